Context: an optimization exercise on an open-source flow, tuned for small area, a short achievable clock period and few clock cycles. The choices shown serve that exercise and are no tape-out recipe.
RTL that was checked went through simulation tests only; none was proved equivalent to the original.
The runs stand in the order in which they began. Some may have run side by side, so a run need not build on the results above it, and the first need not be the original design.
Some runs may be left out. An edit can pass the tests and still lose a function that they never use.
Only the layout flow was run in runs 2, 4, 5, 7 to 16 and 21; the RTL was not checked for function there.

**flow/config.mk**
```make
export PLATFORM = sky130hd
export DESIGN_NAME = geofence
export DESIGN_NICKNAME = geofence
export VERILOG_FILES = /design/flow/design.v
export SDC_FILE = /design/flow/constraint.sdc
export NUM_CORES = 4
export LEC_CHECK = 0
export CAP_MARGIN = 20
export CORE_MARGIN = 2
export CORE_UTILIZATION = 40
export SLEW_MARGIN = 20
```
**flow/constraint.sdc**
```tcl
create_clock -name core_clock -period 13.0 [get_ports {clk}]
set_input_delay 2.6000 -clock core_clock [delete_from_list [all_inputs] [get_ports {clk}]]
set_output_delay 2.6000 -clock core_clock [all_outputs]
set_load 0.01 [all_outputs]
```
**flow/design.v**
```verilog
`timescale 1ns/10ps
module geofence (clk, reset, X, Y, valid, is_inside);
input clk;
input reset;
input [9:0] X;
input [9:0] Y;
output reg valid;
output reg is_inside;
parameter INIT=3'd0, IN_DATA=3'd1, FIND_LEFT_POINT=3'd2, SLOPE_SORT=3'd3
          ,CROSS_PRODUCT=3'd4,CROSS_PRODUCT1=3'd5,FINAL=3'd6;
reg [3:0] state, next_state;
reg [19:0] data_y_x[0:7];
reg signed [21:0] multiply_result1,multiply_result2,
                  cross_pro_result1,cross_pro_result2,cross_pro_result3,cross_pro_result4;
reg [2:0] i, j, k,h;
reg [3:0] f;
mul_shift_add slope1(
    .a(data_y_x[i][19:10]), 
    .b(data_y_x[1][19:10]),
    .c(data_y_x[i+1][9:0]),
    .d(data_y_x[1][9:0]),
    .result(multiply_result1)
);
mul_shift_add slope2(
    .a(data_y_x[i+1][19:10]),
    .b(data_y_x[1][19:10]),
    .c(data_y_x[i][9:0]),
    .d(data_y_x[1][9:0]),
    .result(multiply_result2)
);
mul_shift_add cross_pro1(
    .a(data_y_x[j][9:0]),
    .b(data_y_x[0][9:0]),
    .c(data_y_x[j+1][19:10]),
    .d(data_y_x[0][19:10]),
    .result(cross_pro_result1)
);
mul_shift_add cross_pro2(
    .a(data_y_x[j][19:10]),
    .b(data_y_x[0][19:10]),
    .c(data_y_x[j+1][9:0]),
    .d(data_y_x[0][9:0]),
    .result(cross_pro_result2)
);
mul_shift_add cross_pro3(
    .a(data_y_x[1][19:10]),
    .b(data_y_x[0][19:10]),
    .c(data_y_x[7][9:0]),
    .d(data_y_x[0][9:0]),
    .result(cross_pro_result3)
);
mul_shift_add cross_pro4(
    .a(data_y_x[7][19:10]),
    .b(data_y_x[0][19:10]),
    .c(data_y_x[1][9:0]),
    .d(data_y_x[0][9:0]),
    .result(cross_pro_result4)
);
always @(posedge clk or posedge reset ) begin
  if(reset) state<=IN_DATA;
  else state<=next_state;
end
always @(*) begin
    case (state)
        INIT: next_state<=IN_DATA;
        IN_DATA: next_state<=(i>6)?FIND_LEFT_POINT:IN_DATA;
        FIND_LEFT_POINT:next_state<=(j>4)?SLOPE_SORT:FIND_LEFT_POINT;
        SLOPE_SORT:next_state<=(k>3)?CROSS_PRODUCT:SLOPE_SORT;
        CROSS_PRODUCT:next_state<=(j>5)?CROSS_PRODUCT1:CROSS_PRODUCT;
        CROSS_PRODUCT1:next_state<=FINAL;
        FINAL:next_state<=INIT;
        default: next_state<=INIT;
    endcase
end
always @(posedge clk or posedge reset) begin
    if (reset) begin
        i<=0;
        j<=0;
        k<=0;
        h<=0;
        valid<=0;
    end
    else begin
       case (state)
       INIT: begin
            i<=0;
            j<=0;
            k<=0;
            h<=0;
            valid<=0;          
        end
        IN_DATA: begin
            data_y_x[i][9:0]<=X;
            data_y_x[i][19:10]<=Y;
            i<=i+1;
        end
        FIND_LEFT_POINT: begin
            i<=2;
            data_y_x[1]<=(data_y_x[1][9:0]<data_y_x[j+2][9:0])?data_y_x[1]:data_y_x[j+2];
            data_y_x[j+2]<=(data_y_x[1][9:0]<data_y_x[j+2][9:0])?data_y_x[j+2]:data_y_x[1];
            j<=j+1;
        end
        SLOPE_SORT:begin
            j<=1;   
            data_y_x[i]<=(multiply_result1>multiply_result2)?data_y_x[i]:data_y_x[i+1];
            data_y_x[i+1]<=(multiply_result1>multiply_result2)?data_y_x[i+1]:data_y_x[i];
            k<=(i>5)?k+1:k;
            i<=(i>5)?2:i+1;
        end
        CROSS_PRODUCT:begin
            k<=0;
            h<=(cross_pro_result1<cross_pro_result2)?h+1:h;
            j<=j+1;
        end
        CROSS_PRODUCT1:begin
            h<=(cross_pro_result3<cross_pro_result4)?h+1:h;
        end
        FINAL:begin
            is_inside<=(h>6||h==0)?1:0;
            valid<=1;
        end
        default: begin
            i<=0;
            j<=0;
            k<=0;
            valid<=0;
            is_inside<=0;
        end   
    endcase
    end
end
endmodule
module mul_shift_add(
    input  [9:0] a,
    input  [9:0] b,
    input  [9:0] c,
    input  [9:0] d,
    output reg signed [21:0] result
);
    reg signed [10:0] a_b,c_d,a_abs, b_abs;
    reg  [21:0] accumulate1;
    always @(*) begin
            a_b=a-b;
            c_d=c-d;
            a_abs=(a_b < 0)?-a_b:a_b;
            b_abs=(c_d < 0)?-c_d:c_d;
            accumulate1= ((b_abs[0])?a_abs:0)+((b_abs[1])?a_abs<<1:0)+((b_abs[2])?a_abs<<2:0)+((b_abs[3])?a_abs<<3:0)+
                       ((b_abs[4])?a_abs<<4:0)+((b_abs[5])?a_abs<<5:0)+((b_abs[6])?a_abs<<6:0)+((b_abs[7])?a_abs<<7:0)+
                       ((b_abs[8])?a_abs<<8:0)+((b_abs[9])?a_abs<<9:0);
            result=((a_b < 0) ^ (c_d < 0))?-accumulate1:accumulate1;
    end
endmodule
```
**flow/run.sh**
```bash
#!/bin/bash
# synth_recipe.tcl (not shown) runs the flow's synth.tcl, then flattens the netlist and writes it again
# the make line also repeats each setting of config.mk as NAME=value (left out here)
make -C /OpenROAD-flow-scripts/flow DESIGN_CONFIG=/design/flow/config.mk WORK_HOME=/design/flow/orfs CLKGATE_MAP_FILE= SYNTH_SCRIPT=/design/flow/synth_recipe.tcl finish
```
==> results of run 1 <==
layout make-up:
cell class | instances | area [um2]
fillers | 12000 | 68400
clock buffers | 17 | 425
inverters | 663 | 2490
well taps | 1625 | 2030
flip-flops and latches | 177 | 5240
clock inverters | 15 | 199
multi-input cells | 4683 | 40800
repair buffers | 239 | 1930
state kept, by name (all words and copies together) (netlist names):
signal and flops:
h 3, j 3, state 3, is_inside 1
valid 1, k 3, data_y_x 160, i 3
worst paths after layout:
kind	end	slack (ns)	cells after the start
hold reg to reg	k[2]$_DFFE_PP0P_	0.55	2
setup / recovery	data_y_x[1][14]$_DFFE_PP_	0.58	47
hold / removal	k[2]$_DFFE_PP0P_	0.55	2
min in group asynchronous	valid$_DFFE_PP0N_	2.83	2
max in group asynchronous	i[2]$_DFFE_PP0N_	9.70	2
setup reg to reg	data_y_x[1][14]$_DFFE_PP_	0.58	47
cells in the mapped netlist, drive strengths merged (111+ instances only):
master	instances	area (um2)
xor2	175	1530
edfxtp	161	4830
nor2	641	2410
xnor2	271	2370
o21ai	231	1160
nand2	619	2330
clkbuf	227	855
a21oi	263	1320
nand2b	111	694
ha	419	5240
inv	661	2480
o211ai	135	1010
fa	642	12900
critical path: cells and delay by family, from the launching register on:
| family | cells | cell delay [ns] |
|---|---|---|
| AO/OA/AOI/OAI | 12 | 2.37 |
| adder cells (fa/ha/maj) | 9 | 4.06 |
| multiplexers | 2 | 0.47 |
| flip-flops | 1 | 0.43 |
| AND/OR/NAND/NOR | 11 | 2.07 |
| buffers and inverters | 8 | 1.38 |
| XOR/XNOR | 5 | 1.32 |
cells in the final DEF, fill, tap and decap left out, types with 12 or more instances in the layout:
cell,instances
a211oi_1,25
a21o_1,90
a21oi_1,261
a221oi_1,32
a222oi_1,106
a22oi_1,65
a31o_2,20
a31oi_1,25
a41oi_1,30
and2_1,63
and3_1,12
buf_4,207
clkbuf_16,17
clkdlybuf4s50_1,23
dfrtp_1,12
edfxtp_1,161
fa_1,642
ha_1,412
inv_1,658
mux2_2,58
mux2i_1,53
nand2_1,616
nand2b_1,110
nand3_1,54
nand4_1,28
nor2_1,634
nor2b_1,75
nor3_1,71
nor4_1,12
o211ai_1,135
o21a_1,50
o21ai_0,219
o21bai_1,14
o31ai_1,45
or2_2,35
or3_1,17
xnor2_1,245
xnor2_2,24
xor2_1,165
layer usage:
metal / wire [um] / global-route usage (%) / vias up
met5: 65 / 0 / -
met4: 7100 / 9.91 / 8
met3: 14800 / 4.71 / 417
met2: 72100 / 41.0 / 1972
met1: 70100 / 35.7 / 21300
li1: - / - / 19800
what timing repair did:
item                       in CTS  in global routing
pin swaps                       0                  5
setup endpoints to repair      17                163
resized for setup               2                 71
setup buffers                   0                 12
cells by family after synthesis:
family,after synthesis
adder cells (fa/ha/maj),1061
AND/OR/NAND/NOR,1800
multiplexers,113
buffers and inverters,927
AO/OA/AOI/OAI,1256
flip-flops,177
XOR/XNOR,453
per-stage QoR:
| step | utilization (%) | area (um2) | setup slack, ns | hold WS [ns] | setup TNS, ns |
|---|---|---|---|---|---|
| after global routing | 43.7 | 53100 | -0.0376 | 0.605 | -0.537 |
| after floorplan | - | 48900 | 0.0163 | 0.494 | 0 |
| after global placement | 42.8 | 52000 | 0.0492 | 0.526 | 0 |
| after detailed placement | 42.8 | 52000 | -0.0361 | 0.538 | -0.303 |
| after CTS | 43.3 | 52600 | 0.000741 | 0.553 | 0 |
| final | 43.7 | 53100 | 0.580 | 0.546 | 0 |
==> flow_summary.yaml, run 1 <==
outcome:
  status: "no timing/DRC/antenna violations"
floorplan:
  die_h_um: 354
  die_x_um: 354
  dieArea_mm2: 0.125
  start_util_pct: 40.2
  io_pins: 24
  fp-row-count: 128
  core_area_mm2: 0.122
yosys:
  ys_types: 98
  synthMuxAreaShare_pct: 2.46
  ys_ff_latch: 177
  synth_top_family_by_area: "adder cells"
  synthAdderAreaFrac_pct: 37.0
  synth_edf_count: 161
  async_reset_ff_share_pct: 9.04
  synth_compound_area_share_pct: 17.8
  synthSimpleGateAreaFrac_pct: 16.6
  syn_area_per_cell_um2: 8.45
  ys.flop_type: "edfxtp_1"
  synth-xor-area-share_pct: 8.31
  syn-num-nets: 6870
  synth_cells: 5787
  seq_area_frac_synth_pct: 10.7
  yosys_warnings: 4
  syn_area_mm2: 0.0489
min_path:
  worstHoldStart: "k[2]$_DFFE_PP0P_"
  hold_path.class: "flop to flop"
place:
  post-dp-hpwl_um: 132000
  dp.cells: 7375
  gp_congestion: 0.961
  port_buffers: 23
clock_tree:
  clkTransAtPathRegs_ns: 0.08
  clockRootBuffer: "clkbuf_16"
  cts_sinks: 177
  cts_tree: "yes"
  clk_latency_ns: 0.51
  cts_max_level: 4
  cts_buffers: 17
  ctsHoldBuffers: 0
  cts_max_path_buffers: 2
worst_setup_path:
  crit_start: "i[0]$_DFFE_PP0N_"
  cpPeakStageDelay_ns: 0.63
  r2r_start: "i[0]$_DFFE_PP0N_"
  critPathCaptureType: "flop"
  critPathLaunchType: "flop"
  cp.required_ns: 13.20
  cp_slowest_cell: "or4b_2"
  arrival_ns: 12.62
  path_class: "flop to flop"
  cpMostUsedCell: "fa_1"
  path_max_fanout: 28
sta:
  maxSlewHeadroom_pct: 19.7
  post-route-period-util_pct: 95.5
  tightest_slew_ns: 1.20
  hold_viol: 0
  skew_ns: 0.0180
  period_needed_ns: 12.42
  fmax_mhz: 80.5
  setup-violations-final: 0
  slew_viol_final: 0
layout:
  drive_above_1_share_pct: 8.11
  area_growth_pct: 8.62
  num_antenna_cells: 0
  final_cells: 7419
  nNetsFinal: 6864
route:
  drc: 0
  avgRoutedWirePerCell_um: 22.1
  vias: 43500
  via_per_inst: 5.87
  drt_iter0_markers: 5007
  drt-total-wl_um: 164000
  ant_nets: 0
  first_pass_iters: 14
grt:
  grt_max_degree: 88
  gr-total-overflow: 0
  grt_pass1_wl_um: 256000
  grtUsageTotal_pct: 26.1
  grt_pass1_vias: 43300
  antenna_found_initial: 6
run:
  drv_cap: 0
Testbench counts, summed over its fixed seeds: cycles 56,320.
Power of run 1 is not shown: the default activity estimate is doubtful for this run.
==> run 2, diff against run 1 <==
==> flow/design.v (replaced) <==
`timescale 1ns/10ps
module geofence (clk, reset, X, Y, valid, is_inside);
input clk;
input reset;
input [9:0] X;
input [9:0] Y;
output reg valid;
output reg is_inside;
localparam S0 = 3'd0, S1 = 3'd1, S2 = 3'd2, S3 = 3'd3, SF = 3'd4;
reg [3:0] cnt;           
reg [2:0] st;
reg [9:0] px, py;        
reg       wsx, wsy;      
reg [9:0] wmx, wmy;
reg       lsx, lsy, rsx, rsy;
reg [9:0] lmx, lmy, rmx, rmy;
wire       dsx = X < px;
wire       dsy = Y < py;
wire [9:0] dmx = dsx ? px - X : X - px;
wire [9:0] dmy = dsy ? py - Y : Y - py;
function automatic [1:0] cross_sign;    
    input       asx, asy; input [9:0] amx, amy;
    input       bsx, bsy; input [9:0] bmx, bmy;
    reg s1, s2;
    reg [19:0] m1, m2;
    reg [20:0] d;
    begin
        m1 = amx * bmy;
        m2 = amy * bmx;
        s1 = asx ^ bsy;
        s2 = asy ^ bsx;
        d  = {1'b0, m1} - {1'b0, m2};
        if (s1 != s2)
            cross_sign = (((amx == 0) || (bmy == 0)) && ((amy == 0) || (bmx == 0))) ? 2'b01 : {s1, 1'b0};
        else if (d == 0)
            cross_sign = 2'b01;
        else
            cross_sign = {s1 ^ d[20], 1'b0};
    end
endfunction
wire [1:0] ca = cross_sign(lsx, lsy, lmx, lmy, wsx, wsy, wmx, wmy);   
wire [1:0] cb = cross_sign(wsx, wsy, wmx, wmy, rsx, rsy, rmx, rmy);   
wire a_neg = ca[1], a_zero = ca[0], a_pos = !ca[1] && !ca[0];
wire b_neg = cb[1], b_zero = cb[0];
wire w_zero = (wmx == 0) && (wmy == 0);
wire opp = ((lmx != 0) && (lsx != wsx)) || ((lmy != 0) && (lsy != wsy));
reg [2:0] st_n;
reg       set_l, set_r, neg_l;
always @(*) begin
    st_n  = st;
    set_l = 1'b0;
    set_r = 1'b0;
    neg_l = 1'b0;
    if (!w_zero) begin
        case (st)
        S0: begin st_n = S1; set_l = 1'b1; set_r = 1'b1; end
        S1: begin
            if (a_neg && b_neg) st_n = SF;
            else if (a_neg) begin set_l = 1'b1; if (b_zero) st_n = S2; end
            else if (b_neg) begin set_r = 1'b1; if (a_zero) st_n = S2; end
            else if (a_zero && b_zero && opp) st_n = S3;
        end
        S2: if (a_neg) st_n = SF;
        S3: if (a_pos) st_n = S2;
            else if (a_neg) begin st_n = S2; neg_l = 1'b1; end
        default: st_n = SF;
        endcase
    end
end
wire proc = (cnt >= 4'd2) && (cnt <= 4'd8);
always @(posedge clk or posedge reset) begin
    if (reset) begin
        cnt <= 4'd0;
        st <= S0;
        valid <= 1'b0;
        is_inside <= 1'b0;
    end else begin
        cnt <= (cnt == 4'd9) ? 4'd0 : cnt + 4'd1;
        valid <= (cnt == 4'd8);
        if (cnt == 4'd8) is_inside <= (st_n == SF);
        if (proc) st <= st_n;
        else st <= S0;
    end
end
always @(posedge clk) begin
    if (cnt == 4'd0) begin
        px <= X;
        py <= Y;
    end
    if (cnt >= 4'd1 && cnt <= 4'd7) begin
        wsx <= dsx; wmx <= dmx;
        wsy <= dsy; wmy <= dmy;
    end
    if (proc && set_l) begin
        lsx <= wsx; lmx <= wmx;
        lsy <= wsy; lmy <= wmy;
    end else if (proc && neg_l) begin
        lsx <= !lsx;
        lsy <= !lsy;
    end
    if (proc && set_r) begin
        rsx <= wsx; rmx <= wmx;
        rsy <= wsy; rmy <= wmy;
    end
end
endmodule
==> flow_summary.yaml, run 2 <==
sta:
  final.setup.tns_ns: 0
  maxSlewHeadroom_pct: 25.5
  hold_viol: 0
  tightest_slew_ns: 1.12
  fmax_mhz: 111
  post-route-period-util_pct: 69.6
  setup-violations-final: 0
  rsz0062_at_grt: "no"
  period_needed_ns: 9.04
  slew_viol_final: 0
  skew_ns: 0.00982
route:
  avgRoutedWirePerCell_um: 16.3
  drt_iter0_markers: 731
  drc: 0
  via_per_inst: 5.14
  ant_nets: 0
  drt-total-wl_um: 44300
  vias: 14000
  first_pass_iters: 5
yosys:
  synth_most_common_cell: "inv_1"
  seq_area_frac_synth_pct: 14.2
  synthTopCellsByCount: "inv_1 (435), fa_1 (328), ha_1 (242), nand2_1 (224), and2_1 (215)"
  synthSimpleGateAreaFrac_pct: 16.1
  synth-xor-area-share_pct: 1.68
  syn_area_per_cell_um2: 9.38
  syn_area_mm2: 0.0198
  ys_ff_latch: 95
  synth_edf_count: 86
  synthAdderAreaFrac_pct: 48.5
  syn-num-nets: 2700
  synthMuxAreaShare_pct: 1.51
  async_reset_ff_share_pct: 9.47
  synth_top_area_cell: "fa_1"
  ys_types: 77
  yosys_warnings: 1
  ys.flop_type: "edfxtp_1"
  synth_cells: 2108
  synth_compound_area_share_pct: 7.75
  synth.top_cell.area_share_pct: 33.2
  synth_area_leaders: "fa_1 (33%), ha_1 (15%), edfxtp_1 (13%), inv_1 (8.3%), and2_1 (6.8%)"
  synth_top_family_by_area: "adder cells"
place:
  post-dp-hpwl_um: 35700
  port_buffers: 23
  gp_congestion: 0.850
worst_setup_path:
  cp.required_ns: 12.96
  cpPeakStageDelay_ns: 1.09
  critPathCaptureType: "flop"
  critPathLaunchType: "flop"
  arrival_ns: 9.01
  cp_slowest_cell: "edfxtp_1"
  path_cells: "nand2_1, fa_1, fa_1, fa_1, fa_1, fa_1, fa_1, inv_1, fa_1, inv_1, ha_1, and4_1, nand2_1, o21ai_0, o22ai_1, or4_1, nor4_2, nand4b_1, o22a_2, nor2_1, nor2_1, nor2_2"
  path_max_fanout: 23
  cpMostUsedCell: "fa_1"
  crit_family: "adder cells"
  path_class: "flop to flop"
  worst-path-buf-inv: 2
grt:
  antenna_found_initial: 0
  gr-total-overflow: 0
  grt_max_degree: 24
  grtUsageTotal_pct: 18.5
  grt_pass1_wl_um: 75900
  grt_pass1_vias: 14900
layout:
  layout_commonest_cell: "inv_1"
  fill_cells: 4872
  area_growth_pct: 5.21
  drive_above_1_share_pct: 2.43
  ff_latch_area_mm2: 0.00281
  num_antenna_cells: 0
  nNetsFinal: 2645
  final_cell_mix: "inv_1 (435), fa_1 (328), ha_1 (242)"
  multi_input_area_mm2: 0.0150
clock_tree:
  clkTransAtPathRegs_ns: 0.07
  ctsHoldBuffers: 0
  cts_resized: 0
  cts_buffers: 9
  cts_tree: "yes"
  clockRootBuffer: "clkbuf_16"
  cts_setup_buffers: 0
  cts_sinks: 95
  clk_latency_ns: 0.35
  cts_max_level: 3
  cts_max_path_buffers: 2
floorplan:
  start_util_pct: 40.5
  die_h_um: 226
  core_area_mm2: 0.0488
  io_pins: 24
  dieArea_mm2: 0.0512
  die_x_um: 226
  fp-row-count: 81
min_path:
  hold_path.class: "flop to flop"
outcome:
  status: "no timing/DRC/antenna violations"
run:
  drv_cap: 0
==> run 2: per-stage QoR <==
step	instances	hold WS (ns)	setup WS [ns]	utilization, %	cell area [um2]
3_5_place_dp	2706	0.535	3.97	42.0	20500
6_report	2722	0.533	3.96	42.6	20800
5_1_grt	2722	0.575	3.36	42.6	20800
3_3_place_gp	2706	0.523	4.04	42.0	20500
4_1_cts	2722	0.552	3.94	42.6	20800
2_1_floorplan	2108	0.424	5.12	-	19800
==> run 2: logic make-up after synthesis <==
kind of cell    count (synthesis)
xor+xnor                       38
buf+inv                       530
flops                          95
mux                            29
simple gates                  620
compound gates                226
fa+ha+maj                     570
==> run 2: layout make-up <==
class / instances / area share (%)
clock buffers: 9 / 1.08
clock inverters: 7 / 0.265
inverters: 435 / 7.85
multi-input cells: 1483 / 72.0
flip-flops and latches: 95 / 13.5
well taps: 664 / 4.00
repair buffers: 29 / 1.32
==> run 2: final timing paths <==
kind,cells after the start,to,slack (ns),startpoint
max,22,rmy[6]$_DFFE_PP_,3.96,wmx[4]$_DFFE_PP_
min,1,is_inside$_DFFE_PP0P_,0.53,is_inside$_DFFE_PP0P_
max reg2reg,22,rmy[6]$_DFFE_PP_,3.96,wmx[4]$_DFFE_PP_
min reg2reg,1,is_inside$_DFFE_PP0P_,0.53,is_inside$_DFFE_PP0P_
max in group asynchronous,2,is_inside$_DFFE_PP0P_,10.23,reset
min in group asynchronous,2,st[2]$_DFF_PP0_,2.52,reset
==> run 2: layer usage <==
layer | wire length [um] | track usage [%] | vias up
met5 | 0 | 0 | -
met4 | 608 | 3.14 | 0
met3 | 1850 | 1.18 | 41
met2 | 22400 | 33.0 | 318
met1 | 19400 | 25.1 | 7089
li1 | - | - | 6551
==> run 2: worst register-to-register path: stages (launching register included) <==
cell and delay, ns:
edfxtp_1 1.09, nand2_1 0.21, fa_1 0.55, fa_1 0.56, fa_1 0.43, fa_1 0.53, fa_1 0.44, fa_1 0.49
inv_1 0.05, fa_1 0.47, inv_1 0.04, ha_1 0.40, and4_1 0.28, nand2_1 0.07, o21ai_0 0.44, o22ai_1 0.16
or4_1 0.55, nor4_2 0.27, nand4b_1 0.31, o22a_2 0.36, nor2_1 0.12, nor2_1 0.06, nor2_2 0.78
Power of run 2 is not shown: default switching activity piles up to over one toggle a cycle in this logic, so the estimate is an artifact.
==> run 3, diff against run 2 <==
==> flow/design.v (replaced) <==
`timescale 1ns/10ps
module geofence (clk, reset, X, Y, valid, is_inside);
input clk;
input reset;
input [9:0] X;
input [9:0] Y;
output reg valid;
output reg is_inside;
localparam S0 = 3'd0, S1 = 3'd1, S2 = 3'd2, S3 = 3'd3, SF = 3'd4;
reg [3:0] cnt;           
reg [2:0] st;
reg [9:0] px, py;        
reg       wsx, wsy;      
reg [9:0] wmx, wmy;
reg       lsx, lsy, rsx, rsy;
reg [9:0] lmx, lmy, rmx, rmy;
wire [10:0] dx = {1'b0, X} - {1'b0, px};
wire [10:0] dy = {1'b0, Y} - {1'b0, py};
wire       dsx = dx[10];
wire       dsy = dy[10];
wire [9:0] dmx = (dx[9:0] ^ {10{dsx}}) + {9'd0, dsx};
wire [9:0] dmy = (dy[9:0] ^ {10{dsy}}) + {9'd0, dsy};
wire       a_n, a_z, b_n, b_z;
xsign ua (.a(lmx), .b(wmy), .c(lmy), .d(wmx), .neg(a_n), .zero(a_z));   
xsign ub (.a(wmx), .b(rmy), .c(wmy), .d(rmx), .neg(b_n), .zero(b_z));   
wire lzx = lmx == 0, lzy = lmy == 0, wzx = wmx == 0, wzy = wmy == 0;
wire rzx = rmx == 0, rzy = rmy == 0;
wire a_s1 = lsx ^ wsy, a_s2 = lsy ^ wsx;
wire b_s1 = wsx ^ rsy, b_s2 = wsy ^ rsx;
wire [1:0] ca = (a_s1 != a_s2) ? (((lzx || wzy) && (lzy || wzx)) ? 2'b01 : {a_s1, 1'b0})
                               : (a_z ? 2'b01 : {a_s1 ^ a_n, 1'b0});
wire [1:0] cb = (b_s1 != b_s2) ? (((wzx || rzy) && (wzy || rzx)) ? 2'b01 : {b_s1, 1'b0})
                               : (b_z ? 2'b01 : {b_s1 ^ b_n, 1'b0});
wire a_neg = ca[1], a_zero = ca[0], a_pos = !ca[1] && !ca[0];
wire b_neg = cb[1], b_zero = cb[0];
wire w_zero = wzx && wzy;
wire opp = (!lzx && (lsx != wsx)) || (!lzy && (lsy != wsy));
reg [2:0] st_n;
reg       set_l, set_r, neg_l;
always @(*) begin
    st_n  = st;
    set_l = 1'b0;
    set_r = 1'b0;
    neg_l = 1'b0;
    if (!w_zero) begin
        case (st)
        S0: begin st_n = S1; set_l = 1'b1; set_r = 1'b1; end
        S1: begin
            if (a_neg && b_neg) st_n = SF;
            else if (a_neg) begin set_l = 1'b1; if (b_zero) st_n = S2; end
            else if (b_neg) begin set_r = 1'b1; if (a_zero) st_n = S2; end
            else if (a_zero && b_zero && opp) st_n = S3;
        end
        S2: if (a_neg) st_n = SF;
        S3: if (a_pos) st_n = S2;
            else if (a_neg) begin st_n = S2; neg_l = 1'b1; end
        default: st_n = SF;
        endcase
    end
end
wire proc = (cnt >= 4'd2) && (cnt <= 4'd8);
always @(posedge clk or posedge reset) begin
    if (reset) begin
        cnt <= 4'd0;
        st <= S0;
        valid <= 1'b0;
        is_inside <= 1'b0;
    end else begin
        cnt <= (cnt == 4'd9) ? 4'd0 : cnt + 4'd1;
        valid <= (cnt == 4'd8);
        if (cnt == 4'd8) is_inside <= (st_n == SF);
        if (proc) st <= st_n;
        else st <= S0;
    end
end
always @(posedge clk) begin
    if (cnt == 4'd0) begin
        px <= X;
        py <= Y;
    end
    wsx <= dsx; wmx <= dmx;
    wsy <= dsy; wmy <= dmy;
    if (proc && set_l) begin
        lsx <= wsx; lmx <= wmx;
        lsy <= wsy; lmy <= wmy;
    end else if (proc && neg_l) begin
        lsx <= !lsx;
        lsy <= !lsy;
    end
    if (proc && set_r) begin
        rsx <= wsx; rmx <= wmx;
        rsy <= wsy; rmy <= wmy;
    end
end
endmodule
module xsign (input [9:0] a, input [9:0] b, input [9:0] c, input [9:0] d, output neg, output zero);
wire [9:0] cn = ~c, dn = ~d;
wire t1, t2, t3, t4, t5, t6, t7, t8, t9, t10, t11, t12, t13, t14, t15, t16, t17, t18, t19, t20, t21, t22, t23, t24, t25, t26, t27, t28, t29, t30, t31, t32, t33, t34, t35, t36, t37, t38, t39, t40, t41, t42, t43, t44, t45, t46, t47, t48, t49, t50, t51, t52, t53, t54, t55, t56, t57, t58, t59, t60, t61, t62, t63, t64, t65, t66, t67, t68, t69, t70, t71, t72, t73, t74, t75, t76, t77, t78, t79, t80, t81, t82, t83, t84, t85, t86, t87, t88, t89, t90, t91, t92, t93, t94, t95, t96, t97, t98, t99, t100, t101, t102, t103, t104, t105, t106, t107, t108, t109, t110, t111, t112, t113, t114, t115, t116, t117, t118, t119, t120, t121, t122, t123, t124, t125, t126, t127, t128, t129, t130, t131, t132, t133, t134, t135, t136, t137, t138, t139, t140, t141, t142, t143, t144, t145, t146, t147, t148, t149, t150, t151, t152, t153, t154, t155, t156, t157, t158, t159, t160, t161, t162, t163, t164, t165, t166, t167, t168, t169, t170, t171, t172, t173, t174, t175, t176, t177, t178, t179, t180, t181, t182, t183, t184, t185, t186, t187, t188, t189, t190, t191, t192, t193, t194, t195, t196, t197, t198, t199, t200, t201, t202, t203, t204, t205, t206, t207, t208, t209, t210, t211, t212, t213, t214, t215, t216, t217, t218, t219, t220, t221, t222, t223, t224, t225, t226, t227, t228, t229, t230, t231, t232, t233, t234, t235, t236, t237, t238, t239, t240, t241, t242, t243, t244, t245, t246, t247, t248, t249, t250, t251, t252, t253, t254, t255, t256, t257, t258, t259, t260, t261, t262, t263, t264, t265, t266, t267, t268, t269, t270, t271, t272, t273, t274, t275, t276, t277, t278, t279, t280, t281, t282, t283, t284, t285, t286, t287, t288, t289, t290, t291, t292, t293, t294, t295, t296, t297, t298, t299, t300, t301, t302, t303, t304, t305, t306, t307, t308, t309, t310, t311, t312, t313, t314, t315, t316, t317, t318, t319, t320, t321, t322, t323, t324, t325, t326, t327, t328, t329, t330, t331, t332, t333, t334, t335, t336, t337, t338, t339, t340, t341, t342, t343, t344, t345, t346, t347, t348, t349, t350, t351, t352, t353, t354, t355, t356, t357, t358, t359, t360, t361, t362, t363, t364, t365, t366, t367, t368, t369, t370, t371, t372, t373, t374, t375, t376, t377, t378, t379, t380, t381, t382, t383, t384, t385, t386, t387, t388, t389, t390, t391, t392, t393, t394, t395, t396, t397, t398, t399, t400, t401, t402, t403, t404, t405, t406, t407, t408, t409, t410, t411, t412, t413, t414, t415, t416, t417, t418, t419, t420, t421, t422, t423, t424, t425, t426, t427, t428, t429, t430, t431, t432, t433, t434, t435, t436, t437, t438, t439, t440, t441, t442, t443, t444, t445, t446, t447, t448, t449, t450, t451, t452, t453, t454, t455, t456, t457, t458, t459, t460, t461, t462, t463, t464, t465, t466, t467, t468, t469, t470, t471, t472, t473, t474, t475, t476, t477, t478, t479, t480, t481, t482, t483, t484, t485, t486, t487, t488, t489, t490, t491, t492, t493, t494, t495, t496, t497, t498, t499, t500, t501, t502, t503, t504, t505, t506, t507, t508, t509, t510, t511, t512, t513, t514, t515, t516, t517, t518, t519, t520, t521, t522, t523, t524, t525, t526, t527, t528, t529, t530, t531, t532, t533, t534, t535, t536, t537, t538, t539, t540, t541, t542, t543, t544, t545, t546, t547, t548, t549, t550, t551, t552, t553, t554, t555, t556, t557, t558, t559, t560, t561, t562, t563, t564, t565, t566, t567, t568, t569, t570, t571, t572, t573, t574, t575, t576, t577, t578, t579, t580, t581, t582, t583, t584, t585, t586, t587, t588, t589, t590, t591, t592, t593, t594, t595, t596, t597, t598, t599, t600, t601, t602, t603, t604;
assign t1 = (a[0] & b[0]);
assign t2 = (cn[0] & d[0]);
assign t3 = d[0];
assign t4 = (a[0] & b[1]);
assign t5 = (a[1] & b[0]);
assign t6 = (cn[1] & d[0]);
assign t7 = (cn[0] & d[1]);
assign t8 = d[1];
assign t9 = (a[0] & b[2]);
assign t10 = (a[1] & b[1]);
assign t11 = (a[2] & b[0]);
assign t12 = (cn[2] & d[0]);
assign t13 = (cn[1] & d[1]);
assign t14 = (cn[0] & d[2]);
assign t15 = d[2];
assign t16 = (a[0] & b[3]);
assign t17 = (a[1] & b[2]);
assign t18 = (a[2] & b[1]);
assign t19 = (a[3] & b[0]);
assign t20 = (cn[3] & d[0]);
assign t21 = (cn[2] & d[1]);
assign t22 = (cn[1] & d[2]);
assign t23 = (cn[0] & d[3]);
assign t24 = d[3];
assign t25 = (a[0] & b[4]);
assign t26 = (a[1] & b[3]);
assign t27 = (a[2] & b[2]);
assign t28 = (a[3] & b[1]);
assign t29 = (a[4] & b[0]);
assign t30 = (cn[4] & d[0]);
assign t31 = (cn[3] & d[1]);
assign t32 = (cn[2] & d[2]);
assign t33 = (cn[1] & d[3]);
assign t34 = (cn[0] & d[4]);
assign t35 = d[4];
assign t36 = (a[0] & b[5]);
assign t37 = (a[1] & b[4]);
assign t38 = (a[2] & b[3]);
assign t39 = (a[3] & b[2]);
assign t40 = (a[4] & b[1]);
assign t41 = (a[5] & b[0]);
assign t42 = (cn[5] & d[0]);
assign t43 = (cn[4] & d[1]);
assign t44 = (cn[3] & d[2]);
assign t45 = (cn[2] & d[3]);
assign t46 = (cn[1] & d[4]);
assign t47 = (cn[0] & d[5]);
assign t48 = d[5];
assign t49 = (a[0] & b[6]);
assign t50 = (a[1] & b[5]);
assign t51 = (a[2] & b[4]);
assign t52 = (a[3] & b[3]);
assign t53 = (a[4] & b[2]);
assign t54 = (a[5] & b[1]);
assign t55 = (a[6] & b[0]);
assign t56 = (cn[6] & d[0]);
assign t57 = (cn[5] & d[1]);
assign t58 = (cn[4] & d[2]);
assign t59 = (cn[3] & d[3]);
assign t60 = (cn[2] & d[4]);
assign t61 = (cn[1] & d[5]);
assign t62 = (cn[0] & d[6]);
assign t63 = d[6];
assign t64 = (a[0] & b[7]);
assign t65 = (a[1] & b[6]);
assign t66 = (a[2] & b[5]);
assign t67 = (a[3] & b[4]);
assign t68 = (a[4] & b[3]);
assign t69 = (a[5] & b[2]);
assign t70 = (a[6] & b[1]);
assign t71 = (a[7] & b[0]);
assign t72 = (cn[7] & d[0]);
assign t73 = (cn[6] & d[1]);
assign t74 = (cn[5] & d[2]);
assign t75 = (cn[4] & d[3]);
assign t76 = (cn[3] & d[4]);
assign t77 = (cn[2] & d[5]);
assign t78 = (cn[1] & d[6]);
assign t79 = (cn[0] & d[7]);
assign t80 = d[7];
assign t81 = (a[0] & b[8]);
assign t82 = (a[1] & b[7]);
assign t83 = (a[2] & b[6]);
assign t84 = (a[3] & b[5]);
assign t85 = (a[4] & b[4]);
assign t86 = (a[5] & b[3]);
assign t87 = (a[6] & b[2]);
assign t88 = (a[7] & b[1]);
assign t89 = (a[8] & b[0]);
assign t90 = (cn[8] & d[0]);
assign t91 = (cn[7] & d[1]);
assign t92 = (cn[6] & d[2]);
assign t93 = (cn[5] & d[3]);
assign t94 = (cn[4] & d[4]);
assign t95 = (cn[3] & d[5]);
assign t96 = (cn[2] & d[6]);
assign t97 = (cn[1] & d[7]);
assign t98 = (cn[0] & d[8]);
assign t99 = d[8];
assign t100 = (a[0] & b[9]);
assign t101 = (a[1] & b[8]);
assign t102 = (a[2] & b[7]);
assign t103 = (a[3] & b[6]);
assign t104 = (a[4] & b[5]);
assign t105 = (a[5] & b[4]);
assign t106 = (a[6] & b[3]);
assign t107 = (a[7] & b[2]);
assign t108 = (a[8] & b[1]);
assign t109 = (a[9] & b[0]);
assign t110 = (cn[9] & d[0]);
assign t111 = (cn[8] & d[1]);
assign t112 = (cn[7] & d[2]);
assign t113 = (cn[6] & d[3]);
assign t114 = (cn[5] & d[4]);
assign t115 = (cn[4] & d[5]);
assign t116 = (cn[3] & d[6]);
assign t117 = (cn[2] & d[7]);
assign t118 = (cn[1] & d[8]);
assign t119 = (cn[0] & d[9]);
assign t120 = d[9];
assign t121 = (a[1] & b[9]);
assign t122 = (a[2] & b[8]);
assign t123 = (a[3] & b[7]);
assign t124 = (a[4] & b[6]);
assign t125 = (a[5] & b[5]);
assign t126 = (a[6] & b[4]);
assign t127 = (a[7] & b[3]);
assign t128 = (a[8] & b[2]);
assign t129 = (a[9] & b[1]);
assign t130 = (cn[9] & d[1]);
assign t131 = (cn[8] & d[2]);
assign t132 = (cn[7] & d[3]);
assign t133 = (cn[6] & d[4]);
assign t134 = (cn[5] & d[5]);
assign t135 = (cn[4] & d[6]);
assign t136 = (cn[3] & d[7]);
assign t137 = (cn[2] & d[8]);
assign t138 = (cn[1] & d[9]);
assign t139 = dn[0];
assign t140 = (a[2] & b[9]);
assign t141 = (a[3] & b[8]);
assign t142 = (a[4] & b[7]);
assign t143 = (a[5] & b[6]);
assign t144 = (a[6] & b[5]);
assign t145 = (a[7] & b[4]);
assign t146 = (a[8] & b[3]);
assign t147 = (a[9] & b[2]);
assign t148 = (cn[9] & d[2]);
assign t149 = (cn[8] & d[3]);
assign t150 = (cn[7] & d[4]);
assign t151 = (cn[6] & d[5]);
assign t152 = (cn[5] & d[6]);
assign t153 = (cn[4] & d[7]);
assign t154 = (cn[3] & d[8]);
assign t155 = (cn[2] & d[9]);
assign t156 = dn[1];
assign t157 = (a[3] & b[9]);
assign t158 = (a[4] & b[8]);
assign t159 = (a[5] & b[7]);
assign t160 = (a[6] & b[6]);
assign t161 = (a[7] & b[5]);
assign t162 = (a[8] & b[4]);
assign t163 = (a[9] & b[3]);
assign t164 = (cn[9] & d[3]);
assign t165 = (cn[8] & d[4]);
assign t166 = (cn[7] & d[5]);
assign t167 = (cn[6] & d[6]);
assign t168 = (cn[5] & d[7]);
assign t169 = (cn[4] & d[8]);
assign t170 = (cn[3] & d[9]);
assign t171 = dn[2];
assign t172 = (a[4] & b[9]);
assign t173 = (a[5] & b[8]);
assign t174 = (a[6] & b[7]);
assign t175 = (a[7] & b[6]);
assign t176 = (a[8] & b[5]);
assign t177 = (a[9] & b[4]);
assign t178 = (cn[9] & d[4]);
assign t179 = (cn[8] & d[5]);
assign t180 = (cn[7] & d[6]);
assign t181 = (cn[6] & d[7]);
assign t182 = (cn[5] & d[8]);
assign t183 = (cn[4] & d[9]);
assign t184 = dn[3];
assign t185 = (a[5] & b[9]);
assign t186 = (a[6] & b[8]);
assign t187 = (a[7] & b[7]);
assign t188 = (a[8] & b[6]);
assign t189 = (a[9] & b[5]);
assign t190 = (cn[9] & d[5]);
assign t191 = (cn[8] & d[6]);
assign t192 = (cn[7] & d[7]);
assign t193 = (cn[6] & d[8]);
assign t194 = (cn[5] & d[9]);
assign t195 = dn[4];
assign t196 = (a[6] & b[9]);
assign t197 = (a[7] & b[8]);
assign t198 = (a[8] & b[7]);
assign t199 = (a[9] & b[6]);
assign t200 = (cn[9] & d[6]);
assign t201 = (cn[8] & d[7]);
assign t202 = (cn[7] & d[8]);
assign t203 = (cn[6] & d[9]);
assign t204 = dn[5];
assign t205 = (a[7] & b[9]);
assign t206 = (a[8] & b[8]);
assign t207 = (a[9] & b[7]);
assign t208 = (cn[9] & d[7]);
assign t209 = (cn[8] & d[8]);
assign t210 = (cn[7] & d[9]);
assign t211 = dn[6];
assign t212 = (a[8] & b[9]);
assign t213 = (a[9] & b[8]);
assign t214 = (cn[9] & d[8]);
assign t215 = (cn[8] & d[9]);
assign t216 = dn[7];
assign t217 = (a[9] & b[9]);
assign t218 = (cn[9] & d[9]);
assign t219 = dn[8];
assign t220 = dn[9];
assign {t222, t221} = {1'b0, t100} + {1'b0, t101} + {1'b0, t102};
assign {t224, t223} = {1'b0, t121} + {1'b0, t122} + {1'b0, t123};
assign {t226, t225} = {1'b0, t49} + {1'b0, t50} + {1'b0, t51};
assign {t228, t227} = {1'b0, t64} + {1'b0, t65} + {1'b0, t66};
assign {t230, t229} = {1'b0, t67} + {1'b0, t68} + {1'b0, t69};
assign t231 = t70 ^ t71;
assign t232 = t70 & t71;
assign {t234, t233} = {1'b0, t81} + {1'b0, t82} + {1'b0, t83};
assign {t236, t235} = {1'b0, t84} + {1'b0, t85} + {1'b0, t86};
assign {t238, t237} = {1'b0, t87} + {1'b0, t88} + {1'b0, t89};
assign {t240, t239} = {1'b0, t90} + {1'b0, t91} + {1'b0, t92};
assign t241 = t93 ^ t94;
assign t242 = t93 & t94;
assign {t244, t243} = {1'b0, t103} + {1'b0, t104} + {1'b0, t105};
assign {t246, t245} = {1'b0, t106} + {1'b0, t107} + {1'b0, t108};
assign {t248, t247} = {1'b0, t109} + {1'b0, t110} + {1'b0, t111};
assign {t250, t249} = {1'b0, t112} + {1'b0, t113} + {1'b0, t114};
assign {t252, t251} = {1'b0, t115} + {1'b0, t116} + {1'b0, t117};
assign t253 = t118 ^ t119;
assign t254 = t118 & t119;
assign {t256, t255} = {1'b0, t124} + {1'b0, t125} + {1'b0, t126};
assign {t258, t257} = {1'b0, t127} + {1'b0, t128} + {1'b0, t129};
assign {t260, t259} = {1'b0, t130} + {1'b0, t131} + {1'b0, t132};
assign {t262, t261} = {1'b0, t133} + {1'b0, t134} + {1'b0, t135};
assign {t264, t263} = {1'b0, t136} + {1'b0, t137} + {1'b0, t138};
assign t265 = ~(t139 ^ t223);
assign t266 = t139 | t223;
assign {t268, t267} = {1'b0, t140} + {1'b0, t141} + {1'b0, t142};
assign {t270, t269} = {1'b0, t143} + {1'b0, t144} + {1'b0, t145};
assign {t272, t271} = {1'b0, t146} + {1'b0, t147} + {1'b0, t148};
assign {t274, t273} = {1'b0, t149} + {1'b0, t150} + {1'b0, t151};
assign {t276, t275} = {1'b0, t152} + {1'b0, t153} + {1'b0, t154};
assign t277 = t155 ^ t156;
assign t278 = t155 & t156;
assign {t280, t279} = {1'b0, t157} + {1'b0, t158} + {1'b0, t159};
assign {t282, t281} = {1'b0, t160} + {1'b0, t161} + {1'b0, t162};
assign {t284, t283} = {1'b0, t163} + {1'b0, t164} + {1'b0, t165};
assign {t286, t285} = {1'b0, t166} + {1'b0, t167} + {1'b0, t168};
assign {t288, t287} = {1'b0, t172} + {1'b0, t173} + {1'b0, t174};
assign {t290, t289} = {1'b0, t175} + {1'b0, t176} + {1'b0, t177};
assign {t292, t291} = {1'b0, t25} + {1'b0, t26} + {1'b0, t27};
assign {t294, t293} = {1'b0, t36} + {1'b0, t37} + {1'b0, t38};
assign {t296, t295} = {1'b0, t39} + {1'b0, t40} + {1'b0, t41};
assign t297 = t42 ^ t43;
assign t298 = t42 & t43;
assign {t300, t299} = {1'b0, t52} + {1'b0, t53} + {1'b0, t54};
assign {t302, t301} = {1'b0, t55} + {1'b0, t56} + {1'b0, t57};
assign {t304, t303} = {1'b0, t58} + {1'b0, t59} + {1'b0, t60};
assign t305 = t61 ^ t62;
assign t306 = t61 & t62;
assign {t308, t307} = {1'b0, t72} + {1'b0, t73} + {1'b0, t74};
assign {t310, t309} = {1'b0, t75} + {1'b0, t76} + {1'b0, t77};
assign {t312, t311} = {1'b0, t78} + {1'b0, t79} + {1'b0, t80};
assign {t314, t313} = {1'b0, t227} + {1'b0, t229} + {1'b0, t231};
assign {t316, t315} = {1'b0, t95} + {1'b0, t96} + {1'b0, t97};
assign {t318, t317} = {1'b0, t98} + {1'b0, t99} + {1'b0, t233};
assign {t320, t319} = {1'b0, t235} + {1'b0, t237} + {1'b0, t239};
assign {t322, t321} = {1'b0, t241} + {1'b0, t228} + {1'b0, t230};
assign {t324, t323} = {1'b0, t120} + {1'b0, t221} + {1'b0, t243};
assign {t326, t325} = {1'b0, t245} + {1'b0, t247} + {1'b0, t249};
assign {t328, t327} = {1'b0, t251} + {1'b0, t253} + {1'b0, t234};
assign {t330, t329} = {1'b0, t236} + {1'b0, t238} + {1'b0, t240};
assign {t332, t331} = {1'b0, t222} + {1'b0, t255} + {1'b0, t257};
assign {t334, t333} = {1'b0, t259} + {1'b0, t261} + {1'b0, t263};
assign {t336, t335} = {1'b0, t265} + {1'b0, t244} + {1'b0, t246};
assign {t338, t337} = {1'b0, t248} + {1'b0, t250} + {1'b0, t252};
assign {t340, t339} = {1'b0, t224} + {1'b0, t267} + {1'b0, t269};
assign {t342, t341} = {1'b0, t271} + {1'b0, t273} + {1'b0, t275};
assign {t344, t343} = {1'b0, t277} + {1'b0, t256} + {1'b0, t258};
assign {t346, t345} = {1'b0, t260} + {1'b0, t262} + {1'b0, t264};
assign {t348, t347} = {1'b0, t169} + {1'b0, t170} + {1'b0, t171};
assign {t350, t349} = {1'b0, t279} + {1'b0, t281} + {1'b0, t283};
assign {t352, t351} = {1'b0, t285} + {1'b0, t268} + {1'b0, t270};
assign {t354, t353} = {1'b0, t272} + {1'b0, t274} + {1'b0, t276};
assign {t356, t355} = {1'b0, t178} + {1'b0, t179} + {1'b0, t180};
assign {t358, t357} = {1'b0, t181} + {1'b0, t182} + {1'b0, t183};
assign {t360, t359} = {1'b0, t184} + {1'b0, t287} + {1'b0, t289};
assign {t362, t361} = {1'b0, t280} + {1'b0, t282} + {1'b0, t284};
assign {t364, t363} = {1'b0, t185} + {1'b0, t186} + {1'b0, t187};
assign {t366, t365} = {1'b0, t188} + {1'b0, t189} + {1'b0, t190};
assign {t368, t367} = {1'b0, t191} + {1'b0, t192} + {1'b0, t193};
assign {t370, t369} = {1'b0, t194} + {1'b0, t195} + {1'b0, t288};
assign {t372, t371} = {1'b0, t196} + {1'b0, t197} + {1'b0, t198};
assign {t374, t373} = {1'b0, t199} + {1'b0, t200} + {1'b0, t201};
assign t375 = t9 ^ t10;
assign t376 = t9 & t10;
assign {t378, t377} = {1'b0, t16} + {1'b0, t17} + {1'b0, t18};
assign {t380, t379} = {1'b0, t19} + {1'b0, t20} + {1'b0, t21};
assign {t382, t381} = {1'b0, t28} + {1'b0, t29} + {1'b0, t30};
assign {t384, t383} = {1'b0, t31} + {1'b0, t32} + {1'b0, t33};
assign t385 = t34 ^ t35;
assign t386 = t34 & t35;
assign {t388, t387} = {1'b0, t44} + {1'b0, t45} + {1'b0, t46};
assign {t390, t389} = {1'b0, t47} + {1'b0, t48} + {1'b0, t293};
assign {t392, t391} = {1'b0, t295} + {1'b0, t297} + {1'b0, t292};
assign {t394, t393} = {1'b0, t63} + {1'b0, t225} + {1'b0, t299};
assign {t396, t395} = {1'b0, t301} + {1'b0, t303} + {1'b0, t305};
assign {t398, t397} = {1'b0, t294} + {1'b0, t296} + {1'b0, t298};
assign {t400, t399} = {1'b0, t226} + {1'b0, t307} + {1'b0, t309};
assign {t402, t401} = {1'b0, t311} + {1'b0, t313} + {1'b0, t300};
assign {t404, t403} = {1'b0, t302} + {1'b0, t304} + {1'b0, t306};
assign {t406, t405} = {1'b0, t232} + {1'b0, t315} + {1'b0, t317};
assign {t408, t407} = {1'b0, t319} + {1'b0, t321} + {1'b0, t308};
assign {t410, t409} = {1'b0, t310} + {1'b0, t312} + {1'b0, t314};
assign {t412, t411} = {1'b0, t242} + {1'b0, t323} + {1'b0, t325};
assign {t414, t413} = {1'b0, t327} + {1'b0, t329} + {1'b0, t316};
assign {t416, t415} = {1'b0, t318} + {1'b0, t320} + {1'b0, t322};
assign {t418, t417} = {1'b0, t254} + {1'b0, t331} + {1'b0, t333};
assign {t420, t419} = {1'b0, t335} + {1'b0, t337} + {1'b0, t324};
assign {t422, t421} = {1'b0, t326} + {1'b0, t328} + {1'b0, t330};
assign {t424, t423} = {1'b0, t266} + {1'b0, t339} + {1'b0, t341};
assign {t426, t425} = {1'b0, t343} + {1'b0, t345} + {1'b0, t332};
assign {t428, t427} = {1'b0, t334} + {1'b0, t336} + {1'b0, t338};
assign {t430, t429} = {1'b0, t278} + {1'b0, t347} + {1'b0, t349};
assign {t432, t431} = {1'b0, t351} + {1'b0, t353} + {1'b0, t340};
assign {t434, t433} = {1'b0, t342} + {1'b0, t344} + {1'b0, t346};
assign {t436, t435} = {1'b0, t286} + {1'b0, t355} + {1'b0, t357};
assign {t438, t437} = {1'b0, t359} + {1'b0, t361} + {1'b0, t348};
assign {t440, t439} = {1'b0, t350} + {1'b0, t352} + {1'b0, t354};
assign {t442, t441} = {1'b0, t290} + {1'b0, t363} + {1'b0, t365};
assign {t444, t443} = {1'b0, t367} + {1'b0, t369} + {1'b0, t356};
assign {t446, t445} = {1'b0, t358} + {1'b0, t360} + {1'b0, t362};
assign {t448, t447} = {1'b0, t202} + {1'b0, t203} + {1'b0, t204};
assign {t450, t449} = {1'b0, t371} + {1'b0, t373} + {1'b0, t364};
assign {t452, t451} = {1'b0, t366} + {1'b0, t368} + {1'b0, t370};
assign {t454, t453} = {1'b0, t205} + {1'b0, t206} + {1'b0, t207};
assign {t456, t455} = {1'b0, t208} + {1'b0, t209} + {1'b0, t210};
assign {t458, t457} = {1'b0, t211} + {1'b0, t372} + {1'b0, t374};
assign {t460, t459} = {1'b0, t212} + {1'b0, t213} + {1'b0, t214};
assign t461 = t4 ^ t5;
assign t462 = t4 & t5;
assign {t464, t463} = {1'b0, t11} + {1'b0, t12} + {1'b0, t13};
assign t465 = t14 ^ t15;
assign t466 = t14 & t15;
assign {t468, t467} = {1'b0, t22} + {1'b0, t23} + {1'b0, t24};
assign {t470, t469} = {1'b0, t377} + {1'b0, t379} + {1'b0, t376};
assign {t472, t471} = {1'b0, t291} + {1'b0, t381} + {1'b0, t383};
assign {t474, t473} = {1'b0, t385} + {1'b0, t378} + {1'b0, t380};
assign {t476, t475} = {1'b0, t387} + {1'b0, t389} + {1'b0, t391};
assign {t478, t477} = {1'b0, t382} + {1'b0, t384} + {1'b0, t386};
assign {t480, t479} = {1'b0, t393} + {1'b0, t395} + {1'b0, t397};
assign {t482, t481} = {1'b0, t388} + {1'b0, t390} + {1'b0, t392};
assign {t484, t483} = {1'b0, t399} + {1'b0, t401} + {1'b0, t403};
assign {t486, t485} = {1'b0, t394} + {1'b0, t396} + {1'b0, t398};
assign {t488, t487} = {1'b0, t405} + {1'b0, t407} + {1'b0, t409};
assign {t490, t489} = {1'b0, t400} + {1'b0, t402} + {1'b0, t404};
assign {t492, t491} = {1'b0, t411} + {1'b0, t413} + {1'b0, t415};
assign {t494, t493} = {1'b0, t406} + {1'b0, t408} + {1'b0, t410};
assign {t496, t495} = {1'b0, t417} + {1'b0, t419} + {1'b0, t421};
assign {t498, t497} = {1'b0, t412} + {1'b0, t414} + {1'b0, t416};
assign {t500, t499} = {1'b0, t423} + {1'b0, t425} + {1'b0, t427};
assign {t502, t501} = {1'b0, t418} + {1'b0, t420} + {1'b0, t422};
assign {t504, t503} = {1'b0, t429} + {1'b0, t431} + {1'b0, t433};
assign {t506, t505} = {1'b0, t424} + {1'b0, t426} + {1'b0, t428};
assign {t508, t507} = {1'b0, t435} + {1'b0, t437} + {1'b0, t439};
assign {t510, t509} = {1'b0, t430} + {1'b0, t432} + {1'b0, t434};
assign {t512, t511} = {1'b0, t441} + {1'b0, t443} + {1'b0, t445};
assign {t514, t513} = {1'b0, t436} + {1'b0, t438} + {1'b0, t440};
assign {t516, t515} = {1'b0, t447} + {1'b0, t449} + {1'b0, t451};
assign {t518, t517} = {1'b0, t442} + {1'b0, t444} + {1'b0, t446};
assign {t520, t519} = {1'b0, t453} + {1'b0, t455} + {1'b0, t457};
assign {t522, t521} = {1'b0, t448} + {1'b0, t450} + {1'b0, t452};
assign {t524, t523} = {1'b0, t215} + {1'b0, t216} + {1'b0, t459};
assign {t526, t525} = {1'b0, t454} + {1'b0, t456} + {1'b0, t458};
assign {t528, t527} = {1'b0, t217} + {1'b0, t218} + {1'b0, t219};
assign t529 = t6 ^ t7;
assign t530 = t6 & t7;
assign {t532, t531} = {1'b0, t375} + {1'b0, t463} + {1'b0, t465};
assign {t534, t533} = {1'b0, t467} + {1'b0, t469} + {1'b0, t464};
assign {t536, t535} = {1'b0, t471} + {1'b0, t473} + {1'b0, t468};
assign {t538, t537} = {1'b0, t475} + {1'b0, t477} + {1'b0, t472};
assign {t540, t539} = {1'b0, t479} + {1'b0, t481} + {1'b0, t476};
assign {t542, t541} = {1'b0, t483} + {1'b0, t485} + {1'b0, t480};
assign {t544, t543} = {1'b0, t487} + {1'b0, t489} + {1'b0, t484};
assign {t546, t545} = {1'b0, t491} + {1'b0, t493} + {1'b0, t488};
assign {t548, t547} = {1'b0, t495} + {1'b0, t497} + {1'b0, t492};
assign {t550, t549} = {1'b0, t499} + {1'b0, t501} + {1'b0, t496};
assign {t552, t551} = {1'b0, t503} + {1'b0, t505} + {1'b0, t500};
assign {t554, t553} = {1'b0, t507} + {1'b0, t509} + {1'b0, t504};
assign {t556, t555} = {1'b0, t511} + {1'b0, t513} + {1'b0, t508};
assign {t558, t557} = {1'b0, t515} + {1'b0, t517} + {1'b0, t512};
assign {t560, t559} = {1'b0, t519} + {1'b0, t521} + {1'b0, t516};
assign {t562, t561} = {1'b0, t523} + {1'b0, t525} + {1'b0, t520};
assign {t564, t563} = {1'b0, t460} + {1'b0, t527} + {1'b0, t524};
assign t565 = t1 ^ t2;
assign t566 = t1 & t2;
assign {t568, t567} = {1'b0, t8} + {1'b0, t461} + {1'b0, t529};
assign {t570, t569} = {1'b0, t462} + {1'b0, t531} + {1'b0, t530};
assign {t572, t571} = {1'b0, t466} + {1'b0, t533} + {1'b0, t532};
assign {t574, t573} = {1'b0, t470} + {1'b0, t535} + {1'b0, t534};
assign {t576, t575} = {1'b0, t474} + {1'b0, t537} + {1'b0, t536};
assign {t578, t577} = {1'b0, t478} + {1'b0, t539} + {1'b0, t538};
assign {t580, t579} = {1'b0, t482} + {1'b0, t541} + {1'b0, t540};
assign {t582, t581} = {1'b0, t486} + {1'b0, t543} + {1'b0, t542};
assign {t584, t583} = {1'b0, t490} + {1'b0, t545} + {1'b0, t544};
assign {t586, t585} = {1'b0, t494} + {1'b0, t547} + {1'b0, t546};
assign {t588, t587} = {1'b0, t498} + {1'b0, t549} + {1'b0, t548};
assign {t590, t589} = {1'b0, t502} + {1'b0, t551} + {1'b0, t550};
assign {t592, t591} = {1'b0, t506} + {1'b0, t553} + {1'b0, t552};
assign {t594, t593} = {1'b0, t510} + {1'b0, t555} + {1'b0, t554};
assign {t596, t595} = {1'b0, t514} + {1'b0, t557} + {1'b0, t556};
assign {t598, t597} = {1'b0, t518} + {1'b0, t559} + {1'b0, t558};
assign {t600, t599} = {1'b0, t522} + {1'b0, t561} + {1'b0, t560};
assign {t602, t601} = {1'b0, t526} + {1'b0, t563} + {1'b0, t562};
assign {t604, t603} = {1'b0, t220} + {1'b0, t528} + {1'b0, t564};
wire [20:0] r1 = {1'b1, t603, t601, t599, t597, t595, t593, t591, t589, t587, t585, t583, t581, t579, t577, t575, t573, t571, t569, t567, t3};
wire [20:0] r2 = {t604, t602, t600, t598, t596, t594, t592, t590, t588, t586, t584, t582, t580, t578, t576, t574, t572, t570, t568, t566, t565};
wire [20:0] s = r1 + r2;
assign neg = s[20];
wire [20:0] zc = {r1[19:0] | r2[19:0], 1'b0};
assign zero = ((r1 ^ r2) == zc);
endmodule
==> flow_summary.yaml, run 3 <==
layout:
  layout_commonest_cell: "fa_1"
  finalInstanceArea_mm2: 0.0186
  area_growth_pct: 6.59
  nNetsFinal: 2240
  final_cell_mix: "fa_1 (360), inv_1 (332), nand2_1 (135)"
  utilization_pct: 43.2
  num_antenna_cells: 0
  drive_above_1_share_pct: 3.05
route:
  via_per_inst: 5.13
  first_pass_iters: 5
  drt_iter0_markers: 759
  drt-total-wl_um: 43800
  avgRoutedWirePerCell_um: 18.9
  drc: 0
  vias: 11900
  ant_nets: 0
yosys:
  synth_most_common_cell: "fa_1"
  synth_area_leaders: "fa_1 (41%), edfxtp_1 (11%), ha_1 (8.9%), inv_1 (7.1%), and2_1 (3.9%)"
  yosys_warnings: 1
  synth_cells: 1757
  synthTopCellsByCount: "fa_1 (360), inv_1 (332), nand2_1 (135), ha_1 (124), and2_1 (110)"
  ys_types: 67
  syn-num-nets: 2263
  synth_top_area_cell: "fa_1"
  syn_area_per_cell_um2: 9.95
  ys.flop_type: "edfxtp_1"
  async_reset_ff_share_pct: 9.47
  seq_area_frac_synth_pct: 14.8
  synth_edf_count: 64
  syn_area_mm2: 0.0175
  synth.top_cell.area_share_pct: 41.2
  ys_ff_latch: 95
grt:
  antenna_found_initial: 0
  grt_pass1_wl_um: 71300
  grt_max_degree: 26
  grtUsageTotal_pct: 20.7
  gr-total-overflow: 0
  grt_pass1_vias: 13200
worst_setup_path:
  path_cells: "inv_1, nor2_1, fa_1, fa_1, inv_1, fa_1, fa_1, fa_1, fa_1, inv_1, ha_1, a21oi_1, o21ai_0, nor4b_1, a221oi_2, o211ai_1, mux2i_1, nand4_1, a211o_1, inv_2, mux2i_1"
  r2r-end: "lsy$_DFFE_PP_"
  r2r_slack_ns: 5.35
  crit_family: "adder cells"
  path_max_fanout: 21
  cp.required_ns: 13.10
  cpPeakStageDelay_ns: 0.81
  critPathCaptureType: "flop"
  cpMostUsedCell: "fa_1"
  arrival_ns: 7.75
  worst-path-buf-inv: 4
  path_depth: 21
  r2r_start: "wmx[1]$_DFF_P_"
  path_class: "flop to flop"
  critPathLaunchType: "flop"
  crit_end: "lsy$_DFFE_PP_"
  r2r_cells: 21
  cp_slowest_cell: "dfxtp_1"
  crit_start: "wmx[1]$_DFF_P_"
clock_tree:
  ctsHoldBuffers: 0
  clk_latency_ns: 0.35
  cts_buffers: 9
  cts_setup_buffers: 0
  clkTransAtPathRegs_ns: 0.08
  cts_max_path_buffers: 2
  clockRootBuffer: "clkbuf_16"
  cts_sinks: 95
  cts_tree: "yes"
  cts_max_level: 3
  cts_resized: 0
floorplan:
  die_x_um: 213
  dieArea_mm2: 0.0454
  core_area_mm2: 0.0431
  die_h_um: 213
  start_util_pct: 40.6
  io_pins: 24
  fp-row-count: 76
sta:
  final.setup.tns_ns: 0
  skew_ns: 0.0124
  slew_viol_final: 0
  hold_viol: 0
  fmax_mhz: 131
  rsz0062_at_grt: "no"
  maxSlewHeadroom_pct: 45.9
  tightest_slew_ns: 0.804
  period_needed_ns: 7.65
  setup-violations-final: 0
  worst_slack_ns: 5.35
  post-route-period-util_pct: 58.9
place:
  gp_congestion: 0.859
  post-dp-hpwl_um: 33000
  port_buffers: 23
  dpl_cell_area_mm2: 0.0183
  pre_cts_ws_ns: 5.42
min_path:
  hold_path.class: "flop to flop"
outcome:
  status: "no timing/DRC/antenna violations"
run:
  drv_cap: 0
run 3: changes by cell type in the layout (fill, tap and decap cells not counted), sizes merged, moves of 32 or more:
cell	previous run	this run
nor2b	16	92
and2	217	110
inv	438	337
ha	242	124
nand2	224	135
nand2b	12	63
fa	328	360
run 3: worst min path at each step:
stage	slack, ns	start	depth (start not counted)	to
floorplan	0.47	wmy[1]$_DFF_P_	0	lmy[1]$_DFFE_PP_
global placement	0.53	is_inside$_DFFE_PP0P_	2	is_inside$_DFFE_PP0P_
detailed placement	0.52	is_inside$_DFFE_PP0P_	2	is_inside$_DFFE_PP0P_
CTS	0.55	is_inside$_DFFE_PP0P_	2	is_inside$_DFFE_PP0P_
global route	0.57	is_inside$_DFFE_PP0P_	2	is_inside$_DFFE_PP0P_
finish	0.55	is_inside$_DFFE_PP0P_	2	is_inside$_DFFE_PP0P_
run 3: layer usage:
layer / wire, um / global-route usage (%) / share of wire [%]
met1: 18100 / 27.5 / 41
met2: 22100 / 35.6 / 50
met3: 2640 / 2.66 / 6.0
met4: 1010 / 5.64 / 2.3
met5: 0 / 0 / 0
run 3: cells by family (layout without fill, tap and decap cells):
logic type      after synthesis  after routing  synth area share [%]
compound gates              106            106                  4.07
xor+xnor                     85             85                  4.26
fa+ha+maj                   484            484                  50.1
buf+inv                     415            397                  8.91
flops                        95             95                  14.8
mux                           5              5                 0.286
simple gates                567            567                  17.5
run 3: final cells by class:
cell class / instances / area, um2
fill: 4068 / 24400
multi-input combinational: 1247 / 13300
sequential: 95 / 2590
inverter: 336 / 1260
tap: 585 / 732
timing repair buffer: 45 / 395
clock buffer: 9 / 225
clock inverter: 7 / 85.1
run 3: worst min-delay path: stages, from the launching register on:
cell and delay [ns]:
dfrtp_1 0.38, nand2_1 0.06, o21ai_1 0.06
run 3: per-stage QoR:
step / instances / hold slack (ns)
global placement: 2308 / 0.526
global route: 2324 / 0.569
floorplan: 1757 / 0.466
detailed placement: 2308 / 0.525
finish: 2324 / 0.548
CTS: 2324 / 0.550
Testbench counts for the RTL of run 3, summed over its fixed seeds: cycles 12,800.
Power of run 3 is left out for the same reason.
==> run 4, diff against run 3 <==
--- a/flow/design.v
+++ b/flow/design.v
@@ -523,8 +523,45 @@
 assign {t604, t603} = {1'b0, t220} + {1'b0, t528} + {1'b0, t564};
 wire [20:0] r1 = {1'b1, t603, t601, t599, t597, t595, t593, t591, t589, t587, t585, t583, t581, t579, t577, t575, t573, t571, t569, t567, t3};
 wire [20:0] r2 = {t604, t602, t600, t598, t596, t594, t592, t590, t588, t586, t584, t582, t580, t578, t576, t574, t572, t570, t568, t566, t565};
-wire [20:0] s = r1 + r2;
-assign neg = s[20];
+wire cg0_0 = (r1[1] & r2[1]) | ((r1[1] | r2[1]) & (r1[0] & r2[0]));
+wire cp0_0 = (r1[1] | r2[1]) & (r1[0] | r2[0]);
+wire cg0_2 = (r1[3] & r2[3]) | ((r1[3] | r2[3]) & (r1[2] & r2[2]));
+wire cp0_2 = (r1[3] | r2[3]) & (r1[2] | r2[2]);
+wire cg0_4 = (r1[5] & r2[5]) | ((r1[5] | r2[5]) & (r1[4] & r2[4]));
+wire cp0_4 = (r1[5] | r2[5]) & (r1[4] | r2[4]);
+wire cg0_6 = (r1[7] & r2[7]) | ((r1[7] | r2[7]) & (r1[6] & r2[6]));
+wire cp0_6 = (r1[7] | r2[7]) & (r1[6] | r2[6]);
+wire cg0_8 = (r1[9] & r2[9]) | ((r1[9] | r2[9]) & (r1[8] & r2[8]));
+wire cp0_8 = (r1[9] | r2[9]) & (r1[8] | r2[8]);
+wire cg0_10 = (r1[11] & r2[11]) | ((r1[11] | r2[11]) & (r1[10] & r2[10]));
+wire cp0_10 = (r1[11] | r2[11]) & (r1[10] | r2[10]);
+wire cg0_12 = (r1[13] & r2[13]) | ((r1[13] | r2[13]) & (r1[12] & r2[12]));
+wire cp0_12 = (r1[13] | r2[13]) & (r1[12] | r2[12]);
+wire cg0_14 = (r1[15] & r2[15]) | ((r1[15] | r2[15]) & (r1[14] & r2[14]));
+wire cp0_14 = (r1[15] | r2[15]) & (r1[14] | r2[14]);
+wire cg0_16 = (r1[17] & r2[17]) | ((r1[17] | r2[17]) & (r1[16] & r2[16]));
+wire cp0_16 = (r1[17] | r2[17]) & (r1[16] | r2[16]);
+wire cg0_18 = (r1[19] & r2[19]) | ((r1[19] | r2[19]) & (r1[18] & r2[18]));
+wire cp0_18 = (r1[19] | r2[19]) & (r1[18] | r2[18]);
+wire cg1_0 = cg0_2 | (cp0_2 & cg0_0);
+wire cp1_0 = cp0_2 & cp0_0;
+wire cg1_2 = cg0_6 | (cp0_6 & cg0_4);
+wire cp1_2 = cp0_6 & cp0_4;
+wire cg1_4 = cg0_10 | (cp0_10 & cg0_8);
+wire cp1_4 = cp0_10 & cp0_8;
+wire cg1_6 = cg0_14 | (cp0_14 & cg0_12);
+wire cp1_6 = cp0_14 & cp0_12;
+wire cg1_8 = cg0_18 | (cp0_18 & cg0_16);
+wire cp1_8 = cp0_18 & cp0_16;
+wire cg2_0 = cg1_2 | (cp1_2 & cg1_0);
+wire cp2_0 = cp1_2 & cp1_0;
+wire cg2_2 = cg1_6 | (cp1_6 & cg1_4);
+wire cp2_2 = cp1_6 & cp1_4;
+wire cg3_0 = cg2_2 | (cp2_2 & cg2_0);
+wire cp3_0 = cp2_2 & cp2_0;
+wire cg4_0 = cg1_8 | (cp1_8 & cg3_0);
+wire cp4_0 = cp1_8 & cp3_0;
+assign neg = r1[20] ^ r2[20] ^ cg4_0;
 wire [20:0] zc = {r1[19:0] | r2[19:0], 1'b0};
 assign zero = ((r1 ^ r2) == zc);
 endmodule
==> flow/flow/run.sh (new file) <==
#!/bin/bash
# Standard ORFS layout, with timing repair aimed at a setup slack of 6.5 ns
# (the clock period and constraints are the design's).
set -euo pipefail
bash standard.sh SETUP_SLACK_MARGIN=6.5 finish > standard_flow.log 2>&1
==> flow/standard.sh (new file) <==
#!/bin/bash
# synth_recipe.tcl (not shown) runs the flow's synth.tcl, then flattens the netlist and writes it again
# the make line also repeats each setting of config.mk as NAME=value (left out here)
make -C /OpenROAD-flow-scripts/flow DESIGN_CONFIG=/design/flow/config.mk WORK_HOME=/design/flow/orfs CLKGATE_MAP_FILE= SYNTH_SCRIPT=/design/flow/synth_recipe.tcl "${@:-finish}"
removed: flow/run.sh
==> flow_summary.yaml, run 4 <==
grt:
  grt_busiest_layer: "met2"
  grtUsageTotal_pct: 22.2
  grt_pass1_wl_um: 76100
  antenna_found_initial: 1
  gr-total-overflow: 0
  grtUsageMet3_pct: 3.69
  grt_pass1_vias: 13800
  grt_max_degree: 26
  met1_usage_pct: 29.3
  use_met2_pct: 37.3
min_path:
  worstHoldStart: "px[0]$_DFFE_PN_"
  hold_path.class: "flop to flop"
  min_to: "wmx[0]$_DFF_P_"
  min_path_cells: 2
sta:
  setup-violations-final: 0
  maxSlewHeadroom_pct: 39.8
  hold_viol: 0
  post-route-period-util_pct: 55.1
  fmax_mhz: 140
  tightest_slew_ns: 0.895
  skew_ns: 0.0148
  rsz0062_at_grt: "yes"
  period_needed_ns: 7.16
  slew_viol_final: 0
  final.setup.tns_ns: 0
layout:
  area_growth_pct: 13.4
  layout_commonest_cell: "inv_1"
  fill_cells: 4060
  nNetsFinal: 2374
  drive_above_1_share_pct: 10.0
  final_cell_mix: "inv_1 (362), fa_1 (360), ha_1 (122)"
yosys:
  syn_area_mm2: 0.0176
  syn-num-nets: 2296
  ys.flop_type: "edfxtp_1"
  seq_area_frac_synth_pct: 14.7
  synth_most_common_cell: "inv_1"
  synth_area_leaders: "fa_1 (41%), edfxtp_1 (11%), ha_1 (8.8%), inv_1 (7.8%), nor2b_1 (3.9%)"
  synthTopCellsByCount: "inv_1 (366), fa_1 (360), ha_1 (124), nand2_1 (117), nor2b_1 (109)"
  synth_cells: 1790
  ys_ff_latch: 95
  ys_types: 63
  syn_area_per_cell_um2: 9.84
  synth_edf_count: 64
  synth_top_area_cell: "fa_1"
  yosys_warnings: 1
  async_reset_ff_share_pct: 9.47
  synth.top_cell.area_share_pct: 40.9
route:
  vias: 12600
  drt-total-wl_um: 47200
  avgRoutedWirePerCell_um: 19.2
  via_per_inst: 5.13
  drc: 0
  drt_iter0_markers: 944
  ant_nets: 0
  first_pass_iters: 5
clock_tree:
  cts_sinks: 95
  cts_max_level: 3
  cts_max_path_buffers: 2
  clk_latency_ns: 0.35
  cts_tree: "yes"
  ctsHoldBuffers: 0
  cts_buffers: 9
  clockRootBuffer: "clkbuf_16"
  clkTransAtPathRegs_ns: 0.06
worst_setup_path:
  path_class: "flop to flop"
  critPathCaptureType: "flop"
  r2r_slack_ns: 5.84
  arrival_ns: 7.22
  cp.required_ns: 13.06
  critPathLaunchType: "flop"
  r2r_start: "rmy[6]$_DFFE_PP_"
  path_max_fanout: 5
  r2r_cells: 20
  r2r-end: "rsx$_DFFE_PP_"
run:
  drv_cap: 0
floorplan:
  core_area_mm2: 0.0433
  dieArea_mm2: 0.0457
  io_pins: 24
  die_x_um: 214
  fp-row-count: 76
  start_util_pct: 40.7
  die_h_um: 214
place:
  port_buffers: 23
  gp_congestion: 0.868
  post-dp-hpwl_um: 32900
outcome:
  status: "no timing/DRC/antenna violations"
==> run 4: critical path, stage by stage, from the launching register on <==
cell,delay (ns)
edfxtp_1,0.47
and2_1,0.23
fa_1,0.51
inv_1,0.06
fa_1,0.51
fa_1,0.58
fa_1,0.45
fa_1,0.57
fa_1,0.43
ha_1,0.25
or4_4,0.53
or4b_4,0.52
a211oi_4,0.24
o41ai_4,0.13
and2_4,0.22
mux2i_1,0.11
a2111o_1,0.42
nand2b_4,0.19
buf_12,0.14
a21oi_4,0.14
buf_6,0.15
==> run 4: layout make-up <==
cell class	instances	area, um2	area share, %
repair buffers	145	1380	6.89
inverters	368	1390	6.94
diodes	1	2.50	0.0125
clock buffers	13	283	1.42
well taps	585	732	3.67
clock inverters	3	22.5	0.113
flip-flops and latches	95	2630	13.2
multi-input cells	1249	13500	67.8
==> run 4: worst max path at each step <==
stage                     start                    end  slack (ns)  cells past startpoint
3_3_place_gp     wmx[2]$_DFF_P_       rmx[8]$_DFFE_PP_        5.02                     20
5_1_grt        rmx[5]$_DFFE_PP_  is_inside$_DFFE_PP0P_        5.66                     23
4_1_cts          wmy[9]$_DFF_P_  is_inside$_DFFE_PP0P_        5.92                     24
3_5_place_dp     wmy[4]$_DFF_P_          lsy$_DFFE_PP_        5.07                     22
6_report       rmy[6]$_DFFE_PP_          rsx$_DFFE_PP_        5.84                     20
2_1_floorplan  rmx[3]$_DFFE_PP_       rmx[0]$_DFFE_PP_        6.05                     22
==> run 4: what timing repair did <==
| action | CTS | global route |
|---|---|---|
| pin swaps | 6 | 6 |
| setup endpoints to repair | 50 | 50 |
| gates cloned | 4 | 0 |
| buffers inserted | 99 | 10 |
| resized for setup | 47 | 13 |
==> run 4: logic make-up (layout without fill, tap and decap cells) <==
logic type	count (synthesis)	after routing	synth area share (%)
simple gates	561	561	17.1
other cells	0	1	0
compound gates	109	111	4.18
xor+xnor	85	85	4.23
fa+ha+maj	484	484	49.7
mux	8	8	0.469
flops	95	95	14.7
buf+inv	448	529	9.55
==> run 4: per-stage QoR <==
step,setup WS [ns],hold slack (ns),cell area [um2],utilization (%),std cells
after global placement,5.02,0.538,18400,42.6,2329
after global routing,5.66,0.572,20000,46.2,2459
final,5.84,0.550,20000,46.2,2459
after CTS,5.92,0.554,19800,45.9,2448
after detailed placement,5.07,0.535,18400,42.6,2329
after floorplan,6.05,0.466,17800,-,1790
==> run 4: routing by layer <==
layer  wire length [um]  vias up
met5                  0        -
met1              19200     6457
met4               1780        0
met2              22800      476
li1                   -     5550
met3               3450      122
Power of run 4 is left out for the same reason.
==> run 5, diff against run 4 <==
==> flow/flow/run.sh (replaced) <==
#!/bin/bash
# Standard ORFS layout, with timing repair aimed at a setup slack of 7.5 ns
# (the clock period and constraints are the design's).
set -euo pipefail
bash standard.sh SETUP_SLACK_MARGIN=7.5 finish > standard_flow.log 2>&1
==> flow_summary.yaml, run 5 <==
worst_setup_path:
  r2r_cells: 23
  r2r-end: "rmx[9]$_DFFE_PP_"
  path_class: "flop to flop"
  crit_start: "wmx[4]$_DFF_P_"
  critPathCaptureType: "flop"
  r2r_start: "wmx[4]$_DFF_P_"
  path_max_fanout: 14
  arrival_ns: 7.25
  cp.required_ns: 13.07
  r2r_slack_ns: 5.82
  critPathLaunchType: "flop"
yosys:
  synth_edf_count: 64
  synth_most_common_cell: "inv_1"
  ys.flop_type: "edfxtp_1"
  ys_types: 63
  synth.top_cell.area_share_pct: 40.9
  synthTopCellsByCount: "inv_1 (366), fa_1 (360), ha_1 (124), nand2_1 (117), nor2b_1 (109)"
  syn-num-nets: 2296
  synth_area_leaders: "fa_1 (41%), edfxtp_1 (11%), ha_1 (8.8%), inv_1 (7.8%), nor2b_1 (3.9%)"
  async_reset_ff_share_pct: 9.47
  synth_top_area_cell: "fa_1"
  seq_area_frac_synth_pct: 14.7
  synth_cells: 1790
  ys_ff_latch: 95
  syn_area_per_cell_um2: 9.84
  syn_area_mm2: 0.0176
  yosys_warnings: 1
place:
  post-dp-hpwl_um: 33000
  gp_congestion: 0.860
  port_buffers: 23
  pre_cts_ws_ns: 5.04
min_path:
  min_path_cells: 1
  hold_path.class: "flop to flop"
  min_to: "cnt[2]$_DFF_PP0_"
  worstHoldStart: "cnt[2]$_DFF_PP0_"
sta:
  worst_slack_ns: 5.82
  period_needed_ns: 7.18
  fmax_mhz: 139
  hold_viol: 0
  tightest_slew_ns: 0.792
  rsz0062_at_grt: "yes"
  final.setup.tns_ns: 0
  maxSlewHeadroom_pct: 46.7
  setup-violations-final: 0
  skew_ns: 0.0116
  post-route-period-util_pct: 55.2
  holdWs_ns: 0.572
  slew_viol_final: 0
floorplan:
  fp-row-count: 76
  dieArea_mm2: 0.0457
  core_area_mm2: 0.0433
  io_pins: 24
  start_util_pct: 40.7
  die_x_um: 214
  die_h_um: 214
clock_tree:
  cts_tree: "yes"
  cts_sinks: 95
  clkTransAtPathRegs_ns: 0.07
  clockRootBuffer: "clkbuf_16"
  ctsHoldBuffers: 0
  cts_max_path_buffers: 2
  clk_latency_ns: 0.36
  cts_max_level: 3
  cts_buffers: 9
grt:
  grt_pass1_vias: 14100
  grt_pass1_wl_um: 77500
  antenna_found_initial: 1
  grtUsageTotal_pct: 22.6
  gr-total-overflow: 0
  grt_max_degree: 26
route:
  drt-total-wl_um: 48600
  ant_nets: 0
  drt_iter0_markers: 949
  via_per_inst: 5.16
  avgRoutedWirePerCell_um: 19.6
  first_pass_iters: 6
  vias: 12800
  drc: 0
layout:
  nNetsFinal: 2394
  layout_commonest_cell: "inv_1"
  area_growth_pct: 15.3
  drive_above_1_share_pct: 13.0
  final_cell_mix: "inv_1 (360), fa_1 (355), ha_1 (117)"
  fill_cells: 4036
  utilization_pct: 46.9
run:
  drv_cap: 0
outcome:
  status: "no timing/DRC/antenna violations"
-- run 5: cell count changes in the layout (fill, tap and decap cells not counted), sizes merged, moves of 2 or more --
cell | previous run | this run
buf | 121 | 140
clkdlybuf4s50 | 23 | 20
clkbuf | 13 | 11
dlymetal6s2s | 0 | 2
-- run 5: cell families after synthesis --
kind of cell,after synthesis,synth area share [%]
mux,8,0.469
buf+inv,448,9.55
flops,95,14.7
xor+xnor,85,4.23
fa+ha+maj,484,49.7
simple gates,561,17.1
compound gates,109,4.18
-- run 5: critical path: stages (launching register included) --
cell and delay (ns):
dfxtp_4 0.53, nand2_2 0.09, fa_1 0.51, inv_1 0.08
fa_1 0.55, inv_2 0.05, fa_1 0.55, fa_1 0.44
fa_1 0.56, inv_2 0.04, fa_1 0.51, inv_1 0.05
ha_2 0.16, or4_4 0.48, or4b_4 0.53, a211oi_4 0.24
o41ai_4 0.12, and2_4 0.21, mux2i_1 0.12, a2111o_1 0.44
nand2b_4 0.18, buf_6 0.13, a21oi_4 0.17, buf_6 0.15
-- run 5: timing repair --
action | CTS | global route
cloned | 5 | 0
setup buffers | 110 | 18
endpoints found under the hold margin | 0 | 0
setup endpoints to repair | 60 | 57
resized for setup | 65 | 39
pin swaps | 26 | 25
-- run 5: worst max path at each step --
stage / endpoint / slack, ns / cells past startpoint
floorplan: rmx[0]$_DFFE_PP_ / 6.05 / 22
global placement: rmx[7]$_DFFE_PP_ / 5.03 / 20
detailed placement: lsx$_DFFE_PP_ / 5.04 / 22
CTS: rmx[7]$_DFFE_PP_ / 5.92 / 24
global route: rmx[9]$_DFFE_PP_ / 5.63 / 23
finish: rmx[9]$_DFFE_PP_ / 5.82 / 23
-- run 5: layout make-up --
| type | instances | area [um2] | share of cell area [%] |
|---|---|---|---|
| Tap cell | 585 | 732 | 3.60 |
| Multi-Input combinational cell | 1249 | 13700 | 67.4 |
| Timing Repair Buffer | 165 | 1560 | 7.68 |
| Clock inverter | 5 | 36.3 | 0.179 |
| Inverter | 368 | 1390 | 6.86 |
| Clock buffer | 11 | 264 | 1.30 |
| Antenna cell | 1 | 2.50 | 0.0123 |
| Sequential cell | 95 | 2630 | 13.0 |
-- run 5: routing by layer --
layer / vias up / wire (um) / track usage (%)
li1: 5593 / - / -
met1: 6575 / 19700 / 29.8
met2: 505 / 23400 / 37.7
met3: 126 / 3750 / 3.88
met4: 0 / 1800 / 7.83
met5: - / 0 / 0
-- run 5: stage by stage --
| step | instances | cell area (um2) |
|---|---|---|
| finish | 2479 | 20300 |
| floorplan | 1790 | 17800 |
| CTS | 2460 | 20000 |
| detailed placement | 2329 | 18500 |
| global placement | 2329 | 18500 |
| global route | 2478 | 20300 |
Power of run 5 is left out for the same reason.
==> run 6, diff against run 5 <==
--- a/flow/design.v
+++ b/flow/design.v
@@ -523,45 +523,8 @@
 assign {t604, t603} = {1'b0, t220} + {1'b0, t528} + {1'b0, t564};
 wire [20:0] r1 = {1'b1, t603, t601, t599, t597, t595, t593, t591, t589, t587, t585, t583, t581, t579, t577, t575, t573, t571, t569, t567, t3};
 wire [20:0] r2 = {t604, t602, t600, t598, t596, t594, t592, t590, t588, t586, t584, t582, t580, t578, t576, t574, t572, t570, t568, t566, t565};
-wire cg0_0 = (r1[1] & r2[1]) | ((r1[1] | r2[1]) & (r1[0] & r2[0]));
-wire cp0_0 = (r1[1] | r2[1]) & (r1[0] | r2[0]);
-wire cg0_2 = (r1[3] & r2[3]) | ((r1[3] | r2[3]) & (r1[2] & r2[2]));
-wire cp0_2 = (r1[3] | r2[3]) & (r1[2] | r2[2]);
-wire cg0_4 = (r1[5] & r2[5]) | ((r1[5] | r2[5]) & (r1[4] & r2[4]));
-wire cp0_4 = (r1[5] | r2[5]) & (r1[4] | r2[4]);
-wire cg0_6 = (r1[7] & r2[7]) | ((r1[7] | r2[7]) & (r1[6] & r2[6]));
-wire cp0_6 = (r1[7] | r2[7]) & (r1[6] | r2[6]);
-wire cg0_8 = (r1[9] & r2[9]) | ((r1[9] | r2[9]) & (r1[8] & r2[8]));
-wire cp0_8 = (r1[9] | r2[9]) & (r1[8] | r2[8]);
-wire cg0_10 = (r1[11] & r2[11]) | ((r1[11] | r2[11]) & (r1[10] & r2[10]));
-wire cp0_10 = (r1[11] | r2[11]) & (r1[10] | r2[10]);
-wire cg0_12 = (r1[13] & r2[13]) | ((r1[13] | r2[13]) & (r1[12] & r2[12]));
-wire cp0_12 = (r1[13] | r2[13]) & (r1[12] | r2[12]);
-wire cg0_14 = (r1[15] & r2[15]) | ((r1[15] | r2[15]) & (r1[14] & r2[14]));
-wire cp0_14 = (r1[15] | r2[15]) & (r1[14] | r2[14]);
-wire cg0_16 = (r1[17] & r2[17]) | ((r1[17] | r2[17]) & (r1[16] & r2[16]));
-wire cp0_16 = (r1[17] | r2[17]) & (r1[16] | r2[16]);
-wire cg0_18 = (r1[19] & r2[19]) | ((r1[19] | r2[19]) & (r1[18] & r2[18]));
-wire cp0_18 = (r1[19] | r2[19]) & (r1[18] | r2[18]);
-wire cg1_0 = cg0_2 | (cp0_2 & cg0_0);
-wire cp1_0 = cp0_2 & cp0_0;
-wire cg1_2 = cg0_6 | (cp0_6 & cg0_4);
-wire cp1_2 = cp0_6 & cp0_4;
-wire cg1_4 = cg0_10 | (cp0_10 & cg0_8);
-wire cp1_4 = cp0_10 & cp0_8;
-wire cg1_6 = cg0_14 | (cp0_14 & cg0_12);
-wire cp1_6 = cp0_14 & cp0_12;
-wire cg1_8 = cg0_18 | (cp0_18 & cg0_16);
-wire cp1_8 = cp0_18 & cp0_16;
-wire cg2_0 = cg1_2 | (cp1_2 & cg1_0);
-wire cp2_0 = cp1_2 & cp1_0;
-wire cg2_2 = cg1_6 | (cp1_6 & cg1_4);
-wire cp2_2 = cp1_6 & cp1_4;
-wire cg3_0 = cg2_2 | (cp2_2 & cg2_0);
-wire cp3_0 = cp2_2 & cp2_0;
-wire cg4_0 = cg1_8 | (cp1_8 & cg3_0);
-wire cp4_0 = cp1_8 & cp3_0;
-assign neg = r1[20] ^ r2[20] ^ cg4_0;
+wire [20:0] s = r1 + r2;
+assign neg = s[20];
 wire [20:0] zc = {r1[19:0] | r2[19:0], 1'b0};
 assign zero = ((r1 ^ r2) == zc);
 endmodule
==> flow/run.sh (new file) <==
#!/bin/bash
# synth_recipe.tcl (not shown) runs the flow's synth.tcl, then flattens the netlist and writes it again
# the make line also repeats each setting of config.mk as NAME=value (left out here)
make -C /OpenROAD-flow-scripts/flow DESIGN_CONFIG=/design/flow/config.mk WORK_HOME=/design/flow/orfs CLKGATE_MAP_FILE= SYNTH_SCRIPT=/design/flow/synth_recipe.tcl finish
--- a/flow/config.mk
+++ b/flow/config.mk
@@ -8,4 +8,5 @@
 export CAP_MARGIN = 20
 export CORE_MARGIN = 2
 export CORE_UTILIZATION = 40
+export SETUP_SLACK_MARGIN = 5
 export SLEW_MARGIN = 20
removed: flow/flow/run.sh
removed: flow/standard.sh
==> flow_summary.yaml, run 6 <==
route:
  via_per_inst: 5.12
  avgRoutedWirePerCell_um: 18.9
  drc: 0
  drt_iter0_markers: 759
  vias: 11900
  ant_nets: 0
  drt-total-wl_um: 43800
  first_pass_iters: 5
yosys:
  synthAdderAreaFrac_pct: 50.1
  synth_cells: 1757
  synth_top_area_cell: "fa_1"
  synth_most_common_cell: "fa_1"
  seq_area_frac_synth_pct: 14.8
  yosys_warnings: 1
  ys.flop_type: "edfxtp_1"
  synth.top_cell.area_share_pct: 41.2
  synth_edf_count: 64
  synthTopCellsByCount: "fa_1 (360), inv_1 (332), nand2_1 (135), ha_1 (124), and2_1 (110)"
  async_reset_ff_share_pct: 9.47
  syn_area_per_cell_um2: 9.95
  syn-num-nets: 2263
  synthSimpleGateAreaFrac_pct: 17.5
  ys_types: 67
  syn_area_mm2: 0.0175
  synth_top_family_by_area: "adder cells"
  synth_compound_area_share_pct: 4.07
  synthMuxAreaShare_pct: 0.286
  ys_ff_latch: 95
  synth-xor-area-share_pct: 4.26
  synth_area_leaders: "fa_1 (41%), edfxtp_1 (11%), ha_1 (8.9%), inv_1 (7.1%), and2_1 (3.9%)"
clock_tree:
  cts_sinks: 95
  cts_resized: 0
  clockRootBuffer: "clkbuf_16"
  ctsHoldBuffers: 0
  cts_setup_buffers: 0
  cts_tree: "yes"
  clkTransAtPathRegs_ns: 0.08
  cts_max_path_buffers: 2
  cts_max_level: 3
  cts_buffers: 9
  clk_latency_ns: 0.35
layout:
  final_cell_mix: "fa_1 (360), inv_1 (332), nand2_1 (135)"
  ff_latch_area_mm2: 0.00259
  num_antenna_cells: 0
  nNetsFinal: 2240
  layout_commonest_cell: "fa_1"
  finalInstanceArea_mm2: 0.0186
  area_growth_pct: 6.60
  drive_above_1_share_pct: 3.11
  fill_cells: 4067
  multi_input_area_mm2: 0.0133
worst_setup_path:
  arrival_ns: 7.63
  worst-path-buf-inv: 5
  cp.required_ns: 13.10
  r2r-end: "lsy$_DFFE_PP_"
  critPathLaunchType: "flop"
  critPathCaptureType: "flop"
  path_max_fanout: 21
  r2r_cells: 22
  crit_family: "adder cells"
  cpMostUsedCell: "fa_1"
  path_cells: "buf_4, nand2_1, fa_1, inv_1, fa_1, inv_1, fa_1, fa_1, fa_1, fa_1, inv_1, ha_1, a21o_1, a221o_1, a221oi_2, o21ai_2, nor4bb_1, nor3_2, nand4_1, a211o_1, inv_2, mux2i_1"
  r2r_start: "wmx[6]$_DFF_P_"
  path_class: "flop to flop"
  cp_slowest_cell: "dfxtp_1"
  cpPeakStageDelay_ns: 0.77
  r2r_slack_ns: 5.46
sta:
  skew_ns: 0.0134
  period_needed_ns: 7.54
  final.setup.tns_ns: 0
  post-route-period-util_pct: 58.0
  setup-violations-final: 0
  rsz0062_at_grt: "no"
  holdWs_ns: 0.548
  maxSlewHeadroom_pct: 45.7
  slew_viol_final: 0
  tightest_slew_ns: 0.807
  hold_viol: 0
  fmax_mhz: 133
grt:
  grtUsageTotal_pct: 20.7
  grt_pass1_vias: 13200
  antenna_found_initial: 0
  grt_max_degree: 26
  grt_pass1_wl_um: 71300
  gr-total-overflow: 0
place:
  port_buffers: 23
  dpl_cell_area_mm2: 0.0183
  gp_congestion: 0.859
  post-dp-hpwl_um: 33000
min_path:
  hold_path.class: "flop to flop"
  min_to: "is_inside$_DFFE_PP0P_"
  worstHoldStart: "is_inside$_DFFE_PP0P_"
  min_path_cells: 2
floorplan:
  die_h_um: 213
  start_util_pct: 40.6
  dieArea_mm2: 0.0454
  die_x_um: 213
  fp-row-count: 76
  core_area_mm2: 0.0431
  io_pins: 24
run:
  drv_cap: 0
outcome:
  status: "no timing/DRC/antenna violations"
## run 6: layout make-up
cell class	instances	share of cell area, %
Clock buffer	9	1.21
Clock inverter	7	0.457
Inverter	336	6.77
Multi-Input combinational cell	1247	71.6
Sequential cell	95	13.9
Tap cell	585	3.93
Timing Repair Buffer	45	2.12
## run 6: routing by layer
| layer | routed length [um] | part of all wire, % | GRT usage [%] |
|---|---|---|---|
| met1 | 18100 | 41 | 27.5 |
| met2 | 22200 | 51 | 35.6 |
| met3 | 2540 | 5.8 | 2.66 |
| met4 | 949 | 2.2 | 5.64 |
| met5 | 0 | 0 | 0 |
## run 6: worst max-delay path by stage
stage	start	to	cells past startpoint
floorplan	wmx[4]$_DFF_P_	rmx[0]$_DFFE_PP_	22
global placement	wmx[1]$_DFF_P_	lsy$_DFFE_PP_	21
detailed placement	wmx[1]$_DFF_P_	lsy$_DFFE_PP_	21
CTS	wmx[1]$_DFF_P_	lsy$_DFFE_PP_	21
global route	wmx[8]$_DFF_P_	lsy$_DFFE_PP_	21
finish	wmx[6]$_DFF_P_	lsy$_DFFE_PP_	22
## run 6: cells by family after synthesis
family,count (synthesis)
compound gates,106
buf+inv,415
flops,95
simple gates,567
xor+xnor,85
fa+ha+maj,484
mux,5
## run 6: worst min-delay path, cell delays in order, from the launching register on
cell     delay, ns
dfrtp_1       0.38
nand2_1       0.06
o21ai_1       0.06
## run 6: per-stage QoR
step / utilization, % / std cells / setup WS [ns]
2_1_floorplan: - / 1757 / 5.09
3_3_place_gp: 42.5 / 2308 / 5.56
3_5_place_dp: 42.5 / 2308 / 5.42
4_1_cts: 43.2 / 2324 / 5.42
5_1_grt: 43.2 / 2324 / 5.01
6_report: 43.2 / 2324 / 5.46
Testbench counts for the RTL of run 6, summed over its fixed seeds: cycles 12,800.
Power of run 6 is left out for the same reason.
==> run 7, diff against run 6 <==
--- a/flow/design.v
+++ b/flow/design.v
@@ -11,9 +11,11 @@
 reg [2:0] st;
 reg [9:0] px, py;        
 reg       wsx, wsy;      
-reg [9:0] wmx, wmy;
+reg [9:0] wmx_n, wmy_n;      
+wire [9:0] wmx = ~wmx_n, wmy = ~wmy_n;
 reg       lsx, lsy, rsx, rsy;
-reg [9:0] lmx, lmy, rmx, rmy;
+reg [9:0] lmx_n, lmy, rmx, rmy_n;   
+wire [9:0] lmx = ~lmx_n, rmy = ~rmy_n;
 wire [10:0] dx = {1'b0, X} - {1'b0, px};
 wire [10:0] dy = {1'b0, Y} - {1'b0, py};
 wire       dsx = dx[10];
@@ -22,7 +24,7 @@
 wire [9:0] dmy = (dy[9:0] ^ {10{dsy}}) + {9'd0, dsy};
 wire       a_n, a_z, b_n, b_z;
 xsign ua (.a(lmx), .b(wmy), .c(lmy), .d(wmx), .neg(a_n), .zero(a_z));   
-xsign ub (.a(wmx), .b(rmy), .c(wmy), .d(rmx), .neg(b_n), .zero(b_z));   
+xsign ub (.a(wmx), .b(rmy), .c(rmx), .d(wmy), .neg(b_n), .zero(b_z));   
 wire lzx = lmx == 0, lzy = lmy == 0, wzx = wmx == 0, wzy = wmy == 0;
 wire rzx = rmx == 0, rzy = rmy == 0;
 wire a_s1 = lsx ^ wsy, a_s2 = lsy ^ wsx;
@@ -78,10 +80,10 @@
         px <= X;
         py <= Y;
     end
-    wsx <= dsx; wmx <= dmx;
-    wsy <= dsy; wmy <= dmy;
+    wsx <= dsx; wmx_n <= ~dmx;
+    wsy <= dsy; wmy_n <= ~dmy;
     if (proc && set_l) begin
-        lsx <= wsx; lmx <= wmx;
+        lsx <= wsx; lmx_n <= wmx_n;
         lsy <= wsy; lmy <= wmy;
     end else if (proc && neg_l) begin
         lsx <= !lsx;
@@ -89,7 +91,7 @@
     end
     if (proc && set_r) begin
         rsx <= wsx; rmx <= wmx;
-        rsy <= wsy; rmy <= wmy;
+        rsy <= wsy; rmy_n <= wmy_n;
     end
 end
 endmodule
@@ -523,8 +525,45 @@
 assign {t604, t603} = {1'b0, t220} + {1'b0, t528} + {1'b0, t564};
 wire [20:0] r1 = {1'b1, t603, t601, t599, t597, t595, t593, t591, t589, t587, t585, t583, t581, t579, t577, t575, t573, t571, t569, t567, t3};
 wire [20:0] r2 = {t604, t602, t600, t598, t596, t594, t592, t590, t588, t586, t584, t582, t580, t578, t576, t574, t572, t570, t568, t566, t565};
-wire [20:0] s = r1 + r2;
-assign neg = s[20];
+wire cg0_0 = (r1[1] & r2[1]) | ((r1[1] | r2[1]) & (r1[0] & r2[0]));
+wire cp0_0 = (r1[1] | r2[1]) & (r1[0] | r2[0]);
+wire cg0_2 = (r1[3] & r2[3]) | ((r1[3] | r2[3]) & (r1[2] & r2[2]));
+wire cp0_2 = (r1[3] | r2[3]) & (r1[2] | r2[2]);
+wire cg0_4 = (r1[5] & r2[5]) | ((r1[5] | r2[5]) & (r1[4] & r2[4]));
+wire cp0_4 = (r1[5] | r2[5]) & (r1[4] | r2[4]);
+wire cg0_6 = (r1[7] & r2[7]) | ((r1[7] | r2[7]) & (r1[6] & r2[6]));
+wire cp0_6 = (r1[7] | r2[7]) & (r1[6] | r2[6]);
+wire cg0_8 = (r1[9] & r2[9]) | ((r1[9] | r2[9]) & (r1[8] & r2[8]));
+wire cp0_8 = (r1[9] | r2[9]) & (r1[8] | r2[8]);
+wire cg0_10 = (r1[11] & r2[11]) | ((r1[11] | r2[11]) & (r1[10] & r2[10]));
+wire cp0_10 = (r1[11] | r2[11]) & (r1[10] | r2[10]);
+wire cg0_12 = (r1[13] & r2[13]) | ((r1[13] | r2[13]) & (r1[12] & r2[12]));
+wire cp0_12 = (r1[13] | r2[13]) & (r1[12] | r2[12]);
+wire cg0_14 = (r1[15] & r2[15]) | ((r1[15] | r2[15]) & (r1[14] & r2[14]));
+wire cp0_14 = (r1[15] | r2[15]) & (r1[14] | r2[14]);
+wire cg0_16 = (r1[17] & r2[17]) | ((r1[17] | r2[17]) & (r1[16] & r2[16]));
+wire cp0_16 = (r1[17] | r2[17]) & (r1[16] | r2[16]);
+wire cg0_18 = (r1[19] & r2[19]) | ((r1[19] | r2[19]) & (r1[18] & r2[18]));
+wire cp0_18 = (r1[19] | r2[19]) & (r1[18] | r2[18]);
+wire cg1_0 = cg0_2 | (cp0_2 & cg0_0);
+wire cp1_0 = cp0_2 & cp0_0;
+wire cg1_2 = cg0_6 | (cp0_6 & cg0_4);
+wire cp1_2 = cp0_6 & cp0_4;
+wire cg1_4 = cg0_10 | (cp0_10 & cg0_8);
+wire cp1_4 = cp0_10 & cp0_8;
+wire cg1_6 = cg0_14 | (cp0_14 & cg0_12);
+wire cp1_6 = cp0_14 & cp0_12;
+wire cg1_8 = cg0_18 | (cp0_18 & cg0_16);
+wire cp1_8 = cp0_18 & cp0_16;
+wire cg2_0 = cg1_2 | (cp1_2 & cg1_0);
+wire cp2_0 = cp1_2 & cp1_0;
+wire cg2_2 = cg1_6 | (cp1_6 & cg1_4);
+wire cp2_2 = cp1_6 & cp1_4;
+wire cg3_0 = cg2_2 | (cp2_2 & cg2_0);
+wire cp3_0 = cp2_2 & cp2_0;
+wire cg4_0 = cg1_8 | (cp1_8 & cg3_0);
+wire cp4_0 = cp1_8 & cp3_0;
+assign neg = r1[20] ^ r2[20] ^ cg4_0;
 wire [20:0] zc = {r1[19:0] | r2[19:0], 1'b0};
 assign zero = ((r1 ^ r2) == zc);
 endmodule
==> flow/flow/run.sh (new file) <==
#!/bin/bash
# Standard ORFS layout with two additions (same clock period and constraints):
#  1. after the standard synthesis, flow/polarity.py removes the inverters that
#     Yosys's full-adder extraction leaves between adders (logic unchanged);
#  2. timing repair aims at a larger setup slack than the default.
set -euo pipefail
RES="$PWD/orfs/results/$FLOW_PLATFORM/geofence/base"
LIB="$FLOW_HOME/platforms/$FLOW_PLATFORM/lib/sky130_fd_sc_hd__tt_025C_1v80.lib"
bash standard.sh "$RES/1_2_yosys.v" > synth.log 2>&1
cp "$RES/1_2_yosys.v" 1_2_yosys.before_polarity.v
python3 flow/polarity.py "$RES/1_2_yosys.v" "$LIB" > polarity.log 2>&1
bash standard.sh SETUP_SLACK_6.5=MARGIN finish > layout.log 2>&1
==> flow/flow/polarity.py (new file) <==
#!/usr/bin/env python3
"""Inverter clean-up for a Yosys-mapped sky130hd netlist (flat, one module).

A full adder is self-dual: FA(~a, ~b, ~c) = (~sum, ~cout).  Simple gates have
an output-complemented twin with the same pins (and2/nand2, or2/nor2, ...).
This pass removes every inverter, then picks for each full adder and each such
gate whether it works in complemented polarity, so that as few signals as
possible need an inverter, re-adding one inverter per signal that still needs
its complement.  The logic function of the netlist is unchanged.

usage: polarity.py netlist.v liberty.lib [out.v]
"""
import re, sys, random

src, libf = sys.argv[1], sys.argv[2]
dst = sys.argv[3] if len(sys.argv) > 3 else src
P = "sky130_fd_sc_hd__"
OUTPINS = {"X", "Y", "Q", "Q_N", "SUM", "COUT", "HI", "LO"}
PAIRS = [("and2", "nand2"), ("or2", "nor2"), ("xor2", "xnor2"), ("a21o", "a21oi"),
         ("o21a", "o21ai"), ("a22o", "a22oi"), ("o22a", "o22ai"), ("and3", "nand3"),
         ("or3", "nor3"), ("and4", "nand4"), ("or4", "nor4"), ("a211o", "a211oi"),
         ("o211a", "o211ai"), ("a31o", "a31oi"), ("o31a", "o31ai"), ("and2b", "nand2b"),
         ("or2b", "nor2b"), ("mux2", "mux2i")]
COMP = {}
for a, b in PAIRS:
    COMP[a] = b
    COMP[b] = a

lib = open(libf).read()
area = {}
cpos = [(m.start(), m.group(1)) for m in re.finditer(r'cell \("(' + P + r'\w+)"\)', lib)]
for i, (pos, name) in enumerate(cpos):
    end = cpos[i + 1][0] if i + 1 < len(cpos) else len(lib)
    m = re.search(r'\n\s*area : ([0-9.]+);', lib[pos:end])
    if m:
        area[name] = float(m.group(1))
dont_use = {"sky130_fd_sc_hd__probe_p_8", "sky130_fd_sc_hd__probec_p_8"}

def family(t):
    m = re.match(P + r'(\w+?)_(\d+)$', t)
    return (m.group(1), int(m.group(2))) if m else (None, None)

def comp_type(t):
    fam, _ = family(t)
    c = COMP.get(fam)
    if not c:
        return None
    for size in (1, 2, 0, 4):
        name = f"{P}{c}_{size}"
        if name in area:
            return name
    return None

text = open(src).read()
mstart = text.index("module ")
hdr_end = text.index(";", mstart) + 1
endm = text.rindex("endmodule")
body = text[hdr_end:endm]
inst_re = re.compile(r'\n(\s*)(' + P + r'\w+)\s+(\S+)\s*\((.*?)\);', re.S)
pin_re = re.compile(r'\.(\w+)\(\s*((?:\\\S+\s)|[^()\s]*)\s*\)')
cells = []
for m in inst_re.finditer(body):
    pins = [(p, n.strip()) for p, n in pin_re.findall(m.group(4))]
    cells.append({"type": m.group(2), "name": m.group(3), "pins": pins, "span": m.span()})
ports = set()
for m in re.finditer(r'\n\s*(?:input|output|inout)\s+(?:\[[^\]]*\]\s*)?([^;]+);', body):
    for n in m.group(1).split(","):
        ports.add(n.strip())
def netbase(n):
    return n.split("[")[0].strip() if not n.startswith("\\") else n

drv = {}
for i, c in enumerate(cells):
    for p, n in c["pins"]:
        if p in OUTPINS and n:
            drv[n] = (i, p)

def is_inv(c):
    fam, _ = family(c["type"])
    return fam in ("inv", "clkinv")

removable = set()
for i, c in enumerate(cells):
    if is_inv(c):
        y = dict(c["pins"]).get("Y")
        a = dict(c["pins"]).get("A")
        if y and a and netbase(y) not in ports and not y.startswith("1'") and not a.startswith("1'"):
            removable.add(i)

memo = {}
def base(n):
    if n in memo:
        return memo[n]
    d = drv.get(n)
    if d and d[0] in removable:
        a = dict(cells[d[0]]["pins"])["A"]
        b, q = base(a)
        r = (b, q ^ 1)
    else:
        r = (n, 0)
    memo[n] = r
    return r

flip_kind = {}
for i, c in enumerate(cells):
    if i in removable:
        continue
    fam, _ = family(c["type"])
    if fam == "fa":
        flip_kind[i] = "fa"
    elif fam in COMP and comp_type(c["type"]):
        flip_kind[i] = "gate"
flip = {i: 0 for i in flip_kind}

# consumer pins
cons = {}      # base -> list of (cell, pin index, q)
for i, c in enumerate(cells):
    if i in removable:
        continue
    for k, (p, n) in enumerate(c["pins"]):
        if p in OUTPINS or not n or n.startswith("1'"):
            continue
        b, q = base(n)
        cons.setdefault(b, []).append((i, k, q))
cell_in_bases = {}
for b, lst in cons.items():
    for i, k, q in lst:
        cell_in_bases.setdefault(i, set()).add(b)
cell_out_bases = {}
for n, (i, p) in drv.items():
    if i not in removable:
        cell_out_bases.setdefault(i, set()).add(n)

def fdrv(b):
    d = drv.get(b)
    return flip.get(d[0], 0) if d else 0

def needs(b):
    fd = fdrv(b)
    for i, k, q in cons.get(b, ()):
        fc = flip[i] if flip_kind.get(i) == "fa" else 0
        if q ^ fc ^ fd:
            return 1
    return 0

INV = area[P + "inv_1"]
def gate_cost(i):
    if flip_kind.get(i) == "gate" and flip[i]:
        return area[comp_type(cells[i]["type"])] - area[cells[i]["type"]]
    return 0.0

def affected(i):
    s = set(cell_out_bases.get(i, ()))
    if flip_kind[i] == "fa":
        s |= cell_in_bases.get(i, set())
    return s

def total():
    return INV * sum(needs(b) for b in cons) + sum(gate_cost(i) for i in flip_kind)

start = total()
before_inv = len(removable)
rng = random.Random(1)
order = list(flip_kind)

def local_cost(i):
    aff = affected(i)
    return INV * sum(needs(b) for b in aff) + gate_cost(i)

def greedy():
    improved = True
    passes = 0
    while improved and passes < 50:
        improved = False
        passes += 1
        rng.shuffle(order)
        for i in order:
            c0 = local_cost(i)
            flip[i] ^= 1
            c1 = local_cost(i)
            if c1 < c0 - 1e-9:
                improved = True
            else:
                flip[i] ^= 1

# simulated annealing over single flips, then greedy polish
import math
cur = total()
best, bestflip = cur, dict(flip)
T0, T1 = 4.0, 0.05
steps = 400 * len(order) if order else 0
for s_ in range(steps):
    T = T0 * (T1 / T0) ** (s_ / max(1, steps - 1))
    i = order[rng.randrange(len(order))]
    c0 = local_cost(i)
    flip[i] ^= 1
    c1 = local_cost(i)
    d = c1 - c0
    if d <= 0 or rng.random() < math.exp(-d / T):
        cur += d
        if cur < best - 1e-9:
            best, bestflip = cur, dict(flip)
    else:
        flip[i] ^= 1
flip.update(bestflip)
greedy()
end = total()

# rewrite
newpins = {i: list(c["pins"]) for i, c in enumerate(cells)}
newtype = {i: c["type"] for i, c in enumerate(cells)}
for i, k in flip_kind.items():
    if k == "gate" and flip[i]:
        t = comp_type(cells[i]["type"])
        newtype[i] = t
        outp = "Y" if family(t)[0] in [b for a, b in PAIRS] and family(t)[0] != "mux2" or family(t)[0] == "mux2i" else "X"
        # inverting families use Y, non-inverting use X
        fam = family(t)[0]
        outp = "Y" if fam in ("nand2", "nor2", "xnor2", "a21oi", "o21ai", "a22oi", "o22ai", "nand3", "nor3", "nand4", "nor4", "a211oi", "o211ai", "a31oi", "o31ai", "nand2b", "nor2b", "mux2i") else "X"
        newpins[i] = [((outp if p in ("X", "Y") else p), n) for p, n in newpins[i]]
newinv = []
newwires = []
cnt = 0
for b, lst in cons.items():
    fd = fdrv(b)
    invnet = None
    for i, k, q in lst:
        fc = flip[i] if flip_kind.get(i) == "fa" else 0
        if q ^ fc ^ fd:
            if invnet is None:
                cnt += 1
                invnet = f"_pol{cnt}_"
                newwires.append(invnet)
                newinv.append((f"_polinv{cnt}_", b, invnet))
            n = invnet
        else:
            n = b
        p, _ = newpins[i][k]
        newpins[i][k] = (p, n)

def fmt(n):
    return n + " " if n.startswith("\\") else n
out = []
pos = 0
for i, c in enumerate(cells):
    s, e = c["span"]
    out.append(body[pos:s])
    pos = e
    if i in removable:
        continue
    ind = "\n  "
    pins = ",\n".join(f"    .{p}({fmt(n)})" for p, n in newpins[i])
    out.append(f"{ind}{newtype[i]} {c['name']} (\n{pins}\n  );")
out.append(body[pos:])
for name, a, y in newinv:
    out.append(f"  {P}inv_1 {name} (\n    .A({fmt(a)}),\n    .Y({y})\n  );\n")
nb = "".join(out)
decl = "".join(f"\n  wire {w};" for w in newwires)
res = text[:hdr_end] + decl + nb + text[endm:]
open(dst, "w").write(res)
nflip = sum(1 for i in flip if flip[i])
print(f"polarity: removed {before_inv} inverters, added {len(newinv)}; flipped {nflip} cells; cost {start:.1f} -> {end:.1f} (um2, inverters + gate swaps)")
==> flow/standard.sh (new file) <==
#!/bin/bash
# synth_recipe.tcl (not shown) runs the flow's synth.tcl, then flattens the netlist and writes it again
# the make line also repeats each setting of config.mk as NAME=value (left out here)
make -C /OpenROAD-flow-scripts/flow DESIGN_CONFIG=/design/flow/config.mk WORK_HOME=/design/flow/orfs CLKGATE_MAP_FILE= SYNTH_SCRIPT=/design/flow/synth_recipe.tcl "${@:-finish}"
--- a/flow/config.mk
+++ b/flow/config.mk
@@ -5,8 +5,8 @@
 export SDC_FILE = /design/flow/constraint.sdc
 export NUM_CORES = 4
 export LEC_CHECK = 0
+export ABC_CLOCK_PERIOD_IN_PS = 4000
 export CAP_MARGIN = 20
 export CORE_MARGIN = 2
 export CORE_UTILIZATION = 40
-export SETUP_SLACK_MARGIN = 5
 export SLEW_MARGIN = 20
removed: flow/run.sh
==> flow_summary.yaml, run 7 <==
grt:
  grt_pass1_vias: 12700
  grtUsageTotal_pct: 21.3
  antenna_found_initial: 0
  gr-total-overflow: 0
  grt_pass1_wl_um: 68700
  grt_max_degree: 26
run:
  drv_cap: 0
worst_setup_path:
  critPathCaptureType: "flop"
  cpPeakStageDelay_ns: 0.83
  path_max_fanout: 22
  cpMostUsedCell: "fa_1"
  path_class: "flop to flop"
  r2r-end: "rmx[2]$_DFFE_PP_"
  r2r_slack_ns: 5.45
  critPathLaunchType: "flop"
  path_cells: "buf_4, nor2_1, fa_1, fa_1, fa_1, fa_1, fa_1, fa_1, inv_1, ha_1, nor4_1, nand3_1, a211o_1, a31oi_2, xnor2_1, inv_1, a221o_1, o21a_1, nor2_4"
  r2r_cells: 19
  cp.required_ns: 12.98
  arrival_ns: 7.53
  cp_slowest_cell: "dfxtp_1"
  r2r_start: "wmy_n[5]$_DFF_P_"
layout:
  num_antenna_cells: 0
  finalInstanceArea_mm2: 0.0173
  multi_input_area_mm2: 0.0127
  layout_commonest_cell: "nor2_1"
  final_cells: 2102
  final_cell_mix: "nor2_1 (432), fa_1 (360), inv_1 (169)"
  drive_above_1_share_pct: 3.04
  nNetsFinal: 2078
  area_growth_pct: 6.11
  fill_cells: 3809
  utilization_pct: 43.3
  ff_latch_area_mm2: 0.00259
yosys:
  syn_area_mm2: 0.0163
  syn-num-nets: 2109
  yosys_warnings: 1
  synth_cells: 1603
  syn_area_per_cell_um2: 10.2
sta:
  tightest_slew_ns: 0.959
  post-route-period-util_pct: 58.1
  skew_ns: 0.0103
  slew_viol_final: 0
  fmax_mhz: 132
  maxSlewHeadroom_pct: 35.5
  setup-violations-final: 0
  final.setup.tns_ns: 0
  rsz0062_at_grt: "no"
  hold_viol: 0
  period_needed_ns: 7.55
clock_tree:
  ctsHoldBuffers: 0
  cts_resized: 0
  clockRootBuffer: "clkbuf_16"
  cts_setup_buffers: 0
  cts_max_path_buffers: 2
  clkTransAtPathRegs_ns: 0.07
  clk_latency_ns: 0.35
  cts_sinks: 95
  cts_max_level: 3
  cts_tree: "yes"
  cts_buffers: 9
route:
  drt-total-wl_um: 41500
  avgRoutedWirePerCell_um: 19.7
  ant_nets: 0
  drc: 0
  vias: 11400
  drt_iter0_markers: 713
  first_pass_iters: 5
  via_per_inst: 5.44
place:
  gp_congestion: 0.836
  port_buffers: 23
  dp.cells: 2086
  dpl_cell_area_mm2: 0.0170
  post-dp-hpwl_um: 31600
min_path:
  min_path_cells: 1
  worstHoldStart: "px[0]$_DFFE_PN_"
  hold_path.class: "flop to flop"
  min_to: "wmx_n[0]$_DFF_P_"
floorplan:
  die_x_um: 206
  die_h_um: 206
  io_pins: 24
  fp-row-count: 73
  start_util_pct: 40.8
  core_area_mm2: 0.0399
  dieArea_mm2: 0.0423
outcome:
  status: "no timing/DRC/antenna violations"
-- run 7: per-layer routing --
| metal | routed length, um | vias to the layer above | share of wire (%) | global-route usage [%] |
|---|---|---|---|---|
| met1 | 17200 | 5909 | 41 | 29.1 |
| met2 | 19800 | 460 | 48 | 34.5 |
| met3 | 3150 | 87 | 7.6 | 3.26 |
| met4 | 1410 | 0 | 3.4 | 7.63 |
| met5 | 0 | - | 0 | 0 |
| li1 | - | 4972 | - | - |
-- run 7: stage by stage --
stage	hold slack, ns	worst slack [ns]
after global routing	0.543	5.12
after floorplan	0.409	5.67
after detailed placement	0.484	5.18
after global placement	0.472	5.33
final	0.498	5.45
after CTS	0.510	5.16
-- run 7: worst max-delay path by stage --
stage,start,end,cells past startpoint,slack (ns)
3_5_place_dp,wmy_n[5]$_DFF_P_,rmx[2]$_DFFE_PP_,18,5.18
2_1_floorplan,wmy_n[7]$_DFF_P_,rmx[0]$_DFFE_PP_,23,5.67
4_1_cts,wmy_n[5]$_DFF_P_,rmx[2]$_DFFE_PP_,18,5.16
6_report,wmy_n[5]$_DFF_P_,rmx[2]$_DFFE_PP_,19,5.45
3_3_place_gp,wmx_n[3]$_DFF_P_,lmx_n[0]$_DFFE_PP_,21,5.33
5_1_grt,wmy_n[5]$_DFF_P_,rmx[0]$_DFFE_PP_,18,5.12
-- run 7: worst max-delay path, delay by kind of cell (launching register included) --
kind | cells | cell delay [ns]
flops | 1 | 0.83
fa+ha+maj | 7 | 3.31
simple gates | 4 | 1.03
buf+inv | 3 | 0.55
xor+xnor | 1 | 0.21
compound gates | 4 | 1.23
-- run 7: final cells by class --
| class | count | area share [%] |
|---|---|---|
| Tap cell | 525 | 3.80 |
| Inverter | 169 | 3.67 |
| Multi-Input combinational cell | 1253 | 73.8 |
| Clock inverter | 5 | 0.196 |
| Timing Repair Buffer | 44 | 2.25 |
| Sequential cell | 95 | 15.0 |
| Clock buffer | 11 | 1.35 |
Power of run 7 is left out for the same reason.
==> run 8, diff against run 7 <==
--- a/flow/config.mk
+++ b/flow/config.mk
@@ -5,7 +5,6 @@
 export SDC_FILE = /design/flow/constraint.sdc
 export NUM_CORES = 4
 export LEC_CHECK = 0
-export ABC_CLOCK_PERIOD_IN_PS = 4000
 export CAP_MARGIN = 20
 export CORE_MARGIN = 2
 export CORE_UTILIZATION = 40
==> flow_summary.yaml, run 8 <==
route:
  ant_nets: 0
  via_per_inst: 5.44
  drt-total-wl_um: 41500
  avgRoutedWirePerCell_um: 19.7
  first_pass_iters: 5
  drc: 0
  vias: 11400
  drt_iter0_markers: 713
floorplan:
  core_area_mm2: 0.0399
  fp-row-count: 73
  dieArea_mm2: 0.0423
  io_pins: 24
  die_x_um: 206
  start_util_pct: 40.8
  die_h_um: 206
place:
  post-dp-hpwl_um: 31600
  port_buffers: 23
  dpl_cell_area_mm2: 0.0170
  gp_congestion: 0.836
clock_tree:
  clkTransAtPathRegs_ns: 0.07
  cts_max_level: 3
  cts_setup_buffers: 0
  cts_sinks: 95
  clockRootBuffer: "clkbuf_16"
  cts_buffers: 9
  ctsHoldBuffers: 0
  clk_latency_ns: 0.35
  cts_tree: "yes"
  cts_max_path_buffers: 2
  cts_resized: 0
sta:
  skew_ns: 0.0103
  hold_viol: 0
  fmax_mhz: 132
  post-route-period-util_pct: 58.1
  maxSlewHeadroom_pct: 35.5
  rsz0062_at_grt: "no"
  final.setup.tns_ns: 0
  period_needed_ns: 7.55
  setup-violations-final: 0
  slew_viol_final: 0
  tightest_slew_ns: 0.959
layout:
  utilization_pct: 43.3
  num_antenna_cells: 0
  finalInstanceArea_mm2: 0.0173
  final_cell_mix: "nor2_1 (432), fa_1 (360), inv_1 (169)"
  area_growth_pct: 6.11
  layout_commonest_cell: "nor2_1"
  drive_above_1_share_pct: 3.04
  nNetsFinal: 2078
yosys:
  syn-num-nets: 2109
  yosys_warnings: 1
  synth_cells: 1603
  syn_area_mm2: 0.0163
  syn_area_per_cell_um2: 10.2
grt:
  grtUsageTotal_pct: 21.3
  grt_pass1_vias: 12700
  met1_usage_pct: 29.1
  antenna_found_initial: 0
  grtUsageMet3_pct: 3.26
  grt_pass1_wl_um: 68700
  gr-total-overflow: 0
  grt_busiest_layer: "met2"
  grt_max_degree: 26
  use_met2_pct: 34.5
worst_setup_path:
  critPathLaunchType: "flop"
  cp.required_ns: 12.98
  path_class: "flop to flop"
  path_max_fanout: 22
  r2r_slack_ns: 5.45
  arrival_ns: 7.53
  critPathCaptureType: "flop"
run:
  drv_cap: 0
outcome:
  status: "no timing/DRC/antenna violations"
min_path:
  hold_path.class: "flop to flop"
run 8: final timing paths:
kind                                  start          endpoint  cells past startpoint
setup / recovery           wmy_n[5]$_DFF_P_  rmx[2]$_DFFE_PP_                     19
hold / removal              px[0]$_DFFE_PN_  wmx_n[0]$_DFF_P_                      1
setup reg to reg           wmy_n[5]$_DFF_P_  rmx[2]$_DFFE_PP_                     19
hold reg to reg             px[0]$_DFFE_PN_  wmx_n[0]$_DFF_P_                      1
max in group asynchronous             reset   st[2]$_DFF_PP0_                      2
min in group asynchronous             reset   valid$_DFF_PP0_                      2
run 8: cell type report:
class                      instances  area, um2
clock buffer                      11        233
timing repair buffer              44        388
multi-input combinational       1253      12700
clock inverter                     5       33.8
tap                              525        657
sequential                        95       2590
fill                            3809      22600
inverter                         169        634
run 8: critical path: stages (launching register included):
cell and delay [ns]:
dfxtp_1 0.83, buf_4 0.36, nor2_1 0.10, fa_1 0.50
fa_1 0.53, fa_1 0.58, fa_1 0.45, fa_1 0.51
fa_1 0.52, inv_1 0.05, ha_1 0.22, nor4_1 0.27
nand3_1 0.16, a211o_1 0.36, a31oi_2 0.18, xnor2_1 0.21
inv_1 0.14, a221o_1 0.44, o21a_1 0.25, nor2_4 0.50
run 8: metal layers:
metal | vias up | part of all wire (%)
met1 | 5909 | 41
met5 | - | 0
met2 | 460 | 48
li1 | 4972 | -
met3 | 87 | 7.6
met4 | 0 | 3.4
run 8: metrics by stage:
| step | hold slack, ns | cells | setup slack (ns) |
|---|---|---|---|
| after floorplan | 0.409 | 1603 | 5.67 |
| final | 0.498 | 2102 | 5.45 |
| after CTS | 0.510 | 2102 | 5.16 |
| after global routing | 0.543 | 2102 | 5.12 |
| after detailed placement | 0.484 | 2086 | 5.18 |
| after global placement | 0.472 | 2086 | 5.33 |
Power of run 8 is left out for the same reason.
==> run 9, diff against run 8 <==
--- a/flow/flow/run.sh
+++ b/flow/flow/run.sh
@@ -9,4 +9,4 @@
 bash standard.sh "$RES/1_2_yosys.v" > synth.log 2>&1
 cp "$RES/1_2_yosys.v" 1_2_yosys.before_polarity.v
 python3 flow/polarity.py "$RES/1_2_yosys.v" "$LIB" > polarity.log 2>&1
-bash standard.sh SETUP_SLACK_6.5=MARGIN finish > layout.log 2>&1
+bash standard.sh SETUP_SLACK_MARGIN=6.5 finish > layout.log 2>&1
==> flow_summary.yaml, run 9 <==
outcome:
  status: "no timing/DRC/antenna violations"
yosys:
  syn_area_per_cell_um2: 10.2
  yosys_warnings: 1
  synth_cells: 1603
  syn-num-nets: 2109
  syn_area_mm2: 0.0163
place:
  post-dp-hpwl_um: 30900
  port_buffers: 23
  gp_congestion: 0.835
sta:
  tightest_slew_ns: 0.847
  setup-violations-final: 0
  slew_viol_final: 0
  post-route-period-util_pct: 49.3
  hold_viol: 0
  period_needed_ns: 6.41
  skew_ns: 0.00789
  final.setup.tns_ns: 0
  rsz0062_at_grt: "yes"
  fmax_mhz: 156
  maxSlewHeadroom_pct: 42.8
clock_tree:
  clkTransAtPathRegs_ns: 0.07
  cts_max_level: 3
  clk_latency_ns: 0.37
  cts_max_path_buffers: 2
  ctsHoldBuffers: 0
  cts_tree: "yes"
  cts_buffers: 9
  clockRootBuffer: "clkbuf_16"
  cts_sinks: 95
worst_setup_path:
  critPathLaunchType: "flop"
  r2r-end: "rmy_n[0]$_DFFE_PP_"
  critPathCaptureType: "flop"
  path_class: "flop to flop"
  arrival_ns: 6.49
  r2r_cells: 20
  r2r_start: "lmy[7]$_DFFE_PP_"
  cp.required_ns: 13.08
  path_max_fanout: 11
  r2r_slack_ns: 6.59
floorplan:
  die_x_um: 206
  core_area_mm2: 0.0399
  dieArea_mm2: 0.0423
  start_util_pct: 40.8
  fp-row-count: 73
  die_h_um: 206
  io_pins: 24
route:
  drt-total-wl_um: 45600
  vias: 12200
  drt_iter0_markers: 1041
  first_pass_iters: 5
  drc: 0
  avgRoutedWirePerCell_um: 20.3
  via_per_inst: 5.42
  ant_nets: 0
min_path:
  min_to: "wmx_n[0]$_DFF_P_"
  worstHoldStart: "px[0]$_DFFE_PN_"
  min_path_cells: 1
  hold_path.class: "flop to flop"
layout:
  ff_latch_area_mm2: 0.00263
  nNetsFinal: 2223
  drive_above_1_share_pct: 17.0
  num_antenna_cells: 0
  fill_cells: 3613
  multi_input_area_mm2: 0.0132
  area_growth_pct: 18.5
  layout_commonest_cell: "nor2_1"
  final_cell_mix: "nor2_1 (400), fa_1 (348), inv_1 (165)"
  utilization_pct: 48.3
grt:
  grt_pass1_vias: 13100
  grt_pass1_wl_um: 71300
  grt_max_degree: 26
  grtUsageTotal_pct: 22.3
  gr-total-overflow: 0
  antenna_found_initial: 0
run:
  drv_cap: 0
[run 9: how the worst max path moves through the flow]
stage                             startpoint                 end  slack (ns)
after global placement      wmx_n[3]$_DFF_P_  lmx_n[0]$_DFFE_PP_        5.59
after CTS                 lmx_n[2]$_DFFE_PP_    rmx[3]$_DFFE_PP_        6.50
after floorplan             wmy_n[8]$_DFF_P_    rmx[0]$_DFFE_PP_        6.50
after detailed placement    wmy_n[7]$_DFF_P_    rmx[2]$_DFFE_PP_        5.54
after global routing      lmx_n[2]$_DFFE_PP_    rmx[3]$_DFFE_PP_        6.41
final                       lmy[7]$_DFFE_PP_  rmy_n[0]$_DFFE_PP_        6.59
[run 9: layer usage]
metal | track usage, % | vias to the layer above | wire, um
met4 | 8.66 | 0 | 1610
met1 | 28.8 | 6173 | 17700
met2 | 36.3 | 602 | 21800
met3 | 5.34 | 118 | 4490
li1 | - | 5279 | -
met5 | 0 | - | 0
[run 9: what timing repair did]
action                     4_1_cts  5_1_grt
setup endpoints to repair       50       51
resized for setup               77      103
pin swaps                       20       73
gates cloned                     6        3
setup buffers                   77       60
[run 9: final cells by class]
class,instances,share of cell area (%)
Multi-Input combinational cell,1255,68.3
Sequential cell,95,13.7
Timing Repair Buffer,187,9.84
Tap cell,525,3.41
Inverter,169,3.29
Clock buffer,10,1.24
Clock inverter,6,0.311
[run 9: metrics by stage]
stage,setup slack (ns),cell area [um2],hold WS [ns],std cells
after CTS,6.50,18300,0.513,2184
after global placement,5.59,17000,0.471,2085
after floorplan,6.50,16300,0.409,1603
after detailed placement,5.54,17000,0.486,2085
final,6.59,19300,0.507,2247
after global routing,6.41,19300,0.558,2247
[run 9: worst max-delay path, stage by stage (launching register included)]
cell	delay [ns]
edfxtp_1	0.54
buf_6	0.20
nor2_4	0.08
fa_1	0.45
fa_1	0.58
fa_1	0.45
fa_1	0.54
fa_2	0.45
fa_1	0.56
inv_2	0.05
ha_4	0.17
nor4_4	0.26
nand3_2	0.11
a211o_1	0.35
a31oi_4	0.18
xnor2_2	0.16
inv_2	0.07
a221o_2	0.40
o21a_4	0.26
nor2_4	0.10
buf_12	0.15
Power of run 9 is left out for the same reason.
==> run 10, diff against run 9 <==
--- a/flow/flow/run.sh
+++ b/flow/flow/run.sh
@@ -9,4 +9,4 @@
 bash standard.sh "$RES/1_2_yosys.v" > synth.log 2>&1
 cp "$RES/1_2_yosys.v" 1_2_yosys.before_polarity.v
 python3 flow/polarity.py "$RES/1_2_yosys.v" "$LIB" > polarity.log 2>&1
-bash standard.sh SETUP_SLACK_MARGIN=6.5 finish > layout.log 2>&1
+bash standard.sh SETUP_SLACK_MARGIN=3 finish > layout.log 2>&1
--- a/flow/config.mk
+++ b/flow/config.mk
@@ -7,5 +7,6 @@
 export LEC_CHECK = 0
 export CAP_MARGIN = 20
 export CORE_MARGIN = 2
-export CORE_UTILIZATION = 40
+export CORE_UTILIZATION = 65
+export PLACE_DENSITY = 0.75
 export SLEW_MARGIN = 20
==> flow_summary.yaml, run 10 <==
route:
  drt-total-wl_um: 39200
  first_pass_iters: 5
  ant_nets: 0
  avgRoutedWirePerCell_um: 20.6
  drc: 0
  drt_iter0_markers: 952
  via_per_inst: 6.16
  vias: 11700
floorplan:
  io_pins: 24
  die_h_um: 162
  dieArea_mm2: 0.0263
  die_x_um: 162
  fp-row-count: 57
  core_area_mm2: 0.0245
  start_util_pct: 66.5
worst_setup_path:
  r2r_slack_ns: 5.18
  worst-path-buf-inv: 2
  r2r-end: "rmy_n[2]$_DFFE_PP_"
  r2r_start: "wmy_n[5]$_DFF_P_"
  cpMostUsedCell: "fa_1"
  path_class: "flop to flop"
  cpPeakStageDelay_ns: 0.82
  path_cells: "buf_4, nor2_1, fa_1, fa_1, fa_1, fa_1, fa_1, fa_1, ha_1, or2_1, a2111oi_0, a211o_1, a31oi_2, xnor2_1, inv_1, a221o_1, o21a_1, nor2_2"
  crit_family: "adder cells"
  arrival_ns: 7.79
  cp.required_ns: 12.97
  crit_start: "wmy_n[5]$_DFF_P_"
  crit_end: "rmy_n[2]$_DFFE_PP_"
  cp_slowest_cell: "nor2_2"
  r2r_cells: 18
  critPathLaunchType: "flop"
  critPathCaptureType: "flop"
  path_max_fanout: 22
  path_depth: 18
grt:
  grt_pass1_vias: 12700
  gr-total-overflow: 0
  antenna_found_initial: 0
  grt_max_degree: 26
  grtUsageTotal_pct: 32.5
  grt_pass1_wl_um: 65300
place:
  gp_congestion: 0.885
  port_buffers: 23
  post-dp-hpwl_um: 30000
clock_tree:
  cts_tree: "yes"
  cts_setup_buffers: 0
  cts_max_level: 3
  cts_max_path_buffers: 2
  ctsHoldBuffers: 0
  clk_latency_ns: 0.36
  cts_buffers: 9
  clkTransAtPathRegs_ns: 0.07
  clockRootBuffer: "clkbuf_16"
  cts_resized: 0
  cts_sinks: 95
sta:
  rsz0062_at_grt: "no"
  final.setup.tns_ns: 0
  setup-violations-final: 0
  fmax_mhz: 128
  tightest_slew_ns: 1.08
  skew_ns: 0.0117
  maxSlewHeadroom_pct: 27.8
  slew_viol_final: 0
  period_needed_ns: 7.82
  hold_viol: 0
  post-route-period-util_pct: 60.1
layout:
  area_growth_pct: 4.79
  ff_latch_area_mm2: 0.00259
  num_antenna_cells: 0
  drive_above_1_share_pct: 3.11
  nNetsFinal: 2078
  layout_commonest_cell: "nor2_1"
  fill_cells: 1843
  final_cell_mix: "nor2_1 (432), fa_1 (360), inv_1 (169)"
  multi_input_area_mm2: 0.0127
yosys:
  synth_cells: 1603
  syn_area_mm2: 0.0163
  yosys_warnings: 1
  syn_area_per_cell_um2: 10.2
  syn-num-nets: 2109
outcome:
  status: "no timing/DRC/antenna violations"
min_path:
  hold_path.class: "flop to flop"
run:
  drv_cap: 0
## run 10: cell count changes in the layout (fill, tap and decap cells not counted), sizes merged
cell	previous run	this run
inv	174	170
bufbuf	4	0
bufinv	0	1
a21oi	36	35
clkinv	1	3
clkbuf	13	11
buf	157	21
nor2	434	433
## run 10: layout make-up
class / instances / area share [%]
Multi-Input combinational cell: 1253 / 74.7
Tap cell: 324 / 2.38
Clock buffer: 11 / 1.42
Inverter: 169 / 3.72
Clock inverter: 5 / 0.381
Sequential cell: 95 / 15.2
Timing Repair Buffer: 44 / 2.27
## run 10: worst min-delay path by stage
stage | start | end | slack (ns) | cells past startpoint
after floorplan | wsx$_DFF_P_ | rsx$_DFFE_PP_ | 0.41 | 0
after global placement | px[0]$_DFFE_PN_ | wmx_n[0]$_DFF_P_ | 0.48 | 1
after detailed placement | py[0]$_DFFE_PN_ | wmy_n[0]$_DFF_P_ | 0.50 | 1
after CTS | py[0]$_DFFE_PN_ | wmy_n[0]$_DFF_P_ | 0.52 | 1
after global routing | py[0]$_DFFE_PN_ | wmy_n[0]$_DFF_P_ | 0.53 | 1
final | px[0]$_DFFE_PN_ | wmx_n[0]$_DFF_P_ | 0.51 | 1
## run 10: stage by stage
step | util (%) | cells | hold slack [ns] | cell area [um2] | worst slack, ns
6_report | 69.7 | 1901 | 0.511 | 17100 | 5.18
5_1_grt | 69.7 | 1901 | 0.532 | 17100 | 4.92
4_1_cts | 69.7 | 1901 | 0.520 | 17000 | 5.30
3_5_place_dp | 68.4 | 1885 | 0.500 | 16700 | 5.34
3_3_place_gp | 68.4 | 1885 | 0.476 | 16700 | 5.46
2_1_floorplan | - | 1603 | 0.409 | 16300 | 5.67
## run 10: worst reg2reg max path: stages (launching register included)
cell and delay (ns):
dfxtp_1 0.77, buf_4 0.35, nor2_1 0.09, fa_1 0.58, fa_1 0.44, fa_1 0.51
fa_1 0.44, fa_1 0.56, fa_1 0.45, ha_1 0.23, or2_1 0.20, a2111oi_0 0.47
a211o_1 0.26, a31oi_2 0.10, xnor2_1 0.34, inv_1 0.14, a221o_1 0.44, o21a_1 0.23
nor2_2 0.82
## run 10: routing by layer
metal | global-route usage, % | vias to the layer above | share of wire, %
met4 | 9.49 | 0 | 3.5
li1 | - | 4971 | -
met5 | 0 | - | 0
met1 | 44.9 | 5905 | 38
met3 | 6.31 | 125 | 9.9
met2 | 53.2 | 701 | 48
Power of run 10 is left out for the same reason.
==> run 11, diff against run 10 <==
==> flow/design.v (replaced) <==
`timescale 1ns/10ps
module geofence (clk, reset, X, Y, valid, is_inside);
input clk;
input reset;
input [9:0] X;
input [9:0] Y;
output reg valid;
output reg is_inside;
localparam S0 = 3'd0, S1 = 3'd1, S2 = 3'd2, S3 = 3'd3, SF = 3'd4;
reg [3:0] cnt;           
reg [2:0] st;
reg [9:0] px, py;        
reg       wsx, wsy;      
reg [9:0] wmx, wmy_n;        
wire [9:0] wmy = ~wmy_n;
reg       lsx, lsy, rsx, rsy;
reg [9:0] lmx_n, lmy, rmx_n, rmy;       
wire [9:0] lmx = ~lmx_n, rmx = ~rmx_n;
wire [10:0] dx = {1'b0, X} - {1'b0, px};
wire [10:0] dy = {1'b0, Y} - {1'b0, py};
wire       dsx = dx[10];
wire       dsy = dy[10];
wire [9:0] dmx = (dx[9:0] ^ {10{dsx}}) + {9'd0, dsx};
wire [9:0] dmy = (dy[9:0] ^ {10{dsy}}) + {9'd0, dsy};
wire       a_n, a_z, b_n, b_z;
xsign ua (.a(lmx), .b(wmy), .c(lmy), .d(wmx), .neg(a_n), .zero(a_z));   
xsign ub (.a(wmy), .b(rmx), .c(wmx), .d(rmy), .neg(b_n), .zero(b_z));   
wire lzx = lmx == 0, lzy = lmy == 0, wzx = wmx == 0, wzy = wmy == 0;
wire rzx = rmx == 0, rzy = rmy == 0;
wire a_s1 = lsx ^ wsy, a_s2 = lsy ^ wsx;
wire b_s1 = wsy ^ rsx, b_s2 = wsx ^ rsy;
wire [1:0] ca = (a_s1 != a_s2) ? (((lzx || wzy) && (lzy || wzx)) ? 2'b01 : {a_s1, 1'b0})
                               : (a_z ? 2'b01 : {a_s1 ^ a_n, 1'b0});
wire [1:0] cr = (b_s1 != b_s2) ? (((wzx || rzy) && (wzy || rzx)) ? 2'b01 : {b_s1, 1'b0})
                               : (b_z ? 2'b01 : {b_s1 ^ b_n, 1'b0});
wire a_neg = ca[1], a_zero = ca[0], a_pos = !ca[1] && !ca[0];
wire b_neg = !cr[1] && !cr[0], b_zero = cr[0];
wire w_zero = wzx && wzy;
wire opp = (!lzx && (lsx != wsx)) || (!lzy && (lsy != wsy));
reg [2:0] st_n;
reg       set_l, set_r, neg_l;
always @(*) begin
    st_n  = st;
    set_l = 1'b0;
    set_r = 1'b0;
    neg_l = 1'b0;
    if (!w_zero) begin
        case (st)
        S0: begin st_n = S1; set_l = 1'b1; set_r = 1'b1; end
        S1: begin
            if (a_neg && b_neg) st_n = SF;
            else if (a_neg) begin set_l = 1'b1; if (b_zero) st_n = S2; end
            else if (b_neg) begin set_r = 1'b1; if (a_zero) st_n = S2; end
            else if (a_zero && b_zero && opp) st_n = S3;
        end
        S2: if (a_neg) st_n = SF;
        S3: if (a_pos) st_n = S2;
            else if (a_neg) begin st_n = S2; neg_l = 1'b1; end
        default: st_n = SF;
        endcase
    end
end
wire proc = (cnt >= 4'd2) && (cnt <= 4'd8);
always @(posedge clk or posedge reset) begin
    if (reset) begin
        cnt <= 4'd0;
        st <= S0;
        valid <= 1'b0;
        is_inside <= 1'b0;
    end else begin
        cnt <= (cnt == 4'd9) ? 4'd0 : cnt + 4'd1;
        valid <= (cnt == 4'd8);
        if (cnt == 4'd8) is_inside <= (st_n == SF);
        if (proc) st <= st_n;
        else st <= S0;
    end
end
always @(posedge clk) begin
    if (cnt == 4'd0) begin
        px <= X;
        py <= Y;
    end
    wsx <= dsx; wmx <= dmx;
    wsy <= dsy; wmy_n <= ~dmy;
    if (proc && set_l) begin
        lsx <= wsx; lmx_n <= ~wmx;
        lsy <= wsy; lmy <= wmy;
    end else if (proc && neg_l) begin
        lsx <= !lsx;
        lsy <= !lsy;
    end
    if (proc && set_r) begin
        rsx <= wsx; rmx_n <= ~wmx;
        rsy <= wsy; rmy <= wmy;
    end
end
endmodule
module xsign (input [9:0] a, input [9:0] b, input [9:0] c, input [9:0] d, output neg, output zero);
wire t1, t2, t3, t4, t5, t6, t7, t8, t9, t10, t11, t12, t13, t14, t15, t16, t17, t18, t19, t20, t21, t22, t23, t24, t25, t26, t27, t28, t29, t30, t31, t32, t33, t34, t35, t36, t37, t38, t39, t40, t41, t42, t43, t44, t45, t46, t47, t48, t49, t50, t51, t52, t53, t54, t55, t56, t57, t58, t59, t60, t61, t62, t63, t64, t65, t66, t67, t68, t69, t70, t71, t72, t73, t74, t75, t76, t77, t78, t79, t80, t81, t82, t83, t84, t85, t86, t87, t88, t89, t90, t91, t92, t93, t94, t95, t96, t97, t98, t99, t100, t101, t102, t103, t104, t105, t106, t107, t108, t109, t110, t111, t112, t113, t114, t115, t116, t117, t118, t119, t120, t121, t122, t123, t124, t125, t126, t127, t128, t129, t130, t131, t132, t133, t134, t135, t136, t137, t138, t139, t140, t141, t142, t143, t144, t145, t146, t147, t148, t149, t150, t151, t152, t153, t154, t155, t156, t157, t158, t159, t160, t161, t162, t163, t164, t165, t166, t167, t168, t169, t170, t171, t172, t173, t174, t175, t176, t177, t178, t179, t180, t181, t182, t183, t184, t185, t186, t187, t188, t189, t190, t191, t192, t193, t194, t195, t196, t197, t198, t199, t200, t201, t202, t203, t204, t205, t206, t207, t208, t209, t210, t211, t212, t213, t214, t215, t216, t217, t218, t219, t220, t221, t222, t223, t224, t225, t226, t227, t228, t229, t230, t231, t232, t233, t234, t235, t236, t237, t238, t239, t240, t241, t242, t243, t244, t245, t246, t247, t248, t249, t250, t251, t252, t253, t254, t255, t256, t257, t258, t259, t260, t261, t262, t263, t264, t265, t266, t267, t268, t269, t270, t271, t272, t273, t274, t275, t276, t277, t278, t279, t280, t281, t282, t283, t284, t285, t286, t287, t288, t289, t290, t291, t292, t293, t294, t295, t296, t297, t298, t299, t300, t301, t302, t303, t304, t305, t306, t307, t308, t309, t310, t311, t312, t313, t314, t315, t316, t317, t318, t319, t320, t321, t322, t323, t324, t325, t326, t327, t328, t329, t330, t331, t332, t333, t334, t335, t336, t337, t338, t339, t340, t341, t342, t343, t344, t345, t346, t347, t348, t349, t350, t351, t352, t353, t354, t355, t356, t357, t358, t359, t360, t361, t362, t363, t364, t365, t366, t367, t368, t369, t370, t371, t372, t373, t374, t375, t376, t377, t378, t379, t380, t381, t382, t383, t384, t385, t386, t387, t388, t389, t390, t391, t392, t393, t394, t395, t396, t397, t398, t399, t400, t401, t402, t403, t404, t405, t406, t407, t408, t409, t410, t411, t412, t413, t414, t415, t416, t417, t418, t419, t420, t421, t422, t423, t424, t425, t426, t427, t428, t429, t430, t431, t432, t433, t434, t435, t436, t437, t438, t439, t440, t441, t442, t443, t444, t445, t446, t447, t448, t449, t450, t451, t452, t453, t454, t455, t456, t457, t458, t459, t460, t461, t462, t463, t464, t465, t466, t467, t468, t469, t470, t471, t472, t473, t474, t475, t476, t477, t478, t479, t480, t481, t482, t483, t484, t485, t486, t487, t488, t489, t490, t491, t492, t493, t494, t495, t496, t497, t498, t499, t500, t501, t502, t503, t504, t505, t506, t507, t508, t509, t510, t511, t512, t513, t514, t515, t516, t517, t518, t519, t520, t521, t522, t523, t524, t525, t526, t527, t528, t529, t530, t531, t532, t533, t534, t535, t536, t537, t538, t539, t540, t541, t542, t543, t544, t545, t546, t547, t548, t549, t550, t551, t552, t553, t554, t555, t556, t557, t558, t559, t560, t561, t562, t563, t564, t565, t566;
assign t1 = (a[0] & b[0]);
assign t2 = ~(c[0] & d[0]);
assign t3 = (a[0] & b[1]);
assign t4 = (a[1] & b[0]);
assign t5 = ~(c[1] & d[0]);
assign t6 = ~(c[0] & d[1]);
assign t7 = (a[0] & b[2]);
assign t8 = (a[1] & b[1]);
assign t9 = (a[2] & b[0]);
assign t10 = ~(c[2] & d[0]);
assign t11 = ~(c[1] & d[1]);
assign t12 = ~(c[0] & d[2]);
assign t13 = (a[0] & b[3]);
assign t14 = (a[1] & b[2]);
assign t15 = (a[2] & b[1]);
assign t16 = (a[3] & b[0]);
assign t17 = ~(c[3] & d[0]);
assign t18 = ~(c[2] & d[1]);
assign t19 = ~(c[1] & d[2]);
assign t20 = ~(c[0] & d[3]);
assign t21 = (a[0] & b[4]);
assign t22 = (a[1] & b[3]);
assign t23 = (a[2] & b[2]);
assign t24 = (a[3] & b[1]);
assign t25 = (a[4] & b[0]);
assign t26 = ~(c[4] & d[0]);
assign t27 = ~(c[3] & d[1]);
assign t28 = ~(c[2] & d[2]);
assign t29 = ~(c[1] & d[3]);
assign t30 = ~(c[0] & d[4]);
assign t31 = (a[0] & b[5]);
assign t32 = (a[1] & b[4]);
assign t33 = (a[2] & b[3]);
assign t34 = (a[3] & b[2]);
assign t35 = (a[4] & b[1]);
assign t36 = (a[5] & b[0]);
assign t37 = ~(c[5] & d[0]);
assign t38 = ~(c[4] & d[1]);
assign t39 = ~(c[3] & d[2]);
assign t40 = ~(c[2] & d[3]);
assign t41 = ~(c[1] & d[4]);
assign t42 = ~(c[0] & d[5]);
assign t43 = (a[0] & b[6]);
assign t44 = (a[1] & b[5]);
assign t45 = (a[2] & b[4]);
assign t46 = (a[3] & b[3]);
assign t47 = (a[4] & b[2]);
assign t48 = (a[5] & b[1]);
assign t49 = (a[6] & b[0]);
assign t50 = ~(c[6] & d[0]);
assign t51 = ~(c[5] & d[1]);
assign t52 = ~(c[4] & d[2]);
assign t53 = ~(c[3] & d[3]);
assign t54 = ~(c[2] & d[4]);
assign t55 = ~(c[1] & d[5]);
assign t56 = ~(c[0] & d[6]);
assign t57 = (a[0] & b[7]);
assign t58 = (a[1] & b[6]);
assign t59 = (a[2] & b[5]);
assign t60 = (a[3] & b[4]);
assign t61 = (a[4] & b[3]);
assign t62 = (a[5] & b[2]);
assign t63 = (a[6] & b[1]);
assign t64 = (a[7] & b[0]);
assign t65 = ~(c[7] & d[0]);
assign t66 = ~(c[6] & d[1]);
assign t67 = ~(c[5] & d[2]);
assign t68 = ~(c[4] & d[3]);
assign t69 = ~(c[3] & d[4]);
assign t70 = ~(c[2] & d[5]);
assign t71 = ~(c[1] & d[6]);
assign t72 = ~(c[0] & d[7]);
assign t73 = (a[0] & b[8]);
assign t74 = (a[1] & b[7]);
assign t75 = (a[2] & b[6]);
assign t76 = (a[3] & b[5]);
assign t77 = (a[4] & b[4]);
assign t78 = (a[5] & b[3]);
assign t79 = (a[6] & b[2]);
assign t80 = (a[7] & b[1]);
assign t81 = (a[8] & b[0]);
assign t82 = ~(c[8] & d[0]);
assign t83 = ~(c[7] & d[1]);
assign t84 = ~(c[6] & d[2]);
assign t85 = ~(c[5] & d[3]);
assign t86 = ~(c[4] & d[4]);
assign t87 = ~(c[3] & d[5]);
assign t88 = ~(c[2] & d[6]);
assign t89 = ~(c[1] & d[7]);
assign t90 = ~(c[0] & d[8]);
assign t91 = (a[0] & b[9]);
assign t92 = (a[1] & b[8]);
assign t93 = (a[2] & b[7]);
assign t94 = (a[3] & b[6]);
assign t95 = (a[4] & b[5]);
assign t96 = (a[5] & b[4]);
assign t97 = (a[6] & b[3]);
assign t98 = (a[7] & b[2]);
assign t99 = (a[8] & b[1]);
assign t100 = (a[9] & b[0]);
assign t101 = ~(c[9] & d[0]);
assign t102 = ~(c[8] & d[1]);
assign t103 = ~(c[7] & d[2]);
assign t104 = ~(c[6] & d[3]);
assign t105 = ~(c[5] & d[4]);
assign t106 = ~(c[4] & d[5]);
assign t107 = ~(c[3] & d[6]);
assign t108 = ~(c[2] & d[7]);
assign t109 = ~(c[1] & d[8]);
assign t110 = ~(c[0] & d[9]);
assign t111 = (a[1] & b[9]);
assign t112 = (a[2] & b[8]);
assign t113 = (a[3] & b[7]);
assign t114 = (a[4] & b[6]);
assign t115 = (a[5] & b[5]);
assign t116 = (a[6] & b[4]);
assign t117 = (a[7] & b[3]);
assign t118 = (a[8] & b[2]);
assign t119 = (a[9] & b[1]);
assign t120 = ~(c[9] & d[1]);
assign t121 = ~(c[8] & d[2]);
assign t122 = ~(c[7] & d[3]);
assign t123 = ~(c[6] & d[4]);
assign t124 = ~(c[5] & d[5]);
assign t125 = ~(c[4] & d[6]);
assign t126 = ~(c[3] & d[7]);
assign t127 = ~(c[2] & d[8]);
assign t128 = ~(c[1] & d[9]);
assign t129 = (a[2] & b[9]);
assign t130 = (a[3] & b[8]);
assign t131 = (a[4] & b[7]);
assign t132 = (a[5] & b[6]);
assign t133 = (a[6] & b[5]);
assign t134 = (a[7] & b[4]);
assign t135 = (a[8] & b[3]);
assign t136 = (a[9] & b[2]);
assign t137 = ~(c[9] & d[2]);
assign t138 = ~(c[8] & d[3]);
assign t139 = ~(c[7] & d[4]);
assign t140 = ~(c[6] & d[5]);
assign t141 = ~(c[5] & d[6]);
assign t142 = ~(c[4] & d[7]);
assign t143 = ~(c[3] & d[8]);
assign t144 = ~(c[2] & d[9]);
assign t145 = (a[3] & b[9]);
assign t146 = (a[4] & b[8]);
assign t147 = (a[5] & b[7]);
assign t148 = (a[6] & b[6]);
assign t149 = (a[7] & b[5]);
assign t150 = (a[8] & b[4]);
assign t151 = (a[9] & b[3]);
assign t152 = ~(c[9] & d[3]);
assign t153 = ~(c[8] & d[4]);
assign t154 = ~(c[7] & d[5]);
assign t155 = ~(c[6] & d[6]);
assign t156 = ~(c[5] & d[7]);
assign t157 = ~(c[4] & d[8]);
assign t158 = ~(c[3] & d[9]);
assign t159 = (a[4] & b[9]);
assign t160 = (a[5] & b[8]);
assign t161 = (a[6] & b[7]);
assign t162 = (a[7] & b[6]);
assign t163 = (a[8] & b[5]);
assign t164 = (a[9] & b[4]);
assign t165 = ~(c[9] & d[4]);
assign t166 = ~(c[8] & d[5]);
assign t167 = ~(c[7] & d[6]);
assign t168 = ~(c[6] & d[7]);
assign t169 = ~(c[5] & d[8]);
assign t170 = ~(c[4] & d[9]);
assign t171 = (a[5] & b[9]);
assign t172 = (a[6] & b[8]);
assign t173 = (a[7] & b[7]);
assign t174 = (a[8] & b[6]);
assign t175 = (a[9] & b[5]);
assign t176 = ~(c[9] & d[5]);
assign t177 = ~(c[8] & d[6]);
assign t178 = ~(c[7] & d[7]);
assign t179 = ~(c[6] & d[8]);
assign t180 = ~(c[5] & d[9]);
assign t181 = (a[6] & b[9]);
assign t182 = (a[7] & b[8]);
assign t183 = (a[8] & b[7]);
assign t184 = (a[9] & b[6]);
assign t185 = ~(c[9] & d[6]);
assign t186 = ~(c[8] & d[7]);
assign t187 = ~(c[7] & d[8]);
assign t188 = ~(c[6] & d[9]);
assign t189 = (a[7] & b[9]);
assign t190 = (a[8] & b[8]);
assign t191 = (a[9] & b[7]);
assign t192 = ~(c[9] & d[7]);
assign t193 = ~(c[8] & d[8]);
assign t194 = ~(c[7] & d[9]);
assign t195 = (a[8] & b[9]);
assign t196 = (a[9] & b[8]);
assign t197 = ~(c[9] & d[8]);
assign t198 = ~(c[8] & d[9]);
assign t199 = (a[9] & b[9]);
assign t200 = ~(c[9] & d[9]);
assign {t202, t201} = {1'b0, t91} + {1'b0, t92} + {1'b0, t93};
assign t203 = t111 ^ t112;
assign t204 = t111 & t112;
assign {t206, t205} = {1'b0, t43} + {1'b0, t44} + {1'b0, t45};
assign {t208, t207} = {1'b0, t57} + {1'b0, t58} + {1'b0, t59};
assign {t210, t209} = {1'b0, t60} + {1'b0, t61} + {1'b0, t62};
assign t211 = t63 ^ t64;
assign t212 = t63 & t64;
assign {t214, t213} = {1'b0, t73} + {1'b0, t74} + {1'b0, t75};
assign {t216, t215} = {1'b0, t76} + {1'b0, t77} + {1'b0, t78};
assign {t218, t217} = {1'b0, t79} + {1'b0, t80} + {1'b0, t81};
assign {t220, t219} = {1'b0, t82} + {1'b0, t83} + {1'b0, t84};
assign t221 = t85 ^ t86;
assign t222 = t85 & t86;
assign {t224, t223} = {1'b0, t94} + {1'b0, t95} + {1'b0, t96};
assign {t226, t225} = {1'b0, t97} + {1'b0, t98} + {1'b0, t99};
assign {t228, t227} = {1'b0, t100} + {1'b0, t101} + {1'b0, t102};
assign {t230, t229} = {1'b0, t103} + {1'b0, t104} + {1'b0, t105};
assign {t232, t231} = {1'b0, t106} + {1'b0, t107} + {1'b0, t108};
assign t233 = t109 ^ t110;
assign t234 = t109 & t110;
assign {t236, t235} = {1'b0, t113} + {1'b0, t114} + {1'b0, t115};
assign {t238, t237} = {1'b0, t116} + {1'b0, t117} + {1'b0, t118};
assign {t240, t239} = {1'b0, t119} + {1'b0, t120} + {1'b0, t121};
assign {t242, t241} = {1'b0, t122} + {1'b0, t123} + {1'b0, t124};
assign {t244, t243} = {1'b0, t125} + {1'b0, t126} + {1'b0, t127};
assign t245 = ~(t128 ^ t203);
assign t246 = t128 | t203;
assign {t248, t247} = {1'b0, t129} + {1'b0, t130} + {1'b0, t131};
assign {t250, t249} = {1'b0, t132} + {1'b0, t133} + {1'b0, t134};
assign {t252, t251} = {1'b0, t135} + {1'b0, t136} + {1'b0, t137};
assign {t254, t253} = {1'b0, t138} + {1'b0, t139} + {1'b0, t140};
assign {t256, t255} = {1'b0, t141} + {1'b0, t142} + {1'b0, t143};
assign {t258, t257} = {1'b0, t145} + {1'b0, t146} + {1'b0, t147};
assign {t260, t259} = {1'b0, t148} + {1'b0, t149} + {1'b0, t150};
assign {t262, t261} = {1'b0, t151} + {1'b0, t152} + {1'b0, t153};
assign {t264, t263} = {1'b0, t159} + {1'b0, t160} + {1'b0, t161};
assign {t266, t265} = {1'b0, t21} + {1'b0, t22} + {1'b0, t23};
assign {t268, t267} = {1'b0, t31} + {1'b0, t32} + {1'b0, t33};
assign {t270, t269} = {1'b0, t34} + {1'b0, t35} + {1'b0, t36};
assign t271 = t37 ^ t38;
assign t272 = t37 & t38;
assign {t274, t273} = {1'b0, t46} + {1'b0, t47} + {1'b0, t48};
assign {t276, t275} = {1'b0, t49} + {1'b0, t50} + {1'b0, t51};
assign {t278, t277} = {1'b0, t52} + {1'b0, t53} + {1'b0, t54};
assign t279 = t55 ^ t56;
assign t280 = t55 & t56;
assign {t282, t281} = {1'b0, t65} + {1'b0, t66} + {1'b0, t67};
assign {t284, t283} = {1'b0, t68} + {1'b0, t69} + {1'b0, t70};
assign t285 = ~(t71 ^ t72);
assign t286 = t71 | t72;
assign {t288, t287} = {1'b0, t207} + {1'b0, t209} + {1'b0, t211};
assign {t290, t289} = {1'b0, t87} + {1'b0, t88} + {1'b0, t89};
assign t291 = ~(t90 ^ t213);
assign t292 = t90 | t213;
assign {t294, t293} = {1'b0, t215} + {1'b0, t217} + {1'b0, t219};
assign {t296, t295} = {1'b0, t221} + {1'b0, t208} + {1'b0, t210};
assign t297 = ~(t223 ^ t201);
assign t298 = t223 | t201;
assign {t300, t299} = {1'b0, t225} + {1'b0, t227} + {1'b0, t229};
assign {t302, t301} = {1'b0, t231} + {1'b0, t233} + {1'b0, t214};
assign {t304, t303} = {1'b0, t216} + {1'b0, t218} + {1'b0, t220};
assign {t306, t305} = {1'b0, t202} + {1'b0, t235} + {1'b0, t237};
assign {t308, t307} = {1'b0, t239} + {1'b0, t241} + {1'b0, t243};
assign {t310, t309} = {1'b0, t245} + {1'b0, t224} + {1'b0, t226};
assign {t312, t311} = {1'b0, t228} + {1'b0, t230} + {1'b0, t232};
assign {t314, t313} = {1'b0, t144} + {1'b0, t204} + {1'b0, t247};
assign {t316, t315} = {1'b0, t249} + {1'b0, t251} + {1'b0, t253};
assign {t318, t317} = {1'b0, t255} + {1'b0, t236} + {1'b0, t238};
assign {t320, t319} = {1'b0, t240} + {1'b0, t242} + {1'b0, t244};
assign {t322, t321} = {1'b0, t154} + {1'b0, t155} + {1'b0, t156};
assign {t324, t323} = {1'b0, t157} + {1'b0, t158} + {1'b0, t257};
assign {t326, t325} = {1'b0, t259} + {1'b0, t261} + {1'b0, t248};
assign {t328, t327} = {1'b0, t250} + {1'b0, t252} + {1'b0, t254};
assign {t330, t329} = {1'b0, t162} + {1'b0, t163} + {1'b0, t164};
assign {t332, t331} = {1'b0, t165} + {1'b0, t166} + {1'b0, t167};
assign {t334, t333} = {1'b0, t168} + {1'b0, t169} + {1'b0, t170};
assign {t336, t335} = {1'b0, t263} + {1'b0, t258} + {1'b0, t260};
assign {t338, t337} = {1'b0, t171} + {1'b0, t172} + {1'b0, t173};
assign {t340, t339} = {1'b0, t174} + {1'b0, t175} + {1'b0, t176};
assign {t342, t341} = {1'b0, t177} + {1'b0, t178} + {1'b0, t179};
assign {t344, t343} = {1'b0, t181} + {1'b0, t182} + {1'b0, t183};
assign t345 = t7 ^ t8;
assign t346 = t7 & t8;
assign {t348, t347} = {1'b0, t13} + {1'b0, t14} + {1'b0, t15};
assign {t350, t349} = {1'b0, t16} + {1'b0, t17} + {1'b0, t18};
assign {t352, t351} = {1'b0, t24} + {1'b0, t25} + {1'b0, t26};
assign {t354, t353} = {1'b0, t27} + {1'b0, t28} + {1'b0, t29};
assign t355 = ~t30;
assign t356 = t30;
assign {t358, t357} = {1'b0, t39} + {1'b0, t40} + {1'b0, t41};
assign t359 = ~(t42 ^ t267);
assign t360 = t42 | t267;
assign {t362, t361} = {1'b0, t269} + {1'b0, t271} + {1'b0, t266};
assign t363 = ~(t273 ^ t205);
assign t364 = t273 | t205;
assign {t366, t365} = {1'b0, t275} + {1'b0, t277} + {1'b0, t279};
assign {t368, t367} = {1'b0, t268} + {1'b0, t270} + {1'b0, t272};
assign {t370, t369} = {1'b0, t206} + {1'b0, t281} + {1'b0, t283};
assign {t372, t371} = {1'b0, t285} + {1'b0, t287} + {1'b0, t274};
assign {t374, t373} = {1'b0, t276} + {1'b0, t278} + {1'b0, t280};
assign {t376, t375} = {1'b0, t212} + {1'b0, t289} + {1'b0, t291};
assign {t378, t377} = {1'b0, t293} + {1'b0, t295} + {1'b0, t282};
assign {t380, t379} = {1'b0, t284} + {1'b0, t286} + {1'b0, t288};
assign {t382, t381} = {1'b0, t222} + {1'b0, t297} + {1'b0, t299};
assign {t384, t383} = {1'b0, t301} + {1'b0, t303} + {1'b0, t290};
assign {t386, t385} = {1'b0, t292} + {1'b0, t294} + {1'b0, t296};
assign {t388, t387} = {1'b0, t234} + {1'b0, t305} + {1'b0, t307};
assign {t390, t389} = {1'b0, t309} + {1'b0, t311} + {1'b0, t298};
assign {t392, t391} = {1'b0, t300} + {1'b0, t302} + {1'b0, t304};
assign {t394, t393} = {1'b0, t246} + {1'b0, t313} + {1'b0, t315};
assign {t396, t395} = {1'b0, t317} + {1'b0, t319} + {1'b0, t306};
assign {t398, t397} = {1'b0, t308} + {1'b0, t310} + {1'b0, t312};
assign {t400, t399} = {1'b0, t256} + {1'b0, t321} + {1'b0, t323};
assign {t402, t401} = {1'b0, t325} + {1'b0, t327} + {1'b0, t314};
assign {t404, t403} = {1'b0, t316} + {1'b0, t318} + {1'b0, t320};
assign {t406, t405} = {1'b0, t262} + {1'b0, t329} + {1'b0, t331};
assign {t408, t407} = {1'b0, t333} + {1'b0, t335} + {1'b0, t322};
assign {t410, t409} = {1'b0, t324} + {1'b0, t326} + {1'b0, t328};
assign {t412, t411} = {1'b0, t180} + {1'b0, t264} + {1'b0, t337};
assign {t414, t413} = {1'b0, t339} + {1'b0, t341} + {1'b0, t330};
assign {t416, t415} = {1'b0, t332} + {1'b0, t334} + {1'b0, t336};
assign {t418, t417} = {1'b0, t184} + {1'b0, t185} + {1'b0, t186};
assign {t420, t419} = {1'b0, t187} + {1'b0, t188} + {1'b0, t343};
assign {t422, t421} = {1'b0, t338} + {1'b0, t340} + {1'b0, t342};
assign {t424, t423} = {1'b0, t189} + {1'b0, t190} + {1'b0, t191};
assign {t426, t425} = {1'b0, t192} + {1'b0, t193} + {1'b0, t194};
assign t427 = t3 ^ t4;
assign t428 = t3 & t4;
assign {t430, t429} = {1'b0, t9} + {1'b0, t10} + {1'b0, t11};
assign t431 = ~t12;
assign t432 = t12;
assign t433 = ~(t19 ^ t20);
assign t434 = t19 | t20;
assign {t436, t435} = {1'b0, t347} + {1'b0, t349} + {1'b0, t346};
assign {t438, t437} = {1'b0, t265} + {1'b0, t351} + {1'b0, t353};
assign {t440, t439} = {1'b0, t355} + {1'b0, t348} + {1'b0, t350};
assign {t442, t441} = {1'b0, t357} + {1'b0, t359} + {1'b0, t361};
assign {t444, t443} = {1'b0, t352} + {1'b0, t354} + {1'b0, t356};
assign {t446, t445} = {1'b0, t363} + {1'b0, t365} + {1'b0, t367};
assign {t448, t447} = {1'b0, t358} + {1'b0, t360} + {1'b0, t362};
assign {t450, t449} = {1'b0, t369} + {1'b0, t371} + {1'b0, t373};
assign {t452, t451} = {1'b0, t364} + {1'b0, t366} + {1'b0, t368};
assign {t454, t453} = {1'b0, t375} + {1'b0, t377} + {1'b0, t379};
assign {t456, t455} = {1'b0, t370} + {1'b0, t372} + {1'b0, t374};
assign {t458, t457} = {1'b0, t381} + {1'b0, t383} + {1'b0, t385};
assign {t460, t459} = {1'b0, t376} + {1'b0, t378} + {1'b0, t380};
assign {t462, t461} = {1'b0, t387} + {1'b0, t389} + {1'b0, t391};
assign {t464, t463} = {1'b0, t382} + {1'b0, t384} + {1'b0, t386};
assign {t466, t465} = {1'b0, t393} + {1'b0, t395} + {1'b0, t397};
assign {t468, t467} = {1'b0, t388} + {1'b0, t390} + {1'b0, t392};
assign {t470, t469} = {1'b0, t399} + {1'b0, t401} + {1'b0, t403};
assign {t472, t471} = {1'b0, t394} + {1'b0, t396} + {1'b0, t398};
assign {t474, t473} = {1'b0, t405} + {1'b0, t407} + {1'b0, t409};
assign {t476, t475} = {1'b0, t400} + {1'b0, t402} + {1'b0, t404};
assign {t478, t477} = {1'b0, t411} + {1'b0, t413} + {1'b0, t415};
assign {t480, t479} = {1'b0, t406} + {1'b0, t408} + {1'b0, t410};
assign {t482, t481} = {1'b0, t417} + {1'b0, t419} + {1'b0, t421};
assign {t484, t483} = {1'b0, t412} + {1'b0, t414} + {1'b0, t416};
assign {t486, t485} = {1'b0, t344} + {1'b0, t423} + {1'b0, t425};
assign {t488, t487} = {1'b0, t418} + {1'b0, t420} + {1'b0, t422};
assign {t490, t489} = {1'b0, t195} + {1'b0, t196} + {1'b0, t197};
assign {t492, t491} = {1'b0, t198} + {1'b0, t424} + {1'b0, t426};
assign t493 = t5 ^ t6;
assign t494 = t5 & t6;
assign {t496, t495} = {1'b0, t345} + {1'b0, t429} + {1'b0, t431};
assign {t498, t497} = {1'b0, t433} + {1'b0, t435} + {1'b0, t430};
assign {t500, t499} = {1'b0, t437} + {1'b0, t439} + {1'b0, t434};
assign {t502, t501} = {1'b0, t441} + {1'b0, t443} + {1'b0, t438};
assign {t504, t503} = {1'b0, t445} + {1'b0, t447} + {1'b0, t442};
assign {t506, t505} = {1'b0, t449} + {1'b0, t451} + {1'b0, t446};
assign {t508, t507} = {1'b0, t453} + {1'b0, t455} + {1'b0, t450};
assign {t510, t509} = {1'b0, t457} + {1'b0, t459} + {1'b0, t454};
assign {t512, t511} = {1'b0, t461} + {1'b0, t463} + {1'b0, t458};
assign {t514, t513} = {1'b0, t465} + {1'b0, t467} + {1'b0, t462};
assign {t516, t515} = {1'b0, t469} + {1'b0, t471} + {1'b0, t466};
assign {t518, t517} = {1'b0, t473} + {1'b0, t475} + {1'b0, t470};
assign {t520, t519} = {1'b0, t477} + {1'b0, t479} + {1'b0, t474};
assign {t522, t521} = {1'b0, t481} + {1'b0, t483} + {1'b0, t478};
assign {t524, t523} = {1'b0, t485} + {1'b0, t487} + {1'b0, t482};
assign {t526, t525} = {1'b0, t489} + {1'b0, t491} + {1'b0, t486};
assign {t528, t527} = {1'b0, t199} + {1'b0, t200} + {1'b0, t490};
assign t529 = t1 ^ t2;
assign t530 = t1 & t2;
assign t531 = ~(t493 ^ t427);
assign t532 = t493 | t427;
assign {t534, t533} = {1'b0, t428} + {1'b0, t495} + {1'b0, t494};
assign {t536, t535} = {1'b0, t432} + {1'b0, t497} + {1'b0, t496};
assign {t538, t537} = {1'b0, t436} + {1'b0, t499} + {1'b0, t498};
assign {t540, t539} = {1'b0, t440} + {1'b0, t501} + {1'b0, t500};
assign {t542, t541} = {1'b0, t444} + {1'b0, t503} + {1'b0, t502};
assign {t544, t543} = {1'b0, t448} + {1'b0, t505} + {1'b0, t504};
assign {t546, t545} = {1'b0, t452} + {1'b0, t507} + {1'b0, t506};
assign {t548, t547} = {1'b0, t456} + {1'b0, t509} + {1'b0, t508};
assign {t550, t549} = {1'b0, t460} + {1'b0, t511} + {1'b0, t510};
assign {t552, t551} = {1'b0, t464} + {1'b0, t513} + {1'b0, t512};
assign {t554, t553} = {1'b0, t468} + {1'b0, t515} + {1'b0, t514};
assign {t556, t555} = {1'b0, t472} + {1'b0, t517} + {1'b0, t516};
assign {t558, t557} = {1'b0, t476} + {1'b0, t519} + {1'b0, t518};
assign {t560, t559} = {1'b0, t480} + {1'b0, t521} + {1'b0, t520};
assign {t562, t561} = {1'b0, t484} + {1'b0, t523} + {1'b0, t522};
assign {t564, t563} = {1'b0, t488} + {1'b0, t525} + {1'b0, t524};
assign {t566, t565} = {1'b0, t492} + {1'b0, t527} + {1'b0, t526};
wire [20:0] r1 = {1'b1, t528, t565, t563, t561, t559, t557, t555, t553, t551, t549, t547, t545, t543, t541, t539, t537, t535, t533, t531, 1'b1};
wire [20:0] r2 = {1'b0, t566, t564, t562, t560, t558, t556, t554, t552, t550, t548, t546, t544, t542, t540, t538, t536, t534, t532, t530, t529};
wire cg0_0 = (r1[1] & r2[1]) | ((r1[1] | r2[1]) & (r1[0] & r2[0]));
wire cp0_0 = (r1[1] | r2[1]) & (r1[0] | r2[0]);
wire cg0_2 = (r1[3] & r2[3]) | ((r1[3] | r2[3]) & (r1[2] & r2[2]));
wire cp0_2 = (r1[3] | r2[3]) & (r1[2] | r2[2]);
wire cg0_4 = (r1[5] & r2[5]) | ((r1[5] | r2[5]) & (r1[4] & r2[4]));
wire cp0_4 = (r1[5] | r2[5]) & (r1[4] | r2[4]);
wire cg0_6 = (r1[7] & r2[7]) | ((r1[7] | r2[7]) & (r1[6] & r2[6]));
wire cp0_6 = (r1[7] | r2[7]) & (r1[6] | r2[6]);
wire cg0_8 = (r1[9] & r2[9]) | ((r1[9] | r2[9]) & (r1[8] & r2[8]));
wire cp0_8 = (r1[9] | r2[9]) & (r1[8] | r2[8]);
wire cg0_10 = (r1[11] & r2[11]) | ((r1[11] | r2[11]) & (r1[10] & r2[10]));
wire cp0_10 = (r1[11] | r2[11]) & (r1[10] | r2[10]);
wire cg0_12 = (r1[13] & r2[13]) | ((r1[13] | r2[13]) & (r1[12] & r2[12]));
wire cp0_12 = (r1[13] | r2[13]) & (r1[12] | r2[12]);
wire cg0_14 = (r1[15] & r2[15]) | ((r1[15] | r2[15]) & (r1[14] & r2[14]));
wire cp0_14 = (r1[15] | r2[15]) & (r1[14] | r2[14]);
wire cg0_16 = (r1[17] & r2[17]) | ((r1[17] | r2[17]) & (r1[16] & r2[16]));
wire cp0_16 = (r1[17] | r2[17]) & (r1[16] | r2[16]);
wire cg0_18 = (r1[19] & r2[19]) | ((r1[19] | r2[19]) & (r1[18] & r2[18]));
wire cp0_18 = (r1[19] | r2[19]) & (r1[18] | r2[18]);
wire cg1_0 = cg0_2 | (cp0_2 & cg0_0);
wire cp1_0 = cp0_2 & cp0_0;
wire cg1_2 = cg0_6 | (cp0_6 & cg0_4);
wire cp1_2 = cp0_6 & cp0_4;
wire cg1_4 = cg0_10 | (cp0_10 & cg0_8);
wire cp1_4 = cp0_10 & cp0_8;
wire cg1_6 = cg0_14 | (cp0_14 & cg0_12);
wire cp1_6 = cp0_14 & cp0_12;
wire cg1_8 = cg0_18 | (cp0_18 & cg0_16);
wire cp1_8 = cp0_18 & cp0_16;
wire cg2_0 = cg1_2 | (cp1_2 & cg1_0);
wire cp2_0 = cp1_2 & cp1_0;
wire cg2_2 = cg1_6 | (cp1_6 & cg1_4);
wire cp2_2 = cp1_6 & cp1_4;
wire cg3_0 = cg2_2 | (cp2_2 & cg2_0);
wire cp3_0 = cp2_2 & cp2_0;
wire cg4_0 = cg1_8 | (cp1_8 & cg3_0);
wire cp4_0 = cp1_8 & cp3_0;
assign neg = r1[20] ^ r2[20] ^ cg4_0;
wire [20:0] zc = {r1[19:0] | r2[19:0], 1'b0};
assign zero = ((r1 ^ r2) == zc);
endmodule
--- a/flow/flow/run.sh
+++ b/flow/flow/run.sh
@@ -9,4 +9,4 @@
 bash standard.sh "$RES/1_2_yosys.v" > synth.log 2>&1
 cp "$RES/1_2_yosys.v" 1_2_yosys.before_polarity.v
 python3 flow/polarity.py "$RES/1_2_yosys.v" "$LIB" > polarity.log 2>&1
-bash standard.sh SETUP_SLACK_MARGIN=3 finish > layout.log 2>&1
+bash standard.sh SETUP_SLACK_MARGIN=7 finish > layout.log 2>&1
--- a/flow/flow/polarity.py
+++ b/flow/flow/polarity.py
@@ -183,25 +183,48 @@
             else:
                 flip[i] ^= 1
 
-# simulated annealing over single flips, then greedy polish
+# simulated annealing over flips of single cells and of a full adder together
+# with the simple gates that drive its inputs
+groups = [[i] for i in order]
+for i in order:
+    if flip_kind[i] != "fa":
+        continue
+    g = [i]
+    for p, n in cells[i]["pins"]:
+        if p in OUTPINS:
+            continue
+        d = drv.get(base(n)[0]) if n else None
+        if d and flip_kind.get(d[0]) == "gate" and d[0] not in g:
+            g.append(d[0])
+    if len(g) > 1:
+        groups.append(g)
+
+def group_cost(g):
+    aff = set()
+    for i in g:
+        aff |= affected(i)
+    return INV * sum(needs(b) for b in aff) + sum(gate_cost(i) for i in g)
+
 import math
 cur = total()
 best, bestflip = cur, dict(flip)
 T0, T1 = 4.0, 0.05
-steps = 400 * len(order) if order else 0
+steps = 400 * len(groups) if groups else 0
 for s_ in range(steps):
     T = T0 * (T1 / T0) ** (s_ / max(1, steps - 1))
-    i = order[rng.randrange(len(order))]
-    c0 = local_cost(i)
-    flip[i] ^= 1
-    c1 = local_cost(i)
+    g = groups[rng.randrange(len(groups))]
+    c0 = group_cost(g)
+    for i in g:
+        flip[i] ^= 1
+    c1 = group_cost(g)
     d = c1 - c0
     if d <= 0 or rng.random() < math.exp(-d / T):
         cur += d
         if cur < best - 1e-9:
             best, bestflip = cur, dict(flip)
     else:
-        flip[i] ^= 1
+        for i in g:
+            flip[i] ^= 1
 flip.update(bestflip)
 greedy()
 end = total()
--- a/flow/config.mk
+++ b/flow/config.mk
@@ -7,6 +7,5 @@
 export LEC_CHECK = 0
 export CAP_MARGIN = 20
 export CORE_MARGIN = 2
-export CORE_UTILIZATION = 65
-export PLACE_DENSITY = 0.75
+export CORE_UTILIZATION = 40
 export SLEW_MARGIN = 20
==> flow_summary.yaml, run 11 <==
grt:
  grtUsageTotal_pct: 22.1
  grt_pass1_vias: 12900
  gr-total-overflow: 0
  antenna_found_initial: 0
  grt_max_degree: 23
  grt_pass1_wl_um: 69600
floorplan:
  die_h_um: 203
  io_pins: 24
  fp-row-count: 72
  core_area_mm2: 0.0387
  start_util_pct: 40.7
  dieArea_mm2: 0.0410
  die_x_um: 203
worst_setup_path:
  cp.required_ns: 13.07
  path_class: "flop to flop"
  r2r_start: "wmy_n[5]$_DFF_P_"
  arrival_ns: 6.71
  critPathLaunchType: "flop"
  r2r_cells: 20
  critPathCaptureType: "flop"
  r2r-end: "rmx_n[7]$_DFFE_PP_"
  r2r_slack_ns: 6.35
  path_max_fanout: 11
place:
  gp_congestion: 0.879
  post-dp-hpwl_um: 30400
  pre_cts_ws_ns: 5.07
  port_buffers: 23
sta:
  maxSlewHeadroom_pct: 43.0
  rsz0062_at_grt: "yes"
  worst_slack_ns: 6.35
  post-route-period-util_pct: 51.1
  hold_viol: 0
  skew_ns: 0.0124
  tightest_slew_ns: 0.847
  period_needed_ns: 6.65
  fmax_mhz: 150
  final.setup.tns_ns: 0
  setup-violations-final: 0
  slew_viol_final: 0
clock_tree:
  cts_tree: "yes"
  cts_buffers: 9
  clk_latency_ns: 0.36
  cts_max_level: 3
  clkTransAtPathRegs_ns: 0.07
  cts_sinks: 95
  clockRootBuffer: "clkbuf_16"
  cts_max_path_buffers: 2
layout:
  drive_above_1_share_pct: 13.7
  area_growth_pct: 17.4
  nNetsFinal: 2184
  final_cell_mix: "fa_1 (316), nor2_1 (219), nand2_1 (213)"
  num_antenna_cells: 0
  layout_commonest_cell: "fa_1"
  fill_cells: 3554
  utilization_pct: 47.8
min_path:
  min_path_cells: 1
  hold_path.class: "flop to flop"
  min_to: "cnt[2]$_DFF_PP0_"
  worstHoldStart: "cnt[2]$_DFF_PP0_"
yosys:
  syn_area_mm2: 0.0158
  synth_cells: 1609
  syn_area_per_cell_um2: 9.80
  syn-num-nets: 2093
  yosys_warnings: 1
route:
  first_pass_iters: 7
  drt_iter0_markers: 1010
  avgRoutedWirePerCell_um: 19.7
  via_per_inst: 5.35
  vias: 11900
  drc: 0
  ant_nets: 0
  drt-total-wl_um: 43800
run:
  drv_cap: 0
outcome:
  status: "no timing/DRC/antenna violations"
[run 11: changes by cell type in the layout (fill, tap and decap cells not counted), moves of 12 or more]
| cell | change |
|---|---|
| xor2_1 | +13 |
| nand2_1 | +192 |
| xnor2_1 | -16 |
| fa_2 | +12 |
| buf_12 | +17 |
| inv_1 | +37 |
| buf_4 | +84 |
| dfxtp_1 | -15 |
| nor2_2 | +12 |
| fa_1 | -44 |
| dfxtp_4 | +12 |
| nor2_1 | -213 |
[run 11: layout make-up]
class	count	area (um2)	share of cell area, %
multi-input combinational	1223	12400	67.2
tap	518	648	3.50
clock buffer	9	225	1.22
inverter	207	777	4.20
timing repair buffer	164	1710	9.23
sequential	95	2640	14.2
clock inverter	7	80.1	0.433
[run 11: per-stage QoR]
| step | instances | hold slack (ns) | cell area (um2) |
|---|---|---|---|
| floorplan | 1609 | 0.406 | 16100 |
| global placement | 2081 | 0.546 | 16500 |
| detailed placement | 2081 | 0.556 | 16500 |
| CTS | 2194 | 0.570 | 18100 |
| global route | 2223 | 0.591 | 18500 |
| finish | 2223 | 0.568 | 18500 |
[run 11: what timing repair did]
| item | CTS | global route |
|---|---|---|
| setup buffers | 90 | 27 |
| endpoints found under the setup margin | 51 | 58 |
| resized for setup | 92 | 33 |
| cloned | 7 | 2 |
| hold buffers | 0 | 0 |
| pin swaps | 23 | 12 |
[run 11: layer usage]
layer	vias to the layer above	routed length, um	part of all wire (%)	track usage, %
li1	5189	-	-	-
met1	5972	17300	39	29.3
met2	594	20500	47	36.0
met3	137	4200	9.6	4.30
met4	0	1810	4.1	8.37
met5	-	0	0	0
[run 11: worst max-delay path by stage]
stage	start	to	slack, ns	cells past startpoint
floorplan	lmx_n[5]$_DFFE_PP_	lsx$_DFFE_PP_	6.59	20
global placement	wmy_n[8]$_DFF_P_	lsx$_DFFE_PP_	5.15	22
detailed placement	wmy_n[8]$_DFF_P_	lsx$_DFFE_PP_	5.07	22
CTS	lmy[8]$_DFFE_PP_	rmy[2]$_DFFE_PP_	6.32	19
global route	wmy_n[5]$_DFF_P_	rmy[6]$_DFFE_PP_	6.13	20
finish	wmy_n[5]$_DFF_P_	rmx_n[7]$_DFFE_PP_	6.35	20
[run 11: critical path, stage by stage (launching register included)]
cell	delay [ns]
dfxtp_4	0.35
buf_12	0.15
nor2_2	0.14
fa_1	0.45
fa_1	0.61
fa_2	0.46
fa_1	0.55
fa_2	0.45
fa_1	0.51
inv_1	0.05
ha_2	0.17
or4_4	0.52
or4b_4	0.52
a311oi_4	0.32
o31ai_4	0.13
nand4_1	0.12
nand2_1	0.06
a21o_4	0.25
nand2b_4	0.18
a21oi_4	0.20
buf_6	0.17
Power of run 11 is left out for the same reason.
==> run 12, diff against run 11 <==
--- a/flow/flow/run.sh
+++ b/flow/flow/run.sh
@@ -9,4 +9,4 @@
 bash standard.sh "$RES/1_2_yosys.v" > synth.log 2>&1
 cp "$RES/1_2_yosys.v" 1_2_yosys.before_polarity.v
 python3 flow/polarity.py "$RES/1_2_yosys.v" "$LIB" > polarity.log 2>&1
-bash standard.sh SETUP_SLACK_MARGIN=7 finish > layout.log 2>&1
+bash standard.sh SETUP_SLACK_MARGIN=6 finish > layout.log 2>&1
==> flow_summary.yaml, run 12 <==
outcome:
  status: "no timing/DRC/antenna violations"
min_path:
  hold_path.class: "flop to flop"
run:
  drv_cap: 0
route:
  drt_iter0_markers: 897
  first_pass_iters: 6
  drt-met1-wl_um: 17200
  ant_nets: 0
  wl_met2_um: 19800
  avgRoutedWirePerCell_um: 19.3
  drt-total-wl_um: 41600
  maxUsedRoutingLayer: "met4"
  vias: 11400
  wl_met3_um: 3180
  via_per_inst: 5.29
  drc: 0
grt:
  gr-total-overflow: 0
  grt_pass1_wl_um: 67100
  grtUsageTotal_pct: 21.1
  grt_max_degree: 23
  grt_pass1_vias: 12400
  antenna_found_initial: 0
sta:
  holdWs_ns: 0.539
  slew_viol_final: 0
  skew_ns: 0.0158
  fmax_mhz: 146
  final.setup.tns_ns: 0
  rsz0062_at_grt: "no"
  worst_slack_ns: 6.15
  maxSlewHeadroom_pct: 48.5
  tightest_slew_ns: 0.770
  setup-violations-final: 0
  period_needed_ns: 6.85
  post-route-period-util_pct: 52.7
  hold_viol: 0
floorplan:
  die_h_um: 203
  core_area_mm2: 0.0387
  dieArea_mm2: 0.0410
  die_x_um: 203
  start_util_pct: 40.7
  fp-row-count: 72
  io_pins: 24
place:
  gp_congestion: 0.845
  port_buffers: 23
  pre_cts_ws_ns: 4.26
  dp.cells: 2081
  post-dp-hpwl_um: 30100
yosys:
  yosys_warnings: 1
  syn_area_mm2: 0.0158
  syn-num-nets: 2093
  syn_area_per_cell_um2: 9.80
  synth_cells: 1609
clock_tree:
  cts_tree: "yes"
  clk_latency_ns: 0.36
  clockRootBuffer: "clkbuf_16"
  ctsHoldBuffers: 0
  cts_buffers: 9
  clkTransAtPathRegs_ns: 0.07
  cts_max_level: 3
  cts_max_path_buffers: 2
  cts_sinks: 95
layout:
  layout_commonest_cell: "fa_1"
  final_cell_mix: "fa_1 (322), nor2_1 (230), nand2_1 (215)"
  final_cells: 2163
  nNetsFinal: 2124
  area_growth_pct: 12.0
  num_antenna_cells: 0
  drive_above_1_share_pct: 8.51
worst_setup_path:
  cp.required_ns: 13.07
  path_max_fanout: 21
  critPathCaptureType: "flop"
  arrival_ns: 6.92
  path_class: "flop to flop"
  critPathLaunchType: "flop"
[run 12: worst paths after layout]
check	cells past startpoint	startpoint	end	slack (ns)
max in group asynchronous	2	reset	st[2]$_DFF_PP0_	10.23
min reg2reg	1	is_inside$_DFFE_PP0P_	is_inside$_DFFE_PP0P_	0.54
max	20	wmy_n[9]$_DFF_P_	rmx_n[6]$_DFFE_PP_	6.15
max reg2reg	20	wmy_n[9]$_DFF_P_	rmx_n[6]$_DFFE_PP_	6.15
min	1	is_inside$_DFFE_PP0P_	is_inside$_DFFE_PP0P_	0.54
min in group asynchronous	2	reset	cnt[1]$_DFF_PP0_	2.52
[run 12: what timing repair did]
action | CTS | global route
gates resized for setup | 43 | 39
pin swaps | 5 | 17
setup endpoints to repair | 50 | 48
cloned | 2 | 3
setup buffers | 41 | 20
[run 12: final cells by class]
cell class	count	area [um2]
clock inverter	6	72.6
inverter	207	777
multi-input combinational	1223	12300
tap	518	648
fill	3661	21100
clock buffer	10	229
sequential	95	2620
timing repair buffer	104	1060
[run 12: stage by stage]
| step | util [%] | area, um2 |
|---|---|---|
| 6_report | 45.6 | 17700 |
| 5_1_grt | 45.6 | 17700 |
| 4_1_cts | 44.7 | 17300 |
| 3_5_place_dp | 42.5 | 16500 |
| 3_3_place_gp | 42.5 | 16500 |
| 2_1_floorplan | - | 15800 |
[run 12: routing by layer]
metal  global-route usage (%)  vias up
li1                         -     5062
met4                     6.86        0
met1                     28.7     5819
met5                        0        -
met2                     34.7      463
met3                     3.26      103
[run 12: critical path, stage by stage, from the launching register on]
cell and delay [ns]:
dfxtp_1 0.34, buf_8 0.21, nor2_1 0.08, fa_1 0.50, fa_1 0.53, fa_1 0.58, fa_1 0.45, fa_2 0.48
fa_1 0.52, inv_1 0.06, ha_2 0.19, or4_4 0.54, or4b_4 0.52, a311oi_4 0.40, o31ai_4 0.13, nand4_1 0.15
nand2_1 0.08, a21o_4 0.26, nand2b_4 0.18, a21oi_4 0.18, buf_6 0.16
Power of run 12 is left out for the same reason.
==> run 13, diff against run 12 <==
--- a/flow/flow/run.sh
+++ b/flow/flow/run.sh
@@ -9,4 +9,4 @@
 bash standard.sh "$RES/1_2_yosys.v" > synth.log 2>&1
 cp "$RES/1_2_yosys.v" 1_2_yosys.before_polarity.v
 python3 flow/polarity.py "$RES/1_2_yosys.v" "$LIB" > polarity.log 2>&1
-bash standard.sh SETUP_SLACK_MARGIN=6 finish > layout.log 2>&1
+bash standard.sh SETUP_SLACK_MARGIN=5.5 finish > layout.log 2>&1
==> flow_summary.yaml, run 13 <==
outcome:
  status: "no timing/DRC/antenna violations"
sta:
  rsz0062_at_grt: "no"
  period_needed_ns: 7.30
  hold_viol: 0
  post-route-period-util_pct: 56.1
  holdWs_ns: 0.506
  skew_ns: 0.00757
  setup-violations-final: 0
  final.setup.tns_ns: 0
  slew_viol_final: 0
  maxSlewHeadroom_pct: 45.9
  tightest_slew_ns: 0.791
  fmax_mhz: 137
grt:
  grt_pass1_vias: 12300
  gr-total-overflow: 0
  grt_pass1_wl_um: 65900
  grtUsageTotal_pct: 20.6
  grt_max_degree: 23
  antenna_found_initial: 0
layout:
  multi_input_area_mm2: 0.0122
  ff_latch_area_mm2: 0.00261
  fill_cells: 3761
  final_cell_mix: "fa_1 (328), nor2_1 (236), nand2_1 (215)"
  area_growth_pct: 9.12
  nNetsFinal: 2100
  drive_above_1_share_pct: 5.80
  layout_commonest_cell: "fa_1"
  num_antenna_cells: 0
worst_setup_path:
  path_class: "flop to flop"
  cpMostUsedCell: "fa_1"
  r2r_slack_ns: 5.70
  worst-path-buf-inv: 2
  r2r_start: "lmy[9]$_DFFE_PP_"
  cp.required_ns: 13.07
  arrival_ns: 7.37
  r2r_cells: 19
  cp_slowest_cell: "edfxtp_1"
  r2r-end: "rmx_n[7]$_DFFE_PP_"
  crit_family: "adder cells"
  path_max_fanout: 11
  path_cells: "nand2_1, fa_1, fa_1, fa_1, fa_1, fa_1, fa_1, inv_1, ha_1, or4_1, or4b_1, a311oi_4, o31ai_2, nand4_1, nand2_1, a21o_1, nand2b_2, a21oi_4, buf_4"
  critPathLaunchType: "flop"
  critPathCaptureType: "flop"
  cpPeakStageDelay_ns: 0.67
route:
  avgRoutedWirePerCell_um: 18.4
  drt_iter0_markers: 837
  ant_nets: 0
  first_pass_iters: 5
  drt-total-wl_um: 39400
  vias: 11100
  drc: 0
  via_per_inst: 5.21
floorplan:
  die_h_um: 203
  core_area_mm2: 0.0387
  fp-row-count: 72
  io_pins: 24
  start_util_pct: 40.7
  die_x_um: 203
  dieArea_mm2: 0.0410
place:
  port_buffers: 23
  post-dp-hpwl_um: 30200
  gp_congestion: 0.905
min_path:
  min_to: "is_inside$_DFFE_PP0P_"
  min_path_cells: 1
  hold_path.class: "flop to flop"
  worstHoldStart: "is_inside$_DFFE_PP0P_"
clock_tree:
  cts_sinks: 95
  cts_max_path_buffers: 2
  clkTransAtPathRegs_ns: 0.08
  clk_latency_ns: 0.35
  clockRootBuffer: "clkbuf_16"
  cts_buffers: 9
  cts_max_level: 3
  cts_tree: "yes"
  ctsHoldBuffers: 0
yosys:
  synth_cells: 1609
  syn_area_per_cell_um2: 9.80
  syn_area_mm2: 0.0158
  syn-num-nets: 2093
  yosys_warnings: 1
run:
  drv_cap: 0
## run 13: final cells by class
| class | count | area share (%) |
|---|---|---|
| multi-input combinational | 1223 | 70.8 |
| sequential | 95 | 15.2 |
| inverter | 207 | 4.52 |
| timing repair buffer | 80 | 3.99 |
| tap | 518 | 3.77 |
| clock buffer | 9 | 1.31 |
| clock inverter | 7 | 0.495 |
## run 13: layer usage
| layer | share of wire [%] | track usage (%) | up-vias |
|---|---|---|---|
| met3 | 7.4 | 3.40 | 64 |
| met5 | 0 | 0 | - |
| met1 | 43 | 28.2 | 5671 |
| met2 | 47 | 33.9 | 397 |
| met4 | 2.4 | 5.50 | 0 |
| li1 | - | - | 5012 |
## run 13: what timing repair did
item | CTS | global route
gates cloned | 2 | 0
setup buffers | 7 | 31
setup endpoints to repair | 50 | 47
resized for setup | 12 | 10
hold endpoints to repair | 0 | 0
pin swaps | 3 | 1
## run 13: how the worst max path moves through the flow
stage,start,depth (start not counted),slack (ns),to
floorplan,wmx[5]$_DFF_P_,20,5.52,lsx$_DFFE_PP_
global placement,wmx[3]$_DFF_P_,19,4.49,lsx$_DFFE_PP_
detailed placement,wmx[3]$_DFF_P_,19,4.26,lsx$_DFFE_PP_
CTS,wmy_n[7]$_DFF_P_,18,5.51,lmy[2]$_DFFE_PP_
global route,wmy_n[7]$_DFF_P_,20,5.52,rmy[7]$_DFFE_PP_
finish,lmy[9]$_DFFE_PP_,19,5.70,rmx_n[7]$_DFFE_PP_
## run 13: metrics by stage
stage	utilization (%)	worst slack [ns]	instance area, um2	std cells
floorplan	-	5.52	15800	1609
global placement	42.5	4.49	16500	2083
detailed placement	42.6	4.26	16500	2083
CTS	43.7	5.51	16900	2108
global route	44.4	5.52	17200	2139
finish	44.4	5.70	17200	2139
Power of run 13 is left out for the same reason.
==> run 14, diff against run 13 <==
--- a/flow/flow/run.sh
+++ b/flow/flow/run.sh
@@ -9,4 +9,4 @@
 bash standard.sh "$RES/1_2_yosys.v" > synth.log 2>&1
 cp "$RES/1_2_yosys.v" 1_2_yosys.before_polarity.v
 python3 flow/polarity.py "$RES/1_2_yosys.v" "$LIB" > polarity.log 2>&1
-bash standard.sh SETUP_SLACK_MARGIN=5.5 finish > layout.log 2>&1
+bash standard.sh SETUP_SLACK_MARGIN=6.5 finish > layout.log 2>&1
==> flow_summary.yaml, run 14 <==
route:
  ant_nets: 0
  via_per_inst: 5.41
  vias: 12000
  avgRoutedWirePerCell_um: 20.5
  drc: 0
  first_pass_iters: 5
  drt_iter0_markers: 1051
  drt-total-wl_um: 45400
sta:
  setup-violations-final: 0
  final.setup.tns_ns: 0
  rsz0062_at_grt: "yes"
  skew_ns: 0.0128
  hold_viol: 0
  period_needed_ns: 6.74
  tightest_slew_ns: 1.00
  slew_viol_final: 0
  post-route-period-util_pct: 51.9
  maxSlewHeadroom_pct: 32.7
  fmax_mhz: 148
floorplan:
  die_x_um: 203
  core_area_mm2: 0.0387
  start_util_pct: 40.7
  io_pins: 24
  fp-row-count: 72
  die_h_um: 203
  dieArea_mm2: 0.0410
clock_tree:
  cts_buffers: 9
  cts_max_level: 3
  cts_tree: "yes"
  cts_max_path_buffers: 2
  clockRootBuffer: "clkbuf_16"
  cts_sinks: 95
  clk_latency_ns: 0.37
  clkTransAtPathRegs_ns: 0.08
worst_setup_path:
  path_class: "flop to flop"
  cp.required_ns: 13.24
  r2r_cells: 21
  path_cells: "buf_12, nor2_2, fa_1, fa_1, fa_1, fa_1, fa_2, fa_1, inv_1, ha_2, or4_4, or4b_4, a311oi_4, o31ai_4, nand4_1, nand2_1, a21o_4, buf_12, a222oi_1, buf_4, nor2_1"
  cpPeakStageDelay_ns: 0.58
  critPathLaunchType: "flop"
  arrival_ns: 6.98
  r2r_start: "lmx_n[6]$_DFFE_PP_"
  path_max_fanout: 7
  r2r_slack_ns: 6.26
  cpMostUsedCell: "fa_1"
  cp_slowest_cell: "fa_1"
  r2r-end: "st[1]$_DFF_PP0_"
  critPathCaptureType: "flop"
min_path:
  min_to: "is_inside$_DFFE_PP0P_"
  worstHoldStart: "is_inside$_DFFE_PP0P_"
  hold_path.class: "flop to flop"
  min_path_cells: 1
yosys:
  synth_cells: 1609
  yosys_warnings: 1
  syn_area_per_cell_um2: 9.80
  syn_area_mm2: 0.0158
  syn-num-nets: 2093
layout:
  area_growth_pct: 16.8
  multi_input_area_mm2: 0.0124
  drive_above_1_share_pct: 12.9
  layout_commonest_cell: "fa_1"
  fill_cells: 3571
  utilization_pct: 47.5
  nNetsFinal: 2172
  num_antenna_cells: 0
  ff_latch_area_mm2: 0.00263
  final_cell_mix: "fa_1 (317), nor2_1 (216), nand2_1 (213)"
grt:
  antenna_found_initial: 0
  grt_pass1_wl_um: 71700
  grt_max_degree: 23
  grtUsageTotal_pct: 22.7
  gr-total-overflow: 0
  grt_pass1_vias: 13100
place:
  gp_congestion: 0.866
  port_buffers: 23
  post-dp-hpwl_um: 31200
outcome:
  status: "no timing/DRC/antenna violations"
run:
  drv_cap: 0
## run 14: layout make-up
type / instances / area share, %
Clock inverter: 7 / 0.469
Tap cell: 518 / 3.52
Timing Repair Buffer: 152 / 9.10
Sequential cell: 95 / 14.3
Multi-Input combinational cell: 1223 / 67.2
Inverter: 207 / 4.22
Clock buffer: 9 / 1.22
## run 14: repair_timing
action,4_1_cts,5_1_grt
endpoints found under the setup margin,50,50
setup buffers,67,34
hold buffers,0,0
gates resized for setup,89,29
cloned,6,3
pin swaps,11,30
## run 14: worst max-delay path, delay by kind of cell, from the launching register on
kind | cells | cell delay [ns]
adder cells (fa/ha/maj) | 7 | 3.14
AO/OA/AOI/OAI | 4 | 1.07
AND/OR/NAND/NOR | 6 | 1.41
flip-flops | 1 | 0.45
buffers and inverters | 4 | 0.54
## run 14: worst max-delay path by stage
stage | cells past startpoint | to | startpoint | slack [ns]
2_1_floorplan | 20 | lsx$_DFFE_PP_ | wmx[4]$_DFF_P_ | 6.50
3_3_place_gp | 19 | lsx$_DFFE_PP_ | wmx[4]$_DFF_P_ | 5.27
3_5_place_dp | 19 | lsx$_DFFE_PP_ | wmx[4]$_DFF_P_ | 5.13
4_1_cts | 20 | rmy[3]$_DFFE_PP_ | lmx_n[5]$_DFFE_PP_ | 6.36
5_1_grt | 21 | st[1]$_DFF_PP0_ | lmx_n[6]$_DFFE_PP_ | 6.12
6_report | 21 | st[1]$_DFF_PP0_ | lmx_n[6]$_DFFE_PP_ | 6.26
## run 14: metrics by stage
step	worst slack [ns]	hold WS (ns)	area, um2	std cells
after floorplan	6.50	0.406	16000	1609
after global placement	5.27	0.528	16600	2085
after detailed placement	5.13	0.518	16600	2085
after CTS	6.36	0.535	18000	2174
after global routing	6.12	0.565	18400	2211
final	6.26	0.526	18400	2211
## run 14: metal layers
metal	vias up	GRT usage, %	wire length, um
met5	-	0	0
met4	0	9.07	1910
met3	146	3.84	4070
met2	610	37.5	21600
met1	6037	29.8	17800
li1	5165	-	-
Power of run 14 is left out for the same reason.
==> run 15, diff against run 14 <==
--- a/flow/design.v
+++ b/flow/design.v
@@ -38,28 +38,25 @@
 wire w_zero = wzx && wzy;
 wire opp = (!lzx && (lsx != wsx)) || (!lzy && (lsy != wsy));
 reg [2:0] st_n;
-reg       set_l, set_r, neg_l;
 always @(*) begin
-    st_n  = st;
-    set_l = 1'b0;
-    set_r = 1'b0;
-    neg_l = 1'b0;
+    st_n = st;
     if (!w_zero) begin
         case (st)
-        S0: begin st_n = S1; set_l = 1'b1; set_r = 1'b1; end
+        S0: st_n = S1;
         S1: begin
             if (a_neg && b_neg) st_n = SF;
-            else if (a_neg) begin set_l = 1'b1; if (b_zero) st_n = S2; end
-            else if (b_neg) begin set_r = 1'b1; if (a_zero) st_n = S2; end
-            else if (a_zero && b_zero && opp) st_n = S3;
+            else if ((a_neg && b_zero) || (b_neg && a_zero)) st_n = S2;
+            else if (!a_neg && !b_neg && a_zero && b_zero && opp) st_n = S3;
         end
         S2: if (a_neg) st_n = SF;
-        S3: if (a_pos) st_n = S2;
-            else if (a_neg) begin st_n = S2; neg_l = 1'b1; end
+        S3: if (!a_zero) st_n = S2;
         default: st_n = SF;
         endcase
     end
 end
+wire set_l = ((st == S0) && !w_zero) || ((st == S1) && a_neg);
+wire set_r = ((st == S0) && !w_zero) || ((st == S1) && b_neg);
+wire neg_l = (st == S3) && a_neg;
 wire proc = (cnt >= 4'd2) && (cnt <= 4'd8);
 always @(posedge clk or posedge reset) begin
     if (reset) begin
==> flow_summary.yaml, run 15 <==
outcome:
  status: "no timing/DRC/antenna violations"
sta:
  skew_ns: 0.0118
  tightest_slew_ns: 0.809
  fmax_mhz: 152
  slew_viol_final: 0
  final.setup.tns_ns: 0
  period_needed_ns: 6.58
  maxSlewHeadroom_pct: 45.6
  hold_viol: 0
  setup-violations-final: 0
  rsz0062_at_grt: "yes"
  post-route-period-util_pct: 50.6
grt:
  grt_pass1_vias: 12900
  antenna_found_initial: 0
  gr-total-overflow: 0
  grtUsageTotal_pct: 22.0
  grt_pass1_wl_um: 69100
  grt_max_degree: 23
worst_setup_path:
  critPathCaptureType: "flop"
  cpMostUsedCell: "fa_1"
  worst-path-buf-inv: 7
  path_class: "flop to flop"
  r2r_slack_ns: 6.42
  cp_slowest_cell: "fa_2"
  arrival_ns: 6.64
  critPathLaunchType: "flop"
  path_max_fanout: 6
  cp.required_ns: 13.06
  cpPeakStageDelay_ns: 0.59
  crit_family: "adder cells"
layout:
  fill_cells: 3492
  drive_above_1_share_pct: 19.3
  nNetsFinal: 2195
  layout_commonest_cell: "fa_1"
  area_growth_pct: 19.8
  num_antenna_cells: 0
  final_cell_mix: "fa_1 (299), nor2_1 (207), nand2_1 (205)"
route:
  drt-total-wl_um: 43900
  via_per_inst: 5.29
  drt_iter0_markers: 958
  avgRoutedWirePerCell_um: 19.6
  vias: 11800
  drc: 0
  first_pass_iters: 6
  ant_nets: 0
yosys:
  synth_cells: 1581
  yosys_warnings: 1
  syn-num-nets: 2065
  syn_area_mm2: 0.0157
  syn_area_per_cell_um2: 9.90
floorplan:
  die_x_um: 202
  die_h_um: 202
  core_area_mm2: 0.0386
  dieArea_mm2: 0.0407
  start_util_pct: 40.5
  fp-row-count: 72
  io_pins: 24
clock_tree:
  clk_latency_ns: 0.35
  clockRootBuffer: "clkbuf_16"
  cts_tree: "yes"
  cts_max_path_buffers: 2
  cts_buffers: 9
  ctsHoldBuffers: 0
  cts_max_level: 3
  clkTransAtPathRegs_ns: 0.08
  cts_sinks: 95
place:
  port_buffers: 23
  gp_congestion: 0.832
  post-dp-hpwl_um: 29100
run:
  drv_cap: 0
min_path:
  hold_path.class: "flop to flop"
run 15: worst register-to-register path: stages (launching register included):
cell and delay, ns:
edfxtp_1 0.48, buf_6 0.17, nor2_4 0.04, ha_4 0.26, inv_2 0.04, ha_4 0.26
inv_2 0.03, fa_1 0.47, fa_1 0.54, fa_1 0.45, fa_2 0.59, fa_1 0.43
ha_1 0.34, xnor2_2 0.16, nor4_2 0.14, nand4_1 0.12, or4_4 0.57, inv_2 0.09
nor3_2 0.05, and3_4 0.16, inv_4 0.06, mux2i_4 0.29, nand2_4 0.13, a21oi_4 0.19
buf_6 0.13, buf_12 0.10
run 15: final timing paths:
| check | startpoint | endpoint | depth (start not counted) |
|---|---|---|---|
| min in group asynchronous | reset | valid$_DFF_PP0_ | 2 |
| hold reg to reg | is_inside$_DFFE_PP0P_ | is_inside$_DFFE_PP0P_ | 2 |
| setup reg to reg | rmx_n[9]$_DFFE_PP_ | rmy[5]$_DFFE_PP_ | 25 |
| setup / recovery | rmx_n[9]$_DFFE_PP_ | rmy[5]$_DFFE_PP_ | 25 |
| hold / removal | is_inside$_DFFE_PP0P_ | is_inside$_DFFE_PP0P_ | 2 |
| max in group asynchronous | reset | st[2]$_DFF_PP0_ | 2 |
run 15: routing by layer:
metal	vias to the layer above	track usage, %	part of all wire, %
li1	5168	-	-
met3	128	4.34	9.8
met1	5938	29.0	39
met5	-	0	0
met4	0	7.09	3.9
met2	578	36.4	47
run 15: repair_timing:
item                                    in CTS  in global routing
cloned                                       6                  3
resized for setup                           81                124
setup buffers                              115                 44
pin swaps                                   29                 83
endpoints found under the setup margin      52                 51
run 15: final cells by class:
class / instances / area [um2] / area share (%)
inverter: 204 / 773 / 4.12
multi-input combinational: 1202 / 12500 / 66.5
clock inverter: 6 / 73.8 / 0.393
clock buffer: 10 / 229 / 1.22
timing repair buffer: 199 / 1900 / 10.1
tap: 518 / 648 / 3.45
sequential: 95 / 2660 / 14.1
run 15: through the flow:
step	cell area [um2]	setup WS (ns)	hold slack, ns	utilization, %	std cells
after floorplan	15700	6.52	0.470	-	1581
after global placement	16300	5.41	0.492	42.2	2049
after detailed placement	16300	5.28	0.479	42.2	2049
after CTS	17900	6.42	0.507	46.3	2186
after global routing	18800	6.29	0.537	48.6	2234
final	18800	6.42	0.504	48.6	2234
Power of run 15 is left out for the same reason.
==> run 16, diff against run 15 <==
--- a/flow/flow/run.sh
+++ b/flow/flow/run.sh
@@ -9,4 +9,4 @@
 bash standard.sh "$RES/1_2_yosys.v" > synth.log 2>&1
 cp "$RES/1_2_yosys.v" 1_2_yosys.before_polarity.v
 python3 flow/polarity.py "$RES/1_2_yosys.v" "$LIB" > polarity.log 2>&1
-bash standard.sh SETUP_SLACK_MARGIN=6.5 finish > layout.log 2>&1
+bash standard.sh SETUP_SLACK_MARGIN=6 finish > layout.log 2>&1
==> flow_summary.yaml, run 16 <==
outcome:
  status: "no timing/DRC/antenna violations"
min_path:
  min_path_cells: 2
  hold_path.class: "flop to flop"
  worstHoldStart: "is_inside$_DFFE_PP0P_"
  min_to: "is_inside$_DFFE_PP0P_"
yosys:
  synth_cells: 1581
  syn-num-nets: 2065
  syn_area_per_cell_um2: 9.90
  yosys_warnings: 1
  syn_area_mm2: 0.0157
worst_setup_path:
  cp.required_ns: 13.26
  r2r_cells: 23
  arrival_ns: 7.03
  r2r_start: "rmx_n[7]$_DFFE_PP_"
  path_class: "flop to flop"
  r2r_slack_ns: 6.23
  critPathCaptureType: "flop"
  path_max_fanout: 8
  r2r-end: "is_inside$_DFFE_PP0P_"
  critPathLaunchType: "flop"
run:
  drv_cap: 0
sta:
  final.setup.tns_ns: 0
  rsz0062_at_grt: "yes"
  post-route-period-util_pct: 52.0
  setup-violations-final: 0
  hold_viol: 0
  period_needed_ns: 6.77
  worst_slack_ns: 6.23
  skew_ns: 0.00953
  maxSlewHeadroom_pct: 39.9
  tightest_slew_ns: 0.896
  slew_viol_final: 0
  fmax_mhz: 148
place:
  post-dp-hpwl_um: 29200
  gp_congestion: 0.861
  port_buffers: 23
  pre_cts_ws_ns: 4.91
route:
  avgRoutedWirePerCell_um: 18.6
  first_pass_iters: 5
  drt_iter0_markers: 772
  drc: 0
  via_per_inst: 5.23
  ant_nets: 0
  drt-total-wl_um: 40500
  vias: 11400
floorplan:
  core_area_mm2: 0.0386
  io_pins: 24
  fp-row-count: 72
  die_x_um: 202
  dieArea_mm2: 0.0407
  start_util_pct: 40.5
  die_h_um: 202
layout:
  nNetsFinal: 2138
  drive_above_1_share_pct: 10.2
  fill_cells: 3588
  area_growth_pct: 13.1
  layout_commonest_cell: "fa_1"
  final_cell_mix: "fa_1 (326), nor2_1 (238), nand2_1 (208)"
  num_antenna_cells: 0
  utilization_pct: 45.8
grt:
  gr-total-overflow: 0
  grt_max_degree: 23
  grtUsageTotal_pct: 20.4
  grt_pass1_vias: 12200
  antenna_found_initial: 0
  grt_pass1_wl_um: 64800
clock_tree:
  clkTransAtPathRegs_ns: 0.08
  cts_sinks: 95
  cts_max_level: 3
  cts_buffers: 9
  clk_latency_ns: 0.36
  cts_tree: "yes"
  cts_max_path_buffers: 2
  clockRootBuffer: "clkbuf_16"
  ctsHoldBuffers: 0
==> run 16: cell count changes in the layout (fill, tap and decap cells not counted), moves of 8 or more <==
cell,change
buf_6,-18
fa_1,+27
inv_1,+8
buf_4,-30
fa_2,-27
nor2_2,-26
nor2_1,+31
==> run 16: worst max-delay path by stage <==
stage                                   from                    end  slack (ns)  depth (start not counted)
after floorplan             wmy_n[1]$_DFF_P_     rmx_n[0]$_DFFE_PP_        6.19                         24
after global placement      wmy_n[1]$_DFF_P_       rmy[1]$_DFFE_PP_        5.00                         23
after detailed placement    wmy_n[2]$_DFF_P_       rmy[1]$_DFFE_PP_        4.91                         23
after CTS                               X[0]         wmx[8]$_DFF_P_        6.03                         20
after global routing                    X[0]         wmx[8]$_DFF_P_        5.93                         20
final                     rmx_n[7]$_DFFE_PP_  is_inside$_DFFE_PP0P_        6.23                         23
==> run 16: what timing repair did <==
action	CTS	global route
setup endpoints to repair	50	52
pin swaps	3	9
buffers inserted	36	74
gates cloned	2	1
resized for setup	36	23
==> run 16: cell type report <==
| class | instances | area, um2 | share of cell area, % |
|---|---|---|---|
| Multi-Input combinational cell | 1202 | 12100 | 68.4 |
| Sequential cell | 95 | 2640 | 14.9 |
| Timing Repair Buffer | 142 | 1240 | 7.02 |
| Inverter | 204 | 766 | 4.33 |
| Tap cell | 518 | 648 | 3.66 |
| Clock buffer | 10 | 239 | 1.35 |
| Clock inverter | 6 | 62.6 | 0.353 |
==> run 16: critical path, stage by stage, from the launching register on <==
cell	delay, ns
edfxtp_1	0.59
buf_4	0.19
nor2_1	0.05
fa_1	0.42
fa_1	0.50
fa_1	0.57
fa_1	0.44
fa_1	0.50
fa_1	0.53
inv_1	0.05
ha_1	0.24
xnor2_1	0.16
nor4_1	0.32
nand4_1	0.14
or4_4	0.56
inv_1	0.09
nor3_1	0.06
and3_1	0.20
inv_2	0.09
mux2i_4	0.29
buf_4	0.16
o22ai_1	0.08
a2bb2oi_2	0.18
o41ai_2	0.27
==> run 16: through the flow <==
stage                     std cells  hold slack [ns]  area [um2]
final                          2177            0.505       17700
after CTS                      2102            0.511       17000
after global placement         2048            0.485       16300
after global routing           2177            0.527       17700
after detailed placement       2048            0.482       16300
after floorplan                1581            0.470       15700
==> run 16: layer usage <==
metal	routed length (um)	part of all wire (%)	GRT usage (%)	vias to the layer above
met2	19600	48	34.4	479
met1	16700	41	27.4	5773
li1	-	-	-	5048
met3	3000	7.4	2.87	90
met4	1140	2.8	6.38	0
met5	0	0	0	-
Power of run 16 is left out for the same reason.
==> run 17, diff against run 16 <==
==> flow/design.v (replaced) <==
`timescale 1ns/10ps
module geofence (clk, reset, X, Y, valid, is_inside);
input clk;
input reset;
input [9:0] X;
input [9:0] Y;
output reg valid;
output reg is_inside;
localparam S0 = 2'd0, S1 = 2'd1, S3 = 2'd3;
reg [3:0] cnt;           
reg [1:0] st;
reg       sf;
reg [9:0] px, py;        
reg       wsx, wsy;      
reg [9:0] wmx, wmy_n;        
wire [9:0] wmy = ~wmy_n;
reg       lsx, lsy, rsx, rsy;
reg [9:0] lmx_n, lmy, rmx_n, rmy;       
wire [9:0] lmx = ~lmx_n, rmx = ~rmx_n;
wire [10:0] dx = {1'b0, X} - {1'b0, px};
wire [10:0] dy = {1'b0, Y} - {1'b0, py};
wire       dsx = dx[10];
wire       dsy = dy[10];
wire [9:0] dmx = (dx[9:0] ^ {10{dsx}}) + {9'd0, dsx};
wire [9:0] dmy = (dy[9:0] ^ {10{dsy}}) + {9'd0, dsy};
wire lzx = lmx == 0, lzy = lmy == 0, wzx = wmx == 0, wzy = wmy == 0;
wire rzx = rmx == 0, rzy = rmy == 0;
wire a_s1 = lsx ^ wsy, a_s2 = lsy ^ wsx;      
wire b_s1 = wsy ^ rsx, b_s2 = wsx ^ rsy;      
wire a_n, a_z, b_n, b_z;
xsign ua (.a(lmx), .b(wmy), .c(lmy), .d(wmx), .inj(a_s1),  .neg(a_n), .zero(a_z));
xsign ub (.a(wmy), .b(rmx), .c(wmx), .d(rmy), .inj(!b_s1), .neg(b_n), .zero(b_z));
wire a_fz = (lzx || wzy) && (lzy || wzx);     
wire b_fz = (wzy || rzx) && (wzx || rzy);
wire a_neg  = (a_s1 != a_s2) ? (a_s1 && !a_fz) : (a_s1 ^ a_n);
wire a_zero = (a_s1 != a_s2) ? a_fz : a_z;
wire b_neg  = (b_s1 != b_s2) ? (!b_s1 && !b_fz) : !(b_s1 ^ b_n);
wire b_zero = (b_s1 != b_s2) ? b_fz : b_z;
wire w_zero = wzx && wzy;
wire opp = ((!lzx && (lsx != wsx)) || (!lzy && (lsy != wsy))) &&
           ((!rzx && (rsx != wsx)) || (!rzy && (rsy != wsy)));
wire set_l  = ((st == S0) && !w_zero) || ((st == S1) && a_neg);
wire set_r  = ((st == S0) && !w_zero) || ((st == S1) && b_neg);
wire flip_l = (st == S3) && a_neg;
wire flip_r = (st == S3) && b_neg;
wire sf_n   = sf || ((st == S1) && a_neg && b_neg);
reg [1:0] st_n;
always @(*) begin
    st_n = st;
    case (st)
    S0: if (!w_zero) st_n = S1;
    S1: if (!w_zero && a_zero && b_zero && opp) st_n = S3;
    S3: if (a_neg || b_neg) st_n = S1;
    default: st_n = st;
    endcase
end
wire proc = (cnt >= 4'd2) && (cnt <= 4'd8);
always @(posedge clk or posedge reset) begin
    if (reset) begin
        cnt <= 4'd0;
        st <= S0;
        sf <= 1'b0;
        valid <= 1'b0;
        is_inside <= 1'b0;
    end else begin
        cnt <= (cnt == 4'd9) ? 4'd0 : cnt + 4'd1;
        valid <= (cnt == 4'd8);
        if (cnt == 4'd8) is_inside <= sf_n;
        if (proc) begin
            st <= st_n;
            sf <= sf_n;
        end else begin
            st <= S0;
            sf <= 1'b0;
        end
    end
end
always @(posedge clk) begin
    if (cnt == 4'd0) begin
        px <= X;
        py <= Y;
    end
    wsx <= dsx; wmx <= dmx;
    wsy <= dsy; wmy_n <= ~dmy;
    if (proc && set_l) begin
        lsx <= wsx; lmx_n <= ~wmx;
        lsy <= wsy; lmy <= wmy;
    end else if (proc && flip_l) begin
        lsx <= !lsx;
        lsy <= !lsy;
    end
    if (proc && set_r) begin
        rsx <= wsx; rmx_n <= ~wmx;
        rsy <= wsy; rmy <= wmy;
    end else if (proc && flip_r) begin
        rsx <= !rsx;
        rsy <= !rsy;
    end
end
endmodule
module xsign (input [9:0] a, input [9:0] b, input [9:0] c, input [9:0] d, input inj, output neg, output zero);
wire injn = ~inj;
wire t1, t2, t3, t4, t5, t6, t7, t8, t9, t10, t11, t12, t13, t14, t15, t16, t17, t18, t19, t20, t21, t22, t23, t24, t25, t26, t27, t28, t29, t30, t31, t32, t33, t34, t35, t36, t37, t38, t39, t40, t41, t42, t43, t44, t45, t46, t47, t48, t49, t50, t51, t52, t53, t54, t55, t56, t57, t58, t59, t60, t61, t62, t63, t64, t65, t66, t67, t68, t69, t70, t71, t72, t73, t74, t75, t76, t77, t78, t79, t80, t81, t82, t83, t84, t85, t86, t87, t88, t89, t90, t91, t92, t93, t94, t95, t96, t97, t98, t99, t100, t101, t102, t103, t104, t105, t106, t107, t108, t109, t110, t111, t112, t113, t114, t115, t116, t117, t118, t119, t120, t121, t122, t123, t124, t125, t126, t127, t128, t129, t130, t131, t132, t133, t134, t135, t136, t137, t138, t139, t140, t141, t142, t143, t144, t145, t146, t147, t148, t149, t150, t151, t152, t153, t154, t155, t156, t157, t158, t159, t160, t161, t162, t163, t164, t165, t166, t167, t168, t169, t170, t171, t172, t173, t174, t175, t176, t177, t178, t179, t180, t181, t182, t183, t184, t185, t186, t187, t188, t189, t190, t191, t192, t193, t194, t195, t196, t197, t198, t199, t200, t201, t202, t203, t204, t205, t206, t207, t208, t209, t210, t211, t212, t213, t214, t215, t216, t217, t218, t219, t220, t221, t222, t223, t224, t225, t226, t227, t228, t229, t230, t231, t232, t233, t234, t235, t236, t237, t238, t239, t240, t241, t242, t243, t244, t245, t246, t247, t248, t249, t250, t251, t252, t253, t254, t255, t256, t257, t258, t259, t260, t261, t262, t263, t264, t265, t266, t267, t268, t269, t270, t271, t272, t273, t274, t275, t276, t277, t278, t279, t280, t281, t282, t283, t284, t285, t286, t287, t288, t289, t290, t291, t292, t293, t294, t295, t296, t297, t298, t299, t300, t301, t302, t303, t304, t305, t306, t307, t308, t309, t310, t311, t312, t313, t314, t315, t316, t317, t318, t319, t320, t321, t322, t323, t324, t325, t326, t327, t328, t329, t330, t331, t332, t333, t334, t335, t336, t337, t338, t339, t340, t341, t342, t343, t344, t345, t346, t347, t348, t349, t350, t351, t352, t353, t354, t355, t356, t357, t358, t359, t360, t361, t362, t363, t364, t365, t366, t367, t368, t369, t370, t371, t372, t373, t374, t375, t376, t377, t378, t379, t380, t381, t382, t383, t384, t385, t386, t387, t388, t389, t390, t391, t392, t393, t394, t395, t396, t397, t398, t399, t400, t401, t402, t403, t404, t405, t406, t407, t408, t409, t410, t411, t412, t413, t414, t415, t416, t417, t418, t419, t420, t421, t422, t423, t424, t425, t426, t427, t428, t429, t430, t431, t432, t433, t434, t435, t436, t437, t438, t439, t440, t441, t442, t443, t444, t445, t446, t447, t448, t449, t450, t451, t452, t453, t454, t455, t456, t457, t458, t459, t460, t461, t462, t463, t464, t465, t466, t467, t468, t469, t470, t471, t472, t473, t474, t475, t476, t477, t478, t479, t480, t481, t482, t483, t484, t485, t486, t487, t488, t489, t490, t491, t492, t493, t494, t495, t496, t497, t498, t499, t500, t501, t502, t503, t504, t505, t506, t507, t508, t509, t510, t511, t512, t513, t514, t515, t516, t517, t518, t519, t520, t521, t522, t523, t524, t525, t526, t527, t528, t529, t530, t531, t532, t533, t534, t535, t536, t537, t538, t539, t540, t541, t542, t543, t544, t545, t546, t547, t548, t549, t550, t551, t552, t553, t554, t555, t556, t557, t558, t559, t560, t561, t562, t563, t564, t565, t566, t567;
assign t1 = (a[0] & b[0]);
assign t2 = ~(c[0] & d[0]);
assign t3 = injn;
assign t4 = (a[0] & b[1]);
assign t5 = (a[1] & b[0]);
assign t6 = ~(c[1] & d[0]);
assign t7 = ~(c[0] & d[1]);
assign t8 = (a[0] & b[2]);
assign t9 = (a[1] & b[1]);
assign t10 = (a[2] & b[0]);
assign t11 = ~(c[2] & d[0]);
assign t12 = ~(c[1] & d[1]);
assign t13 = ~(c[0] & d[2]);
assign t14 = (a[0] & b[3]);
assign t15 = (a[1] & b[2]);
assign t16 = (a[2] & b[1]);
assign t17 = (a[3] & b[0]);
assign t18 = ~(c[3] & d[0]);
assign t19 = ~(c[2] & d[1]);
assign t20 = ~(c[1] & d[2]);
assign t21 = ~(c[0] & d[3]);
assign t22 = (a[0] & b[4]);
assign t23 = (a[1] & b[3]);
assign t24 = (a[2] & b[2]);
assign t25 = (a[3] & b[1]);
assign t26 = (a[4] & b[0]);
assign t27 = ~(c[4] & d[0]);
assign t28 = ~(c[3] & d[1]);
assign t29 = ~(c[2] & d[2]);
assign t30 = ~(c[1] & d[3]);
assign t31 = ~(c[0] & d[4]);
assign t32 = (a[0] & b[5]);
assign t33 = (a[1] & b[4]);
assign t34 = (a[2] & b[3]);
assign t35 = (a[3] & b[2]);
assign t36 = (a[4] & b[1]);
assign t37 = (a[5] & b[0]);
assign t38 = ~(c[5] & d[0]);
assign t39 = ~(c[4] & d[1]);
assign t40 = ~(c[3] & d[2]);
assign t41 = ~(c[2] & d[3]);
assign t42 = ~(c[1] & d[4]);
assign t43 = ~(c[0] & d[5]);
assign t44 = (a[0] & b[6]);
assign t45 = (a[1] & b[5]);
assign t46 = (a[2] & b[4]);
assign t47 = (a[3] & b[3]);
assign t48 = (a[4] & b[2]);
assign t49 = (a[5] & b[1]);
assign t50 = (a[6] & b[0]);
assign t51 = ~(c[6] & d[0]);
assign t52 = ~(c[5] & d[1]);
assign t53 = ~(c[4] & d[2]);
assign t54 = ~(c[3] & d[3]);
assign t55 = ~(c[2] & d[4]);
assign t56 = ~(c[1] & d[5]);
assign t57 = ~(c[0] & d[6]);
assign t58 = (a[0] & b[7]);
assign t59 = (a[1] & b[6]);
assign t60 = (a[2] & b[5]);
assign t61 = (a[3] & b[4]);
assign t62 = (a[4] & b[3]);
assign t63 = (a[5] & b[2]);
assign t64 = (a[6] & b[1]);
assign t65 = (a[7] & b[0]);
assign t66 = ~(c[7] & d[0]);
assign t67 = ~(c[6] & d[1]);
assign t68 = ~(c[5] & d[2]);
assign t69 = ~(c[4] & d[3]);
assign t70 = ~(c[3] & d[4]);
assign t71 = ~(c[2] & d[5]);
assign t72 = ~(c[1] & d[6]);
assign t73 = ~(c[0] & d[7]);
assign t74 = (a[0] & b[8]);
assign t75 = (a[1] & b[7]);
assign t76 = (a[2] & b[6]);
assign t77 = (a[3] & b[5]);
assign t78 = (a[4] & b[4]);
assign t79 = (a[5] & b[3]);
assign t80 = (a[6] & b[2]);
assign t81 = (a[7] & b[1]);
assign t82 = (a[8] & b[0]);
assign t83 = ~(c[8] & d[0]);
assign t84 = ~(c[7] & d[1]);
assign t85 = ~(c[6] & d[2]);
assign t86 = ~(c[5] & d[3]);
assign t87 = ~(c[4] & d[4]);
assign t88 = ~(c[3] & d[5]);
assign t89 = ~(c[2] & d[6]);
assign t90 = ~(c[1] & d[7]);
assign t91 = ~(c[0] & d[8]);
assign t92 = (a[0] & b[9]);
assign t93 = (a[1] & b[8]);
assign t94 = (a[2] & b[7]);
assign t95 = (a[3] & b[6]);
assign t96 = (a[4] & b[5]);
assign t97 = (a[5] & b[4]);
assign t98 = (a[6] & b[3]);
assign t99 = (a[7] & b[2]);
assign t100 = (a[8] & b[1]);
assign t101 = (a[9] & b[0]);
assign t102 = ~(c[9] & d[0]);
assign t103 = ~(c[8] & d[1]);
assign t104 = ~(c[7] & d[2]);
assign t105 = ~(c[6] & d[3]);
assign t106 = ~(c[5] & d[4]);
assign t107 = ~(c[4] & d[5]);
assign t108 = ~(c[3] & d[6]);
assign t109 = ~(c[2] & d[7]);
assign t110 = ~(c[1] & d[8]);
assign t111 = ~(c[0] & d[9]);
assign t112 = (a[1] & b[9]);
assign t113 = (a[2] & b[8]);
assign t114 = (a[3] & b[7]);
assign t115 = (a[4] & b[6]);
assign t116 = (a[5] & b[5]);
assign t117 = (a[6] & b[4]);
assign t118 = (a[7] & b[3]);
assign t119 = (a[8] & b[2]);
assign t120 = (a[9] & b[1]);
assign t121 = ~(c[9] & d[1]);
assign t122 = ~(c[8] & d[2]);
assign t123 = ~(c[7] & d[3]);
assign t124 = ~(c[6] & d[4]);
assign t125 = ~(c[5] & d[5]);
assign t126 = ~(c[4] & d[6]);
assign t127 = ~(c[3] & d[7]);
assign t128 = ~(c[2] & d[8]);
assign t129 = ~(c[1] & d[9]);
assign t130 = (a[2] & b[9]);
assign t131 = (a[3] & b[8]);
assign t132 = (a[4] & b[7]);
assign t133 = (a[5] & b[6]);
assign t134 = (a[6] & b[5]);
assign t135 = (a[7] & b[4]);
assign t136 = (a[8] & b[3]);
assign t137 = (a[9] & b[2]);
assign t138 = ~(c[9] & d[2]);
assign t139 = ~(c[8] & d[3]);
assign t140 = ~(c[7] & d[4]);
assign t141 = ~(c[6] & d[5]);
assign t142 = ~(c[5] & d[6]);
assign t143 = ~(c[4] & d[7]);
assign t144 = ~(c[3] & d[8]);
assign t145 = ~(c[2] & d[9]);
assign t146 = (a[3] & b[9]);
assign t147 = (a[4] & b[8]);
assign t148 = (a[5] & b[7]);
assign t149 = (a[6] & b[6]);
assign t150 = (a[7] & b[5]);
assign t151 = (a[8] & b[4]);
assign t152 = (a[9] & b[3]);
assign t153 = ~(c[9] & d[3]);
assign t154 = ~(c[8] & d[4]);
assign t155 = ~(c[7] & d[5]);
assign t156 = ~(c[6] & d[6]);
assign t157 = ~(c[5] & d[7]);
assign t158 = ~(c[4] & d[8]);
assign t159 = ~(c[3] & d[9]);
assign t160 = (a[4] & b[9]);
assign t161 = (a[5] & b[8]);
assign t162 = (a[6] & b[7]);
assign t163 = (a[7] & b[6]);
assign t164 = (a[8] & b[5]);
assign t165 = (a[9] & b[4]);
assign t166 = ~(c[9] & d[4]);
assign t167 = ~(c[8] & d[5]);
assign t168 = ~(c[7] & d[6]);
assign t169 = ~(c[6] & d[7]);
assign t170 = ~(c[5] & d[8]);
assign t171 = ~(c[4] & d[9]);
assign t172 = (a[5] & b[9]);
assign t173 = (a[6] & b[8]);
assign t174 = (a[7] & b[7]);
assign t175 = (a[8] & b[6]);
assign t176 = (a[9] & b[5]);
assign t177 = ~(c[9] & d[5]);
assign t178 = ~(c[8] & d[6]);
assign t179 = ~(c[7] & d[7]);
assign t180 = ~(c[6] & d[8]);
assign t181 = ~(c[5] & d[9]);
assign t182 = (a[6] & b[9]);
assign t183 = (a[7] & b[8]);
assign t184 = (a[8] & b[7]);
assign t185 = (a[9] & b[6]);
assign t186 = ~(c[9] & d[6]);
assign t187 = ~(c[8] & d[7]);
assign t188 = ~(c[7] & d[8]);
assign t189 = ~(c[6] & d[9]);
assign t190 = (a[7] & b[9]);
assign t191 = (a[8] & b[8]);
assign t192 = (a[9] & b[7]);
assign t193 = ~(c[9] & d[7]);
assign t194 = ~(c[8] & d[8]);
assign t195 = ~(c[7] & d[9]);
assign t196 = (a[8] & b[9]);
assign t197 = (a[9] & b[8]);
assign t198 = ~(c[9] & d[8]);
assign t199 = ~(c[8] & d[9]);
assign t200 = (a[9] & b[9]);
assign t201 = ~(c[9] & d[9]);
assign {t203, t202} = {1'b0, t92} + {1'b0, t93} + {1'b0, t94};
assign t204 = t112 ^ t113;
assign t205 = t112 & t113;
assign {t207, t206} = {1'b0, t44} + {1'b0, t45} + {1'b0, t46};
assign {t209, t208} = {1'b0, t58} + {1'b0, t59} + {1'b0, t60};
assign {t211, t210} = {1'b0, t61} + {1'b0, t62} + {1'b0, t63};
assign t212 = t64 ^ t65;
assign t213 = t64 & t65;
assign {t215, t214} = {1'b0, t74} + {1'b0, t75} + {1'b0, t76};
assign {t217, t216} = {1'b0, t77} + {1'b0, t78} + {1'b0, t79};
assign {t219, t218} = {1'b0, t80} + {1'b0, t81} + {1'b0, t82};
assign {t221, t220} = {1'b0, t83} + {1'b0, t84} + {1'b0, t85};
assign t222 = t86 ^ t87;
assign t223 = t86 & t87;
assign {t225, t224} = {1'b0, t95} + {1'b0, t96} + {1'b0, t97};
assign {t227, t226} = {1'b0, t98} + {1'b0, t99} + {1'b0, t100};
assign {t229, t228} = {1'b0, t101} + {1'b0, t102} + {1'b0, t103};
assign {t231, t230} = {1'b0, t104} + {1'b0, t105} + {1'b0, t106};
assign {t233, t232} = {1'b0, t107} + {1'b0, t108} + {1'b0, t109};
assign t234 = t110 ^ t111;
assign t235 = t110 & t111;
assign {t237, t236} = {1'b0, t114} + {1'b0, t115} + {1'b0, t116};
assign {t239, t238} = {1'b0, t117} + {1'b0, t118} + {1'b0, t119};
assign {t241, t240} = {1'b0, t120} + {1'b0, t121} + {1'b0, t122};
assign {t243, t242} = {1'b0, t123} + {1'b0, t124} + {1'b0, t125};
assign {t245, t244} = {1'b0, t126} + {1'b0, t127} + {1'b0, t128};
assign t246 = ~(t129 ^ t204);
assign t247 = t129 | t204;
assign {t249, t248} = {1'b0, t130} + {1'b0, t131} + {1'b0, t132};
assign {t251, t250} = {1'b0, t133} + {1'b0, t134} + {1'b0, t135};
assign {t253, t252} = {1'b0, t136} + {1'b0, t137} + {1'b0, t138};
assign {t255, t254} = {1'b0, t139} + {1'b0, t140} + {1'b0, t141};
assign {t257, t256} = {1'b0, t142} + {1'b0, t143} + {1'b0, t144};
assign {t259, t258} = {1'b0, t146} + {1'b0, t147} + {1'b0, t148};
assign {t261, t260} = {1'b0, t149} + {1'b0, t150} + {1'b0, t151};
assign {t263, t262} = {1'b0, t152} + {1'b0, t153} + {1'b0, t154};
assign {t265, t264} = {1'b0, t160} + {1'b0, t161} + {1'b0, t162};
assign {t267, t266} = {1'b0, t22} + {1'b0, t23} + {1'b0, t24};
assign {t269, t268} = {1'b0, t32} + {1'b0, t33} + {1'b0, t34};
assign {t271, t270} = {1'b0, t35} + {1'b0, t36} + {1'b0, t37};
assign t272 = t38 ^ t39;
assign t273 = t38 & t39;
assign {t275, t274} = {1'b0, t47} + {1'b0, t48} + {1'b0, t49};
assign {t277, t276} = {1'b0, t50} + {1'b0, t51} + {1'b0, t52};
assign {t279, t278} = {1'b0, t53} + {1'b0, t54} + {1'b0, t55};
assign t280 = t56 ^ t57;
assign t281 = t56 & t57;
assign {t283, t282} = {1'b0, t66} + {1'b0, t67} + {1'b0, t68};
assign {t285, t284} = {1'b0, t69} + {1'b0, t70} + {1'b0, t71};
assign t286 = ~(t72 ^ t73);
assign t287 = t72 | t73;
assign {t289, t288} = {1'b0, t208} + {1'b0, t210} + {1'b0, t212};
assign {t291, t290} = {1'b0, t88} + {1'b0, t89} + {1'b0, t90};
assign t292 = ~(t91 ^ t214);
assign t293 = t91 | t214;
assign {t295, t294} = {1'b0, t216} + {1'b0, t218} + {1'b0, t220};
assign {t297, t296} = {1'b0, t222} + {1'b0, t209} + {1'b0, t211};
assign t298 = ~(t224 ^ t202);
assign t299 = t224 | t202;
assign {t301, t300} = {1'b0, t226} + {1'b0, t228} + {1'b0, t230};
assign {t303, t302} = {1'b0, t232} + {1'b0, t234} + {1'b0, t215};
assign {t305, t304} = {1'b0, t217} + {1'b0, t219} + {1'b0, t221};
assign {t307, t306} = {1'b0, t203} + {1'b0, t236} + {1'b0, t238};
assign {t309, t308} = {1'b0, t240} + {1'b0, t242} + {1'b0, t244};
assign {t311, t310} = {1'b0, t246} + {1'b0, t225} + {1'b0, t227};
assign {t313, t312} = {1'b0, t229} + {1'b0, t231} + {1'b0, t233};
assign {t315, t314} = {1'b0, t145} + {1'b0, t205} + {1'b0, t248};
assign {t317, t316} = {1'b0, t250} + {1'b0, t252} + {1'b0, t254};
assign {t319, t318} = {1'b0, t256} + {1'b0, t237} + {1'b0, t239};
assign {t321, t320} = {1'b0, t241} + {1'b0, t243} + {1'b0, t245};
assign {t323, t322} = {1'b0, t155} + {1'b0, t156} + {1'b0, t157};
assign {t325, t324} = {1'b0, t158} + {1'b0, t159} + {1'b0, t258};
assign {t327, t326} = {1'b0, t260} + {1'b0, t262} + {1'b0, t249};
assign {t329, t328} = {1'b0, t251} + {1'b0, t253} + {1'b0, t255};
assign {t331, t330} = {1'b0, t163} + {1'b0, t164} + {1'b0, t165};
assign {t333, t332} = {1'b0, t166} + {1'b0, t167} + {1'b0, t168};
assign {t335, t334} = {1'b0, t169} + {1'b0, t170} + {1'b0, t171};
assign {t337, t336} = {1'b0, t264} + {1'b0, t259} + {1'b0, t261};
assign {t339, t338} = {1'b0, t172} + {1'b0, t173} + {1'b0, t174};
assign {t341, t340} = {1'b0, t175} + {1'b0, t176} + {1'b0, t177};
assign {t343, t342} = {1'b0, t178} + {1'b0, t179} + {1'b0, t180};
assign {t345, t344} = {1'b0, t182} + {1'b0, t183} + {1'b0, t184};
assign t346 = t8 ^ t9;
assign t347 = t8 & t9;
assign {t349, t348} = {1'b0, t14} + {1'b0, t15} + {1'b0, t16};
assign {t351, t350} = {1'b0, t17} + {1'b0, t18} + {1'b0, t19};
assign {t353, t352} = {1'b0, t25} + {1'b0, t26} + {1'b0, t27};
assign {t355, t354} = {1'b0, t28} + {1'b0, t29} + {1'b0, t30};
assign t356 = ~t31;
assign t357 = t31;
assign {t359, t358} = {1'b0, t40} + {1'b0, t41} + {1'b0, t42};
assign t360 = ~(t43 ^ t268);
assign t361 = t43 | t268;
assign {t363, t362} = {1'b0, t270} + {1'b0, t272} + {1'b0, t267};
assign t364 = ~(t274 ^ t206);
assign t365 = t274 | t206;
assign {t367, t366} = {1'b0, t276} + {1'b0, t278} + {1'b0, t280};
assign {t369, t368} = {1'b0, t269} + {1'b0, t271} + {1'b0, t273};
assign {t371, t370} = {1'b0, t207} + {1'b0, t282} + {1'b0, t284};
assign {t373, t372} = {1'b0, t286} + {1'b0, t288} + {1'b0, t275};
assign {t375, t374} = {1'b0, t277} + {1'b0, t279} + {1'b0, t281};
assign {t377, t376} = {1'b0, t213} + {1'b0, t290} + {1'b0, t292};
assign {t379, t378} = {1'b0, t294} + {1'b0, t296} + {1'b0, t283};
assign {t381, t380} = {1'b0, t285} + {1'b0, t287} + {1'b0, t289};
assign {t383, t382} = {1'b0, t223} + {1'b0, t298} + {1'b0, t300};
assign {t385, t384} = {1'b0, t302} + {1'b0, t304} + {1'b0, t291};
assign {t387, t386} = {1'b0, t293} + {1'b0, t295} + {1'b0, t297};
assign {t389, t388} = {1'b0, t235} + {1'b0, t306} + {1'b0, t308};
assign {t391, t390} = {1'b0, t310} + {1'b0, t312} + {1'b0, t299};
assign {t393, t392} = {1'b0, t301} + {1'b0, t303} + {1'b0, t305};
assign {t395, t394} = {1'b0, t247} + {1'b0, t314} + {1'b0, t316};
assign {t397, t396} = {1'b0, t318} + {1'b0, t320} + {1'b0, t307};
assign {t399, t398} = {1'b0, t309} + {1'b0, t311} + {1'b0, t313};
assign {t401, t400} = {1'b0, t257} + {1'b0, t322} + {1'b0, t324};
assign {t403, t402} = {1'b0, t326} + {1'b0, t328} + {1'b0, t315};
assign {t405, t404} = {1'b0, t317} + {1'b0, t319} + {1'b0, t321};
assign {t407, t406} = {1'b0, t263} + {1'b0, t330} + {1'b0, t332};
assign {t409, t408} = {1'b0, t334} + {1'b0, t336} + {1'b0, t323};
assign {t411, t410} = {1'b0, t325} + {1'b0, t327} + {1'b0, t329};
assign {t413, t412} = {1'b0, t181} + {1'b0, t265} + {1'b0, t338};
assign {t415, t414} = {1'b0, t340} + {1'b0, t342} + {1'b0, t331};
assign {t417, t416} = {1'b0, t333} + {1'b0, t335} + {1'b0, t337};
assign {t419, t418} = {1'b0, t185} + {1'b0, t186} + {1'b0, t187};
assign {t421, t420} = {1'b0, t188} + {1'b0, t189} + {1'b0, t344};
assign {t423, t422} = {1'b0, t339} + {1'b0, t341} + {1'b0, t343};
assign {t425, t424} = {1'b0, t190} + {1'b0, t191} + {1'b0, t192};
assign {t427, t426} = {1'b0, t193} + {1'b0, t194} + {1'b0, t195};
assign t428 = t4 ^ t5;
assign t429 = t4 & t5;
assign {t431, t430} = {1'b0, t10} + {1'b0, t11} + {1'b0, t12};
assign t432 = ~t13;
assign t433 = t13;
assign t434 = ~(t20 ^ t21);
assign t435 = t20 | t21;
assign {t437, t436} = {1'b0, t348} + {1'b0, t350} + {1'b0, t347};
assign {t439, t438} = {1'b0, t266} + {1'b0, t352} + {1'b0, t354};
assign {t441, t440} = {1'b0, t356} + {1'b0, t349} + {1'b0, t351};
assign {t443, t442} = {1'b0, t358} + {1'b0, t360} + {1'b0, t362};
assign {t445, t444} = {1'b0, t353} + {1'b0, t355} + {1'b0, t357};
assign {t447, t446} = {1'b0, t364} + {1'b0, t366} + {1'b0, t368};
assign {t449, t448} = {1'b0, t359} + {1'b0, t361} + {1'b0, t363};
assign {t451, t450} = {1'b0, t370} + {1'b0, t372} + {1'b0, t374};
assign {t453, t452} = {1'b0, t365} + {1'b0, t367} + {1'b0, t369};
assign {t455, t454} = {1'b0, t376} + {1'b0, t378} + {1'b0, t380};
assign {t457, t456} = {1'b0, t371} + {1'b0, t373} + {1'b0, t375};
assign {t459, t458} = {1'b0, t382} + {1'b0, t384} + {1'b0, t386};
assign {t461, t460} = {1'b0, t377} + {1'b0, t379} + {1'b0, t381};
assign {t463, t462} = {1'b0, t388} + {1'b0, t390} + {1'b0, t392};
assign {t465, t464} = {1'b0, t383} + {1'b0, t385} + {1'b0, t387};
assign {t467, t466} = {1'b0, t394} + {1'b0, t396} + {1'b0, t398};
assign {t469, t468} = {1'b0, t389} + {1'b0, t391} + {1'b0, t393};
assign {t471, t470} = {1'b0, t400} + {1'b0, t402} + {1'b0, t404};
assign {t473, t472} = {1'b0, t395} + {1'b0, t397} + {1'b0, t399};
assign {t475, t474} = {1'b0, t406} + {1'b0, t408} + {1'b0, t410};
assign {t477, t476} = {1'b0, t401} + {1'b0, t403} + {1'b0, t405};
assign {t479, t478} = {1'b0, t412} + {1'b0, t414} + {1'b0, t416};
assign {t481, t480} = {1'b0, t407} + {1'b0, t409} + {1'b0, t411};
assign {t483, t482} = {1'b0, t418} + {1'b0, t420} + {1'b0, t422};
assign {t485, t484} = {1'b0, t413} + {1'b0, t415} + {1'b0, t417};
assign {t487, t486} = {1'b0, t345} + {1'b0, t424} + {1'b0, t426};
assign {t489, t488} = {1'b0, t419} + {1'b0, t421} + {1'b0, t423};
assign {t491, t490} = {1'b0, t196} + {1'b0, t197} + {1'b0, t198};
assign {t493, t492} = {1'b0, t199} + {1'b0, t425} + {1'b0, t427};
assign t494 = t6 ^ t7;
assign t495 = t6 & t7;
assign {t497, t496} = {1'b0, t346} + {1'b0, t430} + {1'b0, t432};
assign {t499, t498} = {1'b0, t434} + {1'b0, t436} + {1'b0, t431};
assign {t501, t500} = {1'b0, t438} + {1'b0, t440} + {1'b0, t435};
assign {t503, t502} = {1'b0, t442} + {1'b0, t444} + {1'b0, t439};
assign {t505, t504} = {1'b0, t446} + {1'b0, t448} + {1'b0, t443};
assign {t507, t506} = {1'b0, t450} + {1'b0, t452} + {1'b0, t447};
assign {t509, t508} = {1'b0, t454} + {1'b0, t456} + {1'b0, t451};
assign {t511, t510} = {1'b0, t458} + {1'b0, t460} + {1'b0, t455};
assign {t513, t512} = {1'b0, t462} + {1'b0, t464} + {1'b0, t459};
assign {t515, t514} = {1'b0, t466} + {1'b0, t468} + {1'b0, t463};
assign {t517, t516} = {1'b0, t470} + {1'b0, t472} + {1'b0, t467};
assign {t519, t518} = {1'b0, t474} + {1'b0, t476} + {1'b0, t471};
assign {t521, t520} = {1'b0, t478} + {1'b0, t480} + {1'b0, t475};
assign {t523, t522} = {1'b0, t482} + {1'b0, t484} + {1'b0, t479};
assign {t525, t524} = {1'b0, t486} + {1'b0, t488} + {1'b0, t483};
assign {t527, t526} = {1'b0, t490} + {1'b0, t492} + {1'b0, t487};
assign {t529, t528} = {1'b0, t200} + {1'b0, t201} + {1'b0, t491};
assign t530 = t1 ^ t2;
assign t531 = t1 & t2;
assign t532 = ~(t494 ^ t428);
assign t533 = t494 | t428;
assign {t535, t534} = {1'b0, t429} + {1'b0, t496} + {1'b0, t495};
assign {t537, t536} = {1'b0, t433} + {1'b0, t498} + {1'b0, t497};
assign {t539, t538} = {1'b0, t437} + {1'b0, t500} + {1'b0, t499};
assign {t541, t540} = {1'b0, t441} + {1'b0, t502} + {1'b0, t501};
assign {t543, t542} = {1'b0, t445} + {1'b0, t504} + {1'b0, t503};
assign {t545, t544} = {1'b0, t449} + {1'b0, t506} + {1'b0, t505};
assign {t547, t546} = {1'b0, t453} + {1'b0, t508} + {1'b0, t507};
assign {t549, t548} = {1'b0, t457} + {1'b0, t510} + {1'b0, t509};
assign {t551, t550} = {1'b0, t461} + {1'b0, t512} + {1'b0, t511};
assign {t553, t552} = {1'b0, t465} + {1'b0, t514} + {1'b0, t513};
assign {t555, t554} = {1'b0, t469} + {1'b0, t516} + {1'b0, t515};
assign {t557, t556} = {1'b0, t473} + {1'b0, t518} + {1'b0, t517};
assign {t559, t558} = {1'b0, t477} + {1'b0, t520} + {1'b0, t519};
assign {t561, t560} = {1'b0, t481} + {1'b0, t522} + {1'b0, t521};
assign {t563, t562} = {1'b0, t485} + {1'b0, t524} + {1'b0, t523};
assign {t565, t564} = {1'b0, t489} + {1'b0, t526} + {1'b0, t525};
assign {t567, t566} = {1'b0, t493} + {1'b0, t528} + {1'b0, t527};
wire [20:0] r1 = {1'b1, t529, t566, t564, t562, t560, t558, t556, t554, t552, t550, t548, t546, t544, t542, t540, t538, t536, t534, t532, t3};
wire [20:0] r2 = {1'b0, t567, t565, t563, t561, t559, t557, t555, t553, t551, t549, t547, t545, t543, t541, t539, t537, t535, t533, t531, t530};
wire cg0_0 = (r1[1] & r2[1]) | ((r1[1] | r2[1]) & (r1[0] & r2[0]));
wire cp0_0 = (r1[1] | r2[1]) & (r1[0] | r2[0]);
wire cg0_2 = (r1[3] & r2[3]) | ((r1[3] | r2[3]) & (r1[2] & r2[2]));
wire cp0_2 = (r1[3] | r2[3]) & (r1[2] | r2[2]);
wire cg0_4 = (r1[5] & r2[5]) | ((r1[5] | r2[5]) & (r1[4] & r2[4]));
wire cp0_4 = (r1[5] | r2[5]) & (r1[4] | r2[4]);
wire cg0_6 = (r1[7] & r2[7]) | ((r1[7] | r2[7]) & (r1[6] & r2[6]));
wire cp0_6 = (r1[7] | r2[7]) & (r1[6] | r2[6]);
wire cg0_8 = (r1[9] & r2[9]) | ((r1[9] | r2[9]) & (r1[8] & r2[8]));
wire cp0_8 = (r1[9] | r2[9]) & (r1[8] | r2[8]);
wire cg0_10 = (r1[11] & r2[11]) | ((r1[11] | r2[11]) & (r1[10] & r2[10]));
wire cp0_10 = (r1[11] | r2[11]) & (r1[10] | r2[10]);
wire cg0_12 = (r1[13] & r2[13]) | ((r1[13] | r2[13]) & (r1[12] & r2[12]));
wire cp0_12 = (r1[13] | r2[13]) & (r1[12] | r2[12]);
wire cg0_14 = (r1[15] & r2[15]) | ((r1[15] | r2[15]) & (r1[14] & r2[14]));
wire cp0_14 = (r1[15] | r2[15]) & (r1[14] | r2[14]);
wire cg0_16 = (r1[17] & r2[17]) | ((r1[17] | r2[17]) & (r1[16] & r2[16]));
wire cp0_16 = (r1[17] | r2[17]) & (r1[16] | r2[16]);
wire cg0_18 = (r1[19] & r2[19]) | ((r1[19] | r2[19]) & (r1[18] & r2[18]));
wire cp0_18 = (r1[19] | r2[19]) & (r1[18] | r2[18]);
wire cg1_0 = cg0_2 | (cp0_2 & cg0_0);
wire cp1_0 = cp0_2 & cp0_0;
wire cg1_2 = cg0_6 | (cp0_6 & cg0_4);
wire cp1_2 = cp0_6 & cp0_4;
wire cg1_4 = cg0_10 | (cp0_10 & cg0_8);
wire cp1_4 = cp0_10 & cp0_8;
wire cg1_6 = cg0_14 | (cp0_14 & cg0_12);
wire cp1_6 = cp0_14 & cp0_12;
wire cg1_8 = cg0_18 | (cp0_18 & cg0_16);
wire cp1_8 = cp0_18 & cp0_16;
wire cg2_0 = cg1_2 | (cp1_2 & cg1_0);
wire cp2_0 = cp1_2 & cp1_0;
wire cg2_2 = cg1_6 | (cp1_6 & cg1_4);
wire cp2_2 = cp1_6 & cp1_4;
wire cg3_0 = cg2_2 | (cp2_2 & cg2_0);
wire cp3_0 = cp2_2 & cp2_0;
wire cg4_0 = cg1_8 | (cp1_8 & cg3_0);
wire cp4_0 = cp1_8 & cp3_0;
assign neg = r1[20] ^ r2[20] ^ cg4_0;
wire [20:0] zx = r1 ^ r2;
wire [20:0] zc = {r1[19:0] | r2[19:0], 1'b0};
assign zero = inj ? (&zx) : (zx == zc);
endmodule
--- a/flow/flow/run.sh
+++ b/flow/flow/run.sh
@@ -9,4 +9,4 @@
 bash standard.sh "$RES/1_2_yosys.v" > synth.log 2>&1
 cp "$RES/1_2_yosys.v" 1_2_yosys.before_polarity.v
 python3 flow/polarity.py "$RES/1_2_yosys.v" "$LIB" > polarity.log 2>&1
-bash standard.sh SETUP_SLACK_MARGIN=6 finish > layout.log 2>&1
+bash standard.sh SETUP_SLACK_MARGIN=6.5 finish > layout.log 2>&1
==> flow_summary.yaml, run 17 <==
yosys:
  syn_area_mm2: 0.0158
  synth_cells: 1603
  syn-num-nets: 2090
  syn_area_per_cell_um2: 9.84
  yosys_warnings: 1
outcome:
  status: "no timing/DRC/antenna violations"
layout:
  layout_commonest_cell: "fa_1"
  area_growth_pct: 15.6
  nNetsFinal: 2181
  num_antenna_cells: 0
  drive_above_1_share_pct: 12.9
  final_cell_mix: "fa_1 (313), nor2_1 (228), nand2_1 (204)"
floorplan:
  fp-row-count: 72
  start_util_pct: 40.6
  io_pins: 24
  die_h_um: 203
  die_x_um: 203
  dieArea_mm2: 0.0410
  core_area_mm2: 0.0388
route:
  first_pass_iters: 7
  drt_iter0_markers: 989
  ant_nets: 0
  avgRoutedWirePerCell_um: 20.3
  vias: 11900
  drt-total-wl_um: 45000
  via_per_inst: 5.36
  drc: 0
worst_setup_path:
  cpMostUsedCell: "fa_1"
  path_cells: "nor2_2, fa_1, fa_2, fa_1, fa_1, fa_2, fa_1, inv_1, ha_1, nor4_2, inv_1, or4b_4, a211oi_4, nor4_4, o211a_1, a2111o_1, a21boi_4, buf_6"
  critPathCaptureType: "flop"
  path_max_fanout: 8
  cpPeakStageDelay_ns: 0.57
  cp.required_ns: 13.05
  critPathLaunchType: "flop"
  path_class: "flop to flop"
  arrival_ns: 6.65
  cp_slowest_cell: "fa_1"
  worst-path-buf-inv: 3
  crit_family: "adder cells"
place:
  port_buffers: 23
  gp_congestion: 0.887
  post-dp-hpwl_um: 31700
clock_tree:
  cts_tree: "yes"
  clkTransAtPathRegs_ns: 0.07
  clockRootBuffer: "clkbuf_16"
  cts_max_level: 3
  cts_buffers: 9
  ctsHoldBuffers: 0
  clk_latency_ns: 0.35
  cts_sinks: 95
  cts_max_path_buffers: 2
sta:
  maxSlewHeadroom_pct: 59.5
  skew_ns: 0.0125
  final.setup.tns_ns: 0
  rsz0062_at_grt: "yes"
  tightest_slew_ns: 0.608
  slew_viol_final: 0
  fmax_mhz: 152
  period_needed_ns: 6.60
  setup-violations-final: 0
  hold_viol: 0
  post-route-period-util_pct: 50.7
grt:
  antenna_found_initial: 0
  grt_max_degree: 23
  grt_pass1_wl_um: 71800
  gr-total-overflow: 0
  grtUsageTotal_pct: 22.8
  grt_pass1_vias: 13100
run:
  drv_cap: 0
min_path:
  hold_path.class: "flop to flop"
-- run 17: cell types whose count changed in the layout (fill, tap and decap cells not counted), moves of 5 or more --
cell / change
xnor2_1: +12
nand3_1: -5
xor2_1: -11
fa_2: +13
fa_1: -13
nand4_1: +13
nor2_1: -10
nor2_2: +13
buf_6: +13
o21ai_0: +5
-- run 17: path summary, 6_finish.rpt --
| check | startpoint | to | slack, ns | cells after the start |
|---|---|---|---|---|
| max in group asynchronous | reset | st[1]$_DFFE_PP0P_ | 10.18 | 2 |
| worst min-delay path | is_inside$_DFFE_PP0P_ | is_inside$_DFFE_PP0P_ | 0.49 | 2 |
| min in group asynchronous | reset | valid$_DFF_PP0_ | 2.53 | 2 |
| worst min register to register | is_inside$_DFFE_PP0P_ | is_inside$_DFFE_PP0P_ | 0.49 | 2 |
| worst max-delay path | rmx_n[9]$_DFFE_PP_ | rmx_n[0]$_DFFE_PP_ | 6.40 | 18 |
| worst max register to register | rmx_n[9]$_DFFE_PP_ | rmx_n[0]$_DFFE_PP_ | 6.40 | 18 |
-- run 17: metrics by stage --
| step | instances | area, um2 | hold slack (ns) | utilization (%) | setup WS [ns] |
|---|---|---|---|---|---|
| global route | 2217 | 18200 | 0.550 | 47.0 | 6.22 |
| finish | 2217 | 18200 | 0.493 | 47.0 | 6.40 |
| CTS | 2189 | 17800 | 0.501 | 45.7 | 6.50 |
| detailed placement | 2077 | 16500 | 0.485 | 42.4 | 4.78 |
| global placement | 2077 | 16500 | 0.480 | 42.4 | 4.93 |
| floorplan | 1603 | 15800 | 0.446 | - | 6.50 |
-- run 17: repair_timing --
| action | CTS | global route |
|---|---|---|
| pin swaps | 6 | 15 |
| setup buffers | 92 | 27 |
| setup endpoints to repair | 51 | 53 |
| gates resized for setup | 52 | 69 |
| gates cloned | 4 | 1 |
-- run 17: final cells by class --
type,instances,area [um2]
Sequential cell,95,2630
Multi-Input combinational cell,1224,12400
Inverter,203,762
Timing Repair Buffer,161,1540
Clock inverter,6,67.6
Fill cell,3552,20600
Tap cell,518,648
Clock buffer,10,229
-- run 17: worst min-delay path, cell delays in order, from the launching register on --
cell and delay (ns):
dfrtp_1 0.35, nand2_1 0.05, o21ai_0 0.06
-- run 17: routing by layer --
| metal | wire length, um | global-route usage, % |
|---|---|---|
| met5 | 0 | 0 |
| met2 | 21700 | 38.2 |
| met3 | 4240 | 4.90 |
| met4 | 1430 | 7.27 |
| met1 | 17600 | 29.6 |
Testbench counts for the RTL of run 17, summed over its fixed seeds: cycles 12,800.
Power of run 17 is left out for the same reason.
==> run 18, diff against run 17 <==
--- a/flow/flow/run.sh
+++ b/flow/flow/run.sh
@@ -9,4 +9,4 @@
 bash standard.sh "$RES/1_2_yosys.v" > synth.log 2>&1
 cp "$RES/1_2_yosys.v" 1_2_yosys.before_polarity.v
 python3 flow/polarity.py "$RES/1_2_yosys.v" "$LIB" > polarity.log 2>&1
-bash standard.sh SETUP_SLACK_MARGIN=6.5 finish > layout.log 2>&1
+bash standard.sh SETUP_SLACK_MARGIN=6 finish > layout.log 2>&1
==> flow_summary.yaml, run 18 <==
layout:
  final_cell_mix: "fa_1 (328), nor2_1 (243), nand2_1 (205)"
  multi_input_area_mm2: 0.0122
  finalInstanceArea_mm2: 0.0172
  ff_latch_area_mm2: 0.00261
  utilization_pct: 44.4
  layout_commonest_cell: "fa_1"
  area_growth_pct: 9.30
  nNetsFinal: 2106
  fill_cells: 3642
  num_antenna_cells: 0
  drive_above_1_share_pct: 5.97
clock_tree:
  clockRootBuffer: "clkbuf_16"
  cts_tree: "yes"
  cts_buffers: 9
  clkTransAtPathRegs_ns: 0.07
  cts_max_level: 3
  cts_max_path_buffers: 2
  ctsHoldBuffers: 0
  cts_sinks: 95
  clk_latency_ns: 0.35
worst_setup_path:
  arrival_ns: 6.85
  critPathLaunchType: "flop"
  path_class: "flop to flop"
  cp.required_ns: 13.06
  path_max_fanout: 22
  critPathCaptureType: "flop"
place:
  port_buffers: 23
  post-dp-hpwl_um: 32100
  gp_congestion: 0.901
  dpl_cell_area_mm2: 0.0165
yosys:
  syn_area_per_cell_um2: 9.84
  syn_area_mm2: 0.0158
  yosys_warnings: 1
  synth_cells: 1603
  syn-num-nets: 2090
sta:
  rsz0062_at_grt: "no"
  fmax_mhz: 147
  tightest_slew_ns: 0.801
  hold_viol: 0
  slew_viol_final: 0
  skew_ns: 0.0120
  final.setup.tns_ns: 0
  setup-violations-final: 0
  period_needed_ns: 6.79
  post-route-period-util_pct: 52.3
  maxSlewHeadroom_pct: 46.4
floorplan:
  core_area_mm2: 0.0388
  die_x_um: 203
  die_h_um: 203
  fp-row-count: 72
  start_util_pct: 40.6
  dieArea_mm2: 0.0410
  io_pins: 24
min_path:
  hold_path.class: "flop to flop"
route:
  avgRoutedWirePerCell_um: 20.0
  first_pass_iters: 6
  drc: 0
  drt_iter0_markers: 1062
  via_per_inst: 5.44
  drt-total-wl_um: 42800
  ant_nets: 0
  vias: 11600
grt:
  grt_pass1_vias: 12600
  antenna_found_initial: 0
  grt_pass1_wl_um: 69200
  grt_max_degree: 23
  gr-total-overflow: 0
  grtUsageTotal_pct: 21.8
outcome:
  status: "no timing/DRC/antenna violations"
run:
  drv_cap: 0
-- run 18: through the flow --
step	cells	hold WS, ns	setup WS [ns]
3_5_place_dp	2078	0.493	4.55
6_report	2142	0.496	6.21
4_1_cts	2110	0.509	6.00
2_1_floorplan	1603	0.446	6.24
5_1_grt	2142	0.568	6.02
3_3_place_gp	2078	0.484	4.68
-- run 18: repair_timing --
action	in CTS	in global routing
resized for setup	20	14
setup buffers	15	31
pin swaps	2	4
setup endpoints to repair	51	48
gates cloned	1	1
-- run 18: area by class of cell --
| cell class | instances | share of cell area (%) |
|---|---|---|
| multi-input cells | 1224 | 70.8 |
| flip-flops and latches | 95 | 15.1 |
| inverters | 203 | 4.42 |
| repair buffers | 86 | 4.27 |
| well taps | 518 | 3.76 |
| clock buffers | 11 | 1.35 |
| clock inverters | 5 | 0.239 |
-- run 18: critical path, stage by stage, from the launching register on --
cell	delay, ns
dfxtp_4	0.56
nor2_1	0.13
fa_1	0.53
fa_1	0.48
fa_1	0.52
fa_1	0.51
fa_1	0.46
fa_1	0.58
inv_1	0.05
ha_1	0.24
nor4_1	0.35
inv_1	0.11
or4b_4	0.50
a211oi_2	0.18
nor4_1	0.12
o211a_1	0.24
a2111o_1	0.45
a21boi_4	0.31
buf_4	0.19
-- run 18: layer usage --
layer | track usage, % | wire length (um)
met1 | 29.3 | 17700
met2 | 36.2 | 20400
met3 | 3.88 | 3370
met4 | 6.67 | 1320
met5 | 0 | 0
-- run 18: final timing paths --
check                                         to                   from  slack [ns]  depth (start not counted)
setup / recovery              rmx_n[2]$_DFFE_PP_       wmy_n[6]$_DFF_P_        6.21                         18
hold / removal             is_inside$_DFFE_PP0P_  is_inside$_DFFE_PP0P_        0.50                          2
hold reg to reg            is_inside$_DFFE_PP0P_  is_inside$_DFFE_PP0P_        0.50                          2
max in group asynchronous      st[0]$_DFFE_PP0P_                  reset       10.16                          2
setup reg to reg              rmx_n[2]$_DFFE_PP_       wmy_n[6]$_DFF_P_        6.21                         18
min in group asynchronous        valid$_DFF_PP0_                  reset        2.54                          2
Power of run 18 is left out for the same reason.
==> run 19, diff against run 18 <==
--- a/flow/config.mk
+++ b/flow/config.mk
@@ -9,3 +9,4 @@
 export CORE_MARGIN = 2
 export CORE_UTILIZATION = 40
 export SLEW_MARGIN = 20
+export TNS_END_PERCENT = 5
==> flow_summary.yaml, run 19 <==
sta:
  final.setup.tns_ns: 0
  period_needed_ns: 6.92
  slew_viol_final: 0
  post-route-period-util_pct: 53.2
  maxSlewHeadroom_pct: 46.4
  hold_viol: 0
  fmax_mhz: 145
  rsz0062_at_grt: "yes"
  tightest_slew_ns: 0.801
  setup-violations-final: 0
  skew_ns: 0.0120
worst_setup_path:
  critPathCaptureType: "flop"
  arrival_ns: 6.98
  cpPeakStageDelay_ns: 0.57
  crit_family: "adder cells"
  cp_slowest_cell: "fa_1"
  cp.required_ns: 13.06
  critPathLaunchType: "flop"
  path_cells: "buf_8, nand2_1, fa_1, fa_1, fa_1, fa_1, fa_1, fa_1, inv_1, ha_1, nor4_1, inv_1, or4b_4, a211oi_2, nor4_1, o211a_1, a2111o_1, a21boi_4, buf_4"
  path_class: "flop to flop"
  r2r_slack_ns: 6.08
  cpMostUsedCell: "fa_1"
  worst-path-buf-inv: 4
  path_max_fanout: 22
route:
  avgRoutedWirePerCell_um: 20.0
  drt-total-wl_um: 42900
  first_pass_iters: 8
  drc: 0
  wl_met2_um: 20400
  via_per_inst: 5.40
  wl_met3_um: 3510
  drt_iter0_markers: 1129
  ant_nets: 0
  maxUsedRoutingLayer: "met4"
  drt-met1-wl_um: 17600
  vias: 11600
place:
  port_buffers: 23
  dpl_cell_area_mm2: 0.0165
  post-dp-hpwl_um: 32100
  gp_congestion: 0.901
layout:
  area_growth_pct: 9.44
  fill_cells: 3646
  drive_above_1_share_pct: 6.15
  final_cell_mix: "fa_1 (328), nor2_1 (243), nand2_1 (205)"
  nNetsFinal: 2109
  finalInstanceArea_mm2: 0.0173
  num_antenna_cells: 0
  layout_commonest_cell: "fa_1"
grt:
  grt_pass1_wl_um: 69000
  gr-total-overflow: 0
  antenna_found_initial: 0
  grtUsageTotal_pct: 21.8
  grt_max_degree: 23
  grt_pass1_vias: 12600
clock_tree:
  clockRootBuffer: "clkbuf_16"
  cts_tree: "yes"
  cts_max_level: 3
  cts_buffers: 9
  cts_max_path_buffers: 2
  clkTransAtPathRegs_ns: 0.07
  cts_sinks: 95
  clk_latency_ns: 0.35
yosys:
  syn_area_per_cell_um2: 9.84
  yosys_warnings: 1
  synth_cells: 1603
  syn_area_mm2: 0.0158
  syn-num-nets: 2090
outcome:
  status: "no timing/DRC/antenna violations"
min_path:
  hold_path.class: "flop to flop"
floorplan:
  io_pins: 24
  dieArea_mm2: 0.0410
  start_util_pct: 40.6
  core_area_mm2: 0.0388
  die_x_um: 203
  fp-row-count: 72
  die_h_um: 203
run:
  drv_cap: 0
run 19: layout make-up:
cell class,count,area [um2],area share (%)
inverters,203,762,4.41
multi-input cells,1224,12200,70.7
well taps,518,648,3.75
clock buffers,11,233,1.35
repair buffers,89,759,4.40
flip-flops and latches,95,2610,15.1
clock inverters,5,41.3,0.239
run 19: what timing repair did:
action | CTS | global route
gates cloned | 1 | 1
setup endpoints to repair | 51 | 50
gates resized for setup | 16 | 18
buffers inserted | 5 | 44
pin swaps | 2 | 3
hold buffers | 0 | 0
run 19: routing by layer:
metal | vias up | global-route usage (%)
li1 | 5033 | -
met1 | 5916 | 29.4
met2 | 538 | 35.9
met3 | 106 | 3.87
met4 | 0 | 6.57
met5 | - | 0
run 19: worst paths after layout:
kind | from | endpoint | cells past startpoint
setup / recovery | wmx[6]$_DFF_P_ | rmx_n[2]$_DFFE_PP_ | 19
hold / removal | is_inside$_DFFE_PP0P_ | is_inside$_DFFE_PP0P_ | 2
setup reg to reg | wmx[6]$_DFF_P_ | rmx_n[2]$_DFFE_PP_ | 19
hold reg to reg | is_inside$_DFFE_PP0P_ | is_inside$_DFFE_PP0P_ | 2
max in group asynchronous | reset | st[0]$_DFFE_PP0P_ | 2
min in group asynchronous | reset | valid$_DFF_PP0_ | 2
run 19: worst register-to-register path, cell delays in order, from the launching register on:
cell      delay, ns
dfxtp_1        0.34
buf_8          0.24
nand2_1        0.14
fa_1           0.48
fa_1           0.48
fa_1           0.52
fa_1           0.52
fa_1           0.46
fa_1           0.57
inv_1          0.05
ha_1           0.24
nor4_1         0.34
inv_1          0.11
or4b_4         0.50
a211oi_2       0.18
nor4_1         0.13
o211a_1        0.24
a2111o_1       0.55
a21boi_4       0.33
buf_4          0.20
run 19: through the flow:
stage                     hold WS [ns]  setup WS (ns)  util (%)  std cells
final                            0.496           6.08      44.5       2145
after global routing             0.568           5.90      44.5       2145
after CTS                        0.509           5.93      43.4       2100
after detailed placement         0.493           4.55      42.4       2078
after global placement           0.484           4.68      42.4       2078
after floorplan                  0.446           6.24         -       1603
Power of run 19 is left out for the same reason.
==> run 20, diff against run 19 <==
--- a/flow/config.mk
+++ b/flow/config.mk
@@ -9,4 +9,4 @@
 export CORE_MARGIN = 2
 export CORE_UTILIZATION = 40
 export SLEW_MARGIN = 20
-export TNS_END_PERCENT = 5
+export SYNTH_HIERARCHICAL = 1
==> flow_summary.yaml, run 20 <==
sta:
  slew_viol_final: 0
  period_needed_ns: 6.77
  setup-violations-final: 0
  final.setup.tns_ns: 0
  maxSlewHeadroom_pct: 45.0
  rsz0062_at_grt: "no"
  hold_viol: 0
  skew_ns: 0.0106
  tightest_slew_ns: 0.820
  fmax_mhz: 148
  post-route-period-util_pct: 52.1
grt:
  antenna_found_initial: 1
  grt_pass1_vias: 12600
  grt_pass1_wl_um: 69400
  gr-total-overflow: 0
  grt_max_degree: 24
  grtUsageTotal_pct: 21.6
outcome:
  status: "no timing/DRC/antenna violations"
layout:
  drive_above_1_share_pct: 5.65
  final_cell_mix: "fa_1 (328), nand2_1 (271), inv_1 (226)"
  layout_commonest_cell: "fa_1"
  nNetsFinal: 2110
  num_antenna_cells: 0
  area_growth_pct: 9.42
clock_tree:
  clockRootBuffer: "clkbuf_16"
  cts_buffers: 9
  cts_max_level: 3
  clk_latency_ns: 0.35
  cts_max_path_buffers: 2
  clkTransAtPathRegs_ns: 0.06
  cts_sinks: 95
  cts_tree: "yes"
  ctsHoldBuffers: 0
worst_setup_path:
  cp_slowest_cell: "dfxtp_1"
  r2r-end: "rmy[6]$_DFFE_PP_"
  critPathCaptureType: "flop"
  path_cells: "clkinvlp_4, and2_1, ha_1, inv_1, ha_1, fa_1, fa_1, fa_1, fa_1, fa_1, ha_1, or4_1, inv_1, nand2_1, a211oi_1, a2111oi_0, a41o_1, a211oi_4, a31o_2"
  r2r_cells: 19
  cpMostUsedCell: "fa_1"
  r2r_start: "wmy_n[1]$_DFF_P_"
  cp.required_ns: 13.02
  r2r_slack_ns: 6.23
  cpPeakStageDelay_ns: 0.51
  critPathLaunchType: "flop"
  crit_start: "wmy_n[1]$_DFF_P_"
  path_max_fanout: 11
  path_class: "flop to flop"
  arrival_ns: 6.79
  crit_end: "rmy[6]$_DFFE_PP_"
yosys:
  synth_cells: 1561
  yosys_warnings: 7
  syn-num-nets: 2049
  syn_area_mm2: 0.0160
  syn_area_per_cell_um2: 10.3
min_path:
  hold_path.class: "flop to flop"
  worstHoldStart: "py[0]$_DFFE_PN_"
route:
  drc: 0
  drt_iter0_markers: 848
  ant_nets: 0
  drt-total-wl_um: 43700
  via_per_inst: 5.34
  vias: 11500
  avgRoutedWirePerCell_um: 20.3
  first_pass_iters: 7
floorplan:
  dieArea_mm2: 0.0417
  die_h_um: 204
  start_util_pct: 40.5
  core_area_mm2: 0.0396
  die_x_um: 204
  fp-row-count: 73
  io_pins: 24
place:
  port_buffers: 23
  gp_congestion: 0.940
  post-dp-hpwl_um: 31200
run:
  drv_cap: 0
-- run 20: cell types whose count changed in the layout (fill, tap and decap cells not counted), sizes merged, moves of 6 or more --
| cell | delta |
|---|---|
| and2 | +135 |
| and3 | +6 |
| buf | -30 |
| clkinvlp | +21 |
| inv | +23 |
| nand2 | +66 |
| nand4 | -11 |
| nor2 | -210 |
| o21ai | -11 |
| o22ai | +6 |
| or4 | +10 |
| xnor2 | +13 |
| xor2 | -12 |
-- run 20: how the worst min path moves through the flow --
stage                             endpoint  cells past startpoint
after floorplan               sf$_DFF_PP0_                      2
after global placement    wmy_n[0]$_DFF_P_                      1
after detailed placement  wmy_n[0]$_DFF_P_                      1
after CTS                 wmy_n[0]$_DFF_P_                      1
after global routing      wmy_n[0]$_DFF_P_                      1
final                     wmy_n[0]$_DFF_P_                      1
-- run 20: layout make-up --
class	instances	area [um2]
sequential	95	2590
fill	3817	22100
multi-input combinational	1210	12500
clock buffer	11	254
tap	525	657
inverter	239	946
clock inverter	5	30.0
timing repair buffer	59	500
timing repair inverter	8	50.0
-- run 20: critical path: cells and delay by family, from the launching register on --
family / cells / cell delay (ns)
adder cells (fa/ha/maj): 8 / 3.07
AND/OR/NAND/NOR: 3 / 0.77
AO/OA/AOI/OAI: 5 / 1.62
buffers and inverters: 3 / 0.46
flip-flops: 1 / 0.51
-- run 20: metal layers --
metal  vias up  GRT usage (%)  share of wire, %
met1      5868           28.4                41
met4         0           6.50               2.7
met3        92           3.14               7.8
met2       482           37.1                49
li1       5040              -                 -
met5         -              0                 0
-- run 20: repair_timing --
item / in CTS / in global routing
endpoints found under the setup margin: 46 / 46
buffers inserted: 0 / 22
gates cloned: 3 / 7
pin swaps: 0 / 1
resized for setup: 13 / 11
-- run 20: per-stage QoR --
stage	setup WS, ns	hold WS (ns)	utilization [%]	instances	cell area (um2)
2_1_floorplan	6.34	0.449	-	1561	16000
3_3_place_gp	5.44	0.487	42.8	2104	17000
3_5_place_dp	5.31	0.483	42.8	2104	17000
4_1_cts	6.00	0.505	43.7	2123	17300
5_1_grt	5.98	0.524	44.3	2152	17600
6_report	6.23	0.499	44.3	2152	17600
Power of run 20 is left out for the same reason.
==> run 21, diff against run 20 <==
--- a/flow/design.v
+++ b/flow/design.v
@@ -14,9 +14,11 @@
 reg       wsx, wsy;      
 reg [9:0] wmx, wmy_n;        
 wire [9:0] wmy = ~wmy_n;
+reg [9:0] wbx_n, wby;        
+wire [9:0] wbx = ~wbx_n;
 reg       lsx, lsy, rsx, rsy;
-reg [9:0] lmx_n, lmy, rmx_n, rmy;       
-wire [9:0] lmx = ~lmx_n, rmx = ~rmx_n;
+reg [9:0] lmx_n, lmy, rmx, rmy_n;       
+wire [9:0] lmx = ~lmx_n, rmy = ~rmy_n;
 wire [10:0] dx = {1'b0, X} - {1'b0, px};
 wire [10:0] dy = {1'b0, Y} - {1'b0, py};
 wire       dsx = dx[10];
@@ -24,17 +26,17 @@
 wire [9:0] dmx = (dx[9:0] ^ {10{dsx}}) + {9'd0, dsx};
 wire [9:0] dmy = (dy[9:0] ^ {10{dsy}}) + {9'd0, dsy};
 wire lzx = lmx == 0, lzy = lmy == 0, wzx = wmx == 0, wzy = wmy == 0;
-wire rzx = rmx == 0, rzy = rmy == 0;
+wire rzx = rmx == 0, rzy = rmy == 0, wbzx = wbx == 0, wbzy = wby == 0;
 wire a_s1 = lsx ^ wsy, a_s2 = lsy ^ wsx;      
-wire b_s1 = wsy ^ rsx, b_s2 = wsx ^ rsy;      
+wire b_s1 = wsx ^ rsy, b_s2 = wsy ^ rsx;      
 wire a_n, a_z, b_n, b_z;
 xsign ua (.a(lmx), .b(wmy), .c(lmy), .d(wmx), .inj(a_s1),  .neg(a_n), .zero(a_z));
-xsign ub (.a(wmy), .b(rmx), .c(wmx), .d(rmy), .inj(!b_s1), .neg(b_n), .zero(b_z));
+xsign ub (.a(wbx), .b(rmy), .c(wby), .d(rmx), .inj(b_s1),  .neg(b_n), .zero(b_z));
 wire a_fz = (lzx || wzy) && (lzy || wzx);     
-wire b_fz = (wzy || rzx) && (wzx || rzy);
+wire b_fz = (wbzx || rzy) && (wbzy || rzx);
 wire a_neg  = (a_s1 != a_s2) ? (a_s1 && !a_fz) : (a_s1 ^ a_n);
 wire a_zero = (a_s1 != a_s2) ? a_fz : a_z;
-wire b_neg  = (b_s1 != b_s2) ? (!b_s1 && !b_fz) : !(b_s1 ^ b_n);
+wire b_neg  = (b_s1 != b_s2) ? (b_s1 && !b_fz) : (b_s1 ^ b_n);
 wire b_zero = (b_s1 != b_s2) ? b_fz : b_z;
 wire w_zero = wzx && wzy;
 wire opp = ((!lzx && (lsx != wsx)) || (!lzy && (lsy != wsy))) &&
@@ -80,8 +82,8 @@
         px <= X;
         py <= Y;
     end
-    wsx <= dsx; wmx <= dmx;
-    wsy <= dsy; wmy_n <= ~dmy;
+    wsx <= dsx; wmx <= dmx; wbx_n <= ~dmx;
+    wsy <= dsy; wmy_n <= ~dmy; wby <= dmy;
     if (proc && set_l) begin
         lsx <= wsx; lmx_n <= ~wmx;
         lsy <= wsy; lmy <= wmy;
@@ -90,8 +92,8 @@
         lsy <= !lsy;
     end
     if (proc && set_r) begin
-        rsx <= wsx; rmx_n <= ~wmx;
-        rsy <= wsy; rmy <= wmy;
+        rsx <= wsx; rmx <= wbx;
+        rsy <= wsy; rmy_n <= ~wby;
     end else if (proc && flip_r) begin
         rsx <= !rsx;
         rsy <= !rsy;
--- a/flow/config.mk
+++ b/flow/config.mk
@@ -9,4 +9,3 @@
 export CORE_MARGIN = 2
 export CORE_UTILIZATION = 40
 export SLEW_MARGIN = 20
-export SYNTH_HIERARCHICAL = 1
==> flow_summary.yaml, run 21 <==
layout:
  drive_above_1_share_pct: 4.17
  layout_commonest_cell: "fa_1"
  area_growth_pct: 7.71
  nNetsFinal: 2153
  final_cell_mix: "fa_1 (328), nor2_1 (247), inv_1 (242)"
worst_setup_path:
  arrival_ns: 6.87
  r2r_start: "wbx_n[0]$_DFF_P_"
  critPathLaunchType: "flop"
  path_cells: "nor2_1, fa_1, fa_1, fa_1, fa_1, fa_1, fa_1, inv_1, ha_1, or4_1, a21oi_1, o31ai_1, a211oi_2, mux2i_1, a31o_4, mux2i_1"
  cp.required_ns: 13.18
  critPathCaptureType: "flop"
  cpPeakStageDelay_ns: 0.67
  path_class: "flop to flop"
  r2r_slack_ns: 6.31
  path_max_fanout: 22
  cpMostUsedCell: "fa_1"
  cp_slowest_cell: "dfxtp_1"
  r2r_cells: 16
  r2r-end: "rsx$_DFFE_PP_"
floorplan:
  start_util_pct: 40.7
  io_pins: 24
  die_h_um: 208
  dieArea_mm2: 0.0433
  fp-row-count: 74
  die_x_um: 208
  core_area_mm2: 0.0409
clock_tree:
  cts_sinks: 115
  cts_max_path_buffers: 2
  clkTransAtPathRegs_ns: 0.06
  cts_tree: "yes"
  clk_latency_ns: 0.44
  clockRootBuffer: "clkbuf_16"
  cts_buffers: 17
  cts_max_level: 4
sta:
  rsz0062_at_grt: "no"
  setup-violations-final: 0
  hold_viol: 0
  fmax_mhz: 149
  tightest_slew_ns: 0.993
  final.setup.tns_ns: 0
  post-route-period-util_pct: 51.5
  maxSlewHeadroom_pct: 33.5
  period_needed_ns: 6.69
  slew_viol_final: 0
  skew_ns: 0.0108
yosys:
  yosys_warnings: 1
  syn-num-nets: 2180
  synth_cells: 1693
  syn_area_per_cell_um2: 9.83
  syn_area_mm2: 0.0166
grt:
  grtUsageTotal_pct: 22.3
  antenna_found_initial: 2
  grt_pass1_vias: 13200
  grt_max_degree: 23
  gr-total-overflow: 0
  grt_pass1_wl_um: 73800
min_path:
  min_to: "sf$_DFF_PP0_"
  hold_path.class: "flop to flop"
  min_path_cells: 2
  worstHoldStart: "sf$_DFF_PP0_"
route:
  ant_nets: 0
  drt-total-wl_um: 45600
  drc: 0
  first_pass_iters: 5
  avgRoutedWirePerCell_um: 20.6
  via_per_inst: 5.35
  vias: 11800
  drt_iter0_markers: 717
place:
  port_buffers: 23
  gp_congestion: 0.899
  post-dp-hpwl_um: 35800
outcome:
  status: "no timing/DRC/antenna violations"
run:
  drv_cap: 0
-- run 21: changes by cell type in the layout (fill, tap and decap cells not counted), sizes merged, moves of 8 or more --
cell	before	now
nand2	271	205
inv	228	248
xnor2	67	41
xor2	17	45
clkbuf	11	19
nand4	16	28
nor2	33	247
buf	36	15
dfxtp	22	42
and2	151	16
clkinvlp	22	2
-- run 21: worst max-delay path, delay by kind of cell (launching register included) --
kind | cells | cell delay, ns
flip-flops | 1 | 0.67
buffers and inverters | 1 | 0.06
adder cells (fa/ha/maj) | 7 | 3.32
multiplexers | 2 | 0.61
AND/OR/NAND/NOR | 2 | 0.66
AO/OA/AOI/OAI | 4 | 1.09
-- run 21: metrics by stage --
step                      cells  hold WS (ns)  setup WS [ns]  util (%)  cell area, um2
after detailed placement   2166         0.500           5.92      42.1           17200
final                      2213         0.507           6.31      43.8           17900
after CTS                  2198         0.513           6.09      43.5           17800
after global placement     2166         0.500           6.04      42.1           17200
after global routing       2213         0.559           6.00      43.8           17900
after floorplan            1693         0.439           6.98         -           16600
-- run 21: final cells by class --
cell class                      count  area [um2]
Antenna cell                        2        5.00
Clock inverter                     13        91.3
Tap cell                          532         666
Fill cell                        3947       23000
Timing Repair Buffer               38         343
Multi-Input combinational cell   1252       12400
Inverter                          242         908
Clock buffer                       19         475
Sequential cell                   115        3000
-- run 21: worst max path at each step --
stage                                   from             to  slack [ns]  depth (start not counted)
after floorplan           lmx_n[2]$_DFFE_PP_  lsx$_DFFE_PP_        6.98                         18
after global placement      wbx_n[3]$_DFF_P_  rsx$_DFFE_PP_        6.04                         16
after detailed placement    wbx_n[3]$_DFF_P_  rsx$_DFFE_PP_        5.92                         16
after CTS                   wbx_n[3]$_DFF_P_  rsx$_DFFE_PP_        6.09                         16
after global routing        wbx_n[7]$_DFF_P_  rsx$_DFFE_PP_        6.00                         16
final                       wbx_n[0]$_DFF_P_  rsx$_DFFE_PP_        6.31                         16
-- run 21: routing by layer --
metal / vias up / routed length, um / global-route usage (%)
met3: 125 / 2830 / 4.00
met1: 6039 / 18500 / 28.1
met5: - / 0 / 0
met4: 0 / 1910 / 10.3
met2: 453 / 22300 / 37.2
li1: 5232 / - / -
-- run 21: what timing repair did --
action	in CTS	in global routing
gates resized for setup	2	9
hold buffers	0	0
endpoints found under the hold margin	0	0
endpoints found under the setup margin	24	24
setup buffers	0	13
Power of run 21 is left out for the same reason.
==> run 22, diff against run 21 <==
--- a/flow/design.v
+++ b/flow/design.v
@@ -14,11 +14,9 @@
 reg       wsx, wsy;      
 reg [9:0] wmx, wmy_n;        
 wire [9:0] wmy = ~wmy_n;
-reg [9:0] wbx_n, wby;        
-wire [9:0] wbx = ~wbx_n;
 reg       lsx, lsy, rsx, rsy;
-reg [9:0] lmx_n, lmy, rmx, rmy_n;       
-wire [9:0] lmx = ~lmx_n, rmy = ~rmy_n;
+reg [9:0] lmx_n, lmy, rmx_n, rmy;       
+wire [9:0] lmx = ~lmx_n, rmx = ~rmx_n;
 wire [10:0] dx = {1'b0, X} - {1'b0, px};
 wire [10:0] dy = {1'b0, Y} - {1'b0, py};
 wire       dsx = dx[10];
@@ -26,17 +24,17 @@
 wire [9:0] dmx = (dx[9:0] ^ {10{dsx}}) + {9'd0, dsx};
 wire [9:0] dmy = (dy[9:0] ^ {10{dsy}}) + {9'd0, dsy};
 wire lzx = lmx == 0, lzy = lmy == 0, wzx = wmx == 0, wzy = wmy == 0;
-wire rzx = rmx == 0, rzy = rmy == 0, wbzx = wbx == 0, wbzy = wby == 0;
+wire rzx = rmx == 0, rzy = rmy == 0;
 wire a_s1 = lsx ^ wsy, a_s2 = lsy ^ wsx;      
-wire b_s1 = wsx ^ rsy, b_s2 = wsy ^ rsx;      
+wire b_s1 = wsy ^ rsx, b_s2 = wsx ^ rsy;      
 wire a_n, a_z, b_n, b_z;
 xsign ua (.a(lmx), .b(wmy), .c(lmy), .d(wmx), .inj(a_s1),  .neg(a_n), .zero(a_z));
-xsign ub (.a(wbx), .b(rmy), .c(wby), .d(rmx), .inj(b_s1),  .neg(b_n), .zero(b_z));
+xsign ub (.a(wmy), .b(rmx), .c(wmx), .d(rmy), .inj(!b_s1), .neg(b_n), .zero(b_z));
 wire a_fz = (lzx || wzy) && (lzy || wzx);     
-wire b_fz = (wbzx || rzy) && (wbzy || rzx);
+wire b_fz = (wzy || rzx) && (wzx || rzy);
 wire a_neg  = (a_s1 != a_s2) ? (a_s1 && !a_fz) : (a_s1 ^ a_n);
 wire a_zero = (a_s1 != a_s2) ? a_fz : a_z;
-wire b_neg  = (b_s1 != b_s2) ? (b_s1 && !b_fz) : (b_s1 ^ b_n);
+wire b_neg  = (b_s1 != b_s2) ? (!b_s1 && !b_fz) : !(b_s1 ^ b_n);
 wire b_zero = (b_s1 != b_s2) ? b_fz : b_z;
 wire w_zero = wzx && wzy;
 wire opp = ((!lzx && (lsx != wsx)) || (!lzy && (lsy != wsy))) &&
@@ -82,8 +80,8 @@
         px <= X;
         py <= Y;
     end
-    wsx <= dsx; wmx <= dmx; wbx_n <= ~dmx;
-    wsy <= dsy; wmy_n <= ~dmy; wby <= dmy;
+    wsx <= dsx; wmx <= dmx;
+    wsy <= dsy; wmy_n <= ~dmy;
     if (proc && set_l) begin
         lsx <= wsx; lmx_n <= ~wmx;
         lsy <= wsy; lmy <= wmy;
@@ -92,8 +90,8 @@
         lsy <= !lsy;
     end
     if (proc && set_r) begin
-        rsx <= wsx; rmx <= wbx;
-        rsy <= wsy; rmy_n <= ~wby;
+        rsx <= wsx; rmx_n <= ~wmx;
+        rsy <= wsy; rmy <= wmy;
     end else if (proc && flip_r) begin
         rsx <= !rsx;
         rsy <= !rsy;
--- a/flow/config.mk
+++ b/flow/config.mk
@@ -7,5 +7,5 @@
 export LEC_CHECK = 0
 export CAP_MARGIN = 20
 export CORE_MARGIN = 2
-export CORE_UTILIZATION = 40
+export CORE_UTILIZATION = 55
 export SLEW_MARGIN = 20
==> flow_summary.yaml, run 22 <==
grt:
  antenna_found_initial: 0
  gr-total-overflow: 0
  grtUsageTotal_pct: 29.7
  grt_max_degree: 23
  grt_pass1_wl_um: 68200
  grt_pass1_vias: 12600
sta:
  holdWs_ns: 0.506
  maxSlewHeadroom_pct: 49.3
  worst_slack_ns: 6.15
  period_needed_ns: 6.85
  tightest_slew_ns: 0.757
  setup-violations-final: 0
  post-route-period-util_pct: 52.7
  hold_viol: 0
  fmax_mhz: 146
  final.setup.tns_ns: 0
  skew_ns: 0.0173
  rsz0062_at_grt: "no"
  slew_viol_final: 0
layout:
  multi_input_area_mm2: 0.0122
  fill_cells: 2440
  final_cell_mix: "fa_1 (328), nor2_1 (243), nand2_1 (205)"
  nNetsFinal: 2139
  drive_above_1_share_pct: 7.85
  area_growth_pct: 10.3
  layout_commonest_cell: "fa_1"
  num_antenna_cells: 0
  ff_latch_area_mm2: 0.00260
yosys:
  syn_area_mm2: 0.0158
  syn_area_per_cell_um2: 9.84
  yosys_warnings: 1
  synth_cells: 1603
  syn-num-nets: 2090
worst_setup_path:
  cp.required_ns: 13.20
  cpMostUsedCell: "fa_1"
  critPathLaunchType: "flop"
  crit_family: "adder cells"
  r2r_start: "wmy_n[6]$_DFF_P_"
  path_cells: "buf_6, nor2_1, fa_1, fa_1, fa_1, fa_1, fa_1, fa_1, inv_1, ha_1, nor4_2, inv_1, or4b_4, a211oi_2, nor4_2, o211a_1, a2111o_1, a21boi_2, buf_12, mux2i_1"
  cpPeakStageDelay_ns: 0.59
  worst-path-buf-inv: 4
  arrival_ns: 7.05
  r2r_cells: 20
  path_max_fanout: 22
  cp_slowest_cell: "fa_1"
  r2r_slack_ns: 6.15
  path_class: "flop to flop"
  critPathCaptureType: "flop"
  r2r-end: "rsx$_DFFE_PP_"
place:
  post-dp-hpwl_um: 31300
  pre_cts_ws_ns: 4.84
  gp_congestion: 0.834
  port_buffers: 23
route:
  drt_iter0_markers: 986
  drc: 0
  drt-total-wl_um: 42500
  vias: 11600
  first_pass_iters: 5
  avgRoutedWirePerCell_um: 20.8
  ant_nets: 0
  via_per_inst: 5.67
clock_tree:
  cts_max_path_buffers: 2
  clkTransAtPathRegs_ns: 0.07
  cts_sinks: 95
  clk_latency_ns: 0.36
  cts_buffers: 9
  clockRootBuffer: "clkbuf_16"
  cts_tree: "yes"
  cts_max_level: 3
floorplan:
  io_pins: 24
  die_h_um: 173
  start_util_pct: 55.4
  dieArea_mm2: 0.0301
  die_x_um: 173
  core_area_mm2: 0.0285
  fp-row-count: 62
outcome:
  status: "no timing/DRC/antenna violations"
min_path:
  min_path_cells: 2
  hold_path.class: "flop to flop"
  worstHoldStart: "is_inside$_DFFE_PP0P_"
  min_to: "is_inside$_DFFE_PP0P_"
run:
  drv_cap: 0
[run 22: routing by layer]
layer / vias up / routed length (um) / global-route usage [%]
met4: 0 / 1360 / 8.83
li1: 5092 / - / -
met3: 107 / 3120 / 4.08
met5: - / 0 / 0
met2: 478 / 21100 / 50.9
met1: 5895 / 16900 / 39.6
[run 22: final cells by class]
class	instances	share of cell area (%)
Multi-Input combinational cell	1222	69.9
Sequential cell	95	15.0
Timing Repair Buffer	121	6.12
Inverter	203	4.38
Tap cell	384	2.76
Clock buffer	10	1.32
Clock inverter	6	0.539
[run 22: how the worst max path moves through the flow]
stage / startpoint / endpoint / cells after the start
floorplan: wmy_n[6]$_DFF_P_ / rsx$_DFFE_PP_ / 19
global route: wmy_n[6]$_DFF_P_ / rsx$_DFFE_PP_ / 20
detailed placement: wmx[3]$_DFF_P_ / lsx$_DFFE_PP_ / 16
global placement: wmx[3]$_DFF_P_ / lsx$_DFFE_PP_ / 16
CTS: wmy_n[6]$_DFF_P_ / rsx$_DFFE_PP_ / 20
finish: wmy_n[6]$_DFF_P_ / rsx$_DFFE_PP_ / 20
[run 22: repair_timing]
item | in CTS | in global routing
hold buffers | 0 | 0
resized for setup | 18 | 15
buffers inserted | 30 | 48
pin swaps | 0 | 1
setup endpoints to repair | 51 | 50
[run 22: worst reg2reg max path: stages (launching register included)]
cell and delay, ns:
dfxtp_1 0.32, buf_6 0.26, nor2_1 0.12, fa_1 0.53, fa_1 0.46, fa_1 0.54, fa_1 0.52, fa_1 0.47
fa_1 0.59, inv_1 0.05, ha_1 0.25, nor4_2 0.29, inv_1 0.10, or4b_4 0.52, a211oi_2 0.19, nor4_2 0.11
o211a_1 0.28, a2111o_1 0.46, a21boi_2 0.22, buf_12 0.20, mux2i_1 0.20
[run 22: stage by stage]
stage / util (%) / cells / area (um2)
2_1_floorplan: - / 1603 / 15800
3_3_place_gp: 57.4 / 1947 / 16300
3_5_place_dp: 57.4 / 1947 / 16300
4_1_cts: 59.5 / 1993 / 17000
5_1_grt: 61.1 / 2041 / 17400
6_report: 61.1 / 2041 / 17400
Testbench counts for the RTL of run 22, summed over its fixed seeds: cycles 12,800.
Power of run 22 is left out for the same reason.
==> run 23, diff against run 22 <==
--- a/flow/config.mk
+++ b/flow/config.mk
@@ -5,7 +5,8 @@
 export SDC_FILE = /design/flow/constraint.sdc
 export NUM_CORES = 4
 export LEC_CHECK = 0
+export ABC_AREA = 1
 export CAP_MARGIN = 20
 export CORE_MARGIN = 2
-export CORE_UTILIZATION = 55
+export CORE_UTILIZATION = 40
 export SLEW_MARGIN = 20
==> flow_summary.yaml, run 23 <==
route:
  first_pass_iters: 5
  via_per_inst: 5.17
  ant_nets: 0
  drt-total-wl_um: 43500
  drc: 0
  drt_iter0_markers: 892
  vias: 12500
  avgRoutedWirePerCell_um: 18.0
min_path:
  hold_path.class: "flop to flop"
place:
  port_buffers: 23
  post-dp-hpwl_um: 34700
  dpl_cell_area_mm2: 0.0174
  dp.cells: 2404
  gp_congestion: 0.925
grt:
  grt_max_degree: 25
  grtUsageTotal_pct: 20.8
  grt_pass1_vias: 13000
  gr-total-overflow: 0
  grt_pass1_wl_um: 69600
  antenna_found_initial: 0
layout:
  nNetsFinal: 2370
  drive_above_1_share_pct: 2.75
  final_cells: 2420
  final_cell_mix: "nand2_1 (429), fa_1 (328), inv_1 (318)"
  num_antenna_cells: 0
  area_growth_pct: 5.66
  layout_commonest_cell: "nand2_1"
  finalInstanceArea_mm2: 0.0177
sta:
  slew_viol_final: 0
  setup-violations-final: 0
  final.setup.tns_ns: 0
  maxSlewHeadroom_pct: 45.4
  tightest_slew_ns: 0.818
  fmax_mhz: 151
  period_needed_ns: 6.63
  post-route-period-util_pct: 51.0
  hold_viol: 0
  rsz0062_at_grt: "no"
  skew_ns: 0.00804
yosys:
  syn_area_per_cell_um2: 8.74
  syn_area_mm2: 0.0167
  synth_cells: 1916
  syn-num-nets: 2403
  yosys_warnings: 1
clock_tree:
  cts_sinks: 95
  clockRootBuffer: "clkbuf_16"
  cts_max_level: 3
  cts_tree: "yes"
  cts_buffers: 9
  clkTransAtPathRegs_ns: 0.07
  cts_max_path_buffers: 2
  ctsHoldBuffers: 0
  clk_latency_ns: 0.34
run:
  drv_cap: 0
worst_setup_path:
  critPathLaunchType: "flop"
  cp.required_ns: 13.08
  critPathCaptureType: "flop"
  path_class: "flop to flop"
  path_max_fanout: 24
  arrival_ns: 6.71
floorplan:
  io_pins: 24
  core_area_mm2: 0.0411
  die_x_um: 209
  fp-row-count: 74
  start_util_pct: 40.7
  die_h_um: 209
  dieArea_mm2: 0.0435
outcome:
  status: "no timing/DRC/antenna violations"
-- run 23: final timing paths --
check / startpoint / endpoint / slack, ns / depth (start not counted)
hold reg to reg: cnt[0]$_DFF_PP0_ / cnt[0]$_DFF_PP0_ / 0.48 / 1
max in group asynchronous: reset / st[1]$_DFFE_PP0P_ / 10.25 / 2
setup reg to reg: wmy_n[6]$_DFF_P_ / rsx$_DFFE_PP_ / 6.37 / 23
min in group asynchronous: reset / valid$_DFF_PP0_ / 2.51 / 2
hold / removal: cnt[0]$_DFF_PP0_ / cnt[0]$_DFF_PP0_ / 0.48 / 1
setup / recovery: wmy_n[6]$_DFF_P_ / rsx$_DFFE_PP_ / 6.37 / 23
-- run 23: timing repair --
item                                    in CTS  in global routing
buffers inserted                             0                  0
endpoints found under the setup margin      22                 44
resized for setup                            1                 11
-- run 23: per-stage QoR --
step	hold slack (ns)	util, %	setup slack [ns]
after floorplan	0.445	-	7.04
after global placement	0.461	42.3	5.99
after detailed placement	0.470	42.3	5.81
after CTS	0.480	43.0	6.09
after global routing	0.518	43.0	6.06
final	0.477	43.0	6.37
-- run 23: final cells by class --
type / instances / area [um2]
tap: 532 / 666
clock buffer: 9 / 225
timing repair buffer: 33 / 305
sequential: 95 / 2600
clock inverter: 7 / 46.3
multi-input combinational: 1426 / 12700
fill: 4066 / 23400
inverter: 318 / 1190
-- run 23: layer usage --
layer  vias to the layer above  global-route usage [%]  part of all wire [%]
met2                       512                    35.2                    48
met3                        75                    4.45                   9.0
met5                         -                       0                     0
met1                      6246                    27.2                    40
met4                         0                    5.25                   2.5
li1                       5669                       -                     -
-- run 23: worst max-delay path, stage by stage (launching register included) --
cell and delay (ns):
dfxtp_1 0.57, inv_1 0.38, nand2_1 0.13, fa_1 0.56, inv_1 0.06, fa_1 0.47, fa_1 0.53, fa_1 0.52
fa_1 0.46, fa_1 0.58, inv_1 0.05, ha_1 0.24, nor2_1 0.17, nand2_1 0.09, nor3_1 0.17, nand2_1 0.07
nand2_1 0.11, nand2_1 0.14, nand3_1 0.13, nand2_1 0.06, nor2_1 0.26, nand2_1 0.17, nand2_4 0.29, o21ai_0 0.13
Power of run 23 is left out for the same reason.
==> run 24, diff against run 23 <==
--- a/flow/flow/run.sh
+++ b/flow/flow/run.sh
@@ -9,4 +9,4 @@
 bash standard.sh "$RES/1_2_yosys.v" > synth.log 2>&1
 cp "$RES/1_2_yosys.v" 1_2_yosys.before_polarity.v
 python3 flow/polarity.py "$RES/1_2_yosys.v" "$LIB" > polarity.log 2>&1
-bash standard.sh SETUP_SLACK_MARGIN=6 finish > layout.log 2>&1
+bash standard.sh SETUP_SLACK_MARGIN=6.25 finish > layout.log 2>&1
--- a/flow/config.mk
+++ b/flow/config.mk
@@ -5,7 +5,6 @@
 export SDC_FILE = /design/flow/constraint.sdc
 export NUM_CORES = 4
 export LEC_CHECK = 0
-export ABC_AREA = 1
 export CAP_MARGIN = 20
 export CORE_MARGIN = 2
 export CORE_UTILIZATION = 40
==> flow_summary.yaml, run 24 <==
outcome:
  status: "no timing/DRC/antenna violations"
place:
  post-dp-hpwl_um: 32400
  gp_congestion: 0.927
  port_buffers: 23
  dp.cells: 2076
yosys:
  syn-num-nets: 2090
  yosys_warnings: 1
  syn_area_mm2: 0.0158
  synth_cells: 1603
  syn_area_per_cell_um2: 9.84
sta:
  tightest_slew_ns: 0.781
  period_needed_ns: 6.58
  slew_viol_final: 0
  final.setup.tns_ns: 0
  maxSlewHeadroom_pct: 47.7
  hold_viol: 0
  setup-violations-final: 0
  post-route-period-util_pct: 50.6
  skew_ns: 0.0112
  fmax_mhz: 152
  rsz0062_at_grt: "no"
layout:
  nNetsFinal: 2182
  num_antenna_cells: 0
  area_growth_pct: 14.6
  layout_commonest_cell: "fa_1"
  drive_above_1_share_pct: 12.0
  final_cells: 2218
  final_cell_mix: "fa_1 (315), nor2_1 (236), nand2_1 (205)"
worst_setup_path:
  critPathCaptureType: "flop"
  critPathLaunchType: "flop"
  r2r-end: "rsx$_DFFE_PP_"
  r2r_start: "rmx_n[8]$_DFFE_PP_"
  arrival_ns: 6.77
  crit_start: "rmx_n[8]$_DFFE_PP_"
  cp.required_ns: 13.19
  path_class: "flop to flop"
  r2r_cells: 22
  path_max_fanout: 6
  r2r_slack_ns: 6.42
floorplan:
  io_pins: 24
  dieArea_mm2: 0.0410
  die_h_um: 203
  die_x_um: 203
  core_area_mm2: 0.0388
  fp-row-count: 72
  start_util_pct: 40.6
route:
  avgRoutedWirePerCell_um: 20.5
  drt-total-wl_um: 45500
  wl_met3_um: 4290
  maxUsedRoutingLayer: "met4"
  drt-met1-wl_um: 18300
  drt_iter0_markers: 1102
  wl_met2_um: 21400
  ant_nets: 0
  vias: 11900
  drc: 0
  via_per_inst: 5.39
  first_pass_iters: 6
run:
  drv_cap: 0
grt:
  grt_pass1_wl_um: 69700
  grtUsageTotal_pct: 22.0
  grt_max_degree: 23
  gr-total-overflow: 0
  grt_pass1_vias: 12800
  antenna_found_initial: 0
clock_tree:
  cts_sinks: 95
  clk_latency_ns: 0.35
  cts_tree: "yes"
  ctsHoldBuffers: 0
  clockRootBuffer: "clkbuf_16"
  clkTransAtPathRegs_ns: 0.06
  cts_buffers: 9
  cts_max_level: 3
  cts_max_path_buffers: 2
min_path:
  min_path_cells: 2
  min_to: "is_inside$_DFFE_PP0P_"
  worstHoldStart: "is_inside$_DFFE_PP0P_"
  hold_path.class: "flop to flop"
==> run 24: worst max-delay path, stage by stage, from the launching register on <==
cell	delay [ns]
edfxtp_1	0.53
buf_6	0.16
nor2_1	0.04
ha_1	0.27
inv_1	0.04
ha_1	0.27
inv_1	0.07
fa_2	0.60
fa_1	0.43
fa_2	0.56
fa_2	0.43
fa_1	0.58
inv_1	0.06
ha_2	0.21
nor2_4	0.12
or4b_4	0.50
a211oi_4	0.23
nor4_4	0.09
o211a_1	0.24
a2111o_1	0.44
a21boi_4	0.24
buf_4	0.13
mux2i_1	0.18
==> run 24: final cells by class <==
cell class,instances,area [um2]
timing repair buffer,162,1430
sequential,95,2630
inverter,203,762
clock inverter,7,87.6
tap,518,648
clock buffer,9,225
multi-input combinational,1224,12300
fill,3579,20800
==> run 24: metal layers <==
metal	vias up	global-route usage (%)
li1	5187	-
met1	6043	29.3
met2	611	36.2
met3	104	4.61
met4	0	7.14
met5	-	0
==> run 24: stage by stage <==
step                util [%]  cell area (um2)  hold slack [ns]  worst slack, ns
global route            46.6            18100            0.551             6.21
global placement        42.4            16500            0.486             5.33
CTS                     44.0            17100            0.518             6.26
finish                  46.6            18100            0.508             6.42
floorplan                  -            15800            0.446             6.44
detailed placement      42.4            16500            0.497             5.03
==> run 24: timing repair <==
action,CTS,global route
gates resized for setup,28,56
endpoints found under the setup margin,51,50
cloned,1,3
buffers inserted,27,95
pin swaps,2,12
==> run 24: how the worst max path moves through the flow <==
stage,end,slack (ns)
floorplan,rsx$_DFFE_PP_,6.44
global placement,lsx$_DFFE_PP_,5.33
detailed placement,lsx$_DFFE_PP_,5.03
CTS,rmx_n[2]$_DFFE_PP_,6.26
global route,rsx$_DFFE_PP_,6.21
finish,rsx$_DFFE_PP_,6.42
Power of run 24 is left out for the same reason.
==> run 25, diff against run 24 <==
--- a/flow/flow/run.sh
+++ b/flow/flow/run.sh
@@ -9,4 +9,4 @@
 bash standard.sh "$RES/1_2_yosys.v" > synth.log 2>&1
 cp "$RES/1_2_yosys.v" 1_2_yosys.before_polarity.v
 python3 flow/polarity.py "$RES/1_2_yosys.v" "$LIB" > polarity.log 2>&1
-bash standard.sh SETUP_SLACK_MARGIN=6.25 finish > layout.log 2>&1
+bash standard.sh SETUP_SLACK_MARGIN=5.75 finish > layout.log 2>&1
==> flow_summary.yaml, run 25 <==
sta:
  skew_ns: 0.00789
  tightest_slew_ns: 0.794
  period_needed_ns: 7.02
  maxSlewHeadroom_pct: 46.8
  slew_viol_final: 0
  final.setup.tns_ns: 0
  post-route-period-util_pct: 54.0
  setup-violations-final: 0
  fmax_mhz: 142
  hold_viol: 0
  rsz0062_at_grt: "yes"
layout:
  nNetsFinal: 2084
  drive_above_1_share_pct: 4.62
  area_growth_pct: 7.94
  multi_input_area_mm2: 0.0122
  utilization_pct: 43.9
  ff_latch_area_mm2: 0.00261
  finalInstanceArea_mm2: 0.0170
  layout_commonest_cell: "fa_1"
  fill_cells: 3673
  final_cell_mix: "fa_1 (328), nor2_1 (243), nand2_1 (205)"
  num_antenna_cells: 0
run:
  drv_cap: 0
grt:
  grtUsageTotal_pct: 21.7
  gr-total-overflow: 0
  grt_max_degree: 23
  grt_pass1_vias: 12500
  grt_pass1_wl_um: 68900
  antenna_found_initial: 0
worst_setup_path:
  cpMostUsedCell: "fa_1"
  path_cells: "nor2_1, fa_1, fa_1, fa_1, fa_1, fa_1, fa_1, inv_1, ha_1, nor4_1, inv_1, or4b_4, a211oi_2, nor4_1, o211a_1, a2111o_1, a21boi_4, buf_4"
  crit_family: "adder cells"
  critPathCaptureType: "flop"
  arrival_ns: 7.08
  cpPeakStageDelay_ns: 0.71
  cp.required_ns: 13.06
  path_class: "flop to flop"
  worst-path-buf-inv: 3
  cp_slowest_cell: "edfxtp_1"
  critPathLaunchType: "flop"
  path_max_fanout: 11
route:
  ant_nets: 0
  drc: 0
  vias: 11400
  drt_iter0_markers: 1051
  first_pass_iters: 6
  via_per_inst: 5.39
  avgRoutedWirePerCell_um: 20.0
  drt-total-wl_um: 42400
place:
  gp_congestion: 0.901
  port_buffers: 23
  dpl_cell_area_mm2: 0.0165
  post-dp-hpwl_um: 32100
yosys:
  syn_area_mm2: 0.0158
  yosys_warnings: 1
  syn_area_per_cell_um2: 9.84
  syn-num-nets: 2090
  synth_cells: 1603
floorplan:
  fp-row-count: 72
  start_util_pct: 40.6
  die_x_um: 203
  dieArea_mm2: 0.0410
  core_area_mm2: 0.0388
  die_h_um: 203
  io_pins: 24
clock_tree:
  cts_max_level: 3
  cts_max_path_buffers: 2
  cts_buffers: 9
  cts_sinks: 95
  cts_tree: "yes"
  clk_latency_ns: 0.34
  clockRootBuffer: "clkbuf_16"
  clkTransAtPathRegs_ns: 0.07
min_path:
  hold_path.class: "flop to flop"
outcome:
  status: "no timing/DRC/antenna violations"
[run 25: cell count changes in the layout (fill, tap and decap cells not counted), moves of 6 or more]
cell,previous run,this run
nor2_1,236,243
fa_2,13,0
dfxtp_4,12,5
nor2_2,6,0
fa_1,315,328
buf_6,11,0
buf_4,117,41
[run 25: repair_timing]
| action | 4_1_cts | 5_1_grt |
|---|---|---|
| hold buffers | 0 | 0 |
| setup buffers | 0 | 25 |
| pin swaps | 1 | 2 |
| gates cloned | 1 | 0 |
| setup endpoints to repair | 48 | 45 |
| gates resized for setup | 14 | 7 |
| endpoints found under the hold margin | 0 | 0 |
[run 25: worst paths after layout]
path | start | to | slack (ns) | cells after the start
worst max-delay path | rmx_n[4]$_DFFE_PP_ | rmx_n[7]$_DFFE_PP_ | 5.98 | 18
worst min-delay path | is_inside$_DFFE_PP0P_ | is_inside$_DFFE_PP0P_ | 0.50 | 2
worst max register to register | rmx_n[4]$_DFFE_PP_ | rmx_n[7]$_DFFE_PP_ | 5.98 | 18
worst min register to register | is_inside$_DFFE_PP0P_ | is_inside$_DFFE_PP0P_ | 0.50 | 2
max in group asynchronous | reset | st[0]$_DFFE_PP0P_ | 10.16 | 2
min in group asynchronous | reset | valid$_DFF_PP0_ | 2.54 | 2
[run 25: layout make-up]
type	instances	share of cell area, %
well taps	518	3.81
clock buffers	11	1.37
repair buffers	65	3.28
clock inverters	5	0.242
multi-input cells	1223	71.5
inverters	203	4.47
flip-flops and latches	95	15.3
[run 25: worst reg2reg max path, delay by kind of cell, from the launching register on]
family,cells,cell delay (ns)
adders and majority gates,7,3.32
AOI/OAI and AO/OA,4,1.31
and+or+nand+nor,4,1.06
DFF,1,0.71
buffers and inverters,3,0.34
[run 25: metal layers]
metal	wire (um)	GRT usage (%)	vias to the layer above
met5	0	0	-
met4	1230	6.67	0
met3	3380	3.77	97
met2	20300	35.9	508
met1	17500	29.3	5842
li1	-	-	4987
[run 25: stage by stage]
step | std cells | setup WS, ns | hold slack (ns)
floorplan | 1603 | 6.24 | 0.446
global placement | 2078 | 4.68 | 0.484
detailed placement | 2078 | 4.55 | 0.493
CTS | 2095 | 5.80 | 0.509
global route | 2120 | 5.74 | 0.568
finish | 2120 | 5.98 | 0.496
Power of run 25 is left out for the same reason.
==> run 26, diff against run 25 <==
--- a/flow/design.v
+++ b/flow/design.v
@@ -10,6 +10,7 @@
 reg [3:0] cnt;           
 reg [1:0] st;
 reg       sf;
+reg       z0;
 reg [9:0] px, py;        
 reg       wsx, wsy;      
 reg [9:0] wmx, wmy_n;        
@@ -27,29 +28,27 @@
 wire rzx = rmx == 0, rzy = rmy == 0;
 wire a_s1 = lsx ^ wsy, a_s2 = lsy ^ wsx;      
 wire b_s1 = wsy ^ rsx, b_s2 = wsx ^ rsy;      
-wire a_n, a_z, b_n, b_z;
-xsign ua (.a(lmx), .b(wmy), .c(lmy), .d(wmx), .inj(a_s1),  .neg(a_n), .zero(a_z));
-xsign ub (.a(wmy), .b(rmx), .c(wmx), .d(rmy), .inj(!b_s1), .neg(b_n), .zero(b_z));
+wire a_n, b_n;
+xsign ua (.a(lmx), .b(wmy), .c(lmy), .d(wmx), .inj(a_s1),  .neg(a_n));
+xsign ub (.a(wmy), .b(rmx), .c(wmx), .d(rmy), .inj(!b_s1), .neg(b_n));
 wire a_fz = (lzx || wzy) && (lzy || wzx);     
 wire b_fz = (wzy || rzx) && (wzx || rzy);
 wire a_neg  = (a_s1 != a_s2) ? (a_s1 && !a_fz) : (a_s1 ^ a_n);
-wire a_zero = (a_s1 != a_s2) ? a_fz : a_z;
 wire b_neg  = (b_s1 != b_s2) ? (!b_s1 && !b_fz) : !(b_s1 ^ b_n);
-wire b_zero = (b_s1 != b_s2) ? b_fz : b_z;
 wire w_zero = wzx && wzy;
-wire opp = ((!lzx && (lsx != wsx)) || (!lzy && (lsy != wsy))) &&
-           ((!rzx && (rsx != wsx)) || (!rzy && (rsy != wsy)));
+wire opp = (!lzx && (lsx != wsx)) || (!lzy && (lsy != wsy));
 wire set_l  = ((st == S0) && !w_zero) || ((st == S1) && a_neg);
 wire set_r  = ((st == S0) && !w_zero) || ((st == S1) && b_neg);
 wire flip_l = (st == S3) && a_neg;
 wire flip_r = (st == S3) && b_neg;
 wire sf_n   = sf || ((st == S1) && a_neg && b_neg);
+wire z0_n   = (st == S0) || ((st == S1) && z0 && !a_neg && !b_neg);
 reg [1:0] st_n;
 always @(*) begin
     st_n = st;
     case (st)
     S0: if (!w_zero) st_n = S1;
-    S1: if (!w_zero && a_zero && b_zero && opp) st_n = S3;
+    S1: if (!w_zero && z0 && !a_neg && !b_neg && opp) st_n = S3;
     S3: if (a_neg || b_neg) st_n = S1;
     default: st_n = st;
     endcase
@@ -60,6 +59,7 @@
         cnt <= 4'd0;
         st <= S0;
         sf <= 1'b0;
+        z0 <= 1'b0;
         valid <= 1'b0;
         is_inside <= 1'b0;
     end else begin
@@ -69,9 +69,11 @@
         if (proc) begin
             st <= st_n;
             sf <= sf_n;
+            z0 <= z0_n;
         end else begin
             st <= S0;
             sf <= 1'b0;
+            z0 <= 1'b0;
         end
     end
 end
@@ -98,7 +100,7 @@
     end
 end
 endmodule
-module xsign (input [9:0] a, input [9:0] b, input [9:0] c, input [9:0] d, input inj, output neg, output zero);
+module xsign (input [9:0] a, input [9:0] b, input [9:0] c, input [9:0] d, input inj, output neg);
 wire injn = ~inj;
 wire t1, t2, t3, t4, t5, t6, t7, t8, t9, t10, t11, t12, t13, t14, t15, t16, t17, t18, t19, t20, t21, t22, t23, t24, t25, t26, t27, t28, t29, t30, t31, t32, t33, t34, t35, t36, t37, t38, t39, t40, t41, t42, t43, t44, t45, t46, t47, t48, t49, t50, t51, t52, t53, t54, t55, t56, t57, t58, t59, t60, t61, t62, t63, t64, t65, t66, t67, t68, t69, t70, t71, t72, t73, t74, t75, t76, t77, t78, t79, t80, t81, t82, t83, t84, t85, t86, t87, t88, t89, t90, t91, t92, t93, t94, t95, t96, t97, t98, t99, t100, t101, t102, t103, t104, t105, t106, t107, t108, t109, t110, t111, t112, t113, t114, t115, t116, t117, t118, t119, t120, t121, t122, t123, t124, t125, t126, t127, t128, t129, t130, t131, t132, t133, t134, t135, t136, t137, t138, t139, t140, t141, t142, t143, t144, t145, t146, t147, t148, t149, t150, t151, t152, t153, t154, t155, t156, t157, t158, t159, t160, t161, t162, t163, t164, t165, t166, t167, t168, t169, t170, t171, t172, t173, t174, t175, t176, t177, t178, t179, t180, t181, t182, t183, t184, t185, t186, t187, t188, t189, t190, t191, t192, t193, t194, t195, t196, t197, t198, t199, t200, t201, t202, t203, t204, t205, t206, t207, t208, t209, t210, t211, t212, t213, t214, t215, t216, t217, t218, t219, t220, t221, t222, t223, t224, t225, t226, t227, t228, t229, t230, t231, t232, t233, t234, t235, t236, t237, t238, t239, t240, t241, t242, t243, t244, t245, t246, t247, t248, t249, t250, t251, t252, t253, t254, t255, t256, t257, t258, t259, t260, t261, t262, t263, t264, t265, t266, t267, t268, t269, t270, t271, t272, t273, t274, t275, t276, t277, t278, t279, t280, t281, t282, t283, t284, t285, t286, t287, t288, t289, t290, t291, t292, t293, t294, t295, t296, t297, t298, t299, t300, t301, t302, t303, t304, t305, t306, t307, t308, t309, t310, t311, t312, t313, t314, t315, t316, t317, t318, t319, t320, t321, t322, t323, t324, t325, t326, t327, t328, t329, t330, t331, t332, t333, t334, t335, t336, t337, t338, t339, t340, t341, t342, t343, t344, t345, t346, t347, t348, t349, t350, t351, t352, t353, t354, t355, t356, t357, t358, t359, t360, t361, t362, t363, t364, t365, t366, t367, t368, t369, t370, t371, t372, t373, t374, t375, t376, t377, t378, t379, t380, t381, t382, t383, t384, t385, t386, t387, t388, t389, t390, t391, t392, t393, t394, t395, t396, t397, t398, t399, t400, t401, t402, t403, t404, t405, t406, t407, t408, t409, t410, t411, t412, t413, t414, t415, t416, t417, t418, t419, t420, t421, t422, t423, t424, t425, t426, t427, t428, t429, t430, t431, t432, t433, t434, t435, t436, t437, t438, t439, t440, t441, t442, t443, t444, t445, t446, t447, t448, t449, t450, t451, t452, t453, t454, t455, t456, t457, t458, t459, t460, t461, t462, t463, t464, t465, t466, t467, t468, t469, t470, t471, t472, t473, t474, t475, t476, t477, t478, t479, t480, t481, t482, t483, t484, t485, t486, t487, t488, t489, t490, t491, t492, t493, t494, t495, t496, t497, t498, t499, t500, t501, t502, t503, t504, t505, t506, t507, t508, t509, t510, t511, t512, t513, t514, t515, t516, t517, t518, t519, t520, t521, t522, t523, t524, t525, t526, t527, t528, t529, t530, t531, t532, t533, t534, t535, t536, t537, t538, t539, t540, t541, t542, t543, t544, t545, t546, t547, t548, t549, t550, t551, t552, t553, t554, t555, t556, t557, t558, t559, t560, t561, t562, t563, t564, t565, t566, t567;
 assign t1 = (a[0] & b[0]);
@@ -546,7 +548,4 @@
 wire cg4_0 = cg1_8 | (cp1_8 & cg3_0);
 wire cp4_0 = cp1_8 & cp3_0;
 assign neg = r1[20] ^ r2[20] ^ cg4_0;
-wire [20:0] zx = r1 ^ r2;
-wire [20:0] zc = {r1[19:0] | r2[19:0], 1'b0};
-assign zero = inj ? (&zx) : (zx == zc);
 endmodule
--- a/flow/flow/run.sh
+++ b/flow/flow/run.sh
@@ -9,4 +9,4 @@
 bash standard.sh "$RES/1_2_yosys.v" > synth.log 2>&1
 cp "$RES/1_2_yosys.v" 1_2_yosys.before_polarity.v
 python3 flow/polarity.py "$RES/1_2_yosys.v" "$LIB" > polarity.log 2>&1
-bash standard.sh SETUP_SLACK_MARGIN=5.75 finish > layout.log 2>&1
+bash standard.sh SETUP_SLACK_MARGIN=6 finish > layout.log 2>&1
==> flow_summary.yaml, run 26 <==
clock_tree:
  cts_max_level: 3
  clockRootBuffer: "clkbuf_16"
  clk_latency_ns: 0.35
  cts_tree: "yes"
  clkTransAtPathRegs_ns: 0.08
  cts_max_path_buffers: 2
  cts_sinks: 96
  cts_buffers: 9
place:
  port_buffers: 23
  gp_congestion: 0.862
  post-dp-hpwl_um: 26400
sta:
  post-route-period-util_pct: 51.6
  final.setup.tns_ns: 0
  fmax_mhz: 149
  skew_ns: 0.0157
  rsz0062_at_grt: "no"
  setup-violations-final: 0
  hold_viol: 0
  slew_viol_final: 0
  period_needed_ns: 6.71
  tightest_slew_ns: 0.721
  maxSlewHeadroom_pct: 51.8
worst_setup_path:
  path_class: "flop to flop"
  arrival_ns: 6.72
  critPathLaunchType: "flop"
  cp.required_ns: 13.01
  critPathCaptureType: "flop"
  path_max_fanout: 11
yosys:
  syn_area_mm2: 0.0144
  yosys_warnings: 1
  syn-num-nets: 1836
  syn_area_per_cell_um2: 10.1
  synth_cells: 1428
layout:
  final_cell_mix: "fa_1 (328), nor2_1 (232), nand2_1 (213)"
  layout_commonest_cell: "fa_1"
  drive_above_1_share_pct: 5.50
  num_antenna_cells: 0
  area_growth_pct: 7.90
  nNetsFinal: 1820
outcome:
  status: "no timing/DRC/antenna violations"
route:
  drt-total-wl_um: 35000
  drt_iter0_markers: 937
  via_per_inst: 5.38
  avgRoutedWirePerCell_um: 18.6
  drc: 0
  vias: 10100
  first_pass_iters: 6
  ant_nets: 0
floorplan:
  die_x_um: 194
  fp-row-count: 69
  core_area_mm2: 0.0355
  die_h_um: 194
  io_pins: 24
  start_util_pct: 40.5
  dieArea_mm2: 0.0375
grt:
  grt_pass1_wl_um: 58700
  antenna_found_initial: 0
  grt_pass1_vias: 11000
  grt_max_degree: 23
  grtUsageTotal_pct: 19.8
  gr-total-overflow: 0
min_path:
  hold_path.class: "flop to flop"
run:
  drv_cap: 0
run 26: worst paths after layout:
kind	start	to	slack (ns)	cells after the start
min in group asynchronous	reset	valid$_DFF_PP0_	2.51	2
setup / recovery	rmy[6]$_DFFE_PP_	rmx_n[1]$_DFFE_PP_	6.29	15
hold / removal	is_inside$_DFFE_PP0P_	is_inside$_DFFE_PP0P_	0.51	1
hold reg to reg	is_inside$_DFFE_PP0P_	is_inside$_DFFE_PP0P_	0.51	1
setup reg to reg	rmy[6]$_DFFE_PP_	rmx_n[1]$_DFFE_PP_	6.29	15
max in group asynchronous	reset	sf$_DFF_PP0_	10.20	2
run 26: area by class of cell:
| cell class | instances | area, um2 |
|---|---|---|
| timing repair buffer | 56 | 478 |
| multi-input combinational | 1106 | 11000 |
| sequential | 96 | 2650 |
| tap | 461 | 577 |
| clock buffer | 9 | 225 |
| clock inverter | 7 | 96.3 |
| inverter | 143 | 537 |
| fill | 3347 | 20000 |
run 26: layer usage:
layer	wire [um]	track usage, %
met4	680	4.92
met3	2230	2.30
met5	0	0
met1	15400	28.4
met2	16700	32.2
run 26: stage by stage:
stage	area, um2	hold WS (ns)	util [%]	std cells	setup WS, ns
floorplan	14400	0.471	-	1428	6.69
global placement	15000	0.501	42.2	1839	5.46
detailed placement	15000	0.496	42.2	1839	5.57
CTS	15300	0.517	43.2	1856	6.04
global route	15500	0.558	43.7	1878	6.01
finish	15500	0.510	43.7	1878	6.29
run 26: timing repair:
item                       4_1_cts  5_1_grt
setup endpoints to repair       44       26
cloned                           1        0
hold buffers                     0        0
gates resized for setup         11       10
buffers inserted                 0       22
pin swaps                        1        1
run 26: critical path, cell delays in order, from the launching register on:
cell and delay (ns):
edfxtp_1 0.69, nand2_1 0.15, fa_1 0.51, fa_1 0.52, fa_1 0.57, fa_1 0.44, fa_1 0.57, fa_1 0.45
o211ai_1 0.25, o211ai_1 0.12, nor3_1 0.24, or4b_1 0.53, a21oi_2 0.26, mux2i_1 0.32, nand2_1 0.29, a21oi_4 0.45
Testbench counts for the RTL of run 26, summed over its fixed seeds: cycles 12,800.
Power of run 26 is left out for the same reason.
==> run 27, diff against run 26 <==
--- a/flow/flow/run.sh
+++ b/flow/flow/run.sh
@@ -9,4 +9,4 @@
 bash standard.sh "$RES/1_2_yosys.v" > synth.log 2>&1
 cp "$RES/1_2_yosys.v" 1_2_yosys.before_polarity.v
 python3 flow/polarity.py "$RES/1_2_yosys.v" "$LIB" > polarity.log 2>&1
-bash standard.sh SETUP_SLACK_MARGIN=6 finish > layout.log 2>&1
+bash standard.sh SETUP_SLACK_MARGIN=6.5 finish > layout.log 2>&1
==> flow_summary.yaml, run 27 <==
layout:
  fill_cells: 3312
  nNetsFinal: 1877
  final_cell_mix: "fa_1 (328), nor2_1 (232), nand2_1 (212)"
  final_cells: 1935
  layout_commonest_cell: "fa_1"
  area_growth_pct: 12.0
  drive_above_1_share_pct: 9.50
  utilization_pct: 45.4
  num_antenna_cells: 0
yosys:
  syn_area_per_cell_um2: 10.1
  syn_area_mm2: 0.0144
  syn-num-nets: 1836
  yosys_warnings: 1
  synth_cells: 1428
worst_setup_path:
  r2r_start: "wmx[0]$_DFF_P_"
  path_max_fanout: 22
  crit_start: "wmx[0]$_DFF_P_"
  path_class: "flop to flop"
  r2r-end: "lmy[9]$_DFFE_PP_"
  path_depth: 16
  cp_slowest_cell: "fa_1"
  cpPeakStageDelay_ns: 0.58
  arrival_ns: 6.32
  cp.required_ns: 13.02
  critPathCaptureType: "flop"
  r2r_cells: 16
  cpMostUsedCell: "fa_1"
  worst-path-buf-inv: 1
  critPathLaunchType: "flop"
  path_cells: "buf_4, nand2_1, fa_1, fa_1, fa_1, fa_1, fa_1, fa_1, nor2b_1, a2111o_1, a211oi_1, a21oi_1, o311a_1, a21oi_2, o21ai_2, a21oi_4"
  r2r_slack_ns: 6.70
  crit_family: "adder cells"
  crit_end: "lmy[9]$_DFFE_PP_"
clock_tree:
  cts_buffers: 9
  cts_max_level: 3
  clkTransAtPathRegs_ns: 0.08
  cts_tree: "yes"
  ctsHoldBuffers: 0
  clk_latency_ns: 0.36
  cts_sinks: 96
  cts_max_path_buffers: 2
  clockRootBuffer: "clkbuf_16"
floorplan:
  start_util_pct: 40.5
  core_area_mm2: 0.0355
  dieArea_mm2: 0.0375
  die_x_um: 194
  fp-row-count: 69
  io_pins: 24
  die_h_um: 194
grt:
  grt_pass1_vias: 11100
  use_met2_pct: 32.8
  gr-total-overflow: 0
  grt_pass1_wl_um: 59300
  grtUsageMet3_pct: 2.28
  grt_busiest_layer: "met2"
  antenna_found_initial: 0
  grtUsageTotal_pct: 20.0
  met1_usage_pct: 28.6
  grt_max_degree: 23
sta:
  final.setup.tns_ns: 0
  rsz0062_at_grt: "yes"
  hold_viol: 0
  slew_viol_final: 0
  holdWs_ns: 0.509
  skew_ns: 0.0167
  period_needed_ns: 6.30
  post-route-period-util_pct: 48.5
  fmax_mhz: 159
  setup-violations-final: 0
  tightest_slew_ns: 0.719
  maxSlewHeadroom_pct: 50.8
route:
  first_pass_iters: 5
  avgRoutedWirePerCell_um: 18.9
  via_per_inst: 5.35
  drt-total-wl_um: 36600
  drt_iter0_markers: 912
  drc: 0
  ant_nets: 0
  vias: 10400
run:
  drv_cap: 0
place:
  port_buffers: 23
  dp.cells: 1839
  gp_congestion: 0.862
  post-dp-hpwl_um: 26400
min_path:
  hold_path.class: "flop to flop"
outcome:
  status: "no timing/DRC/antenna violations"
## run 27: through the flow
stage                     instance area, um2  worst slack (ns)
after floorplan                        14400              6.69
after global placement                 15000              5.46
after detailed placement               15000              5.57
after CTS                              15500              6.50
after global routing                   16100              6.47
final                                  16100              6.70
## run 27: metal layers
layer,part of all wire [%],vias to the layer above
met5,0,-
met4,1.9,0
met3,6.8,41
met2,48,401
met1,43,5330
li1,-,4586
## run 27: area by class of cell
cell class	count	area [um2]	area share, %
Clock buffer	9	225	1.40
Clock inverter	7	96.3	0.598
Inverter	143	537	3.33
Multi-Input combinational cell	1107	11000	68.4
Sequential cell	96	2650	16.5
Tap cell	461	577	3.58
Timing Repair Buffer	112	1000	6.23
## run 27: repair_timing
| item | in CTS | in global routing |
|---|---|---|
| gates resized for setup | 25 | 19 |
| endpoints found under the setup margin | 53 | 50 |
| pin swaps | 3 | 2 |
| setup buffers | 20 | 58 |
| cloned | 2 | 0 |
## run 27: worst min-delay path by stage
stage                           from               endpoint  slack, ns  cells after the start
2_1_floorplan        py[0]$_DFFE_PN_       wmy_n[0]$_DFF_P_       0.47                      1
3_3_place_gp   is_inside$_DFFE_PP0P_  is_inside$_DFFE_PP0P_       0.50                      1
3_5_place_dp   is_inside$_DFFE_PP0P_  is_inside$_DFFE_PP0P_       0.50                      1
4_1_cts        is_inside$_DFFE_PP0P_  is_inside$_DFFE_PP0P_       0.52                      1
5_1_grt        is_inside$_DFFE_PP0P_  is_inside$_DFFE_PP0P_       0.56                      1
6_report       is_inside$_DFFE_PP0P_  is_inside$_DFFE_PP0P_       0.51                      1
Power of run 27 is left out for the same reason.
==> run 28, diff against run 27 <==
--- a/flow/flow/run.sh
+++ b/flow/flow/run.sh
@@ -9,4 +9,4 @@
 bash standard.sh "$RES/1_2_yosys.v" > synth.log 2>&1
 cp "$RES/1_2_yosys.v" 1_2_yosys.before_polarity.v
 python3 flow/polarity.py "$RES/1_2_yosys.v" "$LIB" > polarity.log 2>&1
-bash standard.sh SETUP_SLACK_MARGIN=6.5 finish > layout.log 2>&1
+bash standard.sh SETUP_SLACK_MARGIN=7 finish > layout.log 2>&1
==> flow_summary.yaml, run 28 <==
worst_setup_path:
  r2r_cells: 19
  r2r_slack_ns: 6.79
  critPathLaunchType: "flop"
  critPathCaptureType: "flop"
  crit_start: "rmy[4]$_DFFE_PP_"
  path_max_fanout: 4
  crit_end: "rmx_n[7]$_DFFE_PP_"
  path_class: "flop to flop"
  r2r-end: "rmx_n[7]$_DFFE_PP_"
  r2r_start: "rmy[4]$_DFFE_PP_"
  arrival_ns: 6.28
  cp.required_ns: 13.07
layout:
  num_antenna_cells: 0
  final_cell_mix: "fa_1 (307), nor2_1 (210), nand2_1 (209)"
  nNetsFinal: 1963
  multi_input_area_mm2: 0.0113
  ff_latch_area_mm2: 0.00268
  drive_above_1_share_pct: 19.1
  fill_cells: 3086
  layout_commonest_cell: "fa_1"
  final_cells: 2021
  area_growth_pct: 20.6
place:
  post-dp-hpwl_um: 26700
  port_buffers: 23
  dp.cells: 1836
  gp_congestion: 0.851
sta:
  period_needed_ns: 6.21
  tightest_slew_ns: 0.697
  slew_viol_final: 0
  setup-violations-final: 0
  fmax_mhz: 161
  maxSlewHeadroom_pct: 52.3
  hold_viol: 0
  final.setup.tns_ns: 0
  rsz0062_at_grt: "yes"
  post-route-period-util_pct: 47.8
  skew_ns: 0.0161
yosys:
  syn_area_mm2: 0.0144
  yosys_warnings: 1
  syn-num-nets: 1836
  synth_cells: 1428
  syn_area_per_cell_um2: 10.1
floorplan:
  die_h_um: 194
  io_pins: 24
  dieArea_mm2: 0.0375
  start_util_pct: 40.5
  fp-row-count: 69
  die_x_um: 194
  core_area_mm2: 0.0355
grt:
  grt_max_degree: 23
  grt_pass1_vias: 11900
  grtUsageMet3_pct: 4.54
  antenna_found_initial: 0
  grt_busiest_layer: "met2"
  met1_usage_pct: 30.6
  use_met2_pct: 36.6
  grtUsageTotal_pct: 22.7
  grt_pass1_wl_um: 65900
  gr-total-overflow: 0
clock_tree:
  clockRootBuffer: "clkbuf_16"
  cts_sinks: 96
  cts_max_level: 3
  cts_tree: "yes"
  ctsHoldBuffers: 0
  clk_latency_ns: 0.36
  clkTransAtPathRegs_ns: 0.07
  cts_buffers: 9
  cts_max_path_buffers: 2
run:
  drv_cap: 0
route:
  avgRoutedWirePerCell_um: 20.6
  ant_nets: 0
  drt_iter0_markers: 1155
  drt-total-wl_um: 41600
  via_per_inst: 5.48
  first_pass_iters: 6
  drc: 0
  vias: 11100
outcome:
  status: "no timing/DRC/antenna violations"
min_path:
  hold_path.class: "flop to flop"
==> run 28: worst min-delay path by stage <==
stage,startpoint,end,slack [ns],cells after the start
final,z0$_DFF_PP0_,z0$_DFF_PP0_,0.53,2
after global routing,is_inside$_DFFE_PP0P_,is_inside$_DFFE_PP0P_,0.55,1
after CTS,z0$_DFF_PP0_,z0$_DFF_PP0_,0.53,2
after detailed placement,is_inside$_DFFE_PP0P_,is_inside$_DFFE_PP0P_,0.51,1
after global placement,sf$_DFF_PP0_,sf$_DFF_PP0_,0.51,2
after floorplan,py[0]$_DFFE_PN_,wmy_n[0]$_DFF_P_,0.47,1
==> run 28: layout make-up <==
| cell class | instances | share of cell area [%] |
|---|---|---|
| Sequential cell | 96 | 15.5 |
| Timing Repair Buffer | 198 | 11.1 |
| Clock inverter | 5 | 0.260 |
| Inverter | 143 | 3.11 |
| Tap cell | 461 | 3.33 |
| Multi-Input combinational cell | 1107 | 65.2 |
| Clock buffer | 11 | 1.52 |
==> run 28: stage by stage <==
| stage | cell area [um2] | worst slack (ns) | hold slack [ns] | utilization, % |
|---|---|---|---|---|
| finish | 17300 | 6.79 | 0.530 | 48.9 |
| global route | 17300 | 6.64 | 0.549 | 48.9 |
| CTS | 16800 | 6.80 | 0.530 | 47.4 |
| detailed placement | 15000 | 5.53 | 0.510 | 42.1 |
| global placement | 15000 | 5.73 | 0.512 | 42.1 |
| floorplan | 14400 | 7.00 | 0.471 | - |
==> run 28: repair_timing <==
item / 4_1_cts / 5_1_grt
resized for setup: 99 / 73
buffers inserted: 128 / 32
setup endpoints to repair: 56 / 54
endpoints found under the hold margin: 0 / 0
pin swaps: 37 / 78
gates cloned: 8 / 1
==> run 28: worst max-delay path: stages (launching register included) <==
cell	delay (ns)
edfxtp_1	0.49
buf_6	0.17
nand2_4	0.05
fa_1	0.45
fa_1	0.59
fa_1	0.46
fa_1	0.51
fa_1	0.53
fa_1	0.45
buf_6	0.15
o22ai_4	0.15
a211oi_2	0.05
nor3_2	0.19
or4b_4	0.52
a21oi_4	0.25
mux2i_4	0.32
nand2_4	0.10
buf_6	0.15
a21oi_4	0.18
buf_6	0.16
==> run 28: layer usage <==
metal  up-vias  part of all wire (%)
met5         -                     0
met2       585                    48
met4         0                   4.2
li1       4759                     -
met3       130                   9.6
met1      5593                    39
Power of run 28 is left out for the same reason.
==> run 29, diff against run 28 <==
--- a/flow/flow/run.sh
+++ b/flow/flow/run.sh
@@ -9,4 +9,4 @@
 bash standard.sh "$RES/1_2_yosys.v" > synth.log 2>&1
 cp "$RES/1_2_yosys.v" 1_2_yosys.before_polarity.v
 python3 flow/polarity.py "$RES/1_2_yosys.v" "$LIB" > polarity.log 2>&1
-bash standard.sh SETUP_SLACK_MARGIN=7 finish > layout.log 2>&1
+bash standard.sh SETUP_SLACK_MARGIN=6.75 finish > layout.log 2>&1
==> flow_summary.yaml, run 29 <==
floorplan:
  fp-row-count: 69
  die_x_um: 194
  io_pins: 24
  core_area_mm2: 0.0355
  start_util_pct: 40.5
  die_h_um: 194
  dieArea_mm2: 0.0375
worst_setup_path:
  crit_family: "adder cells"
  path_cells: "nor2_1, ha_1, inv_1, ha_1, inv_1, fa_2, fa_2, fa_2, fa_2, fa_1, buf_6, o22ai_4, a211oi_2, nor3_2, or4b_4, a21oi_4, mux2i_2, nand2_2, a21oi_4, buf_6, buf_16"
  cp_slowest_cell: "fa_2"
  r2r_slack_ns: 6.76
  arrival_ns: 6.31
  path_max_fanout: 6
  critPathLaunchType: "flop"
  worst-path-buf-inv: 5
  path_class: "flop to flop"
  cp.required_ns: 13.08
  path_depth: 21
  r2r_cells: 21
  cpPeakStageDelay_ns: 0.55
  cpMostUsedCell: "fa_2"
  r2r-end: "rmy[2]$_DFFE_PP_"
  r2r_start: "rmx_n[8]$_DFFE_PP_"
  critPathCaptureType: "flop"
sta:
  skew_ns: 0.0105
  fmax_mhz: 160
  period_needed_ns: 6.24
  slew_viol_final: 0
  rsz0062_at_grt: "yes"
  setup-violations-final: 0
  hold_viol: 0
  final.setup.tns_ns: 0
  tightest_slew_ns: 0.744
  post-route-period-util_pct: 48.0
  maxSlewHeadroom_pct: 50.4
clock_tree:
  cts_tree: "yes"
  clockRootBuffer: "clkbuf_16"
  clkTransAtPathRegs_ns: 0.07
  cts_max_path_buffers: 2
  cts_max_level: 3
  clk_latency_ns: 0.36
  cts_buffers: 9
  cts_sinks: 96
yosys:
  yosys_warnings: 1
  syn_area_per_cell_um2: 10.1
  syn_area_mm2: 0.0144
  syn-num-nets: 1836
  synth_cells: 1428
layout:
  nNetsFinal: 1949
  drive_above_1_share_pct: 16.9
  ff_latch_area_mm2: 0.00268
  final_cells: 2008
  area_growth_pct: 18.4
  final_cell_mix: "fa_1 (315), nor2_1 (213), nand2_1 (212)"
  multi_input_area_mm2: 0.0112
  finalInstanceArea_mm2: 0.0170
  layout_commonest_cell: "fa_1"
  fill_cells: 3219
  utilization_pct: 48.0
grt:
  grt_max_degree: 23
  grt_pass1_vias: 11500
  grt_pass1_wl_um: 63600
  antenna_found_initial: 1
  gr-total-overflow: 0
  grtUsageTotal_pct: 22.0
min_path:
  min_to: "wmy_n[0]$_DFF_P_"
  hold_path.class: "flop to flop"
  min_path_cells: 1
  worstHoldStart: "py[0]$_DFFE_PN_"
route:
  via_per_inst: 5.42
  drt-total-wl_um: 40400
  drt_iter0_markers: 991
  avgRoutedWirePerCell_um: 20.1
  drc: 0
  ant_nets: 0
  first_pass_iters: 5
  vias: 10900
place:
  dp.cells: 1836
  gp_congestion: 0.844
  dpl_cell_area_mm2: 0.0150
  post-dp-hpwl_um: 26600
  port_buffers: 23
run:
  drv_cap: 0
outcome:
  status: "no timing/DRC/antenna violations"
## run 29: final cells by class
| cell class | instances | share of cell area (%) |
|---|---|---|
| multi-input cells | 1107 | 65.7 |
| inverters | 143 | 3.15 |
| diodes | 1 | 0.0147 |
| clock buffers | 9 | 1.32 |
| flip-flops and latches | 96 | 15.7 |
| well taps | 461 | 3.39 |
| repair buffers | 184 | 10.3 |
| clock inverters | 7 | 0.426 |
## run 29: worst max-delay path by stage
stage	from	to	slack, ns
final	rmx_n[8]$_DFFE_PP_	rmy[2]$_DFFE_PP_	6.76
after global routing	rmx_n[7]$_DFFE_PP_	rsx$_DFFE_PP_	6.61
after CTS	rmx_n[3]$_DFFE_PP_	rsx$_DFFE_PP_	6.68
after detailed placement	wmx[2]$_DFF_P_	rsx$_DFFE_PP_	5.37
after global placement	wmy_n[1]$_DFF_P_	rsy$_DFFE_PP_	5.58
after floorplan	lmx_n[5]$_DFFE_PP_	lsx$_DFFE_PP_	6.79
## run 29: timing repair
item	4_1_cts	5_1_grt
pin swaps	15	43
buffers inserted	94	54
setup endpoints to repair	54	54
hold buffers	0	0
resized for setup	61	64
gates cloned	6	1
hold endpoints to repair	0	0
## run 29: routing by layer
| metal | up-vias | share of wire, % | GRT usage (%) | wire length, um |
|---|---|---|---|---|
| met2 | 520 | 47 | 35.9 | 19100 |
| met5 | - | 0.027 | 0 | 11 |
| met3 | 105 | 9.4 | 4.66 | 3800 |
| met4 | 2 | 3.9 | 7.41 | 1560 |
| li1 | 4736 | - | - | - |
| met1 | 5530 | 40 | 29.2 | 16000 |
## run 29: metrics by stage
step,hold slack [ns],worst slack [ns]
4_1_cts,0.522,6.68
3_3_place_gp,0.501,5.58
6_report,0.525,6.76
3_5_place_dp,0.495,5.37
2_1_floorplan,0.471,6.79
5_1_grt,0.532,6.61
## run 29: worst register-to-register path, stage by stage, from the launching register on
cell      delay, ns
edfxtp_1       0.52
nor2_1         0.18
ha_1           0.24
inv_1          0.06
ha_1           0.23
inv_1          0.08
fa_2           0.47
fa_2           0.55
fa_2           0.44
fa_2           0.36
fa_1           0.52
buf_6          0.15
o22ai_4        0.18
a211oi_2       0.06
nor3_2         0.27
or4b_4         0.51
a21oi_4        0.19
mux2i_2        0.31
nand2_2        0.16
a21oi_4        0.23
buf_6          0.14
buf_16         0.11
Power of run 29 is left out for the same reason.
==> run 30, diff against run 29 <==
--- a/flow/flow/run.sh
+++ b/flow/flow/run.sh
@@ -9,4 +9,4 @@
 bash standard.sh "$RES/1_2_yosys.v" > synth.log 2>&1
 cp "$RES/1_2_yosys.v" 1_2_yosys.before_polarity.v
 python3 flow/polarity.py "$RES/1_2_yosys.v" "$LIB" > polarity.log 2>&1
-bash standard.sh SETUP_SLACK_MARGIN=6.75 finish > layout.log 2>&1
+bash standard.sh SETUP_SLACK_MARGIN=6.5 finish > layout.log 2>&1
--- a/flow/config.mk
+++ b/flow/config.mk
@@ -7,5 +7,5 @@
 export LEC_CHECK = 0
 export CAP_MARGIN = 20
 export CORE_MARGIN = 2
-export CORE_UTILIZATION = 40
+export CORE_UTILIZATION = 55
 export SLEW_MARGIN = 20
==> flow_summary.yaml, run 30 <==
outcome:
  status: "no timing/DRC/antenna violations"
run:
  drv_cap: 0
grt:
  antenna_found_initial: 0
  grt_pass1_wl_um: 58600
  grtUsageTotal_pct: 27.5
  gr-total-overflow: 0
  grt_pass1_vias: 11100
  grt_max_degree: 23
min_path:
  hold_path.class: "flop to flop"
  worstHoldStart: "is_inside$_DFFE_PP0P_"
worst_setup_path:
  r2r-end: "rmy[9]$_DFFE_PP_"
  r2r_slack_ns: 6.69
  path_max_fanout: 22
  crit_start: "wmx[5]$_DFF_P_"
  critPathLaunchType: "flop"
  cp.required_ns: 13.07
  arrival_ns: 6.37
  critPathCaptureType: "flop"
  path_class: "flop to flop"
  r2r_cells: 17
  crit_end: "rmy[9]$_DFFE_PP_"
  r2r_start: "wmx[5]$_DFF_P_"
route:
  first_pass_iters: 5
  via_per_inst: 5.68
  drc: 0
  ant_nets: 0
  avgRoutedWirePerCell_um: 20.1
  vias: 10300
  drt_iter0_markers: 747
  drt-total-wl_um: 36500
yosys:
  syn_area_mm2: 0.0144
  synth_cells: 1428
  yosys_warnings: 1
  syn_area_per_cell_um2: 10.1
  syn-num-nets: 1836
layout:
  area_growth_pct: 11.2
  final_cell_mix: "fa_1 (327), nor2_1 (231), nand2_1 (211)"
  fill_cells: 2193
  drive_above_1_share_pct: 10.2
  nNetsFinal: 1883
  ff_latch_area_mm2: 0.00266
  multi_input_area_mm2: 0.0110
  final_cells: 1815
  layout_commonest_cell: "fa_1"
  num_antenna_cells: 0
floorplan:
  die_h_um: 166
  start_util_pct: 55.7
  dieArea_mm2: 0.0275
  fp-row-count: 59
  die_x_um: 166
  core_area_mm2: 0.0258
  io_pins: 24
sta:
  skew_ns: 0.0116
  maxSlewHeadroom_pct: 46.9
  hold_viol: 0
  rsz0062_at_grt: "no"
  final.setup.tns_ns: 0
  holdWs_ns: 0.500
  period_needed_ns: 6.31
  worst_slack_ns: 6.69
  fmax_mhz: 159
  setup-violations-final: 0
  post-route-period-util_pct: 48.5
  tightest_slew_ns: 0.777
  slew_viol_final: 0
clock_tree:
  cts_sinks: 96
  cts_tree: "yes"
  cts_max_path_buffers: 2
  cts_max_level: 3
  clk_latency_ns: 0.35
  clkTransAtPathRegs_ns: 0.07
  cts_buffers: 9
  clockRootBuffer: "clkbuf_16"
  ctsHoldBuffers: 0
place:
  port_buffers: 23
  dp.cells: 1714
  post-dp-hpwl_um: 26700
  pre_cts_ws_ns: 5.47
  gp_congestion: 0.829
==> run 30: critical path: stages, from the launching register on <==
cell and delay [ns]:
dfxtp_1 0.34, buf_8 0.23, nand2_1 0.11, fa_1 0.49, fa_1 0.52, fa_1 0.58, fa_1 0.46, fa_1 0.57
fa_1 0.45, o211ai_1 0.23, o211ai_1 0.14, nor3_2 0.31, or4b_4 0.53, a21oi_4 0.21, mux2i_4 0.33, nand2_4 0.13
a21oi_4 0.21, buf_12 0.17
==> run 30: metal layers <==
layer  track usage, %  wire (um)  vias to the layer above
met4             7.94        975                        0
met5                0          0                        -
met3             4.13       2570                       65
met2             46.9      18500                      391
met1             37.1      14400                     5270
li1                 -          -                     4589
==> run 30: metrics by stage <==
step / utilization (%) / area [um2]
floorplan: - / 14400
CTS: 59.6 / 15400
finish: 61.9 / 16000
detailed placement: 57.3 / 14800
global placement: 57.3 / 14800
global route: 61.9 / 16000
==> run 30: what timing repair did <==
action / 4_1_cts / 5_1_grt
cloned: 1 / 0
gates resized for setup: 26 / 29
endpoints found under the setup margin: 52 / 46
pin swaps: 2 / 4
buffers inserted: 21 / 63
==> run 30: how the worst min path moves through the flow <==
stage | end | cells after the start
final | is_inside$_DFFE_PP0P_ | 1
after global routing | is_inside$_DFFE_PP0P_ | 1
after CTS | is_inside$_DFFE_PP0P_ | 1
after detailed placement | is_inside$_DFFE_PP0P_ | 1
after global placement | is_inside$_DFFE_PP0P_ | 1
after floorplan | wmy_n[0]$_DFF_P_ | 1
==> run 30: layout make-up <==
class	instances	share of cell area (%)
clock buffers	9	1.41
clock inverters	7	0.634
inverters	143	3.36
multi-input cells	1106	68.8
flip-flops and latches	96	16.6
well taps	335	2.62
repair buffers	119	6.53
Power of run 30 is left out for the same reason.

-- re-timing with driven ports --
The flow's constraints put no driver on any port. The routed layouts listed below were extracted and timed again, unchanged, in two steps.
Step 1 sets driving cells, clkbuf_16 on the clock port and buf_2 on the other inputs (assumed; they add their load-dependent delay and slew).
Step 2 times the ports against the registers' clock, not the clock port: input delays grow and output delays shrink by t, the midpoint of the rising clock arrivals with the driver on.
Slacks: no drivers / after step 1 / after step 2; pairs: no drivers / after step 1.
| run | t (ns) | setup WS [ns] | worst hold slack (ns) | clock arrival spread, ns | worst slew at a driven data input, ns |
|---|---|---|---|---|---|
| run 1 | 0.560 | 0.580 / 0.580 / 0.580 | 0.546 / 0.546 / 0.546 | 0.018 / 0.018 | 0.11 |
| run 2 | 0.380 | 3.956 / 3.956 / 3.956 | 0.533 / 0.533 / 0.533 | 0.010 / 0.010 | 0.03 |
| run 3 | 0.392 | 5.349 / 5.349 / 5.349 | 0.548 / 0.548 / 0.548 | 0.012 / 0.013 | 0.03 |
| run 4 | 0.381 | 5.840 / 5.840 / 5.840 | 0.550 / 0.550 / 0.550 | 0.015 / 0.015 | 0.04 |
| run 5 | 0.390 | 5.823 / 5.823 / 5.823 | 0.572 / 0.572 / 0.572 | 0.012 / 0.012 | 0.04 |
| run 6 | 0.392 | 5.463 / 5.463 / 5.463 | 0.548 / 0.548 / 0.548 | 0.014 / 0.014 | 0.03 |
| run 7 | 0.395 | 5.448 / 5.448 / 5.448 | 0.498 / 0.498 / 0.498 | 0.010 / 0.011 | 0.04 |
| run 8 | 0.395 | 5.448 / 5.448 / 5.448 | 0.498 / 0.498 / 0.498 | 0.010 / 0.011 | 0.04 |
| run 9 | 0.413 | 6.593 / 6.593 / 6.522 | 0.507 / 0.507 / 0.507 | 0.008 / 0.008 | 0.04 |
| run 10 | 0.403 | 5.183 / 5.183 / 5.183 | 0.511 / 0.511 / 0.511 | 0.012 / 0.012 | 0.04 |
| run 11 | 0.391 | 6.355 / 6.355 / 6.355 | 0.568 / 0.568 / 0.568 | 0.014 / 0.013 | 0.04 |
| run 12 | 0.392 | 6.149 / 6.149 / 6.149 | 0.539 / 0.539 / 0.539 | 0.016 / 0.016 | 0.03 |
| run 13 | 0.387 | 5.704 / 5.704 / 5.704 | 0.506 / 0.506 / 0.506 | 0.007 / 0.008 | 0.04 |
| run 14 | 0.399 | 6.257 / 6.257 / 6.257 | 0.526 / 0.526 / 0.526 | 0.012 / 0.013 | 0.04 |
| run 15 | 0.387 | 6.419 / 6.419 / 6.419 | 0.504 / 0.504 / 0.504 | 0.012 / 0.012 | 0.03 |
| run 16 | 0.402 | 6.235 / 6.235 / 5.934 | 0.505 / 0.505 / 0.505 | 0.010 / 0.010 | 0.03 |
| run 17 | 0.384 | 6.405 / 6.405 / 6.405 | 0.493 / 0.493 / 0.493 | 0.013 / 0.013 | 0.04 |
| run 18 | 0.380 | 6.207 / 6.207 / 6.207 | 0.496 / 0.496 / 0.496 | 0.011 / 0.012 | 0.04 |
| run 19 | 0.381 | 6.080 / 6.080 / 6.080 | 0.496 / 0.496 / 0.496 | 0.012 / 0.012 | 0.04 |
| run 20 | 0.388 | 6.233 / 6.233 / 6.233 | 0.499 / 0.499 / 0.499 | 0.011 / 0.011 | 0.04 |
| run 21 | 0.476 | 6.309 / 6.309 / 6.110 | 0.507 / 0.507 / 0.507 | 0.011 / 0.011 | 0.10 |
| run 22 | 0.395 | 6.152 / 6.152 / 6.152 | 0.506 / 0.506 / 0.506 | 0.017 / 0.018 | 0.03 |
| run 23 | 0.382 | 6.374 / 6.374 / 6.374 | 0.477 / 0.477 / 0.477 | 0.008 / 0.008 | 0.04 |
| run 24 | 0.388 | 6.421 / 6.421 / 6.360 | 0.508 / 0.508 / 0.508 | 0.011 / 0.011 | 0.03 |
| run 25 | 0.379 | 5.981 / 5.981 / 5.981 | 0.496 / 0.496 / 0.496 | 0.009 / 0.009 | 0.04 |
| run 26 | 0.390 | 6.292 / 6.292 / 6.275 | 0.510 / 0.510 / 0.510 | 0.016 / 0.016 | 0.03 |
| run 27 | 0.395 | 6.701 / 6.701 / 6.464 | 0.509 / 0.509 / 0.509 | 0.016 / 0.017 | 0.03 |
| run 28 | 0.397 | 6.788 / 6.788 / 6.788 | 0.530 / 0.530 / 0.530 | 0.017 / 0.016 | 0.03 |
| run 29 | 0.396 | 6.762 / 6.762 / 6.659 | 0.525 / 0.525 / 0.525 | 0.011 / 0.011 | 0.03 |
| run 30 | 0.391 | 6.693 / 6.693 / 6.397 | 0.500 / 0.500 / 0.500 | 0.012 / 0.013 | 0.03 |
After both steps every run listed still meets setup and hold. The setup slack of run 16, which loses most, moves by 0.000 ns with the drivers and by -0.301 ns with both steps.
